This is an optimization exercise on Yosys and OpenROAD, whose aim is small area, a short achievable clock period and few clock cycles, not a production implementation. The RTL was checked by simulation tests, not by an equivalence proof against the original design. Runs are listed by start time; runs that overlapped did not see each other's results, and the first one shown may already differ from the original design. Some runs may be left out. An edit can pass the tests and still lose a function that they never use. No driver is modelled on the clock port, so clocking that relies on it looks cheaper here than on a real chip. Power is estimated from default activity; no workload was simulated.

===== run.sh =====
#!/bin/bash
# synth_recipe.tcl (not shown) runs the flow's synth.tcl, then flattens the netlist and writes it again
# the make line also repeats each setting of config.mk as NAME=value (left out here)
make -C /OpenROAD-flow-scripts/flow DESIGN_CONFIG=/design/flow/config.mk WORK_HOME=/design/flow/orfs CLKGATE_MAP_FILE= SYNTH_SCRIPT=/design/flow/synth_recipe.tcl finish

===== config.mk =====
export PLATFORM = sky130hd
export DESIGN_NAME = viterbi_decoder
export DESIGN_NICKNAME = viterbi_decoder
export VERILOG_FILES = /design/flow/design.v
export SDC_FILE = /design/flow/constraint.sdc
export NUM_CORES = 4
export LEC_CHECK = 0
export CAP_MARGIN = 20
export CORE_MARGIN = 2
export CORE_UTILIZATION = 40
export SLEW_MARGIN = 20

===== constraint.sdc =====
create_clock -name core_clock -period 5.0 [get_ports {sys_clk}]
set_input_delay 1.0000 -clock core_clock [delete_from_list [all_inputs] [get_ports {sys_clk}]]
set_output_delay 1.0000 -clock core_clock [all_outputs]
set_load 0.01 [all_outputs]

===== design.v =====
`timescale 1ns / 1ps
module control(clk,rst,en,en_extract,en_branch,en_add,en_memory,en_traceback);
input clk,rst,en;
output reg en_extract,en_branch,en_add,en_memory,en_traceback;
reg [2:0] state, nxt_state;
reg [3:0] count;
localparam [2:0] s0 = 000;  
localparam [2:0] s1 = 001;  
localparam [2:0] s2 = 010;  
localparam [2:0] s3 = 011;  
localparam [2:0] s4 = 100;  
always @ (posedge clk or negedge rst)
begin
    if (rst == 0)
    begin
        count <= 0;
        state <= s0;
    end
    else
    begin
        if (en == 1)
        begin
            count <= count + 1; 
            state <= nxt_state;
        end
        else 
        begin
            count <= count;
            state <= state; 
        end
    end
end
always @ (*) 
begin
    if(en == 1)
    begin
    case(state)
    s0:
    begin
        en_extract=0; en_branch=0; en_add=0; en_memory=0; en_traceback=0;
        nxt_state = s1;
    end
    s1:
    begin
        en_extract=1; en_branch=0; en_add=0; en_memory=0; en_traceback=0;
        nxt_state = s2;
    end
    s2:
    begin
        en_extract=1; en_branch=1; en_add=1; en_memory=0; en_traceback=0;
        nxt_state = s3;
    end
    s3:
    begin
        en_extract=1; en_branch=1; en_add=1; en_memory=1; en_traceback=0;
        if(count < 11)
            nxt_state = s3;
        else 
            nxt_state = s4;
    end
    s4:
    begin
        en_extract=0; en_branch=0; en_add=0; en_memory=1; en_traceback=1;  
        nxt_state = s4;
    end
    default:
    begin
        en_extract=0; en_branch=0; en_add=0; en_memory=0; en_traceback=0;
        nxt_state = s0;
    end
    endcase
    end
    else
    begin
        en_extract=0; en_branch=0; en_add=0; en_memory=0; en_traceback=0;
        nxt_state = s0;
    end
end
endmodule
`timescale 1ns / 1ps
module extract_bit(rst,clk,en_extract,i_data,o_Rx);
input rst,clk,en_extract;
input [15:0] i_data;
output reg [1:0] o_Rx;
reg [3:0] count;
always @ (posedge clk or negedge rst)  
begin
    if (rst == 0)
    begin
        count <= 4'b1111;  
        o_Rx <= 2'b00;
    end
    else 
    begin
        if (en_extract == 1)
        begin
            o_Rx <= {i_data[count], i_data[count - 1]};
            count <= count - 2;  
        end
        else if(en_extract == 0)
        begin
            o_Rx <= 2'b00;
            count <= count;
        end
    end
end
endmodule
`timescale 1ns / 1ps
module branch_metric(rst,en_branch,i_Rx,HD1,HD2,HD3,HD4,HD5,HD6,HD7,HD8);
input rst, en_branch;
input [1:0] i_Rx;
output reg [1:0] HD1,HD2,HD3,HD4,HD5,HD6,HD7,HD8;
always @ (*)  
if(rst == 0)
begin
    HD1 = 0;
    HD2 = 0;
    HD3 = 0;
    HD4 = 0;
    HD5 = 0;
    HD6 = 0;
    HD7 = 0;
    HD8 = 0;
end
else
begin
        if (en_branch == 1)  
        begin
            case (i_Rx)
            2'b00:
            begin
                HD1 = 2'd0;
                HD2 = 2'd2;
                HD3 = 2'd1;
                HD4 = 2'd1;
                HD5 = 2'd2;
                HD6 = 2'd0;
                HD7 = 2'd1;
                HD8 = 2'd1;
            end
            2'b01:
            begin
                HD1 = 2'd1;
                HD2 = 2'd1;
                HD3 = 2'd2;
                HD4 = 2'd0;
                HD5 = 2'd1;
                HD6 = 2'd1;
                HD7 = 2'd0;
                HD8 = 2'd2;
            end
            2'b10:
            begin
                HD1 = 2'd1;
                HD2 = 2'd1;
                HD3 = 2'd0;
                HD4 = 2'd2;
                HD5 = 2'd1;
                HD6 = 2'd1;
                HD7 = 2'd2;
                HD8 = 2'd0;
            end
            2'b11:
            begin
                HD1 = 2'd2;
                HD2 = 2'd0;
                HD3 = 2'd1;
                HD4 = 2'd1;
                HD5 = 2'd0;
                HD6 = 2'd2;
                HD7 = 2'd1;
                HD8 = 2'd1;
            end
            endcase
        end
        else 
        begin
            HD1 = 0;
            HD2 = 0;
            HD3 = 0;
            HD4 = 0;
            HD5 = 0;
            HD6 = 0;
            HD7 = 0;
            HD8 = 0;
    end
end
endmodule
`timescale 1ns / 1ps
module add_compare_select(clk, rst, en_add,
                        HD1, HD2, HD3, HD4, HD5, HD6, HD7, HD8,
                        o_prv_st_00, o_prv_st_10, o_prv_st_01, o_prv_st_11,
                        o_select_node);
input clk, rst, en_add;
input [1:0] HD1, HD2, HD3, HD4, HD5, HD6, HD7, HD8;
output reg [1:0] o_prv_st_00, o_prv_st_01, o_prv_st_10, o_prv_st_11;
output reg [1:0] o_select_node;
reg [4:0] sum00, sum10, sum01, sum11;  
reg [4:0] min_sum;
reg [3:0] count;
reg [1:0] min_node;
always @(posedge clk or negedge rst)
begin
    if(rst == 0)
    begin
        count <= 3'b000;
        sum00 <= 5'b00000;  
        sum10 <= 5'b00000;
        sum01 <= 5'b00000;
        sum11 <= 5'b00000;
        o_prv_st_00 <= 2'b00;
        o_prv_st_01 <= 2'b00;
        o_prv_st_10 <= 2'b00;
        o_prv_st_11 <= 2'b00;
        o_select_node <= 2'b00;
    end
    else 
    begin
    if(en_add == 1)  
    begin   
                if(((HD1 + sum00) == (HD5 + sum01)) || ((HD1 + sum00) < (HD5 + sum01)))
                begin
                    sum00 <= HD1 + sum00;
                    o_prv_st_00 <= 2'b00; 
                end
                else
                begin
                    sum00 <= HD5 + sum01; 
                    o_prv_st_00 <= 2'b01;
                end
                if(((HD2 + sum00) == (HD6 + sum01)) || ((HD2 + sum00) < (HD6 + sum01)))
                begin
                    sum10 <= HD2 + sum00;
                    o_prv_st_10 <= 2'b00;
                end
                else
                begin
                    sum10 <= HD6 + sum01;
                    o_prv_st_10 <= 2'b01;
                end
                if(((HD3 + sum10) == (HD7 + sum11)) || ((HD3 + sum10) < (HD7 + sum11)))
                begin
                    sum01 <= HD3 + sum10;
                    o_prv_st_01 <= 2'b10;
                end
                else
                begin
                    sum01 <= HD7 + sum11;
                    o_prv_st_01 <= 2'b11;
                end
                if(((HD4 + sum10) == (HD8 + sum11)) || ((HD4 + sum10) < (HD8 + sum11)))
                begin
                    sum11 <= HD4 + sum10; 
                    o_prv_st_11 <= 2'b10;
                end
                else
                begin
                    sum11 <= HD8 + sum11;
                    o_prv_st_11 <= 2'b11;
                end
        o_select_node <= min_node;
        count <= count + 1;
    end
    else
    begin
        count <= count;
        sum00 <= sum00;  
        sum10 <= sum10;
        sum01 <= sum01;
        sum11 <= sum11;
        o_prv_st_00 <= 2'b00;
        o_prv_st_01 <= 2'b00;
        o_prv_st_10 <= 2'b00;
        o_prv_st_11 <= 2'b00;
        o_select_node <= 2'b00;
    end
end
end
always @ (posedge clk or negedge rst)  
begin
    if(rst == 0)
    begin 
        min_sum = 5'b11111;
        min_node = 2'b00;
    end
    else
    begin
    if(count == 8 || count > 8)  
        begin 
        if(sum00 < min_sum)  
        begin
            min_sum = sum00;
            min_node = 2'b00;
        end
        else if(sum10 < min_sum) 
        begin
            min_sum = sum10;
            min_node = 2'b10;
        end
        else if(sum01 < min_sum)
        begin
            min_sum = sum01;
            min_node = 2'b01;
        end
        else if(sum11 < min_sum)
        begin
            min_sum = sum11;
            min_node = 2'b11;
        end
        end
        else
        begin
            min_sum = 5'b11111;
            min_node = 2'b00;
        end
    end
end
endmodule
`timescale 1ns / 1ps
module memory(clk,rst,en_memory,i_prv_st_00,i_prv_st_10,i_prv_st_01,i_prv_st_11,
                o_bck_prv_st_00,o_bck_prv_st_10,o_bck_prv_st_01,o_bck_prv_st_11);
input clk,rst,en_memory;
input [1:0] i_prv_st_00,i_prv_st_10,i_prv_st_01,i_prv_st_11;
output reg [1:0] o_bck_prv_st_00,o_bck_prv_st_10,o_bck_prv_st_01,o_bck_prv_st_11;
reg [3:0] count; 
reg [1:0] trellis_diagr[0:3][0:7];
reg [2:0] trace;
integer i;
integer k;
always @ (posedge clk or negedge rst)
begin
    if (rst == 0)
    begin 
        count <= 0; 
        trace <= 7;
        for(i = 0; i < 4; i = i + 1)begin  
            for(k = 0; k < 8; k = k + 1)begin
                trellis_diagr[i][k] <= 2'b00;  
            end
        end
    end
    else 
    begin
        if (en_memory == 1)  
        begin
            if(count < 8)
            begin
            trellis_diagr[0][count] <= i_prv_st_00; 
            trellis_diagr[2][count] <= i_prv_st_10; 
            trellis_diagr[1][count] <= i_prv_st_01;
            trellis_diagr[3][count] <= i_prv_st_11;
            count <= count + 1;
            end
            if(count == 8 || count > 8)
            begin
                o_bck_prv_st_00 <= trellis_diagr[0][trace]; 
                o_bck_prv_st_10 <= trellis_diagr[2][trace]; 
                o_bck_prv_st_01 <= trellis_diagr[1][trace]; 
                o_bck_prv_st_11 <= trellis_diagr[3][trace];
                if(trace != 0)
                trace <= trace - 1;
            end
        end
    end
end
endmodule
`timescale 1ns / 1ps
module traceback_output(clk,rst,en_traceback,i_select_node,
                        i_bck_prv_st_00,i_bck_prv_st_10,i_bck_prv_st_01,i_bck_prv_st_11,
                        o_data,o_done);
input clk,rst,en_traceback;
input [1:0] i_select_node;
input [1:0] i_bck_prv_st_00,i_bck_prv_st_10,i_bck_prv_st_01,i_bck_prv_st_11; 
output reg [7:0] o_data;
output reg o_done;
reg [7:0] select_bit_out;
reg [3:0] count;
reg in_bit;
localparam [1:0] s0 = 2'b00;
localparam [1:0] s1 = 2'b01;
localparam [1:0] s2 = 2'b10;
localparam [1:0] s3 = 2'b11;
reg [1:0] select_node, nxt_select_node; 
always @ (posedge clk or negedge rst)
begin
    if (rst == 0)
    begin
        o_data <= 0;
        o_done <= 0;
        select_bit_out <= 8'b00000000;
        count <= 0;
        select_node <= s0;
    end
    else
    begin
        if (en_traceback == 1) 
        begin
            select_node <= nxt_select_node;
            if(count < 8 || count == 8)
            begin
                count <= count + 1;   
                if (count < 8) select_bit_out[count[2:0]] <= in_bit;  
            end
            else
            begin
                count <= count;
                o_data <= select_bit_out;
                o_done <= 1;
            end
        end
        else
        begin  
            select_node <= i_select_node;
            count <= count;
            select_bit_out <= 8'b00000000;
            o_done <= 0;
        end
    end
end
always @ (*) 
begin
    case (select_node)  
    s0:  
    begin   
        if (i_bck_prv_st_00 == 2'b00)  
        begin
            nxt_select_node = s0;  
        end
        else
        begin
            nxt_select_node = s1;  
        end
        in_bit = 0;
    end
    s1:  
    begin
        if (i_bck_prv_st_01 == 2'b10)
        begin
            nxt_select_node = s2;  
        end
        else
        begin
            nxt_select_node = s3;  
        end
        in_bit = 0;
    end
    s2:  
    begin
        if (i_bck_prv_st_10 == 2'b00)
        begin
            nxt_select_node = s0;  
        end
        else
        begin
            nxt_select_node = s1;  
        end
        in_bit = 1;
    end
    s3:
    begin
        if (i_bck_prv_st_11 == 2'b10)
        begin
            nxt_select_node = s2;  
        end
        else
        begin
            nxt_select_node = s3;  
        end
        in_bit = 1;
    end
    endcase
end
endmodule
`timescale 1ns / 1ps
module viterbi_decoder(sys_clk,rst,en,i_data,o_data,o_done);
input sys_clk,rst,en;
input [15:0] i_data;
output [7:0] o_data;
output o_done;
wire en_e,en_b,en_a,en_m,en_t;
wire [1:0] rx;
wire [1:0] hd1,hd2,hd3,hd4,hd5,hd6,hd7,hd8;
wire [1:0] prv_st_00,prv_st_10,prv_st_01,prv_st_11;
wire [1:0] node;
wire [1:0] bck_prv_st_00,bck_prv_st_10,bck_prv_st_01,bck_prv_st_11;
control C1 (.clk(sys_clk),
            .rst(rst),
            .en(en),
            .en_extract(en_e),
            .en_branch(en_b),
            .en_add(en_a),
            .en_memory(en_m),
            .en_traceback(en_t));
extract_bit Ex1 (.rst(rst),
                 .clk(sys_clk),
                 .en_extract(en_e),
                 .i_data(i_data),
                 .o_Rx(rx));
branch_metric Br1 (.rst(rst),
                   .en_branch(en_b),
                   .i_Rx(rx),
                   .HD1(hd1),
                   .HD2(hd2),
                   .HD3(hd3),
                   .HD4(hd4),
                   .HD5(hd5),
                   .HD6(hd6),
                   .HD7(hd7),
                   .HD8(hd8));
add_compare_select Add1 (.clk(sys_clk),
                         .rst(rst),
                         .en_add(en_a),
                         .HD1(hd1),
                         .HD2(hd2),
                         .HD3(hd3),
                         .HD4(hd4),
                         .HD5(hd5),
                         .HD6(hd6),
                         .HD7(hd7),
                         .HD8(hd8),
                         .o_prv_st_00(prv_st_00),
                         .o_prv_st_10(prv_st_10),
                         .o_prv_st_01(prv_st_01),
                         .o_prv_st_11(prv_st_11),
                         .o_select_node(node));
 memory M1 (.clk(sys_clk),
            .rst(rst),
            .en_memory(en_m),
            .i_prv_st_00(prv_st_00),
            .i_prv_st_10(prv_st_10),
            .i_prv_st_01(prv_st_01),
            .i_prv_st_11(prv_st_11),
            .o_bck_prv_st_00(bck_prv_st_00),
            .o_bck_prv_st_10(bck_prv_st_10),
            .o_bck_prv_st_01(bck_prv_st_01),
            .o_bck_prv_st_11(bck_prv_st_11));
traceback_output Tr1 (.clk(sys_clk),
                      .rst(rst),
                      .en_traceback(en_t),
                      .i_select_node(node),
                      .i_bck_prv_st_00(bck_prv_st_00),
                      .i_bck_prv_st_10(bck_prv_st_10),
                      .i_bck_prv_st_01(bck_prv_st_01),
                      .i_bck_prv_st_11(bck_prv_st_11),
                      .o_data(o_data),
                      .o_done(o_done));
endmodule

==> flow_metrics.env, run 1 <==
export IMPL_cts_tree="done"
export IMPL_die_h_um=150
export IMPL_fin_skew_ns=0.0109
export IMPL_synth_ff_type="dfrtp_1"
export IMPL_outcome="timing/DRC/antenna clean"
export IMPL_grt_overflow=0
export IMPL_period_minus_slack_ns=4.16
export IMPL_tns_ns=0
export IMPL_first_pass_iters=5
export IMPL_rrSetupSlack_ns=1.31
export IMPL_cts_reportedPaths_clkPinSlew_ns=0.07
export IMPL_drt_initial_drc_count=292
export IMPL_rows=53
export IMPL_grt_start_max_net_pins=80
export IMPL_drt_wl_total_mm=17.5
export IMPL_worst_pin_slew_ns=0.820
export IMPL_ys_seq_elements=152
export IMPL_setup_viol=0
export IMPL_hp_class="primary input to asynchronous set/reset pin"
export IMPL_core_area_mm2=0.0210
export IMPL_diodes=0
export IMPL_synth_area_mm2=0.00854
export IMPL_met1_usage_pct=24.0
export IMPL_grt_pass1_wl_mm=29.4
export IMPL_antenna_found_initial=0
export IMPL_drc=0
export IMPL_drive_above_1_share_pct=18.1
export IMPL_yosysUniqueCellTypes=65
export IMPL_crit_arrival_ns=4.51
export IMPL_numCtsBuffers=17
export IMPL_die_w_um=150
export IMPL_yosysSeqAreaShare_pct=45.2
export IMPL_fin_crit_sh_pct=83.2
export IMPL_synth_edff_count=8
export IMPL_slew_violations=0
export IMPL_startpoint_type="primary input"
export IMPL_relSlewSlack_pct=45.3
export IMPL_syn_area_per_cell_um2=10.7
export IMPL_route_detailed_wl_per_inst_um=16.0
export IMPL_path_class="primary input to register"
export IMPL_post_cts_buffers=0
export IMPL_rsz0062_at_grt="false"
export IMPL_hold_buffers=0
export IMPL_max_vdd_ir_drop_mv=0.287
export IMPL_max_freq_mhz=240
export IMPL_ys_top_cells_by_area="dfrtp_1 39%, mux2_2 10%, ha_1 9.2%"
export IMPL_gp_congestion=0.751
export IMPL_holdWs_ns=0.361
export IMPL_initial_core_util_pct=40.6
export IMPL_vias=5702
export IMPL_synthArstFlopShare_pct=94.7
export IMPL_p_leak_nw=4.40
export IMPL_syn2layout_area_growth_pct=12.7
export IMPL_ctsLongestPathBuffers=2
export IMPL_cts_root_buf="clkbuf_16"
export IMPL_clock_latency_ns=0.43
export IMPL_cts_resized_gates=0
export IMPL_busiest_layer="met2"
export IMPL_cp_required_ns=5.35
export IMPL_ant_nets=0
export IMPL_hpwl_mm=12.2
export IMPL_final_nets=893
export IMPL_io_buffers=27
export IMPL_htree_levels=4
export IMPL_met3_usage_pct=3.09
export IMPL_most_common_layout_cells="133 x dfrtp_1, 85 x nand2_1, 77 x mux2_2"
export IMPL_yosysWarnings=7
export IMPL_power_density_mw_per_mm2=552
export IMPL_ios=28
export IMPL_cts_sinks=152
export IMPL_first_global_vias=5569
export IMPL_met2_usage_pct=25.7
export IMPL_final_hold_viol_count=0
export IMPL_vias_per_cell=5.19
export IMPL_track_usage_pct=16.6
export IMPL_cp_end_kind="register"
export IMPL_final_util_pct=45.8
export IMPL_final_common_cell="dfrtp_1"
export IMPL_drv_cap=0
export IMPL_syn_inst=796
export IMPL_worst_path_max_fanout=14
export IMPL_die_area_mm2=0.0225
export IMPL_synth_top_cell_area_share_pct=39.0
export IMPL_synth_top_area_cell="dfrtp_1"
## cells by family (layout without fill, tap and decap cells)
kind of cell             Yosys count  count (layout)  share of synthesized area (%)
AND/OR/NAND/NOR                  210             210                           11.7
buffers and inverters             66              94                           3.06
AO/OA/AOI/OAI                    146             146                           11.2
flip-flops                       152             152                           45.2
adder cells (fa/ha/maj)           67              67                           9.73
multiplexers                     104             104                           13.9
XOR/XNOR                          51              51                           5.32
## cell usage after synthesis (all sizes together), types with 2 or more instances
master  number
a211oi       4
a21o         4
a21oi       39
a221oi       5
a222oi       4
a22oi       18
a31oi        4
and2        23
and3         2
buf          7
clkbuf      29
dfrtp      133
dfstp       11
edfxtp       8
ha          63
inv         30
maj3         4
mux2        77
mux2i       23
mux4         4
nand2       89
nand2b      11
nand3       13
nand4        8
nor2        48
nor2b        5
nor3         3
o211ai       3
o21a         3
o21ai       41
o22a         6
o31ai        2
or2          2
or3          3
xnor2       40
xor2        11
## area by class of cell
cell class | instances | area, um2
inverters | 30 | 113
well taps | 275 | 344
flip-flops and latches | 152 | 3860
multi-input cells | 578 | 4420
clock buffers | 19 | 454
clock inverters | 13 | 119
repair buffers | 32 | 313
fillers | 1919 | 11400
## metal layers
| layer | share of wire (%) | up-vias |
|---|---|---|
| met5 | 0 | - |
| met4 | 1.2 | 0 |
| met3 | 2.1 | 15 |
| met2 | 46 | 62 |
| met1 | 51 | 2787 |
| li1 | - | 2838 |
## sequential cells by signal, indices dropped and copies added (netlist names), 3 cells and up
register	flops
Add1.count	4
Add1.min_sum	5
Add1.sum00	5
Add1.sum01	5
Add1.sum10	5
Add1.sum11	5
C1.count	4
C1.state	3
Ex1.count	3
M1.count	4
M1.trace	3
M1.trellis_diagr	64
Tr1.count	4
Tr1.o_data	8
Tr1.select_bit_out	8
## through the flow
stage               std cells  cell area (um2)  setup WS [ns]  total power (W)
detailed placement       1067             9050          0.362          0.00409
global placement         1067             9050          0.496          0.00407
finish                   1099             9620          0.838          0.00531
CTS                      1099             9620          0.861          0.00534
floorplan                 796             8540           1.16          0.00358
global route             1099             9620          0.572          0.00573
## critical path, cell delays in order
cell and delay [ns]:
clkdlybuf4s50_1 0.48, and4b_4 0.37, nor2b_1 0.27, ha_1 0.27, nor2_1 0.06, o21ai_0 0.19
nand2_1 0.09, xor2_1 0.20, inv_1 0.06, ha_1 0.30, nand4_1 0.09, o21ai_1 0.59
mux2_2 0.40, o21ai_0 0.14
## worst paths after layout
check,to,startpoint,cells after the start
max,Add1.sum11[1],en,14
min,M1.trellis_diagr[4][1],rst,1
max reg2reg,Add1.sum11[1],C1.state[2],13
min reg2reg,Tr1.select_node[1],Add1.o_select_node[1],2
max in group asynchronous,Tr1.count[0],rst,2
min in group core_clock,Tr1.select_node[1],Add1.o_select_node[1],2
## power breakdown
group / switching, W / internal [W] / total [W]
clock network: 0.000567 / 0.000686 / 0.00125
logic: 0.00109 / 0.00100 / 0.00210
registers: 0.000381 / 0.00158 / 0.00196
Testbench counts, summed over its fixed seeds: cycles 36,800.
==> inputs of run 2 (changes only) <==
==> design.v (replaced) <==
`timescale 1ns / 1ps
module viterbi_decoder(sys_clk,rst,en,i_data,o_data,o_done);
input sys_clk,rst,en;
input [15:0] i_data;
output [7:0] o_data;
output o_done;
reg done;
reg [5:0] q;
reg [4:0] pm [0:3];
reg [4:0] nm [0:3];
reg [7:0] sv [0:3];    
reg [7:0] ns [0:3];
reg [1:0] rx;
reg [4:0] ma, mb;
integer k, s, pa, pb;
reg [1:0] ea, eb;
reg [5:0] dec;
always @(*) begin
    for (s = 0; s < 4; s = s + 1) begin pm[s] = 0; sv[s] = 0; end
    for (k = 0; k < 8; k = k + 1) begin
        rx = i_data[15-2*k -: 2];
        for (s = 0; s < 4; s = s + 1) begin
            case (s)
            0: begin pa = 0; pb = 1; ea = 2'b00; eb = 2'b11; end
            2: begin pa = 0; pb = 1; ea = 2'b11; eb = 2'b00; end
            1: begin pa = 2; pb = 3; ea = 2'b10; eb = 2'b01; end
            default: begin pa = 2; pb = 3; ea = 2'b01; eb = 2'b10; end
            endcase
            ma = pm[pa] + (rx[1]^ea[1]) + (rx[0]^ea[0]);
            mb = pm[pb] + (rx[1]^eb[1]) + (rx[0]^eb[0]);
            if (ma <= mb) begin nm[s] = ma; ns[s] = {sv[pa][6:0], s[1]}; end
            else          begin nm[s] = mb; ns[s] = {sv[pb][6:0], s[1]}; end
        end
        for (s = 0; s < 4; s = s + 1) begin pm[s] = nm[s]; sv[s] = ns[s]; end
    end
    dec = sv[0][7:2];
end
always @(posedge sys_clk or negedge rst)
    if (rst == 0) done <= 1'b0;
    else if (en) done <= 1'b1;
always @(posedge sys_clk)
    if (!done) q <= dec;
assign o_done = done;
assign o_data = {q, 2'b00};
endmodule
==> run 2 against run 1 <==
The layout now fails its checks (negative setup slack). Utilization is 23 points higher. Non-clock buffer count is 634 higher. Cell count is 110% higher. Global-route usage is 11 points higher. Clock skew is 0.011 ns lower. Register-to-register slack better by 2.8 ns.
==> flow_metrics.env, run 2 <==
export IMPL_outcome="complete, but fails checks"
export IMPL_ys_top_cells_by_area="ha_1 18%, fa_1 11%, inv_1 6.2%"
export IMPL_vias=12200
export IMPL_drive_above_1_share_pct=47.9
export IMPL_worst_pin_slew_ns=0.634
export IMPL_first_global_vias=12400
export IMPL_numCtsBuffers=3
export IMPL_yosysUniqueCellTypes=102
export IMPL_relSlewSlack_pct=57.3
export IMPL_grt_pass1_wl_mm=59.0
export IMPL_setup_viol=6
export IMPL_gp_congestion=0.932
export IMPL_drt_wl_total_mm=36.5
export IMPL_largest_register="q"
export IMPL_htree_levels=1
export IMPL_worst_path_max_fanout=6
export IMPL_cp_required_ns=4.97
export IMPL_crit_arrival_ns=16.49
export IMPL_syn_inst=1293
export IMPL_ctsLongestPathBuffers=2
export IMPL_hp_class="register to register"
export IMPL_fin_skew_ns=0.000322
export IMPL_cts_root_buf="clkbuf_16"
export IMPL_grt_start_max_net_pins=13
export IMPL_ant_nets=0
export IMPL_slew_violations=0
export IMPL_route_detailed_wl_per_inst_um=16.1
export IMPL_syn2layout_area_growth_pct=70.9
export IMPL_largest_reg_flops=6
export IMPL_cts_sinks=7
export IMPL_rows=57
export IMPL_synth_top_area_cell="ha_1"
export IMPL_final_nets=2158
export IMPL_fin_ws_ns=-11.52
export IMPL_io_buffers=25
export IMPL_drc=0
export IMPL_diodes=0
export IMPL_hold_buffers=0
export IMPL_so_violations="negative setup slack"
export IMPL_die_w_um=161
export IMPL_period_minus_slack_ns=16.52
export IMPL_tns_ns=-68.98
export IMPL_grt_overflow=0
export IMPL_first_pass_iters=5
export IMPL_hpwl_mm=30.1
export IMPL_top_regs="q: 6 flops, done: 1 flops"
export IMPL_cts_tree="done"
export IMPL_cp_end_kind="register"
export IMPL_ys_seq_elements=7
export IMPL_ios=28
export IMPL_synth_area_mm2=0.00980
export IMPL_cts_reportedPaths_clkPinSlew_ns=0.04
export IMPL_final_util_pct=69.3
export IMPL_max_freq_mhz=60.5
export IMPL_drt_initial_drc_count=742
export IMPL_antenna_found_initial=0
export IMPL_clock_latency_ns=0.23
export IMPL_crit_top_cell="ha_4"
export IMPL_synth_top_cell_area_share_pct=18.0
export IMPL_syn_area_per_cell_um2=7.58
export IMPL_die_area_mm2=0.0258
export IMPL_most_common_layout_cells="628 x buf_4, 130 x inv_1, 101 x nand2_1"
export IMPL_yosysSeqAreaShare_pct=2.09
export IMPL_yosysWarnings=5
export IMPL_core_area_mm2=0.0242
export IMPL_cp_slowest_cell="or4bb_4"
export IMPL_synth_ff_type="edfxtp_1"
export IMPL_drv_cap=0
export IMPL_final_common_cell="buf_4"
export IMPL_synthArstFlopShare_pct=14.3
export IMPL_final_hold_viol_count=0
export IMPL_slowest_delay_ns=0.48
export IMPL_track_usage_pct=27.4
export IMPL_vias_per_cell=5.40
export IMPL_synth_edff_count=6
export IMPL_fin_crit_sh_pct=330
export IMPL_path_class="primary input to register"
export IMPL_fillerInstances=1892
export IMPL_die_h_um=161
export IMPL_synth_common_cells="162 x inv_1, 141 x ha_1, 105 x nand2_1"
export IMPL_startpoint_type="primary input"
export IMPL_initial_core_util_pct=40.5
export IMPL_rsz0062_at_grt="true"
export IMPL_synth_most_common_cell="inv_1"
export IMPL_holdWs_ns=0.532
run 2: cell types whose count changed after synthesis, moves of 33 or more:
cell     delta
mux2_2     -56
inv_1     +132
o21ai_0    +43
a21oi_1    +33
ha_1       +78
fa_1       +54
dfrtp_1   -132
run 2: layout make-up:
cell class	instances	area [um2]	area share, %
Clock buffer	3	75.1	0.448
Sequential cell	7	205	1.23
Inverter	163	642	3.83
Tap cell	324	405	2.42
Clock inverter	1	5.00	0.0299
Timing Repair Buffer	666	5150	30.8
Multi-Input combinational cell	1103	10300	61.3
run 2: layer usage:
layer / vias up / track usage (%) / part of all wire [%]
met5: - / 0 / 0
met3: 96 / 1.70 / 3.2
met2: 316 / 50.0 / 50
li1: 6049 / - / -
met1: 5770 / 34.6 / 44
met4: 0 / 7.99 / 3.3
run 2: cell families after synthesis:
logic type | count (synthesis) | synth area share (%)
simple gates | 407 | 21.7
compound gates | 383 | 27.4
fa+ha+maj | 196 | 29.1
buf+inv | 184 | 7.41
mux | 59 | 6.55
xor+xnor | 56 | 5.63
flops | 7 | 2.09
other cells | 1 | 0.0383
run 2: per-stage QoR:
stage,setup WS [ns],cells,area (um2)
CTS,-11.27,2251,16200
floorplan,-11.35,1294,10500
global placement,-12.73,2199,15400
detailed placement,-12.88,2199,15400
global route,-12.13,2267,16700
finish,-11.52,2267,16700
run 2: path summary, 6_finish.rpt:
check                      startpoint  endpoint  slack [ns]  cells past startpoint
max                        i_data[14]      q[5]      -11.52                     96
min                              done      done        0.53                      1
max reg2reg                      done      q[5]        4.11                      1
min reg2reg                      done      done        0.53                      1
max in group asynchronous         rst      done        3.99                      1
min in group asynchronous         rst      done        0.91                      1
run 2: worst max-delay path: cells and delay by family:
kind	cells	cell delay (ns)
AO/OA/AOI/OAI	29	4.16
adder cells (fa/ha/maj)	22	5.87
XOR/XNOR	3	0.63
AND/OR/NAND/NOR	21	3.00
buffers and inverters	21	1.80
run 2: repair_timing:
item / CTS / global route
buffers inserted: 47 / 16
endpoints found under the setup margin: 6 / 6
hold endpoints to repair: 0 / 0
gates resized for setup: 103 / 95
pin swaps: 56 / 64
gates cloned: 1 / 0
Testbench counts for the RTL of run 2, summed over its fixed seeds: cycles 3,200.
Power of run 2 is not shown: default switching activity piles up to over one toggle a cycle in this logic, so the estimate is an artifact.
==> inputs of run 3 (changes only) <==
==> design.v (replaced) <==
`timescale 1ns / 1ps
module viterbi_decoder(sys_clk,rst,en,i_data,o_data,o_done);
input sys_clk,rst,en;
input [15:0] i_data;
output [7:0] o_data;
output o_done;
reg done;
reg [5:0] q;
reg [15:0] fw;    
reg [15:0] bw;    
always @(*)
    case (i_data[15:8])
    8'd0: fw = 16'h88a8;
    8'd1: fw = 16'h8404;
    8'd2: fw = 16'h4840;
    8'd3: fw = 16'h888a;
    8'd4: fw = 16'h3044;
    8'd5: fw = 16'h0411;
    8'd6: fw = 16'h4011;
    8'd7: fw = 16'h0344;
    8'd8: fw = 16'h1044;
    8'd9: fw = 16'h0c11;
    8'd10: fw = 16'hc011;
    8'd11: fw = 16'h0144;
    8'd12: fw = 16'h1210;
    8'd13: fw = 16'h222a;
    8'd14: fw = 16'h22a2;
    8'd15: fw = 16'h2101;
    8'd16: fw = 16'hb844;
    8'd17: fw = 16'h8c11;
    8'd18: fw = 16'hc811;
    8'd19: fw = 16'h8b44;
    8'd20: fw = 16'h748a;
    8'd21: fw = 16'h3740;
    8'd22: fw = 16'h7304;
    8'd23: fw = 16'h47a8;
    8'd24: fw = 16'hdc01;
    8'd25: fw = 16'h1da2;
    8'd26: fw = 16'hd12a;
    8'd27: fw = 16'hcd10;
    8'd28: fw = 16'h3244;
    8'd29: fw = 16'h2e11;
    8'd30: fw = 16'he211;
    8'd31: fw = 16'h2344;
    8'd32: fw = 16'h9810;
    8'd33: fw = 16'h882a;
    8'd34: fw = 16'h88a2;
    8'd35: fw = 16'h8901;
    8'd36: fw = 16'hba44;
    8'd37: fw = 16'ha611;
    8'd38: fw = 16'h6a11;
    8'd39: fw = 16'hab44;
    8'd40: fw = 16'h9a44;
    8'd41: fw = 16'hae11;
    8'd42: fw = 16'hea11;
    8'd43: fw = 16'ha944;
    8'd44: fw = 16'h22a8;
    8'd45: fw = 16'h2604;
    8'd46: fw = 16'h6240;
    8'd47: fw = 16'h228a;
    8'd48: fw = 16'h9844;
    8'd49: fw = 16'h8411;
    8'd50: fw = 16'h4811;
    8'd51: fw = 16'h8944;
    8'd52: fw = 16'h7401;
    8'd53: fw = 16'h37a2;
    8'd54: fw = 16'h732a;
    8'd55: fw = 16'h4710;
    8'd56: fw = 16'hdc8a;
    8'd57: fw = 16'h1d40;
    8'd58: fw = 16'hd104;
    8'd59: fw = 16'hcda8;
    8'd60: fw = 16'h1244;
    8'd61: fw = 16'h2611;
    8'd62: fw = 16'h6211;
    8'd63: fw = 16'h2144;
    8'd64: fw = 16'h9844;
    8'd65: fw = 16'h8411;
    8'd66: fw = 16'h4811;
    8'd67: fw = 16'h8944;
    8'd68: fw = 16'h7401;
    8'd69: fw = 16'h37a2;
    8'd70: fw = 16'h732a;
    8'd71: fw = 16'h4710;
    8'd72: fw = 16'hdc8a;
    8'd73: fw = 16'h1d40;
    8'd74: fw = 16'hd104;
    8'd75: fw = 16'hcda8;
    8'd76: fw = 16'h1244;
    8'd77: fw = 16'h2611;
    8'd78: fw = 16'h6211;
    8'd79: fw = 16'h2144;
    8'd80: fw = 16'h9810;
    8'd81: fw = 16'h882a;
    8'd82: fw = 16'h88a2;
    8'd83: fw = 16'h8901;
    8'd84: fw = 16'hba44;
    8'd85: fw = 16'ha611;
    8'd86: fw = 16'h6a11;
    8'd87: fw = 16'hab44;
    8'd88: fw = 16'h9a44;
    8'd89: fw = 16'hae11;
    8'd90: fw = 16'hea11;
    8'd91: fw = 16'ha944;
    8'd92: fw = 16'h22a8;
    8'd93: fw = 16'h2604;
    8'd94: fw = 16'h6240;
    8'd95: fw = 16'h228a;
    8'd96: fw = 16'hb844;
    8'd97: fw = 16'h8c11;
    8'd98: fw = 16'hc811;
    8'd99: fw = 16'h8b44;
    8'd100: fw = 16'h748a;
    8'd101: fw = 16'h3740;
    8'd102: fw = 16'h7304;
    8'd103: fw = 16'h47a8;
    8'd104: fw = 16'hdc01;
    8'd105: fw = 16'h1da2;
    8'd106: fw = 16'hd12a;
    8'd107: fw = 16'hcd10;
    8'd108: fw = 16'h3244;
    8'd109: fw = 16'h2e11;
    8'd110: fw = 16'he211;
    8'd111: fw = 16'h2344;
    8'd112: fw = 16'h88a8;
    8'd113: fw = 16'h8404;
    8'd114: fw = 16'h4840;
    8'd115: fw = 16'h888a;
    8'd116: fw = 16'h3044;
    8'd117: fw = 16'h0411;
    8'd118: fw = 16'h4011;
    8'd119: fw = 16'h0344;
    8'd120: fw = 16'h1044;
    8'd121: fw = 16'h0c11;
    8'd122: fw = 16'hc011;
    8'd123: fw = 16'h0144;
    8'd124: fw = 16'h1210;
    8'd125: fw = 16'h222a;
    8'd126: fw = 16'h22a2;
    8'd127: fw = 16'h2101;
    8'd128: fw = 16'h9844;
    8'd129: fw = 16'h8411;
    8'd130: fw = 16'h4811;
    8'd131: fw = 16'h8944;
    8'd132: fw = 16'h7401;
    8'd133: fw = 16'h37a2;
    8'd134: fw = 16'h732a;
    8'd135: fw = 16'h4710;
    8'd136: fw = 16'hdc8a;
    8'd137: fw = 16'h1d40;
    8'd138: fw = 16'hd104;
    8'd139: fw = 16'hcda8;
    8'd140: fw = 16'h1244;
    8'd141: fw = 16'h2611;
    8'd142: fw = 16'h6211;
    8'd143: fw = 16'h2144;
    8'd144: fw = 16'h9810;
    8'd145: fw = 16'h882a;
    8'd146: fw = 16'h88a2;
    8'd147: fw = 16'h8901;
    8'd148: fw = 16'hba44;
    8'd149: fw = 16'ha611;
    8'd150: fw = 16'h6a11;
    8'd151: fw = 16'hab44;
    8'd152: fw = 16'h9a44;
    8'd153: fw = 16'hae11;
    8'd154: fw = 16'hea11;
    8'd155: fw = 16'ha944;
    8'd156: fw = 16'h22a8;
    8'd157: fw = 16'h2604;
    8'd158: fw = 16'h6240;
    8'd159: fw = 16'h228a;
    8'd160: fw = 16'hb844;
    8'd161: fw = 16'h8c11;
    8'd162: fw = 16'hc811;
    8'd163: fw = 16'h8b44;
    8'd164: fw = 16'h748a;
    8'd165: fw = 16'h3740;
    8'd166: fw = 16'h7304;
    8'd167: fw = 16'h47a8;
    8'd168: fw = 16'hdc01;
    8'd169: fw = 16'h1da2;
    8'd170: fw = 16'hd12a;
    8'd171: fw = 16'hcd10;
    8'd172: fw = 16'h3244;
    8'd173: fw = 16'h2e11;
    8'd174: fw = 16'he211;
    8'd175: fw = 16'h2344;
    8'd176: fw = 16'h88a8;
    8'd177: fw = 16'h8404;
    8'd178: fw = 16'h4840;
    8'd179: fw = 16'h888a;
    8'd180: fw = 16'h3044;
    8'd181: fw = 16'h0411;
    8'd182: fw = 16'h4011;
    8'd183: fw = 16'h0344;
    8'd184: fw = 16'h1044;
    8'd185: fw = 16'h0c11;
    8'd186: fw = 16'hc011;
    8'd187: fw = 16'h0144;
    8'd188: fw = 16'h1210;
    8'd189: fw = 16'h222a;
    8'd190: fw = 16'h22a2;
    8'd191: fw = 16'h2101;
    8'd192: fw = 16'h88a8;
    8'd193: fw = 16'h8404;
    8'd194: fw = 16'h4840;
    8'd195: fw = 16'h888a;
    8'd196: fw = 16'h3044;
    8'd197: fw = 16'h0411;
    8'd198: fw = 16'h4011;
    8'd199: fw = 16'h0344;
    8'd200: fw = 16'h1044;
    8'd201: fw = 16'h0c11;
    8'd202: fw = 16'hc011;
    8'd203: fw = 16'h0144;
    8'd204: fw = 16'h1210;
    8'd205: fw = 16'h222a;
    8'd206: fw = 16'h22a2;
    8'd207: fw = 16'h2101;
    8'd208: fw = 16'hb844;
    8'd209: fw = 16'h8c11;
    8'd210: fw = 16'hc811;
    8'd211: fw = 16'h8b44;
    8'd212: fw = 16'h748a;
    8'd213: fw = 16'h3740;
    8'd214: fw = 16'h7304;
    8'd215: fw = 16'h47a8;
    8'd216: fw = 16'hdc01;
    8'd217: fw = 16'h1da2;
    8'd218: fw = 16'hd12a;
    8'd219: fw = 16'hcd10;
    8'd220: fw = 16'h3244;
    8'd221: fw = 16'h2e11;
    8'd222: fw = 16'he211;
    8'd223: fw = 16'h2344;
    8'd224: fw = 16'h9810;
    8'd225: fw = 16'h882a;
    8'd226: fw = 16'h88a2;
    8'd227: fw = 16'h8901;
    8'd228: fw = 16'hba44;
    8'd229: fw = 16'ha611;
    8'd230: fw = 16'h6a11;
    8'd231: fw = 16'hab44;
    8'd232: fw = 16'h9a44;
    8'd233: fw = 16'hae11;
    8'd234: fw = 16'hea11;
    8'd235: fw = 16'ha944;
    8'd236: fw = 16'h22a8;
    8'd237: fw = 16'h2604;
    8'd238: fw = 16'h6240;
    8'd239: fw = 16'h228a;
    8'd240: fw = 16'h9844;
    8'd241: fw = 16'h8411;
    8'd242: fw = 16'h4811;
    8'd243: fw = 16'h8944;
    8'd244: fw = 16'h7401;
    8'd245: fw = 16'h37a2;
    8'd246: fw = 16'h732a;
    8'd247: fw = 16'h4710;
    8'd248: fw = 16'hdc8a;
    8'd249: fw = 16'h1d40;
    8'd250: fw = 16'hd104;
    8'd251: fw = 16'hcda8;
    8'd252: fw = 16'h1244;
    8'd253: fw = 16'h2611;
    8'd254: fw = 16'h6211;
    8'd255: fw = 16'h2144;
    default: fw = 16'h0000;
    endcase
always @(*)
    case (i_data[7:0])
    8'd0: bw = 16'h00f8;
    8'd1: bw = 16'ha0a8;
    8'd2: bw = 16'ha0a8;
    8'd3: bw = 16'hac00;
    8'd4: bw = 16'h54a4;
    8'd5: bw = 16'hfc50;
    8'd6: bw = 16'hfc50;
    8'd7: bw = 16'hfc52;
    8'd8: bw = 16'h54a4;
    8'd9: bw = 16'ha404;
    8'd10: bw = 16'ha404;
    8'd11: bw = 16'hae09;
    8'd12: bw = 16'h5451;
    8'd13: bw = 16'h5451;
    8'd14: bw = 16'h5451;
    8'd15: bw = 16'hae01;
    8'd16: bw = 16'h0058;
    8'd17: bw = 16'h0c50;
    8'd18: bw = 16'h0c50;
    8'd19: bw = 16'haea1;
    8'd20: bw = 16'h5c00;
    8'd21: bw = 16'h5ca2;
    8'd22: bw = 16'h5ca2;
    8'd23: bw = 16'hfff2;
    8'd24: bw = 16'h5404;
    8'd25: bw = 16'h5e54;
    8'd26: bw = 16'h5e54;
    8'd27: bw = 16'hae54;
    8'd28: bw = 16'h5406;
    8'd29: bw = 16'h5e01;
    8'd30: bw = 16'h5e01;
    8'd31: bw = 16'h5ea1;
    8'd32: bw = 16'h0454;
    8'd33: bw = 16'h0454;
    8'd34: bw = 16'h0454;
    8'd35: bw = 16'hfe04;
    8'd36: bw = 16'h04a1;
    8'd37: bw = 16'hf401;
    8'd38: bw = 16'hf401;
    8'd39: bw = 16'hfe06;
    8'd40: bw = 16'h04a1;
    8'd41: bw = 16'ha650;
    8'd42: bw = 16'ha650;
    8'd43: bw = 16'ha658;
    8'd44: bw = 16'h55f2;
    8'd45: bw = 16'hf5a2;
    8'd46: bw = 16'hf5a2;
    8'd47: bw = 16'hf600;
    8'd48: bw = 16'h0409;
    8'd49: bw = 16'h0e04;
    8'd50: bw = 16'h0e04;
    8'd51: bw = 16'h0ea4;
    8'd52: bw = 16'h0401;
    8'd53: bw = 16'h0e51;
    8'd54: bw = 16'h0e51;
    8'd55: bw = 16'hfe51;
    8'd56: bw = 16'h0600;
    8'd57: bw = 16'h06a8;
    8'd58: bw = 16'h06a8;
    8'd59: bw = 16'haaf8;
    8'd60: bw = 16'h5552;
    8'd61: bw = 16'h5650;
    8'd62: bw = 16'h5650;
    8'd63: bw = 16'hfea4;
    8'd64: bw = 16'h1060;
    8'd65: bw = 16'hb010;
    8'd66: bw = 16'hb010;
    8'd67: bw = 16'hb01a;
    8'd68: bw = 16'h1040;
    8'd69: bw = 16'hb045;
    8'd70: bw = 16'hb045;
    8'd71: bw = 16'hbf45;
    8'd72: bw = 16'h9000;
    8'd73: bw = 16'h902a;
    8'd74: bw = 16'h902a;
    8'd75: bw = 16'haa2f;
    8'd76: bw = 16'h5585;
    8'd77: bw = 16'h9505;
    8'd78: bw = 16'h9505;
    8'd79: bw = 16'hbf1a;
    8'd80: bw = 16'h1015;
    8'd81: bw = 16'h1015;
    8'd82: bw = 16'h1015;
    8'd83: bw = 16'hbf10;
    8'd84: bw = 16'h104a;
    8'd85: bw = 16'h1f40;
    8'd86: bw = 16'h1f40;
    8'd87: bw = 16'hbf90;
    8'd88: bw = 16'h104a;
    8'd89: bw = 16'h9a05;
    8'd90: bw = 16'h9a05;
    8'd91: bw = 16'h9a25;
    8'd92: bw = 16'h558f;
    8'd93: bw = 16'h5f8a;
    8'd94: bw = 16'h5f8a;
    8'd95: bw = 16'h9f00;
    8'd96: bw = 16'h0025;
    8'd97: bw = 16'h3005;
    8'd98: bw = 16'h3005;
    8'd99: bw = 16'hba4a;
    8'd100: bw = 16'h3500;
    8'd101: bw = 16'h358a;
    8'd102: bw = 16'h358a;
    8'd103: bw = 16'hff8f;
    8'd104: bw = 16'h1510;
    8'd105: bw = 16'hb515;
    8'd106: bw = 16'hb515;
    8'd107: bw = 16'hba15;
    8'd108: bw = 16'h1590;
    8'd109: bw = 16'hb540;
    8'd110: bw = 16'hb540;
    8'd111: bw = 16'hb54a;
    8'd112: bw = 16'h002f;
    8'd113: bw = 16'h0a2a;
    8'd114: bw = 16'h0a2a;
    8'd115: bw = 16'h3a00;
    8'd116: bw = 16'h151a;
    8'd117: bw = 16'h3f05;
    8'd118: bw = 16'h3f05;
    8'd119: bw = 16'h3f85;
    8'd120: bw = 16'h151a;
    8'd121: bw = 16'h1a10;
    8'd122: bw = 16'h1a10;
    8'd123: bw = 16'hba60;
    8'd124: bw = 16'h1545;
    8'd125: bw = 16'h1545;
    8'd126: bw = 16'h1545;
    8'd127: bw = 16'hba40;
    8'd128: bw = 16'h4090;
    8'd129: bw = 16'he040;
    8'd130: bw = 16'he040;
    8'd131: bw = 16'he04a;
    8'd132: bw = 16'h4010;
    8'd133: bw = 16'he015;
    8'd134: bw = 16'he015;
    8'd135: bw = 16'hef15;
    8'd136: bw = 16'h6000;
    8'd137: bw = 16'h608a;
    8'd138: bw = 16'h608a;
    8'd139: bw = 16'haa8f;
    8'd140: bw = 16'h5525;
    8'd141: bw = 16'h6505;
    8'd142: bw = 16'h6505;
    8'd143: bw = 16'hef4a;
    8'd144: bw = 16'h4045;
    8'd145: bw = 16'h4045;
    8'd146: bw = 16'h4045;
    8'd147: bw = 16'hef40;
    8'd148: bw = 16'h401a;
    8'd149: bw = 16'h4f10;
    8'd150: bw = 16'h4f10;
    8'd151: bw = 16'hef60;
    8'd152: bw = 16'h401a;
    8'd153: bw = 16'h6a05;
    8'd154: bw = 16'h6a05;
    8'd155: bw = 16'h6a85;
    8'd156: bw = 16'h552f;
    8'd157: bw = 16'h5f2a;
    8'd158: bw = 16'h5f2a;
    8'd159: bw = 16'h6f00;
    8'd160: bw = 16'h0085;
    8'd161: bw = 16'hc005;
    8'd162: bw = 16'hc005;
    8'd163: bw = 16'hea1a;
    8'd164: bw = 16'hc500;
    8'd165: bw = 16'hc52a;
    8'd166: bw = 16'hc52a;
    8'd167: bw = 16'hff2f;
    8'd168: bw = 16'h4540;
    8'd169: bw = 16'he545;
    8'd170: bw = 16'he545;
    8'd171: bw = 16'hea45;
    8'd172: bw = 16'h4560;
    8'd173: bw = 16'he510;
    8'd174: bw = 16'he510;
    8'd175: bw = 16'he51a;
    8'd176: bw = 16'h008f;
    8'd177: bw = 16'h0a8a;
    8'd178: bw = 16'h0a8a;
    8'd179: bw = 16'hca00;
    8'd180: bw = 16'h454a;
    8'd181: bw = 16'hcf05;
    8'd182: bw = 16'hcf05;
    8'd183: bw = 16'hcf25;
    8'd184: bw = 16'h454a;
    8'd185: bw = 16'h4a40;
    8'd186: bw = 16'h4a40;
    8'd187: bw = 16'hea90;
    8'd188: bw = 16'h4515;
    8'd189: bw = 16'h4515;
    8'd190: bw = 16'h4515;
    8'd191: bw = 16'hea10;
    8'd192: bw = 16'h00f2;
    8'd193: bw = 16'ha0a2;
    8'd194: bw = 16'ha0a2;
    8'd195: bw = 16'ha300;
    8'd196: bw = 16'h51a1;
    8'd197: bw = 16'hf350;
    8'd198: bw = 16'hf350;
    8'd199: bw = 16'hf358;
    8'd200: bw = 16'h51a1;
    8'd201: bw = 16'ha101;
    8'd202: bw = 16'ha101;
    8'd203: bw = 16'hab06;
    8'd204: bw = 16'h5154;
    8'd205: bw = 16'h5154;
    8'd206: bw = 16'h5154;
    8'd207: bw = 16'hab04;
    8'd208: bw = 16'h0052;
    8'd209: bw = 16'h0350;
    8'd210: bw = 16'h0350;
    8'd211: bw = 16'haba4;
    8'd212: bw = 16'h5300;
    8'd213: bw = 16'h53a8;
    8'd214: bw = 16'h53a8;
    8'd215: bw = 16'hfff8;
    8'd216: bw = 16'h5101;
    8'd217: bw = 16'h5b51;
    8'd218: bw = 16'h5b51;
    8'd219: bw = 16'hab51;
    8'd220: bw = 16'h5109;
    8'd221: bw = 16'h5b04;
    8'd222: bw = 16'h5b04;
    8'd223: bw = 16'h5ba4;
    8'd224: bw = 16'h0151;
    8'd225: bw = 16'h0151;
    8'd226: bw = 16'h0151;
    8'd227: bw = 16'hfb01;
    8'd228: bw = 16'h01a4;
    8'd229: bw = 16'hf104;
    8'd230: bw = 16'hf104;
    8'd231: bw = 16'hfb09;
    8'd232: bw = 16'h01a4;
    8'd233: bw = 16'ha950;
    8'd234: bw = 16'ha950;
    8'd235: bw = 16'ha952;
    8'd236: bw = 16'h55f8;
    8'd237: bw = 16'hf5a8;
    8'd238: bw = 16'hf5a8;
    8'd239: bw = 16'hf900;
    8'd240: bw = 16'h0106;
    8'd241: bw = 16'h0b01;
    8'd242: bw = 16'h0b01;
    8'd243: bw = 16'h0ba1;
    8'd244: bw = 16'h0104;
    8'd245: bw = 16'h0b54;
    8'd246: bw = 16'h0b54;
    8'd247: bw = 16'hfb54;
    8'd248: bw = 16'h0900;
    8'd249: bw = 16'h09a2;
    8'd250: bw = 16'h09a2;
    8'd251: bw = 16'haaf2;
    8'd252: bw = 16'h5558;
    8'd253: bw = 16'h5950;
    8'd254: bw = 16'h5950;
    8'd255: bw = 16'hfba1;
    default: bw = 16'h0000;
    endcase
wire [4:0] k0 = {({1'b0,fw[1:0]} + {1'b0,bw[1:0]}), bw[9:8]};
wire [4:0] k1 = {({1'b0,fw[3:2]} + {1'b0,bw[3:2]}), bw[11:10]};
wire [4:0] k2 = {({1'b0,fw[5:4]} + {1'b0,bw[5:4]}), bw[13:12]};
wire [4:0] k3 = {({1'b0,fw[7:6]} + {1'b0,bw[7:6]}), bw[15:14]};
wire c01 = k1 < k0;
wire c23 = k3 < k2;
wire [4:0] ka = c01 ? k1 : k0;
wire [4:0] kb = c23 ? k3 : k2;
wire cab = kb < ka;
wire [1:0] s = cab ? {1'b1, c23} : {1'b0, c01};
reg [1:0] u12, u65;
always @(*) begin
    case (s)
    2'd0: begin u12 = fw[9:8];   u65 = bw[9:8];   end
    2'd1: begin u12 = fw[11:10]; u65 = bw[11:10]; end
    2'd2: begin u12 = fw[13:12]; u65 = bw[13:12]; end
    default: begin u12 = fw[15:14]; u65 = bw[15:14]; end
    endcase
end
wire [5:0] dec = {u12, s[0], s[1], u65[0], u65[1]};
always @(posedge sys_clk or negedge rst)
    if (rst == 0) done <= 1'b0;
    else if (en) done <= 1'b1;
always @(posedge sys_clk)
    if (!done) q <= dec;
assign o_done = done;
assign o_data = {q, 2'b00};
endmodule
==> run 3 against run 2 <==
Still fails the layout checks on negative setup slack. Via count is 55% lower. Utilization fell by 6.7 points. Global-route usage fell by 0.55 points. Cell area decreased by 64%. Clock-buffer cell count increased by 1. Critical endpoint is now q[0]. Critical path depth is 73 lower. Hold slack worse by 0.040 ns. Sequential cell count stayed put. Highest routed layer unchanged. Non-clock buffer count is 471 lower. First-iteration DRC count shrank 20%. Register-to-register slack improved by 0.02 ns.
==> flow_metrics.env, run 3 <==
export IMPL_internal_power_w=0.000841
export IMPL_outcome="complete, but fails checks"
export IMPL_track_usage_pct=26.8
export IMPL_relSlewSlack_pct=52.6
export IMPL_final_util_pct=62.6
export IMPL_critPathLaunch="i_data[2]"
export IMPL_synth_top_cell_area_share_pct=8.76
export IMPL_max_freq_mhz=180
export IMPL_grt_start_max_net_pins=28
export IMPL_die_area_mm2=0.0108
export IMPL_htree_levels=1
export IMPL_die_h_um=104
export IMPL_drv_cap=0
export IMPL_yosysUniqueCellTypes=74
export IMPL_worst_pin_slew_ns=0.705
export IMPL_most_common_layout_cells="156 x buf_4, 59 x a21oi_1, 52 x nand2_1"
export IMPL_p_sw_w=0.000694
export IMPL_first_pass_iters=5
export IMPL_holdPathStages=1
export IMPL_ios=28
export IMPL_synth_edff_count=6
export IMPL_drt_initial_drc_count=596
export IMPL_pwr_share_seq_pct=6.0
export IMPL_largest_register="q"
export IMPL_crit_arrival_ns=5.51
export IMPL_power_density_mw_per_mm2=252
export IMPL_cp_end_kind="register"
export IMPL_syn_area_per_cell_um2=6.48
export IMPL_grt_pass1_wl_mm=24.8
export IMPL_die_w_um=104
export IMPL_syn2layout_area_growth_pct=52.4
export IMPL_initial_core_util_pct=41.1
export IMPL_slowest_delay_ns=0.49
export IMPL_io_buffers=25
export IMPL_switching_share_pct=45.2
export IMPL_antenna_found_initial=0
export IMPL_setup_viol=6
export IMPL_syn_inst=617
export IMPL_vias_per_cell=6.18
export IMPL_drc=0
export IMPL_final_nets=796
export IMPL_synth_area_mm2=0.00400
export IMPL_core_area_mm2=0.00973
export IMPL_first_global_vias=5224
export IMPL_path_class="primary input to register"
export IMPL_fin_crit_sh_pct=111
export IMPL_max_vdd_ir_drop_mv=0.188
export IMPL_period_minus_slack_ns=5.55
export IMPL_combPwrFrac_pct=89.1
export IMPL_yosysSeqAreaShare_pct=5.13
export IMPL_drt_wl_total_mm=15.0
export IMPL_ys_top_cells_by_area="a21oi_1 8.8%, o21ai_0 7.6%, ha_1 7.2%"
export IMPL_cp_slowest_cell="fa_1"
export IMPL_cp_required_ns=4.97
export IMPL_synthArstFlopShare_pct=14.3
export IMPL_fin_ws_ns=-0.546
export IMPL_crit_chain="buf_2 > buf_6 > or2_4 > mux2i_1 > a211oi_2 > a21oi_2 > nor2_2 > buf_4 > nor2_1 > a21oi_2 > fa_1 > ha_1 > and3_4 > a221oi_4 > nand2_4 > mux2i_4 > ha_4 > a21o_1 > a21o_1 > a21oi_2 > o41ai_4 > o21ai_4 > mux2_4"
export IMPL_largest_reg_flops=6
export IMPL_clock_latency_ns=0.22
export IMPL_slew_violations=0
export IMPL_synth_most_common_cell="a21oi_1"
export IMPL_cts_sinks=7
export IMPL_so_violations="negative setup slack"
export IMPL_yosysWarnings=1
export IMPL_p_leak_nw=2.49
export IMPL_final_common_cell="buf_4"
export IMPL_ant_nets=0
export IMPL_gp_congestion=1.00
export IMPL_fin_skew_ns=0.000190
export IMPL_fillerInstances=875
export IMPL_p_clk_share_pct=5.0
export IMPL_hold_buffers=0
export IMPL_hpwl_mm=11.1
export IMPL_synth_common_cells="70 x a21oi_1, 61 x o21ai_0, 56 x nand2_1"
export IMPL_ctsLongestPathBuffers=2
export IMPL_worstHoldStart="done"
export IMPL_rsz0062_at_grt="true"
export IMPL_hp_class="register to register"
export IMPL_cts_tree="done"
export IMPL_rr_worst_depth=1
export IMPL_diodes=0
export IMPL_top_regs="q: 6 flops, done: 1 flops"
export IMPL_ys_seq_elements=7
export IMPL_cts_root_buf="clkbuf_8"
export IMPL_grt_overflow=0
export IMPL_startpoint_type="primary input"
export IMPL_holdWs_ns=0.493
export IMPL_synth_top_area_cell="a21oi_1"
export IMPL_cts_reportedPaths_clkPinSlew_ns=0.04
export IMPL_synth_ff_type="edfxtp_1"
export IMPL_vias=5447
export IMPL_numCtsBuffers=3
export IMPL_crit_top_cell="a21oi_2"
export IMPL_rows=36
export IMPL_reg2reg_from="done"
export IMPL_route_detailed_wl_per_inst_um=17.0
export IMPL_worst_path_max_fanout=5
export IMPL_drive_above_1_share_pct=39.7
export IMPL_final_hold_viol_count=0
==> run 3: changes by cell type in the layout (fill, tap and decap cells not counted), sizes merged, moves of 20 or more <==
cell,previous run,this run
ha,141,23
fa,54,4
mux2i,37,14
xnor2,33,3
o21a,32,4
nand3,44,19
inv,162,18
nand2,105,57
o21ai,93,64
buf,643,181
and3,22,2
==> run 3: area by class of cell <==
| type | count | area, um2 | area share (%) |
|---|---|---|---|
| Tap cell | 133 | 166 | 2.73 |
| Timing Repair Buffer | 195 | 1580 | 26.0 |
| Clock buffer | 4 | 45.0 | 0.739 |
| Inverter | 20 | 90.1 | 1.48 |
| Sequential cell | 7 | 205 | 3.37 |
| Multi-Input combinational cell | 523 | 4000 | 65.7 |
==> run 3: logic make-up (layout without fill, tap and decap cells) <==
| family | Yosys count | in the layout | synth area share (%) |
|---|---|---|---|
| and+or+nand+nor | 201 | 201 | 24.4 |
| other | 1 | 2 | 0.0938 |
| DFF | 7 | 7 | 5.13 |
| adders and majority gates | 30 | 30 | 9.98 |
| xor gates and xnor gates | 6 | 6 | 1.31 |
| AOI/OAI and AO/OA | 261 | 261 | 42.8 |
| muxes | 23 | 23 | 7.07 |
| buffers and inverters | 88 | 219 | 9.17 |
==> run 3: repair_timing <==
item / 4_1_cts / 5_1_grt
endpoints found under the setup margin: 6 / 6
buffers inserted: 17 / 6
pin swaps: 39 / 28
cloned: 2 / 0
resized for setup: 138 / 48
==> run 3: worst paths after layout <==
kind	to	slack (ns)
max	q[0]	-0.55
min	done	0.49
max reg2reg	q[1]	4.13
min reg2reg	done	0.49
max in group asynchronous	done	3.98
min in group asynchronous	done	0.92
==> run 3: power groups by stage <==
| stage | registers, W | logic [W] | clock network (W) |
|---|---|---|---|
| floorplan | 0.0000926 | 0.000811 | 0 |
| global placement | 0.0000927 | 0.00115 | 0 |
| detailed placement | 0.0000926 | 0.00117 | 0 |
| CTS | 0.0000918 | 0.00130 | 0.0000791 |
| global route | 0.0000917 | 0.00148 | 0.0000803 |
| finish | 0.0000918 | 0.00137 | 0.0000763 |
==> run 3: routing by layer <==
metal	track usage [%]	share of wire, %
met5	0	0
met2	44.1	47
met4	7.14	2.1
met3	3.13	7.7
met1	37.1	44
==> run 3: per-stage QoR <==
step	cells	area, um2	worst slack (ns)	setup TNS [ns]	total power [W]
3_3_place_gp	853	5340	-1.37	-7.45	0.00124
3_5_place_dp	853	5340	-1.47	-8.02	0.00127
5_1_grt	882	6090	-0.741	-3.70	0.00165
6_report	882	6090	-0.546	-2.48	0.00154
2_1_floorplan	618	4170	-0.718	-3.08	0.000904
4_1_cts	876	5890	-0.556	-2.55	0.00147
==> run 3: critical path: cells and delay by family <==
kind            cells  cell delay (ns)
fa+ha+maj           3             1.06
simple gates        5             0.76
compound gates      9             1.56
mux                 3             0.70
buf+inv             3             0.41
Testbench counts for the RTL of run 3, summed over its fixed seeds: cycles 3,200.
==> inputs of run 4 (changes only) <==
==> design.v (replaced) <==
`timescale 1ns / 1ps
module vit_comb(i_data, dec);
input [15:0] i_data;
output [5:0] dec;
  wire new_n23, new_n24, new_n25, new_n26, new_n27, new_n28, new_n29,
    new_n30, new_n31, new_n32, new_n33, new_n34, new_n35, new_n36, new_n37,
    new_n38, new_n39, new_n40, new_n41, new_n42, new_n43, new_n44, new_n45,
    new_n46, new_n47, new_n48, new_n49, new_n50, new_n51, new_n52, new_n53,
    new_n54, new_n55, new_n56, new_n57, new_n58, new_n59, new_n60, new_n61,
    new_n62, new_n63, new_n64, new_n65, new_n66, new_n67, new_n68, new_n69,
    new_n70, new_n71, new_n72, new_n73, new_n74, new_n75, new_n76, new_n77,
    new_n78, new_n79, new_n80, new_n81, new_n82, new_n83, new_n84, new_n85,
    new_n86, new_n87, new_n88, new_n89, new_n90, new_n91, new_n92, new_n93,
    new_n94, new_n95, new_n96, new_n97, new_n98, new_n99, new_n100,
    new_n101, new_n102, new_n103, new_n104, new_n105, new_n106, new_n107,
    new_n108, new_n109, new_n110, new_n111, new_n112, new_n113, new_n114,
    new_n115, new_n116, new_n117, new_n118, new_n119, new_n120, new_n121,
    new_n122, new_n123, new_n124, new_n125, new_n126, new_n127, new_n128,
    new_n129, new_n130, new_n131, new_n132, new_n133, new_n134, new_n135,
    new_n136, new_n137, new_n138, new_n139, new_n140, new_n141, new_n142,
    new_n143, new_n144, new_n145, new_n146, new_n147, new_n148, new_n149,
    new_n150, new_n151, new_n152, new_n153, new_n154, new_n155, new_n156,
    new_n157, new_n158, new_n159, new_n160, new_n161, new_n162, new_n163,
    new_n164, new_n165, new_n166, new_n167, new_n168, new_n169, new_n170,
    new_n171, new_n172, new_n173, new_n174, new_n175, new_n176, new_n177,
    new_n178, new_n179, new_n180, new_n181, new_n182, new_n183, new_n184,
    new_n185, new_n186, new_n187, new_n188, new_n189, new_n190, new_n191,
    new_n192, new_n193, new_n194, new_n195, new_n196, new_n197, new_n198,
    new_n199, new_n200, new_n201, new_n202, new_n203, new_n204, new_n205,
    new_n206, new_n207, new_n208, new_n209, new_n210, new_n212, new_n213,
    new_n214, new_n215, new_n216, new_n217, new_n218, new_n220, new_n221,
    new_n222, new_n223, new_n224, new_n225, new_n226, new_n227, new_n228,
    new_n229, new_n230, new_n231, new_n232, new_n233, new_n234, new_n235,
    new_n236, new_n237, new_n238, new_n239, new_n240, new_n242, new_n243,
    new_n244, new_n245, new_n246, new_n247, new_n248, new_n249, new_n250,
    new_n251, new_n252, new_n253, new_n254, new_n255, new_n256, new_n257,
    new_n258, new_n259, new_n260, new_n261, new_n262, new_n263, new_n264,
    new_n265, new_n266, new_n267, new_n268, new_n269, new_n270, new_n271,
    new_n273, new_n274, new_n275, new_n276, new_n277, new_n278, new_n279,
    new_n280, new_n281, new_n282, new_n283, new_n284, new_n285, new_n286,
    new_n288, new_n289, new_n290, new_n291, new_n292, new_n293, new_n294,
    new_n295, new_n296, new_n297, new_n298, new_n299, new_n300, new_n301,
    new_n302, new_n303, new_n304, new_n305, new_n306, new_n307, new_n308,
    new_n309, new_n310, new_n311, new_n312, new_n313, new_n314, new_n315,
    new_n316, new_n317, new_n318, new_n319, new_n320;
  assign new_n23 = i_data[4] & ~i_data[5];
  assign new_n24 = i_data[6] & i_data[7];
  assign new_n25 = ~i_data[6] & ~i_data[7];
  assign new_n26 = ~new_n24 & ~new_n25;
  assign new_n27 = ~i_data[14] & i_data[15];
  assign new_n28 = i_data[14] & ~i_data[15];
  assign new_n29 = ~new_n27 & ~new_n28;
  assign new_n30 = i_data[12] & ~new_n29;
  assign new_n31 = ~i_data[12] & new_n29;
  assign new_n32 = ~new_n30 & ~new_n31;
  assign new_n33 = i_data[10] & i_data[11];
  assign new_n34 = ~i_data[10] & ~i_data[11];
  assign new_n35 = ~new_n33 & ~new_n34;
  assign new_n36 = new_n32 & new_n35;
  assign new_n37 = ~i_data[8] & ~i_data[9];
  assign new_n38 = new_n36 & new_n37;
  assign new_n39 = ~i_data[12] & ~i_data[13];
  assign new_n40 = i_data[12] & i_data[13];
  assign new_n41 = ~new_n39 & ~new_n40;
  assign new_n42 = ~i_data[11] & ~new_n41;
  assign new_n43 = i_data[11] & new_n41;
  assign new_n44 = ~new_n42 & ~new_n43;
  assign new_n45 = new_n36 & new_n44;
  assign new_n46 = ~new_n37 & ~new_n45;
  assign new_n47 = ~new_n38 & ~new_n46;
  assign new_n48 = ~new_n32 & ~new_n35;
  assign new_n49 = i_data[8] & i_data[9];
  assign new_n50 = ~new_n48 & new_n49;
  assign new_n51 = ~new_n44 & new_n48;
  assign new_n52 = ~new_n49 & new_n51;
  assign new_n53 = ~new_n50 & ~new_n52;
  assign new_n54 = ~new_n47 & new_n53;
  assign new_n55 = i_data[8] & ~i_data[9];
  assign new_n56 = new_n44 & new_n48;
  assign new_n57 = ~new_n55 & new_n56;
  assign new_n58 = ~i_data[8] & i_data[9];
  assign new_n59 = new_n36 & ~new_n44;
  assign new_n60 = ~new_n58 & new_n59;
  assign new_n61 = ~new_n48 & new_n55;
  assign new_n62 = ~new_n36 & new_n58;
  assign new_n63 = ~new_n61 & ~new_n62;
  assign new_n64 = ~new_n60 & new_n63;
  assign new_n65 = ~new_n57 & new_n64;
  assign new_n66 = new_n54 & new_n65;
  assign new_n67 = ~new_n26 & new_n66;
  assign new_n68 = ~new_n37 & ~new_n49;
  assign new_n69 = ~new_n36 & new_n68;
  assign new_n70 = ~new_n56 & ~new_n69;
  assign new_n71 = ~new_n58 & ~new_n70;
  assign new_n72 = ~new_n55 & new_n59;
  assign new_n73 = ~new_n48 & new_n58;
  assign new_n74 = ~new_n72 & ~new_n73;
  assign new_n75 = ~new_n71 & new_n74;
  assign new_n76 = ~i_data[6] & i_data[7];
  assign new_n77 = ~new_n75 & new_n76;
  assign new_n78 = new_n36 & new_n49;
  assign new_n79 = ~new_n45 & ~new_n49;
  assign new_n80 = ~new_n78 & ~new_n79;
  assign new_n81 = new_n37 & ~new_n48;
  assign new_n82 = ~new_n37 & new_n51;
  assign new_n83 = ~new_n81 & ~new_n82;
  assign new_n84 = ~new_n80 & new_n83;
  assign new_n85 = i_data[6] & ~i_data[7];
  assign new_n86 = ~new_n84 & new_n85;
  assign new_n87 = ~new_n77 & ~new_n86;
  assign new_n88 = ~new_n67 & new_n87;
  assign new_n89 = ~new_n23 & new_n88;
  assign new_n90 = ~i_data[4] & ~i_data[5];
  assign new_n91 = i_data[4] & i_data[5];
  assign new_n92 = ~new_n90 & ~new_n91;
  assign new_n93 = new_n75 & new_n84;
  assign new_n94 = new_n26 & new_n93;
  assign new_n95 = new_n25 & ~new_n54;
  assign new_n96 = new_n24 & ~new_n65;
  assign new_n97 = ~new_n95 & ~new_n96;
  assign new_n98 = ~new_n94 & new_n97;
  assign new_n99 = ~new_n26 & new_n93;
  assign new_n100 = ~new_n98 & ~new_n99;
  assign new_n101 = ~new_n90 & ~new_n100;
  assign new_n102 = ~new_n26 & ~new_n66;
  assign new_n103 = new_n75 & new_n85;
  assign new_n104 = new_n76 & new_n84;
  assign new_n105 = ~new_n103 & ~new_n104;
  assign new_n106 = ~new_n102 & new_n105;
  assign new_n107 = new_n26 & new_n66;
  assign new_n108 = new_n106 & ~new_n107;
  assign new_n109 = ~new_n91 & ~new_n108;
  assign new_n110 = ~new_n101 & new_n109;
  assign new_n111 = new_n101 & ~new_n109;
  assign new_n112 = ~new_n110 & ~new_n111;
  assign new_n113 = new_n92 & ~new_n112;
  assign new_n114 = ~new_n90 & ~new_n98;
  assign new_n115 = ~new_n91 & new_n106;
  assign new_n116 = ~new_n114 & ~new_n115;
  assign new_n117 = ~new_n113 & ~new_n116;
  assign new_n118 = ~i_data[4] & new_n117;
  assign new_n119 = new_n89 & ~new_n118;
  assign new_n120 = ~i_data[4] & i_data[5];
  assign new_n121 = ~new_n88 & ~new_n120;
  assign new_n122 = new_n88 & ~new_n120;
  assign new_n123 = ~new_n23 & ~new_n122;
  assign new_n124 = new_n25 & ~new_n65;
  assign new_n125 = new_n24 & ~new_n54;
  assign new_n126 = ~new_n124 & ~new_n125;
  assign new_n127 = ~new_n94 & new_n126;
  assign new_n128 = ~new_n99 & ~new_n127;
  assign new_n129 = ~new_n107 & ~new_n128;
  assign new_n130 = new_n123 & new_n129;
  assign new_n131 = ~new_n23 & new_n107;
  assign new_n132 = ~new_n120 & ~new_n131;
  assign new_n133 = ~new_n129 & new_n132;
  assign new_n134 = ~new_n130 & ~new_n133;
  assign new_n135 = ~new_n121 & ~new_n134;
  assign new_n136 = ~new_n119 & new_n135;
  assign new_n137 = ~new_n92 & new_n134;
  assign new_n138 = ~new_n136 & ~new_n137;
  assign new_n139 = i_data[2] & ~i_data[3];
  assign new_n140 = ~new_n138 & ~new_n139;
  assign new_n141 = ~i_data[2] & i_data[3];
  assign new_n142 = new_n99 & ~new_n120;
  assign new_n143 = new_n89 & ~new_n142;
  assign new_n144 = new_n127 & new_n132;
  assign new_n145 = ~new_n143 & ~new_n144;
  assign new_n146 = ~new_n141 & new_n145;
  assign new_n147 = ~new_n140 & new_n146;
  assign new_n148 = new_n112 & ~new_n141;
  assign new_n149 = new_n117 & ~new_n148;
  assign new_n150 = i_data[0] & i_data[1];
  assign new_n151 = ~new_n149 & ~new_n150;
  assign new_n152 = ~new_n147 & new_n151;
  assign new_n153 = ~i_data[2] & ~i_data[3];
  assign new_n154 = i_data[2] & i_data[3];
  assign new_n155 = ~new_n91 & new_n108;
  assign new_n156 = ~new_n90 & ~new_n155;
  assign new_n157 = ~new_n77 & ~new_n103;
  assign new_n158 = new_n107 & new_n157;
  assign new_n159 = ~new_n90 & new_n158;
  assign new_n160 = new_n98 & ~new_n159;
  assign new_n161 = new_n91 & ~new_n160;
  assign new_n162 = ~new_n91 & new_n160;
  assign new_n163 = ~new_n99 & ~new_n106;
  assign new_n164 = ~new_n162 & new_n163;
  assign new_n165 = ~new_n161 & ~new_n164;
  assign new_n166 = new_n156 & ~new_n165;
  assign new_n167 = ~i_data[2] & new_n107;
  assign new_n168 = ~new_n156 & ~new_n167;
  assign new_n169 = new_n165 & new_n168;
  assign new_n170 = ~new_n166 & ~new_n169;
  assign new_n171 = ~new_n154 & ~new_n170;
  assign new_n172 = ~new_n153 & ~new_n171;
  assign new_n173 = ~new_n91 & new_n99;
  assign new_n174 = ~new_n90 & ~new_n106;
  assign new_n175 = ~new_n173 & new_n174;
  assign new_n176 = ~new_n162 & ~new_n175;
  assign new_n177 = ~new_n172 & new_n176;
  assign new_n178 = ~i_data[0] & ~i_data[1];
  assign new_n179 = new_n134 & ~new_n154;
  assign new_n180 = ~new_n23 & new_n99;
  assign new_n181 = new_n122 & ~new_n180;
  assign new_n182 = ~new_n23 & ~new_n107;
  assign new_n183 = ~new_n120 & ~new_n182;
  assign new_n184 = new_n127 & ~new_n183;
  assign new_n185 = ~new_n181 & ~new_n184;
  assign new_n186 = ~new_n153 & new_n185;
  assign new_n187 = ~new_n179 & new_n186;
  assign new_n188 = ~new_n178 & ~new_n187;
  assign new_n189 = ~new_n177 & new_n188;
  assign new_n190 = ~new_n152 & new_n189;
  assign new_n191 = ~new_n154 & ~new_n185;
  assign new_n192 = ~new_n153 & ~new_n154;
  assign new_n193 = new_n134 & ~new_n192;
  assign new_n194 = ~new_n191 & ~new_n193;
  assign new_n195 = new_n189 & ~new_n194;
  assign new_n196 = new_n152 & ~new_n195;
  assign new_n197 = ~new_n117 & ~new_n141;
  assign new_n198 = ~new_n139 & ~new_n145;
  assign new_n199 = ~new_n197 & new_n198;
  assign new_n200 = new_n138 & ~new_n199;
  assign new_n201 = ~new_n139 & ~new_n146;
  assign new_n202 = ~new_n112 & new_n201;
  assign new_n203 = ~new_n200 & ~new_n202;
  assign new_n204 = new_n170 & new_n176;
  assign new_n205 = new_n192 & ~new_n204;
  assign new_n206 = ~new_n203 & new_n205;
  assign new_n207 = ~new_n171 & ~new_n192;
  assign new_n208 = new_n203 & new_n207;
  assign new_n209 = ~new_n206 & ~new_n208;
  assign new_n210 = ~new_n196 & ~new_n209;
  assign dec[0] = new_n190 | new_n210;
  assign new_n212 = new_n172 & ~new_n176;
  assign new_n213 = ~new_n194 & ~new_n212;
  assign new_n214 = ~dec[0] & ~new_n213;
  assign new_n215 = ~new_n117 & ~new_n201;
  assign new_n216 = new_n112 & new_n200;
  assign new_n217 = ~new_n215 & ~new_n216;
  assign new_n218 = dec[0] & ~new_n217;
  assign dec[1] = new_n214 | new_n218;
  assign new_n220 = ~new_n99 & new_n123;
  assign new_n221 = ~new_n107 & ~new_n220;
  assign new_n222 = ~new_n217 & ~new_n221;
  assign new_n223 = new_n99 & new_n126;
  assign new_n224 = ~new_n156 & ~new_n223;
  assign new_n225 = ~new_n158 & ~new_n224;
  assign new_n226 = new_n217 & ~new_n225;
  assign new_n227 = dec[0] & ~new_n226;
  assign new_n228 = ~new_n222 & new_n227;
  assign new_n229 = i_data[4] & ~new_n223;
  assign new_n230 = ~new_n107 & ~new_n229;
  assign new_n231 = ~i_data[5] & new_n230;
  assign new_n232 = new_n106 & ~new_n231;
  assign new_n233 = i_data[5] & ~new_n230;
  assign new_n234 = ~new_n232 & ~new_n233;
  assign new_n235 = new_n213 & ~new_n234;
  assign new_n236 = ~new_n99 & ~new_n182;
  assign new_n237 = ~new_n121 & ~new_n236;
  assign new_n238 = ~new_n213 & ~new_n237;
  assign new_n239 = ~dec[0] & ~new_n238;
  assign new_n240 = ~new_n235 & new_n239;
  assign dec[2] = ~new_n228 & ~new_n240;
  assign new_n242 = new_n24 & ~new_n93;
  assign new_n243 = ~new_n25 & new_n54;
  assign new_n244 = ~new_n65 & new_n243;
  assign new_n245 = ~new_n242 & ~new_n244;
  assign new_n246 = new_n217 & new_n245;
  assign new_n247 = ~new_n24 & new_n54;
  assign new_n248 = new_n25 & ~new_n93;
  assign new_n249 = ~new_n247 & ~new_n248;
  assign new_n250 = ~new_n217 & new_n249;
  assign new_n251 = ~new_n246 & ~new_n250;
  assign new_n252 = new_n228 & new_n251;
  assign new_n253 = new_n213 & new_n245;
  assign new_n254 = ~new_n213 & new_n249;
  assign new_n255 = ~new_n253 & ~new_n254;
  assign new_n256 = new_n240 & new_n255;
  assign new_n257 = ~new_n252 & ~new_n256;
  assign new_n258 = ~dec[0] & ~new_n235;
  assign new_n259 = ~new_n66 & new_n85;
  assign new_n260 = ~new_n75 & ~new_n76;
  assign new_n261 = new_n84 & new_n260;
  assign new_n262 = ~new_n259 & ~new_n261;
  assign new_n263 = ~new_n227 & ~new_n262;
  assign new_n264 = ~new_n258 & new_n263;
  assign new_n265 = dec[0] & ~new_n222;
  assign new_n266 = new_n84 & ~new_n85;
  assign new_n267 = ~new_n66 & new_n76;
  assign new_n268 = ~new_n266 & ~new_n267;
  assign new_n269 = ~new_n239 & ~new_n268;
  assign new_n270 = ~new_n265 & new_n269;
  assign new_n271 = ~new_n264 & ~new_n270;
  assign dec[3] = ~new_n257 | ~new_n271;
  assign new_n273 = ~new_n55 & ~new_n271;
  assign new_n274 = new_n257 & ~new_n273;
  assign new_n275 = new_n58 & new_n271;
  assign new_n276 = ~new_n36 & ~new_n68;
  assign new_n277 = ~new_n56 & ~new_n276;
  assign new_n278 = ~new_n275 & new_n277;
  assign new_n279 = ~new_n274 & new_n278;
  assign new_n280 = ~dec[2] & new_n257;
  assign new_n281 = ~new_n37 & new_n280;
  assign new_n282 = dec[2] & new_n271;
  assign new_n283 = ~new_n49 & new_n282;
  assign new_n284 = ~new_n281 & ~new_n283;
  assign new_n285 = ~new_n51 & ~new_n69;
  assign new_n286 = ~new_n284 & new_n285;
  assign dec[4] = new_n279 | new_n286;
  assign new_n288 = ~new_n32 & new_n41;
  assign new_n289 = ~new_n34 & ~new_n288;
  assign new_n290 = ~new_n33 & ~new_n289;
  assign new_n291 = dec[3] & ~new_n290;
  assign new_n292 = ~new_n279 & new_n291;
  assign new_n293 = ~i_data[10] & ~new_n42;
  assign new_n294 = new_n32 & new_n43;
  assign new_n295 = ~new_n293 & ~new_n294;
  assign new_n296 = new_n279 & new_n295;
  assign new_n297 = ~i_data[11] & new_n32;
  assign new_n298 = new_n49 & new_n297;
  assign new_n299 = ~i_data[10] & ~new_n288;
  assign new_n300 = ~i_data[11] & ~new_n32;
  assign new_n301 = ~new_n299 & ~new_n300;
  assign new_n302 = ~new_n37 & new_n301;
  assign new_n303 = new_n32 & new_n41;
  assign new_n304 = ~i_data[10] & ~new_n303;
  assign new_n305 = ~i_data[11] & ~new_n304;
  assign new_n306 = new_n37 & new_n305;
  assign new_n307 = i_data[10] & new_n41;
  assign new_n308 = ~new_n306 & ~new_n307;
  assign new_n309 = ~new_n302 & new_n308;
  assign new_n310 = ~new_n298 & ~new_n309;
  assign new_n311 = new_n282 & ~new_n310;
  assign new_n312 = new_n37 & new_n297;
  assign new_n313 = new_n49 & new_n305;
  assign new_n314 = ~new_n49 & new_n301;
  assign new_n315 = ~new_n307 & ~new_n314;
  assign new_n316 = ~new_n313 & new_n315;
  assign new_n317 = ~new_n312 & ~new_n316;
  assign new_n318 = new_n280 & ~new_n317;
  assign new_n319 = ~new_n311 & ~new_n318;
  assign new_n320 = ~new_n296 & new_n319;
  assign dec[5] = ~new_n292 & new_n320;
endmodule
module viterbi_decoder(sys_clk,rst,en,i_data,o_data,o_done);
input sys_clk,rst,en;
input [15:0] i_data;
output [7:0] o_data;
output o_done;
reg done;
reg [5:0] q;
wire [5:0] dec;
vit_comb U0 (.i_data(i_data), .dec(dec));
always @(posedge sys_clk or negedge rst)
    if (rst == 0) done <= 1'b0;
    else if (en) done <= 1'b1;
always @(posedge sys_clk)
    if (!done) q <= dec;
assign o_done = done;
assign o_data = {q, 2'b00};
endmodule
==> run 4 against run 3 <==
The run now finishes clean. Utilization increased by 6.8 points. Critical path depth decreased by 4. Global-route usage decreased by 0.43 points. Die area decreased by 38%. Fmax increased by 13%. Non-clock buffer count decreased by 51. Via count decreased by 44%. Wire length decreased by 41%. Register-to-register slack got worse by 0.03 ns. Highest routed layer unchanged.
==> flow_metrics.env, run 4 <==
export IMPL_rrSetupSlack_ns=4.10
export IMPL_vias_per_cell=5.94
export IMPL_hp_class="register to register"
export IMPL_drt_wl_total_mm=8.84
export IMPL_ant_nets=0
export IMPL_grt_start_max_net_pins=14
export IMPL_first_global_vias=2951
export IMPL_reg2reg_to="q[0]"
export IMPL_hpwl_mm=5.90
export IMPL_power_density_mw_per_mm2=292
export IMPL_die_area_mm2=0.00668
export IMPL_max_vdd_ir_drop_mv=0.168
export IMPL_htree_levels=1
export IMPL_setup_viol=0
export IMPL_final_nets=481
export IMPL_pwr_share_seq_pct=6.4
export IMPL_drive_above_1_share_pct=49.2
export IMPL_drc=0
export IMPL_synth_ff_type="edfxtp_1"
export IMPL_final_util_pct=69.4
export IMPL_worst_path_max_fanout=5
export IMPL_io_buffers=25
export IMPL_hold_buffers=0
export IMPL_outcome="timing/DRC/antenna clean"
export IMPL_crit_arrival_ns=4.87
export IMPL_synth_edff_count=6
export IMPL_p_leak_nw=1.77
export IMPL_final_hold_viol_count=0
export IMPL_numCtsBuffers=3
export IMPL_met3_usage_pct=3.30
export IMPL_slowest_delay_ns=0.35
export IMPL_syn_inst=307
export IMPL_yosysSeqAreaShare_pct=8.49
export IMPL_syn2layout_area_growth_pct=69.1
export IMPL_reg2reg_from="done"
export IMPL_worstHoldStart="done"
export IMPL_diodes=0
export IMPL_grt_pass1_wl_mm=14.0
export IMPL_final_common_cell="buf_4"
export IMPL_antenna_found_initial=0
export IMPL_cp_end_kind="register"
export IMPL_cts_root_buf="clkbuf_8"
export IMPL_holdPathStages=1
export IMPL_syn_area_per_cell_um2=7.87
export IMPL_slew_violations=0
export IMPL_switching_share_pct=44.2
export IMPL_yosysWarnings=1
export IMPL_yosysUniqueCellTypes=86
export IMPL_startpoint_type="primary input"
export IMPL_gp_congestion=0.903
export IMPL_relSlewSlack_pct=65.3
export IMPL_most_common_layout_cells="107 x buf_4, 25 x nor2_1, 24 x nand2_1"
export IMPL_die_w_um=81.7
export IMPL_fin_ws_ns=0.105
export IMPL_path_class="primary input to register"
export IMPL_min_to="done"
export IMPL_holdWs_ns=0.504
export IMPL_vias=3067
export IMPL_core_area_mm2=0.00589
export IMPL_stdcell_count=516
export IMPL_rr_worst_depth=1
export IMPL_initial_core_util_pct=41.1
export IMPL_first_pass_iters=5
export IMPL_cp_slowest_cell="mux2_4"
export IMPL_dp_cells=470
export IMPL_met1_usage_pct=34.7
export IMPL_ys_top_cells_by_area="ha_1 10%, edfxtp_1 7.5%, mux2i_1 5.4%"
export IMPL_drv_cap=0
export IMPL_track_usage_pct=26.4
export IMPL_drt_initial_drc_count=222
export IMPL_place_ws_ns=-0.717
export IMPL_largest_reg_flops=6
export IMPL_route_detailed_wl_per_inst_um=17.1
export IMPL_top_regs="q: 6 flops, done: 1 flops"
export IMPL_largest_register="q"
export IMPL_max_freq_mhz=204
export IMPL_busiest_layer="met2"
export IMPL_p_sw_w=0.000526
export IMPL_cts_tree="done"
export IMPL_grt_overflow=0
export IMPL_crit_chain="buf_2 > xnor2_2 > ha_4 > buf_4 > nor3_4 > mux2i_1 > o211ai_2 > buf_4 > o32ai_4 > a2bb2oi_4 > mux2_4 > a211oi_2 > o31a_1 > mux2i_2 > o22ai_4 > mux2_4 > a21oi_2 > a311oi_1 > o221a_1"
export IMPL_combPwrFrac_pct=86.9
export IMPL_cts_sinks=7
export IMPL_synth_top_area_cell="ha_1"
export IMPL_worst_pin_slew_ns=0.518
export IMPL_rows=28
export IMPL_cp_required_ns=4.98
export IMPL_cts_reportedPaths_clkPinSlew_ns=0.04
export IMPL_fin_crit_sh_pct=97.9
export IMPL_ctsLongestPathBuffers=2
export IMPL_period_minus_slack_ns=4.89
export IMPL_synth_common_cells="27 x nand2_1, 27 x nor2_1, 21 x inv_1"
export IMPL_clock_latency_ns=0.23
export IMPL_die_h_um=81.7
export IMPL_internal_power_w=0.000665
export IMPL_ios=28
export IMPL_tns_ns=0
export IMPL_ys_seq_elements=7
export IMPL_p_clk_share_pct=6.7
export IMPL_synth_top_cell_area_share_pct=10.4
export IMPL_fin_skew_ns=0.000732
export IMPL_met2_usage_pct=42.7
export IMPL_synth_area_mm2=0.00242
export IMPL_synthArstFlopShare_pct=14.3
## run 4: cell count changes after synthesis, sizes merged, moves of 15 or more
cell	change
o21ai	-44
nand2	-30
nor2	-22
a21oi	-53
buf	-15
clkbuf	-37
## run 4: power groups by stage
stage	clock [W]	sequential (W)	combinational, W
CTS	0.0000806	0.0000762	0.000952
finish	0.0000797	0.0000762	0.00104
floorplan	0	0.0000771	0.000484
detailed placement	0	0.0000771	0.000748
global placement	0	0.0000771	0.000736
global route	0.0000850	0.0000761	0.00110
## run 4: layout make-up
type                    count  area (um2)
multi-input cells         264        2470
fillers                   428        1800
repair buffers            144        1180
flip-flops and latches      7         205
well taps                  75        93.8
inverters                  22        82.6
clock buffers               4        45.0
## run 4: logic make-up after synthesis
kind of cell,count (synthesis),synth area share (%)
other,1,0.155
DFF,7,8.49
and+or+nand+nor,106,22.5
muxes,18,8.34
adders and majority gates,21,10.8
AOI/OAI and AO/OA,111,39.0
xor gates and xnor gates,5,3.06
buffers and inverters,38,7.61
## run 4: stage by stage
step | power [W] | area (um2)
6_report | 0.00119 | 4090
5_1_grt | 0.00126 | 4090
4_1_cts | 0.00111 | 3920
3_5_place_dp | 0.000825 | 3270
3_3_place_gp | 0.000813 | 3270
2_1_floorplan | 0.000561 | 2430
## run 4: worst max path at each step
stage	start	end	slack, ns	cells past startpoint
2_1_floorplan	i_data[12]	q[5]	0.03	18
3_3_place_gp	i_data[11]	q[4]	-0.63	18
3_5_place_dp	i_data[11]	q[5]	-0.72	18
4_1_cts	i_data[15]	q[5]	0.007	15
5_1_grt	i_data[9]	q[5]	-0.02	20
6_report	i_data[12]	q[5]	0.11	19
## run 4: repair_timing
action / in CTS / in global routing
hold endpoints to repair: 0 / 0
setup buffers: 30 / 12
cloned: 1 / 0
pin swaps: 36 / 29
endpoints found under the setup margin: 4 / 2
resized for setup: 87 / 29
## run 4: worst max-delay path, delay by kind of cell
family | cells | cell delay (ns)
AO/OA/AOI/OAI | 9 | 1.68
multiplexers | 4 | 1.09
AND/OR/NAND/NOR | 1 | 0.13
adder cells (fa/ha/maj) | 1 | 0.25
XOR/XNOR | 1 | 0.24
buffers and inverters | 3 | 0.47
## run 4: routing by layer
| layer | wire [um] | part of all wire, % |
|---|---|---|
| met5 | 0 | 0 |
| met1 | 3960 | 45 |
| met2 | 4180 | 47 |
| met3 | 444 | 5.0 |
| met4 | 257 | 2.9 |
Testbench counts for the RTL of run 4, summed over its fixed seeds: cycles 3,200.
==> inputs of run 5 (changes only) <==
--- a/config.mk
+++ b/config.mk
@@ -5,6 +5,7 @@
 export SDC_FILE = /design/flow/constraint.sdc
 export NUM_CORES = 4
 export LEC_CHECK = 0
+export ABC_AREA = 1
 export CAP_MARGIN = 20
 export CORE_MARGIN = 2
 export CORE_UTILIZATION = 40
==> run 5 against run 4 <==
Still clean. Combinational power down 55%. Non-clock buffer count down 117. Clock skew up 0.00073 ns. Sequential cell count unchanged. Via count down 33%. Register-to-register slack about the same. Clock power down 4.0%. Synthesized cell count up 8.1%. Largest cell class unchanged.
==> flow_metrics.env, run 5 <==
export IMPL_outcome="timing/DRC/antenna clean"
export IMPL_synth_most_common_cell="nand2_1"
export IMPL_worstHoldStart="done"
export IMPL_vias=2062
export IMPL_fillerInstances=529
export IMPL_max_vdd_ir_drop_mv=0.0987
export IMPL_route_detailed_wl_per_inst_um=10.7
export IMPL_hold_buffers=0
export IMPL_clock_latency_ns=0.22
export IMPL_synth_edff_count=6
export IMPL_diodes=0
export IMPL_cp_slowest_cell="clkdlybuf4s50_1"
export IMPL_max_freq_mhz=218
export IMPL_drive_above_1_share_pct=18.8
export IMPL_die_w_um=74.6
export IMPL_rr_worst_depth=1
export IMPL_cp_end_kind="register"
export IMPL_antenna_found_initial=0
export IMPL_cp_buffers_inverters=5
export IMPL_hpwl_mm=3.96
export IMPL_die_area_mm2=0.00557
export IMPL_holdPathStages=1
export IMPL_power_density_mw_per_mm2=261
export IMPL_min_to="done"
export IMPL_grt_overflow=0
export IMPL_largest_register="q"
export IMPL_cts_root_buf="clkbuf_8"
export IMPL_numCtsBuffers=3
export IMPL_fin_crit_sh_pct=91.7
export IMPL_crit_top_cell="nand2_1"
export IMPL_rsz0062_at_grt="false"
export IMPL_fin_skew_ns=0.00146
export IMPL_place_ws_ns=0.186
export IMPL_final_nets=402
export IMPL_grt_start_max_net_pins=8
export IMPL_fin_ws_ns=0.417
export IMPL_drt_wl_total_mm=4.57
export IMPL_yosysWarnings=1
export IMPL_largest_reg_flops=6
export IMPL_rrSetupSlack_ns=4.11
export IMPL_setup_viol=0
export IMPL_ant_nets=0
export IMPL_ios=28
export IMPL_ys_top_cells_by_area="nand2_1 18%, ha_1 13%, inv_1 11%"
export IMPL_cp_required_ns=4.97
export IMPL_synth_top_area_cell="nand2_1"
export IMPL_syn2layout_area_growth_pct=19.6
export IMPL_slew_violations=0
export IMPL_drc=0
export IMPL_ys_seq_elements=7
export IMPL_synth_ff_type="edfxtp_1"
export IMPL_tns_ns=0
export IMPL_cts_reportedPaths_clkPinSlew_ns=0.04
export IMPL_slowest_delay_ns=0.55
export IMPL_crit_arrival_ns=4.55
export IMPL_final_common_cell="nand2_1"
export IMPL_gp_congestion=0.930
export IMPL_reg2reg_from="done"
export IMPL_initial_core_util_pct=41.9
export IMPL_syn_area_per_cell_um2=6.01
export IMPL_worst_path_max_fanout=5
export IMPL_syn_inst=332
export IMPL_final_hold_viol_count=0
export IMPL_seqCellArea_um2=205
export IMPL_core_area_mm2=0.00475
export IMPL_post_cts_buffers=0
export IMPL_period_minus_slack_ns=4.58
export IMPL_yosysSeqAreaShare_pct=10.3
export IMPL_hp_class="register to register"
export IMPL_top_regs="q: 6 flops, done: 1 flops"
export IMPL_track_usage_pct=17.2
export IMPL_die_h_um=74.6
export IMPL_startpoint_type="primary input"
export IMPL_rows=25
export IMPL_path_class="primary input to register"
export IMPL_htree_levels=1
export IMPL_cp_top_family="simple AND/OR/NAND/NOR gates"
export IMPL_ctsLongestPathBuffers=2
export IMPL_path_depth=31
export IMPL_reg2reg_to="q[5]"
export IMPL_synthArstFlopShare_pct=14.3
export IMPL_vias_per_cell=4.81
export IMPL_first_pass_iters=4
export IMPL_synth_area_mm2=0.00199
export IMPL_most_common_layout_cells="98 x nand2_1, 58 x inv_1, 27 x nand2_2"
export IMPL_io_buffers=25
export IMPL_cts_tree="done"
export IMPL_p_leak_nw=1.31
export IMPL_drt_initial_drc_count=79
export IMPL_cts_sinks=7
export IMPL_multi_input_area_mm2=0.00155
export IMPL_grt_pass1_wl_mm=7.78
export IMPL_drv_cap=0
export IMPL_first_global_vias=1907
export IMPL_yosysUniqueCellTypes=37
export IMPL_synth_top_cell_area_share_pct=18.4
export IMPL_synth_common_cells="98 x nand2_1, 58 x inv_1, 27 x nand2_2"
run 5: timing repair:
action	CTS	global route
endpoints found under the setup margin	0	1
hold endpoints to repair	0	0
gates resized for setup	0	2
run 5: layout make-up:
type	instances	share of cell area, %
timing repair buffer	27	11.2
tap	67	3.52
inverter	61	9.60
multi-input combinational	263	65.2
clock buffer	4	1.89
sequential	7	8.60
run 5: cells by family after synthesis:
| logic type | Yosys count | share of synthesized area [%] |
|---|---|---|
| AO/OA/AOI/OAI | 34 | 11.4 |
| XOR/XNOR | 1 | 0.439 |
| adder cells (fa/ha/maj) | 21 | 13.0 |
| buffers and inverters | 63 | 12.2 |
| flip-flops | 7 | 10.3 |
| other | 1 | 0.188 |
| AND/OR/NAND/NOR | 205 | 52.4 |
run 5: report_power, final:
group          total (W)             switching [W]  internal, W  leakage, nW
registers      0.0000757  0.0000000000000000000416    0.0000757       0.0628
clock network  0.0000765                 0.0000215    0.0000549       0.0228
logic           0.000471                  0.000303     0.000168         1.23
run 5: worst max path at each step:
stage / startpoint / end / slack, ns
floorplan: i_data[12] / q[5] / 1.09
global placement: i_data[12] / q[5] / 0.22
detailed placement: i_data[12] / q[5] / 0.19
CTS: i_data[12] / q[5] / 0.40
global route: i_data[10] / q[5] / 0.01
finish: i_data[10] / q[5] / 0.42
run 5: metal layers:
layer / share of wire [%] / track usage, %
met5: 0 / 0
met4: 1.2 / 2.78
met3: 3.4 / 1.74
met2: 49 / 33.7
met1: 46 / 20.4
run 5: stage by stage:
step	util (%)	hold WS [ns]	instances	total power, W	cell area, um2
after floorplan	-	0.532	333	0.000453	2000
after global placement	49.1	0.492	425	0.000545	2330
after detailed placement	49.1	0.500	425	0.000548	2330
after CTS	50.0	0.509	429	0.000626	2380
after global routing	50.2	0.535	429	0.000697	2380
final	50.2	0.504	429	0.000624	2380
==> inputs of run 6 (changes only) <==
--- a/config.mk
+++ b/config.mk
@@ -5,8 +5,8 @@
 export SDC_FILE = /design/flow/constraint.sdc
 export NUM_CORES = 4
 export LEC_CHECK = 0
-export ABC_AREA = 1
 export CAP_MARGIN = 20
 export CORE_MARGIN = 2
 export CORE_UTILIZATION = 40
+export GPL_TIMING_DRIVEN = 0
 export SLEW_MARGIN = 20
==> run 6 against run 5 <==
Synthesized area up 21%. Synthesized cell count down 7.5%. Non-clock buffer count up 48. Global-route usage up 4.5 points. Setup slack worse by 0.31 ns. Fmax down 6.3%. Via count up 32%. Clock power up 3%. Power up 72%. Sequential power up 0.7%. Critical endpoint unchanged. Highest routed layer unchanged.
==> flow_metrics.env, run 6 <==
export IMPL_outcome="timing/DRC/antenna clean"
export IMPL_first_pass_iters=5
export IMPL_largest_reg_flops=6
export IMPL_initial_core_util_pct=41.1
export IMPL_ys_seq_elements=7
export IMPL_synth_area_mm2=0.00242
export IMPL_path_class="primary input to register"
export IMPL_drc=0
export IMPL_met1_usage_pct=30.6
export IMPL_min_to="done"
export IMPL_synth_ff_type="edfxtp_1"
export IMPL_cts_tree="done"
export IMPL_final_hold_viol_count=0
export IMPL_cts_sinks=7
export IMPL_largest_register="q"
export IMPL_final_util_pct=63.3
export IMPL_ctsLongestPathBuffers=2
export IMPL_syn_inst=307
export IMPL_rr_worst_depth=1
export IMPL_synth_top_area_cell="ha_1"
export IMPL_total_power_w=0.00108
export IMPL_cp_end_kind="register"
export IMPL_met2_usage_pct=35.9
export IMPL_top_regs="q: 6 flops, done: 1 flops"
export IMPL_grt_start_max_net_pins=11
export IMPL_setup_viol=0
export IMPL_drt_wl_total_mm=7.88
export IMPL_synth_top_cell_area_share_pct=10.4
export IMPL_syn2layout_area_growth_pct=54.1
export IMPL_htree_levels=1
export IMPL_holdPathStages=1
export IMPL_yosysSeqAreaShare_pct=8.49
export IMPL_met3_usage_pct=0.989
export IMPL_stdcell_count=447
export IMPL_antenna_found_initial=0
export IMPL_startpoint_type="primary input"
export IMPL_reg2reg_from="done"
export IMPL_slew_violations=0
export IMPL_route_detailed_wl_per_inst_um=17.6
export IMPL_die_w_um=81.7
export IMPL_core_area_mm2=0.00589
export IMPL_hold_buffers=0
export IMPL_ios=28
export IMPL_diodes=0
export IMPL_final_nets=412
export IMPL_max_freq_mhz=204
export IMPL_crit_arrival_ns=4.87
export IMPL_yosysWarnings=1
export IMPL_numCtsBuffers=3
export IMPL_syn_area_per_cell_um2=7.87
export IMPL_worstHoldStart="done"
export IMPL_synth_edff_count=6
export IMPL_power_density_mw_per_mm2=289
export IMPL_io_buffers=23
export IMPL_fin_crit_sh_pct=97.9
export IMPL_yosysUniqueCellTypes=86
export IMPL_hp_class="register to register"
export IMPL_rows=28
export IMPL_synth_common_cells="27 x nand2_1, 27 x nor2_1, 21 x inv_1"
export IMPL_grt_overflow=0
export IMPL_drt_initial_drc_count=135
export IMPL_critPathLaunch="i_data[14]"
export IMPL_period_minus_slack_ns=4.89
export IMPL_ys_top_cells_by_area="ha_1 10%, edfxtp_1 7.5%, mux2i_1 5.4%"
export IMPL_cp_required_ns=4.98
export IMPL_cts_root_buf="clkbuf_8"
export IMPL_final_common_cell="buf_4"
export IMPL_gp_congestion=0.823
export IMPL_synthArstFlopShare_pct=14.3
export IMPL_max_vdd_ir_drop_mv=0.181
export IMPL_die_area_mm2=0.00668
export IMPL_clock_latency_ns=0.23
export IMPL_most_common_layout_cells="35 x buf_4, 26 x nand2_1, 25 x nor2_1"
export IMPL_hpwl_mm=5.00
export IMPL_p_leak_nw=1.46
export IMPL_drive_above_1_share_pct=41.4
export IMPL_track_usage_pct=21.7
export IMPL_ant_nets=0
export IMPL_vias=2731
export IMPL_fin_skew_ns=0.00159
export IMPL_busiest_layer="met2"
export IMPL_grt_pass1_wl_mm=11.6
export IMPL_rrSetupSlack_ns=4.10
export IMPL_die_h_um=81.7
export IMPL_vias_per_cell=6.11
export IMPL_drv_cap=0
export IMPL_cts_reportedPaths_clkPinSlew_ns=0.04
export IMPL_dp_cells=406
export IMPL_first_global_vias=2439
export IMPL_worst_path_max_fanout=7
export IMPL_reg2reg_to="q[3]"
run 6: cell count changes after synthesis, sizes merged, moves of 6 or more:
cell	previous run	this run
nand2	130	27
inv	61	21
nand3	35	7
nor3	1	16
mux2i	0	13
o211ai	1	12
buf	2	10
a211oi	0	7
a21oi	11	18
o21ai	13	20
clkbuf	0	6
run 6: how the worst max path moves through the flow:
stage	to	slack (ns)	cells after the start
2_1_floorplan	q[5]	0.03	18
3_3_place_gp	q[5]	-1.12	18
3_5_place_dp	q[5]	-1.13	18
4_1_cts	q[5]	0.006	19
5_1_grt	q[5]	-0.03	19
6_report	q[5]	0.11	17
run 6: cell families (layout without fill, tap and decap cells):
family / after synthesis / after routing / synth area share [%]
multiplexers: 18 / 18 / 8.34
other: 1 / 2 / 0.155
XOR/XNOR: 5 / 5 / 3.06
AO/OA/AOI/OAI: 111 / 112 / 39.0
flip-flops: 7 / 7 / 8.49
adder cells (fa/ha/maj): 21 / 21 / 10.8
buffers and inverters: 38 / 101 / 7.61
AND/OR/NAND/NOR: 106 / 106 / 22.5
run 6: final cells by class:
type                       count  area (um2)
clock buffer                   4        45.0
inverter                      22        88.8
timing repair buffer          59         532
multi-input combinational    264        2590
sequential                     7         205
fill                         481        2160
tap                           75        93.8
buffer                        16         168
run 6: what timing repair did:
item                       CTS  global route
setup endpoints to repair    6             2
gates resized for setup     74            76
gates cloned                 1             2
pin swaps                   26            46
setup buffers               12            22
run 6: worst max-delay path: stages:
cell	delay, ns
buf_4	0.11
xor3_2	0.50
buf_4	0.18
nor3_4	0.21
o21ai_4	0.14
or3_4	0.42
buf_8	0.15
o211ai_1	0.24
a21o_1	0.21
o21bai_1	0.11
or4b_4	0.48
o2bb2ai_4	0.18
mux2i_2	0.18
mux2_4	0.31
a21oi_2	0.12
a311oi_1	0.05
o221a_1	0.27
run 6: metrics by stage:
step / area [um2] / hold slack (ns) / setup slack [ns] / TNS [ns]
floorplan: 2430 / 0.532 / 0.0301 / 0
global placement: 2750 / 0.479 / -1.12 / -4.12
detailed placement: 2750 / 0.514 / -1.13 / -4.19
CTS: 3250 / 0.520 / 0.00553 / 0
global route: 3720 / 0.549 / -0.0323 / -0.0323
finish: 3720 / 0.509 / 0.107 / 0
run 6: power breakdown:
| part | switching [W] | internal [W] |
|---|---|---|
| Combinational | 0.000481 | 0.000440 |
| Clock | 0.0000234 | 0.0000551 |
| Sequential | 0.0000000000000000000384 | 0.0000762 |
run 6: metal layers:
layer | vias up | routed length (um)
li1 | 1306 | -
met1 | 1334 | 3630
met2 | 85 | 3890
met3 | 6 | 296
met4 | 0 | 62
met5 | - | 0
==> inputs of run 7 (changes only) <==
--- a/config.mk
+++ b/config.mk
@@ -5,8 +5,9 @@
 export SDC_FILE = /design/flow/constraint.sdc
 export NUM_CORES = 4
 export LEC_CHECK = 0
+export ABC_AREA = 1
 export CAP_MARGIN = 20
 export CORE_MARGIN = 2
 export CORE_UTILIZATION = 40
-export GPL_TIMING_DRIVEN = 0
+export SETUP_SLACK_MARGIN = 0.5
 export SLEW_MARGIN = 20
==> run 7 against run 6 <==
Power shrank 32%. Still clean. Combinational power shrank 37%. Largest power group unchanged. Synthesized area fell by 17%. Register-to-register slack about the same. Clock power decreased by 3%. Cell area fell by 28%. Sequential share of layout area grew 2.1 points. Critical path depth up 8. Clock-buffer cell count unchanged. Clock skew about the same. Critical endpoint unchanged. Sequential power is 0.5% lower. Via count decreased by 21%.
==> flow_metrics.env, run 7 <==
export IMPL_period_minus_slack_ns=4.31
export IMPL_largest_reg_flops=6
export IMPL_synth_area_mm2=0.00199
export IMPL_crit_arrival_ns=4.29
export IMPL_max_vdd_ir_drop_mv=0.130
export IMPL_syn_area_per_cell_um2=6.01
export IMPL_max_freq_mhz=232
export IMPL_fillerInstances=492
export IMPL_startpoint_type="primary input"
export IMPL_clock_latency_ns=0.22
export IMPL_first_global_vias=1907
export IMPL_syn2layout_area_growth_pct=35.2
export IMPL_hp_class="register to register"
export IMPL_cts_root_buf="clkbuf_8"
export IMPL_largest_register="q"
export IMPL_die_area_mm2=0.00557
export IMPL_io_buffers=25
export IMPL_gp_congestion=0.930
export IMPL_die_w_um=74.6
export IMPL_yosysUniqueCellTypes=37
export IMPL_power_density_mw_per_mm2=272
export IMPL_track_usage_pct=17.2
export IMPL_drt_wl_total_mm=4.83
export IMPL_cp_required_ns=4.97
export IMPL_tns_ns=0
export IMPL_grt_overflow=0
export IMPL_core_area_mm2=0.00475
export IMPL_grt_pass1_wl_mm=7.78
export IMPL_p_leak_nw=1.41
export IMPL_synth_ff_type="edfxtp_1"
export IMPL_holdWs_ns=0.504
export IMPL_vias=2148
export IMPL_reg2reg_from="done"
export IMPL_ctsLongestPathBuffers=2
export IMPL_vias_per_cell=4.89
export IMPL_numCtsBuffers=3
export IMPL_synth_most_common_cell="nand2_1"
export IMPL_rrSetupSlack_ns=4.10
export IMPL_final_common_cell="nand2_1"
export IMPL_route_detailed_wl_per_inst_um=11.0
export IMPL_outcome="timing/DRC/antenna clean"
export IMPL_cts_reportedPaths_clkPinSlew_ns=0.04
export IMPL_grt_start_max_net_pins=8
export IMPL_ys_seq_elements=7
export IMPL_synth_common_cells="98 x nand2_1, 58 x inv_1, 27 x nand2_2"
export IMPL_cp_end_kind="register"
export IMPL_synthArstFlopShare_pct=14.3
export IMPL_drv_cap=0
export IMPL_reg2reg_to="q[5]"
export IMPL_final_hold_viol_count=0
export IMPL_slew_violations=0
export IMPL_drt_initial_drc_count=71
export IMPL_setup_viol=0
export IMPL_antenna_found_initial=0
export IMPL_ant_nets=0
export IMPL_worstHoldStart="done"
export IMPL_htree_levels=1
export IMPL_drc=0
export IMPL_initial_core_util_pct=41.9
export IMPL_synth_top_area_cell="nand2_1"
export IMPL_rsz0062_at_grt="false"
export IMPL_holdPathStages=1
export IMPL_ios=28
export IMPL_worst_path_max_fanout=7
export IMPL_drive_above_1_share_pct=33.6
export IMPL_path_class="primary input to register"
export IMPL_cts_tree="done"
export IMPL_min_to="done"
export IMPL_yosysSeqAreaShare_pct=10.3
export IMPL_syn_inst=332
export IMPL_final_nets=412
export IMPL_hpwl_mm=3.96
export IMPL_top_regs="q: 6 flops, done: 1 flops"
export IMPL_rr_worst_depth=1
export IMPL_hold_buffers=0
export IMPL_most_common_layout_cells="77 x nand2_1, 50 x inv_1, 45 x nand2_2"
export IMPL_cts_sinks=7
export IMPL_yosysWarnings=1
export IMPL_first_pass_iters=4
export IMPL_synth_top_cell_area_share_pct=18.4
export IMPL_ys_top_cells_by_area="nand2_1 18%, ha_1 13%, inv_1 11%"
export IMPL_diodes=0
export IMPL_fin_skew_ns=0.00126
export IMPL_rows=25
export IMPL_die_h_um=74.6
export IMPL_fin_crit_sh_pct=86.3
export IMPL_synth_edff_count=6
==> run 7: changes by cell type after synthesis, sizes merged, moves of 8 or more <==
cell    change
buf         -8
nor3       -15
o211ai     -11
nand3      +28
nand2     +103
mux2i      -13
inv        +40
==> run 7: per-stage QoR <==
stage	setup WS [ns]	instance area, um2	std cells	util (%)	power (W)
2_1_floorplan	1.09	2000	333	-	0.000453
3_3_place_gp	0.222	2330	425	49.1	0.000545
3_5_place_dp	0.186	2330	425	49.1	0.000548
4_1_cts	0.503	2380	429	50.0	0.000626
5_1_grt	0.456	2700	439	56.7	0.000809
6_report	0.687	2700	439	56.7	0.000733
==> run 7: worst max-delay path by stage <==
| stage | start | endpoint | cells past startpoint | slack, ns |
|---|---|---|---|---|
| 2_1_floorplan | i_data[12] | q[5] | 28 | 1.09 |
| 5_1_grt | i_data[14] | q[5] | 32 | 0.46 |
| 3_3_place_gp | i_data[12] | q[5] | 29 | 0.22 |
| 6_report | i_data[11] | q[5] | 25 | 0.69 |
| 4_1_cts | i_data[13] | q[5] | 29 | 0.50 |
| 3_5_place_dp | i_data[12] | q[5] | 29 | 0.19 |
==> run 7: where the power goes <==
group          leakage, nW              switching, W  total [W]  internal, W
clock               0.0228                 0.0000216  0.0000765    0.0000549
combinational         1.32                  0.000358   0.000581     0.000223
sequential          0.0628  0.0000000000000000000417  0.0000758    0.0000758
==> run 7: cell type report <==
type / count / area [um2] / area share [%]
clock buffer: 4 / 45.0 / 1.67
inverter: 61 / 231 / 8.58
multi-input combinational: 263 / 1790 / 66.3
sequential: 7 / 205 / 7.61
tap: 67 / 83.8 / 3.11
timing repair buffer: 37 / 344 / 12.8
==> run 7: logic make-up after synthesis <==
logic type               synth area share, %
other                                  0.188
flip-flops                              10.3
buffers and inverters                   12.2
adder cells (fa/ha/maj)                 13.0
XOR/XNOR                               0.439
AO/OA/AOI/OAI                           11.4
AND/OR/NAND/NOR                         52.4
==> run 7: worst max-delay path, cell delays in order <==
cell	delay [ns]
clkdlybuf4s50_1	0.50
inv_2	0.07
ha_4	0.31
nand3_4	0.10
inv_2	0.07
nand2_1	0.09
a21oi_4	0.22
nand3_4	0.17
o21ai_2	0.18
inv_1	0.06
nand2_1	0.10
o21ai_4	0.08
or2_4	0.24
nand2_1	0.07
nand2_1	0.06
nand2_2	0.10
nand3_4	0.09
nand2_4	0.09
nand4_1	0.15
nor2_2	0.19
nor2_4	0.06
nand2_2	0.07
nand2_2	0.05
a21oi_2	0.09
nor2_1	0.05
==> run 7: metal layers <==
metal / global-route usage (%) / part of all wire [%]
met3: 1.74 / 2.8
met1: 20.4 / 45
met2: 33.7 / 51
met4: 2.78 / 1.2
met5: 0 / 0
==> run 7: repair_timing <==
action,CTS,global route
setup endpoints to repair,2,4
resized for setup,2,66
pin swaps,1,34
buffers inserted,0,10
==> inputs of run 8 (changes only) <==
--- a/config.mk
+++ b/config.mk
@@ -9,5 +9,5 @@
 export CAP_MARGIN = 20
 export CORE_MARGIN = 2
 export CORE_UTILIZATION = 40
-export SETUP_SLACK_MARGIN = 0.5
+export SETUP_SLACK_MARGIN = 1.0
 export SLEW_MARGIN = 20
==> run 8 against run 7 <==
Synthesized cell count did not move. Combinational power is 12% higher. Hold slack about the same. Global-route usage up 1.4 points. Critical path type unchanged. Sequential power barely moved. Largest cell class unchanged. Still clean. Utilization is 6.0 points higher. Largest power group unchanged. Register-to-register slack barely moved.
==> flow_metrics.env, run 8 <==
export IMPL_critPathCapture="q[5]"
export IMPL_drv_cap=0
export IMPL_syn2layout_area_growth_pct=49.5
export IMPL_cts_tree="done"
export IMPL_ant_nets=0
export IMPL_period_minus_slack_ns=4.00
export IMPL_hpwl_mm=3.96
export IMPL_final_common_cell="nand2_1"
export IMPL_cts_sinks=7
export IMPL_synth_top_cell_area_share_pct=18.4
export IMPL_synth_edff_count=6
export IMPL_cp_required_ns=4.97
export IMPL_clock_latency_ns=0.22
export IMPL_stdcell_count=459
export IMPL_initial_core_util_pct=41.9
export IMPL_fin_skew_ns=0.000302
export IMPL_startpoint_type="primary input"
export IMPL_cp_end_kind="register"
export IMPL_most_common_layout_cells="69 x nand2_1, 49 x nand2_2, 48 x inv_1"
export IMPL_final_area_mm2=0.00298
export IMPL_max_freq_mhz=250
export IMPL_track_usage_pct=18.6
export IMPL_syn_inst=332
export IMPL_path_class="primary input to register"
export IMPL_route_detailed_wl_per_inst_um=11.6
export IMPL_gp_congestion=0.930
export IMPL_top_regs="q: 6 flops, done: 1 flops"
export IMPL_reg2reg_from="done"
export IMPL_worst_path_max_fanout=7
export IMPL_synth_most_common_cell="nand2_1"
export IMPL_synth_top_area_cell="nand2_1"
export IMPL_yosysUniqueCellTypes=37
export IMPL_crit_arrival_ns=3.97
export IMPL_fin_ws_ns=1.00
export IMPL_drt_initial_drc_count=89
export IMPL_io_buffers=25
export IMPL_cts_reportedPaths_clkPinSlew_ns=0.04
export IMPL_drc=0
export IMPL_synth_area_mm2=0.00199
export IMPL_grt_overflow=0
export IMPL_rsz0062_at_grt="true"
export IMPL_cts_root_buf="clkbuf_8"
export IMPL_ctsLongestPathBuffers=2
export IMPL_vias_per_cell=4.83
export IMPL_max_vdd_ir_drop_mv=0.110
export IMPL_synth_common_cells="98 x nand2_1, 58 x inv_1, 27 x nand2_2"
export IMPL_antenna_found_initial=0
export IMPL_grt_pass1_wl_mm=8.35
export IMPL_drt_wl_total_mm=5.32
export IMPL_rows=25
export IMPL_dp_cells=425
export IMPL_first_global_vias=2050
export IMPL_core_area_mm2=0.00475
export IMPL_ys_seq_elements=7
export IMPL_diodes=0
export IMPL_rr_worst_depth=1
export IMPL_syn_area_per_cell_um2=6.01
export IMPL_reg2reg_to="q[5]"
export IMPL_outcome="timing/DRC/antenna clean"
export IMPL_fin_crit_sh_pct=80.0
export IMPL_critPathLaunch="i_data[12]"
export IMPL_die_w_um=74.6
export IMPL_yosysWarnings=1
export IMPL_power_density_mw_per_mm2=269
export IMPL_place_ws_ns=0.186
export IMPL_htree_levels=1
export IMPL_p_leak_nw=1.53
export IMPL_vias=2217
export IMPL_fillerInstances=461
export IMPL_slew_violations=0
export IMPL_hp_class="register to register"
export IMPL_grt_start_max_net_pins=8
export IMPL_synthArstFlopShare_pct=14.3
export IMPL_numCtsBuffers=3
export IMPL_ios=28
export IMPL_first_pass_iters=4
export IMPL_largest_reg_flops=6
export IMPL_die_area_mm2=0.00557
export IMPL_placed_area_mm2=0.00233
export IMPL_setup_viol=0
export IMPL_tns_ns=0
export IMPL_final_nets=432
export IMPL_yosysSeqAreaShare_pct=10.3
export IMPL_largest_register="q"
export IMPL_rrSetupSlack_ns=4.10
export IMPL_synth_ff_type="edfxtp_1"
export IMPL_drive_above_1_share_pct=43.6
export IMPL_die_h_um=74.6
export IMPL_ys_top_cells_by_area="nand2_1 18%, ha_1 13%, inv_1 11%"
export IMPL_final_hold_viol_count=0
-- run 8: cell type report --
type	count	area (um2)	area share [%]
clock buffers	4	45.0	1.51
inverters	61	231	7.76
multi-input cells	263	1930	64.6
flip-flops and latches	7	205	6.88
well taps	67	83.8	2.81
repair buffers	57	489	16.4
-- run 8: where the power goes --
part                      switching (W)  internal, W
clock                         0.0000220    0.0000550
combinational                  0.000386     0.000264
sequential     0.0000000000000000000417    0.0000758
-- run 8: worst min-delay path by stage --
stage          from    to  slack (ns)  depth (start not counted)
4_1_cts        done  done        0.51                          1
3_3_place_gp   done  done        0.49                          1
5_1_grt        done  done        0.54                          1
2_1_floorplan  done  done        0.53                          1
3_5_place_dp   done  done        0.50                          1
6_report       done  done        0.50                          1
-- run 8: critical path, cell delays in order --
cell,delay (ns)
buf_8,0.10
xor2_2,0.17
inv_2,0.07
ha_4,0.28
nand4_1,0.15
buf_4,0.18
a21oi_4,0.13
nor2_4,0.06
nand3_4,0.16
nand3_4,0.12
nand3_2,0.10
nand2_2,0.07
nand2_2,0.07
nand3_2,0.07
nand2_2,0.07
nand2_2,0.07
nand2_1,0.06
nand2_1,0.06
nand2_2,0.10
nand3_4,0.09
nand2_4,0.11
nand4_1,0.14
nor2_1,0.15
nor2_2,0.08
nand2_1,0.09
nand2_1,0.05
a21oi_1,0.11
nor2_1,0.05
-- run 8: logic make-up (layout without fill, tap and decap cells) --
family / Yosys count / count (layout) / synth area share, %
buffers and inverters: 63 / 122 / 12.2
flip-flops: 7 / 7 / 10.3
AND/OR/NAND/NOR: 205 / 205 / 52.4
AO/OA/AOI/OAI: 34 / 34 / 11.4
adder cells (fa/ha/maj): 21 / 21 / 13.0
XOR/XNOR: 1 / 1 / 0.439
other: 1 / 2 / 0.188
-- run 8: per-layer routing --
metal / part of all wire (%) / vias to the layer above / GRT usage (%)
li1: - / 1168 / -
met1: 42 / 1005 / 21.1
met2: 54 / 36 / 38.2
met3: 3.0 / 8 / 1.61
met4: 1.3 / 0 / 2.18
met5: 0 / - / 0
-- run 8: through the flow --
stage / hold slack (ns) / utilization (%) / total power, W
6_report: 0.504 / 62.7 / 0.000803
5_1_grt: 0.535 / 62.7 / 0.000876
4_1_cts: 0.509 / 56.9 / 0.000718
3_5_place_dp: 0.500 / 49.1 / 0.000548
3_3_place_gp: 0.492 / 49.1 / 0.000545
2_1_floorplan: 0.532 / - / 0.000453
-- run 8: repair_timing --
item	in CTS	in global routing
pin swaps	40	36
hold buffers	0	0
endpoints found under the setup margin	6	5
gates resized for setup	70	53
endpoints found under the hold margin	0	0
buffers inserted	18	12
==> inputs of run 9 (changes only) <==
==> flow/run.sh (new file) <==
#!/bin/bash
# Standard layout, with the port buffers made from the plain buffer cell
# instead of the delay cell that buffer_ports picks by default.
set -euo pipefail
bash standard.sh "BUFFER_PORTS_ARGS=-buffer_cell sky130_fd_sc_hd__buf_1" finish > make_finish.log 2>&1
==> standard.sh (new file) <==
#!/bin/bash
# synth_recipe.tcl (not shown) runs the flow's synth.tcl, then flattens the netlist and writes it again
# the make line also repeats each setting of config.mk as NAME=value (left out here)
make -C /OpenROAD-flow-scripts/flow DESIGN_CONFIG=/design/flow/config.mk WORK_HOME=/design/flow/orfs CLKGATE_MAP_FILE= SYNTH_SCRIPT=/design/flow/synth_recipe.tcl "${@:-finish}"
--- a/config.mk
+++ b/config.mk
@@ -9,5 +9,4 @@
 export CAP_MARGIN = 20
 export CORE_MARGIN = 2
 export CORE_UTILIZATION = 40
-export SETUP_SLACK_MARGIN = 1.0
 export SLEW_MARGIN = 20
removed: run.sh
==> run 9 against run 8 <==
Synthesized cell count stayed put. Power fell by 24%. Non-clock buffer count is 32 lower. Setup slack got worse by 0.38 ns. Register-to-register slack gained 0.02 ns.
==> flow_metrics.env, run 9 <==
export IMPL_rrSetupSlack_ns=4.12
export IMPL_switching_share_pct=52.8
export IMPL_yosysWarnings=1
export IMPL_die_area_mm2=0.00557
export IMPL_grt_overflow=0
export IMPL_drv_cap=0
export IMPL_first_global_vias=1838
export IMPL_gp_congestion=0.872
export IMPL_rsz0062_at_grt="false"
export IMPL_pwr_share_seq_pct=12.4
export IMPL_hp_class="register to register"
export IMPL_fin_ws_ns=0.623
export IMPL_io_buffers=25
export IMPL_p_sw_w=0.000322
export IMPL_startpoint_type="primary input"
export IMPL_grt_pass1_wl_mm=7.51
export IMPL_most_common_layout_cells="98 x nand2_1, 58 x inv_1, 27 x nand2_2"
export IMPL_internal_power_w=0.000288
export IMPL_cp_end_kind="register"
export IMPL_yosysSeqAreaShare_pct=10.3
export IMPL_numCtsBuffers=3
export IMPL_setup_viol=0
export IMPL_htree_levels=1
export IMPL_ios=28
export IMPL_cts_reportedPaths_clkPinSlew_ns=0.04
export IMPL_vias=2022
export IMPL_track_usage_pct=16.7
export IMPL_reg2reg_from="done"
export IMPL_syn_inst=332
export IMPL_hold_buffers=0
export IMPL_yosysUniqueCellTypes=37
export IMPL_largest_reg_flops=6
export IMPL_ys_top_cells_by_area="nand2_1 18%, ha_1 13%, inv_1 11%"
export IMPL_syn2layout_area_growth_pct=10.6
export IMPL_route_detailed_wl_per_inst_um=10.3
export IMPL_drc=0
export IMPL_hpwl_mm=3.88
export IMPL_tns_ns=0
export IMPL_ctsLongestPathBuffers=2
export IMPL_post_cts_buffers=0
export IMPL_final_util_pct=46.4
export IMPL_place_ws_ns=0.387
export IMPL_crit_arrival_ns=4.35
export IMPL_die_h_um=74.6
export IMPL_combPwrFrac_pct=74.8
export IMPL_drive_above_1_share_pct=18.1
export IMPL_cp_required_ns=4.98
export IMPL_ys_seq_elements=7
export IMPL_power_density_mw_per_mm2=276
export IMPL_fillerInstances=550
export IMPL_final_hold_viol_count=0
export IMPL_synth_area_mm2=0.00199
export IMPL_initial_core_util_pct=41.9
export IMPL_drt_initial_drc_count=109
export IMPL_fin_skew_ns=0.000580
export IMPL_multi_input_area_mm2=0.00155
export IMPL_worstHoldStart="done"
export IMPL_stdcell_count=427
export IMPL_die_w_um=74.6
export IMPL_core_area_mm2=0.00475
export IMPL_syn_area_per_cell_um2=6.01
export IMPL_clock_latency_ns=0.22
export IMPL_ant_nets=0
export IMPL_p_leak_nw=1.22
export IMPL_path_class="primary input to register"
export IMPL_seqCellArea_um2=205
export IMPL_slew_violations=0
export IMPL_final_nets=400
export IMPL_worst_path_max_fanout=5
export IMPL_drt_wl_total_mm=4.42
export IMPL_cts_resized_gates=0
export IMPL_dp_cells=423
export IMPL_fin_crit_sh_pct=87.5
export IMPL_cts_tree="done"
export IMPL_p_clk_share_pct=12.8
export IMPL_period_minus_slack_ns=4.38
export IMPL_diodes=0
export IMPL_synth_edff_count=6
export IMPL_synth_top_area_cell="nand2_1"
export IMPL_synth_most_common_cell="nand2_1"
export IMPL_synth_top_cell_area_share_pct=18.4
export IMPL_final_common_cell="nand2_1"
export IMPL_first_pass_iters=4
export IMPL_synthArstFlopShare_pct=14.3
export IMPL_outcome="timing/DRC/antenna clean"
export IMPL_largest_register="q"
export IMPL_vias_per_cell=4.74
export IMPL_synth_common_cells="98 x nand2_1, 58 x inv_1, 27 x nand2_2"
export IMPL_rows=25
export IMPL_antenna_found_initial=0
export IMPL_max_freq_mhz=228
export IMPL_cts_root_buf="clkbuf_8"
export IMPL_synth_ff_type="edfxtp_1"
export IMPL_max_vdd_ir_drop_mv=0.108
export IMPL_critPathLaunch="i_data[12]"
export IMPL_cts_sinks=7
export IMPL_top_regs="q: 6 flops, done: 1 flops"
export IMPL_grt_start_max_net_pins=8
export IMPL_total_power_w=0.000610
run 9: critical path, cell delays in order:
cell and delay [ns]:
buf_1 0.17, xor2_1 0.32, inv_1 0.11, ha_1 0.33
nand4_1 0.18, nand2_1 0.07, nand2_1 0.17, nand4_2 0.20
nor2_2 0.25, nand2_1 0.08, a21oi_1 0.22, nand2_1 0.10
inv_1 0.09, o21ai_0 0.09, nand2_2 0.12, inv_1 0.06
o21ai_1 0.14, nand3_1 0.12, nand3_2 0.09, nand2_2 0.08
nand2_1 0.07, nand2_1 0.08, a21oi_1 0.15, nor2_1 0.06
run 9: area by class of cell:
cell class	count	share of cell area, %
multi-input combinational	263	70.2
inverter	61	10.4
clock buffer	4	2.04
tap	67	3.80
sequential	7	9.30
timing repair buffer	25	4.25
run 9: per-stage QoR:
stage / hold slack, ns / area [um2]
2_1_floorplan: 0.532 / 2000
3_3_place_gp: 0.488 / 2160
3_5_place_dp: 0.499 / 2160
4_1_cts: 0.508 / 2210
5_1_grt: 0.526 / 2210
6_report: 0.503 / 2210
run 9: cell families (layout without fill, tap and decap cells):
kind of cell             after synthesis  after routing  synth area share [%]
XOR/XNOR                               1              1                 0.439
flip-flops                             7              7                  10.3
buffers and inverters                 63             90                  12.2
adder cells (fa/ha/maj)               21             21                  13.0
AND/OR/NAND/NOR                      205            205                  52.4
AO/OA/AOI/OAI                         34             34                  11.4
other                                  1              2                 0.188
run 9: power groups by stage:
stage	Combinational (W)	Sequential, W	Clock, W
detailed placement	0.000457	0.0000766	0
global route	0.000525	0.0000757	0.0000837
CTS	0.000458	0.0000757	0.0000805
global placement	0.000456	0.0000766	0
floorplan	0.000377	0.0000767	0
finish	0.000456	0.0000758	0.0000779
run 9: worst paths after layout:
check | to | cells after the start
worst max-delay path | q[5] | 24
worst min-delay path | done | 1
worst max register to register | q[0] | 1
worst min register to register | done | 1
max in group asynchronous | done | 1
min in group asynchronous | done | 1
run 9: per-layer routing:
| metal | part of all wire, % | vias up | global-route usage (%) |
|---|---|---|---|
| met5 | 0 | - | 0 |
| met4 | 0 | 0 | 2.38 |
| met3 | 1.7 | 0 | 1.20 |
| met2 | 48 | 29 | 30.8 |
| met1 | 50 | 892 | 22.0 |
| li1 | - | 1101 | - |
==> inputs of run 10 (changes only) <==
==> flow/run.sh (replaced) <==
#!/bin/bash
# Standard layout, with the port buffers made from the plain buffer cell
# instead of the delay cell that buffer_ports picks by default.
set -euo pipefail
bash standard.sh "BUFFER_PORTS_ARGS=-buffer_cell sky130_fd_sc_hd__buf_2" finish > make_finish.log 2>&1
==> run 10 against run 9 <==
Power increased by 1.2%. First-iteration DRC count decreased by 44%. Clock-buffer cell count unchanged. Die area unchanged. Combinational power about the same. Sequential power about the same. Highest routed layer is now met4.
==> flow_metrics.env, run 10 <==
export IMPL_drt_initial_drc_count=61
export IMPL_die_area_mm2=0.00557
export IMPL_max_vdd_ir_drop_mv=0.111
export IMPL_drv_cap=0
export IMPL_fin_crit_sh_pct=84.7
export IMPL_track_usage_pct=17.5
export IMPL_synth_common_cells="98 x nand2_1, 58 x inv_1, 27 x nand2_2"
export IMPL_grt_pass1_wl_mm=7.65
export IMPL_rows=25
export IMPL_ctsLongestPathBuffers=2
export IMPL_synth_area_mm2=0.00199
export IMPL_fin_ws_ns=0.767
export IMPL_synth_ff_type="edfxtp_1"
export IMPL_core_area_mm2=0.00475
export IMPL_hpwl_mm=3.96
export IMPL_final_hold_viol_count=0
export IMPL_final_nets=400
export IMPL_yosysWarnings=1
export IMPL_first_pass_iters=4
export IMPL_crit_top_cell="nand2_1"
export IMPL_htree_levels=1
export IMPL_top_regs="q: 6 flops, done: 1 flops"
export IMPL_p_leak_nw=1.29
export IMPL_post_cts_buffers=0
export IMPL_cts_resized_gates=0
export IMPL_max_freq_mhz=236
export IMPL_drc=0
export IMPL_diodes=0
export IMPL_synth_top_area_cell="nand2_1"
export IMPL_setup_viol=0
export IMPL_final_area_mm2=0.00224
export IMPL_vias_per_cell=4.78
export IMPL_period_minus_slack_ns=4.23
export IMPL_cp_buffers_inverters=4
export IMPL_place_ws_ns=0.501
export IMPL_drt_wl_total_mm=4.59
export IMPL_cts_root_buf="clkbuf_8"
export IMPL_most_common_layout_cells="98 x nand2_1, 58 x inv_1, 27 x nand2_2"
export IMPL_largest_register="q"
export IMPL_ys_top_cells_by_area="nand2_1 18%, ha_1 13%, inv_1 11%"
export IMPL_rsz0062_at_grt="false"
export IMPL_cp_end_kind="register"
export IMPL_total_power_w=0.000617
export IMPL_hold_buffers=0
export IMPL_yosysSeqAreaShare_pct=10.3
export IMPL_initial_core_util_pct=41.9
export IMPL_vias=2043
export IMPL_synth_top_cell_area_share_pct=18.4
export IMPL_syn_inst=332
export IMPL_outcome="timing/DRC/antenna clean"
export IMPL_slew_violations=0
export IMPL_grt_start_max_net_pins=8
export IMPL_grt_overflow=0
export IMPL_drive_above_1_share_pct=25.0
export IMPL_first_global_vias=1781
export IMPL_synth_edff_count=6
export IMPL_startpoint_type="primary input"
export IMPL_cts_sinks=7
export IMPL_fin_skew_ns=0.000837
export IMPL_die_w_um=74.6
export IMPL_tns_ns=0
export IMPL_ys_seq_elements=7
export IMPL_syn_area_per_cell_um2=6.01
export IMPL_holdWs_ns=0.495
export IMPL_largest_reg_flops=6
export IMPL_placed_area_mm2=0.00219
export IMPL_ios=28
export IMPL_power_density_mw_per_mm2=276
export IMPL_syn2layout_area_growth_pct=12.2
export IMPL_clock_latency_ns=0.23
export IMPL_die_h_um=74.6
export IMPL_ant_nets=0
export IMPL_cts_reportedPaths_clkPinSlew_ns=0.04
export IMPL_synthArstFlopShare_pct=14.3
export IMPL_cp_slowest_cell="ha_1"
export IMPL_final_common_cell="nand2_1"
export IMPL_yosysUniqueCellTypes=37
export IMPL_crit_arrival_ns=4.22
export IMPL_io_buffers=25
export IMPL_hp_class="register to register"
export IMPL_path_class="primary input to register"
export IMPL_numCtsBuffers=3
export IMPL_synth_most_common_cell="nand2_1"
export IMPL_slowest_delay_ns=0.35
export IMPL_cp_top_family="simple AND/OR/NAND/NOR gates"
export IMPL_worst_path_max_fanout=5
export IMPL_cts_tree="done"
export IMPL_route_detailed_wl_per_inst_um=10.7
export IMPL_antenna_found_initial=0
export IMPL_gp_congestion=0.874
export IMPL_cp_required_ns=4.99
run 10: cell counts after synthesis:
No cell type changed its count.
run 10: kinds of logic (layout without fill, tap and decap cells):
| family | count (synthesis) | count (layout) | synth area share (%) |
|---|---|---|---|
| compound gates | 34 | 34 | 11.4 |
| other cells | 1 | 2 | 0.188 |
| flops | 7 | 7 | 10.3 |
| buf+inv | 63 | 90 | 12.2 |
| fa+ha+maj | 21 | 21 | 13.0 |
| xor+xnor | 1 | 1 | 0.439 |
| simple gates | 205 | 205 | 52.4 |
run 10: cell type report:
cell class,count,area [um2]
fill,524,2520
multi-input combinational,263,1550
inverter,61,229
sequential,7,205
timing repair buffer,25,125
tap,67,83.8
clock buffer,4,45.0
run 10: through the flow:
| step | util [%] | instances |
|---|---|---|
| global placement | 46.1 | 423 |
| detailed placement | 46.1 | 423 |
| global route | 47.1 | 427 |
| floorplan | - | 333 |
| finish | 47.1 | 427 |
| CTS | 47.1 | 427 |
run 10: routing by layer:
| metal | global-route usage, % | part of all wire [%] | vias to the layer above |
|---|---|---|---|
| li1 | - | - | 1102 |
| met1 | 22.4 | 48 | 906 |
| met2 | 31.6 | 48 | 30 |
| met3 | 1.61 | 3.0 | 5 |
| met4 | 4.76 | 1.2 | 0 |
| met5 | 0 | 0 | - |
run 10: worst paths after layout:
kind                             from   end  slack (ns)  cells past startpoint
max                        i_data[12]  q[5]        0.77                     31
max in group asynchronous         rst  done        4.39                      1
min                              done  done        0.49                      1
min in group asynchronous         rst  done        0.53                      1
max reg2reg                      done  q[0]        4.12                      1
min reg2reg                      done  done        0.49                      1
run 10: where the power goes:
group / total, W / leakage [nW] / switching, W / internal (W)
Clock: 0.0000823 / 0.0228 / 0.0000270 / 0.0000553
Combinational: 0.000459 / 1.20 / 0.000300 / 0.000159
Sequential: 0.0000757 / 0.0628 / 0.0000000000000000000346 / 0.0000757
Total: 0.000617 / 1.29 / 0.000326 / 0.000290
==> inputs of run 11 (changes only) <==
==> design.v (replaced) <==
`timescale 1ns / 1ps
module vit_comb(i_data, dec);
input [15:0] i_data;
output [5:0] dec;
  wire new_n23, new_n24, new_n25, new_n26, new_n27, new_n28, new_n29,
    new_n30, new_n31, new_n32, new_n33, new_n34, new_n35, new_n36, new_n37,
    new_n38, new_n39, new_n40, new_n41, new_n42, new_n43, new_n44, new_n45,
    new_n46, new_n47, new_n48, new_n49, new_n50, new_n51, new_n52, new_n53,
    new_n54, new_n55, new_n56, new_n57, new_n58, new_n59, new_n60, new_n61,
    new_n62, new_n63, new_n64, new_n65, new_n66, new_n67, new_n68, new_n69,
    new_n70, new_n71, new_n72, new_n73, new_n74, new_n75, new_n76, new_n77,
    new_n78, new_n79, new_n80, new_n81, new_n82, new_n83, new_n84, new_n85,
    new_n86, new_n87, new_n88, new_n89, new_n90, new_n91, new_n92, new_n93,
    new_n94, new_n95, new_n96, new_n97, new_n98, new_n99, new_n100,
    new_n101, new_n102, new_n103, new_n104, new_n105, new_n106, new_n107,
    new_n108, new_n109, new_n110, new_n111, new_n112, new_n113, new_n114,
    new_n115, new_n116, new_n117, new_n118, new_n119, new_n120, new_n121,
    new_n122, new_n123, new_n124, new_n125, new_n126, new_n127, new_n128,
    new_n129, new_n131, new_n132, new_n133, new_n134, new_n135, new_n136,
    new_n137, new_n138, new_n140, new_n141, new_n142, new_n143, new_n144,
    new_n145, new_n146, new_n147, new_n148, new_n149, new_n150, new_n151,
    new_n153, new_n154, new_n155, new_n156, new_n157, new_n158, new_n159,
    new_n160, new_n161, new_n162, new_n163, new_n164, new_n165, new_n166,
    new_n167, new_n169, new_n170, new_n171, new_n172, new_n173, new_n174,
    new_n175, new_n176, new_n177, new_n178, new_n180, new_n181, new_n182,
    new_n183, new_n184, new_n185, new_n186, new_n187, new_n188;
  assign new_n23 = i_data[14] & ~i_data[15];
  assign new_n24 = ~i_data[14] & i_data[15];
  assign new_n25 = ~new_n23 & ~new_n24;
  assign new_n26 = ~i_data[12] & ~new_n25;
  assign new_n27 = i_data[12] & new_n25;
  assign new_n28 = ~new_n26 & ~new_n27;
  assign new_n29 = ~i_data[10] & ~i_data[11];
  assign new_n30 = i_data[10] & i_data[11];
  assign new_n31 = ~new_n29 & ~new_n30;
  assign new_n32 = ~new_n28 & new_n31;
  assign new_n33 = new_n28 & ~new_n31;
  assign new_n34 = ~new_n32 & ~new_n33;
  assign new_n35 = ~i_data[8] & ~i_data[9];
  assign new_n36 = i_data[8] & i_data[9];
  assign new_n37 = ~new_n35 & ~new_n36;
  assign new_n38 = i_data[12] & ~i_data[13];
  assign new_n39 = ~i_data[12] & i_data[13];
  assign new_n40 = ~new_n38 & ~new_n39;
  assign new_n41 = i_data[10] & ~new_n40;
  assign new_n42 = ~i_data[10] & new_n40;
  assign new_n43 = ~new_n41 & ~new_n42;
  assign new_n44 = new_n37 & new_n43;
  assign new_n45 = ~new_n37 & ~new_n43;
  assign new_n46 = ~new_n44 & ~new_n45;
  assign new_n47 = ~new_n34 & ~new_n46;
  assign new_n48 = ~i_data[6] & ~i_data[7];
  assign new_n49 = i_data[6] & i_data[7];
  assign new_n50 = ~new_n48 & ~new_n49;
  assign new_n51 = i_data[9] & ~i_data[11];
  assign new_n52 = ~i_data[9] & i_data[11];
  assign new_n53 = ~new_n51 & ~new_n52;
  assign new_n54 = new_n40 & new_n53;
  assign new_n55 = ~new_n40 & ~new_n53;
  assign new_n56 = ~new_n54 & ~new_n55;
  assign new_n57 = new_n50 & new_n56;
  assign new_n58 = ~new_n50 & ~new_n56;
  assign new_n59 = ~new_n57 & ~new_n58;
  assign new_n60 = new_n47 & ~new_n59;
  assign new_n61 = ~new_n34 & new_n43;
  assign new_n62 = new_n34 & new_n37;
  assign new_n63 = ~new_n61 & ~new_n62;
  assign new_n64 = i_data[5] & ~i_data[7];
  assign new_n65 = ~i_data[5] & i_data[7];
  assign new_n66 = ~new_n64 & ~new_n65;
  assign new_n67 = new_n63 & new_n66;
  assign new_n68 = ~new_n63 & ~new_n66;
  assign new_n69 = ~new_n67 & ~new_n68;
  assign new_n70 = ~i_data[4] & ~i_data[5];
  assign new_n71 = i_data[4] & i_data[5];
  assign new_n72 = ~new_n70 & ~new_n71;
  assign new_n73 = ~new_n60 & new_n72;
  assign new_n74 = ~new_n34 & new_n59;
  assign new_n75 = i_data[6] & new_n63;
  assign new_n76 = ~i_data[6] & ~new_n63;
  assign new_n77 = ~new_n75 & ~new_n76;
  assign new_n78 = ~new_n74 & new_n77;
  assign new_n79 = ~new_n72 & ~new_n78;
  assign new_n80 = ~new_n73 & ~new_n79;
  assign new_n81 = new_n69 & new_n80;
  assign new_n82 = i_data[2] & ~new_n81;
  assign new_n83 = ~new_n60 & new_n82;
  assign new_n84 = ~i_data[3] & ~new_n83;
  assign new_n85 = ~new_n47 & new_n50;
  assign new_n86 = new_n47 & new_n56;
  assign new_n87 = ~new_n85 & ~new_n86;
  assign new_n88 = i_data[4] & new_n87;
  assign new_n89 = ~i_data[4] & ~new_n87;
  assign new_n90 = ~new_n88 & ~new_n89;
  assign new_n91 = ~new_n74 & ~new_n77;
  assign new_n92 = new_n90 & ~new_n91;
  assign new_n93 = ~new_n72 & new_n92;
  assign new_n94 = new_n84 & new_n93;
  assign new_n95 = ~i_data[0] & ~i_data[1];
  assign new_n96 = new_n60 & new_n69;
  assign new_n97 = ~new_n90 & new_n96;
  assign new_n98 = i_data[0] & i_data[1];
  assign new_n99 = ~new_n97 & ~new_n98;
  assign new_n100 = ~new_n95 & ~new_n99;
  assign new_n101 = ~new_n60 & ~new_n72;
  assign new_n102 = ~new_n78 & ~new_n101;
  assign new_n103 = new_n74 & ~new_n90;
  assign new_n104 = new_n102 & ~new_n103;
  assign new_n105 = ~i_data[2] & new_n96;
  assign new_n106 = new_n72 & new_n90;
  assign new_n107 = ~i_data[3] & ~new_n106;
  assign new_n108 = ~new_n105 & new_n107;
  assign new_n109 = new_n104 & new_n108;
  assign new_n110 = ~new_n100 & ~new_n109;
  assign new_n111 = ~new_n94 & ~new_n110;
  assign new_n112 = new_n78 & new_n101;
  assign new_n113 = ~new_n69 & new_n80;
  assign new_n114 = ~i_data[2] & ~i_data[3];
  assign new_n115 = ~new_n113 & new_n114;
  assign new_n116 = new_n104 & ~new_n115;
  assign new_n117 = i_data[2] & i_data[3];
  assign new_n118 = ~new_n113 & new_n117;
  assign new_n119 = ~new_n116 & ~new_n118;
  assign new_n120 = ~new_n112 & ~new_n119;
  assign new_n121 = ~new_n84 & ~new_n93;
  assign new_n122 = ~new_n120 & new_n121;
  assign new_n123 = ~new_n111 & ~new_n122;
  assign new_n124 = new_n95 & ~new_n97;
  assign new_n125 = ~i_data[2] & ~new_n60;
  assign new_n126 = i_data[3] & ~new_n125;
  assign new_n127 = ~new_n78 & new_n126;
  assign new_n128 = new_n106 & new_n127;
  assign new_n129 = ~new_n124 & ~new_n128;
  assign dec[0] = ~new_n123 & new_n129;
  assign new_n131 = i_data[3] & ~new_n97;
  assign new_n132 = ~new_n82 & new_n131;
  assign new_n133 = ~new_n92 & new_n102;
  assign new_n134 = ~new_n132 & new_n133;
  assign new_n135 = ~i_data[3] & new_n82;
  assign new_n136 = ~new_n134 & ~new_n135;
  assign new_n137 = dec[0] & ~new_n136;
  assign new_n138 = ~new_n119 & ~dec[0];
  assign dec[1] = new_n137 | new_n138;
  assign new_n140 = ~new_n73 & dec[1];
  assign new_n141 = ~new_n79 & ~new_n101;
  assign new_n142 = ~dec[1] & new_n141;
  assign new_n143 = ~new_n140 & ~new_n142;
  assign new_n144 = ~i_data[4] & ~dec[0];
  assign new_n145 = i_data[4] & dec[0];
  assign new_n146 = ~new_n144 & ~new_n145;
  assign new_n147 = new_n143 & new_n146;
  assign new_n148 = new_n73 & new_n91;
  assign new_n149 = ~new_n87 & ~new_n112;
  assign new_n150 = ~new_n148 & new_n149;
  assign new_n151 = ~new_n143 & new_n150;
  assign dec[2] = new_n147 | new_n151;
  assign new_n153 = i_data[6] & dec[1];
  assign new_n154 = ~i_data[6] & ~dec[1];
  assign new_n155 = ~new_n153 & ~new_n154;
  assign new_n156 = ~new_n37 & ~new_n59;
  assign new_n157 = ~new_n63 & ~new_n156;
  assign new_n158 = i_data[7] & dec[2];
  assign new_n159 = ~i_data[7] & ~dec[2];
  assign new_n160 = ~new_n158 & ~new_n159;
  assign new_n161 = ~dec[1] & ~new_n160;
  assign new_n162 = dec[1] & new_n160;
  assign new_n163 = ~new_n60 & ~new_n162;
  assign new_n164 = ~new_n161 & new_n163;
  assign new_n165 = new_n157 & new_n164;
  assign new_n166 = ~new_n155 & ~new_n165;
  assign new_n167 = ~new_n157 & ~new_n164;
  assign dec[3] = ~new_n166 & ~new_n167;
  assign new_n169 = new_n37 & ~dec[3];
  assign new_n170 = ~new_n37 & dec[3];
  assign new_n171 = ~new_n169 & ~new_n170;
  assign new_n172 = ~i_data[8] & dec[2];
  assign new_n173 = i_data[8] & ~dec[2];
  assign new_n174 = ~new_n172 & ~new_n173;
  assign new_n175 = new_n171 & new_n174;
  assign new_n176 = new_n33 & ~new_n46;
  assign new_n177 = ~new_n32 & ~new_n171;
  assign new_n178 = ~new_n176 & ~new_n177;
  assign dec[4] = ~new_n175 & new_n178;
  assign new_n180 = ~new_n31 & ~dec[4];
  assign new_n181 = new_n31 & dec[4];
  assign new_n182 = ~new_n180 & ~new_n181;
  assign new_n183 = ~i_data[10] & ~dec[3];
  assign new_n184 = i_data[10] & dec[3];
  assign new_n185 = ~new_n183 & ~new_n184;
  assign new_n186 = ~new_n182 & new_n185;
  assign new_n187 = new_n34 & ~new_n40;
  assign new_n188 = new_n182 & new_n187;
  assign dec[5] = new_n186 | new_n188;
endmodule
module viterbi_decoder(sys_clk,rst,en,i_data,o_data,o_done);
input sys_clk,rst,en;
input [15:0] i_data;
output [7:0] o_data;
output o_done;
reg done;
reg [5:0] q;
wire [5:0] dec;
vit_comb U0 (.i_data(i_data), .dec(dec));
always @(posedge sys_clk or negedge rst)
    if (rst == 0) done <= 1'b0;
    else if (en) done <= 1'b1;
always @(posedge sys_clk)
    if (!done) q <= dec;
assign o_done = done;
assign o_data = {q, 2'b00};
endmodule
==> flow/run.sh (replaced) <==
#!/bin/bash
# The standard layout (standard.sh, standard synthesis unchanged),
# except that the port buffers are made from sky130_fd_sc_hd__buf_2 instead of
# the delay cell that buffer_ports picks by default. Every port still gets
# one buffer. The make output goes to make_finish.log; ORFS's own per-step
# logs are under orfs/logs/.
set -euo pipefail
bash standard.sh "BUFFER_PORTS_ARGS=-buffer_cell sky130_fd_sc_hd__buf_2" finish > make_finish.log 2>&1
==> run 11 against run 10 <==
Still clean. Non-clock buffer count stayed put. Setup slack worse by 0.087 ns. Combinational power is 31% lower. Register-to-register slack hardly changed. Clock skew is 0.0042 ns higher. Synthesized area is 35% lower. Largest power group unchanged.
==> flow_metrics.env, run 11 <==
export IMPL_dp_cells=273
export IMPL_htree_levels=1
export IMPL_cp_end_kind="register"
export IMPL_final_hold_viol_count=0
export IMPL_p_clk_share_pct=11.2
export IMPL_first_global_vias=1139
export IMPL_reg2reg_from="done"
export IMPL_outcome="timing/DRC/antenna clean"
export IMPL_clock_latency_ns=0.25
export IMPL_total_power_w=0.000437
export IMPL_cts_tree="done"
export IMPL_max_vdd_ir_drop_mv=0.0801
export IMPL_slew_violations=0
export IMPL_grt_start_max_net_pins=7
export IMPL_switching_share_pct=50.9
export IMPL_holdPathStages=1
export IMPL_post_cts_buffers=0
export IMPL_tns_ns=0
export IMPL_rr_worst_depth=1
export IMPL_synth_top_cell_area_share_pct=16.6
export IMPL_reg2reg_to="q[4]"
export IMPL_hp_class="register to register"
export IMPL_synth_area_mm2=0.00130
export IMPL_rsz0062_at_grt="false"
export IMPL_fillerInstances=336
export IMPL_synth_ff_type="edfxtp_1"
export IMPL_numCtsBuffers=3
export IMPL_pwr_share_seq_pct=16.5
export IMPL_top_regs="q: 6 flops, done: 1 flops"
export IMPL_p_sw_w=0.000222
export IMPL_startpoint_type="primary input"
export IMPL_io_buffers=25
export IMPL_syn_inst=206
export IMPL_ys_seq_elements=7
export IMPL_die_w_um=61.0
export IMPL_vias=1279
export IMPL_initial_core_util_pct=42.2
export IMPL_slowest_delay_ns=0.34
export IMPL_power_density_mw_per_mm2=293
export IMPL_die_area_mm2=0.00372
export IMPL_largest_register="q"
export IMPL_setup_viol=0
export IMPL_worst_path_max_fanout=6
export IMPL_drc=0
export IMPL_combPwrFrac_pct=72.3
export IMPL_synthArstFlopShare_pct=14.3
export IMPL_synth_top_area_cell="nand3_1"
export IMPL_drv_cap=0
export IMPL_antenna_found_initial=0
export IMPL_yosysWarnings=1
export IMPL_fin_crit_sh_pct=86.4
export IMPL_synth_common_cells="55 x nand2_1, 43 x nand3_1, 30 x inv_1"
export IMPL_syn2layout_area_growth_pct=14.4
export IMPL_cp_required_ns=5.00
export IMPL_path_class="primary input to register"
export IMPL_place_ws_ns=0.428
export IMPL_die_h_um=61.0
export IMPL_cts_sinks=7
export IMPL_grt_overflow=0
export IMPL_drt_wl_total_mm=2.61
export IMPL_min_to="done"
export IMPL_ctsLongestPathBuffers=2
export IMPL_yosysSeqAreaShare_pct=15.8
export IMPL_worstHoldStart="done"
export IMPL_cp_slowest_cell="ha_1"
export IMPL_hpwl_mm=2.30
export IMPL_fin_ws_ns=0.679
export IMPL_rrSetupSlack_ns=4.11
export IMPL_cts_root_buf="clkbuf_4"
export IMPL_core_area_mm2=0.00308
export IMPL_max_freq_mhz=231
export IMPL_ys_top_cells_by_area="nand3_1 17%, nand2_1 16%, edfxtp_1 14%"
export IMPL_diodes=0
export IMPL_vias_per_cell=4.62
export IMPL_most_common_layout_cells="55 x nand2_1, 43 x nand3_1, 30 x inv_1"
export IMPL_p_leak_nw=0.850
export IMPL_first_pass_iters=4
export IMPL_critPathLaunch="i_data[15]"
export IMPL_largest_reg_flops=6
export IMPL_drt_initial_drc_count=30
export IMPL_ios=28
export IMPL_synth_edff_count=6
export IMPL_crit_arrival_ns=4.32
export IMPL_route_detailed_wl_per_inst_um=9.43
export IMPL_period_minus_slack_ns=4.32
export IMPL_crit_top_cell="nand2_1"
export IMPL_final_common_cell="nand2_1"
export IMPL_syn_area_per_cell_um2=6.31
export IMPL_final_nets=255
export IMPL_hold_buffers=0
export IMPL_track_usage_pct=16.3
export IMPL_synth_most_common_cell="nand2_1"
export IMPL_ant_nets=0
export IMPL_cts_resized_gates=0
export IMPL_stdcell_count=277
export IMPL_grt_pass1_wl_mm=4.66
export IMPL_cts_reportedPaths_clkPinSlew_ns=0.05
export IMPL_internal_power_w=0.000214
export IMPL_fin_skew_ns=0.00501
export IMPL_yosysUniqueCellTypes=27
export IMPL_rows=20
export IMPL_gp_congestion=0.843
export IMPL_drive_above_1_share_pct=30.0
run 11: changes by cell type in the layout (fill, tap and decap cells not counted), sizes merged, moves of 2 or more:
cell / change
a21oi: -10
a32o: -2
ha: -18
inv: -27
nand2: -52
nand3: +14
nand4: -5
nor2: -19
o21ai: -9
o21bai: -2
o22ai: -3
xnor2: +4
xor2: +6
run 11: kinds of logic (layout without fill, tap and decap cells):
kind of cell	Yosys count	count (layout)	share of synthesized area (%)
simple gates	142	142	58.0
buf+inv	37	63	11.5
xor+xnor	11	11	8.57
flops	7	7	15.8
compound gates	6	6	3.85
fa+ha+maj	2	2	1.92
other cells	1	2	0.288
run 11: power groups by stage:
stage / Sequential [W] / Combinational [W] / Clock, W
2_1_floorplan: 0.0000732 / 0.000266 / 0
3_3_place_gp: 0.0000731 / 0.000317 / 0
3_5_place_dp: 0.0000731 / 0.000317 / 0
4_1_cts: 0.0000721 / 0.000318 / 0.0000517
5_1_grt: 0.0000719 / 0.000363 / 0.0000547
6_report: 0.0000721 / 0.000315 / 0.0000490
run 11: metal layers:
| layer | up-vias | track usage (%) | part of all wire (%) |
|---|---|---|---|
| li1 | 712 | - | - |
| met1 | 543 | 22.3 | 51 |
| met2 | 22 | 27.8 | 46 |
| met3 | 2 | 0.630 | 2.5 |
| met4 | 0 | 5.59 | 0.54 |
| met5 | - | 0 | 0 |
run 11: cell type report:
| type | count | area (um2) | share of cell area [%] |
|---|---|---|---|
| clock buffers | 4 | 26.3 | 1.77 |
| repair buffers | 25 | 125 | 8.41 |
| flip-flops and latches | 7 | 205 | 13.8 |
| multi-input cells | 163 | 948 | 63.8 |
| inverters | 34 | 128 | 8.58 |
| well taps | 44 | 55.1 | 3.70 |
run 11: how the worst max path moves through the flow:
stage	endpoint	slack, ns	cells after the start
2_1_floorplan	q[5]	0.94	32
3_3_place_gp	q[5]	0.44	33
3_5_place_dp	q[5]	0.43	33
4_1_cts	q[5]	0.69	33
5_1_grt	q[5]	0.25	33
6_report	q[5]	0.68	33
run 11: metrics by stage:
stage | util (%) | instance area, um2 | hold WS [ns]
floorplan | - | 1300 | 0.532
global placement | 47.5 | 1460 | 0.476
detailed placement | 47.5 | 1460 | 0.504
CTS | 48.3 | 1490 | 0.507
global route | 48.3 | 1490 | 0.505
finish | 48.3 | 1490 | 0.500
run 11: critical path, delay by kind of cell:
family / cells / cell delay, ns
AO/OA/AOI/OAI: 1 / 0.06
buffers and inverters: 4 / 0.41
adder cells (fa/ha/maj): 1 / 0.34
AND/OR/NAND/NOR: 25 / 2.13
XOR/XNOR: 2 / 0.39
Testbench counts for the RTL of run 11, summed over its fixed seeds: cycles 3,200.
==> inputs of run 12 (changes only) <==
--- a/config.mk
+++ b/config.mk
@@ -9,4 +9,5 @@
 export CAP_MARGIN = 20
 export CORE_MARGIN = 2
 export CORE_UTILIZATION = 40
+export GPL_TIMING_DRIVEN = 0
 export SLEW_MARGIN = 20
==> run 12 against run 11 <==
Non-clock buffer count grew 2. Clock skew up 0.0019 ns. Cell area rose by 1.2%. Clock-buffer cell count stayed put. First-iteration DRC count is 57% higher. Critical path depth unchanged. Utilization grew 0.57 points. Setup slack improved by 0.0077 ns. Largest cell class unchanged. Largest power group unchanged. Highest routed layer unchanged.
==> flow_metrics.env, run 12 <==
export IMPL_ios=28
export IMPL_vias_per_cell=4.59
export IMPL_slew_violations=0
export IMPL_outcome="timing/DRC/antenna clean"
export IMPL_core_area_mm2=0.00308
export IMPL_fin_ws_ns=0.687
export IMPL_route_detailed_wl_per_inst_um=9.24
export IMPL_first_pass_iters=4
export IMPL_cts_sinks=7
export IMPL_cts_root_buf="clkbuf_4"
export IMPL_largest_register="q"
export IMPL_p_clk_share_pct=11.4
export IMPL_synth_ff_type="edfxtp_1"
export IMPL_fillerInstances=322
export IMPL_largest_reg_flops=6
export IMPL_grt_overflow=0
export IMPL_grt_pass1_wl_mm=4.56
export IMPL_die_area_mm2=0.00372
export IMPL_top_regs="q: 6 flops, done: 1 flops"
export IMPL_die_h_um=61.0
export IMPL_pwr_share_seq_pct=16.4
export IMPL_drt_wl_total_mm=2.58
export IMPL_final_hold_viol_count=0
export IMPL_synth_area_mm2=0.00130
export IMPL_fin_crit_sh_pct=86.3
export IMPL_io_buffers=24
export IMPL_vias=1280
export IMPL_worst_path_max_fanout=6
export IMPL_syn2layout_area_growth_pct=15.8
export IMPL_yosysUniqueCellTypes=27
export IMPL_cts_reportedPaths_clkPinSlew_ns=0.05
export IMPL_place_ws_ns=0.419
export IMPL_grt_start_max_net_pins=7
export IMPL_min_to="done"
export IMPL_hp_class="register to register"
export IMPL_post_cts_buffers=0
export IMPL_synth_common_cells="55 x nand2_1, 43 x nand3_1, 30 x inv_1"
export IMPL_drc=0
export IMPL_p_sw_w=0.000223
export IMPL_rsz0062_at_grt="false"
export IMPL_rrSetupSlack_ns=4.12
export IMPL_syn_inst=206
export IMPL_synth_top_area_cell="nand3_1"
export IMPL_drv_cap=0
export IMPL_track_usage_pct=15.8
export IMPL_drive_above_1_share_pct=30.6
export IMPL_yosysSeqAreaShare_pct=15.8
export IMPL_combPwrFrac_pct=72.2
export IMPL_startpoint_type="primary input"
export IMPL_cp_slowest_cell="ha_1"
export IMPL_ant_nets=0
export IMPL_final_common_cell="nand2_1"
export IMPL_drt_initial_drc_count=47
export IMPL_antenna_found_initial=0
export IMPL_final_nets=257
export IMPL_ys_seq_elements=7
export IMPL_period_minus_slack_ns=4.31
export IMPL_cts_tree="done"
export IMPL_numCtsBuffers=3
export IMPL_cp_end_kind="register"
export IMPL_internal_power_w=0.000216
export IMPL_holdWs_ns=0.498
export IMPL_initial_core_util_pct=42.2
export IMPL_cp_required_ns=5.00
export IMPL_holdPathStages=1
export IMPL_worstHoldStart="done"
export IMPL_slowest_delay_ns=0.35
export IMPL_reg2reg_to="q[4]"
export IMPL_diodes=0
export IMPL_htree_levels=1
export IMPL_crit_arrival_ns=4.31
export IMPL_most_common_layout_cells="55 x nand2_1, 43 x nand3_1, 30 x inv_1"
export IMPL_stdcell_count=279
export IMPL_hold_buffers=0
export IMPL_crit_top_cell="nand2_1"
export IMPL_die_w_um=61.0
export IMPL_max_freq_mhz=232
export IMPL_hpwl_mm=2.27
export IMPL_reg2reg_from="done"
export IMPL_seqCellArea_um2=205
export IMPL_synth_most_common_cell="nand2_1"
export IMPL_yosysWarnings=1
export IMPL_synth_edff_count=6
export IMPL_cts_resized_gates=0
export IMPL_dp_cells=275
export IMPL_rr_worst_depth=1
export IMPL_max_vdd_ir_drop_mv=0.0753
export IMPL_rows=20
export IMPL_tns_ns=0
export IMPL_multi_input_area_um2=948
export IMPL_ys_top_cells_by_area="nand3_1 17%, nand2_1 16%, edfxtp_1 14%"
export IMPL_path_class="primary input to register"
export IMPL_setup_viol=0
export IMPL_gp_congestion=0.832
export IMPL_synth_top_cell_area_share_pct=16.6
export IMPL_first_global_vias=1132
export IMPL_p_leak_nw=0.861
export IMPL_switching_share_pct=50.9
export IMPL_ctsLongestPathBuffers=2
export IMPL_power_density_mw_per_mm2=292
export IMPL_synthArstFlopShare_pct=14.3
export IMPL_fin_skew_ns=0.00689
export IMPL_syn_area_per_cell_um2=6.31
export IMPL_clock_latency_ns=0.25
run 12: cell count changes in the layout (fill, tap and decap cells not counted):
| cell | before | now |
|---|---|---|
| buf_4 | 0 | 3 |
| buf_2 | 25 | 24 |
run 12: layout make-up:
| type | instances | area share (%) |
|---|---|---|
| sequential | 7 | 13.6 |
| clock buffer | 4 | 1.75 |
| buffer | 3 | 1.50 |
| tap | 44 | 3.66 |
| timing repair buffer | 24 | 7.98 |
| multi-input combinational | 163 | 63.0 |
| inverter | 34 | 8.48 |
run 12: layer usage:
metal / vias to the layer above / track usage (%) / part of all wire, %
met5: - / 0 / 0
met4: 0 / 4.97 / 1.0
met3: 4 / 0.630 / 2.8
met2: 23 / 26.7 / 45
met1: 543 / 21.7 / 52
li1: 710 / - / -
run 12: worst max path at each step:
stage | start | endpoint | slack, ns | cells after the start
2_1_floorplan | i_data[15] | q[5] | 0.94 | 32
4_1_cts | i_data[15] | q[5] | 0.68 | 33
5_1_grt | i_data[15] | q[5] | 0.18 | 33
3_3_place_gp | i_data[15] | q[5] | 0.40 | 33
6_report | i_data[15] | q[5] | 0.69 | 33
3_5_place_dp | i_data[15] | q[5] | 0.42 | 33
run 12: cells by family (layout without fill, tap and decap cells):
group           after synthesis  count (layout)  synth area share, %
simple gates                142             142                 58.0
buf+inv                      37              65                 11.5
xor+xnor                     11              11                 8.57
flops                         7               7                 15.8
compound gates                6               6                 3.85
fa+ha+maj                     2               2                 1.92
other cells                   1               2                0.288
run 12: per-stage QoR:
step / instance area [um2] / power [W] / utilization, %
finish: 1510 / 0.000439 / 48.9
global placement: 1480 / 0.000392 / 48.0
global route: 1510 / 0.000489 / 48.9
CTS: 1510 / 0.000443 / 48.9
detailed placement: 1480 / 0.000392 / 48.0
floorplan: 1300 / 0.000339 / -
run 12: critical path: cells and delay by family:
family          cells  cell delay [ns]
fa+ha+maj           1             0.35
compound gates      1             0.05
buf+inv             4             0.39
xor+xnor            2             0.38
simple gates       25             2.12
run 12: power by group through the flow:
stage               Sequential, W  Combinational [W]   Clock, W
finish                  0.0000721           0.000317  0.0000499
global route            0.0000720           0.000365  0.0000524
CTS                     0.0000720           0.000320  0.0000514
detailed placement      0.0000732           0.000319          0
global placement        0.0000732           0.000319          0
floorplan               0.0000732           0.000266          0
==> inputs of run 13 (changes only) <==
--- a/config.mk
+++ b/config.mk
@@ -9,5 +9,5 @@
 export CAP_MARGIN = 20
 export CORE_MARGIN = 2
 export CORE_UTILIZATION = 40
-export GPL_TIMING_DRIVEN = 0
+export SETUP_SLACK_MARGIN = 0.3
 export SLEW_MARGIN = 20
==> run 13 against run 12 <==
Synthesized area unchanged. Synthesized cell count unchanged. Cell count decreased by 0.72%. Die area unchanged. Sequential cell count unchanged. Clock power decreased by 2%. Sequential share of layout area increased by 0.16 points. Global-route usage increased by 0.59 points. Wire length increased by 1.4%. Critical path type unchanged. Largest cell class unchanged. Highest routed layer unchanged.
==> flow_metrics.env, run 13 <==
export IMPL_outcome="timing/DRC/antenna clean"
export IMPL_first_pass_iters=4
export IMPL_core_area_mm2=0.00308
export IMPL_drv_cap=0
export IMPL_hpwl_mm=2.30
export IMPL_combPwrFrac_pct=72.3
export IMPL_p_sw_w=0.000223
export IMPL_htree_levels=1
export IMPL_grt_overflow=0
export IMPL_cts_root_buf="clkbuf_4"
export IMPL_cts_reportedPaths_clkPinSlew_ns=0.05
export IMPL_ios=28
export IMPL_clock_latency_ns=0.25
export IMPL_reg2reg_to="q[4]"
export IMPL_hp_class="register to register"
export IMPL_numCtsBuffers=3
export IMPL_crit_arrival_ns=4.25
export IMPL_synth_ff_type="edfxtp_1"
export IMPL_final_nets=255
export IMPL_rrSetupSlack_ns=4.11
export IMPL_gp_congestion=0.843
export IMPL_ys_seq_elements=7
export IMPL_yosysSeqAreaShare_pct=15.8
export IMPL_final_hold_viol_count=0
export IMPL_stdcell_count=277
export IMPL_worst_path_max_fanout=6
export IMPL_die_area_mm2=0.00372
export IMPL_slowest_delay_ns=0.35
export IMPL_cp_end_kind="register"
export IMPL_startpoint_type="primary input"
export IMPL_fin_crit_sh_pct=85.1
export IMPL_ys_top_cells_by_area="nand3_1 17%, nand2_1 16%, edfxtp_1 14%"
export IMPL_vias=1279
export IMPL_largest_reg_flops=6
export IMPL_most_common_layout_cells="55 x nand2_1, 43 x nand3_1, 29 x inv_1"
export IMPL_crit_top_cell="nand2_1"
export IMPL_max_freq_mhz=235
export IMPL_internal_power_w=0.000215
export IMPL_initial_core_util_pct=42.2
export IMPL_synth_common_cells="55 x nand2_1, 43 x nand3_1, 30 x inv_1"
export IMPL_final_util_pct=48.3
export IMPL_p_clk_share_pct=11.2
export IMPL_dp_cells=273
export IMPL_io_buffers=25
export IMPL_grt_start_max_net_pins=7
export IMPL_grt_pass1_wl_mm=4.66
export IMPL_yosysWarnings=1
export IMPL_cts_sinks=7
export IMPL_tns_ns=0
export IMPL_cts_tree="done"
export IMPL_cp_slowest_cell="ha_1"
export IMPL_drt_wl_total_mm=2.61
export IMPL_synth_area_mm2=0.00130
export IMPL_track_usage_pct=16.3
export IMPL_slew_violations=0
export IMPL_yosysUniqueCellTypes=27
export IMPL_syn_inst=206
export IMPL_pwr_share_seq_pct=16.5
export IMPL_final_common_cell="nand2_1"
export IMPL_rr_worst_depth=1
export IMPL_power_density_mw_per_mm2=294
export IMPL_rsz0062_at_grt="false"
export IMPL_vias_per_cell=4.62
export IMPL_path_class="primary input to register"
export IMPL_max_vdd_ir_drop_mv=0.0801
export IMPL_syn_area_per_cell_um2=6.31
export IMPL_die_h_um=61.0
export IMPL_antenna_found_initial=0
export IMPL_synth_edff_count=6
export IMPL_die_w_um=61.0
export IMPL_ctsLongestPathBuffers=2
export IMPL_cp_required_ns=5.00
export IMPL_drive_above_1_share_pct=30.5
export IMPL_diodes=0
export IMPL_p_leak_nw=0.849
export IMPL_synth_top_cell_area_share_pct=16.6
export IMPL_synth_top_area_cell="nand3_1"
export IMPL_largest_register="q"
export IMPL_worstHoldStart="done"
export IMPL_setup_viol=0
export IMPL_period_minus_slack_ns=4.26
export IMPL_reg2reg_from="done"
export IMPL_drt_initial_drc_count=30
export IMPL_min_to="done"
export IMPL_top_regs="q: 6 flops, done: 1 flops"
export IMPL_route_detailed_wl_per_inst_um=9.43
export IMPL_synthArstFlopShare_pct=14.3
export IMPL_fin_skew_ns=0.00501
export IMPL_fillerInstances=336
export IMPL_holdPathStages=1
export IMPL_drc=0
export IMPL_syn2layout_area_growth_pct=14.4
export IMPL_synth_most_common_cell="nand2_1"
export IMPL_switching_share_pct=50.9
export IMPL_first_global_vias=1139
export IMPL_rows=20
export IMPL_ant_nets=0
## run 13: timing repair
| item | in CTS | in global routing |
|---|---|---|
| hold buffers | 0 | 0 |
| endpoints found under the setup margin | 0 | 1 |
| buffers inserted | 0 | 0 |
| resized for setup | 0 | 1 |
## run 13: final cells by class
type	count	area (um2)	area share [%]
multi-input cells	163	948	63.8
flip-flops and latches	7	205	13.8
inverters	34	128	8.58
repair buffers	25	125	8.41
well taps	44	55.1	3.70
clock buffers	4	26.3	1.77
## run 13: logic make-up (layout without fill, tap and decap cells)
kind of cell,Yosys count,in the layout,synth area share (%)
AOI/OAI and AO/OA,6,6,3.85
adders and majority gates,2,2,1.92
xor gates and xnor gates,11,11,8.57
buffers and inverters,37,63,11.5
DFF,7,7,15.8
and+or+nand+nor,142,142,58.0
other,1,2,0.288
## run 13: through the flow
stage | cell area (um2) | setup slack, ns | power, W | hold slack [ns]
2_1_floorplan | 1300 | 0.936 | 0.000339 | 0.532
3_3_place_gp | 1460 | 0.437 | 0.000390 | 0.476
3_5_place_dp | 1460 | 0.428 | 0.000390 | 0.504
4_1_cts | 1490 | 0.687 | 0.000442 | 0.507
5_1_grt | 1490 | 0.318 | 0.000490 | 0.505
6_report | 1490 | 0.745 | 0.000437 | 0.500
## run 13: per-layer routing
layer / vias up / part of all wire, % / track usage (%)
met5: - / 0 / 0
met4: 0 / 0.54 / 5.59
met3: 2 / 2.5 / 0.630
met2: 22 / 46 / 27.8
met1: 543 / 51 / 22.3
li1: 712 / - / -
## run 13: worst max-delay path by stage
stage | cells past startpoint | to | from
after floorplan | 32 | q[5] | i_data[15]
final | 33 | q[5] | i_data[15]
after CTS | 33 | q[5] | i_data[15]
after global placement | 33 | q[5] | i_data[15]
after detailed placement | 33 | q[5] | i_data[15]
after global routing | 33 | q[5] | i_data[15]
## run 13: critical path: cells and delay by family
kind / cells / cell delay, ns
and+or+nand+nor: 25 / 2.11
buffers and inverters: 4 / 0.35
adders and majority gates: 1 / 0.35
xor gates and xnor gates: 2 / 0.39
AOI/OAI and AO/OA: 1 / 0.06
## run 13: power groups by stage
stage | clock [W] | combinational [W] | sequential, W
global route | 0.0000547 | 0.000364 | 0.0000719
detailed placement | 0 | 0.000317 | 0.0000731
finish | 0.0000490 | 0.000316 | 0.0000721
CTS | 0.0000517 | 0.000318 | 0.0000721
global placement | 0 | 0.000317 | 0.0000731
floorplan | 0 | 0.000266 | 0.0000732
==> inputs of run 14 (changes only) <==
--- a/config.mk
+++ b/config.mk
@@ -9,5 +9,5 @@
 export CAP_MARGIN = 20
 export CORE_MARGIN = 2
 export CORE_UTILIZATION = 40
-export SETUP_SLACK_MARGIN = 0.3
+export SETUP_SLACK_MARGIN = 0.8
 export SLEW_MARGIN = 20
==> run 14 against run 13 <==
Utilization increased by 11 points. Global-route usage increased by 0.087 points. Cell count increased by 1.8%. Non-clock buffer count increased by 5. Combinational power increased by about 40%. Synthesized cell count unchanged. Still clean. Hold slack about the same. Clock power about the same. Synthesized area unchanged. Power increased by 29%.
==> flow_metrics.env, run 14 <==
export IMPL_slew_violations=0
export IMPL_syn2layout_area_growth_pct=40.2
export IMPL_final_common_cell="nand2_1"
export IMPL_cp_slowest_cell="ha_4"
export IMPL_crit_arrival_ns=4.05
export IMPL_diodes=0
export IMPL_synth_top_area_cell="nand3_1"
export IMPL_grt_pass1_wl_mm=4.69
export IMPL_htree_levels=1
export IMPL_core_area_mm2=0.00308
export IMPL_synth_common_cells="55 x nand2_1, 43 x nand3_1, 30 x inv_1"
export IMPL_drc=0
export IMPL_drt_wl_total_mm=3.07
export IMPL_cts_tree="done"
export IMPL_cts_root_buf="clkbuf_4"
export IMPL_setup_viol=0
export IMPL_track_usage_pct=16.4
export IMPL_period_minus_slack_ns=4.05
export IMPL_slowest_delay_ns=0.31
export IMPL_syn_inst=206
export IMPL_numCtsBuffers=3
export IMPL_first_global_vias=1148
export IMPL_hpwl_mm=2.30
export IMPL_io_buffers=25
export IMPL_die_h_um=61.0
export IMPL_largest_reg_flops=6
export IMPL_route_detailed_wl_per_inst_um=10.9
export IMPL_grt_overflow=0
export IMPL_drt_initial_drc_count=31
export IMPL_largest_register="q"
export IMPL_max_freq_mhz=247
export IMPL_outcome="timing/DRC/antenna clean"
export IMPL_ios=28
export IMPL_yosysSeqAreaShare_pct=15.8
export IMPL_first_pass_iters=4
export IMPL_fin_skew_ns=0.00418
export IMPL_rows=20
export IMPL_vias=1351
export IMPL_crit_top_cell="nand2_4"
export IMPL_final_nets=260
export IMPL_relSlewSlack_pct=61.8
export IMPL_cp_end_kind="register"
export IMPL_fin_crit_sh_pct=81.0
export IMPL_worst_pin_slew_ns=0.571
export IMPL_synth_most_common_cell="nand2_1"
export IMPL_yosysUniqueCellTypes=27
export IMPL_fillerInstances=292
export IMPL_final_hold_viol_count=0
export IMPL_path_class="primary input to register"
export IMPL_antenna_found_initial=0
export IMPL_holdWs_ns=0.500
export IMPL_rsz0062_at_grt="true"
export IMPL_initial_core_util_pct=42.2
export IMPL_most_common_layout_cells="41 x nand2_1, 28 x inv_1, 24 x buf_2"
export IMPL_tns_ns=0
export IMPL_max_vdd_ir_drop_mv=0.0989
export IMPL_grt_start_max_net_pins=7
export IMPL_hp_class="register to register"
export IMPL_synth_edff_count=6
export IMPL_die_area_mm2=0.00372
export IMPL_ctsLongestPathBuffers=2
export IMPL_startpoint_type="primary input"
export IMPL_hold_buffers=0
export IMPL_top_regs="q: 6 flops, done: 1 flops"
export IMPL_worst_path_max_fanout=5
export IMPL_cts_reportedPaths_clkPinSlew_ns=0.05
export IMPL_multi_input_area_mm2=0.00123
export IMPL_p_leak_nw=0.961
export IMPL_ys_top_cells_by_area="nand3_1 17%, nand2_1 16%, edfxtp_1 14%"
export IMPL_cts_sinks=7
export IMPL_drv_cap=0
export IMPL_yosysWarnings=1
export IMPL_ys_seq_elements=7
export IMPL_synth_ff_type="edfxtp_1"
export IMPL_gp_congestion=0.843
export IMPL_syn_area_per_cell_um2=6.31
export IMPL_synth_top_cell_area_share_pct=16.6
export IMPL_power_density_mw_per_mm2=309
export IMPL_clock_latency_ns=0.25
export IMPL_vias_per_cell=4.79
export IMPL_die_w_um=61.0
export IMPL_drive_above_1_share_pct=49.2
export IMPL_synthArstFlopShare_pct=14.3
export IMPL_ant_nets=0
export IMPL_synth_area_mm2=0.00130
export IMPL_cp_required_ns=5.00
export IMPL_seqCellArea_um2=205
==> run 14: cell types whose count changed in the layout (fill, tap and decap cells not counted), sizes merged <==
cell / change
buf: +5
==> run 14: worst paths after layout <==
path	cells after the start	startpoint	slack [ns]	end
hold / removal	1	done	0.50	done
hold reg to reg	1	done	0.50	done
max in group asynchronous	1	rst	4.40	done
setup reg to reg	1	done	4.11	q[4]
min in group asynchronous	1	rst	0.52	done
setup / recovery	33	i_data[14]	0.95	q[5]
==> run 14: through the flow <==
stage / area [um2] / cells / util, % / setup WS, ns / power (W)
6_report: 1820 / 282 / 59.2 / 0.949 / 0.000564
5_1_grt: 1820 / 282 / 59.2 / 0.706 / 0.000614
4_1_cts: 1500 / 279 / 48.8 / 0.807 / 0.000447
3_5_place_dp: 1460 / 273 / 47.5 / 0.428 / 0.000390
3_3_place_gp: 1460 / 273 / 47.5 / 0.437 / 0.000390
2_1_floorplan: 1300 / 207 / - / 0.936 / 0.000339
==> run 14: cells by family after synthesis <==
group / count (synthesis) / share of synthesized area (%)
AOI/OAI and AO/OA: 6 / 3.85
adders and majority gates: 2 / 1.92
and+or+nand+nor: 142 / 58.0
buffers and inverters: 37 / 11.5
xor gates and xnor gates: 11 / 8.57
DFF: 7 / 15.8
other: 1 / 0.288
==> run 14: area by class of cell <==
class | instances | area share [%]
Inverter | 34 | 7.28
Tap cell | 44 | 3.02
Timing Repair Buffer | 30 | 9.47
Sequential cell | 7 | 11.3
Multi-Input combinational cell | 163 | 67.5
Clock buffer | 4 | 1.44
==> run 14: layer usage <==
metal  GRT usage, %  vias to the layer above  wire [um]
met4           5.59                        0         14
met5              0                        -          0
met2           28.1                       28       1590
met1           22.3                      601       1390
li1               -                      720          -
met3          0.630                        2         67
==> run 14: power breakdown <==
group	internal (W)	switching [W]	leakage, nW
clock network	0.0000303	0.0000187	0.0150
registers	0.0000721	0.0000000000000000000314	0.0630
logic	0.000165	0.000278	0.883
total	0.000268	0.000296	0.961
==> run 14: critical path, delay by kind of cell <==
| family | cells | cell delay [ns] |
|---|---|---|
| AOI/OAI and AO/OA | 1 | 0.06 |
| xor gates and xnor gates | 2 | 0.36 |
| adders and majority gates | 1 | 0.31 |
| buffers and inverters | 4 | 0.38 |
| and+or+nand+nor | 25 | 1.93 |
==> run 14: repair_timing <==
action | CTS | global route
pin swaps | 1 | 31
setup buffers | 2 | 3
cloned | 0 | 0
resized for setup | 1 | 64
setup endpoints to repair | 1 | 2
==> inputs of run 15 (changes only) <==
--- a/config.mk
+++ b/config.mk
@@ -9,5 +9,6 @@
 export CAP_MARGIN = 20
 export CORE_MARGIN = 2
 export CORE_UTILIZATION = 40
-export SETUP_SLACK_MARGIN = 0.8
+export CTS_BUF_LIST = sky130_fd_sc_hd__clkbuf_2
+export SETUP_SLACK_MARGIN = 0.3
 export SLEW_MARGIN = 20
==> run 15 against run 14 <==
Die area unchanged. Largest cell class unchanged. Power decreased by 24%. Utilization decreased by 11 points. Still clean on timing, DRC and antenna. Sequential cell count unchanged. Critical path depth unchanged. First-iteration DRC count decreased by 3.2%. Cell area decreased by 19%.
==> flow_metrics.env, run 15 <==
export IMPL_outcome="timing/DRC/antenna clean"
export IMPL_synth_area_mm2=0.00130
export IMPL_fillerInstances=340
export IMPL_slew_violations=0
export IMPL_grt_start_max_net_pins=7
export IMPL_startpoint_type="primary input"
export IMPL_p_leak_nw=0.850
export IMPL_grt_pass1_wl_mm=4.66
export IMPL_busiest_layer="met2"
export IMPL_track_usage_pct=16.3
export IMPL_rrSetupSlack_ns=4.10
export IMPL_hp_class="register to register"
export IMPL_grt_overflow=0
export IMPL_hpwl_mm=2.30
export IMPL_ys_seq_elements=7
export IMPL_worst_path_max_fanout=6
export IMPL_initial_core_util_pct=42.2
export IMPL_vias=1278
export IMPL_hold_buffers=0
export IMPL_place_ws_ns=0.428
export IMPL_top_regs="q: 6 flops, done: 1 flops"
export IMPL_largest_register="q"
export IMPL_cts_root_buf="clkbuf_2"
export IMPL_ctsLongestPathBuffers=2
export IMPL_drc=0
export IMPL_cts_resized_gates=0
export IMPL_final_hold_viol_count=0
export IMPL_drt_initial_drc_count=30
export IMPL_numCtsBuffers=3
export IMPL_antenna_found_initial=0
export IMPL_drt_wl_total_mm=2.61
export IMPL_period_minus_slack_ns=4.27
export IMPL_largest_reg_flops=6
export IMPL_htree_levels=1
export IMPL_first_global_vias=1139
export IMPL_cts_sinks=7
export IMPL_tns_ns=0
export IMPL_fin_crit_sh_pct=85.5
export IMPL_drv_cap=0
export IMPL_first_pass_iters=4
export IMPL_rsz0062_at_grt="false"
export IMPL_core_area_mm2=0.00308
export IMPL_cp_slowest_cell="ha_1"
export IMPL_cts_tree="done"
export IMPL_crit_arrival_ns=4.25
export IMPL_final_util_pct=48.1
export IMPL_synth_top_area_cell="nand3_1"
export IMPL_fin_skew_ns=0.00890
export IMPL_io_buffers=25
export IMPL_rr_worst_depth=1
export IMPL_ant_nets=0
export IMPL_cp_end_kind="register"
export IMPL_most_common_layout_cells="55 x nand2_1, 43 x nand3_1, 29 x inv_1"
export IMPL_max_vdd_ir_drop_mv=0.0807
export IMPL_ys_top_cells_by_area="nand3_1 17%, nand2_1 16%, edfxtp_1 14%"
export IMPL_yosysWarnings=1
export IMPL_met1_usage_pct=22.3
export IMPL_ios=28
export IMPL_syn_inst=206
export IMPL_drive_above_1_share_pct=30.9
export IMPL_max_freq_mhz=234
export IMPL_post_cts_buffers=0
export IMPL_cts_reportedPaths_clkPinSlew_ns=0.07
export IMPL_cp_required_ns=4.98
export IMPL_clock_latency_ns=0.23
export IMPL_syn2layout_area_growth_pct=14.0
export IMPL_path_class="primary input to register"
export IMPL_rows=20
export IMPL_power_density_mw_per_mm2=289
export IMPL_vias_per_cell=4.61
export IMPL_yosysSeqAreaShare_pct=15.8
export IMPL_synth_edff_count=6
export IMPL_crit_top_cell="nand2_1"
export IMPL_final_nets=255
export IMPL_final_common_cell="nand2_1"
export IMPL_fin_ws_ns=0.727
export IMPL_yosysUniqueCellTypes=27
export IMPL_gp_congestion=0.843
export IMPL_met3_usage_pct=0.630
export IMPL_diodes=0
export IMPL_synth_common_cells="55 x nand2_1, 43 x nand3_1, 30 x inv_1"
export IMPL_synth_top_cell_area_share_pct=16.6
export IMPL_synthArstFlopShare_pct=14.3
export IMPL_die_area_mm2=0.00372
export IMPL_die_w_um=61.0
export IMPL_slowest_delay_ns=0.35
export IMPL_route_detailed_wl_per_inst_um=9.42
export IMPL_die_h_um=61.0
export IMPL_synth_ff_type="edfxtp_1"
export IMPL_holdPathStages=1
export IMPL_syn_area_per_cell_um2=6.31
export IMPL_synth_most_common_cell="nand2_1"
export IMPL_setup_viol=0
export IMPL_met2_usage_pct=27.8
-- run 15: cell counts after synthesis --
No cell type changed its count.
-- run 15: report_power, final --
group                     switching (W)  internal (W)
logic                          0.000204      0.000112
registers      0.0000000000000000000314     0.0000719
clock network                 0.0000191     0.0000212
-- run 15: path summary, 6_finish.rpt --
check | startpoint | endpoint
setup / recovery | i_data[15] | q[5]
hold / removal | done | done
setup reg to reg | done | q[4]
hold reg to reg | done | done
max in group asynchronous | rst | done
min in group asynchronous | rst | done
-- run 15: layout make-up --
class / count / area, um2 / share of cell area [%]
Multi-Input combinational cell: 163 / 948 / 64.0
Timing Repair Buffer: 25 / 125 / 8.45
Clock buffer: 4 / 20.0 / 1.35
Inverter: 34 / 128 / 8.61
Sequential cell: 7 / 205 / 13.9
Tap cell: 44 / 55.1 / 3.72
-- run 15: logic make-up (layout without fill, tap and decap cells) --
kind of cell	after synthesis	after routing	synth area share, %
DFF	7	7	15.8
adders and majority gates	2	2	1.92
AOI/OAI and AO/OA	6	6	3.85
buffers and inverters	37	63	11.5
xor gates and xnor gates	11	11	8.57
other	1	2	0.288
and+or+nand+nor	142	142	58.0
-- run 15: metrics by stage --
| stage | hold slack, ns | total power (W) | std cells | area (um2) |
|---|---|---|---|---|
| after floorplan | 0.532 | 0.000339 | 207 | 1300 |
| after detailed placement | 0.504 | 0.000390 | 273 | 1460 |
| after CTS | 0.516 | 0.000432 | 277 | 1480 |
| after global routing | 0.511 | 0.000480 | 277 | 1480 |
| final | 0.505 | 0.000428 | 277 | 1480 |
| after global placement | 0.476 | 0.000390 | 273 | 1460 |
-- run 15: critical path: cells and delay by family --
kind / cells / cell delay, ns
simple gates: 25 / 2.11
compound gates: 1 / 0.06
fa+ha+maj: 1 / 0.35
buf+inv: 4 / 0.35
xor+xnor: 2 / 0.39
-- run 15: per-layer routing --
| layer | vias to the layer above | share of wire, % |
|---|---|---|
| met5 | - | 0 |
| met4 | 0 | 0.54 |
| met3 | 2 | 3.0 |
| met2 | 22 | 46 |
| met1 | 542 | 50 |
| li1 | 712 | - |
==> inputs of run 16 (changes only) <==
==> design.v (replaced) <==
`timescale 1ns / 1ps
module vit_comb(i_data, dec);
input [15:0] i_data;
output [5:0] dec;
  wire new_n23, new_n24, new_n25, new_n26, new_n27, new_n28, new_n29,
    new_n30, new_n31, new_n32, new_n33, new_n34, new_n35, new_n36, new_n37,
    new_n38, new_n39, new_n40, new_n41, new_n42, new_n43, new_n44, new_n45,
    new_n46, new_n47, new_n48, new_n49, new_n50, new_n51, new_n52, new_n53,
    new_n54, new_n55, new_n56, new_n57, new_n58, new_n59, new_n60, new_n61,
    new_n62, new_n63, new_n64, new_n65, new_n66, new_n67, new_n68, new_n69,
    new_n70, new_n71, new_n72, new_n73, new_n74, new_n75, new_n76, new_n77,
    new_n78, new_n79, new_n80, new_n81, new_n82, new_n83, new_n84, new_n85,
    new_n86, new_n87, new_n88, new_n89, new_n90, new_n91, new_n92, new_n93,
    new_n94, new_n95, new_n96, new_n97, new_n98, new_n99, new_n100,
    new_n101, new_n102, new_n103, new_n104, new_n105, new_n106, new_n107,
    new_n108, new_n109, new_n110, new_n111, new_n112, new_n113, new_n114,
    new_n115, new_n116, new_n117, new_n118, new_n119, new_n120, new_n121,
    new_n122, new_n123, new_n124, new_n125, new_n126, new_n127, new_n128,
    new_n129, new_n130, new_n131, new_n133, new_n134, new_n135, new_n136,
    new_n137, new_n138, new_n139, new_n140, new_n141, new_n143, new_n144,
    new_n145, new_n146, new_n147, new_n148, new_n149, new_n150, new_n151,
    new_n152, new_n153, new_n154, new_n156, new_n157, new_n158, new_n159,
    new_n160, new_n161, new_n162, new_n163, new_n164, new_n165, new_n166,
    new_n167, new_n168, new_n169, new_n170, new_n172, new_n173, new_n174,
    new_n175, new_n176, new_n177, new_n178, new_n179, new_n180, new_n182,
    new_n183, new_n184, new_n185, new_n186, new_n187, new_n188, new_n189,
    new_n190;
  assign new_n23 = ~i_data[14] & ~i_data[15];
  assign new_n24 = i_data[14] & i_data[15];
  assign new_n25 = ~new_n23 & ~new_n24;
  assign new_n26 = i_data[12] & new_n25;
  assign new_n27 = ~i_data[12] & ~new_n25;
  assign new_n28 = ~new_n26 & ~new_n27;
  assign new_n29 = ~i_data[10] & ~i_data[11];
  assign new_n30 = i_data[10] & i_data[11];
  assign new_n31 = ~new_n29 & ~new_n30;
  assign new_n32 = new_n28 & new_n31;
  assign new_n33 = ~new_n28 & ~new_n31;
  assign new_n34 = ~new_n32 & ~new_n33;
  assign new_n35 = ~i_data[6] & ~i_data[7];
  assign new_n36 = i_data[6] & i_data[7];
  assign new_n37 = ~new_n35 & ~new_n36;
  assign new_n38 = ~i_data[12] & ~i_data[13];
  assign new_n39 = i_data[12] & i_data[13];
  assign new_n40 = ~new_n38 & ~new_n39;
  assign new_n41 = i_data[9] & ~i_data[11];
  assign new_n42 = ~i_data[9] & i_data[11];
  assign new_n43 = ~new_n41 & ~new_n42;
  assign new_n44 = new_n40 & new_n43;
  assign new_n45 = ~new_n40 & ~new_n43;
  assign new_n46 = ~new_n44 & ~new_n45;
  assign new_n47 = new_n37 & new_n46;
  assign new_n48 = ~new_n37 & ~new_n46;
  assign new_n49 = ~new_n47 & ~new_n48;
  assign new_n50 = ~new_n34 & ~new_n49;
  assign new_n51 = ~i_data[10] & ~new_n40;
  assign new_n52 = i_data[10] & new_n40;
  assign new_n53 = ~new_n51 & ~new_n52;
  assign new_n54 = ~new_n34 & ~new_n53;
  assign new_n55 = ~i_data[8] & ~i_data[9];
  assign new_n56 = i_data[8] & i_data[9];
  assign new_n57 = ~new_n55 & ~new_n56;
  assign new_n58 = new_n34 & ~new_n57;
  assign new_n59 = ~new_n54 & ~new_n58;
  assign new_n60 = i_data[6] & ~new_n59;
  assign new_n61 = ~i_data[6] & new_n59;
  assign new_n62 = ~new_n60 & ~new_n61;
  assign new_n63 = ~new_n50 & new_n62;
  assign new_n64 = new_n53 & ~new_n57;
  assign new_n65 = ~new_n53 & new_n57;
  assign new_n66 = ~new_n64 & ~new_n65;
  assign new_n67 = ~new_n34 & new_n66;
  assign new_n68 = new_n49 & new_n67;
  assign new_n69 = ~i_data[4] & ~i_data[5];
  assign new_n70 = i_data[4] & i_data[5];
  assign new_n71 = ~new_n69 & ~new_n70;
  assign new_n72 = ~new_n68 & ~new_n71;
  assign new_n73 = new_n63 & new_n72;
  assign new_n74 = ~i_data[0] & ~i_data[1];
  assign new_n75 = i_data[5] & ~i_data[7];
  assign new_n76 = ~i_data[5] & i_data[7];
  assign new_n77 = ~new_n75 & ~new_n76;
  assign new_n78 = new_n59 & new_n77;
  assign new_n79 = ~new_n59 & ~new_n77;
  assign new_n80 = ~new_n78 & ~new_n79;
  assign new_n81 = new_n68 & ~new_n80;
  assign new_n82 = ~new_n37 & ~new_n67;
  assign new_n83 = new_n46 & new_n67;
  assign new_n84 = ~new_n82 & ~new_n83;
  assign new_n85 = i_data[4] & new_n84;
  assign new_n86 = ~i_data[4] & ~new_n84;
  assign new_n87 = ~new_n85 & ~new_n86;
  assign new_n88 = new_n81 & new_n87;
  assign new_n89 = i_data[0] & i_data[1];
  assign new_n90 = ~new_n88 & ~new_n89;
  assign new_n91 = ~new_n74 & ~new_n90;
  assign new_n92 = ~new_n63 & ~new_n72;
  assign new_n93 = new_n50 & new_n87;
  assign new_n94 = new_n92 & ~new_n93;
  assign new_n95 = ~i_data[2] & new_n81;
  assign new_n96 = new_n71 & ~new_n87;
  assign new_n97 = ~i_data[3] & ~new_n96;
  assign new_n98 = ~new_n95 & new_n97;
  assign new_n99 = new_n94 & new_n98;
  assign new_n100 = ~new_n91 & ~new_n99;
  assign new_n101 = ~new_n50 & ~new_n62;
  assign new_n102 = ~new_n87 & ~new_n101;
  assign new_n103 = ~new_n71 & new_n102;
  assign new_n104 = i_data[2] & ~new_n68;
  assign new_n105 = ~i_data[3] & ~new_n104;
  assign new_n106 = new_n103 & new_n105;
  assign new_n107 = ~new_n100 & ~new_n106;
  assign new_n108 = ~new_n73 & ~new_n107;
  assign new_n109 = new_n74 & ~new_n88;
  assign new_n110 = ~i_data[2] & ~new_n68;
  assign new_n111 = i_data[3] & ~new_n110;
  assign new_n112 = ~new_n63 & new_n111;
  assign new_n113 = new_n96 & new_n112;
  assign new_n114 = ~new_n109 & ~new_n113;
  assign new_n115 = ~new_n108 & new_n114;
  assign new_n116 = ~new_n63 & ~new_n71;
  assign new_n117 = ~new_n68 & new_n71;
  assign new_n118 = ~new_n116 & ~new_n117;
  assign new_n119 = new_n80 & new_n118;
  assign new_n120 = i_data[2] & i_data[3];
  assign new_n121 = ~new_n119 & new_n120;
  assign new_n122 = ~new_n94 & ~new_n121;
  assign new_n123 = ~i_data[2] & ~i_data[3];
  assign new_n124 = ~new_n119 & new_n123;
  assign new_n125 = ~new_n122 & ~new_n124;
  assign new_n126 = ~new_n115 & new_n125;
  assign new_n127 = ~new_n73 & new_n104;
  assign new_n128 = ~i_data[3] & ~new_n127;
  assign new_n129 = ~new_n103 & ~new_n128;
  assign new_n130 = ~new_n107 & ~new_n129;
  assign new_n131 = new_n114 & ~new_n130;
  assign dec[0] = ~new_n126 & new_n131;
  assign new_n133 = new_n92 & ~new_n102;
  assign new_n134 = ~new_n80 & new_n118;
  assign new_n135 = i_data[2] & ~i_data[3];
  assign new_n136 = ~new_n134 & new_n135;
  assign new_n137 = ~new_n133 & ~new_n136;
  assign new_n138 = ~i_data[2] & i_data[3];
  assign new_n139 = ~new_n134 & new_n138;
  assign new_n140 = ~new_n137 & ~new_n139;
  assign new_n141 = new_n131 & new_n140;
  assign dec[1] = new_n126 | new_n141;
  assign new_n143 = ~new_n117 & dec[1];
  assign new_n144 = ~new_n72 & ~new_n116;
  assign new_n145 = ~dec[1] & new_n144;
  assign new_n146 = ~new_n143 & ~new_n145;
  assign new_n147 = ~i_data[4] & ~dec[0];
  assign new_n148 = i_data[4] & dec[0];
  assign new_n149 = ~new_n147 & ~new_n148;
  assign new_n150 = new_n146 & new_n149;
  assign new_n151 = new_n101 & new_n117;
  assign new_n152 = ~new_n73 & new_n84;
  assign new_n153 = ~new_n151 & new_n152;
  assign new_n154 = ~new_n146 & new_n153;
  assign dec[2] = new_n150 | new_n154;
  assign new_n156 = ~new_n50 & ~new_n57;
  assign new_n157 = ~new_n54 & ~new_n156;
  assign new_n158 = i_data[7] & dec[1];
  assign new_n159 = ~i_data[7] & ~dec[1];
  assign new_n160 = ~new_n158 & ~new_n159;
  assign new_n161 = dec[2] & new_n160;
  assign new_n162 = ~dec[2] & ~new_n160;
  assign new_n163 = ~new_n68 & ~new_n162;
  assign new_n164 = ~new_n161 & new_n163;
  assign new_n165 = new_n157 & new_n164;
  assign new_n166 = ~new_n157 & ~new_n164;
  assign new_n167 = i_data[6] & dec[1];
  assign new_n168 = ~i_data[6] & ~dec[1];
  assign new_n169 = ~new_n167 & ~new_n168;
  assign new_n170 = ~new_n166 & new_n169;
  assign dec[3] = new_n165 | new_n170;
  assign new_n172 = ~new_n57 & dec[3];
  assign new_n173 = new_n57 & ~dec[3];
  assign new_n174 = ~new_n172 & ~new_n173;
  assign new_n175 = ~new_n67 & new_n174;
  assign new_n176 = ~new_n32 & ~new_n175;
  assign new_n177 = ~i_data[8] & dec[2];
  assign new_n178 = i_data[8] & ~dec[2];
  assign new_n179 = ~new_n177 & ~new_n178;
  assign new_n180 = new_n174 & new_n179;
  assign dec[4] = ~new_n176 & ~new_n180;
  assign new_n182 = ~new_n31 & ~dec[4];
  assign new_n183 = new_n31 & dec[4];
  assign new_n184 = ~new_n182 & ~new_n183;
  assign new_n185 = i_data[10] & dec[3];
  assign new_n186 = ~i_data[10] & ~dec[3];
  assign new_n187 = ~new_n185 & ~new_n186;
  assign new_n188 = ~new_n184 & new_n187;
  assign new_n189 = new_n34 & new_n40;
  assign new_n190 = new_n184 & new_n189;
  assign dec[5] = new_n188 | new_n190;
endmodule
module viterbi_decoder(sys_clk,rst,en,i_data,o_data,o_done);
input sys_clk,rst,en;
input [15:0] i_data;
output [7:0] o_data;
output o_done;
reg done;
reg [5:0] q;
wire [5:0] dec;
vit_comb U0 (.i_data(i_data), .dec(dec));
always @(posedge sys_clk or negedge rst)
    if (rst == 0) done <= 1'b0;
    else if (en) done <= 1'b1;
always @(posedge sys_clk)
    if (!done) q <= dec;
assign o_done = done;
assign o_data = {q, 2'b00};
endmodule
--- a/config.mk
+++ b/config.mk
@@ -9,6 +9,5 @@
 export CAP_MARGIN = 20
 export CORE_MARGIN = 2
 export CORE_UTILIZATION = 40
-export CTS_BUF_LIST = sky130_fd_sc_hd__clkbuf_2
 export SETUP_SLACK_MARGIN = 0.3
 export SLEW_MARGIN = 20
==> run 16 against run 15 <==
Still clean. First-iteration DRC count down 6.7%. Clock skew down 0.0070 ns. Cell count down 7.9%. Critical path type unchanged. Critical endpoint unchanged. Largest cell class unchanged. Largest power group unchanged. Highest routed layer unchanged.
==> flow_metrics.env, run 16 <==
export IMPL_outcome="timing/DRC/antenna clean"
export IMPL_cts_resized_gates=0
export IMPL_die_h_um=57.5
export IMPL_worst_path_max_fanout=6
export IMPL_cp_required_ns=5.00
export IMPL_most_common_layout_cells="68 x nand2_1, 32 x nand3_1, 26 x inv_1"
export IMPL_synth_top_area_cell="nand2_1"
export IMPL_antenna_found_initial=0
export IMPL_htree_levels=1
export IMPL_yosysSeqAreaShare_pct=17.9
export IMPL_internal_power_w=0.000194
export IMPL_reg2reg_to="q[4]"
export IMPL_synth_edff_count=6
export IMPL_place_ws_ns=0.661
export IMPL_pwr_share_seq_pct=18.9
export IMPL_clock_latency_ns=0.24
export IMPL_first_global_vias=1035
export IMPL_fin_ws_ns=0.917
export IMPL_synth_common_cells="68 x nand2_1, 32 x nand3_1, 26 x inv_1"
export IMPL_ios=28
export IMPL_fin_crit_sh_pct=81.7
export IMPL_setup_viol=0
export IMPL_largest_register="q"
export IMPL_synth_top_cell_area_share_pct=22.3
export IMPL_p_clk_share_pct=12.8
export IMPL_rr_worst_depth=1
export IMPL_cp_top_family="simple AND/OR/NAND/NOR gates"
export IMPL_min_to="done"
export IMPL_cts_sinks=7
export IMPL_crit_top_cell="nand2_2"
export IMPL_cts_tree="done"
export IMPL_synth_area_mm2=0.00115
export IMPL_hpwl_mm=2.17
export IMPL_cp_slowest_cell="a22oi_1"
export IMPL_numCtsBuffers=3
export IMPL_startpoint_type="primary input"
export IMPL_cts_root_buf="clkbuf_4"
export IMPL_grt_start_max_net_pins=7
export IMPL_worstHoldStart="done"
export IMPL_drc=0
export IMPL_rsz0062_at_grt="false"
export IMPL_grt_overflow=0
export IMPL_first_pass_iters=4
export IMPL_synth_ff_type="edfxtp_1"
export IMPL_yosysWarnings=1
export IMPL_combPwrFrac_pct=68.3
export IMPL_cp_end_kind="register"
export IMPL_stdcell_count=255
export IMPL_syn_area_per_cell_um2=5.85
export IMPL_switching_share_pct=49.2
export IMPL_drt_wl_total_mm=2.42
export IMPL_core_area_mm2=0.00273
export IMPL_grt_pass1_wl_mm=4.07
export IMPL_syn2layout_area_growth_pct=15.6
export IMPL_max_vdd_ir_drop_mv=0.173
export IMPL_final_nets=245
export IMPL_tns_ns=0
export IMPL_hold_buffers=0
export IMPL_diodes=0
export IMPL_vias=1219
export IMPL_reg2reg_from="done"
export IMPL_hp_class="register to register"
export IMPL_path_class="primary input to register"
export IMPL_ant_nets=0
export IMPL_final_area_mm2=0.00133
export IMPL_power_density_mw_per_mm2=288
export IMPL_cp_buffers_inverters=3
export IMPL_critPathLaunch="i_data[10]"
export IMPL_largest_reg_flops=6
export IMPL_die_w_um=57.5
export IMPL_holdWs_ns=0.499
export IMPL_fin_skew_ns=0.00190
export IMPL_placed_area_mm2=0.00130
export IMPL_path_depth=27
export IMPL_cts_reportedPaths_clkPinSlew_ns=0.05
export IMPL_route_detailed_wl_per_inst_um=9.49
export IMPL_slew_violations=0
export IMPL_vias_per_cell=4.78
export IMPL_p_sw_w=0.000187
export IMPL_holdPathStages=1
export IMPL_yosysUniqueCellTypes=26
export IMPL_io_buffers=25
export IMPL_max_freq_mhz=245
export IMPL_synthArstFlopShare_pct=14.3
export IMPL_drive_above_1_share_pct=27.2
export IMPL_die_area_mm2=0.00331
export IMPL_ys_seq_elements=7
export IMPL_gp_congestion=0.924
export IMPL_ctsLongestPathBuffers=2
export IMPL_drv_cap=0
export IMPL_post_cts_buffers=0
export IMPL_final_common_cell="nand2_1"
export IMPL_track_usage_pct=15.2
export IMPL_initial_core_util_pct=41.9
export IMPL_syn_inst=196
export IMPL_crit_arrival_ns=4.08
export IMPL_top_regs="q: 6 flops, done: 1 flops"
export IMPL_period_minus_slack_ns=4.08
export IMPL_drt_initial_drc_count=28
export IMPL_rows=19
export IMPL_final_hold_viol_count=0
export IMPL_slowest_delay_ns=0.33
export IMPL_dp_cells=251
export IMPL_ys_top_cells_by_area="nand2_1 22%, edfxtp_1 16%, nand3_1 14%"
export IMPL_synth_most_common_cell="nand2_1"
export IMPL_rrSetupSlack_ns=4.12
export IMPL_p_leak_nw=0.772
==> run 16: cell count changes in the layout (fill, tap and decap cells not counted), moves of 2 or more <==
cell      before  now
a22oi_1        0    2
clkbuf_2       4    0
clkbuf_4       0    3
inv_1         29   26
nand2_1       55   68
nand2_4        8    2
nand3_1       43   32
nand4_1        3    0
nor2_1         5    8
o211ai_1       0    2
==> run 16: layout make-up <==
class	instances	area [um2]
multi-input cells	156	810
well taps	31	38.8
flip-flops and latches	7	205
inverters	32	120
fillers	290	1410
repair buffers	25	125
clock buffers	4	26.3
==> run 16: worst max-delay path by stage <==
| stage | to |
|---|---|
| 6_report | q[5] |
| 2_1_floorplan | q[5] |
| 5_1_grt | q[5] |
| 3_5_place_dp | q[5] |
| 3_3_place_gp | q[5] |
| 4_1_cts | q[5] |
==> run 16: layer usage <==
| layer | up-vias | track usage, % | part of all wire (%) |
|---|---|---|---|
| met4 | 0 | 5.98 | 0.41 |
| met5 | - | 0 | 0 |
| met2 | 30 | 26.3 | 46 |
| li1 | 671 | - | - |
| met3 | 2 | 0.680 | 4.8 |
| met1 | 516 | 19.8 | 48 |
==> run 16: per-stage QoR <==
stage | power [W] | util [%]
finish | 0.000381 | 48.5
global placement | 0.000329 | 47.5
floorplan | 0.000288 | -
CTS | 0.000386 | 48.5
detailed placement | 0.000335 | 47.5
global route | 0.000420 | 48.5
==> run 16: logic make-up after synthesis <==
logic type	synth area share (%)
fa+ha+maj	1.09
compound gates	6.55
other cells	0.327
buf+inv	11.8
xor+xnor	6.77
flops	17.9
simple gates	55.6
==> run 16: power groups by stage <==
stage / clock network (W) / registers (W) / logic (W)
after detailed placement: 0 / 0.0000732 / 0.000262
after CTS: 0.0000509 / 0.0000722 / 0.000263
after floorplan: 0 / 0.0000733 / 0.000214
after global placement: 0 / 0.0000732 / 0.000256
final: 0.0000487 / 0.0000722 / 0.000260
after global routing: 0.0000513 / 0.0000721 / 0.000297
Testbench counts for the RTL of run 16, summed over its fixed seeds: cycles 3,200.
==> inputs of run 17 (changes only) <==
--- a/config.mk
+++ b/config.mk
@@ -9,5 +9,5 @@
 export CAP_MARGIN = 20
 export CORE_MARGIN = 2
 export CORE_UTILIZATION = 40
-export SETUP_SLACK_MARGIN = 0.3
+export SETUP_SLACK_MARGIN = 1.1
 export SLEW_MARGIN = 20
==> run 17 against run 16 <==
First-iteration DRC count shrank 25%. Sequential share of layout area shrank 3.0 points. Synthesized area is the same. Synthesized cell count is the same. Clock power is essentially flat. Combinational power grew 52%. Cell count grew 7.1%. Clock-buffer cell count is the same. Setup slack gained 0.070 ns.
==> flow_metrics.env, run 17 <==
export IMPL_outcome="timing/DRC/antenna clean"
export IMPL_syn_inst=196
export IMPL_rows=19
export IMPL_synthArstFlopShare_pct=14.3
export IMPL_hpwl_mm=2.17
export IMPL_die_h_um=57.5
export IMPL_period_minus_slack_ns=4.01
export IMPL_syn2layout_area_growth_pct=43.9
export IMPL_reg2reg_from="done"
export IMPL_io_buffers=25
export IMPL_dp_cells=251
export IMPL_slew_violations=0
export IMPL_switching_share_pct=48.3
export IMPL_stdcell_count=273
export IMPL_antenna_found_initial=0
export IMPL_fillerInstances=256
export IMPL_clock_latency_ns=0.24
export IMPL_most_common_layout_cells="54 x nand2_1, 25 x buf_2, 24 x inv_1"
export IMPL_cts_root_buf="clkbuf_4"
export IMPL_route_detailed_wl_per_inst_um=10.8
export IMPL_final_nets=263
export IMPL_drt_initial_drc_count=21
export IMPL_grt_start_max_net_pins=7
export IMPL_path_class="primary input to register"
export IMPL_combPwrFrac_pct=76.6
export IMPL_grt_overflow=0
export IMPL_synth_most_common_cell="nand2_1"
export IMPL_power_density_mw_per_mm2=313
export IMPL_max_freq_mhz=249
export IMPL_final_common_cell="nand2_1"
export IMPL_synth_ff_type="edfxtp_1"
export IMPL_gp_congestion=0.924
export IMPL_crit_arrival_ns=4.01
export IMPL_ios=28
export IMPL_p_clk_share_pct=9.4
export IMPL_pwr_share_seq_pct=14.0
export IMPL_setup_viol=0
export IMPL_p_sw_w=0.000249
export IMPL_die_area_mm2=0.00331
export IMPL_worstHoldStart="done"
export IMPL_drive_above_1_share_pct=45.9
export IMPL_final_hold_viol_count=0
export IMPL_synth_area_mm2=0.00115
export IMPL_diodes=0
export IMPL_yosysWarnings=1
export IMPL_htree_levels=1
export IMPL_core_area_mm2=0.00273
export IMPL_track_usage_pct=16.7
export IMPL_drc=0
export IMPL_cts_reportedPaths_clkPinSlew_ns=0.05
export IMPL_synth_edff_count=6
export IMPL_vias_per_cell=4.90
export IMPL_slowest_delay_ns=0.30
export IMPL_ant_nets=0
export IMPL_synth_common_cells="68 x nand2_1, 32 x nand3_1, 26 x inv_1"
export IMPL_vias=1338
export IMPL_cp_end_kind="register"
export IMPL_drv_cap=0
export IMPL_first_pass_iters=4
export IMPL_die_w_um=57.5
export IMPL_place_ws_ns=0.661
export IMPL_synth_top_area_cell="nand2_1"
export IMPL_fin_ws_ns=0.988
export IMPL_cts_tree="done"
export IMPL_ctsLongestPathBuffers=2
export IMPL_fin_skew_ns=0.00189
export IMPL_numCtsBuffers=3
export IMPL_p_leak_nw=0.918
export IMPL_largest_register="q"
export IMPL_internal_power_w=0.000267
export IMPL_largest_reg_flops=6
export IMPL_ys_seq_elements=7
export IMPL_rsz0062_at_grt="true"
export IMPL_top_regs="q: 6 flops, done: 1 flops"
export IMPL_initial_core_util_pct=41.9
export IMPL_cp_required_ns=5.00
export IMPL_fin_crit_sh_pct=80.2
export IMPL_hp_class="register to register"
export IMPL_cts_sinks=7
export IMPL_max_vdd_ir_drop_mv=0.202
export IMPL_worst_path_max_fanout=5
export IMPL_ys_top_cells_by_area="nand2_1 22%, edfxtp_1 16%, nand3_1 14%"
export IMPL_hold_buffers=0
export IMPL_drt_wl_total_mm=2.95
export IMPL_critPathLaunch="i_data[15]"
export IMPL_yosysSeqAreaShare_pct=17.9
export IMPL_final_util_pct=60.3
export IMPL_synth_top_cell_area_share_pct=22.3
export IMPL_crit_top_cell="buf_4"
export IMPL_total_power_w=0.000517
export IMPL_startpoint_type="primary input"
export IMPL_tns_ns=0
export IMPL_syn_area_per_cell_um2=5.85
export IMPL_first_global_vias=1127
export IMPL_cp_slowest_cell="ha_1"
export IMPL_yosysUniqueCellTypes=26
export IMPL_grt_pass1_wl_mm=4.46
[run 17: cell counts after synthesis]
Identical to the previous run, type by type.
[run 17: metrics by stage]
step,instance area (um2),hold slack (ns)
after detailed placement,1300,0.501
after global placement,1300,0.474
after CTS,1510,0.512
after floorplan,1150,0.532
final,1650,0.499
after global routing,1650,0.516
[run 17: routing by layer]
layer,vias to the layer above,track usage (%),part of all wire (%)
met5,-,0,0
met4,0,6.64,0.98
met3,4,0.907,3.1
met1,598,21.0,45
li1,708,-,-
met2,28,29.5,51
[run 17: final timing paths]
path | slack [ns] | end | cells past startpoint
max | 0.99 | q[5] | 27
min | 0.50 | done | 1
max reg2reg | 4.12 | q[4] | 1
min reg2reg | 0.50 | done | 1
max in group asynchronous | 4.40 | done | 1
min in group asynchronous | 0.52 | done | 1
[run 17: cell type report]
cell class	count	area (um2)	share of cell area, %
clock buffer	4	26.3	1.59
inverter	32	123	7.44
multi-input combinational	156	992	60.2
sequential	7	205	12.4
tap	31	38.8	2.35
timing repair buffer	43	264	16.0
[run 17: timing repair]
action                                  in CTS  in global routing
gates resized for setup                     23                 23
endpoints found under the hold margin        0                  0
gates cloned                                 0                  0
pin swaps                                   19                 27
endpoints found under the setup margin       2                  2
buffers inserted                            12                  6
[run 17: cell families after synthesis]
logic type / after synthesis / share of synthesized area (%)
XOR/XNOR: 8 / 6.77
other: 1 / 0.327
AND/OR/NAND/NOR: 134 / 55.6
buffers and inverters: 34 / 11.8
flip-flops: 7 / 17.9
adder cells (fa/ha/maj): 1 / 1.09
AO/OA/AOI/OAI: 11 / 6.55
[run 17: critical path: cells and delay by family]
family	cells	cell delay, ns
AO/OA/AOI/OAI	1	0.12
XOR/XNOR	2	0.33
adder cells (fa/ha/maj)	1	0.30
buffers and inverters	9	1.08
AND/OR/NAND/NOR	14	1.19
[run 17: power by group through the flow]
| stage | Clock (W) | Sequential, W | Combinational, W |
|---|---|---|---|
| after floorplan | 0 | 0.0000733 | 0.000214 |
| after global placement | 0 | 0.0000732 | 0.000256 |
| after detailed placement | 0 | 0.0000732 | 0.000262 |
| after CTS | 0.0000509 | 0.0000722 | 0.000328 |
| after global routing | 0.0000513 | 0.0000721 | 0.000434 |
| final | 0.0000488 | 0.0000723 | 0.000396 |
==> inputs of run 18 (changes only) <==
--- a/config.mk
+++ b/config.mk
@@ -7,7 +7,6 @@
 export LEC_CHECK = 0
 export ABC_AREA = 1
 export CAP_MARGIN = 20
-export CORE_MARGIN = 2
-export CORE_UTILIZATION = 40
-export SETUP_SLACK_MARGIN = 1.1
+export CORE_AREA = 2 2 68 68
+export DIE_AREA = 0 0 70 70
 export SLEW_MARGIN = 20
==> run 18 against run 17 <==
Still clean. Register-to-register slack hardly changed. Synthesized cell count stayed put. Synthesized area stayed put. Global-route usage is 6.2 points lower. Non-clock buffer count is 18 lower. Clock power is 65% higher. Via count is 6.7% lower. Sequential power hardly changed. Critical path type unchanged. Largest cell class unchanged.
==> flow_metrics.env, run 18 <==
export IMPL_post_cts_buffers=0
export IMPL_drc=0
export IMPL_rr_worst_depth=1
export IMPL_die_w_um=70
export IMPL_outcome="timing/DRC/antenna clean"
export IMPL_syn_area_per_cell_um2=5.85
export IMPL_ios=28
export IMPL_power_density_mw_per_mm2=300
export IMPL_die_area_mm2=0.00490
export IMPL_core_area_mm2=0.00426
export IMPL_ctsLongestPathBuffers=2
export IMPL_yosysSeqAreaShare_pct=17.9
export IMPL_rsz0062_at_grt="false"
export IMPL_hp_class="register to register"
export IMPL_most_common_layout_cells="68 x nand2_1, 32 x nand3_1, 26 x inv_1"
export IMPL_first_pass_iters=4
export IMPL_cts_resized_gates=0
export IMPL_crit_arrival_ns=4.07
export IMPL_final_area_mm2=0.00137
export IMPL_rows=24
export IMPL_yosysUniqueCellTypes=26
export IMPL_track_usage_pct=10.5
export IMPL_largest_register="q"
export IMPL_top_regs="q: 6 flops, done: 1 flops"
export IMPL_ys_seq_elements=7
export IMPL_fin_skew_ns=0.000646
export IMPL_initial_core_util_pct=26.9
export IMPL_max_freq_mhz=245
export IMPL_vias_per_cell=4.53
export IMPL_p_leak_nw=0.782
export IMPL_cts_reportedPaths_clkPinSlew_ns=0.04
export IMPL_multi_input_area_um2=810
export IMPL_antenna_found_initial=0
export IMPL_slew_violations=0
export IMPL_cp_required_ns=4.99
export IMPL_synth_edff_count=6
export IMPL_tns_ns=0
export IMPL_synthArstFlopShare_pct=14.3
export IMPL_hpwl_mm=2.15
export IMPL_seqCellArea_um2=205
export IMPL_htree_levels=1
export IMPL_synth_top_cell_area_share_pct=22.3
export IMPL_path_class="primary input to register"
export IMPL_max_vdd_ir_drop_mv=0.0801
export IMPL_fillerInstances=478
export IMPL_worst_path_max_fanout=6
export IMPL_synth_ff_type="edfxtp_1"
export IMPL_clock_latency_ns=0.23
export IMPL_setup_viol=0
export IMPL_ys_top_cells_by_area="nand2_1 22%, edfxtp_1 16%, nand3_1 14%"
export IMPL_startpoint_type="primary input"
export IMPL_drv_cap=0
export IMPL_grt_pass1_wl_mm=4.31
export IMPL_grt_start_max_net_pins=7
export IMPL_die_h_um=70
export IMPL_synth_top_area_cell="nand2_1"
export IMPL_holdPathStages=1
export IMPL_final_nets=245
export IMPL_hold_buffers=0
export IMPL_largest_reg_flops=6
export IMPL_cp_end_kind="register"
export IMPL_synth_area_mm2=0.00115
export IMPL_yosysWarnings=1
export IMPL_cts_sinks=7
export IMPL_diodes=0
export IMPL_final_common_cell="nand2_1"
export IMPL_grt_overflow=0
export IMPL_synth_common_cells="68 x nand2_1, 32 x nand3_1, 26 x inv_1"
export IMPL_gp_congestion=0.770
export IMPL_first_global_vias=1083
export IMPL_syn_inst=196
export IMPL_placed_area_mm2=0.00133
export IMPL_syn2layout_area_growth_pct=19.7
export IMPL_numCtsBuffers=3
export IMPL_cts_root_buf="clkbuf_8"
export IMPL_fin_crit_sh_pct=81.6
export IMPL_drt_wl_total_mm=2.42
export IMPL_route_detailed_wl_per_inst_um=8.78
export IMPL_cts_tree="done"
export IMPL_final_hold_viol_count=0
export IMPL_period_minus_slack_ns=4.08
export IMPL_synth_most_common_cell="nand2_1"
export IMPL_vias=1249
export IMPL_drt_initial_drc_count=32
export IMPL_drive_above_1_share_pct=27.7
export IMPL_io_buffers=25
export IMPL_ant_nets=0
## run 18: cell counts after synthesis
Identical to the previous run, type by type.
## run 18: final cells by class
| cell class | count | share of cell area [%] |
|---|---|---|
| multi-input combinational | 156 | 59.0 |
| sequential | 7 | 15.0 |
| timing repair buffer | 25 | 9.12 |
| inverter | 32 | 8.76 |
| tap | 52 | 4.74 |
| clock buffer | 3 | 3.01 |
| clock inverter | 1 | 0.365 |
## run 18: cell families (layout without fill, tap and decap cells)
kind of cell    Yosys count  count (layout)  synth area share (%)
flops                     7               7                  17.9
other cells               1               2                 0.327
simple gates            134             134                  55.6
xor+xnor                  8               8                  6.77
buf+inv                  34              61                  11.8
compound gates           11              11                  6.55
fa+ha+maj                 1               1                  1.09
## run 18: metal layers
metal | GRT usage, % | share of wire (%)
met5 | 0 | 0
met1 | 13.1 | 45
met4 | 3.85 | 1.2
met2 | 17.9 | 47
met3 | 1.88 | 6.4
## run 18: per-stage QoR
stage	utilization (%)	setup slack, ns	std cells	power [W]	hold slack (ns)
after floorplan	-	1.14	197	0.000288	0.532
after global placement	31.1	0.641	272	0.000332	0.479
after detailed placement	31.1	0.648	272	0.000334	0.489
after CTS	32.2	0.895	276	0.000417	0.500
after global routing	32.2	0.466	276	0.000460	0.521
final	32.2	0.918	276	0.000411	0.491
## run 18: critical path, stage by stage
cell and delay [ns]:
buf_2 0.15, xor2_1 0.28, ha_1 0.30, inv_1 0.16
nand2_1 0.13, nand2_2 0.11, inv_2 0.04, nand2_1 0.06
nand3_1 0.13, nand2_1 0.14, nand3_1 0.11, a22oi_1 0.32
nand2_4 0.12, nand2_1 0.09, nand2_1 0.05, nand2_1 0.06
nand2_2 0.06, nand2_2 0.09, nand2_2 0.06, nand3_2 0.06
nand2_2 0.07, nand2_2 0.06, nand3_1 0.11, nand2_2 0.11
nand2_1 0.05, nand3_1 0.07, nand2_1 0.05
## run 18: worst paths after layout
kind / from / end / slack, ns
max reg2reg: done / q[0] / 4.11
min: done / done / 0.49
min reg2reg: done / done / 0.49
max: i_data[10] / q[5] / 0.92
min in group asynchronous: rst / done / 0.53
max in group asynchronous: rst / done / 4.38
## run 18: report_power, final
part / switching (W) / internal [W]
Sequential: 0.0000000000000000000298 / 0.0000723
Combinational: 0.000167 / 0.0000909
Clock: 0.0000265 / 0.0000541
==> inputs of run 19 (changes only) <==
--- a/config.mk
+++ b/config.mk
@@ -7,6 +7,6 @@
 export LEC_CHECK = 0
 export ABC_AREA = 1
 export CAP_MARGIN = 20
-export CORE_AREA = 2 2 68 68
-export DIE_AREA = 0 0 70 70
+export CORE_MARGIN = 2
+export CORE_UTILIZATION = 25
 export SLEW_MARGIN = 20
==> run 19 against run 18 <==
Cell area about the same. Setup slack lost 0.084 ns. Critical path type unchanged. Critical path depth shrank 2. Sequential power about the same. Combinational power up 2%. Clock skew grew 0.00080 ns.
==> flow_metrics.env, run 19 <==
export IMPL_die_h_um=71.7
export IMPL_grt_start_max_net_pins=7
export IMPL_ys_top_cells_by_area="nand2_1 22%, edfxtp_1 16%, nand3_1 14%"
export IMPL_hold_buffers=0
export IMPL_htree_levels=1
export IMPL_grt_overflow=0
export IMPL_cts_sinks=7
export IMPL_vias_per_cell=4.34
export IMPL_gp_congestion=0.813
export IMPL_synth_most_common_cell="nand2_1"
export IMPL_largest_reg_flops=6
export IMPL_cts_resized_gates=0
export IMPL_antenna_found_initial=0
export IMPL_syn2layout_area_growth_pct=19.5
export IMPL_fin_crit_sh_pct=83.3
export IMPL_numCtsBuffers=3
export IMPL_die_area_mm2=0.00514
export IMPL_cp_required_ns=4.97
export IMPL_diodes=0
export IMPL_path_class="primary input to register"
export IMPL_rows=24
export IMPL_final_common_cell="nand2_1"
export IMPL_fin_ws_ns=0.834
export IMPL_cts_root_buf="clkbuf_8"
export IMPL_synth_area_mm2=0.00115
export IMPL_yosysUniqueCellTypes=26
export IMPL_synth_top_cell_area_share_pct=22.3
export IMPL_drt_initial_drc_count=38
export IMPL_cts_reportedPaths_clkPinSlew_ns=0.04
export IMPL_worst_path_max_fanout=6
export IMPL_ys_seq_elements=7
export IMPL_clock_latency_ns=0.22
export IMPL_p_leak_nw=0.779
export IMPL_grt_pass1_wl_mm=4.26
export IMPL_cp_top_family="simple AND/OR/NAND/NOR gates"
export IMPL_top_regs="q: 6 flops, done: 1 flops"
export IMPL_die_w_um=71.7
export IMPL_vias=1198
export IMPL_path_depth=25
export IMPL_initial_core_util_pct=26.1
export IMPL_cp_slowest_cell="ha_1"
export IMPL_reg2reg_from="done"
export IMPL_tns_ns=0
export IMPL_first_pass_iters=4
export IMPL_core_area_mm2=0.00438
export IMPL_drt_wl_total_mm=2.46
export IMPL_fin_skew_ns=0.00144
export IMPL_cts_tree="done"
export IMPL_max_vdd_ir_drop_mv=0.0750
export IMPL_yosysWarnings=1
export IMPL_drc=0
export IMPL_crit_arrival_ns=4.14
export IMPL_yosysSeqAreaShare_pct=17.9
export IMPL_synth_edff_count=6
export IMPL_route_detailed_wl_per_inst_um=8.91
export IMPL_placed_area_mm2=0.00133
export IMPL_synth_common_cells="68 x nand2_1, 32 x nand3_1, 26 x inv_1"
export IMPL_ios=28
export IMPL_track_usage_pct=9.97
export IMPL_outcome="timing/DRC/antenna clean"
export IMPL_setup_viol=0
export IMPL_reg2reg_to="q[4]"
export IMPL_critPathLaunch="i_data[10]"
export IMPL_cp_end_kind="register"
export IMPL_max_freq_mhz=240
export IMPL_place_ws_ns=0.545
export IMPL_first_global_vias=1066
export IMPL_syn_area_per_cell_um2=5.85
export IMPL_slew_violations=0
export IMPL_drv_cap=0
export IMPL_hp_class="register to register"
export IMPL_final_nets=245
export IMPL_rr_worst_depth=1
export IMPL_rrSetupSlack_ns=4.12
export IMPL_drive_above_1_share_pct=27.2
export IMPL_rsz0062_at_grt="false"
export IMPL_power_density_mw_per_mm2=299
export IMPL_synth_ff_type="edfxtp_1"
export IMPL_final_area_mm2=0.00137
export IMPL_final_hold_viol_count=0
export IMPL_syn_inst=196
export IMPL_slowest_delay_ns=0.30
export IMPL_critPathCapture="q[5]"
export IMPL_hpwl_mm=2.21
export IMPL_startpoint_type="primary input"
export IMPL_cp_buffers_inverters=3
export IMPL_synth_top_area_cell="nand2_1"
export IMPL_synthArstFlopShare_pct=14.3
export IMPL_ant_nets=0
export IMPL_most_common_layout_cells="68 x nand2_1, 32 x nand3_1, 26 x inv_1"
export IMPL_period_minus_slack_ns=4.17
export IMPL_ctsLongestPathBuffers=2
export IMPL_post_cts_buffers=0
export IMPL_io_buffers=25
export IMPL_largest_register="q"
[run 19: per-layer routing]
metal	part of all wire (%)	routed length [um]	track usage (%)	up-vias
li1	-	-	-	674
met1	48	1170	13.0	503
met3	3.4	83	0.985	2
met2	48	1190	17.0	19
met4	0.49	12	3.77	0
met5	0	0	0	-
[run 19: logic make-up (layout without fill, tap and decap cells)]
group | after synthesis | count (layout) | share of synthesized area, %
flip-flops | 7 | 7 | 17.9
AND/OR/NAND/NOR | 134 | 134 | 55.6
XOR/XNOR | 8 | 8 | 6.77
AO/OA/AOI/OAI | 11 | 11 | 6.55
buffers and inverters | 34 | 61 | 11.8
adder cells (fa/ha/maj) | 1 | 1 | 1.09
other | 1 | 2 | 0.327
[run 19: stage by stage]
step | total power (W) | cells | utilization (%) | hold slack [ns]
global route | 0.000456 | 276 | 31.3 | 0.500
finish | 0.000410 | 276 | 31.3 | 0.486
CTS | 0.000416 | 276 | 31.3 | 0.486
floorplan | 0.000288 | 197 | - | 0.532
detailed placement | 0.000337 | 272 | 30.2 | 0.475
global placement | 0.000333 | 272 | 30.2 | 0.474
[run 19: worst min-delay path by stage]
stage               startpoint    to  slack, ns  cells after the start
finish                    done  done       0.49                      1
CTS                       done  done       0.49                      1
global placement          done  done       0.47                      1
floorplan                 done  done       0.53                      1
global route              done  done       0.50                      1
detailed placement        done  done       0.48                      1
[run 19: final cells by class]
type                            count  area, um2
Tap cell                           52       65.1
Fill cell                         480       3010
Timing Repair Buffer               25        125
Inverter                           32        120
Sequential cell                     7        205
Multi-Input combinational cell    156        810
Clock buffer                        4       45.0
[run 19: report_power, final]
group / total, W / internal, W / leakage (nW) / switching, W
Combinational: 0.000262 / 0.0000910 / 0.694 / 0.000171
Sequential: 0.0000724 / 0.0000724 / 0.0630 / 0.0000000000000000000291
Clock: 0.0000760 / 0.0000549 / 0.0228 / 0.0000212
==> inputs of run 20 (changes only) <==
--- a/config.mk
+++ b/config.mk
@@ -7,6 +7,7 @@
 export LEC_CHECK = 0
 export ABC_AREA = 1
 export CAP_MARGIN = 20
-export CORE_MARGIN = 2
-export CORE_UTILIZATION = 25
+export CORE_AREA = 2 2 68 68
+export DIE_AREA = 0 0 70 70
+export PLACE_DENSITY = 0.85
 export SLEW_MARGIN = 20
==> run 20 against run 19 <==
Critical path depth up 5. Non-clock buffer count unchanged. Power up 0.35%. Clock power up 4.5%. Register-to-register slack about the same. Critical path type unchanged.
==> flow_metrics.env, run 20 <==
export IMPL_worstHoldStart="done"
export IMPL_synth_top_area_cell="nand2_1"
export IMPL_busiest_layer="met2"
export IMPL_met1_usage_pct=12.5
export IMPL_ant_nets=0
export IMPL_cts_sinks=7
export IMPL_total_power_w=0.000411
export IMPL_ys_seq_elements=7
export IMPL_htree_levels=1
export IMPL_yosysUniqueCellTypes=26
export IMPL_final_util_pct=32.1
export IMPL_path_depth=30
export IMPL_gp_congestion=0.842
export IMPL_cp_top_family="simple AND/OR/NAND/NOR gates"
export IMPL_first_pass_iters=4
export IMPL_cp_buffers_inverters=3
export IMPL_p_clk_share_pct=19.3
export IMPL_max_freq_mhz=241
export IMPL_rsz0062_at_grt="false"
export IMPL_drt_initial_drc_count=57
export IMPL_path_class="primary input to register"
export IMPL_post_cts_buffers=0
export IMPL_initial_core_util_pct=26.9
export IMPL_ctsLongestPathBuffers=2
export IMPL_max_vdd_ir_drop_mv=0.0816
export IMPL_numCtsBuffers=3
export IMPL_met3_usage_pct=1.30
export IMPL_grt_pass1_wl_mm=4.44
export IMPL_drv_cap=0
export IMPL_cts_tree="done"
export IMPL_p_leak_nw=0.779
export IMPL_core_area_mm2=0.00426
export IMPL_vias_per_cell=4.49
export IMPL_grt_overflow=0
export IMPL_crit_top_cell="nand2_2"
export IMPL_outcome="timing/DRC/antenna clean"
export IMPL_final_nets=245
export IMPL_period_minus_slack_ns=4.14
export IMPL_hold_buffers=0
export IMPL_largest_reg_flops=6
export IMPL_cp_slowest_cell="xor2_1"
export IMPL_fin_ws_ns=0.856
export IMPL_track_usage_pct=10.5
export IMPL_tns_ns=0
export IMPL_syn2layout_area_growth_pct=19.5
export IMPL_syn_inst=196
export IMPL_internal_power_w=0.000218
export IMPL_final_common_cell="nand2_1"
export IMPL_diodes=0
export IMPL_holdPathStages=1
export IMPL_fin_crit_sh_pct=82.9
export IMPL_first_global_vias=1152
export IMPL_slowest_delay_ns=0.31
export IMPL_drt_wl_total_mm=2.43
export IMPL_cp_end_kind="register"
export IMPL_final_hold_viol_count=0
export IMPL_drive_above_1_share_pct=27.2
export IMPL_synth_most_common_cell="nand2_1"
export IMPL_cts_root_buf="clkbuf_8"
export IMPL_reg2reg_from="done"
export IMPL_setup_viol=0
export IMPL_grt_start_max_net_pins=7
export IMPL_place_ws_ns=0.625
export IMPL_synth_area_mm2=0.00115
export IMPL_synth_edff_count=6
export IMPL_pwr_share_seq_pct=17.6
export IMPL_power_density_mw_per_mm2=300
export IMPL_fin_skew_ns=0.00371
export IMPL_synth_top_cell_area_share_pct=22.3
export IMPL_die_w_um=70
export IMPL_switching_share_pct=46.9
export IMPL_synth_ff_type="edfxtp_1"
export IMPL_met2_usage_pct=18.8
export IMPL_synth_common_cells="68 x nand2_1, 32 x nand3_1, 26 x inv_1"
export IMPL_holdWs_ns=0.492
export IMPL_drc=0
export IMPL_crit_arrival_ns=4.12
export IMPL_ys_top_cells_by_area="nand2_1 22%, edfxtp_1 16%, nand3_1 14%"
export IMPL_p_sw_w=0.000193
export IMPL_yosysWarnings=1
export IMPL_slew_violations=0
export IMPL_most_common_layout_cells="68 x nand2_1, 32 x nand3_1, 26 x inv_1"
export IMPL_route_detailed_wl_per_inst_um=8.79
export IMPL_rrSetupSlack_ns=4.12
export IMPL_die_area_mm2=0.00490
export IMPL_top_regs="q: 6 flops, done: 1 flops"
export IMPL_combPwrFrac_pct=63.1
export IMPL_io_buffers=25
export IMPL_hpwl_mm=2.15
export IMPL_critPathLaunch="i_data[10]"
export IMPL_min_to="done"
export IMPL_rows=24
export IMPL_yosysSeqAreaShare_pct=17.9
export IMPL_clock_latency_ns=0.23
export IMPL_antenna_found_initial=0
export IMPL_die_h_um=70
export IMPL_worst_path_max_fanout=6
export IMPL_hp_class="register to register"
export IMPL_cp_required_ns=4.98
export IMPL_syn_area_per_cell_um2=5.85
export IMPL_cts_resized_gates=0
export IMPL_synthArstFlopShare_pct=14.3
export IMPL_largest_register="q"
export IMPL_vias=1238
export IMPL_rr_worst_depth=1
export IMPL_reg2reg_to="q[4]"
export IMPL_cts_reportedPaths_clkPinSlew_ns=0.04
export IMPL_startpoint_type="primary input"
export IMPL_ios=28
run 20: cell counts after synthesis:
Identical to the previous run, type by type.
run 20: routing by layer:
metal | vias up | wire [um]
met3 | 5 | 137
met1 | 526 | 1030
met2 | 32 | 1220
met5 | - | 0
li1 | 675 | -
met4 | 0 | 44
run 20: layout make-up:
cell class	count	area [um2]
Fill cell	469	2890
Multi-Input combinational cell	156	810
Inverter	32	120
Timing Repair Buffer	25	125
Tap cell	52	65.1
Sequential cell	7	205
Clock buffer	4	45.0
run 20: cells by family (layout without fill, tap and decap cells):
family,Yosys count,count (layout),synth area share [%]
DFF,7,7,17.9
xor gates and xnor gates,8,8,6.77
other,1,2,0.327
adders and majority gates,1,1,1.09
buffers and inverters,34,61,11.8
and+or+nand+nor,134,134,55.6
AOI/OAI and AO/OA,11,11,6.55
run 20: worst max path at each step:
stage | endpoint | slack, ns
after floorplan | q[5] | 1.14
after global placement | q[5] | 0.76
after detailed placement | q[5] | 0.62
after CTS | q[5] | 0.87
after global routing | q[5] | 0.42
final | q[5] | 0.86
run 20: power by group through the flow:
stage	logic (W)	registers [W]	clock network, W
after CTS	0.000261	0.0000724	0.0000818
final	0.000260	0.0000724	0.0000794
after global routing	0.000302	0.0000723	0.0000852
after global placement	0.000253	0.0000733	0
after detailed placement	0.000261	0.0000732	0
after floorplan	0.000214	0.0000733	0
run 20: through the flow:
step / cell area [um2] / std cells
2_1_floorplan: 1150 / 197
3_3_place_gp: 1330 / 272
3_5_place_dp: 1330 / 272
4_1_cts: 1370 / 276
5_1_grt: 1370 / 276
6_report: 1370 / 276
==> inputs of run 21 (changes only) <==
--- a/flow/run.sh
+++ b/flow/run.sh
@@ -5,4 +5,4 @@
 # one buffer. The make output goes to make_finish.log; ORFS's own per-step
 # logs are under orfs/logs/.
 set -euo pipefail
-bash standard.sh "BUFFER_PORTS_ARGS=-buffer_cell sky130_fd_sc_hd__buf_2" finish > make_finish.log 2>&1
+bash standard.sh "BUFFER_PORTS_ARGS=-buffer_cell sky130_fd_sc_hd__buf_2" RECOVER_POWER=100 finish > make_finish.log 2>&1
--- a/config.mk
+++ b/config.mk
@@ -9,5 +9,4 @@
 export CAP_MARGIN = 20
 export CORE_AREA = 2 2 68 68
 export DIE_AREA = 0 0 70 70
-export PLACE_DENSITY = 0.85
 export SLEW_MARGIN = 20
==> run 21 against run 20 <==
Still clean on timing, DRC and antenna. Hold slack improved by 0.0061 ns. Die area did not move. Setup slack got worse by 0.15 ns. Synthesized area did not move. Non-clock buffer count did not move. Utilization fell by 0.38 points. Clock-buffer cell count fell by 1. Largest cell class unchanged. Largest power group unchanged.
==> flow_metrics.env, run 21 <==
export IMPL_crit_arrival_ns=4.28
export IMPL_yosysSeqAreaShare_pct=17.9
export IMPL_most_common_layout_cells="69 x nand2_1, 33 x nand3_1, 26 x inv_1"
export IMPL_rrSetupSlack_ns=4.11
export IMPL_drive_above_1_share_pct=23.2
export IMPL_core_area_mm2=0.00426
export IMPL_synth_most_common_cell="nand2_1"
export IMPL_cp_end_kind="register"
export IMPL_fin_skew_ns=0.000580
export IMPL_drc=0
export IMPL_slew_violations=0
export IMPL_fin_crit_sh_pct=85.8
export IMPL_ctsLongestPathBuffers=2
export IMPL_route_detailed_wl_per_inst_um=8.88
export IMPL_numCtsBuffers=3
export IMPL_period_minus_slack_ns=4.29
export IMPL_critPathCapture="q[5]"
export IMPL_track_usage_pct=10.5
export IMPL_power_density_mw_per_mm2=302
export IMPL_cts_sinks=7
export IMPL_grt_pass1_wl_mm=4.31
export IMPL_yosysUniqueCellTypes=26
export IMPL_setup_viol=0
export IMPL_cts_tree="done"
export IMPL_initial_core_util_pct=26.9
export IMPL_p_leak_nw=0.761
export IMPL_io_buffers=25
export IMPL_final_nets=245
export IMPL_die_area_mm2=0.00490
export IMPL_final_area_mm2=0.00135
export IMPL_first_global_vias=1083
export IMPL_rows=24
export IMPL_largest_reg_flops=6
export IMPL_ant_nets=0
export IMPL_final_common_cell="nand2_1"
export IMPL_synth_area_mm2=0.00115
export IMPL_fin_ws_ns=0.708
export IMPL_critPathLaunch="i_data[10]"
export IMPL_grt_overflow=0
export IMPL_synth_common_cells="68 x nand2_1, 32 x nand3_1, 26 x inv_1"
export IMPL_cp_required_ns=4.99
export IMPL_ys_top_cells_by_area="nand2_1 22%, edfxtp_1 16%, nand3_1 14%"
export IMPL_final_hold_viol_count=0
export IMPL_max_vdd_ir_drop_mv=0.0799
export IMPL_placed_area_mm2=0.00133
export IMPL_hold_buffers=0
export IMPL_clock_latency_ns=0.23
export IMPL_reg2reg_to="q[0]"
export IMPL_first_pass_iters=4
export IMPL_reg2reg_from="done"
export IMPL_m1WireLength_mm=1.16
export IMPL_diodes=0
export IMPL_syn2layout_area_growth_pct=18.1
export IMPL_antenna_found_initial=0
export IMPL_hpwl_mm=2.15
export IMPL_worst_path_max_fanout=6
export IMPL_drt_wl_total_mm=2.45
export IMPL_rsz0062_at_grt="false"
export IMPL_yosysWarnings=1
export IMPL_top_layer="met4"
export IMPL_synth_ff_type="edfxtp_1"
export IMPL_ios=28
export IMPL_hp_class="register to register"
export IMPL_path_class="primary input to register"
export IMPL_vias_per_cell=4.52
export IMPL_cts_reportedPaths_clkPinSlew_ns=0.04
export IMPL_gp_congestion=0.770
export IMPL_wl_met2_mm=1.15
export IMPL_drv_cap=0
export IMPL_htree_levels=1
export IMPL_grt_start_max_net_pins=7
export IMPL_max_freq_mhz=233
export IMPL_top_regs="q: 6 flops, done: 1 flops"
export IMPL_synth_edff_count=6
export IMPL_wl_met3_um=108
export IMPL_synth_top_cell_area_share_pct=22.3
export IMPL_synthArstFlopShare_pct=14.3
export IMPL_rr_worst_depth=1
export IMPL_tns_ns=0
export IMPL_drt_initial_drc_count=32
export IMPL_cts_resized_gates=0
export IMPL_die_h_um=70
export IMPL_post_cts_buffers=0
export IMPL_largest_register="q"
export IMPL_outcome="timing/DRC/antenna clean"
export IMPL_syn_area_per_cell_um2=5.85
export IMPL_die_w_um=70
export IMPL_syn_inst=196
export IMPL_synth_top_area_cell="nand2_1"
export IMPL_ys_seq_elements=7
export IMPL_vias=1248
export IMPL_startpoint_type="primary input"
export IMPL_place_ws_ns=0.648
export IMPL_cts_root_buf="clkbuf_8"
## run 21: worst min-delay path by stage
stage,from,to,slack (ns),cells past startpoint
finish,done,done,0.50,1
global route,rst,done,0.53,1
CTS,done,done,0.50,1
detailed placement,done,done,0.49,1
global placement,done,done,0.48,1
floorplan,done,done,0.53,1
## run 21: area by class of cell
cell class	count	area, um2
Fill cell	487	2910
Clock inverter	1	5.00
Inverter	32	120
Timing Repair Buffer	25	115
Multi-Input combinational cell	156	802
Tap cell	52	65.1
Clock buffer	3	41.3
Sequential cell	7	205
## run 21: critical path, stage by stage
cell and delay [ns]:
clkbuf_1 0.25, xor2_1 0.30, ha_1 0.30, inv_1 0.16
nand2_1 0.12, nand2_1 0.15, inv_2 0.05, nand2_1 0.07
nand3_1 0.13, nand2_1 0.14, nand3_1 0.10, a22oi_1 0.22
nand3_1 0.22, nand2_4 0.14, nand2_2 0.05, nand3_1 0.10
nand2_2 0.10, nand2_2 0.06, nand3_2 0.07, nand2_2 0.09
nand2_2 0.05, nand3_1 0.08, nand2_2 0.07, nand2_2 0.07
nand2_1 0.05, nand3_1 0.07, nand2_1 0.05
## run 21: stage by stage
stage / power (W) / utilization, % / hold slack [ns] / cells
2_1_floorplan: 0.000288 / - / 0.532 / 197
3_3_place_gp: 0.000332 / 31.1 / 0.479 / 272
3_5_place_dp: 0.000334 / 31.1 / 0.489 / 272
4_1_cts: 0.000417 / 32.2 / 0.500 / 276
5_1_grt: 0.000458 / 31.7 / 0.526 / 276
6_report: 0.000409 / 31.7 / 0.498 / 276
## run 21: cells by family (layout without fill, tap and decap cells)
kind of cell | count (synthesis) | count (layout) | synth area share (%)
AO/OA/AOI/OAI | 11 | 11 | 6.55
XOR/XNOR | 8 | 8 | 6.77
adder cells (fa/ha/maj) | 1 | 1 | 1.09
buffers and inverters | 34 | 61 | 11.8
flip-flops | 7 | 7 | 17.9
other | 1 | 2 | 0.327
AND/OR/NAND/NOR | 134 | 134 | 55.6
## run 21: report_power, final
group	internal, W	switching (W)
Clock	0.0000541	0.0000265
Sequential	0.0000723	0.0000000000000000000348
Combinational	0.0000899	0.000166
## run 21: per-layer routing
layer / vias up / global-route usage, %
met4: 0 / 3.85
met5: - / 0
met1: 556 / 13.1
met2: 22 / 17.9
li1: 667 / -
met3: 3 / 1.88
==> inputs of run 22 (changes only) <==
==> design.v (replaced) <==
`timescale 1ns / 1ps
module vit_comb(i_data, dec);
input [15:0] i_data;
output [5:0] dec;
  wire new_n23, new_n24, new_n25, new_n26, new_n27, new_n28, new_n29,
    new_n30, new_n31, new_n32, new_n33, new_n34, new_n35, new_n36, new_n37,
    new_n38, new_n39, new_n40, new_n41, new_n42, new_n43, new_n44, new_n45,
    new_n46, new_n47, new_n48, new_n49, new_n50, new_n51, new_n52, new_n53,
    new_n54, new_n55, new_n56, new_n57, new_n58, new_n59, new_n60, new_n61,
    new_n62, new_n63, new_n64, new_n65, new_n66, new_n67, new_n68, new_n69,
    new_n70, new_n71, new_n72, new_n73, new_n74, new_n75, new_n76, new_n77,
    new_n78, new_n79, new_n80, new_n81, new_n82, new_n83, new_n84, new_n85,
    new_n86, new_n87, new_n88, new_n89, new_n90, new_n91, new_n92, new_n93,
    new_n94, new_n95, new_n96, new_n97, new_n98, new_n99, new_n100,
    new_n101, new_n102, new_n103, new_n104, new_n105, new_n106, new_n107,
    new_n108, new_n109, new_n110, new_n111, new_n112, new_n113, new_n114,
    new_n115, new_n116, new_n117, new_n118, new_n119, new_n120, new_n121,
    new_n122, new_n123, new_n124, new_n126, new_n127, new_n128, new_n129,
    new_n130, new_n131, new_n132, new_n133, new_n134, new_n135, new_n136,
    new_n137, new_n138, new_n139, new_n140, new_n141, new_n142, new_n144,
    new_n145, new_n146, new_n147, new_n148, new_n149, new_n150, new_n151,
    new_n152, new_n153, new_n154, new_n155, new_n157, new_n158, new_n159,
    new_n160, new_n161, new_n162, new_n163, new_n164, new_n165, new_n166,
    new_n167, new_n168, new_n169, new_n170, new_n171, new_n173, new_n174,
    new_n175, new_n176, new_n177, new_n178, new_n179, new_n180, new_n181,
    new_n183, new_n184, new_n185, new_n186, new_n187, new_n188, new_n189,
    new_n190, new_n191;
  assign new_n23 = ~i_data[14] & i_data[15];
  assign new_n24 = i_data[14] & ~i_data[15];
  assign new_n25 = ~new_n23 & ~new_n24;
  assign new_n26 = ~i_data[12] & new_n25;
  assign new_n27 = i_data[12] & ~new_n25;
  assign new_n28 = ~new_n26 & ~new_n27;
  assign new_n29 = ~i_data[10] & i_data[11];
  assign new_n30 = i_data[10] & ~i_data[11];
  assign new_n31 = ~new_n29 & ~new_n30;
  assign new_n32 = ~new_n28 & new_n31;
  assign new_n33 = new_n28 & ~new_n31;
  assign new_n34 = ~new_n32 & ~new_n33;
  assign new_n35 = ~i_data[12] & i_data[13];
  assign new_n36 = i_data[12] & ~i_data[13];
  assign new_n37 = ~new_n35 & ~new_n36;
  assign new_n38 = ~i_data[9] & i_data[11];
  assign new_n39 = i_data[9] & ~i_data[11];
  assign new_n40 = ~new_n38 & ~new_n39;
  assign new_n41 = ~new_n37 & new_n40;
  assign new_n42 = new_n37 & ~new_n40;
  assign new_n43 = ~new_n41 & ~new_n42;
  assign new_n44 = ~i_data[6] & i_data[7];
  assign new_n45 = i_data[6] & ~i_data[7];
  assign new_n46 = ~new_n44 & ~new_n45;
  assign new_n47 = ~new_n43 & new_n46;
  assign new_n48 = new_n43 & ~new_n46;
  assign new_n49 = ~new_n47 & ~new_n48;
  assign new_n50 = ~new_n34 & ~new_n49;
  assign new_n51 = ~i_data[10] & new_n37;
  assign new_n52 = i_data[10] & ~new_n37;
  assign new_n53 = ~new_n51 & ~new_n52;
  assign new_n54 = ~new_n34 & ~new_n53;
  assign new_n55 = ~i_data[8] & i_data[9];
  assign new_n56 = i_data[8] & ~i_data[9];
  assign new_n57 = ~new_n55 & ~new_n56;
  assign new_n58 = new_n34 & new_n57;
  assign new_n59 = ~new_n54 & ~new_n58;
  assign new_n60 = ~i_data[5] & i_data[7];
  assign new_n61 = i_data[5] & ~i_data[7];
  assign new_n62 = ~new_n60 & ~new_n61;
  assign new_n63 = ~new_n59 & new_n62;
  assign new_n64 = new_n59 & ~new_n62;
  assign new_n65 = ~new_n63 & ~new_n64;
  assign new_n66 = ~new_n50 & new_n65;
  assign new_n67 = ~i_data[10] & new_n57;
  assign new_n68 = i_data[10] & ~new_n57;
  assign new_n69 = ~new_n67 & ~new_n68;
  assign new_n70 = ~new_n37 & new_n69;
  assign new_n71 = new_n37 & ~new_n69;
  assign new_n72 = ~new_n70 & ~new_n71;
  assign new_n73 = ~new_n34 & ~new_n72;
  assign new_n74 = ~new_n46 & ~new_n73;
  assign new_n75 = ~new_n43 & new_n73;
  assign new_n76 = ~new_n74 & ~new_n75;
  assign new_n77 = ~i_data[4] & new_n76;
  assign new_n78 = i_data[4] & ~new_n76;
  assign new_n79 = ~new_n77 & ~new_n78;
  assign new_n80 = ~new_n66 & ~new_n79;
  assign new_n81 = ~i_data[0] & ~i_data[1];
  assign new_n82 = ~new_n80 & ~new_n81;
  assign new_n83 = new_n49 & new_n73;
  assign new_n84 = ~i_data[0] & ~new_n83;
  assign new_n85 = ~i_data[2] & i_data[3];
  assign new_n86 = i_data[2] & ~i_data[3];
  assign new_n87 = ~new_n85 & ~new_n86;
  assign new_n88 = ~new_n83 & ~new_n87;
  assign new_n89 = ~i_data[4] & i_data[5];
  assign new_n90 = i_data[4] & ~i_data[5];
  assign new_n91 = ~new_n89 & ~new_n90;
  assign new_n92 = ~i_data[3] & new_n91;
  assign new_n93 = i_data[3] & ~new_n91;
  assign new_n94 = ~new_n92 & ~new_n93;
  assign new_n95 = ~new_n88 & ~new_n94;
  assign new_n96 = ~new_n84 & ~new_n95;
  assign new_n97 = ~new_n82 & ~new_n96;
  assign new_n98 = ~new_n83 & ~new_n91;
  assign new_n99 = ~i_data[6] & new_n59;
  assign new_n100 = i_data[6] & ~new_n59;
  assign new_n101 = ~new_n99 & ~new_n100;
  assign new_n102 = ~new_n50 & new_n101;
  assign new_n103 = new_n91 & ~new_n102;
  assign new_n104 = ~new_n98 & ~new_n103;
  assign new_n105 = new_n65 & new_n83;
  assign new_n106 = new_n104 & ~new_n105;
  assign new_n107 = new_n87 & ~new_n106;
  assign new_n108 = ~i_data[3] & new_n104;
  assign new_n109 = ~new_n83 & new_n91;
  assign new_n110 = ~new_n102 & ~new_n109;
  assign new_n111 = ~new_n50 & new_n110;
  assign new_n112 = ~new_n80 & ~new_n111;
  assign new_n113 = ~new_n108 & new_n112;
  assign new_n114 = ~new_n107 & new_n113;
  assign new_n115 = ~i_data[2] & new_n105;
  assign new_n116 = ~i_data[3] & ~new_n115;
  assign new_n117 = ~new_n80 & new_n116;
  assign new_n118 = new_n111 & new_n117;
  assign new_n119 = i_data[0] & i_data[1];
  assign new_n120 = ~new_n81 & new_n105;
  assign new_n121 = new_n79 & new_n120;
  assign new_n122 = ~new_n119 & ~new_n121;
  assign new_n123 = ~new_n118 & new_n122;
  assign new_n124 = ~new_n114 & new_n123;
  assign dec[0] = ~new_n97 & ~new_n124;
  assign new_n126 = ~new_n65 & new_n104;
  assign new_n127 = ~i_data[2] & ~i_data[3];
  assign new_n128 = ~new_n126 & new_n127;
  assign new_n129 = new_n110 & ~new_n112;
  assign new_n130 = ~new_n128 & new_n129;
  assign new_n131 = i_data[2] & i_data[3];
  assign new_n132 = ~new_n126 & new_n131;
  assign new_n133 = ~new_n130 & ~new_n132;
  assign new_n134 = ~dec[0] & ~new_n133;
  assign new_n135 = new_n85 & ~new_n104;
  assign new_n136 = new_n50 & ~new_n79;
  assign new_n137 = new_n110 & ~new_n136;
  assign new_n138 = new_n65 & new_n104;
  assign new_n139 = new_n86 & ~new_n138;
  assign new_n140 = ~new_n137 & ~new_n139;
  assign new_n141 = ~new_n135 & ~new_n140;
  assign new_n142 = dec[0] & new_n141;
  assign dec[1] = new_n134 | new_n142;
  assign new_n144 = ~i_data[4] & dec[0];
  assign new_n145 = i_data[4] & ~dec[0];
  assign new_n146 = ~new_n144 & ~new_n145;
  assign new_n147 = ~new_n98 & dec[1];
  assign new_n148 = ~new_n103 & ~new_n109;
  assign new_n149 = ~dec[1] & new_n148;
  assign new_n150 = ~new_n147 & ~new_n149;
  assign new_n151 = new_n146 & new_n150;
  assign new_n152 = new_n74 & ~new_n111;
  assign new_n153 = ~new_n104 & new_n152;
  assign new_n154 = ~new_n75 & ~new_n153;
  assign new_n155 = ~new_n150 & new_n154;
  assign dec[2] = ~new_n151 & ~new_n155;
  assign new_n157 = ~new_n50 & new_n57;
  assign new_n158 = ~new_n54 & ~new_n157;
  assign new_n159 = ~i_data[6] & ~new_n83;
  assign new_n160 = ~new_n158 & ~new_n159;
  assign new_n161 = i_data[6] & ~dec[1];
  assign new_n162 = ~i_data[7] & dec[2];
  assign new_n163 = i_data[7] & ~dec[2];
  assign new_n164 = ~new_n162 & ~new_n163;
  assign new_n165 = dec[1] & new_n164;
  assign new_n166 = ~new_n161 & ~new_n165;
  assign new_n167 = ~new_n160 & ~new_n166;
  assign new_n168 = ~i_data[6] & new_n158;
  assign new_n169 = ~new_n161 & ~new_n168;
  assign new_n170 = ~new_n83 & ~new_n169;
  assign new_n171 = ~new_n164 & new_n170;
  assign dec[3] = new_n167 | new_n171;
  assign new_n173 = ~new_n57 & ~dec[3];
  assign new_n174 = new_n57 & dec[3];
  assign new_n175 = ~new_n173 & ~new_n174;
  assign new_n176 = ~new_n73 & new_n175;
  assign new_n177 = ~new_n33 & ~new_n176;
  assign new_n178 = ~i_data[8] & dec[2];
  assign new_n179 = i_data[8] & ~dec[2];
  assign new_n180 = ~new_n178 & ~new_n179;
  assign new_n181 = new_n175 & new_n180;
  assign dec[4] = ~new_n177 & ~new_n181;
  assign new_n183 = ~i_data[10] & ~dec[3];
  assign new_n184 = i_data[10] & dec[3];
  assign new_n185 = ~new_n183 & ~new_n184;
  assign new_n186 = ~new_n31 & dec[4];
  assign new_n187 = new_n31 & ~dec[4];
  assign new_n188 = ~new_n186 & ~new_n187;
  assign new_n189 = new_n185 & ~new_n188;
  assign new_n190 = new_n34 & ~new_n37;
  assign new_n191 = new_n188 & new_n190;
  assign dec[5] = new_n189 | new_n191;
endmodule
module viterbi_decoder(sys_clk,rst,en,i_data,o_data,o_done);
input sys_clk,rst,en;
input [15:0] i_data;
output [7:0] o_data;
output o_done;
reg done;
reg [5:0] q;
wire [5:0] dec;
vit_comb U0 (.i_data(i_data), .dec(dec));
always @(posedge sys_clk or negedge rst)
    if (rst == 0) done <= 1'b0;
    else if (en) done <= 1'b1;
always @(posedge sys_clk)
    if (!done) q <= dec;
assign o_done = done;
assign o_data = {q, 2'b00};
endmodule
--- a/flow/run.sh
+++ b/flow/run.sh
@@ -5,4 +5,4 @@
 # one buffer. The make output goes to make_finish.log; ORFS's own per-step
 # logs are under orfs/logs/.
 set -euo pipefail
-bash standard.sh "BUFFER_PORTS_ARGS=-buffer_cell sky130_fd_sc_hd__buf_2" RECOVER_POWER=100 finish > make_finish.log 2>&1
+bash standard.sh "BUFFER_PORTS_ARGS=-buffer_cell sky130_fd_sc_hd__buf_2" finish > make_finish.log 2>&1
--- a/config.mk
+++ b/config.mk
@@ -8,5 +8,6 @@
 export ABC_AREA = 1
 export CAP_MARGIN = 20
 export CORE_AREA = 2 2 68 68
+export CTS_BUF_LIST = sky130_fd_sc_hd__clkbuf_2
 export DIE_AREA = 0 0 70 70
 export SLEW_MARGIN = 20
==> run 22 against run 21 <==
Synthesized cell count shrank 5.1%. Via count shrank 3.0%. Combinational power grew 5%. Cell area grew 0.55%. Sequential cell count is the same. Cell count shrank 3.6%. Setup slack gained 0.24 ns. Sequential share of layout area shrank 0.084 points. Still clean. Critical endpoint unchanged.
==> flow_metrics.env, run 22 <==
export IMPL_cp_end_kind="register"
export IMPL_worst_path_max_fanout=7
export IMPL_hpwl_mm=2.19
export IMPL_max_freq_mhz=247
export IMPL_synth_common_cells="58 x nand2_1, 30 x nand3_1, 24 x inv_1"
export IMPL_grt_overflow=0
export IMPL_numCtsBuffers=3
export IMPL_reg2reg_to="q[4]"
export IMPL_stdcell_count=266
export IMPL_dp_cells=262
export IMPL_largest_register="q"
export IMPL_die_w_um=70
export IMPL_ys_seq_elements=7
export IMPL_grt_pass1_wl_mm=4.33
export IMPL_outcome="timing/DRC/antenna clean"
export IMPL_yosysWarnings=1
export IMPL_fin_crit_sh_pct=81.1
export IMPL_reg2reg_from="done"
export IMPL_die_h_um=70
export IMPL_gp_congestion=0.906
export IMPL_track_usage_pct=10.7
export IMPL_ios=28
export IMPL_critPathLaunch="i_data[11]"
export IMPL_syn_area_per_cell_um2=6.25
export IMPL_fin_ws_ns=0.947
export IMPL_hold_buffers=0
export IMPL_setup_viol=0
export IMPL_rows=24
export IMPL_grt_start_max_net_pins=8
export IMPL_cts_resized_gates=0
export IMPL_synth_area_mm2=0.00116
export IMPL_antenna_found_initial=0
export IMPL_first_pass_iters=4
export IMPL_final_nets=239
export IMPL_crit_arrival_ns=4.04
export IMPL_syn2layout_area_growth_pct=17.1
export IMPL_yosysSeqAreaShare_pct=17.7
export IMPL_ctsLongestPathBuffers=2
export IMPL_drt_initial_drc_count=55
export IMPL_vias_per_cell=4.55
export IMPL_cts_reportedPaths_clkPinSlew_ns=0.07
export IMPL_hp_class="register to register"
export IMPL_synth_top_cell_area_share_pct=18.7
export IMPL_die_area_mm2=0.00490
export IMPL_place_ws_ns=0.719
export IMPL_slew_violations=0
export IMPL_yosysUniqueCellTypes=26
export IMPL_ant_nets=0
export IMPL_cts_tree="done"
export IMPL_synth_most_common_cell="nand2_1"
export IMPL_rr_worst_depth=1
export IMPL_max_vdd_ir_drop_mv=0.0613
export IMPL_placed_area_mm2=0.00134
export IMPL_fin_skew_ns=0.00189
export IMPL_synth_edff_count=6
export IMPL_core_area_mm2=0.00426
export IMPL_synth_ff_type="edfxtp_1"
export IMPL_initial_core_util_pct=27.3
export IMPL_startpoint_type="primary input"
export IMPL_post_cts_buffers=0
export IMPL_clock_latency_ns=0.23
export IMPL_rrSetupSlack_ns=4.11
export IMPL_htree_levels=1
export IMPL_power_density_mw_per_mm2=280
export IMPL_tns_ns=0
export IMPL_cts_root_buf="clkbuf_2"
export IMPL_cts_sinks=7
export IMPL_top_regs="q: 6 flops, done: 1 flops"
export IMPL_most_common_layout_cells="58 x nand2_1, 30 x nand3_1, 25 x buf_2"
export IMPL_rsz0062_at_grt="false"
export IMPL_cp_required_ns=4.99
export IMPL_route_detailed_wl_per_inst_um=9.26
export IMPL_drv_cap=0
export IMPL_synth_top_area_cell="nand2_1"
export IMPL_vias=1210
export IMPL_first_global_vias=1058
export IMPL_largest_reg_flops=6
export IMPL_diodes=0
export IMPL_drt_wl_total_mm=2.46
export IMPL_drc=0
export IMPL_final_hold_viol_count=0
export IMPL_critPathCapture="q[5]"
export IMPL_synthArstFlopShare_pct=14.3
export IMPL_final_common_cell="nand2_1"
export IMPL_syn_inst=186
export IMPL_final_area_mm2=0.00136
export IMPL_ys_top_cells_by_area="nand2_1 19%, edfxtp_1 16%, nand3_1 13%"
export IMPL_drive_above_1_share_pct=27.1
export IMPL_period_minus_slack_ns=4.05
export IMPL_p_leak_nw=0.759
export IMPL_path_class="primary input to register"
export IMPL_io_buffers=25
[run 22: worst min path at each step]
stage	start	endpoint	depth (start not counted)
after floorplan	done	done	1
after global placement	done	done	1
after detailed placement	done	done	1
after CTS	rst	done	1
after global routing	rst	done	1
final	done	done	1
[run 22: power by group]
part | switching, W | internal [W] | total [W]
Clock | 0.0000200 | 0.0000213 | 0.0000412
Sequential | 0.0000000000000000000322 | 0.0000713 | 0.0000713
Combinational | 0.000173 | 0.0000949 | 0.000268
[run 22: routing by layer]
layer	part of all wire (%)	GRT usage, %	wire length, um	vias up
met2	48	18.0	1190	28
met3	5.0	1.44	123	2
met5	0	0	0	-
met4	0.41	4.91	10	0
met1	46	13.4	1140	534
li1	-	-	-	646
[run 22: kinds of logic after synthesis]
group           after synthesis  synth area share, %
compound gates               11                 5.27
xor+xnor                     11                 8.93
simple gates                124                 53.1
fa+ha+maj                     5                 5.38
flops                         7                 17.7
other cells                   1                0.323
buf+inv                      27                 9.36
[run 22: worst max-delay path: stages]
cell	delay (ns)
buf_2	0.13
xnor2_1	0.24
inv_1	0.11
ha_1	0.31
inv_1	0.19
nand3_2	0.16
nor2_2	0.24
nand2_1	0.12
nor2_1	0.10
nand2_1	0.05
nand2_1	0.07
a21oi_2	0.04
nand2_2	0.10
nand2_4	0.08
nand2_2	0.06
nand3_2	0.08
nand3_1	0.14
nand3_2	0.11
nand3_1	0.13
nand2_2	0.09
nand2_2	0.06
nand3_1	0.13
nand2_2	0.12
nand2_1	0.05
nand3_1	0.07
nand2_1	0.05
[run 22: cell type report]
type	count	area (um2)
Multi-Input combinational cell	153	852
Tap cell	52	65.1
Timing Repair Buffer	25	125
Inverter	25	93.8
Clock buffer	4	20.0
Sequential cell	7	205
Fill cell	506	2900
[run 22: metrics by stage]
stage | hold slack (ns) | utilization (%) | power, W
final | 0.511 | 31.9 | 0.000381
after global routing | 0.513 | 31.9 | 0.000425
after CTS | 0.516 | 31.9 | 0.000385
after detailed placement | 0.510 | 31.5 | 0.000341
after global placement | 0.480 | 31.5 | 0.000340
after floorplan | 0.532 | - | 0.000292
Testbench counts for the RTL of run 22, summed over its fixed seeds: cycles 3,200.
==> inputs of run 23 (changes only) <==
==> flow/run.sh (replaced) <==
#!/bin/bash
set -euo pipefail
PB="BUFFER_PORTS_ARGS=-buffer_cell sky130_fd_sc_hd__buf_2"
bash standard.sh "$PB" cts > make_cts.log 2>&1
export ORFS_RESULTS="$PWD/orfs/results/${FLOW_PLATFORM}/viterbi_decoder/base"
openroad -no_init -exit flow/resize_step.tcl > resize.log 2>&1
bash standard.sh "$PB" finish > make_finish.log 2>&1
==> flow/resize.tcl (new file) <==
proc obj {} {
  set a 0.0
  foreach inst [[ord::get_db_block] getInsts] {
    set m [$inst getMaster]
    if {[$m getType] eq "CORE"} { set a [expr {$a + [$m getWidth] * [$m getHeight]}] }
  }
  set a [expr {$a / 1e6}]
  set ws [sta::worst_slack_cmd max]
  set ws [expr {[sta::time_sta_ui $ws]}]
  return [list [expr {$a * ($::period - $ws)}] $a $ws]
}
set ::period $::env(FLOW_PERIOD_NS)
set ::dont_use {}
if {[info exists ::env(DONT_USE_CELLS)]} { set ::dont_use $::env(DONT_USE_CELLS) }
set lib_cells {}
proc family {name} {
  if {[regexp {^(sky130_fd_sc_hd__[a-z0-9]+)_([0-9]+)$} $name -> base n]} { return $base }
  return ""
}
set cands {}
set orig_master [dict create]
foreach inst [[ord::get_db_block] getInsts] {
  set m [$inst getMaster]
  set n [$m getName]
  if {[$m getType] ne "CORE"} { continue }
  if {[regexp {df|clkbuf|clkinv|conb|tap|fill|decap|dly} $n]} { continue }
  set f [family $n]
  if {$f eq ""} { continue }
  set alts {}
  foreach lc [get_lib_cells ${f}_*] {
    set ln [get_name $lc]
    if {[family $ln] ne $f || $ln eq $n} { continue }
    if {[regexp {lpflow|probe} $ln] || [lsearch $::dont_use $ln] >= 0} { continue }
    lappend alts $ln
  }
  if {[llength $alts]} { lappend cands [list [$inst getName] $alts]; dict set orig_master [$inst getName] $n }
}
set best [obj]
puts "resize: start obj [lindex $best 0] area [lindex $best 1] slack [lindex $best 2], [llength $cands] candidates"
for {set pass 0} {$pass < 4} {incr pass} {
  set changed 0
  foreach c $cands {
    set iname [lindex $c 0]
    set inst [[ord::get_db_block] findInst $iname]
    set cur [[$inst getMaster] getName]
    set keep $cur
    foreach alt [concat [lindex $c 1] $cur] {
      if {$alt eq $cur} { continue }
      replace_cell [get_cells $iname] [get_lib_cells $alt]
      set o [obj]
      if {[lindex $o 0] < [lindex $best 0] - 1e-6 && [lindex $o 2] >= 0} {
        set best $o; set keep $alt
      }
      replace_cell [get_cells $iname] [get_lib_cells $keep]
    }
    if {$keep ne $cur} { incr changed; set c [list $iname [lindex $c 1]] }
  }
  puts "resize: pass $pass changed $changed obj [lindex $best 0] area [lindex $best 1] slack [lindex $best 2]"
  if {$changed == 0} break
}
foreach c $cands {
  set iname [lindex $c 0]
  set now [[[[ord::get_db_block] findInst $iname] getMaster] getName]
  if {$now ne [dict get $orig_master $iname]} { puts "resize: $iname [dict get $orig_master $iname] -> $now" }
}
==> flow/resize_step.tcl (new file) <==
# Runs between ORFS's cts and grt steps: reads the post-CTS database, sizes
# the logic gates with flow/resize.tcl, legalises the placement and writes the
# database back for the rest of the standard flow.
set res $::env(ORFS_RESULTS)
read_db $res/4_cts.odb
read_liberty $::env(FLOW_HOME)/platforms/sky130hd/lib/sky130_fd_sc_hd__tt_025C_1v80.lib
read_sdc $res/4_cts.sdc
source $::env(FLOW_HOME)/platforms/sky130hd/setRC.tcl
estimate_parasitics -placement
source [file join [file dirname [info script]] resize.tcl]
detailed_placement
check_placement -verbose
estimate_parasitics -placement
puts "resize: after legalisation area/slack [obj]"
write_db $res/4_cts.odb
==> run 23 against run 22 <==
Wire length rose by 1.9%. Highest routed layer unchanged. Clock-buffer cell count did not move. Cell count did not move. Clock skew fell by 0.0017 ns. Hold slack improved by 0.013 ns. Clock power barely moved.
==> flow_metrics.env, run 23 <==
export IMPL_outcome="timing/DRC/antenna clean"
export IMPL_reg2reg_to="q[0]"
export IMPL_cts_resized_gates=0
export IMPL_core_area_mm2=0.00426
export IMPL_post_cts_buffers=0
export IMPL_vias_per_cell=4.59
export IMPL_yosysWarnings=1
export IMPL_final_util_pct=30.1
export IMPL_initial_core_util_pct=27.3
export IMPL_synthArstFlopShare_pct=14.3
export IMPL_stdcell_count=266
export IMPL_hold_buffers=0
export IMPL_dp_cells=262
export IMPL_synth_simple_gate_area_share_pct=53.1
export IMPL_yosysSeqAreaShare_pct=17.7
export IMPL_yosysUniqueCellTypes=26
export IMPL_htree_levels=1
export IMPL_synth_ff_type="edfxtp_1"
export IMPL_path_class="primary input to register"
export IMPL_hp_class="primary input to asynchronous set/reset pin"
export IMPL_startpoint_type="primary input"
export IMPL_reg2reg_from="done"
export IMPL_syn2layout_area_growth_pct=10.4
export IMPL_final_nets=239
export IMPL_max_vdd_ir_drop_mv=0.0623
export IMPL_largest_register="q"
export IMPL_drc=0
export IMPL_cp_end_kind="register"
export IMPL_rsz0062_at_grt="false"
export IMPL_rr_worst_depth=1
export IMPL_top_regs="q: 6 flops, done: 1 flops"
export IMPL_cp_slowest_cell="ha_2"
export IMPL_crit_top_cell="nand2_1"
export IMPL_hpwl_mm=2.19
export IMPL_rows=24
export IMPL_largest_reg_flops=6
export IMPL_power_density_mw_per_mm2=281
export IMPL_drive_above_1_share_pct=12.6
export IMPL_ant_nets=0
export IMPL_most_common_layout_cells="71 x nand2_1, 36 x nand3_1, 23 x buf_1"
export IMPL_diodes=0
export IMPL_numCtsBuffers=3
export IMPL_grt_pass1_wl_mm=4.33
export IMPL_ios=28
export IMPL_p_leak_nw=0.672
export IMPL_grt_start_max_net_pins=8
export IMPL_die_area_mm2=0.00490
export IMPL_synth_common_cells="58 x nand2_1, 30 x nand3_1, 24 x inv_1"
export IMPL_drt_initial_drc_count=51
export IMPL_track_usage_pct=10.6
export IMPL_ctsLongestPathBuffers=2
export IMPL_slew_violations=0
export IMPL_tns_ns=0
export IMPL_synth_area_mm2=0.00116
export IMPL_final_hold_viol_count=0
export IMPL_drv_cap=0
export IMPL_first_pass_iters=4
export IMPL_grt_overflow=0
export IMPL_setup_viol=0
export IMPL_drt_wl_total_mm=2.51
export IMPL_gp_congestion=0.906
export IMPL_fin_skew_ns=0.000213
export IMPL_cts_reportedPaths_clkPinSlew_ns=0.07
export IMPL_multi_input_area_um2=801
export IMPL_first_global_vias=1072
export IMPL_cts_sinks=7
export IMPL_total_power_w=0.000360
export IMPL_rrSetupSlack_ns=4.10
export IMPL_die_h_um=70
export IMPL_slowest_delay_ns=0.37
export IMPL_antenna_found_initial=0
export IMPL_synth_top_cell_area_share_pct=18.7
export IMPL_syn_area_per_cell_um2=6.25
export IMPL_clock_latency_ns=0.23
export IMPL_synth_top_family_by_area="simple AND/OR/NAND/NOR gates"
export IMPL_cts_tree="done"
export IMPL_io_buffers=25
export IMPL_synth_fa_ha_area_share_pct=5.38
export IMPL_die_w_um=70
export IMPL_crit_arrival_ns=4.04
export IMPL_vias=1221
export IMPL_syn_inst=186
export IMPL_fillerInstances=521
export IMPL_route_detailed_wl_per_inst_um=9.44
export IMPL_holdWs_ns=0.524
export IMPL_ys_top_cells_by_area="nand2_1 19%, edfxtp_1 16%, nand3_1 13%"
export IMPL_period_minus_slack_ns=4.05
export IMPL_cp_required_ns=4.99
export IMPL_synth_xor_xnor_area_share_pct=8.93
export IMPL_synth_area_mux_share_pct=0
export IMPL_final_common_cell="nand2_1"
export IMPL_worst_path_max_fanout=7
export IMPL_seqCellArea_um2=205
export IMPL_ys_seq_elements=7
export IMPL_synth_most_common_cell="nand2_1"
export IMPL_fin_crit_sh_pct=81.0
export IMPL_synth_edff_count=6
export IMPL_synth_compound_area_share_pct=5.27
export IMPL_synth_top_area_cell="nand2_1"
export IMPL_max_freq_mhz=247
export IMPL_cts_root_buf="clkbuf_2"
==> run 23: cell counts after synthesis <==
Identical to the previous run, type by type.
==> run 23: metal layers <==
| metal | vias to the layer above | track usage [%] | wire length (um) | part of all wire, % |
|---|---|---|---|---|
| met5 | - | 0 | 0 | 0 |
| met4 | 0 | 4.91 | 10 | 0.40 |
| met3 | 2 | 1.44 | 127 | 5.1 |
| met2 | 22 | 18.3 | 1230 | 49 |
| met1 | 543 | 13.0 | 1140 | 46 |
| li1 | 654 | - | - | - |
==> run 23: how the worst max path moves through the flow <==
stage | startpoint | to | slack [ns]
detailed placement | i_data[11] | q[5] | 0.72
floorplan | i_data[11] | q[5] | 1.25
finish | i_data[11] | q[5] | 0.95
global route | i_data[11] | q[5] | 0.57
global placement | i_data[11] | q[5] | 0.75
CTS | i_data[11] | q[5] | 0.98
==> run 23: metrics by stage <==
stage	setup slack, ns	cell area (um2)
3_3_place_gp	0.754	1340
4_1_cts	0.976	1360
6_report	0.948	1280
3_5_place_dp	0.719	1340
5_1_grt	0.571	1280
2_1_floorplan	1.25	1170
==> run 23: final cells by class <==
| class | instances | share of cell area [%] |
|---|---|---|
| Tap cell | 52 | 5.07 |
| Inverter | 25 | 7.50 |
| Sequential cell | 7 | 16.0 |
| Multi-Input combinational cell | 153 | 62.4 |
| Timing Repair Buffer | 25 | 7.50 |
| Clock buffer | 4 | 1.56 |
==> run 23: report_power, final <==
group	total (W)	internal (W)	leakage, nW	switching [W]
Sequential	0.0000713	0.0000713	0.0631	0.0000000000000000000357
Combinational	0.000248	0.0000862	0.592	0.000162
Clock	0.0000411	0.0000212	0.0166	0.0000198
Total	0.000360	0.000179	0.672	0.000182
==> run 23: kinds of logic after synthesis <==
group / after synthesis
AO/OA/AOI/OAI: 11
AND/OR/NAND/NOR: 124
XOR/XNOR: 11
other: 1
buffers and inverters: 27
adder cells (fa/ha/maj): 5
flip-flops: 7
==> run 23: worst max-delay path, delay by kind of cell <==
kind	cells	cell delay [ns]
and+or+nand+nor	22	2.01
adders and majority gates	1	0.37
buffers and inverters	4	0.30
xor gates and xnor gates	1	0.21
AOI/OAI and AO/OA	1	0.14
==> inputs of run 24 (changes only) <==
--- a/flow/resize.tcl
+++ b/flow/resize.tcl
@@ -1,4 +1,5 @@
 proc obj {} {
+  estimate_parasitics -placement
   set a 0.0
   foreach inst [[ord::get_db_block] getInsts] {
     set m [$inst getMaster]
--- a/flow/resize_step.tcl
+++ b/flow/resize_step.tcl
@@ -12,4 +12,9 @@
 check_placement -verbose
 estimate_parasitics -placement
 puts "resize: after legalisation area/slack [obj]"
+# a second round on the legalised placement
+source [file join [file dirname [info script]] resize.tcl]
+detailed_placement
+check_placement -verbose
+puts "resize: after second legalisation area/slack [obj]"
 write_db $res/4_cts.odb
==> run 24 against run 23 <==
Sequential share of layout area rose by 0.16 points. Power is 1.1% lower. Synthesized area stayed put. Largest power group unchanged.
==> flow_metrics.env, run 24 <==
export IMPL_outcome="timing/DRC/antenna clean"
export IMPL_synth_top_area_cell="nand2_1"
export IMPL_first_pass_iters=4
export IMPL_max_vdd_ir_drop_mv=0.0600
export IMPL_diodes=0
export IMPL_fin_skew_ns=0.00292
export IMPL_ios=28
export IMPL_critPathCapture="q[5]"
export IMPL_track_usage_pct=10.6
export IMPL_final_nets=239
export IMPL_power_density_mw_per_mm2=280
export IMPL_synth_edff_count=6
export IMPL_drt_wl_total_mm=2.47
export IMPL_path_class="primary input to register"
export IMPL_cp_required_ns=4.99
export IMPL_hp_class="register to register"
export IMPL_grt_start_max_net_pins=8
export IMPL_first_global_vias=1053
export IMPL_largest_register="q"
export IMPL_cts_tree="done"
export IMPL_drt_initial_drc_count=73
export IMPL_grt_overflow=0
export IMPL_synth_area_mm2=0.00116
export IMPL_synth_top_cell_area_share_pct=18.7
export IMPL_ys_top_cells_by_area="nand2_1 19%, edfxtp_1 16%, nand3_1 13%"
export IMPL_synth_common_cells="58 x nand2_1, 30 x nand3_1, 24 x inv_1"
export IMPL_vias_per_cell=4.50
export IMPL_cts_root_buf="clkbuf_2"
export IMPL_rows=24
export IMPL_rr_worst_depth=1
export IMPL_io_buffers=25
export IMPL_core_area_mm2=0.00426
export IMPL_gp_congestion=0.906
export IMPL_syn_area_per_cell_um2=6.25
export IMPL_yosysUniqueCellTypes=26
export IMPL_ant_nets=0
export IMPL_top_regs="q: 6 flops, done: 1 flops"
export IMPL_initial_core_util_pct=27.3
export IMPL_grt_pass1_wl_mm=4.28
export IMPL_cp_slowest_cell="ha_1"
export IMPL_final_common_cell="nand2_1"
export IMPL_vias=1196
export IMPL_slowest_delay_ns=0.35
export IMPL_synth_ff_type="edfxtp_1"
export IMPL_startpoint_type="primary input"
export IMPL_rsz0062_at_grt="false"
export IMPL_hpwl_mm=2.19
export IMPL_drive_above_1_share_pct=10.7
export IMPL_ctsLongestPathBuffers=2
export IMPL_yosysWarnings=1
export IMPL_die_h_um=70
export IMPL_die_w_um=70
export IMPL_crit_arrival_ns=3.97
export IMPL_period_minus_slack_ns=3.98
export IMPL_critPathLaunch="i_data[11]"
export IMPL_final_util_pct=29.8
export IMPL_tns_ns=0
export IMPL_drv_cap=0
export IMPL_slew_violations=0
export IMPL_ys_seq_elements=7
export IMPL_syn2layout_area_growth_pct=9.36
export IMPL_stdcell_count=266
export IMPL_final_hold_viol_count=0
export IMPL_cts_resized_gates=0
export IMPL_drc=0
export IMPL_rrSetupSlack_ns=4.11
export IMPL_most_common_layout_cells="70 x nand2_1, 35 x nand3_1, 23 x buf_1"
export IMPL_die_area_mm2=0.00490
export IMPL_cts_reportedPaths_clkPinSlew_ns=0.07
export IMPL_fillerInstances=523
export IMPL_setup_viol=0
export IMPL_syn_inst=186
export IMPL_cp_end_kind="register"
export IMPL_dp_cells=262
export IMPL_largest_reg_flops=6
export IMPL_fin_crit_sh_pct=79.7
export IMPL_cts_sinks=7
export IMPL_post_cts_buffers=0
export IMPL_synthArstFlopShare_pct=14.3
export IMPL_reg2reg_to="q[4]"
export IMPL_numCtsBuffers=3
export IMPL_antenna_found_initial=0
export IMPL_crit_top_cell="nand2_1"
export IMPL_clock_latency_ns=0.23
export IMPL_synth_most_common_cell="nand2_1"
export IMPL_reg2reg_from="done"
export IMPL_htree_levels=1
export IMPL_max_freq_mhz=251
export IMPL_yosysSeqAreaShare_pct=17.7
export IMPL_p_leak_nw=0.678
export IMPL_route_detailed_wl_per_inst_um=9.29
export IMPL_hold_buffers=0
export IMPL_worst_path_max_fanout=7
==> run 24: power breakdown <==
part / switching [W] / internal, W / leakage [nW]
logic: 0.000159 / 0.0000848 / 0.598
clock network: 0.0000199 / 0.0000213 / 0.0166
registers: 0.0000000000000000000355 / 0.0000713 / 0.0631
total: 0.000179 / 0.000177 / 0.678
==> run 24: routing by layer <==
layer / share of wire [%] / global-route usage (%) / vias up
met1: 47 / 13.1 / 526
met3: 4.5 / 1.44 / 2
met5: 0 / 0 / -
li1: - / - / 650
met2: 48 / 18.0 / 18
met4: 0.40 / 4.91 / 0
==> run 24: logic make-up (layout without fill, tap and decap cells) <==
family | Yosys count | count (layout) | share of synthesized area (%)
other | 1 | 2 | 0.323
adder cells (fa/ha/maj) | 5 | 5 | 5.38
AND/OR/NAND/NOR | 124 | 124 | 53.1
flip-flops | 7 | 7 | 17.7
buffers and inverters | 27 | 54 | 9.36
XOR/XNOR | 11 | 11 | 8.93
AO/OA/AOI/OAI | 11 | 11 | 5.27
==> run 24: layout make-up <==
cell class | count | area [um2] | share of cell area [%]
well taps | 52 | 65.1 | 5.12
flip-flops and latches | 7 | 205 | 16.1
inverters | 25 | 96.3 | 7.58
multi-input cells | 153 | 788 | 62.0
repair buffers | 25 | 96.3 | 7.58
clock buffers | 4 | 20.0 | 1.57
==> run 24: metrics by stage <==
stage	worst slack (ns)	hold slack, ns	cell area (um2)	total power (W)
2_1_floorplan	1.25	0.532	1170	0.000292
3_3_place_gp	0.754	0.480	1340	0.000340
3_5_place_dp	0.719	0.510	1340	0.000341
4_1_cts	0.976	0.516	1360	0.000385
5_1_grt	0.626	0.513	1270	0.000400
6_report	1.02	0.512	1270	0.000357
==> run 24: critical path, delay by kind of cell <==
kind | cells | cell delay (ns)
AO/OA/AOI/OAI | 1 | 0.13
buffers and inverters | 4 | 0.31
XOR/XNOR | 1 | 0.21
AND/OR/NAND/NOR | 22 | 1.95
adder cells (fa/ha/maj) | 1 | 0.35
==> run 24: how the worst min path moves through the flow <==
| stage | from | end | cells past startpoint |
|---|---|---|---|
| 2_1_floorplan | done | done | 1 |
| 3_3_place_gp | done | done | 1 |
| 3_5_place_dp | done | done | 1 |
| 4_1_cts | rst | done | 1 |
| 5_1_grt | rst | done | 1 |
| 6_report | done | done | 1 |
==> inputs of run 25 (changes only) <==
==> design.v: back to that of run 16 <==
==> run 25 against run 24 <==
Cell count up 3.8%. Utilization up 0.18 points. Non-clock buffer count unchanged. Wire length down 2.1%. Die area unchanged. Critical endpoint unchanged. Largest power group unchanged.
==> flow_metrics.env, run 25 <==
export IMPL_htree_levels=1
export IMPL_die_h_um=70
export IMPL_slew_violations=0
export IMPL_cp_required_ns=5.00
export IMPL_numCtsBuffers=3
export IMPL_fin_crit_sh_pct=79.1
export IMPL_max_vdd_ir_drop_mv=0.0704
export IMPL_synth_top_cell_area_share_pct=22.3
export IMPL_syn_inst=196
export IMPL_syn2layout_area_growth_pct=11.6
export IMPL_outcome="timing/DRC/antenna clean"
export IMPL_drt_initial_drc_count=43
export IMPL_drive_above_1_share_pct=14.3
export IMPL_ys_seq_elements=7
export IMPL_final_area_mm2=0.00128
export IMPL_post_cts_buffers=0
export IMPL_drt_wl_total_mm=2.42
export IMPL_startpoint_type="primary input"
export IMPL_synth_most_common_cell="nand2_1"
export IMPL_p_sw_w=0.000185
export IMPL_initial_core_util_pct=26.9
export IMPL_first_pass_iters=4
export IMPL_combPwrFrac_pct=68.8
export IMPL_crit_arrival_ns=3.96
export IMPL_path_class="primary input to register"
export IMPL_gp_congestion=0.770
export IMPL_internal_power_w=0.000176
export IMPL_ios=28
export IMPL_yosysSeqAreaShare_pct=17.9
export IMPL_track_usage_pct=10.2
export IMPL_grt_overflow=0
export IMPL_clock_latency_ns=0.23
export IMPL_synth_top_area_cell="nand2_1"
export IMPL_yosysUniqueCellTypes=26
export IMPL_cts_resized_gates=0
export IMPL_syn_area_per_cell_um2=5.85
export IMPL_max_freq_mhz=253
export IMPL_power_density_mw_per_mm2=282
export IMPL_antenna_found_initial=0
export IMPL_final_nets=245
export IMPL_hold_buffers=0
export IMPL_cts_root_buf="clkbuf_2"
export IMPL_drc=0
export IMPL_pwr_share_seq_pct=19.9
export IMPL_vias=1239
export IMPL_route_detailed_wl_per_inst_um=8.76
export IMPL_final_util_pct=30.0
export IMPL_final_hold_viol_count=0
export IMPL_cts_reportedPaths_clkPinSlew_ns=0.08
export IMPL_hp_class="register to register"
export IMPL_core_area_mm2=0.00426
export IMPL_final_common_cell="nand2_1"
export IMPL_io_buffers=25
export IMPL_fin_skew_ns=0.00246
export IMPL_period_minus_slack_ns=3.96
export IMPL_grt_pass1_wl_mm=4.29
export IMPL_p_leak_nw=0.700
export IMPL_worst_path_max_fanout=6
export IMPL_cts_tree="done"
export IMPL_cts_sinks=7
export IMPL_placed_area_mm2=0.00133
export IMPL_synthArstFlopShare_pct=14.3
export IMPL_top_regs="q: 6 flops, done: 1 flops"
export IMPL_drv_cap=0
export IMPL_setup_viol=0
export IMPL_ant_nets=0
export IMPL_vias_per_cell=4.49
export IMPL_largest_register="q"
export IMPL_yosysWarnings=1
export IMPL_ys_top_cells_by_area="nand2_1 22%, edfxtp_1 16%, nand3_1 14%"
export IMPL_largest_reg_flops=6
export IMPL_synth_edff_count=6
export IMPL_diodes=0
export IMPL_total_power_w=0.000361
export IMPL_synth_common_cells="68 x nand2_1, 32 x nand3_1, 26 x inv_1"
export IMPL_fillerInstances=509
export IMPL_switching_share_pct=51.3
export IMPL_tns_ns=0
export IMPL_rows=24
export IMPL_cp_end_kind="register"
export IMPL_die_w_um=70
export IMPL_synth_ff_type="edfxtp_1"
export IMPL_rsz0062_at_grt="false"
export IMPL_p_clk_share_pct=11.3
export IMPL_ctsLongestPathBuffers=2
export IMPL_die_area_mm2=0.00490
export IMPL_synth_area_mm2=0.00115
export IMPL_grt_start_max_net_pins=7
export IMPL_most_common_layout_cells="74 x nand2_1, 35 x nand3_1, 23 x inv_1, 23 x buf_1, 10 x nand2_2"
export IMPL_hpwl_mm=2.15
export IMPL_first_global_vias=1078
## run 25: cells by family after synthesis
kind of cell,Yosys count,synth area share (%)
fa+ha+maj,1,1.09
buf+inv,34,11.8
compound gates,11,6.55
simple gates,134,55.6
xor+xnor,8,6.77
flops,7,17.9
other cells,1,0.327
## run 25: layer usage
metal | share of wire, % | GRT usage [%]
met3 | 4.1 | 1.30
met2 | 47 | 18.0
met1 | 48 | 13.1
met4 | 0.70 | 2.56
met5 | 0 | 0
## run 25: path summary, 6_finish.rpt
kind	start	end	slack, ns	depth (start not counted)
min	done	done	0.50	1
max in group asynchronous	rst	done	4.40	1
min reg2reg	done	done	0.50	1
max	i_data[15]	q[5]	1.04	28
min in group asynchronous	rst	done	0.51	1
max reg2reg	done	q[0]	4.10	1
## run 25: metrics by stage
step | hold slack, ns | setup WS [ns] | cells
global route | 0.499 | 0.585 | 276
global placement | 0.479 | 0.641 | 272
finish | 0.504 | 1.04 | 276
CTS | 0.507 | 0.915 | 276
floorplan | 0.532 | 1.14 | 197
detailed placement | 0.489 | 0.648 | 272
## run 25: cell type report
cell class	instances	area, um2	area share (%)
multi-input cells	156	772	60.4
flip-flops and latches	7	205	16.0
inverters	32	120	9.39
repair buffers	25	96.3	7.53
well taps	52	65.1	5.09
clock buffers	3	15.0	1.17
clock inverters	1	5.00	0.391
## run 25: critical path, cell delays in order
cell,delay [ns]
buf_1,0.08
xnor2_1,0.17
xor2_1,0.17
ha_1,0.27
inv_2,0.11
nand2_1,0.11
nand2_2,0.11
inv_2,0.04
nand2_1,0.06
nand3_1,0.13
nand2_1,0.14
nand3_1,0.11
a22oi_1,0.32
nand2_4,0.11
nand2_2,0.10
nand2_2,0.06
nand2_1,0.05
nand2_1,0.07
nand2_2,0.10
nand2_2,0.06
nand3_2,0.06
nand2_2,0.06
nand2_1,0.07
nand3_1,0.12
nand2_2,0.11
nand2_1,0.05
nand3_1,0.06
nand2_1,0.05
## run 25: power groups by stage
stage	clock network [W]	registers, W	logic [W]
2_1_floorplan	0	0.0000733	0.000214
3_3_place_gp	0	0.0000732	0.000259
3_5_place_dp	0	0.0000732	0.000261
4_1_cts	0.0000422	0.0000719	0.000261
5_1_grt	0.0000456	0.0000719	0.000291
6_report	0.0000407	0.0000719	0.000248
Testbench counts for the RTL of run 25, summed over its fixed seeds: cycles 3,200.
==> inputs of run 26 (changes only) <==
==> design.v: back to that of run 22 <==
==> flow/perturb.tcl (new file) <==
expr {srand(12345)}
proc config_get {} {
  set d [dict create]
  foreach c $::cands { set n [lindex $c 0]; dict set d $n [[[[ord::get_db_block] findInst $n] getMaster] getName] }
  return $d
}
proc config_set {d} {
  dict for {n m} $d {
    if {[[[[ord::get_db_block] findInst $n] getMaster] getName] ne $m} { replace_cell [get_cells $n] [get_lib_cells $m] }
  }
}
proc greedy {maxpass} {
  for {set pass 0} {$pass < $maxpass} {incr pass} {
    set changed 0
    foreach c $::cands {
      set iname [lindex $c 0]
      set inst [[ord::get_db_block] findInst $iname]
      set cur [[$inst getMaster] getName]
      set keep $cur
      foreach alt [lindex $c 1] {
        if {$alt eq $cur} { continue }
        replace_cell [get_cells $iname] [get_lib_cells $alt]
        set o [obj]
        if {[lindex $o 0] < [lindex $::best 0] - 1e-6 && [lindex $o 2] >= 0} { set ::best $o; set keep $alt }
        replace_cell [get_cells $iname] [get_lib_cells $keep]
      }
      if {$keep ne $cur} { incr changed }
    }
    if {$changed == 0} break
  }
}
set bestcfg [config_get]; set bestobj $best
for {set r 0} {$r < $::env(RESIZE_ROUNDS)} {incr r} {
  foreach c $cands {
    if {rand() < 0.1} {
      set alts [lindex $c 1]
      set alt [lindex $alts [expr {int(rand() * [llength $alts])}]]
      set n [lindex $c 0]
      if {[[[[ord::get_db_block] findInst $n] getMaster] getName] ne $alt} { replace_cell [get_cells $n] [get_lib_cells $alt] }
    }
  }
  set best [obj]
  greedy 3
  if {[lindex $best 0] < [lindex $bestobj 0] - 1e-6 && [lindex $best 2] >= 0} {
    set bestobj $best; set bestcfg [config_get]
    puts "resize: round $r improved obj [lindex $best 0] area [lindex $best 1] slack [lindex $best 2]"
  } else {
    config_set $bestcfg; set best $bestobj
    puts "resize: round $r no gain ([lindex $best 0])"
  }
}
config_set $bestcfg
set best [obj]
puts "resize: perturbation done obj [lindex $best 0] area [lindex $best 1] slack [lindex $best 2]"
--- a/flow/resize.tcl
+++ b/flow/resize.tcl
@@ -34,7 +34,7 @@
     if {[regexp {lpflow|probe} $ln] || [lsearch $::dont_use $ln] >= 0} { continue }
     lappend alts $ln
   }
-  if {[llength $alts]} { lappend cands [list [$inst getName] $alts]; dict set orig_master [$inst getName] $n }
+  if {[llength $alts]} { lappend cands [list [$inst getName] [concat $alts $n]]; dict set orig_master [$inst getName] $n }
 }
 set best [obj]
 puts "resize: start obj [lindex $best 0] area [lindex $best 1] slack [lindex $best 2], [llength $cands] candidates"
--- a/flow/resize_step.tcl
+++ b/flow/resize_step.tcl
@@ -8,6 +8,8 @@
 source $::env(FLOW_HOME)/platforms/sky130hd/setRC.tcl
 estimate_parasitics -placement
 source [file join [file dirname [info script]] resize.tcl]
+set ::env(RESIZE_ROUNDS) 6
+source [file join [file dirname [info script]] perturb.tcl]
 detailed_placement
 check_placement -verbose
 estimate_parasitics -placement
==> run 26 against run 25 <==
Critical endpoint unchanged. Combinational power is 2% higher. First-iteration DRC count is 28% higher. Via count is 2.2% lower. Die area stayed put. Synthesized area is 1.4% higher. Highest routed layer unchanged. Utilization is 0.29 points higher.
==> flow_metrics.env, run 26 <==
export IMPL_outcome="timing/DRC/antenna clean"
export IMPL_cp_required_ns=4.99
export IMPL_synth_simple_gate_area_share_pct=53.1
export IMPL_max_vdd_ir_drop_mv=0.0593
export IMPL_vias=1212
export IMPL_vias_per_cell=4.56
export IMPL_startpoint_type="primary input"
export IMPL_synth_top_cell_area_share_pct=18.7
export IMPL_tns_ns=0
export IMPL_die_w_um=70
export IMPL_path_class="primary input to register"
export IMPL_final_nets=239
export IMPL_drv_cap=0
export IMPL_worst_path_max_fanout=7
export IMPL_gp_congestion=0.906
export IMPL_die_area_mm2=0.00490
export IMPL_p_leak_nw=0.679
export IMPL_setup_viol=0
export IMPL_slowest_delay_ns=0.32
export IMPL_synth_ff_type="edfxtp_1"
export IMPL_power_density_mw_per_mm2=283
export IMPL_synth_top_family_by_area="simple AND/OR/NAND/NOR gates"
export IMPL_cts_tree="done"
export IMPL_ctsLongestPathBuffers=2
export IMPL_die_h_um=70
export IMPL_largest_reg_flops=6
export IMPL_slew_violations=0
export IMPL_placed_area_mm2=0.00134
export IMPL_cp_slowest_cell="ha_1"
export IMPL_syn2layout_area_growth_pct=11.1
export IMPL_reg2reg_from="done"
export IMPL_yosysWarnings=1
export IMPL_synth_most_common_cell="nand2_1"
export IMPL_first_pass_iters=4
export IMPL_synth_compound_area_share_pct=5.27
export IMPL_top_regs="q: 6 flops, done: 1 flops"
export IMPL_drt_initial_drc_count=55
export IMPL_worstHoldStart="done"
export IMPL_syn_area_per_cell_um2=6.25
export IMPL_hpwl_mm=2.19
export IMPL_period_minus_slack_ns=3.92
export IMPL_synth_top_area_cell="nand2_1"
export IMPL_cp_top_family="simple AND/OR/NAND/NOR gates"
export IMPL_max_freq_mhz=255
export IMPL_synth_common_cells="58 x nand2_1, 30 x nand3_1, 24 x inv_1"
export IMPL_cts_root_buf="clkbuf_2"
export IMPL_stdcell_count=266
export IMPL_cts_resized_gates=0
export IMPL_yosysSeqAreaShare_pct=17.7
export IMPL_htree_levels=1
export IMPL_core_area_mm2=0.00426
export IMPL_post_cts_buffers=0
export IMPL_hp_class="register to register"
export IMPL_syn_inst=186
export IMPL_most_common_layout_cells="67 x nand2_1, 33 x nand3_1, 23 x buf_1"
export IMPL_grt_overflow=0
export IMPL_clock_latency_ns=0.23
export IMPL_diodes=0
export IMPL_rsz0062_at_grt="false"
export IMPL_track_usage_pct=10.7
export IMPL_ios=28
export IMPL_drive_above_1_share_pct=14.5
export IMPL_grt_pass1_wl_mm=4.36
export IMPL_final_hold_viol_count=0
export IMPL_final_area_mm2=0.00129
export IMPL_drt_wl_total_mm=2.50
export IMPL_numCtsBuffers=3
export IMPL_drc=0
export IMPL_dp_cells=262
export IMPL_cts_sinks=7
export IMPL_final_common_cell="nand2_1"
export IMPL_synth_edff_count=6
export IMPL_yosysUniqueCellTypes=26
export IMPL_crit_arrival_ns=3.90
export IMPL_first_global_vias=1072
export IMPL_fin_crit_sh_pct=78.3
export IMPL_synth_area_mm2=0.00116
export IMPL_synth_xor_xnor_area_share_pct=8.93
export IMPL_rows=24
export IMPL_grt_start_max_net_pins=8
export IMPL_ys_seq_elements=7
export IMPL_synthArstFlopShare_pct=14.3
export IMPL_initial_core_util_pct=27.3
export IMPL_io_buffers=25
export IMPL_ant_nets=0
export IMPL_synth_fa_ha_area_share_pct=5.38
export IMPL_route_detailed_wl_per_inst_um=9.39
export IMPL_cp_end_kind="register"
export IMPL_crit_top_cell="nand2_1"
export IMPL_antenna_found_initial=0
export IMPL_cts_reportedPaths_clkPinSlew_ns=0.07
export IMPL_largest_register="q"
export IMPL_hold_buffers=0
export IMPL_ys_top_cells_by_area="nand2_1 19%, edfxtp_1 16%, nand3_1 13%"
export IMPL_critPathLaunch="i_data[11]"
export IMPL_cp_buffers_inverters=3
export IMPL_synth_area_mux_share_pct=0
export IMPL_fin_skew_ns=0.00294
run 26: cell count changes after synthesis, sizes merged, moves of 2 or more:
| cell | change |
|---|---|
| a22oi | -2 |
| and2 | +2 |
| ha | +4 |
| inv | -7 |
| nand2 | -10 |
| nand3b | +2 |
| nand4 | +2 |
| nor2 | -5 |
| o211ai | -2 |
| o21ai | +4 |
| xnor2 | +4 |
run 26: cell families after synthesis:
kind of cell | count (synthesis)
and+or+nand+nor | 124
adders and majority gates | 5
other | 1
buffers and inverters | 27
xor gates and xnor gates | 11
DFF | 7
AOI/OAI and AO/OA | 11
run 26: final timing paths:
path / depth (start not counted) / end / slack [ns]
min in group asynchronous: 1 / done / 0.53
max in group asynchronous: 1 / done / 4.37
hold / removal: 1 / done / 0.51
setup / recovery: 28 / q[5] / 1.08
hold reg to reg: 1 / done / 0.51
setup reg to reg: 1 / q[4] / 4.11
run 26: area by class of cell:
| type | count | area, um2 |
|---|---|---|
| tap | 52 | 65.1 |
| inverter | 25 | 93.8 |
| sequential | 7 | 205 |
| multi-input combinational | 153 | 811 |
| clock buffer | 4 | 20.0 |
| timing repair buffer | 25 | 96.3 |
| fill | 517 | 2970 |
run 26: metrics by stage:
step           power [W]  util [%]  hold WS (ns)  worst slack, ns
2_1_floorplan   0.000292         -         0.532             1.25
3_3_place_gp    0.000340      31.5         0.480            0.754
3_5_place_dp    0.000341      31.5         0.510            0.719
4_1_cts         0.000385      31.9         0.516            0.976
5_1_grt         0.000410      30.3         0.513            0.686
6_report        0.000366      30.3         0.513             1.08
run 26: metal layers:
layer / global-route usage, % / routed length (um) / vias to the layer above / share of wire, %
met5: 0 / 0 / - / 0
met4: 4.91 / 10 / 0 / 0.40
met3: 1.44 / 115 / 2 / 4.6
met2: 18.5 / 1220 / 22 / 49
met1: 13.2 / 1150 / 537 / 46
li1: - / - / 651 / -
run 26: power by group:
part	total [W]	internal, W	switching (W)
clock	0.0000412	0.0000213	0.0000199
combinational	0.000253	0.0000879	0.000165
sequential	0.0000713	0.0000713	0.0000000000000000000357
Testbench counts for the RTL of run 26, summed over its fixed seeds: cycles 3,200.
==> inputs of run 27 (changes only) <==
==> flow/run.sh (replaced) <==
#!/bin/bash
set -euo pipefail
PB="BUFFER_PORTS_ARGS=-buffer_cell sky130_fd_sc_hd__buf_2"
bash standard.sh "ADDER_MAP_FILE=" "$PB" cts > make_cts.log 2>&1
export ORFS_RESULTS="$PWD/orfs/results/${FLOW_PLATFORM}/viterbi_decoder/base"
openroad -no_init -exit flow/resize_step.tcl > resize.log 2>&1
bash standard.sh "ADDER_MAP_FILE=" "$PB" finish > make_finish.log 2>&1
--- a/flow/resize.tcl
+++ b/flow/resize.tcl
@@ -34,7 +34,7 @@
     if {[regexp {lpflow|probe} $ln] || [lsearch $::dont_use $ln] >= 0} { continue }
     lappend alts $ln
   }
-  if {[llength $alts]} { lappend cands [list [$inst getName] [concat $alts $n]]; dict set orig_master [$inst getName] $n }
+  if {[llength $alts]} { lappend cands [list [$inst getName] $alts]; dict set orig_master [$inst getName] $n }
 }
 set best [obj]
 puts "resize: start obj [lindex $best 0] area [lindex $best 1] slack [lindex $best 2], [llength $cands] candidates"
--- a/flow/resize_step.tcl
+++ b/flow/resize_step.tcl
@@ -8,8 +8,6 @@
 source $::env(FLOW_HOME)/platforms/sky130hd/setRC.tcl
 estimate_parasitics -placement
 source [file join [file dirname [info script]] resize.tcl]
-set ::env(RESIZE_ROUNDS) 6
-source [file join [file dirname [info script]] perturb.tcl]
 detailed_placement
 check_placement -verbose
 estimate_parasitics -placement
removed: flow/perturb.tcl
==> run 27 against run 26 <==
Sequential cell count stayed put. Critical path depth is 1 higher. Sequential power is 1% lower. Synthesized area is 0.32% higher. Clock power is 4% lower. Power is 10% lower. Clock skew is 0.00056 ns higher. Non-clock buffer count stayed put. Largest cell class unchanged. Largest power group unchanged.
==> flow_metrics.env, run 27 <==
export IMPL_reg2reg_from="done"
export IMPL_syn2layout_area_growth_pct=8.58
export IMPL_cp_top_family="simple AND/OR/NAND/NOR gates"
export IMPL_ant_nets=0
export IMPL_holdWs_ns=0.499
export IMPL_gp_congestion=0.833
export IMPL_cp_required_ns=4.98
export IMPL_vias_per_cell=4.50
export IMPL_largest_register="q"
export IMPL_die_h_um=70
export IMPL_drt_wl_total_mm=2.51
export IMPL_cts_sinks=7
export IMPL_syn_area_per_cell_um2=5.89
export IMPL_fin_crit_sh_pct=78.1
export IMPL_die_w_um=70
export IMPL_critPathCapture="q[5]"
export IMPL_ys_seq_elements=7
export IMPL_post_cts_buffers=0
export IMPL_grt_overflow=0
export IMPL_ctsLongestPathBuffers=2
export IMPL_grt_pass1_wl_mm=4.50
export IMPL_grt_start_max_net_pins=8
export IMPL_setup_viol=0
export IMPL_initial_core_util_pct=27.3
export IMPL_syn_inst=198
export IMPL_ys_top_cells_by_area="nand3_1 19%, nand2_1 19%, edfxtp_1 15%"
export IMPL_io_buffers=25
export IMPL_die_area_mm2=0.00490
export IMPL_cp_buffers_inverters=2
export IMPL_final_nets=245
export IMPL_first_pass_iters=4
export IMPL_cts_resized_gates=0
export IMPL_core_area_mm2=0.00426
export IMPL_fin_skew_ns=0.00349
export IMPL_tns_ns=0
export IMPL_cp_end_kind="register"
export IMPL_slowest_delay_ns=0.42
export IMPL_synth_top_cell_area_share_pct=19.3
export IMPL_hpwl_mm=2.23
export IMPL_hp_class="register to register"
export IMPL_clock_latency_ns=0.22
export IMPL_yosysSeqAreaShare_pct=17.6
export IMPL_max_vdd_ir_drop_mv=0.0544
export IMPL_crit_top_cell="nand2_1"
export IMPL_rows=24
export IMPL_synth_edff_count=6
export IMPL_drt_initial_drc_count=41
export IMPL_max_freq_mhz=256
export IMPL_holdPathStages=1
export IMPL_vias=1246
export IMPL_slew_violations=0
export IMPL_synth_most_common_cell="nand2_1"
export IMPL_synthArstFlopShare_pct=14.3
export IMPL_drv_cap=0
export IMPL_cts_tree="done"
export IMPL_drc=0
export IMPL_cp_slowest_cell="xnor2_1"
export IMPL_synth_top_area_cell="nand3_1"
export IMPL_track_usage_pct=10.7
export IMPL_synth_common_cells="59 x nand2_1, 45 x nand3_1, 30 x inv_1"
export IMPL_rrSetupSlack_ns=4.12
export IMPL_final_hold_viol_count=0
export IMPL_route_detailed_wl_per_inst_um=9.08
export IMPL_numCtsBuffers=3
export IMPL_synth_area_mm2=0.00117
export IMPL_top_regs="q: 6 flops, done: 1 flops"
export IMPL_rr_worst_depth=1
export IMPL_crit_arrival_ns=3.88
export IMPL_drive_above_1_share_pct=11.1
export IMPL_path_depth=29
export IMPL_htree_levels=1
export IMPL_final_common_cell="nand2_1"
export IMPL_period_minus_slack_ns=3.90
export IMPL_yosysUniqueCellTypes=25
export IMPL_yosysWarnings=1
export IMPL_reg2reg_to="q[5]"
export IMPL_cts_root_buf="clkbuf_2"
export IMPL_critPathLaunch="i_data[9]"
export IMPL_p_leak_nw=0.687
export IMPL_diodes=0
export IMPL_hold_buffers=0
export IMPL_worst_path_max_fanout=5
export IMPL_largest_reg_flops=6
export IMPL_outcome="timing/DRC/antenna clean"
export IMPL_rsz0062_at_grt="false"
export IMPL_path_class="primary input to register"
export IMPL_power_density_mw_per_mm2=260
export IMPL_antenna_found_initial=0
export IMPL_most_common_layout_cells="62 x nand2_1, 51 x nand3_1, 26 x inv_1"
export IMPL_cts_reportedPaths_clkPinSlew_ns=0.07
export IMPL_startpoint_type="primary input"
export IMPL_synth_ff_type="edfxtp_1"
export IMPL_first_global_vias=1115
export IMPL_ios=28
## run 27: where the power goes
group | switching (W) | leakage [nW] | total, W | internal [W]
clock network | 0.0000184 | 0.0166 | 0.0000397 | 0.0000213
logic | 0.000143 | 0.607 | 0.000219 | 0.0000754
registers | 0.0000000000000000000342 | 0.0629 | 0.0000704 | 0.0000704
total | 0.000162 | 0.687 | 0.000329 | 0.000167
## run 27: worst min-delay path by stage
| stage | startpoint | to | slack (ns) |
|---|---|---|---|
| 6_report | done | done | 0.50 |
| 5_1_grt | rst | done | 0.52 |
| 4_1_cts | done | done | 0.50 |
| 3_5_place_dp | done | done | 0.48 |
| 3_3_place_gp | done | done | 0.48 |
| 2_1_floorplan | done | done | 0.53 |
## run 27: logic make-up (layout without fill, tap and decap cells)
| logic type | count (synthesis) | in the layout | share of synthesized area [%] |
|---|---|---|---|
| and+or+nand+nor | 140 | 140 | 58.7 |
| buffers and inverters | 34 | 60 | 12.2 |
| xor gates and xnor gates | 9 | 9 | 7.40 |
| AOI/OAI and AO/OA | 7 | 7 | 3.76 |
| DFF | 7 | 7 | 17.6 |
| other | 1 | 2 | 0.322 |
## run 27: layout make-up
cell class | count | area [um2]
fillers | 514 | 3000
well taps | 52 | 65.1
repair buffers | 25 | 95.1
inverters | 31 | 116
multi-input cells | 158 | 764
clock buffers | 4 | 20.0
flip-flops and latches | 7 | 205
## run 27: per-layer routing
layer	track usage (%)	wire (um)	vias up	part of all wire (%)
li1	-	-	683	-
met1	14.9	1300	545	52
met2	18.0	1130	18	45
met3	1.01	80	0	3.2
met4	2.56	0	0	0
met5	0	0	-	0
## run 27: stage by stage
step | instances | area (um2) | utilization, % | power, W | worst slack (ns)
floorplan | 199 | 1170 | - | 0.000266 | 1.41
global placement | 273 | 1330 | 31.3 | 0.000306 | 0.946
detailed placement | 273 | 1330 | 31.3 | 0.000308 | 0.879
CTS | 277 | 1350 | 31.7 | 0.000350 | 1.10
global route | 277 | 1270 | 29.7 | 0.000368 | 0.638
finish | 277 | 1270 | 29.7 | 0.000329 | 1.10
==> inputs of run 28 (changes only) <==
==> design.v (replaced) <==
`timescale 1ns / 1ps
module vit_comb(i_data, dec);
input [15:0] i_data;
output [5:0] dec;
  wire new_n23, new_n24, new_n25, new_n26, new_n27, new_n28, new_n29,
    new_n30, new_n31, new_n32, new_n33, new_n34, new_n35, new_n36, new_n37,
    new_n38, new_n39, new_n40, new_n41, new_n42, new_n43, new_n44, new_n45,
    new_n46, new_n47, new_n48, new_n49, new_n50, new_n51, new_n52, new_n53,
    new_n54, new_n55, new_n56, new_n57, new_n58, new_n59, new_n60, new_n61,
    new_n62, new_n63, new_n64, new_n65, new_n66, new_n67, new_n68, new_n69,
    new_n70, new_n71, new_n72, new_n73, new_n74, new_n75, new_n76, new_n77,
    new_n78, new_n79, new_n80, new_n81, new_n82, new_n83, new_n84, new_n85,
    new_n86, new_n87, new_n88, new_n89, new_n90, new_n91, new_n92, new_n93,
    new_n94, new_n95, new_n96, new_n97, new_n98, new_n99, new_n100,
    new_n101, new_n102, new_n103, new_n104, new_n105, new_n106, new_n107,
    new_n108, new_n109, new_n110, new_n111, new_n112, new_n113, new_n114,
    new_n115, new_n116, new_n117, new_n118, new_n119, new_n120, new_n121,
    new_n123, new_n124, new_n125, new_n126, new_n127, new_n128, new_n129,
    new_n130, new_n131, new_n132, new_n133, new_n134, new_n135, new_n136,
    new_n137, new_n139, new_n140, new_n141, new_n142, new_n143, new_n144,
    new_n145, new_n146, new_n147, new_n148, new_n149, new_n150, new_n152,
    new_n153, new_n154, new_n155, new_n156, new_n157, new_n158, new_n159,
    new_n160, new_n161, new_n162, new_n163, new_n164, new_n165, new_n166,
    new_n168, new_n169, new_n170, new_n171, new_n172, new_n173, new_n174,
    new_n175, new_n176, new_n178, new_n179, new_n180, new_n181, new_n182,
    new_n183, new_n184, new_n185, new_n186;
  assign new_n23 = ~i_data[0] & ~i_data[1];
  assign new_n24 = ~i_data[6] & ~i_data[7];
  assign new_n25 = i_data[6] & i_data[7];
  assign new_n26 = ~new_n24 & ~new_n25;
  assign new_n27 = ~i_data[12] & ~i_data[14];
  assign new_n28 = i_data[12] & i_data[14];
  assign new_n29 = ~new_n27 & ~new_n28;
  assign new_n30 = i_data[15] & new_n29;
  assign new_n31 = ~i_data[15] & ~new_n29;
  assign new_n32 = ~new_n30 & ~new_n31;
  assign new_n33 = ~i_data[10] & ~i_data[11];
  assign new_n34 = i_data[10] & i_data[11];
  assign new_n35 = ~new_n33 & ~new_n34;
  assign new_n36 = new_n32 & new_n35;
  assign new_n37 = ~new_n32 & ~new_n35;
  assign new_n38 = ~new_n36 & ~new_n37;
  assign new_n39 = ~i_data[12] & ~i_data[13];
  assign new_n40 = i_data[12] & i_data[13];
  assign new_n41 = ~new_n39 & ~new_n40;
  assign new_n42 = i_data[10] & ~new_n41;
  assign new_n43 = ~i_data[10] & new_n41;
  assign new_n44 = ~new_n42 & ~new_n43;
  assign new_n45 = ~i_data[8] & ~i_data[9];
  assign new_n46 = i_data[8] & i_data[9];
  assign new_n47 = ~new_n45 & ~new_n46;
  assign new_n48 = new_n44 & ~new_n47;
  assign new_n49 = ~new_n44 & new_n47;
  assign new_n50 = ~new_n48 & ~new_n49;
  assign new_n51 = ~new_n38 & ~new_n50;
  assign new_n52 = new_n26 & ~new_n51;
  assign new_n53 = i_data[9] & ~i_data[11];
  assign new_n54 = ~i_data[9] & i_data[11];
  assign new_n55 = ~new_n53 & ~new_n54;
  assign new_n56 = new_n41 & new_n55;
  assign new_n57 = ~new_n41 & ~new_n55;
  assign new_n58 = ~new_n56 & ~new_n57;
  assign new_n59 = new_n51 & ~new_n58;
  assign new_n60 = ~new_n52 & ~new_n59;
  assign new_n61 = i_data[4] & ~new_n60;
  assign new_n62 = ~i_data[4] & new_n60;
  assign new_n63 = ~new_n61 & ~new_n62;
  assign new_n64 = new_n26 & new_n58;
  assign new_n65 = ~new_n26 & ~new_n58;
  assign new_n66 = ~new_n64 & ~new_n65;
  assign new_n67 = ~new_n38 & ~new_n66;
  assign new_n68 = ~new_n63 & new_n67;
  assign new_n69 = ~new_n38 & new_n44;
  assign new_n70 = new_n38 & ~new_n47;
  assign new_n71 = ~new_n69 & ~new_n70;
  assign new_n72 = i_data[5] & ~i_data[7];
  assign new_n73 = ~i_data[5] & i_data[7];
  assign new_n74 = ~new_n72 & ~new_n73;
  assign new_n75 = new_n71 & new_n74;
  assign new_n76 = ~new_n71 & ~new_n74;
  assign new_n77 = ~new_n75 & ~new_n76;
  assign new_n78 = ~new_n63 & new_n77;
  assign new_n79 = ~new_n68 & ~new_n78;
  assign new_n80 = ~new_n23 & new_n79;
  assign new_n81 = new_n51 & new_n66;
  assign new_n82 = ~i_data[0] & ~new_n81;
  assign new_n83 = ~i_data[2] & i_data[3];
  assign new_n84 = i_data[2] & ~i_data[3];
  assign new_n85 = ~new_n83 & ~new_n84;
  assign new_n86 = ~new_n81 & ~new_n85;
  assign new_n87 = ~i_data[4] & ~i_data[5];
  assign new_n88 = i_data[4] & i_data[5];
  assign new_n89 = ~new_n87 & ~new_n88;
  assign new_n90 = i_data[3] & ~new_n89;
  assign new_n91 = ~i_data[3] & new_n89;
  assign new_n92 = ~new_n90 & ~new_n91;
  assign new_n93 = ~new_n86 & new_n92;
  assign new_n94 = ~new_n82 & ~new_n93;
  assign new_n95 = ~new_n80 & ~new_n94;
  assign new_n96 = ~new_n81 & ~new_n89;
  assign new_n97 = i_data[6] & ~new_n71;
  assign new_n98 = ~i_data[6] & new_n71;
  assign new_n99 = ~new_n67 & ~new_n98;
  assign new_n100 = ~new_n97 & new_n99;
  assign new_n101 = ~new_n96 & ~new_n100;
  assign new_n102 = ~new_n67 & new_n101;
  assign new_n103 = ~new_n77 & new_n81;
  assign new_n104 = ~new_n89 & ~new_n100;
  assign new_n105 = ~new_n81 & new_n89;
  assign new_n106 = ~new_n104 & ~new_n105;
  assign new_n107 = ~new_n103 & new_n106;
  assign new_n108 = new_n85 & ~new_n107;
  assign new_n109 = ~i_data[3] & new_n106;
  assign new_n110 = ~new_n108 & ~new_n109;
  assign new_n111 = ~new_n102 & ~new_n110;
  assign new_n112 = ~i_data[2] & new_n103;
  assign new_n113 = ~i_data[3] & ~new_n112;
  assign new_n114 = new_n102 & ~new_n113;
  assign new_n115 = new_n79 & ~new_n114;
  assign new_n116 = ~new_n111 & new_n115;
  assign new_n117 = ~new_n23 & new_n63;
  assign new_n118 = new_n103 & new_n117;
  assign new_n119 = i_data[0] & i_data[1];
  assign new_n120 = ~new_n118 & ~new_n119;
  assign new_n121 = ~new_n116 & new_n120;
  assign dec[0] = ~new_n95 & ~new_n121;
  assign new_n123 = new_n77 & new_n106;
  assign new_n124 = i_data[2] & i_data[3];
  assign new_n125 = ~new_n123 & new_n124;
  assign new_n126 = new_n63 & new_n67;
  assign new_n127 = new_n101 & ~new_n126;
  assign new_n128 = ~new_n108 & new_n127;
  assign new_n129 = ~new_n125 & ~new_n128;
  assign new_n130 = ~dec[0] & ~new_n129;
  assign new_n131 = new_n83 & ~new_n106;
  assign new_n132 = ~new_n77 & new_n106;
  assign new_n133 = new_n84 & ~new_n132;
  assign new_n134 = ~new_n68 & new_n101;
  assign new_n135 = ~new_n133 & ~new_n134;
  assign new_n136 = ~new_n131 & ~new_n135;
  assign new_n137 = dec[0] & new_n136;
  assign dec[1] = new_n130 | new_n137;
  assign new_n139 = ~new_n105 & dec[1];
  assign new_n140 = ~new_n96 & ~new_n104;
  assign new_n141 = ~dec[1] & new_n140;
  assign new_n142 = ~new_n139 & ~new_n141;
  assign new_n143 = ~i_data[4] & ~dec[0];
  assign new_n144 = i_data[4] & dec[0];
  assign new_n145 = ~new_n143 & ~new_n144;
  assign new_n146 = new_n142 & ~new_n145;
  assign new_n147 = new_n52 & ~new_n102;
  assign new_n148 = ~new_n106 & new_n147;
  assign new_n149 = ~new_n59 & ~new_n148;
  assign new_n150 = ~new_n142 & new_n149;
  assign dec[2] = ~new_n146 & ~new_n150;
  assign new_n152 = i_data[6] & ~dec[1];
  assign new_n153 = i_data[7] & ~dec[2];
  assign new_n154 = ~i_data[7] & dec[2];
  assign new_n155 = ~new_n153 & ~new_n154;
  assign new_n156 = dec[1] & new_n155;
  assign new_n157 = ~new_n152 & ~new_n156;
  assign new_n158 = ~i_data[6] & ~new_n81;
  assign new_n159 = ~new_n47 & ~new_n67;
  assign new_n160 = ~new_n69 & ~new_n159;
  assign new_n161 = ~new_n158 & ~new_n160;
  assign new_n162 = ~new_n157 & ~new_n161;
  assign new_n163 = ~i_data[6] & new_n160;
  assign new_n164 = ~new_n152 & ~new_n163;
  assign new_n165 = ~new_n81 & ~new_n164;
  assign new_n166 = ~new_n155 & new_n165;
  assign dec[3] = new_n162 | new_n166;
  assign new_n168 = ~new_n47 & dec[3];
  assign new_n169 = new_n47 & ~dec[3];
  assign new_n170 = ~new_n168 & ~new_n169;
  assign new_n171 = ~new_n51 & new_n170;
  assign new_n172 = ~new_n36 & ~new_n171;
  assign new_n173 = i_data[8] & ~dec[2];
  assign new_n174 = ~i_data[8] & dec[2];
  assign new_n175 = ~new_n173 & ~new_n174;
  assign new_n176 = new_n170 & new_n175;
  assign dec[4] = ~new_n172 & ~new_n176;
  assign new_n178 = ~new_n35 & ~dec[4];
  assign new_n179 = new_n35 & dec[4];
  assign new_n180 = ~new_n178 & ~new_n179;
  assign new_n181 = ~i_data[10] & dec[3];
  assign new_n182 = i_data[10] & ~dec[3];
  assign new_n183 = ~new_n181 & ~new_n182;
  assign new_n184 = ~new_n180 & ~new_n183;
  assign new_n185 = new_n38 & new_n41;
  assign new_n186 = new_n180 & new_n185;
  assign dec[5] = new_n184 | new_n186;
endmodule
module viterbi_decoder(sys_clk,rst,en,i_data,o_data,o_done);
input sys_clk,rst,en;
input [15:0] i_data;
output [7:0] o_data;
output o_done;
reg done;
reg [5:0] q;
wire [5:0] dec;
vit_comb U0 (.i_data(i_data), .dec(dec));
always @(posedge sys_clk or negedge rst)
    if (rst == 0) done <= 1'b0;
    else if (en) done <= 1'b1;
always @(posedge sys_clk)
    if (!done) q <= dec;
assign o_done = done;
assign o_data = {q, 2'b00};
endmodule
==> run 28 against run 27 <==
Clock skew is 0.0011 ns lower. Hold slack worse by 0.0024 ns. Synthesized cell count is 13% lower. Combinational power is 4% lower. Clock power is 2% lower. Utilization is 1.9 points lower. Sequential power hardly changed. Synthesized area is 5.8% lower. Via count is 13% lower.
==> flow_metrics.env, run 28 <==
export IMPL_dp_cells=248
export IMPL_switching_share_pct=48.6
export IMPL_rrSetupSlack_ns=4.12
export IMPL_yosysUniqueCellTypes=31
export IMPL_fin_crit_sh_pct=79.3
export IMPL_track_usage_pct=10.1
export IMPL_drc=0
export IMPL_most_common_layout_cells="49 x nand2_1, 32 x nand3_1, 25 x inv_1"
export IMPL_fin_skew_ns=0.00244
export IMPL_diodes=0
export IMPL_largest_register="q"
export IMPL_final_hold_viol_count=0
export IMPL_pwr_share_seq_pct=22.0
export IMPL_cp_end_kind="register"
export IMPL_startpoint_type="primary input"
export IMPL_post_cts_buffers=0
export IMPL_stdcell_count=252
export IMPL_rows=24
export IMPL_fillerInstances=511
export IMPL_ant_nets=0
export IMPL_die_w_um=70
export IMPL_ios=28
export IMPL_slew_violations=0
export IMPL_gp_congestion=0.838
export IMPL_reg2reg_from="done"
export IMPL_synth_ff_type="edfxtp_1"
export IMPL_vias_per_cell=4.31
export IMPL_cp_required_ns=4.98
export IMPL_syn_area_per_cell_um2=6.39
export IMPL_numCtsBuffers=3
export IMPL_cts_sinks=7
export IMPL_first_global_vias=1000
export IMPL_cts_root_buf="clkbuf_2"
export IMPL_crit_top_cell="nand2_2"
export IMPL_first_pass_iters=4
export IMPL_crit_arrival_ns=3.95
export IMPL_rsz0062_at_grt="false"
export IMPL_cts_reportedPaths_clkPinSlew_ns=0.06
export IMPL_tns_ns=0
export IMPL_final_common_cell="nand2_1"
export IMPL_drv_cap=0
export IMPL_grt_overflow=0
export IMPL_final_nets=220
export IMPL_synthArstFlopShare_pct=14.3
export IMPL_cp_buffers_inverters=2
export IMPL_vias=1086
export IMPL_ctsLongestPathBuffers=2
export IMPL_cp_slowest_cell="xor2_1"
export IMPL_synth_area_mm2=0.00110
export IMPL_syn_inst=172
export IMPL_max_freq_mhz=252
export IMPL_met3_usage_pct=1.30
export IMPL_final_util_pct=27.8
export IMPL_drt_wl_total_mm=2.32
export IMPL_combPwrFrac_pct=65.8
export IMPL_io_buffers=25
export IMPL_worst_path_max_fanout=6
export IMPL_yosysSeqAreaShare_pct=18.7
export IMPL_p_clk_share_pct=12.2
export IMPL_initial_core_util_pct=25.8
export IMPL_antenna_found_initial=0
export IMPL_cts_resized_gates=0
export IMPL_core_area_mm2=0.00426
export IMPL_synth_common_cells="43 x nand2_1, 29 x nand3_1, 24 x inv_1"
export IMPL_clock_latency_ns=0.22
export IMPL_drt_initial_drc_count=46
export IMPL_slowest_delay_ns=0.30
export IMPL_met1_usage_pct=13.1
export IMPL_total_power_w=0.000320
export IMPL_synth_top_cell_area_share_pct=16.4
export IMPL_power_density_mw_per_mm2=270
export IMPL_synth_edff_count=6
export IMPL_period_minus_slack_ns=3.97
export IMPL_hpwl_mm=2.08
export IMPL_syn2layout_area_growth_pct=7.97
export IMPL_grt_start_max_net_pins=7
export IMPL_reg2reg_to="q[2]"
export IMPL_htree_levels=1
export IMPL_hp_class="register to register"
export IMPL_cp_top_family="simple AND/OR/NAND/NOR gates"
export IMPL_synth_most_common_cell="nand2_1"
export IMPL_ys_seq_elements=7
export IMPL_setup_viol=0
export IMPL_die_h_um=70
export IMPL_p_sw_w=0.000156
export IMPL_cts_tree="done"
export IMPL_path_class="primary input to register"
export IMPL_route_detailed_wl_per_inst_um=9.20
export IMPL_drive_above_1_share_pct=14.5
export IMPL_largest_reg_flops=6
export IMPL_die_area_mm2=0.00490
export IMPL_outcome="timing/DRC/antenna clean"
export IMPL_max_vdd_ir_drop_mv=0.0453
export IMPL_ys_top_cells_by_area="edfxtp_1 16%, nand2_1 15%, nand3_1 13%"
export IMPL_p_leak_nw=0.627
export IMPL_busiest_layer="met2"
export IMPL_holdPathStages=1
export IMPL_synth_top_area_cell="edfxtp_1"
export IMPL_met2_usage_pct=17.1
export IMPL_worstHoldStart="done"
export IMPL_rr_worst_depth=1
export IMPL_hold_buffers=0
export IMPL_min_to="done"
export IMPL_internal_power_w=0.000165
export IMPL_grt_pass1_wl_mm=4.13
export IMPL_top_regs="q: 6 flops, done: 1 flops"
export IMPL_yosysWarnings=1
export IMPL_holdWs_ns=0.496
## run 28: changes by cell type in the layout (fill, tap and decap cells not counted), moves of 2 or more
cell and change:
nand3_1 -19, nand2_1 -13, nand2_2 +4, inv_2 -3, nor2_1 -3, a21oi_1 +2
buf_1 -2, buf_2 +2, o21ai_0 +2
## run 28: cell type report
type / count / area, um2 / share of cell area [%]
multi-input combinational: 136 / 693 / 58.4
sequential: 7 / 205 / 17.3
inverter: 28 / 105 / 8.86
timing repair buffer: 25 / 97.6 / 8.23
tap: 52 / 65.1 / 5.49
clock buffer: 4 / 20.0 / 1.69
## run 28: cells by family (layout without fill, tap and decap cells)
group	count (synthesis)	in the layout	synth area share (%)
XOR/XNOR	10	10	8.66
AO/OA/AOI/OAI	13	13	7.40
flip-flops	7	7	18.7
AND/OR/NAND/NOR	111	111	54.0
buffers and inverters	30	57	10.9
other	1	2	0.341
## run 28: how the worst max path moves through the flow
stage | cells after the start | end | startpoint
floorplan | 32 | q[5] | i_data[12]
global placement | 25 | q[5] | i_data[8]
detailed placement | 27 | q[5] | i_data[8]
CTS | 27 | q[5] | i_data[8]
global route | 31 | q[5] | i_data[11]
finish | 31 | q[5] | i_data[11]
## run 28: power groups by stage
stage | Clock (W) | Sequential, W | Combinational [W]
5_1_grt | 0.0000452 | 0.0000703 | 0.000246
6_report | 0.0000390 | 0.0000704 | 0.000211
3_3_place_gp | 0 | 0.0000716 | 0.000237
3_5_place_dp | 0 | 0.0000716 | 0.000240
4_1_cts | 0.0000417 | 0.0000704 | 0.000241
2_1_floorplan | 0 | 0.0000717 | 0.000198
## run 28: layer usage
metal / share of wire (%) / vias up
met1: 48 / 458
met5: 0 / -
met3: 3.8 / 2
met2: 48 / 22
met4: 0.47 / 0
li1: - / 604
## run 28: stage by stage
| stage | area, um2 | setup slack, ns |
|---|---|---|
| final | 1190 | 1.03 |
| after global placement | 1280 | 0.967 |
| after global routing | 1190 | 0.511 |
| after CTS | 1300 | 1.14 |
| after detailed placement | 1280 | 0.892 |
| after floorplan | 1100 | 1.46 |
Testbench counts for the RTL of run 28, summed over its fixed seeds: cycles 3,200.
==> inputs of run 29 (changes only) <==
==> design.v (replaced) <==
`timescale 1ns / 1ps
module vit_comb(i_data, dec);
input [15:0] i_data;
output [5:0] dec;
  wire new_n23, new_n24, new_n25, new_n26, new_n27, new_n28, new_n29,
    new_n30, new_n31, new_n32, new_n33, new_n34, new_n35, new_n36, new_n37,
    new_n38, new_n39, new_n40, new_n41, new_n42, new_n43, new_n44, new_n45,
    new_n46, new_n47, new_n48, new_n49, new_n50, new_n51, new_n52, new_n53,
    new_n54, new_n55, new_n56, new_n57, new_n58, new_n59, new_n60, new_n61,
    new_n62, new_n63, new_n64, new_n65, new_n66, new_n67, new_n68, new_n69,
    new_n70, new_n71, new_n72, new_n73, new_n74, new_n75, new_n76, new_n77,
    new_n78, new_n79, new_n80, new_n81, new_n82, new_n83, new_n84, new_n85,
    new_n86, new_n87, new_n88, new_n89, new_n90, new_n91, new_n92, new_n93,
    new_n94, new_n95, new_n96, new_n97, new_n98, new_n99, new_n100,
    new_n101, new_n102, new_n103, new_n104, new_n105, new_n106, new_n107,
    new_n108, new_n109, new_n110, new_n111, new_n112, new_n113, new_n114,
    new_n115, new_n116, new_n117, new_n118, new_n119, new_n120, new_n121,
    new_n123, new_n124, new_n125, new_n126, new_n127, new_n128, new_n129,
    new_n130, new_n131, new_n132, new_n133, new_n134, new_n135, new_n136,
    new_n137, new_n139, new_n140, new_n141, new_n142, new_n143, new_n144,
    new_n145, new_n146, new_n147, new_n148, new_n149, new_n150, new_n152,
    new_n153, new_n154, new_n155, new_n156, new_n157, new_n158, new_n159,
    new_n160, new_n161, new_n162, new_n163, new_n164, new_n165, new_n166,
    new_n168, new_n169, new_n170, new_n171, new_n172, new_n173, new_n174,
    new_n175, new_n176, new_n178, new_n179, new_n180, new_n181, new_n182,
    new_n183, new_n184, new_n185, new_n186;
  assign new_n23 = ~i_data[0] & ~i_data[1];
  assign new_n24 = ~i_data[14] & i_data[15];
  assign new_n25 = i_data[14] & ~i_data[15];
  assign new_n26 = ~new_n24 & ~new_n25;
  assign new_n27 = i_data[12] & ~new_n26;
  assign new_n28 = ~i_data[12] & new_n26;
  assign new_n29 = ~new_n27 & ~new_n28;
  assign new_n30 = i_data[10] & ~i_data[11];
  assign new_n31 = ~i_data[10] & i_data[11];
  assign new_n32 = ~new_n30 & ~new_n31;
  assign new_n33 = new_n29 & ~new_n32;
  assign new_n34 = ~new_n29 & new_n32;
  assign new_n35 = ~new_n33 & ~new_n34;
  assign new_n36 = i_data[8] & ~i_data[9];
  assign new_n37 = ~i_data[8] & i_data[9];
  assign new_n38 = ~new_n36 & ~new_n37;
  assign new_n39 = i_data[12] & ~i_data[13];
  assign new_n40 = ~i_data[12] & i_data[13];
  assign new_n41 = ~new_n39 & ~new_n40;
  assign new_n42 = ~i_data[10] & ~new_n41;
  assign new_n43 = i_data[10] & new_n41;
  assign new_n44 = ~new_n42 & ~new_n43;
  assign new_n45 = new_n38 & new_n44;
  assign new_n46 = ~new_n38 & ~new_n44;
  assign new_n47 = ~new_n45 & ~new_n46;
  assign new_n48 = ~new_n35 & ~new_n47;
  assign new_n49 = i_data[6] & ~i_data[7];
  assign new_n50 = ~i_data[6] & i_data[7];
  assign new_n51 = ~new_n49 & ~new_n50;
  assign new_n52 = ~new_n48 & ~new_n51;
  assign new_n53 = ~i_data[9] & ~i_data[11];
  assign new_n54 = i_data[9] & i_data[11];
  assign new_n55 = ~new_n53 & ~new_n54;
  assign new_n56 = new_n41 & new_n55;
  assign new_n57 = ~new_n41 & ~new_n55;
  assign new_n58 = ~new_n56 & ~new_n57;
  assign new_n59 = new_n48 & ~new_n58;
  assign new_n60 = ~new_n52 & ~new_n59;
  assign new_n61 = i_data[4] & ~new_n60;
  assign new_n62 = ~i_data[4] & new_n60;
  assign new_n63 = ~new_n61 & ~new_n62;
  assign new_n64 = new_n51 & new_n58;
  assign new_n65 = ~new_n51 & ~new_n58;
  assign new_n66 = ~new_n64 & ~new_n65;
  assign new_n67 = ~new_n35 & new_n66;
  assign new_n68 = ~new_n35 & new_n44;
  assign new_n69 = new_n35 & new_n38;
  assign new_n70 = ~new_n68 & ~new_n69;
  assign new_n71 = ~i_data[5] & i_data[7];
  assign new_n72 = i_data[5] & ~i_data[7];
  assign new_n73 = ~new_n71 & ~new_n72;
  assign new_n74 = new_n70 & new_n73;
  assign new_n75 = ~new_n70 & ~new_n73;
  assign new_n76 = ~new_n74 & ~new_n75;
  assign new_n77 = ~new_n67 & ~new_n76;
  assign new_n78 = ~new_n63 & ~new_n77;
  assign new_n79 = ~new_n23 & ~new_n78;
  assign new_n80 = new_n48 & ~new_n66;
  assign new_n81 = ~i_data[0] & ~new_n80;
  assign new_n82 = ~i_data[2] & i_data[3];
  assign new_n83 = i_data[2] & ~i_data[3];
  assign new_n84 = ~new_n82 & ~new_n83;
  assign new_n85 = ~new_n80 & ~new_n84;
  assign new_n86 = i_data[4] & ~i_data[5];
  assign new_n87 = ~i_data[4] & i_data[5];
  assign new_n88 = ~new_n86 & ~new_n87;
  assign new_n89 = i_data[3] & new_n88;
  assign new_n90 = ~i_data[3] & ~new_n88;
  assign new_n91 = ~new_n89 & ~new_n90;
  assign new_n92 = ~new_n85 & new_n91;
  assign new_n93 = ~new_n81 & ~new_n92;
  assign new_n94 = ~new_n79 & ~new_n93;
  assign new_n95 = i_data[6] & ~new_n70;
  assign new_n96 = ~i_data[6] & new_n70;
  assign new_n97 = ~new_n67 & ~new_n96;
  assign new_n98 = ~new_n95 & new_n97;
  assign new_n99 = new_n88 & ~new_n98;
  assign new_n100 = ~new_n80 & ~new_n88;
  assign new_n101 = ~new_n99 & ~new_n100;
  assign new_n102 = ~new_n76 & new_n80;
  assign new_n103 = new_n101 & ~new_n102;
  assign new_n104 = new_n84 & ~new_n103;
  assign new_n105 = ~new_n80 & new_n88;
  assign new_n106 = ~new_n98 & ~new_n105;
  assign new_n107 = ~new_n67 & new_n106;
  assign new_n108 = ~new_n78 & ~new_n107;
  assign new_n109 = ~i_data[3] & new_n101;
  assign new_n110 = new_n108 & ~new_n109;
  assign new_n111 = ~new_n104 & new_n110;
  assign new_n112 = ~i_data[2] & new_n102;
  assign new_n113 = ~i_data[3] & ~new_n78;
  assign new_n114 = ~new_n112 & new_n113;
  assign new_n115 = new_n107 & new_n114;
  assign new_n116 = i_data[0] & i_data[1];
  assign new_n117 = ~new_n23 & new_n63;
  assign new_n118 = new_n102 & new_n117;
  assign new_n119 = ~new_n116 & ~new_n118;
  assign new_n120 = ~new_n115 & new_n119;
  assign new_n121 = ~new_n111 & new_n120;
  assign dec[0] = ~new_n94 & ~new_n121;
  assign new_n123 = new_n82 & ~new_n101;
  assign new_n124 = ~new_n76 & new_n101;
  assign new_n125 = new_n83 & ~new_n124;
  assign new_n126 = new_n63 & new_n106;
  assign new_n127 = ~new_n107 & ~new_n126;
  assign new_n128 = ~new_n125 & new_n127;
  assign new_n129 = ~new_n123 & ~new_n128;
  assign new_n130 = dec[0] & new_n129;
  assign new_n131 = new_n106 & ~new_n108;
  assign new_n132 = ~new_n104 & new_n131;
  assign new_n133 = new_n76 & new_n101;
  assign new_n134 = i_data[2] & i_data[3];
  assign new_n135 = ~new_n133 & new_n134;
  assign new_n136 = ~new_n132 & ~new_n135;
  assign new_n137 = ~dec[0] & ~new_n136;
  assign dec[1] = new_n130 | new_n137;
  assign new_n139 = new_n52 & ~new_n101;
  assign new_n140 = ~new_n107 & new_n139;
  assign new_n141 = ~new_n59 & ~new_n140;
  assign new_n142 = ~new_n99 & ~new_n105;
  assign new_n143 = ~dec[1] & ~new_n142;
  assign new_n144 = new_n100 & dec[1];
  assign new_n145 = ~new_n143 & ~new_n144;
  assign new_n146 = ~new_n141 & new_n145;
  assign new_n147 = ~i_data[4] & dec[0];
  assign new_n148 = i_data[4] & ~dec[0];
  assign new_n149 = ~new_n147 & ~new_n148;
  assign new_n150 = ~new_n145 & ~new_n149;
  assign dec[2] = new_n146 | new_n150;
  assign new_n152 = i_data[6] & ~dec[1];
  assign new_n153 = ~i_data[7] & ~dec[2];
  assign new_n154 = i_data[7] & dec[2];
  assign new_n155 = ~new_n153 & ~new_n154;
  assign new_n156 = dec[1] & ~new_n155;
  assign new_n157 = ~new_n152 & ~new_n156;
  assign new_n158 = ~i_data[6] & ~new_n80;
  assign new_n159 = new_n38 & ~new_n67;
  assign new_n160 = ~new_n68 & ~new_n159;
  assign new_n161 = ~new_n158 & ~new_n160;
  assign new_n162 = ~new_n157 & ~new_n161;
  assign new_n163 = ~i_data[6] & new_n160;
  assign new_n164 = ~new_n152 & ~new_n163;
  assign new_n165 = ~new_n80 & ~new_n164;
  assign new_n166 = new_n155 & new_n165;
  assign dec[3] = new_n162 | new_n166;
  assign new_n168 = new_n38 & ~dec[3];
  assign new_n169 = ~new_n38 & dec[3];
  assign new_n170 = ~new_n168 & ~new_n169;
  assign new_n171 = ~new_n48 & ~new_n170;
  assign new_n172 = ~new_n33 & ~new_n171;
  assign new_n173 = i_data[8] & ~dec[2];
  assign new_n174 = ~i_data[8] & dec[2];
  assign new_n175 = ~new_n173 & ~new_n174;
  assign new_n176 = ~new_n170 & new_n175;
  assign dec[4] = ~new_n172 & ~new_n176;
  assign new_n178 = new_n32 & dec[4];
  assign new_n179 = ~new_n32 & ~dec[4];
  assign new_n180 = ~new_n178 & ~new_n179;
  assign new_n181 = new_n35 & ~new_n41;
  assign new_n182 = ~new_n180 & new_n181;
  assign new_n183 = ~i_data[10] & ~dec[3];
  assign new_n184 = i_data[10] & dec[3];
  assign new_n185 = ~new_n183 & ~new_n184;
  assign new_n186 = new_n180 & new_n185;
  assign dec[5] = new_n182 | new_n186;
endmodule
module viterbi_decoder(sys_clk,rst,en,i_data,o_data,o_done);
input sys_clk,rst,en;
input [15:0] i_data;
output [7:0] o_data;
output o_done;
reg done;
reg [5:0] q;
wire [5:0] dec;
vit_comb U0 (.i_data(i_data), .dec(dec));
always @(posedge sys_clk or negedge rst)
    if (rst == 0) done <= 1'b0;
    else if (en) done <= 1'b1;
always @(posedge sys_clk)
    if (!done) q <= dec;
assign o_done = done;
assign o_data = {q, 2'b00};
endmodule
==> run 29 against run 28 <==
Still clean. Synthesized area up 3.8%. Sequential share of layout area decreased by 1.0 points. Clock-buffer cell count stayed put. Utilization rose by 1.8 points. Combinational power fell by 9.5%. Die area unchanged. First-iteration DRC count fell by 6.5%. Power fell by 5.6%. Clock power is 5.6% higher. Register-to-register slack hardly changed. Via count grew 13%. Sequential power shrank 1%.
==> flow_metrics.env, run 29 <==
export IMPL_outcome="timing/DRC/antenna clean"
export IMPL_met1_usage_pct=14.3
export IMPL_grt_pass1_wl_mm=4.41
export IMPL_ant_nets=0
export IMPL_die_w_um=70
export IMPL_die_h_um=70
export IMPL_initial_core_util_pct=26.7
export IMPL_cp_required_ns=5.00
export IMPL_largest_register="q"
export IMPL_grt_start_max_net_pins=8
export IMPL_fillerInstances=520
export IMPL_yosysUniqueCellTypes=22
export IMPL_max_vdd_ir_drop_mv=0.0459
export IMPL_max_freq_mhz=270
export IMPL_multi_input_area_um2=751
export IMPL_first_pass_iters=4
export IMPL_diodes=0
export IMPL_synth_edff_count=6
export IMPL_core_area_mm2=0.00426
export IMPL_largest_reg_flops=6
export IMPL_startpoint_type="primary input"
export IMPL_die_area_mm2=0.00490
export IMPL_cp_slowest_cell="nand3_1"
export IMPL_top_regs="q: 6 flops, done: 1 flops"
export IMPL_cts_reportedPaths_clkPinSlew_ns=0.07
export IMPL_ctsLongestPathBuffers=2
export IMPL_drive_above_1_share_pct=15.2
export IMPL_seqCellArea_um2=205
export IMPL_grt_overflow=0
export IMPL_synth_most_common_cell="nand2_1"
export IMPL_final_nets=244
export IMPL_vias_per_cell=4.45
export IMPL_syn_inst=196
export IMPL_drc=0
export IMPL_route_detailed_wl_per_inst_um=8.55
export IMPL_period_minus_slack_ns=3.71
export IMPL_track_usage_pct=10.6
export IMPL_numCtsBuffers=3
export IMPL_ios=28
export IMPL_htree_levels=1
export IMPL_fin_skew_ns=0.00301
export IMPL_synth_top_cell_area_share_pct=20.7
export IMPL_total_power_w=0.000302
export IMPL_dp_cells=272
export IMPL_yosysSeqAreaShare_pct=18.0
export IMPL_rsz0062_at_grt="false"
export IMPL_io_buffers=25
export IMPL_syn_area_per_cell_um2=5.82
export IMPL_ys_seq_elements=7
export IMPL_clock_latency_ns=0.23
export IMPL_yosysWarnings=1
export IMPL_drt_initial_drc_count=43
export IMPL_final_common_cell="nand2_1"
export IMPL_hold_buffers=0
export IMPL_worst_path_max_fanout=4
export IMPL_antenna_found_initial=0
export IMPL_path_class="primary input to register"
export IMPL_drv_cap=0
export IMPL_crit_top_cell="nand2_1"
export IMPL_cts_root_buf="clkbuf_2"
export IMPL_fin_crit_sh_pct=74.1
export IMPL_syn2layout_area_growth_pct=10.6
export IMPL_synth_ff_type="edfxtp_1"
export IMPL_rows=24
export IMPL_slowest_delay_ns=0.14
export IMPL_first_global_vias=1104
export IMPL_power_density_mw_per_mm2=240
export IMPL_synthArstFlopShare_pct=14.3
export IMPL_synth_area_mm2=0.00114
export IMPL_met3_usage_pct=1.01
export IMPL_hpwl_mm=2.13
export IMPL_cts_resized_gates=0
export IMPL_crit_arrival_ns=3.70
export IMPL_final_hold_viol_count=0
export IMPL_tns_ns=0
export IMPL_met2_usage_pct=17.4
export IMPL_cp_end_kind="register"
export IMPL_ys_top_cells_by_area="nand2_1 21%, edfxtp_1 16%, nand3_1 15%"
export IMPL_most_common_layout_cells="74 x nand2_1, 39 x nand3_1, 22 x inv_1"
export IMPL_hp_class="primary input to asynchronous set/reset pin"
export IMPL_synth_common_cells="63 x nand2_1, 34 x nand3_1, 25 x inv_1"
export IMPL_cts_sinks=7
export IMPL_drt_wl_total_mm=2.36
export IMPL_synth_top_area_cell="nand2_1"
export IMPL_slew_violations=0
export IMPL_gp_congestion=0.891
export IMPL_stdcell_count=276
export IMPL_setup_viol=0
export IMPL_cts_tree="done"
export IMPL_post_cts_buffers=0
export IMPL_busiest_layer="met2"
export IMPL_vias=1229
export IMPL_p_leak_nw=0.708
-- run 29: area by class of cell --
class,instances,share of cell area [%]
Clock buffer,4,1.59
Inverter,32,9.52
Multi-Input combinational cell,156,59.5
Sequential cell,7,16.3
Tap cell,52,5.16
Timing Repair Buffer,25,7.94
-- run 29: worst paths after layout --
path / from / end / slack, ns / cells after the start
max in group asynchronous: rst / done / 4.39 / 1
setup / recovery: i_data[12] / q[5] / 1.29 / 33
hold / removal: rst / done / 0.52 / 1
hold reg to reg: done / done / 0.52 / 1
setup reg to reg: done / q[1] / 4.11 / 1
min in group core_clock: done / done / 0.52 / 1
-- run 29: cell families (layout without fill, tap and decap cells) --
| kind of cell | count (synthesis) | after routing | share of synthesized area, % |
|---|---|---|---|
| AOI/OAI and AO/OA | 7 | 7 | 3.95 |
| other | 1 | 2 | 0.329 |
| and+or+nand+nor | 140 | 140 | 59.8 |
| buffers and inverters | 34 | 61 | 11.9 |
| xor gates and xnor gates | 7 | 7 | 6.04 |
| DFF | 7 | 7 | 18.0 |
-- run 29: stage by stage --
step | hold slack, ns | worst slack (ns) | instance area, um2 | utilization, %
after floorplan | 0.532 | 1.60 | 1140 | -
after global placement | 0.479 | 1.14 | 1320 | 30.9
after detailed placement | 0.508 | 1.11 | 1320 | 30.9
after CTS | 0.510 | 1.37 | 1340 | 31.4
after global routing | 0.502 | 0.809 | 1260 | 29.6
final | 0.516 | 1.29 | 1260 | 29.6
-- run 29: report_power, final --
group          total (W)  internal, W              switching, W  leakage, nW
clock network  0.0000412    0.0000212                 0.0000200       0.0166
registers      0.0000695    0.0000695  0.0000000000000000000377       0.0630
logic           0.000191    0.0000671                  0.000124        0.628
total           0.000302     0.000158                  0.000144        0.708
-- run 29: worst max-delay path, delay by kind of cell --
family / cells / cell delay (ns)
buffers and inverters: 3 / 0.27
and+or+nand+nor: 30 / 2.42
-- run 29: layer usage --
metal	share of wire, %	wire (um)
met1	49	1170
met2	44	1050
met3	4.3	101
met4	1.9	44
met5	0	0
Testbench counts for the RTL of run 29, summed over its fixed seeds: cycles 3,200.
==> inputs of run 30 (changes only) <==
==> design.v (replaced) <==
`timescale 1ns / 1ps
module vit_comb(i_data, dec);
input [15:0] i_data;
output [5:0] dec;
  wire new_n23, new_n24, new_n25, new_n26, new_n27, new_n28, new_n29,
    new_n30, new_n31, new_n32, new_n33, new_n34, new_n35, new_n36, new_n37,
    new_n38, new_n39, new_n40, new_n41, new_n42, new_n43, new_n44, new_n45,
    new_n46, new_n47, new_n48, new_n49, new_n50, new_n51, new_n52, new_n53,
    new_n54, new_n55, new_n56, new_n57, new_n58, new_n59, new_n60, new_n61,
    new_n62, new_n63, new_n64, new_n65, new_n66, new_n67, new_n68, new_n69,
    new_n70, new_n71, new_n72, new_n73, new_n74, new_n75, new_n76, new_n77,
    new_n78, new_n79, new_n80, new_n81, new_n82, new_n83, new_n84, new_n85,
    new_n86, new_n87, new_n88, new_n89, new_n90, new_n91, new_n92, new_n93,
    new_n94, new_n95, new_n96, new_n97, new_n98, new_n99, new_n100,
    new_n101, new_n102, new_n103, new_n104, new_n105, new_n106, new_n107,
    new_n108, new_n109, new_n110, new_n111, new_n112, new_n113, new_n114,
    new_n115, new_n116, new_n117, new_n118, new_n119, new_n120, new_n122,
    new_n123, new_n124, new_n125, new_n126, new_n127, new_n128, new_n129,
    new_n130, new_n131, new_n132, new_n133, new_n134, new_n135, new_n136,
    new_n137, new_n139, new_n140, new_n141, new_n142, new_n143, new_n144,
    new_n145, new_n146, new_n147, new_n148, new_n149, new_n150, new_n152,
    new_n153, new_n154, new_n155, new_n156, new_n157, new_n158, new_n159,
    new_n160, new_n161, new_n162, new_n163, new_n164, new_n165, new_n166,
    new_n168, new_n169, new_n170, new_n171, new_n172, new_n173, new_n174,
    new_n175, new_n176, new_n178, new_n179, new_n180, new_n181, new_n182,
    new_n183, new_n184, new_n185, new_n186;
  assign new_n23 = ~i_data[0] & ~i_data[1];
  assign new_n24 = ~i_data[6] & ~i_data[7];
  assign new_n25 = i_data[6] & i_data[7];
  assign new_n26 = ~new_n24 & ~new_n25;
  assign new_n27 = ~i_data[12] & ~i_data[14];
  assign new_n28 = i_data[12] & i_data[14];
  assign new_n29 = ~new_n27 & ~new_n28;
  assign new_n30 = i_data[15] & new_n29;
  assign new_n31 = ~i_data[15] & ~new_n29;
  assign new_n32 = ~new_n30 & ~new_n31;
  assign new_n33 = ~i_data[10] & ~i_data[11];
  assign new_n34 = i_data[10] & i_data[11];
  assign new_n35 = ~new_n33 & ~new_n34;
  assign new_n36 = new_n32 & new_n35;
  assign new_n37 = ~new_n32 & ~new_n35;
  assign new_n38 = ~new_n36 & ~new_n37;
  assign new_n39 = ~i_data[12] & ~i_data[13];
  assign new_n40 = i_data[12] & i_data[13];
  assign new_n41 = ~new_n39 & ~new_n40;
  assign new_n42 = i_data[10] & ~new_n41;
  assign new_n43 = ~i_data[10] & new_n41;
  assign new_n44 = ~new_n42 & ~new_n43;
  assign new_n45 = ~i_data[8] & ~i_data[9];
  assign new_n46 = i_data[8] & i_data[9];
  assign new_n47 = ~new_n45 & ~new_n46;
  assign new_n48 = new_n44 & ~new_n47;
  assign new_n49 = ~new_n44 & new_n47;
  assign new_n50 = ~new_n48 & ~new_n49;
  assign new_n51 = ~new_n38 & ~new_n50;
  assign new_n52 = new_n26 & ~new_n51;
  assign new_n53 = i_data[9] & ~new_n41;
  assign new_n54 = ~i_data[9] & new_n41;
  assign new_n55 = ~new_n53 & ~new_n54;
  assign new_n56 = i_data[11] & new_n55;
  assign new_n57 = ~i_data[11] & ~new_n55;
  assign new_n58 = ~new_n56 & ~new_n57;
  assign new_n59 = new_n51 & ~new_n58;
  assign new_n60 = ~new_n52 & ~new_n59;
  assign new_n61 = i_data[4] & ~new_n60;
  assign new_n62 = ~i_data[4] & new_n60;
  assign new_n63 = ~new_n61 & ~new_n62;
  assign new_n64 = new_n26 & new_n58;
  assign new_n65 = ~new_n26 & ~new_n58;
  assign new_n66 = ~new_n64 & ~new_n65;
  assign new_n67 = ~new_n38 & ~new_n66;
  assign new_n68 = ~new_n38 & new_n44;
  assign new_n69 = new_n38 & ~new_n47;
  assign new_n70 = ~new_n68 & ~new_n69;
  assign new_n71 = i_data[5] & ~new_n70;
  assign new_n72 = ~i_data[5] & new_n70;
  assign new_n73 = ~new_n71 & ~new_n72;
  assign new_n74 = i_data[7] & new_n73;
  assign new_n75 = ~i_data[7] & ~new_n73;
  assign new_n76 = ~new_n74 & ~new_n75;
  assign new_n77 = ~new_n67 & ~new_n76;
  assign new_n78 = ~new_n63 & ~new_n77;
  assign new_n79 = ~new_n23 & ~new_n78;
  assign new_n80 = new_n51 & new_n66;
  assign new_n81 = ~i_data[0] & ~new_n80;
  assign new_n82 = ~i_data[2] & i_data[3];
  assign new_n83 = i_data[2] & ~i_data[3];
  assign new_n84 = ~new_n82 & ~new_n83;
  assign new_n85 = ~new_n80 & ~new_n84;
  assign new_n86 = ~i_data[4] & ~i_data[5];
  assign new_n87 = i_data[4] & i_data[5];
  assign new_n88 = ~new_n86 & ~new_n87;
  assign new_n89 = i_data[3] & ~new_n88;
  assign new_n90 = ~i_data[3] & new_n88;
  assign new_n91 = ~new_n89 & ~new_n90;
  assign new_n92 = ~new_n85 & new_n91;
  assign new_n93 = ~new_n81 & ~new_n92;
  assign new_n94 = ~new_n79 & ~new_n93;
  assign new_n95 = ~new_n80 & ~new_n88;
  assign new_n96 = ~i_data[6] & new_n70;
  assign new_n97 = i_data[6] & ~new_n70;
  assign new_n98 = ~new_n67 & ~new_n97;
  assign new_n99 = ~new_n96 & new_n98;
  assign new_n100 = ~new_n95 & ~new_n99;
  assign new_n101 = ~new_n67 & new_n100;
  assign new_n102 = ~new_n76 & new_n80;
  assign new_n103 = ~new_n88 & ~new_n99;
  assign new_n104 = ~new_n80 & new_n88;
  assign new_n105 = ~new_n103 & ~new_n104;
  assign new_n106 = ~new_n102 & new_n105;
  assign new_n107 = new_n84 & ~new_n106;
  assign new_n108 = ~i_data[3] & new_n105;
  assign new_n109 = ~new_n107 & ~new_n108;
  assign new_n110 = ~new_n101 & ~new_n109;
  assign new_n111 = ~i_data[2] & new_n102;
  assign new_n112 = ~i_data[3] & ~new_n111;
  assign new_n113 = new_n101 & ~new_n112;
  assign new_n114 = ~new_n78 & ~new_n113;
  assign new_n115 = ~new_n110 & new_n114;
  assign new_n116 = i_data[0] & i_data[1];
  assign new_n117 = ~new_n23 & new_n63;
  assign new_n118 = new_n102 & new_n117;
  assign new_n119 = ~new_n116 & ~new_n118;
  assign new_n120 = ~new_n115 & new_n119;
  assign dec[0] = ~new_n94 & ~new_n120;
  assign new_n122 = new_n76 & new_n105;
  assign new_n123 = i_data[2] & i_data[3];
  assign new_n124 = ~new_n122 & new_n123;
  assign new_n125 = new_n63 & new_n67;
  assign new_n126 = new_n100 & ~new_n125;
  assign new_n127 = ~new_n107 & new_n126;
  assign new_n128 = ~new_n124 & ~new_n127;
  assign new_n129 = ~dec[0] & ~new_n128;
  assign new_n130 = new_n82 & ~new_n105;
  assign new_n131 = ~new_n76 & new_n105;
  assign new_n132 = new_n83 & ~new_n131;
  assign new_n133 = ~new_n63 & new_n67;
  assign new_n134 = new_n100 & ~new_n133;
  assign new_n135 = ~new_n132 & ~new_n134;
  assign new_n136 = ~new_n130 & ~new_n135;
  assign new_n137 = dec[0] & new_n136;
  assign dec[1] = new_n129 | new_n137;
  assign new_n139 = ~new_n95 & ~new_n103;
  assign new_n140 = ~dec[1] & ~new_n139;
  assign new_n141 = new_n104 & dec[1];
  assign new_n142 = ~new_n140 & ~new_n141;
  assign new_n143 = new_n52 & ~new_n101;
  assign new_n144 = ~new_n105 & new_n143;
  assign new_n145 = ~new_n59 & ~new_n144;
  assign new_n146 = new_n142 & ~new_n145;
  assign new_n147 = i_data[4] & ~dec[0];
  assign new_n148 = ~i_data[4] & dec[0];
  assign new_n149 = ~new_n147 & ~new_n148;
  assign new_n150 = ~new_n142 & ~new_n149;
  assign dec[2] = new_n146 | new_n150;
  assign new_n152 = i_data[6] & ~dec[1];
  assign new_n153 = i_data[7] & dec[2];
  assign new_n154 = ~i_data[7] & ~dec[2];
  assign new_n155 = ~new_n153 & ~new_n154;
  assign new_n156 = dec[1] & ~new_n155;
  assign new_n157 = ~new_n152 & ~new_n156;
  assign new_n158 = ~i_data[6] & ~new_n80;
  assign new_n159 = ~new_n47 & ~new_n67;
  assign new_n160 = ~new_n68 & ~new_n159;
  assign new_n161 = ~new_n158 & ~new_n160;
  assign new_n162 = ~new_n157 & ~new_n161;
  assign new_n163 = ~i_data[6] & new_n160;
  assign new_n164 = ~new_n152 & ~new_n163;
  assign new_n165 = ~new_n80 & ~new_n164;
  assign new_n166 = new_n155 & new_n165;
  assign dec[3] = new_n162 | new_n166;
  assign new_n168 = ~new_n47 & dec[3];
  assign new_n169 = new_n47 & ~dec[3];
  assign new_n170 = ~new_n168 & ~new_n169;
  assign new_n171 = ~new_n51 & new_n170;
  assign new_n172 = ~new_n36 & ~new_n171;
  assign new_n173 = ~i_data[8] & dec[2];
  assign new_n174 = i_data[8] & ~dec[2];
  assign new_n175 = ~new_n173 & ~new_n174;
  assign new_n176 = new_n170 & new_n175;
  assign dec[4] = ~new_n172 & ~new_n176;
  assign new_n178 = ~new_n35 & ~dec[4];
  assign new_n179 = new_n35 & dec[4];
  assign new_n180 = ~new_n178 & ~new_n179;
  assign new_n181 = new_n38 & new_n41;
  assign new_n182 = new_n180 & ~new_n181;
  assign new_n183 = i_data[10] & dec[3];
  assign new_n184 = ~i_data[10] & ~dec[3];
  assign new_n185 = ~new_n183 & ~new_n184;
  assign new_n186 = ~new_n180 & ~new_n185;
  assign dec[5] = ~new_n182 & ~new_n186;
endmodule
module viterbi_decoder(sys_clk,rst,en,i_data,o_data,o_done);
input sys_clk,rst,en;
input [15:0] i_data;
output [7:0] o_data;
output o_done;
reg done;
reg [5:0] q;
wire [5:0] dec;
vit_comb U0 (.i_data(i_data), .dec(dec));
always @(posedge sys_clk or negedge rst)
    if (rst == 0) done <= 1'b0;
    else if (en) done <= 1'b1;
always @(posedge sys_clk)
    if (!done) q <= dec;
assign o_done = done;
assign o_data = {q, 2'b00};
endmodule
==> run 30 against run 29 <==
Power rose by 9.5%. Global-route usage is 1.0 points lower. Sequential cell count did not move. Sequential share of layout area increased by 0.83 points. Via count decreased by 9.1%. Hold slack lost 0.0096 ns. Critical path depth shrank 2. Synthesized cell count fell by 11%. Sequential power rose by 2%. Critical path type unchanged. Largest cell class unchanged.
==> flow_metrics.env, run 30 <==
export IMPL_gp_congestion=0.834
export IMPL_synth_fa_ha_area_share_pct=0
export IMPL_final_common_cell="nand2_1"
export IMPL_total_power_w=0.000331
export IMPL_synth_area_mm2=0.00108
export IMPL_htree_levels=1
export IMPL_synth_xor_xnor_area_share_pct=10.4
export IMPL_max_vdd_ir_drop_mv=0.0515
export IMPL_crit_arrival_ns=3.79
export IMPL_dp_cells=250
export IMPL_drv_cap=0
export IMPL_seqCellArea_um2=205
export IMPL_synth_top_family_by_area="simple AND/OR/NAND/NOR gates"
export IMPL_track_usage_pct=9.58
export IMPL_cp_end_kind="register"
export IMPL_grt_start_max_net_pins=8
export IMPL_largest_register="q"
export IMPL_cts_root_buf="clkbuf_2"
export IMPL_p_clk_share_pct=12.4
export IMPL_syn2layout_area_growth_pct=10.7
export IMPL_period_minus_slack_ns=3.81
export IMPL_fin_skew_ns=0.00689
export IMPL_synth_most_common_cell="nand2_1"
export IMPL_ant_nets=0
export IMPL_ys_seq_elements=7
export IMPL_worst_path_max_fanout=7
export IMPL_p_leak_nw=0.637
export IMPL_slew_violations=0
export IMPL_synth_top_area_cell="nand2_1"
export IMPL_slowest_delay_ns=0.26
export IMPL_die_w_um=70
export IMPL_synth_ff_type="edfxtp_1"
export IMPL_synth_common_cells="49 x nand2_1, 26 x inv_1, 24 x nand3_1"
export IMPL_internal_power_w=0.000168
export IMPL_yosysUniqueCellTypes=27
export IMPL_clock_latency_ns=0.23
export IMPL_io_buffers=25
export IMPL_hold_buffers=0
export IMPL_fin_crit_sh_pct=76.2
export IMPL_post_cts_buffers=0
export IMPL_fillerInstances=518
export IMPL_first_global_vias=949
export IMPL_initial_core_util_pct=25.4
export IMPL_core_area_mm2=0.00426
export IMPL_reg2reg_from="done"
export IMPL_antenna_found_initial=0
export IMPL_die_h_um=70
export IMPL_ctsLongestPathBuffers=2
export IMPL_synth_compound_area_share_pct=7.74
export IMPL_critPathLaunch="i_data[11]"
export IMPL_combPwrFrac_pct=66.2
export IMPL_stdcell_count=254
export IMPL_drt_initial_drc_count=35
export IMPL_cp_required_ns=4.98
export IMPL_vias_per_cell=4.40
export IMPL_most_common_layout_cells="57 x nand2_1, 29 x nand3_1, 20 x inv_1, 20 x buf_1, 10 x nand2_2"
export IMPL_final_hold_viol_count=0
export IMPL_numCtsBuffers=3
export IMPL_cts_resized_gates=0
export IMPL_setup_viol=0
export IMPL_drt_wl_total_mm=2.30
export IMPL_route_detailed_wl_per_inst_um=9.05
export IMPL_final_util_pct=28.1
export IMPL_rows=24
export IMPL_cp_slowest_cell="xor2_2"
export IMPL_grt_pass1_wl_mm=3.87
export IMPL_die_area_mm2=0.00490
export IMPL_hp_class="register to register"
export IMPL_multi_input_area_um2=698
export IMPL_crit_top_cell="nand2_1"
export IMPL_outcome="timing/DRC/antenna clean"
export IMPL_largest_reg_flops=6
export IMPL_ios=28
export IMPL_synthArstFlopShare_pct=14.3
export IMPL_tns_ns=0
export IMPL_cts_sinks=7
export IMPL_drc=0
export IMPL_power_density_mw_per_mm2=276
export IMPL_max_freq_mhz=262
export IMPL_path_class="primary input to register"
export IMPL_cts_tree="done"
export IMPL_ys_top_cells_by_area="nand2_1 17%, edfxtp_1 17%, nand3_1 11%"
export IMPL_rsz0062_at_grt="false"
export IMPL_pwr_share_seq_pct=21.4
export IMPL_startpoint_type="primary input"
export IMPL_synth_edff_count=6
export IMPL_switching_share_pct=49.3
export IMPL_top_regs="q: 6 flops, done: 1 flops"
export IMPL_final_nets=222
export IMPL_synth_top_cell_area_share_pct=17.0
export IMPL_yosysWarnings=1
export IMPL_hpwl_mm=2.00
export IMPL_synth_simple_gate_area_share_pct=51.2
export IMPL_first_pass_iters=4
export IMPL_grt_overflow=0
export IMPL_yosysSeqAreaShare_pct=18.9
export IMPL_p_sw_w=0.000163
export IMPL_worstHoldStart="done"
export IMPL_drive_above_1_share_pct=16.8
export IMPL_synth_area_mux_share_pct=0
export IMPL_syn_area_per_cell_um2=6.23
export IMPL_syn_inst=174
export IMPL_vias=1117
export IMPL_diodes=0
export IMPL_cts_reportedPaths_clkPinSlew_ns=0.07
run 30: cell types whose count changed in the layout (fill, tap and decap cells not counted), moves of 2 or more:
cell,previous run,this run
a21oi_1,0,2
inv_1,22,20
nand2_1,74,57
nand3_1,39,29
nor2_1,11,8
o211ai_1,0,2
xor2_1,2,7
run 30: metrics by stage:
step / hold WS, ns / instance area (um2) / setup slack [ns]
after floorplan: 0.532 / 1090 / 1.48
after global placement: 0.481 / 1260 / 1.03
after detailed placement: 0.494 / 1260 / 0.977
after CTS: 0.513 / 1280 / 1.22
after global routing: 0.493 / 1200 / 0.778
final: 0.506 / 1200 / 1.19
run 30: final timing paths:
kind	endpoint	cells past startpoint	slack [ns]
max	q[5]	31	1.19
min	done	1	0.51
max reg2reg	q[2]	1	4.11
min reg2reg	done	1	0.51
max in group asynchronous	done	1	4.38
min in group asynchronous	done	1	0.52
run 30: cell families after synthesis:
group | Yosys count
other | 1
xor gates and xnor gates | 12
and+or+nand+nor | 110
buffers and inverters | 31
AOI/OAI and AO/OA | 13
DFF | 7
run 30: critical path, delay by kind of cell:
family                    cells  cell delay (ns)
xor gates and xnor gates      1             0.26
buffers and inverters         1             0.13
and+or+nand+nor              29             2.39
run 30: power by group through the flow:
stage                     Clock (W)  Sequential (W)  Combinational [W]
after floorplan                   0       0.0000720           0.000197
after global placement            0       0.0000720           0.000239
after detailed placement          0       0.0000720           0.000240
after CTS                 0.0000430       0.0000707           0.000241
after global routing      0.0000464       0.0000706           0.000249
final                     0.0000410       0.0000707           0.000219
run 30: per-layer routing:
layer	up-vias	track usage [%]	wire length, um
met1	477	12.3	1080
met4	0	4.49	11
li1	607	-	-
met5	-	0	0
met2	31	15.1	1040
met3	2	2.16	164
run 30: final cells by class:
cell class	instances	area share [%]
well taps	52	5.42
repair buffers	25	8.55
multi-input cells	137	58.2
flip-flops and latches	7	17.1
inverters	29	9.07
clock buffers	4	1.67
Testbench counts for the RTL of run 30, summed over its fixed seeds: cycles 3,200.

what the ideal ports hide:
Ports are ideal in the flow. The routed layouts listed here were re-timed in OpenROAD.
Step 1 assumes that a clkbuf_16 drives the clock port and a buf_2 every other input.
Step 2 times the ports against the registers' clock, not the clock port: input delays grow and output delays shrink by t, the midpoint of the rising clock arrivals with the driver on.
Slacks: ideal / step 1 / step 2; pairs: ideal / step 1.
run | t, ns | setup WS [ns] | clock arrival spread, ns
run 1 | 0.467 | 0.838 / 0.855 / 0.389 | 0.013 / 0.013
run 2 | 0.259 | -11.520 / -11.563 / -11.821 | 0.001 / 0.001
run 3 | 0.241 | -0.546 / -0.564 / -0.805 | 0.001 / 0.000
run 4 | 0.246 | 0.105 / 0.092 / -0.154 | 0.001 / 0.001
run 5 | 0.239 | 0.417 / 0.413 / 0.174 | 0.001 / 0.002
run 6 | 0.246 | 0.107 / 0.101 / -0.146 | 0.002 / 0.001
run 7 | 0.239 | 0.687 / 0.684 / 0.445 | 0.001 / 0.002
run 8 | 0.239 | 1.001 / 0.982 / 0.743 | 0.000 / 0.000
run 9 | 0.241 | 0.623 / 0.619 / 0.378 | 0.000 / 0.001
run 10 | 0.256 | 0.767 / 0.768 / 0.513 | 0.000 / 0.001
run 11 | 0.264 | 0.679 / 0.680 / 0.417 | 0.006 / 0.005
run 12 | 0.262 | 0.687 / 0.687 / 0.426 | 0.007 / 0.007
run 13 | 0.264 | 0.745 / 0.746 / 0.483 | 0.006 / 0.005
run 14 | 0.263 | 0.949 / 0.937 / 0.674 | 0.004 / 0.004
run 15 | 0.242 | 0.727 / 0.728 / 0.485 | 0.009 / 0.009
run 16 | 0.258 | 0.917 / 0.912 / 0.655 | 0.001 / 0.001
run 17 | 0.259 | 0.988 / 0.984 / 0.725 | 0.002 / 0.002
run 18 | 0.249 | 0.918 / 0.918 / 0.669 | 0.001 / 0.001
run 19 | 0.240 | 0.834 / 0.835 / 0.595 | 0.001 / 0.001
run 20 | 0.245 | 0.856 / 0.854 / 0.609 | 0.004 / 0.004
run 21 | 0.249 | 0.708 / 0.706 / 0.457 | 0.001 / 0.001
run 22 | 0.243 | 0.947 / 0.944 / 0.701 | 0.002 / 0.002
run 23 | 0.243 | 0.948 / 0.945 / 0.702 | 0.001 / 0.001
run 24 | 0.243 | 1.017 / 1.015 / 0.772 | 0.003 / 0.003
run 25 | 0.248 | 1.043 / 1.040 / 0.791 | 0.003 / 0.003
run 26 | 0.243 | 1.083 / 1.081 / 0.837 | 0.003 / 0.003
run 27 | 0.233 | 1.096 / 1.094 / 0.860 | 0.003 / 0.003
run 28 | 0.236 | 1.033 / 1.030 / 0.794 | 0.003 / 0.002
run 29 | 0.247 | 1.293 / 1.292 / 1.045 | 0.003 / 0.003
run 30 | 0.240 | 1.188 / 1.183 / 0.942 | 0.007 / 0.007
With both steps, setup timing fails in run 4 and run 6, where it was met with ideal ports. The setup slack of run 1, which loses most, moves by +0.017 ns with the drivers and by -0.449 ns with both steps.
